This is an optimization exercise on Yosys and OpenROAD, whose aim is small area, a short achievable clock period and few clock cycles per item, not a production implementation. At most, simulation tests tie the RTL to the original design; equivalence was not proved. The runs stand in the order in which they began. Some may have run side by side, so a run need not build on the results above it, and the first need not be the original design. Some runs may be left out. An edit can pass the tests and still lose a function that they never use. The RTL of runs 3 to 13, 15, 17, 20 to 24, 27 and 30 to 37 was laid out without a check of its function. Power is estimated from default activity; no workload was simulated.

$ cat config.mk
export PLATFORM = sky130hd
export DESIGN_NAME = TopModule
export DESIGN_NICKNAME = TopModule
export VERILOG_FILES = /design/flow/design.v
export SDC_FILE = /design/flow/constraint.sdc
export NUM_CORES = 4
export LEC_CHECK = 0
export CAP_MARGIN = 20
export CORE_MARGIN = 2
export CORE_UTILIZATION = 40
export SLEW_MARGIN = 20
$ cat constraint.sdc
create_clock -name core_clock -period 4.5 [get_ports {clk}]
set_input_delay 0.9000 -clock core_clock [delete_from_list [all_inputs] [get_ports {clk}]]
set_output_delay 0.9000 -clock core_clock [all_outputs]
set_load 0.01 [all_outputs]
$ cat design.v
module S00_AXI 
#(		
	  parameter integer AXI_DATA_WIDTH	= 32
	, parameter integer AXI_ADDR_WIDTH	= 10
	, parameter integer AXI_REGS_COUNT	= 20
)
(
	  AXI_ACLK
	, AXI_ARESETN
	, AXI_AWADDR
	, AXI_AWVALID
	, AXI_AWREADY
	, AXI_WDATA
	, AXI_WSTRB
	, AXI_WVALID
	, AXI_WREADY
	, AXI_BRESP
	, AXI_BVALID
	, AXI_BREADY
	, AXI_ARADDR
	, AXI_ARVALID
	, AXI_ARREADY
	, AXI_RDATA
	, AXI_RRESP
	, AXI_RVALID
	, AXI_RREADY
	, write_only_registers
	, read_only_registers
);
	localparam integer ADDR_LSB 				= (AXI_DATA_WIDTH/32) + 1;
	localparam integer OPT_MEM_ADDR_BITS 		= 4;
	typedef logic   [AXI_DATA_WIDTH - 1 : 0]    axi_data_t;
	typedef logic   [AXI_ADDR_WIDTH - 1 : 0]    axi_addr_t;
	typedef logic   [(AXI_DATA_WIDTH/8)-1 : 0]  axi_strb_t;
	typedef logic   [1 : 0]                     axi_resp_t;
	input		logic  			AXI_ACLK;
	input		logic  			AXI_ARESETN;
	input		axi_addr_t 		AXI_AWADDR;
	input		logic  			AXI_AWVALID;
	output		logic  			AXI_AWREADY;
	input		axi_data_t 		AXI_WDATA;
	input		axi_strb_t 		AXI_WSTRB;
	input		logic  			AXI_WVALID;
	output		logic  			AXI_WREADY;
	output		axi_resp_t 		AXI_BRESP;
	output		logic  			AXI_BVALID;
	input		logic  			AXI_BREADY;
	input		axi_addr_t 		AXI_ARADDR;
	input		logic  			AXI_ARVALID;
	output		logic  			AXI_ARREADY;
	output		axi_data_t 		AXI_RDATA;
	output		axi_resp_t 		AXI_RRESP;
	output		logic  			AXI_RVALID;
	input		logic  			AXI_RREADY;
	input 		axi_data_t [AXI_REGS_COUNT - 1 : 0]		write_only_registers;
	output		axi_data_t [AXI_REGS_COUNT - 1 : 0]		read_only_registers;
	axi_addr_t		axi_awaddr;
	logic  			axi_awready;
	logic  			axi_wready;
	axi_resp_t 		axi_bresp;
	logic  			axi_bvalid;
	axi_addr_t		axi_araddr;
	logic  			axi_arready;
	axi_data_t		axi_rdata;
	axi_resp_t 		axi_rresp;
	logic  			axi_rvalid;
	assign AXI_AWREADY		= axi_awready;
	assign AXI_WREADY		= axi_wready;
	assign AXI_BRESP		= axi_bresp;
	assign AXI_BVALID		= axi_bvalid;
	assign AXI_ARREADY		= axi_arready;
	assign AXI_RDATA		= axi_rdata;
	assign AXI_RRESP		= axi_rresp;
	assign AXI_RVALID		= axi_rvalid;
	axi_data_t [AXI_REGS_COUNT*2 - 1 : 0] allRegs;
	assign allRegs = {write_only_registers, read_only_registers};
	logic	aw_en;
	always_ff @(posedge AXI_ACLK)
	begin
		if(AXI_ARESETN == 1'b0)
		begin
			axi_awready	 	<= 1'b0;
			aw_en 			<= 1'b1;
		end 
		else
		begin    
			if(~axi_awready && AXI_AWVALID && AXI_WVALID && aw_en)
			begin
				axi_awready 	<= 1'b1;
				aw_en 			<= 1'b0;
			end
			else if(AXI_BREADY && axi_bvalid)
			begin
				aw_en 			<= 1'b1;
				axi_awready	 	<= 1'b0;
			end
			else           
			begin
				axi_awready <= 1'b0;
			end
		end 
	end       
	always_ff @(posedge AXI_ACLK)
	begin
		if(AXI_ARESETN == 1'b0)
		begin
			axi_awaddr <= 0;
		end 
		else
		begin    
			if(~axi_awready && AXI_AWVALID && AXI_WVALID && aw_en)
			begin
				axi_awaddr <= AXI_AWADDR;
			end
		end 
	end       
	always_ff @(posedge AXI_ACLK)
	begin
		if(AXI_ARESETN == 1'b0)
		begin
			axi_wready <= 1'b0;
		end 
		else
		begin    
			if(~axi_wready && AXI_WVALID && AXI_AWVALID && aw_en)
			begin
				axi_wready <= 1'b1;
			end
			else
			begin
				axi_wready <= 1'b0;
			end
		end 
	end       
	logic	 		writeEnable;
	axi_addr_t		writeAddr;
	assign writeEnable 				= axi_wready && AXI_WVALID && axi_awready && AXI_AWVALID;
	assign writeAddr 				= axi_awaddr[ADDR_LSB+OPT_MEM_ADDR_BITS : ADDR_LSB];
	assign writeAddr_valid 			= axi_awaddr[ADDR_LSB+OPT_MEM_ADDR_BITS : ADDR_LSB] < AXI_REGS_COUNT;
	always_ff @(posedge AXI_ACLK)
	begin
		if(AXI_ARESETN == 1'b0)
		begin
			for (integer i = 0; i < AXI_REGS_COUNT; i = i + 1) read_only_registers[i] <= 0;
		end 
		else 
		begin
			if(writeEnable & writeAddr_valid)
			begin
				for (integer byte_index = 0; byte_index <= (AXI_DATA_WIDTH/8)-1; byte_index = byte_index+1)
				begin
					if(AXI_WSTRB[byte_index] == 1) 
					begin
						read_only_registers[writeAddr][(byte_index*8) +: 8] <= AXI_WDATA[(byte_index*8) +: 8];
					end 
				end
			end
		end
	end    
	always_ff @(posedge AXI_ACLK)
	begin
		if(AXI_ARESETN == 1'b0)
		begin
			axi_bvalid  <= 0;
			axi_bresp   <= 2'b0;
		end 
		else
		begin    
			if(axi_awready && AXI_AWVALID && ~axi_bvalid && axi_wready && AXI_WVALID)
			begin
				axi_bvalid <= 1'b1;
				axi_bresp  <= 2'b0; 	       
			end
			else
			begin
				if(AXI_BREADY && axi_bvalid) 
				begin
					axi_bvalid <= 1'b0; 
				end  
			end
		end
	end   
	always_ff @(posedge AXI_ACLK)
	begin
		if(AXI_ARESETN == 1'b0)
		begin
			axi_arready <= 1'b0;
			axi_araddr  <= 32'b0;
		end 
		else
		begin    
			if(~axi_arready && AXI_ARVALID)
			begin
				axi_arready <= 1'b1;
				axi_araddr  <= AXI_ARADDR;
			end
			else
			begin
				axi_arready <= 1'b0;
			end
		end 
	end       
	always_ff @(posedge AXI_ACLK)
	begin
		if(AXI_ARESETN == 1'b0)
		begin
			axi_rvalid <= 0;
			axi_rresp  <= 0;
		end 
		else
		begin    
			if(axi_arready && AXI_ARVALID && ~axi_rvalid)
			begin
				axi_rvalid <= 1'b1;
				axi_rresp  <= 2'b0; 
			end   
			else if(axi_rvalid && AXI_RREADY)
			begin
				axi_rvalid <= 1'b0;
			end                
		end
	end    
	logic							readEnable;
	logic [AXI_DATA_WIDTH - 1 : 0]	dataOut;
	logic [AXI_ADDR_WIDTH - 1 : 0] 	readAddr;
	assign readEnable 		= axi_arready & AXI_ARVALID & ~axi_rvalid;
	assign readAddr 		= axi_araddr[ADDR_LSB+OPT_MEM_ADDR_BITS:ADDR_LSB];
	assign readAddr_valid 	= axi_araddr[ADDR_LSB+OPT_MEM_ADDR_BITS:ADDR_LSB] < AXI_REGS_COUNT*2;
	always_comb 
	begin
		dataOut <= readAddr_valid ? allRegs[readAddr] : 0;
	end
	always_ff @(posedge AXI_ACLK)
	begin
		if(AXI_ARESETN == 1'b0)
		begin
			axi_rdata  <= 0;
		end 
		else
		begin    
			if(readEnable)
			begin
				axi_rdata <= dataOut;     	        
			end   
		end
	end    
endmodule
module TopModule 
#(
      parameter integer   AXI_DATA_WIDTH	  = 32
    , parameter integer   AXI_ADDR_WIDTH	  = 8
)
(
    clk
  , areset_n
  , S00_AXI_AWADDR
  , S00_AXI_AWVALID
  , S00_AXI_AWREADY
  , S00_AXI_WDATA
  , S00_AXI_WSTRB
  , S00_AXI_WVALID
  , S00_AXI_WREADY
  , S00_AXI_BRESP
  , S00_AXI_BVALID
  , S00_AXI_BREADY
  , S00_AXI_ARADDR
  , S00_AXI_ARVALID
  , S00_AXI_ARREADY
  , S00_AXI_RDATA
  , S00_AXI_RRESP
  , S00_AXI_RVALID
  , S00_AXI_RREADY
);
  localparam integer   AXI_REGS_COUNT   = 20;
  typedef logic   [AXI_DATA_WIDTH - 1 : 0]    axi_data_t;
  typedef logic   [AXI_ADDR_WIDTH - 1 : 0]    axi_addr_t;
  typedef logic   [(AXI_DATA_WIDTH/8)-1 : 0]  axi_strb_t;
  typedef logic   [1 : 0]                     axi_resp_t;
  input     logic         clk;
  input     logic         areset_n;
  input     axi_addr_t    S00_AXI_AWADDR;
  input     logic         S00_AXI_AWVALID;
  output    logic         S00_AXI_AWREADY;
  input     axi_data_t    S00_AXI_WDATA;
  input     axi_strb_t    S00_AXI_WSTRB;
  input     logic         S00_AXI_WVALID;
  output    logic         S00_AXI_WREADY;
  output    axi_resp_t    S00_AXI_BRESP;
  output    logic         S00_AXI_BVALID;
  input     logic         S00_AXI_BREADY;
  input     axi_addr_t    S00_AXI_ARADDR;
  input     logic         S00_AXI_ARVALID;
  output    logic         S00_AXI_ARREADY;
  output    axi_data_t    S00_AXI_RDATA;
  output    axi_resp_t    S00_AXI_RRESP;
  output    logic         S00_AXI_RVALID;
  input     logic         S00_AXI_RREADY;
  axi_data_t [AXI_REGS_COUNT - 1 : 0] write_only_registers;
  axi_data_t [AXI_REGS_COUNT - 1 : 0] read_only_registers;
  always_ff @(posedge clk or negedge areset_n) 
  begin
    if(!areset_n) for (integer i = 0; i < AXI_REGS_COUNT; i = i + 1) write_only_registers[i] <= 0;
  end
  S00_AXI 
  #( 
      .AXI_DATA_WIDTH(AXI_DATA_WIDTH)
    , .AXI_ADDR_WIDTH(AXI_ADDR_WIDTH)
    , .AXI_REGS_COUNT(AXI_REGS_COUNT)
  ) 
  axi_slave 
  (
      .AXI_ACLK(        clk)
    , .AXI_ARESETN(     areset_n)
    , .AXI_AWADDR(      S00_AXI_AWADDR)
    , .AXI_AWVALID(     S00_AXI_AWVALID)
    , .AXI_AWREADY(     S00_AXI_AWREADY)
    , .AXI_WDATA(       S00_AXI_WDATA)
    , .AXI_WSTRB(       S00_AXI_WSTRB)
    , .AXI_WVALID(      S00_AXI_WVALID)
    , .AXI_WREADY(      S00_AXI_WREADY)
    , .AXI_BRESP(       S00_AXI_BRESP)
    , .AXI_BVALID(      S00_AXI_BVALID)
    , .AXI_BREADY(      S00_AXI_BREADY)
    , .AXI_ARADDR(      S00_AXI_ARADDR)
    , .AXI_ARVALID(     S00_AXI_ARVALID)
    , .AXI_ARREADY(     S00_AXI_ARREADY)
    , .AXI_RDATA(       S00_AXI_RDATA)
    , .AXI_RRESP(       S00_AXI_RRESP)
    , .AXI_RVALID(      S00_AXI_RVALID)
    , .AXI_RREADY(      S00_AXI_RREADY)
    , .write_only_registers(    write_only_registers)
    , .read_only_registers(     read_only_registers)
  );
endmodule
$ cat run.sh
#!/bin/bash
# synth_recipe.tcl (not shown) runs the flow's synth.tcl, then flattens the netlist and writes it again
# the make line also repeats each setting of config.mk as NAME=value (left out here)
make -C /OpenROAD-flow-scripts/flow DESIGN_CONFIG=/design/flow/config.mk WORK_HOME=/design/flow/orfs CLKGATE_MAP_FILE= SYNTH_SCRIPT=/design/flow/synth_recipe.tcl finish
==> results of run 1 <==
power by group:
group	internal, uW	total [uW]	leakage, uW	switching (uW)
logic	286	968	0.00464	683
registers	6110	6150	0.00554	34.1
clock network	3640	6200	0.00121	2570
how the worst min path moves through the flow:
stage | endpoint | depth (start not counted) | slack, ps
final | axi_slave.read_only_registers[258] | 2 | 450
after global placement | axi_slave.read_only_registers[260] | 2 | 440
after detailed placement | axi_slave.read_only_registers[258] | 2 | 440
after global routing | axi_slave.read_only_registers[256] | 2 | 460
after floorplan | axi_slave.read_only_registers[256] | 2 | 430
after CTS | axi_slave.read_only_registers[258] | 2 | 450
layout make-up:
| cell class | instances | area (sq um) |
|---|---|---|
| fillers | 6886 | 40100 |
| repair buffers | 167 | 1550 |
| well taps | 969 | 1210 |
| multi-input cells | 2170 | 15100 |
| inverters | 41 | 161 |
| clock inverters | 20 | 245 |
| flip-flops and latches | 688 | 13800 |
| clock buffers | 113 | 2210 |
per-layer routing:
metal,track usage (%),up-vias,part of all wire (%)
met5,0,-,0.013
met4,11.9,2,4.2
met3,4.82,236,7.5
met2,41.3,1068,46
met1,33.1,12800,42
li1,-,11600,-
cells by family (layout without fill, tap and decap cells):
family          after synthesis  after routing  share of synthesized area, %
other cells                   1              4                        0.0124
buf+inv                     331            341                          4.44
flops                       688            688                          45.7
fa+ha+maj                     6              6                         0.249
simple gates                894            894                          15.6
compound gates              826            826                          19.3
mux                         439            439                          14.6
xor+xnor                      1              1                        0.0291
flip-flops by register name (all words and copies together) (netlist names):
register	flops
axi_slave.read_only_registers	640
axi_slave.axi_rdata	32
axi_slave.axi_araddr	5
axi_slave.axi_awaddr	5
axi_slave.aw_en	1
axi_slave.axi_arready	1
axi_slave.axi_awready	1
axi_slave.axi_bvalid	1
axi_slave.axi_rvalid	1
axi_slave.axi_wready	1
through the flow:
step                      setup WS [ps]  hold WS, ps
after floorplan                    1220          428
after global placement              781          435
after detailed placement            676          441
after CTS                           659          450
after global routing                376          463
final                               667          449
worst register-to-register path, cell delays in order, from the launching register on:
cell      delay (ps)
dfxtp_1          330
clkinv_1         430
ha_1             560
nor2b_1          150
buf_4            250
nand3_1          680
or4_1           1060
mux2i_1          230
cell usage in the layout (no fill, tap or decap), types with 36 or more instances in the layout:
cell	instances
nand2_1	129
mux2i_1	437
dfxtp_1	686
a22oi_1	424
buf_4	72
clkbuf_16	77
clkdlybuf4s50_1	88
nor2_1	427
a21oi_1	79
a22o_1	96
o22ai_1	72
nand3_1	100
inv_1	36
o21ai_0	95
==> qor.csv, run 1 <==
metric,value,unit
wl_per_cell,24.5,um
worst_path_max_delay_cell,or4_1,
routed_wl,102000,um
via_per_inst,6.17,
clock_path_buffers,3,
ys_seq_area_share,45.7,%
cts_resized,0,
synth.area.top_cells,"dfxtp_1 46%, mux2i_1 15%, a22oi_1 11%, nor2_1 5.3%, a22o_1 2.8%",
rr_startpoint,axi_slave.axi_awaddr[6],
drtIter0Drc,2742,
crit_start,axi_slave.axi_awaddr[6],
ys_ff_latch,688,
first_pass_iters,6,
syn_inst,3186,
drt_drc_violations_left,0,
worstPathRequired,4960,ps
totalPowerFinal,13300,uW
hold_path.class,register to register,
tns,0,ps
syn_area,30100,sq um
clock-sinks,688,
place_hpwl,66400,um
clkTransAtPathRegs,60,ps
critPathArrivalTime,4300,ps
synthArstFlopShare,0,%
grt_util_all_layers,25.6,%
yosysTopAreaCell,dfxtp_1,
cts_tree,yes,
yosysMostFrequentCell,dfxtp_1,
synth-main-ff-cell,dfxtp_1,
max_freq,0.261,GHz
rows,100,
irDropWorstVdd,0.000253,V
min_from,axi_slave.read_only_registers[258],
post_cts_buffers,0,
setup-violations-final,0,
cts_hold_buffers,0,
htreeDepth,3,
grt_overflow,0,
die_area,77500,sq um
final_util,46.1,%
worst_pin_slew,1200,ps
p_leak,0.0114,uW
hold_viol_final,0,
clock_latency,630,ps
fin_cells,4168,
worstSetupPathDepth,7,
place_area,31800,sq um
final_area,34300,sq um
cp-start-kind,register,
ys_top_cells_by_count,"688 x dfxtp_1, 437 x mux2i_1, 429 x nor2_1",
start_util,40.5,%
synth_top_area_share,45.7,%
status,timing/DRC/antenna clean,
slew_headroom,19.7,%
fin_crit_sh,85.2,%
place_congestion,0.883,
die_h,278,um
cts_buffers,75,
crit_buf_inv,2,
p_per_area,388,nW/um^2
reg2reg_depth,7,
critPathMaxStageDelay,1060,ps
synth-warning-count,4,
io_buffers,89,
crit_path_max_fanout,20,
areaGrowthSynthToFinish,13.9,%
timing.rr.end,axi_slave.read_only_registers[128],
antenna_found_initial,4,
endpoint_kind,register,
crit_end,axi_slave.read_only_registers[128],
ant_nets,0,
core,74400,sq um
nets,3208,
first_global_vias,25300,
vias,25700,
crit_chain,"clkinv_1, ha_1, nor2b_1, buf_4, nand3_1, or4_1, mux2i_1",
cpLargestDelayFamily,simple AND/OR/NAND/NOR gates,
avgSynthCellArea,9.46,sq um
grt_max_degree,134,
max_cap_violations,0,
diodes,0,
fin_crit,3830,ps
synth_cell_types,64,
rsz0062_at_grt,no,
synth-edff-count,0,
ioPinCount,100,
grt_pass1_wl,154000,um
critical_path_class,register to register,
r2r_setup_slack,670,ps
clockRootBuffer,clkbuf_16,
slew_viol_final,0,
die_w,278,um
skew,29.4,ps
dp_cells,4033,
drive_gt1_share,8.91,%
Testbench counts, summed over its fixed seeds: cycles 9,600, items 3,200.
==> run 2, diff against run 1 <==
==> design.v (replaced) <==
module S00_AXI
#(
	  parameter integer AXI_DATA_WIDTH	= 32
	, parameter integer AXI_ADDR_WIDTH	= 8
	, parameter integer AXI_REGS_COUNT	= 20
)
(
	  input  logic                              AXI_ACLK
	, input  logic                              AXI_ARESETN
	, input  logic [AXI_ADDR_WIDTH - 1 : 0]     AXI_AWADDR
	, input  logic                              AXI_AWVALID
	, output logic                              AXI_AWREADY
	, input  logic [AXI_DATA_WIDTH - 1 : 0]     AXI_WDATA
	, input  logic [(AXI_DATA_WIDTH/8)-1 : 0]   AXI_WSTRB
	, input  logic                              AXI_WVALID
	, output logic                              AXI_WREADY
	, output logic [1 : 0]                      AXI_BRESP
	, output logic                              AXI_BVALID
	, input  logic                              AXI_BREADY
	, input  logic [AXI_ADDR_WIDTH - 1 : 0]     AXI_ARADDR
	, input  logic                              AXI_ARVALID
	, output logic                              AXI_ARREADY
	, output logic [AXI_DATA_WIDTH - 1 : 0]     AXI_RDATA
	, output logic [1 : 0]                      AXI_RRESP
	, output logic                              AXI_RVALID
	, input  logic                              AXI_RREADY
);
	localparam integer NBYTES = AXI_DATA_WIDTH/8;
	assign AXI_AWREADY = 1'b1;
	assign AXI_WREADY  = 1'b1;
	assign AXI_ARREADY = 1'b1;
	assign AXI_BRESP   = 2'b00;
	assign AXI_RRESP   = 2'b00;
	logic rst_q;
	always_ff @(posedge AXI_ACLK) rst_q <= ~AXI_ARESETN;
	logic                          aw_got, w_got, commit, bvalid;
	logic [4:0]                    waddr;
	logic [AXI_DATA_WIDTH - 1 : 0] wdata;
	logic [NBYTES - 1 : 0]         wstrb;
	logic aw_ok, w_ok;
	assign aw_ok = aw_got | AXI_AWVALID;
	assign w_ok  = w_got  | AXI_WVALID;
	always_ff @(posedge AXI_ACLK)
	begin
		if (!AXI_ARESETN)
		begin
			aw_got <= 1'b0;
			w_got  <= 1'b0;
			commit <= 1'b0;
			bvalid <= 1'b0;
		end
		else
		begin
			aw_got <= aw_ok & ~w_ok;
			w_got  <= w_ok & ~aw_ok;
			commit <= aw_ok & w_ok;
			bvalid <= bvalid ? ~AXI_BREADY : (aw_ok & w_ok);
		end
	end
	always_ff @(posedge AXI_ACLK)
	begin
		if (!aw_got) waddr <= AXI_AWADDR[6:2];
		if (!w_got)
		begin
			wdata <= AXI_WDATA;
			wstrb <= AXI_WSTRB;
		end
	end
	assign AXI_BVALID = bvalid;
	logic [AXI_DATA_WIDTH - 1 : 0] regs [AXI_REGS_COUNT];
	logic [AXI_DATA_WIDTH - 1 : 0] wdata_z;
	assign wdata_z = wdata & {AXI_DATA_WIDTH{~rst_q}};
	genvar r, b;
	generate
		for (r = 0; r < AXI_REGS_COUNT; r = r + 1)
		begin : g_row
			for (b = 0; b < NBYTES; b = b + 1)
			begin : g_byte
				logic ld;
				assign ld = rst_q | (commit & (waddr == r) & wstrb[b]);
				always_ff @(posedge AXI_ACLK)
					if (ld) regs[r][b*8 +: 8] <= wdata_z[b*8 +: 8];
			end
		end
	endgenerate
	logic                          rvalid;
	logic [AXI_REGS_COUNT - 1 : 0] rsel;
	always_ff @(posedge AXI_ACLK)
	begin
		if (!AXI_ARESETN) rvalid <= 1'b0;
		else              rvalid <= rvalid ? ~AXI_RREADY : AXI_ARVALID;
	end
	always_ff @(posedge AXI_ACLK)
	begin
		for (integer i = 0; i < AXI_REGS_COUNT; i = i + 1)
			if (!rvalid) rsel[i] <= (AXI_ARADDR[6:2] == i);
	end
	always_comb
	begin
		AXI_RDATA = '0;
		for (integer i = 0; i < AXI_REGS_COUNT; i = i + 1)
			AXI_RDATA = AXI_RDATA | ({AXI_DATA_WIDTH{rsel[i]}} & regs[i]);
	end
	assign AXI_RVALID = rvalid;
endmodule
module TopModule
#(
      parameter integer   AXI_DATA_WIDTH	  = 32
    , parameter integer   AXI_ADDR_WIDTH	  = 8
)
(
    input  logic                              clk
  , input  logic                              areset_n
  , input  logic [AXI_ADDR_WIDTH - 1 : 0]     S00_AXI_AWADDR
  , input  logic                              S00_AXI_AWVALID
  , output logic                              S00_AXI_AWREADY
  , input  logic [AXI_DATA_WIDTH - 1 : 0]     S00_AXI_WDATA
  , input  logic [(AXI_DATA_WIDTH/8)-1 : 0]   S00_AXI_WSTRB
  , input  logic                              S00_AXI_WVALID
  , output logic                              S00_AXI_WREADY
  , output logic [1 : 0]                      S00_AXI_BRESP
  , output logic                              S00_AXI_BVALID
  , input  logic                              S00_AXI_BREADY
  , input  logic [AXI_ADDR_WIDTH - 1 : 0]     S00_AXI_ARADDR
  , input  logic                              S00_AXI_ARVALID
  , output logic                              S00_AXI_ARREADY
  , output logic [AXI_DATA_WIDTH - 1 : 0]     S00_AXI_RDATA
  , output logic [1 : 0]                      S00_AXI_RRESP
  , output logic                              S00_AXI_RVALID
  , input  logic                              S00_AXI_RREADY
);
  S00_AXI
  #(
      .AXI_DATA_WIDTH(AXI_DATA_WIDTH)
    , .AXI_ADDR_WIDTH(AXI_ADDR_WIDTH)
    , .AXI_REGS_COUNT(20)
  )
  axi_slave
  (
      .AXI_ACLK(        clk)
    , .AXI_ARESETN(     areset_n)
    , .AXI_AWADDR(      S00_AXI_AWADDR)
    , .AXI_AWVALID(     S00_AXI_AWVALID)
    , .AXI_AWREADY(     S00_AXI_AWREADY)
    , .AXI_WDATA(       S00_AXI_WDATA)
    , .AXI_WSTRB(       S00_AXI_WSTRB)
    , .AXI_WVALID(      S00_AXI_WVALID)
    , .AXI_WREADY(      S00_AXI_WREADY)
    , .AXI_BRESP(       S00_AXI_BRESP)
    , .AXI_BVALID(      S00_AXI_BVALID)
    , .AXI_BREADY(      S00_AXI_BREADY)
    , .AXI_ARADDR(      S00_AXI_ARADDR)
    , .AXI_ARVALID(     S00_AXI_ARVALID)
    , .AXI_ARREADY(     S00_AXI_ARREADY)
    , .AXI_RDATA(       S00_AXI_RDATA)
    , .AXI_RRESP(       S00_AXI_RRESP)
    , .AXI_RVALID(      S00_AXI_RVALID)
    , .AXI_RREADY(      S00_AXI_RREADY)
  );
endmodule
==> run 2 against run 1 <==
Effect of this change: largest cell class is now sequential cells; clock power shrank 11%; still clean; sequential share of layout area is 30 points higher; count of clock-buffer cells in the layout fell by 19; first-iteration DRC count is 34% lower.
==> qor.csv, run 2 <==
metric,value,unit
status,timing/DRC/antenna clean,
yosysMostFrequentCell,edfxtp_1,
place_congestion,0.767,
clkTransAtPathRegs,60,ps
final_area,30000,sq um
syn_inst,1375,
critPathArrivalTime,3010,ps
hold_depth,1,
clock_latency,620,ps
drt_drc_violations_left,0,
seq_power_share,54.4,%
cts_tree,yes,
cts_buffers,70,
p_int,11200,uW
drive_gt1_share,10.6,%
synth.area.top_cells,"edfxtp_1 81%, a22o_1 4.2%, a221oi_1 4.1%, a21o_1 2.3%, a22oi_1 1.8%",
avgSynthCellArea,19.0,sq um
synthArstFlopShare,0,%
grt_util_all_layers,20.2,%
rsz0062_at_grt,no,
endpoint_kind,output port,
yosysTopAreaCell,edfxtp_1,
reg2reg_depth,4,
areaGrowthSynthToFinish,15.1,%
synth-edff-count,701,
ys_ff_latch,707,
vias,14100,
ant_nets,0,
first_pass_iters,5,
crit_path_max_fanout,32,
p_per_area,485,nW/um^2
fin_crit,3910,ps
irDropWorstVdd,0.000252,V
mostFrequentLayoutCells,"701 x edfxtp_1, 126 x a22o_1, 121 x a221oi_1",
synth_cell_types,33,
place_hpwl,37800,um
synth-warning-count,2,
final_common_cell,edfxtp_1,
via_per_inst,5.90,
grt_overflow,0,
start_util,40.4,%
clock-sinks,707,
grt_pass1_wl,96400,um
hold_path.class,register to register,
clock_path_buffers,3,
die_area,67200,sq um
synth_top_area_share,80.8,%
p_leak,0.0105,uW
fin_crit_sh,86.8,%
core,64500,sq um
nets,1542,
ys_seq_area_share,81.2,%
switching_share,22.7,%
ys_top_cells_by_count,"701 x edfxtp_1, 126 x a22o_1, 121 x a221oi_1",
htreeDepth,3,
pwr-share-comb,7.7,%
grt_max_degree,69,
ioPinCount,100,
syn_area,26100,sq um
hold_viol_final,0,
final_util,46.5,%
diodes,0,
n_fill_cell,5381,
antenna_found_initial,0,
place_area,27800,sq um
post_cts_buffers,0,
switchingPower,3310,uW
drtIter0Drc,1805,
die_w,259,um
cp-start-kind,register,
first_global_vias,13900,
io_buffers,86,
clkPwrFrac,37.9,%
rows,93,
setup-violations-final,0,
cts_resized,0,
cts_hold_buffers,0,
synth-main-ff-cell,edfxtp_1,
clockRootBuffer,clkbuf_16,
slew_headroom,33.8,%
worst_pin_slew,992,ps
totalPowerFinal,14500,uW
max_freq,0.256,GHz
tns,0,ps
top_register,axi_slave.regs,
die_h,259,um
largest_register_ffs,640,
critical_path_class,register to output port,
wl_per_cell,28.7,um
worstPathRequired,3600,ps
routed_wl,68600,um
top_regs,"axi_slave.regs: 640 flops, axi_slave.wdata: 32 flops, axi_slave.rsel: 20 flops",
max_cap_violations,0,
skew,25.0,ps
slew_viol_final,0,
==> run 2: logic make-up (layout without fill, tap and decap cells) <==
family,after synthesis,in the layout,synth area share (%)
other,2,7,0.0288
flip-flops,707,707,81.2
buffers and inverters,93,247,2.07
AND/OR/NAND/NOR,169,169,3.65
AO/OA/AOI/OAI,403,403,13.0
multiplexers,1,1,0.0432
==> run 2: layer usage <==
| metal | up-vias | GRT usage [%] | wire length [um] |
|---|---|---|---|
| met5 | - | 0 | 0 |
| met4 | 0 | 7.60 | 2100 |
| met1 | 7270 | 27.9 | 28800 |
| met3 | 114 | 4.51 | 5840 |
| met2 | 701 | 31.5 | 31900 |
| li1 | 6009 | - | - |
==> run 2: area by class of cell <==
cell class | instances | area (sq um) | area share (%)
clock buffers | 94 | 1950 | 6.49
clock inverters | 29 | 179 | 0.597
inverters | 4 | 16.3 | 0.0542
multi-input cells | 580 | 4430 | 14.8
flip-flops and latches | 707 | 21200 | 70.6
well taps | 855 | 1070 | 3.57
repair buffers | 120 | 1170 | 3.91
==> run 2: worst paths after layout <==
| path | from | to | slack [ps] |
|---|---|---|---|
| max | axi_slave.rsel[3] | S00_AXI_RDATA[27] | 590 |
| min | axi_slave.aw_got | axi_slave.w_got | 480 |
| max reg2reg | axi_slave.waddr[3] | axi_slave.regs[16][12] | 1750 |
| min reg2reg | axi_slave.aw_got | axi_slave.w_got | 480 |
==> run 2: power by group through the flow <==
stage,Clock (uW),Combinational (uW),Sequential (uW)
after floorplan,0,623,7980
after global placement,0,1100,8030
after detailed placement,0,1120,8060
after CTS,5550,1120,7920
after global routing,5800,1190,7950
final,5510,1120,7910
==> run 2: worst max-delay path: stages, from the launching register on <==
cell and delay (ps):
edfxtp_1 350, buf_4 330, a22o_1 280, a221oi_1 520
and3_1 260, nand4_1 140, clkdlybuf4s50_1 510
==> run 2: metrics by stage <==
stage,hold slack (ps),setup WS (ps),std cells
floorplan,438,2300,1380
global placement,463,1050,2265
detailed placement,469,1030,2265
CTS,488,351,2388
global route,513,472,2389
finish,480,593,2389
Testbench counts for the RTL of run 2, summed over its fixed seeds: cycles 6,400, items 3,200.
==> run 3, diff against run 2 <==
--- a/design.v
+++ b/design.v
@@ -84,23 +84,17 @@
 		end
 	endgenerate
 	logic                          rvalid;
-	logic [AXI_REGS_COUNT - 1 : 0] rsel;
+	logic [AXI_DATA_WIDTH - 1 : 0] rdata;
+	logic [4:0]                    ridx;
 	always_ff @(posedge AXI_ACLK)
 	begin
 		if (!AXI_ARESETN) rvalid <= 1'b0;
 		else              rvalid <= rvalid ? ~AXI_RREADY : AXI_ARVALID;
 	end
+	assign ridx = AXI_ARADDR[6:2];
 	always_ff @(posedge AXI_ACLK)
-	begin
-		for (integer i = 0; i < AXI_REGS_COUNT; i = i + 1)
-			if (!rvalid) rsel[i] <= (AXI_ARADDR[6:2] == i);
-	end
-	always_comb
-	begin
-		AXI_RDATA = '0;
-		for (integer i = 0; i < AXI_REGS_COUNT; i = i + 1)
-			AXI_RDATA = AXI_RDATA | ({AXI_DATA_WIDTH{rsel[i]}} & regs[i]);
-	end
+		if (!rvalid) rdata <= (ridx < AXI_REGS_COUNT) ? regs[ridx] : '0;
+	assign AXI_RDATA  = rdata;
 	assign AXI_RVALID = rvalid;
 endmodule
 module TopModule
--- a/config.mk
+++ b/config.mk
@@ -7,5 +7,6 @@
 export LEC_CHECK = 0
 export CAP_MARGIN = 20
 export CORE_MARGIN = 2
-export CORE_UTILIZATION = 40
+export CORE_UTILIZATION = 60
+export SETUP_SLACK_MARGIN = 2.5
 export SLEW_MARGIN = 20
==> run 3 against run 2 <==
Effect of this change: still clean; wire length increased by 56%; worst setup slack improved by 1600 ps; worst hold slack improved by 16 ps; critical path depth grew 2; cell area is 23% higher; sequential power grew 2%; count of clock-buffer cells in the layout shrank 2; core utilization grew 33 points; sequential share of layout area fell by 12 points; critical endpoint is now axi_slave.rdata[12]; highest routed layer is now met5.
==> qor.csv, run 3 <==
metric,value,unit
status,timing/DRC/antenna clean,
largest_register_ffs,640,
slew_headroom,26.5,%
grt_overflow,0,
totalPowerFinal,15400,uW
top_regs,"axi_slave.regs: 640 flops, axi_slave.rdata: 32 flops, axi_slave.wdata: 32 flops",
antenna_found_initial,3,
worst_path_max_delay_cell,nor3_4,
max_cap_violations,0,
first_global_vias,18500,
routed_wl,107000,um
final_common_cell,edfxtp_1,
fin_crit_sh,50.6,%
max_freq,0.439,GHz
core,46600,sq um
skew,32.3,ps
cp-start-kind,input port,
final_util,79.3,%
synth-edff-count,713,
mostFrequentLayoutCells,"713 x edfxtp_1, 178 x buf_4, 86 x a22oi_1",
drtIter0Drc,3379,
n_fill_cell,2411,
synth_cell_types,73,
seq_power_share,52.5,%
synthArstFlopShare,0,%
critPathMaxStageDelay,470,ps
yosysMostFrequentCell,edfxtp_1,
clkTransAtPathRegs,60,ps
tns,0,ps
clock_path_buffers,3,
hold_path.class,register to register,
syn_area,28300,sq um
synth_top_area_share,75.6,%
synth-main-ff-cell,edfxtp_1,
cts_hold_buffers,0,
fin_crit,2280,ps
areaGrowthSynthToFinish,30.3,%
critical_path_class,input port to register,
clock-sinks,719,
die_area,49000,sq um
htreeDepth,3,
cpLargestDelayFamily,buffers and inverters,
grt_max_degree,42,
io_buffers,86,
avgSynthCellArea,16.7,sq um
irDropWorstVdd,0.000350,V
ys_ff_latch,719,
synth.area.top_cells,"edfxtp_1 76%, a22oi_1 3.4%, a21o_1 2.4%, mux2i_1 2.0%, a21oi_1 1.1%",
ioPinCount,100,
fin_cells,2715,
clockRootBuffer,clkbuf_16,
crit_path_max_fanout,23,
syn_inst,1695,
switchingPower,3650,uW
place_hpwl,52900,um
critPathArrivalTime,2620,ps
grt_pass1_wl,141000,um
hold_depth,1,
slew_viol_final,0,
p_leak,0.0135,uW
place_congestion,0.903,
dp_cells,2330,
pwr-share-comb,9.9,%
drt_drc_violations_left,0,
p_per_area,417,nW/um^2
worstPathRequired,4840,ps
reg2reg_depth,2,
via_per_inst,7.33,
ys_seq_area_share,76.0,%
cts_tree,yes,
ys_top_cells_by_count,"713 x edfxtp_1, 127 x a22oi_1, 91 x a21o_1",
die_h,221,um
hold_viol_final,0,
synth-warning-count,2,
nets,2120,
clkPwrFrac,37.6,%
die_w,221,um
crit_buf_inv,4,
endpoint_kind,register,
ant_nets,0,
clock_latency,620,ps
wl_per_cell,39.5,um
cts_buffers,71,
setup-violations-final,0,
drive_gt1_share,37.3,%
vias,19900,
top_register,axi_slave.regs,
worst_pin_slew,1100,ps
p_int,11700,uW
grt_util_all_layers,42.1,%
hold_ws,496,ps
rsz0062_at_grt,yes,
yosysTopAreaCell,edfxtp_1,
switching_share,23.7,%
first_pass_iters,6,
start_util,60.9,%
worstSetupPathDepth,8,
rows,79,
crit_chain,"buf_16, buf_8, buf_12, nor3_4, nand2_2, buf_6, o21a_1, o31a_1",
## run 3: worst paths after layout
| kind | to | slack (ps) | start |
|---|---|---|---|
| worst max-delay path | axi_slave.rdata[12] | 2220 | S00_AXI_ARADDR[6] |
| worst min-delay path | axi_slave.w_got | 500 | axi_slave.aw_got |
| worst max register to register | axi_slave.regs[19][24] | 2380 | axi_slave.rst_q |
| worst min register to register | axi_slave.w_got | 500 | axi_slave.aw_got |
## run 3: layout make-up
type | count | area, sq um | area share (%)
Antenna cell | 2 | 5.00 | 0.0136
Clock buffer | 92 | 1940 | 5.25
Clock inverter | 26 | 220 | 0.596
Inverter | 9 | 41.3 | 0.112
Multi-Input combinational cell | 856 | 7780 | 21.1
Sequential cell | 719 | 21500 | 58.3
Tap cell | 607 | 759 | 2.06
Timing Repair Buffer | 404 | 4640 | 12.6
## run 3: worst register-to-register path: stages (launching register included)
cell	delay, ps
dfxtp_4	710
buf_6	490
a21o_2	550
## run 3: cells by family (layout without fill, tap and decap cells)
logic type	Yosys count	count (layout)	share of synthesized area, %
simple gates	303	308	6.42
compound gates	467	467	12.1
other cells	2	9	0.0265
flops	719	719	76.0
buf+inv	130	531	2.68
mux	74	74	2.74
## run 3: power groups by stage
stage	Sequential [uW]	Combinational, uW	Clock (uW)
2_1_floorplan	8150	574	0
3_3_place_gp	8180	1040	0
3_5_place_dp	8200	1050	0
4_1_cts	8060	1350	5660
5_1_grt	8120	1530	5990
6_report	8090	1520	5780
## run 3: metrics by stage
stage | worst slack, ps | area, sq um
final | 2220 | 36900
after global routing | 2330 | 36900
after CTS | 2350 | 35600
after detailed placement | 756 | 29800
after global placement | 734 | 29800
after floorplan | 2120 | 28600
## run 3: timing repair
action                     4_1_cts  5_1_grt
cloned                          22        2
buffers inserted               178       63
pin swaps                      103      101
hold endpoints to repair         0        0
resized for setup              533      138
setup endpoints to repair     1077      627
## run 3: metal layers
| layer | up-vias | part of all wire, % | GRT usage, % |
|---|---|---|---|
| li1 | 7608 | - | - |
| met1 | 9695 | 33 | 55.4 |
| met2 | 2052 | 42 | 60.6 |
| met3 | 548 | 17 | 16.1 |
| met4 | 4 | 7.8 | 23.7 |
| met5 | - | 0.023 | 0 |
==> run 4, diff against run 3 <==
--- a/config.mk
+++ b/config.mk
@@ -7,6 +7,6 @@
 export LEC_CHECK = 0
 export CAP_MARGIN = 20
 export CORE_MARGIN = 2
-export CORE_UTILIZATION = 60
+export CORE_UTILIZATION = 40
 export SETUP_SLACK_MARGIN = 2.5
 export SLEW_MARGIN = 20
==> run 4 against run 3 <==
Effect of this change: worst hold slack improved by 1.1 ps; combinational power hardly changed; clock power increased by 5.4%; global-route usage decreased by 14 points; largest power group unchanged.
==> qor.csv, run 4 <==
metric,value,unit
synth_top_area_share,75.6,%
die_w,270,um
rr_startpoint,axi_slave.waddr[4],
synth_cell_types,73,
min_from,axi_slave.aw_got,
r2r_setup_slack,2410,ps
first_global_vias,18500,
grt_util_all_layers,28.0,%
yosysTopAreaCell,edfxtp_1,
synth-warning-count,2,
areaGrowthSynthToFinish,33.2,%
core,70000,sq um
synth-edff-count,713,
skew,37.2,ps
dp_cells,2678,
critical_path_class,input port to register,
vias,19600,
ant_nets,0,
yosysMostFrequentCell,edfxtp_1,
wl_per_cell,34.7,um
crit_path_max_fanout,8,
hold_viol_final,0,
timing.rr.end,axi_slave.regs[2][22],
p_leak,0.0137,uW
clock_latency,640,ps
ys_seq_area_share,76.0,%
switchingPower,3680,uW
cts_buffers,74,
max_cap_violations,0,
routed_wl,107000,um
cts_tree,yes,
die_h,270,um
via_per_inst,6.38,
critPathArrivalTime,2690,ps
switching_share,23.5,%
fin_crit_sh,49.2,%
endpoint_kind,register,
setup-violations-final,0,
drt_drc_violations_left,0,
largest_register_ffs,640,
irDropWorstVdd,0.000258,V
cp-start-kind,input port,
ys_top_cells_by_count,"713 x edfxtp_1, 127 x a22oi_1, 91 x a21o_1",
status,timing/DRC/antenna clean,
place_hpwl,56500,um
rsz0062_at_grt,yes,
clkPwrFrac,38.8,%
rows,97,
fin_crit,2220,ps
p_per_area,416,nW/um^2
fin_cells,3080,
ys_ff_latch,719,
grt_pass1_wl,142000,um
totalPowerFinal,15700,uW
ioPinCount,100,
n_fill_cell,5315,
grt_max_degree,41,
nets,2141,
synth-main-ff-cell,edfxtp_1,
synth.area.top_cells,"edfxtp_1 76%, a22oi_1 3.4%, a21o_1 2.4%, mux2i_1 2.0%, a21oi_1 1.1%",
place_area,30400,sq um
mostFrequentLayoutCells,"713 x edfxtp_1, 193 x buf_4, 81 x a22oi_1, 81 x clkbuf_16, 58 x buf_12",
grt_overflow,0,
hold_end,axi_slave.w_got,
final_util,53.9,%
syn_area,28300,sq um
tns,0,ps
cts_hold_buffers,0,
hold_path.class,register to register,
reg2reg_depth,6,
final_common_cell,edfxtp_1,
slew_headroom,24.9,%
clock-sinks,719,
antenna_found_initial,3,
hold_depth,1,
start_util,40.5,%
place_congestion,0.893,
top_regs,"axi_slave.regs: 640 flops, axi_slave.rdata: 32 flops, axi_slave.wdata: 32 flops",
htreeDepth,3,
clock_path_buffers,3,
drive_gt1_share,37.9,%
drtIter0Drc,3339,
p_int,12000,uW
clkTransAtPathRegs,60,ps
worst_pin_slew,1130,ps
avgSynthCellArea,16.7,sq um
max_freq,0.451,GHz
final_area,37700,sq um
seq_power_share,51.5,%
die_area,73000,sq um
clockRootBuffer,clkbuf_16,
slew_viol_final,0,
synthArstFlopShare,0,%
syn_inst,1695,
io_buffers,86,
top_register,axi_slave.regs,
pwr-share-comb,9.7,%
worstPathRequired,4970,ps
first_pass_iters,6,
==> run 4: worst max-delay path: stages <==
cell and delay (ps):
buf_16 140, buf_4 150, nor2b_4 380, buf_6 240, nand2_1 220, o2bb2ai_1 340, nor4_2 100, a21oi_2 190
==> run 4: worst max-delay path by stage <==
stage	start	endpoint	slack, ps	cells after the start
after CTS	axi_slave.waddr[4]	axi_slave.regs[15][0]	2300	4
after global routing	S00_AXI_ARADDR[2]	axi_slave.rdata[17]	2280	8
after detailed placement	S00_AXI_ARADDR[4]	axi_slave.rdata[2]	610	6
final	S00_AXI_ARADDR[2]	axi_slave.rdata[17]	2280	8
after floorplan	S00_AXI_ARADDR[4]	axi_slave.rdata[12]	2120	7
after global placement	S00_AXI_ARADDR[4]	axi_slave.rdata[2]	610	8
==> run 4: cell families after synthesis <==
family | Yosys count | share of synthesized area [%]
other | 2 | 0.0265
muxes | 74 | 2.74
and+or+nand+nor | 303 | 6.42
buffers and inverters | 130 | 2.68
DFF | 719 | 76.0
AOI/OAI and AO/OA | 467 | 12.1
==> run 4: final cells by class <==
class	instances	area (sq um)	area share, %
Sequential cell	719	21500	57.1
Tap cell	940	1180	3.12
Antenna cell	1	2.50	0.00663
Inverter	9	38.8	0.103
Multi-Input combinational cell	851	7670	20.3
Timing Repair Buffer	427	4960	13.1
Clock inverter	28	228	0.604
Clock buffer	105	2120	5.61
==> run 4: power groups by stage <==
stage / combinational (uW) / clock, uW / sequential [uW]
after detailed placement: 1070 / 0 / 8200
final: 1520 / 6090 / 8080
after floorplan: 574 / 0 / 8150
after CTS: 1350 / 6050 / 8070
after global placement: 1060 / 0 / 8180
after global routing: 1540 / 6320 / 8120
==> run 4: repair_timing <==
| item | in CTS | in global routing |
|---|---|---|
| pin swaps | 104 | 104 |
| resized for setup | 517 | 149 |
| setup buffers | 182 | 67 |
| endpoints found under the setup margin | 1126 | 696 |
| gates cloned | 19 | 0 |
==> run 4: stage by stage <==
step,setup WS (ps),hold WS [ps]
after floorplan,2120,438
after global placement,609,460
after detailed placement,612,475
after CTS,2300,482
after global routing,2280,509
final,2280,497
==> run 4: routing by layer <==
| metal | vias to the layer above | wire (um) | GRT usage, % |
|---|---|---|---|
| met5 | - | 13 | 0 |
| li1 | 7650 | - | - |
| met3 | 416 | 15300 | 9.66 |
| met1 | 9837 | 38300 | 35.9 |
| met2 | 1741 | 46200 | 41.0 |
| met4 | 2 | 7090 | 16.5 |
==> run 5, diff against run 4 <==
--- a/design.v
+++ b/design.v
@@ -33,43 +33,45 @@
 	assign AXI_RRESP   = 2'b00;
 	logic rst_q;
 	always_ff @(posedge AXI_ACLK) rst_q <= ~AXI_ARESETN;
-	logic                          aw_got, w_got, commit, bvalid;
+	logic                          aw_got, w_got, bvalid, rvalid;
 	logic [4:0]                    waddr;
-	logic [AXI_DATA_WIDTH - 1 : 0] wdata;
 	logic [NBYTES - 1 : 0]         wstrb;
-	logic aw_ok, w_ok;
+	logic [AXI_DATA_WIDTH - 1 : 0] rdata;
+	logic [AXI_DATA_WIDTH - 1 : 0] regs [AXI_REGS_COUNT];
+	logic aw_ok, w_ok, wr;
 	assign aw_ok = aw_got | AXI_AWVALID;
 	assign w_ok  = w_got  | AXI_WVALID;
+	assign wr    = aw_ok & w_ok;
 	always_ff @(posedge AXI_ACLK)
 	begin
 		if (!AXI_ARESETN)
 		begin
 			aw_got <= 1'b0;
 			w_got  <= 1'b0;
-			commit <= 1'b0;
 			bvalid <= 1'b0;
+			rvalid <= 1'b0;
 		end
 		else
 		begin
 			aw_got <= aw_ok & ~w_ok;
 			w_got  <= w_ok & ~aw_ok;
-			commit <= aw_ok & w_ok;
-			bvalid <= bvalid ? ~AXI_BREADY : (aw_ok & w_ok);
+			bvalid <= bvalid ? ~AXI_BREADY : wr;
+			rvalid <= rvalid ? ~AXI_RREADY : AXI_ARVALID;
 		end
 	end
+	assign AXI_BVALID = bvalid;
+	assign AXI_RVALID = rvalid;
 	always_ff @(posedge AXI_ACLK)
 	begin
 		if (!aw_got) waddr <= AXI_AWADDR[6:2];
-		if (!w_got)
-		begin
-			wdata <= AXI_WDATA;
-			wstrb <= AXI_WSTRB;
-		end
+		if (!w_got)  wstrb <= AXI_WSTRB;
 	end
-	assign AXI_BVALID = bvalid;
-	logic [AXI_DATA_WIDTH - 1 : 0] regs [AXI_REGS_COUNT];
-	logic [AXI_DATA_WIDTH - 1 : 0] wdata_z;
-	assign wdata_z = wdata & {AXI_DATA_WIDTH{~rst_q}};
+	logic [4:0]                    wa;
+	logic [NBYTES - 1 : 0]         ws;
+	logic [AXI_DATA_WIDTH - 1 : 0] wd;
+	assign wa = aw_got ? waddr : AXI_AWADDR[6:2];
+	assign ws = w_got  ? wstrb : AXI_WSTRB;
+	assign wd = (w_got ? rdata : AXI_WDATA) & {AXI_DATA_WIDTH{~rst_q}};
 	genvar r, b;
 	generate
 		for (r = 0; r < AXI_REGS_COUNT; r = r + 1)
@@ -77,25 +79,22 @@
 			for (b = 0; b < NBYTES; b = b + 1)
 			begin : g_byte
 				logic ld;
-				assign ld = rst_q | (commit & (waddr == r) & wstrb[b]);
+				assign ld = rst_q | (wr & (wa == r) & ws[b]);
 				always_ff @(posedge AXI_ACLK)
-					if (ld) regs[r][b*8 +: 8] <= wdata_z[b*8 +: 8];
+					if (ld) regs[r][b*8 +: 8] <= wd[b*8 +: 8];
 			end
 		end
 	endgenerate
-	logic                          rvalid;
-	logic [AXI_DATA_WIDTH - 1 : 0] rdata;
-	logic [4:0]                    ridx;
+	logic [AXI_DATA_WIDTH - 1 : 0] rnext;
+	always_comb
+	begin
+		rnext = {AXI_DATA_WIDTH{AXI_WVALID}} & AXI_WDATA;
+		for (integer i = 0; i < AXI_REGS_COUNT; i = i + 1)
+			rnext = rnext | ({AXI_DATA_WIDTH{AXI_ARVALID & (AXI_ARADDR[6:2] == i)}} & regs[i]);
+	end
 	always_ff @(posedge AXI_ACLK)
-	begin
-		if (!AXI_ARESETN) rvalid <= 1'b0;
-		else              rvalid <= rvalid ? ~AXI_RREADY : AXI_ARVALID;
-	end
-	assign ridx = AXI_ARADDR[6:2];
-	always_ff @(posedge AXI_ACLK)
-		if (!rvalid) rdata <= (ridx < AXI_REGS_COUNT) ? regs[ridx] : '0;
-	assign AXI_RDATA  = rdata;
-	assign AXI_RVALID = rvalid;
+		if (!rvalid & !w_got) rdata <= rnext;
+	assign AXI_RDATA = rdata;
 endmodule
 module TopModule
 #(
--- a/config.mk
+++ b/config.mk
@@ -7,6 +7,6 @@
 export LEC_CHECK = 0
 export CAP_MARGIN = 20
 export CORE_MARGIN = 2
-export CORE_UTILIZATION = 40
+export CORE_UTILIZATION = 50
 export SETUP_SLACK_MARGIN = 2.5
 export SLEW_MARGIN = 20
==> run 5 against run 4 <==
Effect of this change: sequential cell count is 33 lower; non-clock buffer count is 38 higher; wire length is 6.6% lower; area after synthesis is 5.2% lower; critical path depth is 2 higher; global-route usage is 7.0 points higher; worst setup slack worse by 160 ps; combinational power is 3% higher; clock skew is 14 ps lower; sequential power is 4.3% lower; count of clock-buffer cells in the layout is 16 lower; first-iteration DRC count is 17% lower; critical endpoint is now axi_slave.regs[15][26]; largest cell class unchanged; largest power group unchanged; highest routed layer unchanged.
==> qor.csv, run 5 <==
metric,value,unit
status,timing/DRC/antenna clean,
grt_pass1_wl,135000,um
cpLargestDelayFamily,buffers and inverters,
totalPowerFinal,14900,uW
io_buffers,86,
clkPwrFrac,37.7,%
cts_hold_buffers,0,
cts_tree,yes,
clock-sinks,686,
mostFrequentLayoutCells,"672 x edfxtp_1, 177 x buf_4, 119 x mux2i_1",
clockRootBuffer,clkbuf_16,
critPathMaxStageDelay,360,ps
avgSynthCellArea,17.0,sq um
p_per_area,400,nW/um^2
vias,18500,
diodes,0,
rr_startpoint,axi_slave.aw_got,
pwr-share-comb,10.5,%
synthArstFlopShare,0,%
max_freq,0.422,GHz
fin_crit,2370,ps
irDropWorstVdd,0.000262,V
syn_inst,1577,
place_area,29700,sq um
endpoint_kind,register,
final_common_cell,edfxtp_1,
core,52900,sq um
critPathArrivalTime,2700,ps
skew,23.1,ps
synth-warning-count,2,
clkTransAtPathRegs,60,ps
fin_crit_sh,52.7,%
yosysTopAreaCell,edfxtp_1,
htreeDepth,3,
first_global_vias,17900,
hold_depth,2,
nets,2082,
ys_top_cells_by_count,"672 x edfxtp_1, 126 x mux2i_1, 100 x a22oi_1",
clock_latency,630,ps
yosysMostFrequentCell,edfxtp_1,
hold_viol_final,0,
drtIter0Drc,2760,
setup-violations-final,0,
critical_path_class,register to register,
clock_path_buffers,3,
ant_nets,0,
cts_buffers,70,
synth-main-ff-cell,edfxtp_1,
place_hpwl,53200,um
synth-edff-count,672,
tns,0,ps
ys_seq_area_share,76.2,%
worstPathRequired,4830,ps
hold_ws,489,ps
slew_headroom,46.0,%
top_register,axi_slave.regs,
cp-start-kind,register,
die_area,55600,sq um
seq_power_share,51.8,%
largest_register_ffs,640,
min_from,axi_slave.bvalid,
top_regs,"axi_slave.regs: 640 flops, axi_slave.rdata: 32 flops, axi_slave.waddr: 5 flops",
crit_path_max_fanout,7,
grt_overflow,0,
max_cap_violations,0,
antenna_found_initial,2,
final_area,37300,sq um
grt_max_degree,46,
worst_path_max_delay_cell,dfxtp_4,
switchingPower,3540,uW
switching_share,23.8,%
timing.rr.end,axi_slave.regs[15][26],
p_int,11400,uW
p_leak,0.0135,uW
synth_cell_types,67,
syn_area,26900,sq um
via_per_inst,6.68,
die_h,236,um
first_pass_iters,6,
crit_buf_inv,5,
rsz0062_at_grt,yes,
grt_util_all_layers,35.0,%
r2r_setup_slack,2130,ps
place_congestion,0.891,
synth_top_area_share,75.1,%
hold_end,axi_slave.bvalid,
start_util,50.8,%
ioPinCount,100,
worst_pin_slew,809,ps
reg2reg_depth,10,
ys_ff_latch,686,
rows,84,
areaGrowthSynthToFinish,38.9,%
routed_wl,99800,um
drive_gt1_share,40.8,%
slew_viol_final,0,
hold_path.class,register to register,
wl_per_cell,36.1,um
die_w,236,um
synth.area.top_cells,"edfxtp_1 75%, mux2i_1 4.7%, a22oi_1 2.8%, o21bai_1 1.5%, a22o_1 1.2%",
drt_drc_violations_left,0,
crit_chain,"buf_8, buf_12, nor3b_4, o22ai_4, buf_6, nor3_4, buf_6, nand2_8, o21bai_4, buf_12",
==> run 5: repair_timing <==
action | in CTS | in global routing
pin swaps | 147 | 124
setup endpoints to repair | 1285 | 1035
buffers inserted | 232 | 58
cloned | 12 | 1
endpoints found under the hold margin | 0 | 0
resized for setup | 498 | 127
==> run 5: per-stage QoR <==
stage / cells / setup WS (ps) / util [%]
finish: 2764 / 2130 / 70.6
global route: 2764 / 2120 / 70.6
CTS: 2705 / 2290 / 68.6
detailed placement: 2336 / 501 / 56.2
global placement: 2334 / 460 / 56.2
floorplan: 1582 / 2060 / -
==> run 5: power groups by stage <==
stage               clock network, uW  logic, uW  registers, uW
floorplan                           0        608           7810
global placement                    0       1050           7830
CTS                              5580       1430           7710
finish                           5620       1570           7730
global route                     5850       1610           7770
detailed placement                  0       1070           7860
==> run 5: kinds of logic (layout without fill, tap and decap cells) <==
family / after synthesis / after routing / synth area share [%]
AOI/OAI and AO/OA: 367 / 367 / 10.4
buffers and inverters: 108 / 600 / 1.94
and+or+nand+nor: 259 / 261 / 5.33
DFF: 686 / 686 / 76.2
muxes: 155 / 155 / 6.14
other: 2 / 7 / 0.0280
==> run 5: worst max path at each step <==
stage                            startpoint                endpoint  cells past startpoint
final                      axi_slave.aw_got  axi_slave.regs[15][26]                     10
after global routing       axi_slave.aw_got  axi_slave.regs[15][28]                     10
after CTS                  axi_slave.aw_got   axi_slave.regs[4][14]                      8
after detailed placement    S00_AXI_ARVALID     axi_slave.rdata[12]                      8
after global placement      S00_AXI_ARVALID     axi_slave.rdata[15]                      8
after floorplan           S00_AXI_ARADDR[5]      axi_slave.rdata[9]                      8
==> run 5: final cells by class <==
class | instances | area (sq um)
timing repair buffer | 465 | 5530
multi-input combinational | 790 | 8250
clock buffer | 89 | 1890
clock inverter | 36 | 260
fill | 3140 | 15600
sequential | 686 | 20500
tap | 688 | 861
inverter | 10 | 50.0
==> run 5: worst min-delay path, cell delays in order (launching register included) <==
cell and delay [ps]:
dfxtp_2 330, nand2b_1 60, a21oi_1 50
==> run 5: metal layers <==
metal / vias up / track usage, % / share of wire (%)
met3: 404 / 9.14 / 11
met1: 9315 / 45.0 / 36
li1: 7357 / - / -
met4: 4 / 21.8 / 7.3
met5: - / 0 / 0.027
met2: 1376 / 53.6 / 46
==> run 6, diff against run 5 <==
--- a/config.mk
+++ b/config.mk
@@ -8,5 +8,7 @@
 export CAP_MARGIN = 20
 export CORE_MARGIN = 2
 export CORE_UTILIZATION = 50
+export CTS_BUF_LIST = sky130_fd_sc_hd__clkbuf_4 sky130_fd_sc_hd__clkbuf_8
+export CTS_CLUSTER_SIZE = 25
 export SETUP_SLACK_MARGIN = 2.5
 export SLEW_MARGIN = 20
==> run 6 against run 5 <==
Effect of this change: clock power decreased by 8.0%; critical path type unchanged; still clean on timing, DRC and antenna; highest routed layer unchanged; largest power group unchanged; synthesized cell count is the same; total power shrank 3.3%; fmax rose by 1.7%.
==> qor.csv, run 6 <==
metric,value,unit
pwr-share-comb,10.6,%
rr_startpoint,axi_slave.aw_got,
status,timing/DRC/antenna clean,
slew_viol_final,0,
worst_path_max_delay_cell,dfxtp_4,
cp-start-kind,register,
hold_end,axi_slave.w_got,
synthArstFlopShare,0,%
crit_start,axi_slave.aw_got,
endpoint_kind,register,
synth-main-ff-cell,edfxtp_1,
slew_headroom,35.4,%
rsz0062_at_grt,yes,
antenna_found_initial,3,
critPathArrivalTime,2780,ps
n_fill_cell,3311,
p_int,10900,uW
crit_chain,"buf_12, nor3b_4, o22ai_4, buf_6, nor3_4, buf_6, buf_6, nand2_8, o21bai_4, buf_12",
switchingPower,3550,uW
hold_path.class,input port to register,
ys_seq_area_share,76.2,%
grt_overflow,0,
die_h,236,um
synth.area.top_cells,"edfxtp_1 75%, mux2i_1 4.7%, a22oi_1 2.8%, o21bai_1 1.5%, a22o_1 1.2%",
final_common_cell,edfxtp_1,
core,52900,sq um
hold_depth,2,
synth_cell_types,67,
first_global_vias,17500,
drive_gt1_share,40.3,%
clock-sinks,686,
worst_pin_slew,968,ps
areaGrowthSynthToFinish,35.5,%
ioPinCount,100,
tns,0,ps
vias,18400,
r2r_setup_slack,2170,ps
place_congestion,0.891,
fin_crit_sh,51.8,%
grt_max_degree,46,
min_from,S00_AXI_AWVALID,
irDropWorstVdd,0.000266,V
synth-warning-count,2,
start_util,50.8,%
syn_inst,1577,
io_buffers,86,
die_area,55600,sq um
synth_top_area_share,75.1,%
htreeDepth,3,
clockRootBuffer,clkbuf_8,
avgSynthCellArea,17.0,sq um
seq_power_share,53.6,%
grt_pass1_wl,131000,um
rows,84,
p_leak,0.0133,uW
routed_wl,96600,um
via_per_inst,6.53,
cts_buffers,107,
cts_tree,yes,
hold_ws,498,ps
first_pass_iters,6,
drtIter0Drc,2475,
p_per_area,396,nW/um^2
top_regs,"axi_slave.regs: 640 flops, axi_slave.rdata: 32 flops, axi_slave.waddr: 5 flops",
max_freq,0.429,GHz
synth-edff-count,672,
ys_top_cells_by_count,"672 x edfxtp_1, 126 x mux2i_1, 100 x a22oi_1",
top_register,axi_slave.regs,
yosysMostFrequentCell,edfxtp_1,
wl_per_cell,34.4,um
die_w,236,um
largest_register_ffs,640,
reg2reg_depth,10,
critical_path_class,register to register,
mostFrequentLayoutCells,"672 x edfxtp_1, 175 x buf_4, 120 x mux2i_1",
max_cap_violations,0,
worstPathRequired,4950,ps
setup-violations-final,0,
clkPwrFrac,35.9,%
ys_ff_latch,686,
clkTransAtPathRegs,70,ps
hold_viol_final,0,
place_hpwl,53200,um
clock_latency,770,ps
critPathMaxStageDelay,390,ps
crit_path_max_fanout,8,
switching_share,24.6,%
nets,2091,
drt_drc_violations_left,0,
clock_path_buffers,3,
syn_area,26900,sq um
ant_nets,0,
skew,42.2,ps
cp_common_cell,buf_6,
grt_util_all_layers,33.9,%
timing.rr.end,axi_slave.regs[7][28],
fin_crit,2330,ps
yosysTopAreaCell,edfxtp_1,
cts_hold_buffers,0,
[run 6: cell types whose count changed in the layout (fill, tap and decap cells not counted), moves of 5 or more]
cell,change
nor2_4,-5
buf_12,-20
a22oi_1,+8
o22ai_1,+5
clkinv_1,+13
clkinv_2,+10
clkbuf_1,-16
clkbuf_16,-74
clkbuf_4,+31
a221oi_1,+8
a221oi_2,-8
clkbuf_8,+111
a22oi_2,-8
[run 6: repair_timing]
item,4_1_cts,5_1_grt
cloned,8,1
gates resized for setup,450,89
setup endpoints to repair,1285,979
pin swaps,128,129
setup buffers,211,54
[run 6: stage by stage]
step | std cells | util [%] | total power, uW | cell area [sq um] | setup WS, ps
after floorplan | 1582 | - | 8420 | 28100 | 2060
after global placement | 2334 | 56.2 | 8880 | 29700 | 460
after detailed placement | 2336 | 56.2 | 8920 | 29700 | 501
after CTS | 2753 | 67.2 | 14200 | 35500 | 2180
after global routing | 2810 | 68.9 | 14800 | 36400 | 2160
final | 2811 | 68.9 | 14400 | 36400 | 2170
[run 6: worst max-delay path by stage]
stage | to | depth (start not counted)
floorplan | axi_slave.rdata[9] | 8
global placement | axi_slave.rdata[15] | 8
detailed placement | axi_slave.rdata[12] | 8
CTS | S00_AXI_RDATA[29] | 1
global route | axi_slave.regs[7][28] | 10
finish | axi_slave.regs[7][28] | 10
[run 6: metal layers]
metal	up-vias	part of all wire, %	wire, um	GRT usage [%]
met5	-	0.013	13	0
met4	2	6.1	5870	16.3
met3	367	11	11000	8.00
met2	1316	46	44800	53.3
met1	9286	36	34900	44.8
li1	7388	-	-	-
[run 6: critical path: cells and delay by family (launching register included)]
kind	cells	cell delay, ps
AND/OR/NAND/NOR	3	450
flip-flops	1	390
buffers and inverters	5	790
AO/OA/AOI/OAI	2	370
[run 6: cell type report]
| type | instances | area (sq um) | share of cell area, % |
|---|---|---|---|
| flip-flops and latches | 686 | 20500 | 56.2 |
| multi-input cells | 789 | 7940 | 21.8 |
| repair buffers | 438 | 5010 | 13.8 |
| clock buffers | 142 | 1760 | 4.83 |
| well taps | 688 | 861 | 2.36 |
| clock inverters | 56 | 313 | 0.859 |
| inverters | 10 | 47.5 | 0.131 |
| diodes | 2 | 5.00 | 0.0137 |
[run 6: kinds of logic after synthesis]
group | after synthesis | share of synthesized area [%]
flip-flops | 686 | 76.2
AO/OA/AOI/OAI | 367 | 10.4
AND/OR/NAND/NOR | 259 | 5.33
multiplexers | 155 | 6.14
buffers and inverters | 108 | 1.94
other | 2 | 0.0280
[run 6: power by group through the flow]
stage                     registers [uW]  clock network, uW  logic [uW]
after global routing                7760               5450        1570
after global placement              7830                  0        1050
after detailed placement            7860                  0        1070
final                               7720               5170        1530
after floorplan                     7810                  0         608
after CTS                           7710               5140        1400
==> run 7, diff against run 6 <==
--- a/design.v
+++ b/design.v
@@ -33,45 +33,45 @@
 	assign AXI_RRESP   = 2'b00;
 	logic rst_q;
 	always_ff @(posedge AXI_ACLK) rst_q <= ~AXI_ARESETN;
-	logic                          aw_got, w_got, bvalid, rvalid;
-	logic [4:0]                    waddr;
+	logic                          aw_got, w_got, commit, bvalid;
+	logic [AXI_REGS_COUNT - 1 : 0] wrow;
+	logic [AXI_DATA_WIDTH - 1 : 0] wdata;
 	logic [NBYTES - 1 : 0]         wstrb;
-	logic [AXI_DATA_WIDTH - 1 : 0] rdata;
-	logic [AXI_DATA_WIDTH - 1 : 0] regs [AXI_REGS_COUNT];
-	logic aw_ok, w_ok, wr;
+	logic aw_ok, w_ok;
 	assign aw_ok = aw_got | AXI_AWVALID;
 	assign w_ok  = w_got  | AXI_WVALID;
-	assign wr    = aw_ok & w_ok;
 	always_ff @(posedge AXI_ACLK)
 	begin
 		if (!AXI_ARESETN)
 		begin
 			aw_got <= 1'b0;
 			w_got  <= 1'b0;
+			commit <= 1'b0;
 			bvalid <= 1'b0;
-			rvalid <= 1'b0;
 		end
 		else
 		begin
 			aw_got <= aw_ok & ~w_ok;
 			w_got  <= w_ok & ~aw_ok;
-			bvalid <= bvalid ? ~AXI_BREADY : wr;
-			rvalid <= rvalid ? ~AXI_RREADY : AXI_ARVALID;
+			commit <= aw_ok & w_ok;
+			bvalid <= bvalid ? ~AXI_BREADY : (aw_ok & w_ok);
+		end
+	end
+	always_ff @(posedge AXI_ACLK)
+	begin
+		if (!aw_got)
+			for (integer i = 0; i < AXI_REGS_COUNT; i = i + 1)
+				wrow[i] <= (AXI_AWADDR[6:2] == i);
+		if (!w_got)
+		begin
+			wdata <= AXI_WDATA;
+			wstrb <= AXI_WSTRB;
 		end
 	end
 	assign AXI_BVALID = bvalid;
-	assign AXI_RVALID = rvalid;
-	always_ff @(posedge AXI_ACLK)
-	begin
-		if (!aw_got) waddr <= AXI_AWADDR[6:2];
-		if (!w_got)  wstrb <= AXI_WSTRB;
-	end
-	logic [4:0]                    wa;
-	logic [NBYTES - 1 : 0]         ws;
-	logic [AXI_DATA_WIDTH - 1 : 0] wd;
-	assign wa = aw_got ? waddr : AXI_AWADDR[6:2];
-	assign ws = w_got  ? wstrb : AXI_WSTRB;
-	assign wd = (w_got ? rdata : AXI_WDATA) & {AXI_DATA_WIDTH{~rst_q}};
+	logic [AXI_DATA_WIDTH - 1 : 0] regs [AXI_REGS_COUNT];
+	logic [AXI_DATA_WIDTH - 1 : 0] wdata_z;
+	assign wdata_z = wdata & {AXI_DATA_WIDTH{~rst_q}};
 	genvar r, b;
 	generate
 		for (r = 0; r < AXI_REGS_COUNT; r = r + 1)
@@ -79,22 +79,30 @@
 			for (b = 0; b < NBYTES; b = b + 1)
 			begin : g_byte
 				logic ld;
-				assign ld = rst_q | (wr & (wa == r) & ws[b]);
+				assign ld = rst_q | (wrow[r] & commit & wstrb[b]);
 				always_ff @(posedge AXI_ACLK)
-					if (ld) regs[r][b*8 +: 8] <= wd[b*8 +: 8];
+					if (ld) regs[r][b*8 +: 8] <= wdata_z[b*8 +: 8];
 			end
 		end
 	endgenerate
+	logic                          rvalid;
+	logic [AXI_DATA_WIDTH - 1 : 0] rdata;
+	always_ff @(posedge AXI_ACLK)
+	begin
+		if (!AXI_ARESETN) rvalid <= 1'b0;
+		else              rvalid <= rvalid ? ~AXI_RREADY : AXI_ARVALID;
+	end
 	logic [AXI_DATA_WIDTH - 1 : 0] rnext;
 	always_comb
 	begin
-		rnext = {AXI_DATA_WIDTH{AXI_WVALID}} & AXI_WDATA;
+		rnext = '0;
 		for (integer i = 0; i < AXI_REGS_COUNT; i = i + 1)
-			rnext = rnext | ({AXI_DATA_WIDTH{AXI_ARVALID & (AXI_ARADDR[6:2] == i)}} & regs[i]);
+			rnext = rnext | ({AXI_DATA_WIDTH{AXI_ARADDR[6:2] == i}} & regs[i]);
 	end
 	always_ff @(posedge AXI_ACLK)
-		if (!rvalid & !w_got) rdata <= rnext;
-	assign AXI_RDATA = rdata;
+		if (!rvalid) rdata <= rnext;
+	assign AXI_RDATA  = rdata;
+	assign AXI_RVALID = rvalid;
 endmodule
 module TopModule
 #(
--- a/config.mk
+++ b/config.mk
@@ -8,7 +8,5 @@
 export CAP_MARGIN = 20
 export CORE_MARGIN = 2
 export CORE_UTILIZATION = 50
-export CTS_BUF_LIST = sky130_fd_sc_hd__clkbuf_4 sky130_fd_sc_hd__clkbuf_8
-export CTS_CLUSTER_SIZE = 25
-export SETUP_SLACK_MARGIN = 2.5
+export SETUP_SLACK_MARGIN = 1.8
 export SLEW_MARGIN = 20
==> run 7 against run 6 <==
Effect of this change: cell area decreased by 11%; count of clock-buffer cells in the layout decreased by 44; sequential cell count increased by 48; area after synthesis increased by 4.9%; sequential share of layout area increased by 11 points; critical endpoint is now axi_slave.rdata[27]; highest routed layer unchanged.
==> qor.csv, run 7 <==
metric,value,unit
yosysMostFrequentCell,edfxtp_1,
ys_ff_latch,734,
synth_cell_types,67,
first_pass_iters,6,
cts_hold_buffers,0,
place_congestion,0.852,
cp-start-kind,input port,
worst_pin_slew,1020,ps
via_per_inst,6.46,
synth_top_area_share,77.6,%
fin_crit,2670,ps
clock_path_buffers,3,
min_from,axi_slave.w_got,
seq_area,22000,sq um
hold_viol_final,0,
ioPinCount,100,
syn_inst,1559,
routed_wl,83500,um
io_buffers,86,
top_register,axi_slave.regs,
grt_overflow,0,
areaGrowthSynthToFinish,15.3,%
crit_path_max_fanout,10,
avgSynthCellArea,18.1,sq um
drt_drc_violations_left,0,
multi_input_area,5590,sq um
final_common_cell,edfxtp_1,
clock_latency,620,ps
grt_pass1_wl,115000,um
nets,1769,
start_util,50.3,%
synth_xor_area_share,0,%
synth_compound_area_share,10.8,%
fin_ws,1830,ps
post-place-ws,498,ps
crit_start,S00_AXI_ARADDR[6],
grt_util_all_layers,29.1,%
hold_path.class,register to register,
die_h,241,um
skew,20.8,ps
tns,0,ps
slew_headroom,32.0,%
ant_nets,0,
grt_max_degree,81,
diodes,0,
synth-simple-area-share,5.37,%
critical_path_class,input port to register,
dp_cells,2375,
irDropWorstVdd,0.000237,V
rsz0062_at_grt,no,
synthArstFlopShare,0,%
synth-main-ff-cell,edfxtp_1,
synth_top_family_by_area,compound AO/OA/AOI/OAI gates,
yosysTopAreaCell,edfxtp_1,
wl_per_cell,33.1,um
rows,87,
ys_top_cells_by_count,"728 x edfxtp_1, 137 x a22oi_1, 80 x a31o_2",
syn_area,28200,sq um
htreeDepth,3,
rr_startpoint,axi_slave.rst_q,
fin_cells,2519,
die_area,58300,sq um
cts_buffers,75,
setup-violations-final,0,
largest_register_ffs,640,
hold_ws,498,ps
synth.area.top_cells,"edfxtp_1 78%, a22oi_1 3.7%, a31o_2 2.5%, mux2i_1 2.3%, buf_6 1.1%",
max_freq,0.374,GHz
clock-sinks,734,
totalPowerFinal,15300,uW
synth-edff-count,728,
worstPathRequired,4960,ps
max_cap_violations,0,
clkTransAtPathRegs,60,ps
vias,16300,
synthAdderAreaFrac,0,%
fin_crit_sh,59.3,%
endpoint_kind,register,
p_per_area,470,nW/um^2
cts_tree,yes,
ys_seq_area_share,78.0,%
clockRootBuffer,clkbuf_16,
drtIter0Drc,2501,
drive_gt1_share,20.8,%
status,timing/DRC/antenna clean,
mostFrequentLayoutCells,"728 x edfxtp_1, 137 x a22oi_1, 81 x clkdlybuf4s50_1",
n_fill_cell,4177,
top_regs,"axi_slave.regs: 640 flops, axi_slave.rdata: 32 flops, axi_slave.wdata: 32 flops",
first_global_vias,15200,
p_leak,0.0113,uW
synthMuxAreaShare,3.15,%
synth-warning-count,2,
antenna_found_initial,3,
place_hpwl,49800,um
critPathArrivalTime,3130,ps
core,56100,sq um
die_w,241,um
slew_viol_final,0,
==> run 7: changes by cell type after synthesis, sizes merged, moves of 29 or more <==
cell	before	now
nor2b	8	37
o21bai	52	0
a31o	0	80
edfxtp	672	728
mux2i	128	65
a22oi	100	139
==> run 7: what timing repair did <==
action / CTS / global route
cloned: 0 / 0
setup buffers: 13 / 0
pin swaps: 4 / 0
setup endpoints to repair: 32 / 9
resized for setup: 19 / 4
==> run 7: critical path, stage by stage <==
cell and delay, ps:
clkdlybuf4s15_2 320, nand3b_4 370, nor2_2 770, buf_4 350
a22oi_1 120, nand4_1 120, nand4b_1 170
==> run 7: where the power goes <==
| group | internal, uW | leakage, uW | switching (uW) |
|---|---|---|---|
| sequential | 8090 | 0.00751 | 168 |
| combinational | 329 | 0.00269 | 656 |
| clock | 3460 | 0.00113 | 2550 |
==> run 7: final cells by class <==
| type | instances | share of cell area, % |
|---|---|---|
| repair buffers | 174 | 5.00 |
| multi-input cells | 721 | 17.2 |
| clock buffers | 98 | 6.27 |
| flip-flops and latches | 734 | 67.7 |
| clock inverters | 32 | 0.863 |
| well taps | 756 | 2.91 |
| inverters | 4 | 0.0501 |
==> run 7: worst paths after layout <==
| kind | endpoint | slack (ps) | cells past startpoint |
|---|---|---|---|
| setup reg to reg | axi_slave.regs[19][20] | 1930 | 2 |
| hold / removal | axi_slave.aw_got | 500 | 1 |
| setup / recovery | axi_slave.rdata[27] | 1830 | 7 |
| hold reg to reg | axi_slave.aw_got | 500 | 1 |
==> run 7: per-layer routing <==
| layer | wire, um | track usage [%] | share of wire, % | up-vias |
|---|---|---|---|---|
| li1 | - | - | - | 6735 |
| met1 | 34100 | 42.0 | 41 | 8423 |
| met2 | 38200 | 44.3 | 46 | 952 |
| met3 | 8080 | 5.41 | 9.7 | 163 |
| met4 | 3060 | 11.5 | 3.7 | 8 |
| met5 | 50 | 0 | 0.060 | - |
==> run 7: cell families (layout without fill, tap and decap cells) <==
kind of cell           Yosys count  count (layout)
and+or+nand+nor                250             250
DFF                            734             734
AOI/OAI and AO/OA              381             381
muxes                           83              83
other                            2               7
buffers and inverters          109             308
==> run 7: metrics by stage <==
stage	util, %	cell area, sq um
after floorplan	-	28200
after global placement	53.3	29900
after detailed placement	53.3	29900
after CTS	57.8	32400
after global routing	57.9	32500
final	57.9	32500
==> run 8, diff against run 7 <==
--- a/config.mk
+++ b/config.mk
@@ -8,5 +8,5 @@
 export CAP_MARGIN = 20
 export CORE_MARGIN = 2
 export CORE_UTILIZATION = 50
-export SETUP_SLACK_MARGIN = 1.8
+export SETUP_SLACK_MARGIN = 2.3
 export SLEW_MARGIN = 20
==> run 8 against run 7 <==
Effect of this change: area after synthesis unchanged; worst setup slack better by 440 ps; die area unchanged; total power up 1.4%; sequential power about the same; largest cell class unchanged; largest power group unchanged.
==> qor.csv, run 8 <==
metric,value,unit
status,timing/DRC/antenna clean,
grt_max_degree,81,
synth-warning-count,2,
wl_per_cell,33.8,um
rows,87,
grt_util_all_layers,30.2,%
ys_top_cells_by_count,"728 x edfxtp_1, 137 x a22oi_1, 80 x a31o_2",
top_register,axi_slave.regs,
nets,1812,
p_leak,0.0119,uW
fin_crit,2230,ps
hold_path.class,register to register,
clock-sinks,734,
ys_ff_latch,734,
vias,16600,
ys_seq_area_share,78.0,%
via_per_inst,6.45,
fin_crit_sh,49.6,%
grt_pass1_wl,119000,um
synth.area.top_cells,"edfxtp_1 78%, a22oi_1 3.7%, a31o_2 2.5%, mux2i_1 2.3%, buf_6 1.1%",
slew_headroom,37.6,%
final_common_cell,edfxtp_1,
synthArstFlopShare,0,%
slew_viol_final,0,
ant_nets,0,
totalPowerFinal,15500,uW
irDropWorstVdd,0.000271,V
seq_power_share,53.4,%
core,56100,sq um
critPathArrivalTime,2560,ps
n_fill_cell,4147,
clockRootBuffer,clkbuf_16,
crit_path_max_fanout,11,
worst_path_max_delay_cell,a221oi_1,
synth-edff-count,728,
switchingPower,3400,uW
critPathMaxStageDelay,390,ps
first_global_vias,15700,
pwr-share-comb,6.8,%
hold_viol_final,0,
synth_top_area_share,77.6,%
critical_path_class,input port to register,
die_w,241,um
yosysMostFrequentCell,edfxtp_1,
place_hpwl,49900,um
drive_gt1_share,24.6,%
start_util,50.3,%
clock_path_buffers,3,
avgSynthCellArea,18.1,sq um
die_h,241,um
largest_register_ffs,640,
yosysTopAreaCell,edfxtp_1,
clkPwrFrac,39.8,%
io_buffers,86,
die_area,58300,sq um
ioPinCount,100,
routed_wl,86800,um
r2r_setup_slack,2430,ps
crit_chain,"clkbuf_4, buf_12, and3b_1, nand2_4, o22ai_1, a221oi_1, nand4_1",
clock_latency,620,ps
tns,0,ps
worst_pin_slew,933,ps
cts_hold_buffers,0,
synth-main-ff-cell,edfxtp_1,
clkTransAtPathRegs,60,ps
max_cap_violations,0,
areaGrowthSynthToFinish,19.2,%
setup-violations-final,0,
drt_drc_violations_left,0,
switching_share,22.0,%
syn_area,28200,sq um
mostFrequentLayoutCells,"728 x edfxtp_1, 120 x a22oi_1, 84 x buf_4",
first_pass_iters,5,
htreeDepth,3,
cts_tree,yes,
top_regs,"axi_slave.regs: 640 flops, axi_slave.rdata: 32 flops, axi_slave.wdata: 32 flops",
drtIter0Drc,2507,
rsz0062_at_grt,yes,
p_per_area,461,nW/um^2
worstPathRequired,4820,ps
skew,21.2,ps
synth_cell_types,67,
endpoint_kind,register,
cp-start-kind,input port,
antenna_found_initial,4,
cts_buffers,74,
grt_overflow,0,
place_congestion,0.858,
max_freq,0.448,GHz
p_int,12100,uW
syn_inst,1559,
[run 8: worst max-delay path, delay by kind of cell]
| family | cells | cell delay [ps] |
|---|---|---|
| buf+inv | 2 | 320 |
| compound gates | 2 | 510 |
| simple gates | 3 | 820 |
[run 8: layer usage]
layer	track usage [%]	routed length, um	up-vias
met5	0	29	-
met4	13.7	3820	4
met3	5.87	8680	195
met2	45.5	39200	1024
met1	43.1	35000	8521
li1	-	-	6832
[run 8: final timing paths]
check	start	endpoint	cells past startpoint
max reg2reg	axi_slave.rst_q	axi_slave.regs[12][29]	2
max	S00_AXI_ARADDR[5]	axi_slave.rdata[17]	7
min	axi_slave.w_got	axi_slave.aw_got	1
min reg2reg	axi_slave.w_got	axi_slave.aw_got	1
[run 8: logic make-up after synthesis]
family          after synthesis  share of synthesized area (%)
buf+inv                     109                           2.62
mux                          83                           3.15
flops                       734                           78.0
simple gates                250                           5.37
compound gates              381                           10.8
other cells                   2                         0.0267
[run 8: final cells by class]
class,count,area [sq um],area share [%]
sequential,734,22000,65.5
multi-input combinational,723,5830,17.4
timing repair buffer,216,2360,7.04
clock buffer,103,2160,6.43
tap,756,946,2.82
clock inverter,32,265,0.790
inverter,4,16.3,0.0485
antenna,1,2.50,0.00745
[run 8: stage by stage]
stage                     hold WS [ps]  util [%]  std cells  area, sq um  setup WS [ps]
after detailed placement           492      53.4       2366        29900            729
after CTS                          501      59.0       2548        33100           2220
after global routing               549      59.9       2568        33600           2270
final                              512      59.9       2569        33600           2270
after global placement             474      53.4       2366        29900            715
after floorplan                    438         -       1564        28400           2110
[run 8: repair_timing]
action	4_1_cts	5_1_grt
pin swaps	16	17
gates cloned	5	0
buffers inserted	42	19
resized for setup	109	36
setup endpoints to repair	474	30
[run 8: power groups by stage]
| stage | logic, uW | registers, uW | clock network [uW] |
|---|---|---|---|
| floorplan | 517 | 8350 | 0 |
| global placement | 950 | 8380 | 0 |
| detailed placement | 964 | 8410 | 0 |
| CTS | 1010 | 8260 | 6180 |
| global route | 1100 | 8300 | 6450 |
| finish | 1050 | 8260 | 6170 |
==> run 9, diff against run 8 <==
--- a/design.v
+++ b/design.v
@@ -31,12 +31,10 @@
 	assign AXI_ARREADY = 1'b1;
 	assign AXI_BRESP   = 2'b00;
 	assign AXI_RRESP   = 2'b00;
-	logic rst_q;
-	always_ff @(posedge AXI_ACLK) rst_q <= ~AXI_ARESETN;
 	logic                          aw_got, w_got, commit, bvalid;
 	logic [AXI_REGS_COUNT - 1 : 0] wrow;
+	logic [NBYTES - 1 : 0]         wstrb;
 	logic [AXI_DATA_WIDTH - 1 : 0] wdata;
-	logic [NBYTES - 1 : 0]         wstrb;
 	logic aw_ok, w_ok;
 	assign aw_ok = aw_got | AXI_AWVALID;
 	assign w_ok  = w_got  | AXI_WVALID;
@@ -46,42 +44,47 @@
 		begin
 			aw_got <= 1'b0;
 			w_got  <= 1'b0;
-			commit <= 1'b0;
 			bvalid <= 1'b0;
 		end
 		else
 		begin
 			aw_got <= aw_ok & ~w_ok;
 			w_got  <= w_ok & ~aw_ok;
-			commit <= aw_ok & w_ok;
 			bvalid <= bvalid ? ~AXI_BREADY : (aw_ok & w_ok);
 		end
 	end
+	assign AXI_BVALID = bvalid;
 	always_ff @(posedge AXI_ACLK)
 	begin
-		if (!aw_got)
-			for (integer i = 0; i < AXI_REGS_COUNT; i = i + 1)
-				wrow[i] <= (AXI_AWADDR[6:2] == i);
-		if (!w_got)
+		if (!AXI_ARESETN)
 		begin
-			wdata <= AXI_WDATA;
-			wstrb <= AXI_WSTRB;
+			commit <= 1'b1;
+			wrow   <= '1;
+			wstrb  <= '1;
+			wdata  <= '0;
+		end
+		else
+		begin
+			commit <= aw_ok & w_ok;
+			if (!aw_got)
+				for (integer i = 0; i < AXI_REGS_COUNT; i = i + 1)
+					wrow[i] <= (AXI_AWADDR[6:2] == i);
+			if (!w_got)
+			begin
+				wstrb <= AXI_WSTRB;
+				wdata <= AXI_WDATA;
+			end
 		end
 	end
-	assign AXI_BVALID = bvalid;
 	logic [AXI_DATA_WIDTH - 1 : 0] regs [AXI_REGS_COUNT];
-	logic [AXI_DATA_WIDTH - 1 : 0] wdata_z;
-	assign wdata_z = wdata & {AXI_DATA_WIDTH{~rst_q}};
 	genvar r, b;
 	generate
 		for (r = 0; r < AXI_REGS_COUNT; r = r + 1)
 		begin : g_row
 			for (b = 0; b < NBYTES; b = b + 1)
 			begin : g_byte
-				logic ld;
-				assign ld = rst_q | (wrow[r] & commit & wstrb[b]);
 				always_ff @(posedge AXI_ACLK)
-					if (ld) regs[r][b*8 +: 8] <= wdata_z[b*8 +: 8];
+					if (commit & wrow[r] & wstrb[b]) regs[r][b*8 +: 8] <= wdata[b*8 +: 8];
 			end
 		end
 	endgenerate
@@ -95,12 +98,11 @@
 	logic [AXI_DATA_WIDTH - 1 : 0] rnext;
 	always_comb
 	begin
-		rnext = '0;
+		rnext = {AXI_DATA_WIDTH{rvalid}} & rdata;
 		for (integer i = 0; i < AXI_REGS_COUNT; i = i + 1)
-			rnext = rnext | ({AXI_DATA_WIDTH{AXI_ARADDR[6:2] == i}} & regs[i]);
+			rnext = rnext | ({AXI_DATA_WIDTH{~rvalid & (AXI_ARADDR[6:2] == i)}} & regs[i]);
 	end
-	always_ff @(posedge AXI_ACLK)
-		if (!rvalid) rdata <= rnext;
+	always_ff @(posedge AXI_ACLK) rdata <= rnext;
 	assign AXI_RDATA  = rdata;
 	assign AXI_RVALID = rvalid;
 endmodule
--- a/config.mk
+++ b/config.mk
@@ -8,5 +8,5 @@
 export CAP_MARGIN = 20
 export CORE_MARGIN = 2
 export CORE_UTILIZATION = 50
-export SETUP_SLACK_MARGIN = 2.3
+export SETUP_SLACK_MARGIN = 2.6
 export SLEW_MARGIN = 20
==> run 9 against run 8 <==
Effect of this change: still clean on timing, DRC and antenna; clock skew grew 5.8 ps; worst setup slack better by 50 ps; area after synthesis shrank 1.6%; highest routed layer unchanged.
==> qor.csv, run 9 <==
metric,value,unit
die_h,239,um
areaGrowthSynthToFinish,22.8,%
io_buffers,86,
clockRootBuffer,clkbuf_16,
largest_register_ffs,640,
final_util,61.9,%
totalPowerFinal,15900,uW
place_congestion,0.837,
nets,1906,
die_w,239,um
routed_wl,83800,um
critPathArrivalTime,2750,ps
synthArstFlopShare,0,%
syn_inst,1620,
core,55000,sq um
first_pass_iters,5,
rows,86,
yosysMostFrequentCell,edfxtp_1,
grt_util_all_layers,29.9,%
place_area,29600,sq um
ys_seq_area_share,76.0,%
cp-start-kind,register,
slew_viol_final,0,
endpoint_kind,register,
place_hpwl,50000,um
grt_overflow,0,
synth_cell_types,58,
fin_crit_sh,48.5,%
worst_pin_slew,925,ps
p_per_area,467,nW/um^2
cts_tree,yes,
top_register,axi_slave.regs,
cts_hold_buffers,0,
avgSynthCellArea,17.1,sq um
grt_max_degree,81,
hold_path.class,register to register,
htreeDepth,3,
drive_gt1_share,26.7,%
clock_latency,630,ps
ys_ff_latch,733,
diodes,0,
clkTransAtPathRegs,70,ps
worstPathRequired,5070,ps
n_fill_cell,3990,
multi_input_area,6580,sq um
grt_pass1_wl,119000,um
setup-violations-final,0,
max_freq,0.458,GHz
final_area,34000,sq um
synth_top_area_share,69.3,%
hold_viol_final,0,
status,timing/DRC/antenna clean,
first_global_vias,16500,
critical_path_class,register to register,
seq_area,21200,sq um
synth-main-ff-cell,edfxtp_1,
drt_drc_violations_left,0,
antenna_found_initial,2,
fin_crit,2180,ps
clock_path_buffers,3,
synth-warning-count,2,
final_common_cell,edfxtp_1,
max_cap_violations,0,
start_util,50.4,%
clock-sinks,733,
slew_headroom,38.3,%
syn_area,27700,sq um
ant_nets,0,
drtIter0Drc,2106,
yosysTopAreaCell,edfxtp_1,
die_area,57300,sq um
via_per_inst,6.31,
ys_top_cells_by_count,"640 x edfxtp_1, 99 x a22oi_1, 94 x mux2i_1",
ioPinCount,100,
skew,27.0,ps
top_regs,"axi_slave.regs: 640 flops, axi_slave.rdata: 32 flops, axi_slave.wdata: 32 flops",
p_leak,0.0119,uW
vias,16800,
mostFrequentLayoutCells,"640 x edfxtp_1, 94 x mux2i_1, 90 x buf_4",
tns,0,ps
rsz0062_at_grt,yes,
fin_ws,2320,ps
cts_buffers,75,
wl_per_cell,31.5,um
irDropWorstVdd,0.000313,V
synth.area.top_cells,"edfxtp_1 69%, dfxtp_1 6.7%, mux2i_1 3.4%, a22oi_1 2.7%, mux4_2 2.4%",
post-place-ws,709,ps
synth-edff-count,640,
crit_path_max_fanout,11,
[run 9: where the power goes]
part / switching, uW / internal, uW / leakage, uW
clock network: 2590 / 3630 / 0.00117
registers: 345 / 8050 / 0.00693
logic: 745 / 529 / 0.00384
[run 9: path summary, 6_finish.rpt]
check	start	end	cells after the start	slack, ps
worst min-delay path	axi_slave.regs[5][0]	axi_slave.rdata[0]	2	470
worst max register to register	axi_slave.rvalid	axi_slave.rdata[10]	10	2320
worst max-delay path	axi_slave.rvalid	axi_slave.rdata[10]	10	2320
worst min register to register	axi_slave.regs[5][0]	axi_slave.rdata[0]	2	470
[run 9: cells by family (layout without fill, tap and decap cells)]
| group | Yosys count | after routing | synth area share (%) |
|---|---|---|---|
| flops | 733 | 733 | 76.0 |
| buf+inv | 113 | 395 | 1.98 |
| mux | 168 | 168 | 7.62 |
| simple gates | 315 | 318 | 6.36 |
| other cells | 2 | 7 | 0.0271 |
| compound gates | 289 | 289 | 7.96 |
[run 9: area by class of cell]
class | instances | area share, %
well taps | 748 | 2.75
clock inverters | 28 | 0.912
multi-input cells | 782 | 19.3
clock buffers | 112 | 6.25
repair buffers | 252 | 8.53
flip-flops and latches | 733 | 62.2
inverters | 3 | 0.0441
[run 9: critical path: stages, from the launching register on]
cell and delay [ps]:
dfxtp_4 360, buf_6 130, buf_12 120, or4_4 500, buf_8 160, buf_12 120
nor2_4 160, buf_12 190, a221oi_1 90, and3_1 180, nand4_1 80
[run 9: what timing repair did]
item	in CTS	in global routing
resized for setup	377	40
setup endpoints to repair	674	180
pin swaps	63	31
setup buffers	87	15
cloned	10	0
[run 9: stage by stage]
stage	cells	hold slack, ps
final	2658	471
after global routing	2658	497
after CTS	2643	472
after detailed placement	2406	456
after global placement	2406	448
after floorplan	1625	432
[run 9: metal layers]
layer / wire (um) / up-vias / track usage (%)
met3: 8550 / 190 / 7.23
met2: 38000 / 926 / 45.4
met1: 33900 / 8636 / 41.8
met5: 8 / - / 0
li1: - / 7027 / -
met4: 3320 / 2 / 12.1
==> run 10, diff against run 9 <==
--- a/config.mk
+++ b/config.mk
@@ -8,5 +8,5 @@
 export CAP_MARGIN = 20
 export CORE_MARGIN = 2
 export CORE_UTILIZATION = 50
-export SETUP_SLACK_MARGIN = 2.6
+export SETUP_SLACK_MARGIN = 2.3
 export SLEW_MARGIN = 20
==> run 10 against run 9 <==
Effect of this change: still clean; fmax is 5.0% lower; register-to-register slack worse by 98 ps; worst hold slack worse by 11 ps; worst setup slack worse by 120 ps; largest cell class unchanged.
==> qor.csv, run 10 <==
metric,value,unit
mostFrequentLayoutCells,"640 x edfxtp_1, 97 x a22oi_1, 94 x mux2i_1",
avgSynthCellArea,17.1,sq um
synth-warning-count,2,
core,55000,sq um
routed_wl,83200,um
status,timing/DRC/antenna clean,
worst_path_max_delay_cell,dfxtp_4,
first_global_vias,15900,
hold_depth,2,
synth-edff-count,640,
slew_headroom,40.9,%
drt_drc_violations_left,0,
max_freq,0.435,GHz
final_common_cell,edfxtp_1,
dp_cells,2406,
synth-main-ff-cell,edfxtp_1,
critPathMaxStageDelay,410,ps
ys_top_cells_by_count,"640 x edfxtp_1, 99 x a22oi_1, 94 x mux2i_1",
grt_max_degree,81,
io_buffers,86,
clkPwrFrac,38.5,%
switching_share,23.0,%
n_fill_cell,4141,
ys_seq_area_share,76.0,%
yosysMostFrequentCell,edfxtp_1,
synthArstFlopShare,0,%
clock_path_buffers,3,
fin_ws,2200,ps
rsz0062_at_grt,yes,
crit_path_max_fanout,6,
p_int,11900,uW
top_regs,"axi_slave.regs: 640 flops, axi_slave.rdata: 32 flops, axi_slave.wdata: 32 flops",
place_congestion,0.839,
fin_cells,2596,
timing.rr.end,axi_slave.rdata[19],
final_util,59.6,%
skew,24.7,ps
grt_pass1_wl,115000,um
p_per_area,473,nW/um^2
first_pass_iters,5,
reg2reg_depth,8,
tns,0,ps
synth_cell_types,58,
irDropWorstVdd,0.000272,V
top_register,axi_slave.regs,
multi_input_area,6320,sq um
critPathArrivalTime,1400,ps
start_util,50.4,%
hold_path.class,register to register,
grt_overflow,0,
wl_per_cell,32.1,um
pwr-share-comb,7.6,%
hold_end,axi_slave.rdata[14],
die_area,57300,sq um
via_per_inst,6.34,
rr_startpoint,axi_slave.rvalid,
seq_area,21100,sq um
switchingPower,3570,uW
clkTransAtPathRegs,60,ps
ant_nets,0,
syn_area,27700,sq um
fin_crit,2300,ps
r2r_setup_slack,2220,ps
largest_register_ffs,640,
nets,1847,
hold_viol_final,0,
p_leak,0.0115,uW
clock-sinks,733,
ioPinCount,100,
worstPathRequired,3600,ps
critical_path_class,register to output port,
cts_hold_buffers,0,
fin_crit_sh,51.1,%
grt_util_all_layers,29.0,%
place_hpwl,49300,um
crit_chain,"buf_12, clkdlybuf4s15_1",
die_h,239,um
endpoint_kind,output port,
synth.area.top_cells,"edfxtp_1 69%, dfxtp_1 6.7%, mux2i_1 3.4%, a22oi_1 2.7%, mux4_2 2.4%",
drtIter0Drc,2063,
ys_ff_latch,733,
diodes,0,
cts_tree,yes,
yosysTopAreaCell,edfxtp_1,
antenna_found_initial,1,
slew_viol_final,0,
worst_pin_slew,885,ps
clockRootBuffer,clkbuf_16,
synth_top_area_share,69.3,%
totalPowerFinal,15500,uW
seq_power_share,53.9,%
post-place-ws,697,ps
clock_latency,620,ps
vias,16500,
cts_buffers,74,
setup-violations-final,0,
max_cap_violations,0,
cp-start-kind,register,
rows,86,
drive_gt1_share,18.6,%
min_from,axi_slave.regs[16][14],
htreeDepth,3,
die_w,239,um
areaGrowthSynthToFinish,18.2,%
syn_inst,1620,
[run 10: final cells by class]
class,count,share of cell area [%]
tap,748,2.86
clock buffer,125,6.86
multi-input combinational,781,19.3
inverter,3,0.0344
timing repair buffer,195,6.34
sequential,733,64.4
clock inverter,11,0.252
[run 10: what timing repair did]
item | CTS | global route
gates cloned | 4 | 5
setup buffers | 27 | 18
pin swaps | 9 | 7
gates resized for setup | 105 | 30
setup endpoints to repair | 74 | 28
[run 10: worst max-delay path, delay by kind of cell (launching register included)]
family	cells	cell delay, ps
buffers and inverters	2	380
DFF	1	410
[run 10: metrics by stage]
step           instance area (sq um)  hold slack (ps)
2_1_floorplan                  27900              432
3_3_place_gp                   29600              449
3_5_place_dp                   29600              454
4_1_cts                        32400              471
5_1_grt                        32800              503
6_report                       32800              461
[run 10: worst max path at each step]
stage                 startpoint                  end
2_1_floorplan  S00_AXI_ARADDR[2]  axi_slave.rdata[25]
3_3_place_gp   S00_AXI_ARADDR[6]  axi_slave.rdata[10]
3_5_place_dp   S00_AXI_ARADDR[6]  axi_slave.rdata[19]
4_1_cts         axi_slave.rvalid       S00_AXI_RVALID
5_1_grt         axi_slave.rvalid       S00_AXI_RVALID
6_report        axi_slave.rvalid       S00_AXI_RVALID
[run 10: power groups by stage]
stage / Combinational [uW] / Clock (uW) / Sequential (uW)
2_1_floorplan: 624 / 0 / 8350
3_3_place_gp: 1090 / 0 / 8470
3_5_place_dp: 1110 / 0 / 8500
4_1_cts: 1140 / 6000 / 8360
5_1_grt: 1230 / 6270 / 8420
6_report: 1170 / 5970 / 8360
[run 10: layer usage]
layer  GRT usage (%)  routed length (um)  up-vias
li1                -                   -     6880
met2            45.8               38900      936
met4            10.1                2580        0
met3            6.17                8490      171
met5               0                   0        -
met1            40.2               33200     8463
[run 10: logic make-up after synthesis]
| kind of cell | share of synthesized area (%) |
|---|---|
| compound gates | 7.96 |
| buf+inv | 1.98 |
| flops | 76.0 |
| mux | 7.62 |
| other cells | 0.0271 |
| simple gates | 6.36 |
==> run 11, diff against run 10 <==
--- a/config.mk
+++ b/config.mk
@@ -5,8 +5,9 @@
 export SDC_FILE = /design/flow/constraint.sdc
 export NUM_CORES = 4
 export LEC_CHECK = 0
+export ABC_CLOCK_PERIOD_IN_PS = 1500
 export CAP_MARGIN = 20
 export CORE_MARGIN = 2
 export CORE_UTILIZATION = 50
-export SETUP_SLACK_MARGIN = 2.3
+export SETUP_SLACK_MARGIN = 2.6
 export SLEW_MARGIN = 20
==> run 11 against run 10 <==
Effect of this change: clock power increased by 4.0%; clock skew is 2.3 ps higher; die area unchanged; final cell count rose by 2.4%; core utilization rose by 2.3 points; sequential cell count did not move; global-route usage up 0.90 points; area after synthesis did not move; via count increased by 2.0%; count of clock-buffer cells in the layout is 13 lower.
==> qor.csv, run 11 <==
metric,value,unit
status,timing/DRC/antenna clean,
syn_area,27700,sq um
irDropWorstVdd,0.000313,V
drive_gt1_share,26.7,%
yosysMostFrequentCell,edfxtp_1,
p_per_area,467,nW/um^2
mostFrequentLayoutCells,"640 x edfxtp_1, 94 x mux2i_1, 90 x buf_4",
fin_crit,2180,ps
reg2reg_depth,10,
htreeDepth,3,
tns,0,ps
seq_power_share,52.8,%
max_cap_violations,0,
ys_top_cells_by_count,"640 x edfxtp_1, 99 x a22oi_1, 94 x mux2i_1",
n_fill_cell,3990,
clock-sinks,733,
critical_path_class,register to register,
place_hpwl,50000,um
clkPwrFrac,39.1,%
synthArstFlopShare,0,%
ys_ff_latch,733,
crit_path_max_fanout,11,
first_pass_iters,5,
die_h,239,um
clockRootBuffer,clkbuf_16,
critPathArrivalTime,2750,ps
hold_viol_final,0,
p_int,12200,uW
routed_wl,83800,um
multi_input_area,6580,sq um
die_area,57300,sq um
synth-main-ff-cell,edfxtp_1,
antenna_found_initial,2,
top_register,axi_slave.regs,
clock_latency,630,ps
top_regs,"axi_slave.regs: 640 flops, axi_slave.rdata: 32 flops, axi_slave.wdata: 32 flops",
worst_pin_slew,925,ps
hold_path.class,register to register,
setup-violations-final,0,
dr_wl_met3,8550,um
final_common_cell,edfxtp_1,
cts_buffers,75,
vias,16800,
switchingPower,3670,uW
wl_per_cell,31.5,um
first_global_vias,16500,
rows,86,
synth-edff-count,640,
rsz0062_at_grt,yes,
worstPathRequired,5070,ps
diodes,0,
p_leak,0.0119,uW
largest_register_ffs,640,
drtIter0Drc,2106,
cts_tree,yes,
totalPowerFinal,15900,uW
ys_seq_area_share,76.0,%
synth-warning-count,2,
grt_util_all_layers,29.9,%
synth_cell_types,58,
ioPinCount,100,
skew,27.0,ps
top_layer,met5,
die_w,239,um
cts_hold_buffers,0,
avgSynthCellArea,17.1,sq um
areaGrowthSynthToFinish,22.8,%
pwr-share-comb,8.0,%
nets,1906,
switching_share,23.1,%
start_util,50.4,%
cp-start-kind,register,
grt_pass1_wl,119000,um
seq_area,21200,sq um
syn_inst,1620,
grt_overflow,0,
hold_depth,2,
slew_headroom,38.3,%
max_freq,0.458,GHz
clkTransAtPathRegs,70,ps
drt_drc_violations_left,0,
via_per_inst,6.31,
place_congestion,0.837,
met1Wirelength,33900,um
io_buffers,86,
core,55000,sq um
yosysTopAreaCell,edfxtp_1,
fin_crit_sh,48.5,%
synth_top_area_share,69.3,%
ant_nets,0,
slew_viol_final,0,
clock_path_buffers,3,
endpoint_kind,register,
synth.area.top_cells,"edfxtp_1 69%, dfxtp_1 6.7%, mux2i_1 3.4%, a22oi_1 2.7%, mux4_2 2.4%",
dr_wl_met2,38000,um
grt_max_degree,81,
[run 11: cell counts after synthesis]
No cell type changed its count.
[run 11: through the flow]
stage / util (%) / cells / hold WS, ps / worst slack [ps] / area (sq um)
after floorplan: - / 1625 / 432 / 2080 / 27900
after global placement: 53.8 / 2406 / 448 / 721 / 29600
after detailed placement: 53.8 / 2406 / 456 / 709 / 29600
after CTS: 61.4 / 2643 / 472 / 2350 / 33800
after global routing: 61.9 / 2658 / 497 / 2280 / 34000
final: 61.9 / 2658 / 471 / 2320 / 34000
[run 11: worst max-delay path, cell delays in order, from the launching register on]
cell	delay, ps
dfxtp_4	360
buf_6	130
buf_12	120
or4_4	500
buf_8	160
buf_12	120
nor2_4	160
buf_12	190
a221oi_1	90
and3_1	180
nand4_1	80
[run 11: final cells by class]
class	count	area share (%)
Tap cell	748	2.75
Multi-Input combinational cell	782	19.3
Clock buffer	112	6.25
Sequential cell	733	62.2
Timing Repair Buffer	252	8.53
Inverter	3	0.0441
Clock inverter	28	0.912
[run 11: cell families (layout without fill, tap and decap cells)]
| group | after synthesis | count (layout) | share of synthesized area (%) |
|---|---|---|---|
| DFF | 733 | 733 | 76.0 |
| and+or+nand+nor | 315 | 318 | 6.36 |
| AOI/OAI and AO/OA | 289 | 289 | 7.96 |
| muxes | 168 | 168 | 7.62 |
| buffers and inverters | 113 | 395 | 1.98 |
| other | 2 | 7 | 0.0271 |
[run 11: timing repair]
item	4_1_cts	5_1_grt
endpoints found under the setup margin	674	180
cloned	10	0
hold endpoints to repair	0	0
gates resized for setup	377	40
pin swaps	63	31
setup buffers	87	15
[run 11: per-layer routing]
metal / vias up / track usage (%)
met5: - / 0
met4: 2 / 12.1
met3: 190 / 7.23
met2: 926 / 45.4
met1: 8636 / 41.8
li1: 7027 / -
[run 11: worst paths after layout]
kind | startpoint | end | slack, ps
setup / recovery | axi_slave.rvalid | axi_slave.rdata[10] | 2320
hold / removal | axi_slave.regs[5][0] | axi_slave.rdata[0] | 470
setup reg to reg | axi_slave.rvalid | axi_slave.rdata[10] | 2320
hold reg to reg | axi_slave.regs[5][0] | axi_slave.rdata[0] | 470
[run 11: power by group through the flow]
stage / clock (uW) / sequential [uW] / combinational, uW
finish: 6210 / 8390 / 1270
global route: 6520 / 8450 / 1340
CTS: 6250 / 8390 / 1250
detailed placement: 0 / 8500 / 1110
global placement: 0 / 8470 / 1100
floorplan: 0 / 8350 / 624
==> run 12, diff against run 11 <==
--- a/config.mk
+++ b/config.mk
@@ -5,9 +5,10 @@
 export SDC_FILE = /design/flow/constraint.sdc
 export NUM_CORES = 4
 export LEC_CHECK = 0
-export ABC_CLOCK_PERIOD_IN_PS = 1500
 export CAP_MARGIN = 20
 export CORE_MARGIN = 2
 export CORE_UTILIZATION = 50
+export CTS_CLUSTER_DIAMETER = 80
+export CTS_CLUSTER_SIZE = 25
 export SETUP_SLACK_MARGIN = 2.6
 export SLEW_MARGIN = 20
==> run 12 against run 11 <==
Effect of this change: critical path depth down 1; highest routed layer is now met4; global-route usage decreased by 0.055 points; synthesized cell count is the same; still clean; non-clock buffer count rose by 23; largest cell class unchanged; die area stayed put; count of clock-buffer cells in the layout down 54; worst hold slack gained 4.1 ps; register-to-register slack got worse by 60 ps; clock skew up 0.82 ps; area after synthesis unchanged; critical path type unchanged; cell area down 2.3%; fmax decreased by 2.5%.
==> qor.csv, run 12 <==
metric,value,unit
antenna_found_initial,1,
reg2reg_depth,9,
start_util,50.4,%
cpLargestDelayFamily,simple AND/OR/NAND/NOR gates,
ant_nets,0,
drt_drc_violations_left,0,
ys_seq_area_share,76.0,%
endpoint_kind,register,
die_area,57300,sq um
hold_depth,2,
critical_path_class,register to register,
worstPathRequired,4970,ps
grt_overflow,0,
mostFrequentLayoutCells,"640 x edfxtp_1, 98 x buf_4, 94 x mux2i_1",
clock_latency,610,ps
critPathMaxStageDelay,520,ps
skew,27.8,ps
synth-warning-count,2,
avgSynthCellArea,17.1,sq um
yosysTopAreaCell,edfxtp_1,
synth.area.top_cells,"edfxtp_1 69%, dfxtp_1 6.7%, mux2i_1 3.4%, a22oi_1 2.7%, mux4_2 2.4%",
worst_path_max_delay_cell,or4_1,
syn_area,27700,sq um
place_congestion,0.837,
critPathArrivalTime,2710,ps
core,55000,sq um
p_leak,0.0115,uW
nets,1889,
setup-violations-final,0,
ys_ff_latch,733,
r2r_setup_slack,2260,ps
status,timing/DRC/antenna clean,
crit_start,axi_slave.rvalid,
slew_headroom,38.8,%
final_common_cell,edfxtp_1,
hold_viol_final,0,
crit_buf_inv,4,
rsz0062_at_grt,yes,
synth-edff-count,640,
hold_path.class,register to register,
grt_pass1_wl,119000,um
clkTransAtPathRegs,100,ps
rr_startpoint,axi_slave.rvalid,
max_freq,0.447,GHz
rows,86,
worst_pin_slew,917,ps
wl_per_cell,32.3,um
slew_viol_final,0,
top_register,axi_slave.regs,
syn_inst,1620,
clock_path_buffers,3,
worstSetupPathDepth,9,
htreeDepth,2,
synthArstFlopShare,0,%
top_regs,"axi_slave.regs: 640 flops, axi_slave.rdata: 32 flops, axi_slave.wdata: 32 flops",
crit_chain,"buf_6, buf_12, or4_4, buf_8, nor2_4, buf_12, a222oi_1, o21ai_1, or4_1",
n_fill_cell,4072,
crit_path_max_fanout,7,
first_pass_iters,6,
final_area,33200,sq um
routed_wl,84400,um
cts_buffers,36,
place_area,29600,sq um
first_global_vias,16200,
drtIter0Drc,2346,
fin_crit_sh,49.7,%
grt_max_degree,81,
tns,0,ps
synth-main-ff-cell,edfxtp_1,
cp-start-kind,register,
ys_top_cells_by_count,"640 x edfxtp_1, 99 x a22oi_1, 94 x mux2i_1",
irDropWorstVdd,0.000249,V
fin_crit,2240,ps
ioPinCount,100,
synth_top_area_share,69.3,%
yosysMostFrequentCell,edfxtp_1,
die_h,239,um
min_from,axi_slave.regs[2][6],
clock-sinks,733,
cp_common_cell,buf_12,
io_buffers,86,
p_per_area,409,nW/um^2
synth_cell_types,58,
drive_gt1_share,27.0,%
max_cap_violations,0,
cts_tree,yes,
clockRootBuffer,clkbuf_16,
via_per_inst,6.38,
vias,16600,
grt_util_all_layers,29.8,%
areaGrowthSynthToFinish,19.9,%
largest_register_ffs,640,
die_w,239,um
cts_hold_buffers,0,
place_hpwl,50000,um
-- run 12: cell counts after synthesis --
No cell type changed its count.
-- run 12: layer usage --
layer / vias up / part of all wire [%] / GRT usage, %
met3: 182 / 10 / 5.68
met1: 8520 / 40 / 42.7
li1: 6944 / - / -
met5: - / 0 / 0
met4: 0 / 3.9 / 11.2
met2: 999 / 46 / 45.7
-- run 12: final cells by class --
class                   count  area, sq um  area share [%]
flip-flops and latches    733        21200            63.7
well taps                 748          936            2.82
clock buffers              58         1040            3.12
clock inverters             8          111           0.335
inverters                   3         15.0          0.0452
repair buffers            275         3210            9.65
diodes                      3         7.51          0.0226
multi-input cells         781         6760            20.3
-- run 12: what timing repair did --
item,in CTS,in global routing
setup endpoints to repair,675,185
cloned,11,0
pin swaps,68,42
setup buffers,107,16
resized for setup,403,59
-- run 12: worst register-to-register path: cells and delay by family (launching register included) --
kind / cells / cell delay, ps
simple gates: 3 / 710
buf+inv: 4 / 540
compound gates: 2 / 480
flops: 1 / 380
-- run 12: final timing paths --
kind	endpoint
setup / recovery	axi_slave.rdata[19]
setup reg to reg	axi_slave.rdata[19]
hold reg to reg	axi_slave.rdata[6]
hold / removal	axi_slave.rdata[6]
-- run 12: through the flow --
step,power (uW),worst slack [ps],utilization [%],instances,hold slack [ps]
4_1_cts,13600,2390,59.8,2590,480
5_1_grt,13900,2160,60.4,2606,506
6_report,13600,2260,60.5,2609,475
3_5_place_dp,9610,709,53.8,2406,456
3_3_place_gp,9570,721,53.8,2406,448
2_1_floorplan,8970,2080,-,1625,432
-- run 12: power breakdown --
part / leakage [uW] / internal [uW] / switching [uW]
sequential: 0.00693 / 8030 / 349
combinational: 0.00406 / 556 / 764
clock: 0.000552 / 1740 / 2150
total: 0.0115 / 10300 / 3260
-- run 12: cells by family (layout without fill, tap and decap cells) --
logic type,count (synthesis),in the layout,share of synthesized area [%]
flops,733,733,76.0
simple gates,315,317,6.36
compound gates,289,289,7.96
mux,168,168,7.62
buf+inv,113,344,1.98
other cells,2,10,0.0271
==> run 13, diff against run 12 <==
--- a/design.v
+++ b/design.v
@@ -83,8 +83,14 @@
 		begin : g_row
 			for (b = 0; b < NBYTES; b = b + 1)
 			begin : g_byte
-				always_ff @(posedge AXI_ACLK)
-					if (commit & wrow[r] & wstrb[b]) regs[r][b*8 +: 8] <= wdata[b*8 +: 8];
+				logic ld;
+				logic [7:0] nxt;
+				assign ld = commit & wrow[r] & wstrb[b];
+				for (genvar i = 0; i < 8; i = i + 1)
+				begin : g_bit
+					AO22 u_ao (.a(ld), .b(wdata[b*8+i]), .c(~ld), .d(regs[r][b*8+i]), .y(nxt[i]));
+				end
+				always_ff @(posedge AXI_ACLK) regs[r][b*8 +: 8] <= nxt;
 			end
 		end
 	endgenerate
@@ -96,15 +102,88 @@
 		else              rvalid <= rvalid ? ~AXI_RREADY : AXI_ARVALID;
 	end
 	logic [AXI_DATA_WIDTH - 1 : 0] rnext;
-	always_comb
-	begin
-		rnext = {AXI_DATA_WIDTH{rvalid}} & rdata;
-		for (integer i = 0; i < AXI_REGS_COUNT; i = i + 1)
-			rnext = rnext | ({AXI_DATA_WIDTH{~rvalid & (AXI_ARADDR[6:2] == i)}} & regs[i]);
+	logic [AXI_REGS_COUNT - 1 : 0] rsel;
+	RDEC #(.N(AXI_REGS_COUNT)) u_rdec (.a(AXI_ARADDR[6:2]), .hold(rvalid), .sel(rsel));
+	for (genvar i = 0; i < AXI_DATA_WIDTH; i = i + 1)
+	begin : g_rbit
+		logic [AXI_REGS_COUNT - 1 : 0] col;
+		for (genvar j = 0; j < AXI_REGS_COUNT; j = j + 1)
+		begin : g_col
+			assign col[j] = regs[j][i];
+		end
+		RMUX #(.N(AXI_REGS_COUNT)) u_rmux (.sel(rsel), .d(col), .hold(rvalid), .q(rdata[i]), .y(rnext[i]));
 	end
 	always_ff @(posedge AXI_ACLK) rdata <= rnext;
 	assign AXI_RDATA  = rdata;
 	assign AXI_RVALID = rvalid;
+endmodule
+module AO22
+(
+	  input  logic a
+	, input  logic b
+	, input  logic c
+	, input  logic d
+	, output logic y
+);
+	assign y = (a & b) | (c & d);
+endmodule
+module RDEC
+#(
+	  parameter integer N = 20
+)
+(
+	  input  logic [4:0]     a
+	, input  logic           hold
+	, output logic [N - 1:0] sel
+);
+	logic [3:0] lo;
+	logic [7:0] hi;
+	DEC2  u_lo (.a(a[1:0]), .y(lo));
+	DEC3H u_hi (.a(a[4:2]), .hold(hold), .y(hi));
+	for (genvar i = 0; i < N; i = i + 1)
+	begin : g_sel
+		AND2 u_and (.a(hi[i / 4]), .b(lo[i % 4]), .y(sel[i]));
+	end
+endmodule
+module DEC2
+(
+	  input  logic [1:0] a
+	, output logic [3:0] y
+);
+	always_comb
+		for (integer i = 0; i < 4; i = i + 1)
+			y[i] = (a == i);
+endmodule
+module DEC3H
+(
+	  input  logic [2:0] a
+	, input  logic       hold
+	, output logic [7:0] y
+);
+	always_comb
+		for (integer i = 0; i < 8; i = i + 1)
+			y[i] = ~hold & (a == i);
+endmodule
+module AND2
+(
+	  input  logic a
+	, input  logic b
+	, output logic y
+);
+	assign y = a & b;
+endmodule
+module RMUX
+#(
+	  parameter integer N = 20
+)
+(
+	  input  logic [N - 1:0] sel
+	, input  logic [N - 1:0] d
+	, input  logic           hold
+	, input  logic           q
+	, output logic           y
+);
+	assign y = (|(sel & d)) | (hold & q);
 endmodule
 module TopModule
 #(
--- a/config.mk
+++ b/config.mk
@@ -8,7 +8,7 @@
 export CAP_MARGIN = 20
 export CORE_MARGIN = 2
 export CORE_UTILIZATION = 50
-export CTS_CLUSTER_DIAMETER = 80
-export CTS_CLUSTER_SIZE = 25
 export SETUP_SLACK_MARGIN = 2.6
 export SLEW_MARGIN = 20
+export SYNTH_HIERARCHICAL = 1
+export SYNTH_MINIMUM_KEEP_SIZE = 0
==> run 13 against run 12 <==
Effect of this change: still clean; sequential share of layout area decreased by 17 points; total power grew 22%; worst hold slack got worse by 6.4 ps; die area fell by 7.4%; combinational power up 34%; fmax is 0.40% lower; largest power group unchanged.
==> qor.csv, run 13 <==
metric,value,unit
place_congestion,0.804,
largest_register_ffs,640,
post-place-ws,879,ps
avgSynthCellArea,11.8,sq um
fin_crit_sh,49.9,%
ant_nets,0,
die_h,230,um
drive_gt1_share,18.2,%
final_common_cell,dfxtp_1,
clock-sinks,733,
synth-warning-count,11,
mostFrequentLayoutCells,"690 x dfxtp_1, 640 x a22o_1, 234 x a22oi_1",
io_buffers,86,
n_fill_cell,4116,
drtIter0Drc,2576,
top_regs,"axi_slave.regs: 640 flops, axi_slave.rdata: 32 flops, axi_slave.wdata: 32 flops",
nets,2463,
place_hpwl,49900,um
clockRootBuffer,clkbuf_16,
drt_drc_violations_left,0,
max_freq,0.445,GHz
max_cap_violations,0,
final_area,31400,sq um
endpoint_kind,output port,
worst_pin_slew,1090,ps
htreeDepth,3,
slew_headroom,27.2,%
syn_area,25600,sq um
ioPinCount,100,
critPathArrivalTime,1350,ps
top_layer,met5,
vias,21900,
core,50400,sq um
dp_cells,2912,
via_per_inst,6.97,
fin_crit,2250,ps
grt_max_degree,63,
first_pass_iters,8,
setup-violations-final,0,
cts_buffers,75,
clock_latency,620,ps
routed_wl,97500,um
clock_path_buffers,3,
cts_tree,yes,
start_util,50.9,%
met1Wirelength,40200,um
clkTransAtPathRegs,60,ps
fin_ws,2250,ps
crit_path_max_fanout,2,
place_area,27300,sq um
slew_viol_final,0,
grt_pass1_wl,141000,um
worstPathRequired,3600,ps
p_leak,0.0128,uW
die_area,53100,sq um
skew,24.2,ps
grt_overflow,0,
first_global_vias,21000,
areaGrowthSynthToFinish,22.6,%
tns,0,ps
critical_path_class,register to output port,
hold_path.class,register to register,
dr_wl_met3,10200,um
fin_cells,3140,
irDropWorstVdd,0.000325,V
top_register,axi_slave.regs,
antenna_found_initial,9,
syn_inst,2182,
dr_wl_met2,42900,um
p_per_area,528,nW/um^2
hold_viol_final,0,
cp-start-kind,register,
wl_per_cell,31.1,um
grt_util_all_layers,35.6,%
die_w,230,um
rsz0062_at_grt,yes,
status,timing/DRC/antenna clean,
rows,82,
[run 13: repair_timing]
action                     4_1_cts  5_1_grt
setup endpoints to repair      706      580
cloned                          34        3
setup buffers                   50        0
pin swaps                      137       25
resized for setup              358       93
hold buffers                     0        0
[run 13: area by class of cell]
type                            count  area (sq um)  share of cell area [%]
Multi-Input combinational cell   1372         11300                    35.9
Sequential cell                   733         14700                    46.9
Tap cell                          672           841                    2.67
Clock inverter                     18           275                   0.875
Inverter                           80           300                   0.955
Clock buffer                      112          2300                    7.32
Timing Repair Buffer              142          1660                    5.28
Antenna cell                       11          27.5                  0.0875
[run 13: power by group]
part           switching (uW)  internal (uW)
clock                    2620           3930
sequential                794           7480
combinational             841            924
total                    4260          12300
[run 13: routing by layer]
layer / GRT usage [%] / vias up
li1: - / 9408
met1: 49.5 / 11000
met2: 53.5 / 1201
met3: 7.51 / 231
met4: 15.2 / 2
met5: 0 / -
[run 13: path summary, 6_finish.rpt]
check	start	to	slack, ps	cells past startpoint
worst max-delay path	axi_slave.rvalid	S00_AXI_RVALID	2250	3
worst min-delay path	axi_slave.regs[11][24]	axi_slave.regs[11][24]	470	1
worst max register to register	axi_slave.rvalid	axi_slave.rdata[0]	2260	7
worst min register to register	axi_slave.regs[11][24]	axi_slave.regs[11][24]	470	1
[run 13: metrics by stage]
step                      power (uW)  hold slack [ps]  util [%]
final                          16600              469      62.4
after floorplan                 9190              438         -
after global placement          9800              451      54.1
after detailed placement        9890              453      54.1
after CTS                      16500              472      61.9
after global routing           17100              481      62.4
[run 13: worst max-delay path: stages (launching register included)]
cell and delay, ps:
dfxtp_4 360, buf_12 140, buf_12 120, buf_6 110
==> run 14, diff against run 13 <==
--- a/design.v
+++ b/design.v
@@ -102,16 +102,11 @@
 		else              rvalid <= rvalid ? ~AXI_RREADY : AXI_ARVALID;
 	end
 	logic [AXI_DATA_WIDTH - 1 : 0] rnext;
-	logic [AXI_REGS_COUNT - 1 : 0] rsel;
-	RDEC #(.N(AXI_REGS_COUNT)) u_rdec (.a(AXI_ARADDR[6:2]), .hold(rvalid), .sel(rsel));
-	for (genvar i = 0; i < AXI_DATA_WIDTH; i = i + 1)
-	begin : g_rbit
-		logic [AXI_REGS_COUNT - 1 : 0] col;
-		for (genvar j = 0; j < AXI_REGS_COUNT; j = j + 1)
-		begin : g_col
-			assign col[j] = regs[j][i];
-		end
-		RMUX #(.N(AXI_REGS_COUNT)) u_rmux (.sel(rsel), .d(col), .hold(rvalid), .q(rdata[i]), .y(rnext[i]));
+	always_comb
+	begin
+		rnext = {AXI_DATA_WIDTH{rvalid}} & rdata;
+		for (integer i = 0; i < AXI_REGS_COUNT; i = i + 1)
+			rnext = rnext | ({AXI_DATA_WIDTH{~rvalid & (AXI_ARADDR[6:2] == i)}} & regs[i]);
 	end
 	always_ff @(posedge AXI_ACLK) rdata <= rnext;
 	assign AXI_RDATA  = rdata;
@@ -126,64 +121,6 @@
 	, output logic y
 );
 	assign y = (a & b) | (c & d);
-endmodule
-module RDEC
-#(
-	  parameter integer N = 20
-)
-(
-	  input  logic [4:0]     a
-	, input  logic           hold
-	, output logic [N - 1:0] sel
-);
-	logic [3:0] lo;
-	logic [7:0] hi;
-	DEC2  u_lo (.a(a[1:0]), .y(lo));
-	DEC3H u_hi (.a(a[4:2]), .hold(hold), .y(hi));
-	for (genvar i = 0; i < N; i = i + 1)
-	begin : g_sel
-		AND2 u_and (.a(hi[i / 4]), .b(lo[i % 4]), .y(sel[i]));
-	end
-endmodule
-module DEC2
-(
-	  input  logic [1:0] a
-	, output logic [3:0] y
-);
-	always_comb
-		for (integer i = 0; i < 4; i = i + 1)
-			y[i] = (a == i);
-endmodule
-module DEC3H
-(
-	  input  logic [2:0] a
-	, input  logic       hold
-	, output logic [7:0] y
-);
-	always_comb
-		for (integer i = 0; i < 8; i = i + 1)
-			y[i] = ~hold & (a == i);
-endmodule
-module AND2
-(
-	  input  logic a
-	, input  logic b
-	, output logic y
-);
-	assign y = a & b;
-endmodule
-module RMUX
-#(
-	  parameter integer N = 20
-)
-(
-	  input  logic [N - 1:0] sel
-	, input  logic [N - 1:0] d
-	, input  logic           hold
-	, input  logic           q
-	, output logic           y
-);
-	assign y = (|(sel & d)) | (hold & q);
 endmodule
 module TopModule
 #(
==> run 14 against run 13 <==
Effect of this change: final cell count increased by 7.9%; worst setup slack improved by 83 ps; core utilization increased by 0.34 points; largest cell class unchanged.
==> qor.csv, run 14 <==
metric,value,unit
synth_top_area_share,54.1,%
critPathArrivalTime,2720,ps
tns,0,ps
drt_drc_violations_left,0,
worst_path_max_delay_cell,or4b_4,
syn_area,27100,sq um
core,53700,sq um
top_regs,"axi_slave.regs: 640 flops, axi_slave.rdata: 32 flops, axi_slave.wdata: 32 flops",
max_freq,0.462,GHz
drtIter0Drc,2649,
synth-warning-count,9,
hold_viol_final,0,
areaGrowthSynthToFinish,24.3,%
mostFrequentLayoutCells,"696 x dfxtp_1, 663 x a22o_1, 148 x nand2_1",
critPathMaxStageDelay,550,ps
grt_overflow,0,
crit_path_max_fanout,6,
cts_tree,yes,
critical_path_class,input port to register,
slew_headroom,24.1,%
clock-sinks,733,
synth.area.top_cells,"dfxtp_1 54%, a22o_1 21%, mux2i_1 4.2%, a22oi_1 3.0%, nand2_1 2.1%",
rr_startpoint,axi_slave.rvalid,
die_w,237,um
syn_inst,2412,
hold_path.class,register to register,
first_pass_iters,6,
grt_pass1_wl,149000,um
cts_buffers,76,
synth-main-ff-cell,dfxtp_1,
drive_gt1_share,20.3,%
synth-edff-count,0,
ioPinCount,100,
die_h,237,um
status,timing/DRC/antenna clean,
clockRootBuffer,clkbuf_16,
fin_crit,2160,ps
vias,23000,
start_util,50.5,%
crit_chain,"buf_16, buf_12, or4b_4, buf_12, nor3_4, buf_6, clkbuf_16, a22oi_2, nand4_1, or4_1",
min_from,axi_slave.regs[14][3],
top_register,axi_slave.regs,
rsz0062_at_grt,yes,
endpoint_kind,register,
largest_register_ffs,640,
clkTransAtPathRegs,60,ps
ant_nets,0,
worst_pin_slew,1140,ps
skew,21.4,ps
ys_ff_latch,733,
via_per_inst,6.79,
routed_wl,103000,um
place_congestion,0.897,
slew_viol_final,0,
final_util,62.8,%
first_global_vias,21900,
setup-violations-final,0,
synth_cell_types,64,
cp_common_cell,buf_12,
ys_seq_area_share,54.1,%
place_hpwl,64900,um
worstPathRequired,5060,ps
yosysMostFrequentCell,dfxtp_1,
crit_buf_inv,5,
cp-start-kind,input port,
p_leak,0.0141,uW
antenna_found_initial,1,
max_cap_violations,0,
synthArstFlopShare,0,%
fin_crit_sh,48.1,%
ys_top_cells_by_count,"733 x dfxtp_1, 664 x a22o_1, 154 x nand2_1",
htreeDepth,3,
wl_per_cell,30.5,um
clock_latency,630,ps
cpLargestDelayFamily,simple AND/OR/NAND/NOR gates,
diodes,0,
avgSynthCellArea,11.2,sq um
io_buffers,86,
cts_hold_buffers,0,
crit_start,S00_AXI_ARADDR[3],
rows,85,
p_per_area,497,nW/um^2
grt_util_all_layers,35.6,%
yosysTopAreaCell,dfxtp_1,
totalPowerFinal,16800,uW
die_area,56100,sq um
irDropWorstVdd,0.000302,V
nets,2699,
clock_path_buffers,3,
grt_max_degree,37,
final_common_cell,dfxtp_1,
==> run 14: changes by cell type in the layout (fill, tap and decap cells not counted), moves of 47 or more <==
cell / change
and2_4: -47
a22oi_1: -159
nand2_1: +122
mux2i_1: +76
and3_2: -69
buf_4: +53
==> run 14: stage by stage <==
step,area [sq um],hold slack (ps),setup slack (ps),std cells
finish,33700,463,2340,3389
global route,33700,478,2300,3389
CTS,33100,465,2340,3368
detailed placement,28900,447,713,3147
global placement,28900,445,759,3147
floorplan,27600,431,2120,2417
==> run 14: power breakdown <==
group	internal [uW]	leakage (uW)	total (uW)	switching, uW
clock	3620	0.00118	6230	2610
sequential	7480	0.00610	8320	840
combinational	1120	0.00684	2200	1090
==> run 14: what timing repair did <==
item                       CTS  global route
setup endpoints to repair  706           252
setup buffers               79            18
pin swaps                   38            47
cloned                      11             3
resized for setup          397           105
==> run 14: logic make-up after synthesis <==
family                 count (synthesis)  synth area share (%)
AO/OA/AOI/OAI                        947                  29.0
buffers and inverters                188                  3.30
flip-flops                           733                  54.1
multiplexers                         154                  6.16
other                                  2                0.0277
AND/OR/NAND/NOR                      388                  7.38
==> run 14: area by class of cell <==
class | instances | area (sq um)
Fill cell | 4277 | 20000
Sequential cell | 733 | 14800
Multi-Input combinational cell | 1498 | 12400
Timing Repair Buffer | 249 | 2980
Clock buffer | 119 | 2270
Tap cell | 696 | 871
Inverter | 82 | 317
Clock inverter | 12 | 139
==> run 14: path summary, 6_finish.rpt <==
kind | end | slack, ps | cells past startpoint
setup / recovery | axi_slave.rdata[18] | 2340 | 10
hold / removal | axi_slave.regs[14][3] | 460 | 1
setup reg to reg | axi_slave.rdata[25] | 2360 | 7
hold reg to reg | axi_slave.regs[14][3] | 460 | 1
==> run 14: routing by layer <==
| layer | GRT usage [%] | vias to the layer above | share of wire, % |
|---|---|---|---|
| met5 | 0 | - | 0.013 |
| met4 | 15.2 | 2 | 4.9 |
| met3 | 8.03 | 300 | 9.3 |
| met2 | 55.4 | 1239 | 45 |
| met1 | 47.7 | 11500 | 41 |
| li1 | - | 9923 | - |
Testbench counts for the RTL of run 14, summed over its fixed seeds: cycles 6,400, items 3,200.
==> run 15, diff against run 14 <==
--- a/design.v
+++ b/design.v
@@ -34,7 +34,7 @@
 	logic                          aw_got, w_got, commit, bvalid;
 	logic [AXI_REGS_COUNT - 1 : 0] wrow;
 	logic [NBYTES - 1 : 0]         wstrb;
-	logic [AXI_DATA_WIDTH - 1 : 0] wdata;
+	logic [AXI_DATA_WIDTH - 1 : 0] wdata_n;
 	logic aw_ok, w_ok;
 	assign aw_ok = aw_got | AXI_AWVALID;
 	assign w_ok  = w_got  | AXI_WVALID;
@@ -61,7 +61,7 @@
 			commit <= 1'b1;
 			wrow   <= '1;
 			wstrb  <= '1;
-			wdata  <= '0;
+			wdata_n <= '1;
 		end
 		else
 		begin
@@ -72,11 +72,11 @@
 			if (!w_got)
 			begin
 				wstrb <= AXI_WSTRB;
-				wdata <= AXI_WDATA;
+				wdata_n <= ~AXI_WDATA;
 			end
 		end
 	end
-	logic [AXI_DATA_WIDTH - 1 : 0] regs [AXI_REGS_COUNT];
+	logic [AXI_DATA_WIDTH - 1 : 0] regs_n [AXI_REGS_COUNT];
 	genvar r, b;
 	generate
 		for (r = 0; r < AXI_REGS_COUNT; r = r + 1)
@@ -88,39 +88,143 @@
 				assign ld = commit & wrow[r] & wstrb[b];
 				for (genvar i = 0; i < 8; i = i + 1)
 				begin : g_bit
-					AO22 u_ao (.a(ld), .b(wdata[b*8+i]), .c(~ld), .d(regs[r][b*8+i]), .y(nxt[i]));
+					AO22 u_ao (.a(ld), .b(wdata_n[b*8+i]), .c(~ld), .d(regs_n[r][b*8+i]), .y(nxt[i]));
 				end
-				always_ff @(posedge AXI_ACLK) regs[r][b*8 +: 8] <= nxt;
+				always_ff @(posedge AXI_ACLK) regs_n[r][b*8 +: 8] <= nxt;
 			end
 		end
 	endgenerate
-	logic                          rvalid;
+	logic                          rvalid, rvalid_o;
 	logic [AXI_DATA_WIDTH - 1 : 0] rdata;
-	always_ff @(posedge AXI_ACLK)
-	begin
-		if (!AXI_ARESETN) rvalid <= 1'b0;
-		else              rvalid <= rvalid ? ~AXI_RREADY : AXI_ARVALID;
-	end
-	logic [AXI_DATA_WIDTH - 1 : 0] rnext;
+	logic                          rvalid_n;
+	assign rvalid_n = AXI_ARESETN & (rvalid ? ~AXI_RREADY : AXI_ARVALID);
+	always_ff @(posedge AXI_ACLK) rvalid <= rvalid_n;
+	OUTREG u_rvalid_o (.clk(AXI_ACLK), .d(rvalid_n), .q(rvalid_o));
+	logic [3:0]                    lo;
+	logic [7:0]                    hi;
+	logic [AXI_REGS_COUNT - 1 : 0] rsel_n;
+	DEC2  u_lo (.a(AXI_ARADDR[3:2]), .y(lo));
+	DEC3H u_hi (.a(AXI_ARADDR[6:4]), .hold(rvalid), .y(hi));
+	for (genvar i = 0; i < AXI_REGS_COUNT; i = i + 1)
+	begin : g_rsel
+		NAND2 u_nand (.a(hi[i / 4]), .b(lo[i % 4]), .y(rsel_n[i]));
+	end
+	for (genvar i = 0; i < AXI_DATA_WIDTH; i = i + 1)
+	begin : g_rbit
+		logic [10:0] t;
+		for (genvar j = 0; j < 10; j = j + 1)
+		begin : g_pair
+			OAI22 u_oai (.a(rsel_n[2*j]), .b(regs_n[2*j][i]), .c(rsel_n[2*j+1]), .d(regs_n[2*j+1][i]), .y(t[j]));
+		end
+		AND2 u_hold (.a(rvalid), .b(rdata[i]), .y(t[10]));
+		logic rnext;
+		OR11 u_or (.a(t), .y(rnext));
+		always_ff @(posedge AXI_ACLK) rdata[i] <= rnext;
+	end
+	assign AXI_RDATA  = rdata;
+	assign AXI_RVALID = rvalid_o;
+endmodule
+module OUTREG
+(
+	  input  logic clk
+	, input  logic d
+	, output logic q
+);
+	always_ff @(posedge clk) q <= d;
+endmodule
+module AO22
+(
+	  input  logic a
+	, input  logic b
+	, input  logic c
+	, input  logic d
+	, output logic y
+);
+	assign y = (a & b) | (c & d);
+endmodule
+module OAI22
+(
+	  input  logic a
+	, input  logic b
+	, input  logic c
+	, input  logic d
+	, output logic y
+);
+	assign y = ~((a | b) & (c | d));
+endmodule
+module NAND2
+(
+	  input  logic a
+	, input  logic b
+	, output logic y
+);
+	assign y = ~(a & b);
+endmodule
+module AND2
+(
+	  input  logic a
+	, input  logic b
+	, output logic y
+);
+	assign y = a & b;
+endmodule
+module OR11
+(
+	  input  logic [10:0] a
+	, output logic        y
+);
+	logic [3:0] g_n;
+	NOR3  u_n0 (.a(a[0]), .b(a[1]), .c(a[2]),  .y(g_n[0]));
+	NOR3  u_n1 (.a(a[3]), .b(a[4]), .c(a[5]),  .y(g_n[1]));
+	NOR3  u_n2 (.a(a[6]), .b(a[7]), .c(a[8]),  .y(g_n[2]));
+	NOR2  u_n3 (.a(a[9]), .b(a[10]),           .y(g_n[3]));
+	NAND4 u_y  (.a(g_n[0]), .b(g_n[1]), .c(g_n[2]), .d(g_n[3]), .y(y));
+endmodule
+module NOR3
+(
+	  input  logic a
+	, input  logic b
+	, input  logic c
+	, output logic y
+);
+	assign y = ~(a | b | c);
+endmodule
+module NOR2
+(
+	  input  logic a
+	, input  logic b
+	, output logic y
+);
+	assign y = ~(a | b);
+endmodule
+module NAND4
+(
+	  input  logic a
+	, input  logic b
+	, input  logic c
+	, input  logic d
+	, output logic y
+);
+	assign y = ~(a & b & c & d);
+endmodule
+module DEC2
+(
+	  input  logic [1:0] a
+	, output logic [3:0] y
+);
 	always_comb
-	begin
-		rnext = {AXI_DATA_WIDTH{rvalid}} & rdata;
-		for (integer i = 0; i < AXI_REGS_COUNT; i = i + 1)
-			rnext = rnext | ({AXI_DATA_WIDTH{~rvalid & (AXI_ARADDR[6:2] == i)}} & regs[i]);
-	end
-	always_ff @(posedge AXI_ACLK) rdata <= rnext;
-	assign AXI_RDATA  = rdata;
-	assign AXI_RVALID = rvalid;
-endmodule
-module AO22
-(
-	  input  logic a
-	, input  logic b
-	, input  logic c
-	, input  logic d
-	, output logic y
-);
-	assign y = (a & b) | (c & d);
+		for (integer i = 0; i < 4; i = i + 1)
+			y[i] = (a == i);
+endmodule
+module DEC3H
+(
+	  input  logic [2:0] a
+	, input  logic       hold
+	, output logic [7:0] y
+);
+	always_comb
+		for (integer i = 0; i < 8; i = i + 1)
+			y[i] = ~hold & (a == i);
 endmodule
 module TopModule
 #(
--- a/config.mk
+++ b/config.mk
@@ -8,7 +8,9 @@
 export CAP_MARGIN = 20
 export CORE_MARGIN = 2
 export CORE_UTILIZATION = 50
-export SETUP_SLACK_MARGIN = 2.6
+export CTS_CLUSTER_DIAMETER = 80
+export CTS_CLUSTER_SIZE = 25
+export SETUP_SLACK_MARGIN = 2.7
 export SLEW_MARGIN = 20
 export SYNTH_HIERARCHICAL = 1
 export SYNTH_MINIMUM_KEEP_SIZE = 0
==> run 15 against run 14 <==
Effect of this change: still clean on timing, DRC and antenna; combinational power rose by 8%; sequential share of layout area increased by 2.1 points; worst setup slack gained 180 ps; sequential power grew 7.5%; wire length fell by 6.3%; area after synthesis down 4.4%; count of clock-buffer cells in the layout down 76; worst hold slack better by 16 ps; cell area decreased by 4.6%; final cell count shrank 6.5%; register-to-register slack better by 170 ps; clock skew increased by 1.2 ps; critical path type is now register to output port; largest power group unchanged.
==> qor.csv, run 15 <==
metric,value,unit
status,timing/DRC/antenna clean,
drive_gt1_share,23.4,%
avgSynthCellArea,11.4,sq um
die_area,53700,sq um
max_freq,0.503,GHz
start_util,50.5,%
fin_crit_sh,44.2,%
slew_viol_final,0,
via_per_inst,6.90,
syn_area,25900,sq um
hold_path.class,register to register,
syn_inst,2281,
grt_max_degree,63,
wl_per_cell,30.6,um
critical_path_class,register to output port,
rr_startpoint,axi_slave.rvalid,
nets,2533,
crit_buf_inv,1,
clkTransAtPathRegs,100,ps
grt_util_all_layers,34.6,%
p_leak,0.0129,uW
antenna_found_initial,2,
first_global_vias,20700,
crit_chain,buf_6,
p_int,10900,uW
slew_headroom,23.7,%
die_h,232,um
worstPathRequired,3600,ps
setup-violations-final,0,
switching_share,28.3,%
drtIter0Drc,2372,
pwr-share-comb,15.6,%
totalPowerFinal,15200,uW
mostFrequentLayoutCells,"691 x dfxtp_1, 640 x a22o_1, 178 x o22ai_1",
top_regs,"axi_slave.regs_n: 640 flops, axi_slave.rdata: 32 flops, axi_slave.wdata_n: 32 flops",
clock-sinks,734,
vias,21900,
irDropWorstVdd,0.000348,V
io_buffers,86,
hold_depth,1,
seq_power_share,58.8,%
die_w,232,um
synth-warning-count,12,
critPathMaxStageDelay,370,ps
final_util,62.7,%
hold_viol_final,0,
timing.rr.end,axi_slave.rdata[28],
cts_tree,yes,
drt_drc_violations_left,0,
areaGrowthSynthToFinish,24.0,%
ant_nets,0,
switchingPower,4310,uW
first_pass_iters,6,
cpLargestDelayFamily,flip-flops,
fin_crit,1990,ps
clockRootBuffer,clkbuf_16,
routed_wl,96800,um
htreeDepth,2,
clock_path_buffers,3,
multi_input_area,13300,sq um
rows,83,
rsz0062_at_grt,yes,
r2r_setup_slack,2530,ps
seq_area,14800,sq um
worst_path_max_delay_cell,dfxtp_4,
largest_register_ffs,640,
reg2reg_depth,9,
clkPwrFrac,25.6,%
p_per_area,473,nW/um^2
top_register,axi_slave.regs_n,
place_hpwl,49600,um
crit_end,S00_AXI_RDATA[31],
tns,0,ps
worst_pin_slew,1140,ps
place_congestion,0.835,
endpoint_kind,output port,
cts_buffers,36,
critPathArrivalTime,1090,ps
max_cap_violations,0,
grt_pass1_wl,138000,um
crit_start,axi_slave.rdata[31],
core,51300,sq um
clock_latency,600,ps
n_fill_cell,4009,
final_common_cell,dfxtp_1,
grt_overflow,0,
worstSetupPathDepth,1,
crit_path_max_fanout,2,
skew,22.6,ps
ioPinCount,100,
cp-start-kind,register,
## run 15: metrics by stage
stage,cells,area (sq um),hold WS (ps),setup WS (ps)
after global routing,3167,32200,488,2490
after global placement,3017,27700,452,995
after CTS,3144,31100,480,2490
after detailed placement,3017,27700,453,939
final,3169,32200,479,2510
after floorplan,2286,26100,440,2390
## run 15: worst min-delay path by stage
| stage | from | end | slack [ps] |
|---|---|---|---|
| 3_5_place_dp | axi_slave.regs_n[18][21] | axi_slave.regs_n[18][21] | 450 |
| 3_3_place_gp | axi_slave.regs_n[14][5] | axi_slave.regs_n[14][5] | 450 |
| 5_1_grt | axi_slave.regs_n[1][17] | axi_slave.regs_n[1][17] | 490 |
| 4_1_cts | axi_slave.regs_n[3][25] | axi_slave.regs_n[3][25] | 480 |
| 2_1_floorplan | axi_slave.regs_n[0][0] | axi_slave.regs_n[0][0] | 440 |
| 6_report | axi_slave.regs_n[0][0] | axi_slave.regs_n[0][0] | 480 |
## run 15: power by group through the flow
stage | Sequential (uW) | Combinational (uW) | Clock, uW
final | 8940 | 2380 | 3900
after global routing | 9080 | 2540 | 4120
after CTS | 8830 | 2260 | 3890
after detailed placement | 8870 | 2030 | 0
after global placement | 8840 | 1970 | 0
after floorplan | 8570 | 1510 | 0
## run 15: repair_timing
action                                  in CTS  in global routing
gates resized for setup                    425                178
hold buffers                                 0                  0
endpoints found under the setup margin     706                590
cloned                                      39                  6
buffers inserted                            37                 17
pin swaps                                   66                 38
## run 15: layer usage
| metal | share of wire (%) | global-route usage, % |
|---|---|---|
| met5 | 0 | 0 |
| met4 | 4.5 | 13.8 |
| met3 | 9.0 | 6.19 |
| met2 | 44 | 52.7 |
| met1 | 42 | 48.5 |
## run 15: area by class of cell
cell class	count	area share [%]
clock inverter	8	0.377
sequential	734	45.9
antenna	2	0.0156
clock buffer	43	3.01
tap	680	2.65
timing repair buffer	152	5.91
multi-input combinational	1470	41.2
inverter	80	0.934
==> run 16, diff against run 15 <==
--- a/design.v
+++ b/design.v
@@ -34,7 +34,6 @@
 	logic                          aw_got, w_got, commit, bvalid;
 	logic [AXI_REGS_COUNT - 1 : 0] wrow;
 	logic [NBYTES - 1 : 0]         wstrb;
-	logic [AXI_DATA_WIDTH - 1 : 0] wdata_n;
 	logic aw_ok, w_ok;
 	assign aw_ok = aw_got | AXI_AWVALID;
 	assign w_ok  = w_got  | AXI_WVALID;
@@ -61,7 +60,6 @@
 			commit <= 1'b1;
 			wrow   <= '1;
 			wstrb  <= '1;
-			wdata_n <= '1;
 		end
 		else
 		begin
@@ -69,14 +67,13 @@
 			if (!aw_got)
 				for (integer i = 0; i < AXI_REGS_COUNT; i = i + 1)
 					wrow[i] <= (AXI_AWADDR[6:2] == i);
-			if (!w_got)
-			begin
-				wstrb <= AXI_WSTRB;
-				wdata_n <= ~AXI_WDATA;
-			end
+			if (!w_got) wstrb <= AXI_WSTRB;
 		end
 	end
 	logic [AXI_DATA_WIDTH - 1 : 0] regs_n [AXI_REGS_COUNT];
+	logic [AXI_DATA_WIDTH - 1 : 0] rdata;
+	logic [AXI_DATA_WIDTH - 1 : 0] wdata_n;
+	assign wdata_n = ~rdata;
 	genvar r, b;
 	generate
 		for (r = 0; r < AXI_REGS_COUNT; r = r + 1)
@@ -95,7 +92,6 @@
 		end
 	endgenerate
 	logic                          rvalid, rvalid_o;
-	logic [AXI_DATA_WIDTH - 1 : 0] rdata;
 	logic                          rvalid_n;
 	assign rvalid_n = AXI_ARESETN & (rvalid ? ~AXI_RREADY : AXI_ARVALID);
 	always_ff @(posedge AXI_ACLK) rvalid <= rvalid_n;
@@ -104,21 +100,24 @@
 	logic [7:0]                    hi;
 	logic [AXI_REGS_COUNT - 1 : 0] rsel_n;
 	DEC2  u_lo (.a(AXI_ARADDR[3:2]), .y(lo));
-	DEC3H u_hi (.a(AXI_ARADDR[6:4]), .hold(rvalid), .y(hi));
+	DEC3H u_hi (.a(AXI_ARADDR[6:4]), .en(AXI_ARVALID), .y(hi));
 	for (genvar i = 0; i < AXI_REGS_COUNT; i = i + 1)
 	begin : g_rsel
 		NAND2 u_nand (.a(hi[i / 4]), .b(lo[i % 4]), .y(rsel_n[i]));
 	end
+	logic hold;
+	assign hold = rvalid | w_got;
 	for (genvar i = 0; i < AXI_DATA_WIDTH; i = i + 1)
 	begin : g_rbit
-		logic [10:0] t;
+		logic [11:0] t;
 		for (genvar j = 0; j < 10; j = j + 1)
 		begin : g_pair
 			OAI22 u_oai (.a(rsel_n[2*j]), .b(regs_n[2*j][i]), .c(rsel_n[2*j+1]), .d(regs_n[2*j+1][i]), .y(t[j]));
 		end
-		AND2 u_hold (.a(rvalid), .b(rdata[i]), .y(t[10]));
+		AND2 u_hold (.a(hold), .b(rdata[i]), .y(t[10]));
+		AND2 u_wr (.a(AXI_WVALID), .b(AXI_WDATA[i]), .y(t[11]));
 		logic rnext;
-		OR11 u_or (.a(t), .y(rnext));
+		OR12 u_or (.a(t), .y(rnext));
 		always_ff @(posedge AXI_ACLK) rdata[i] <= rnext;
 	end
 	assign AXI_RDATA  = rdata;
@@ -168,16 +167,16 @@
 );
 	assign y = a & b;
 endmodule
-module OR11
-(
-	  input  logic [10:0] a
+module OR12
+(
+	  input  logic [11:0] a
 	, output logic        y
 );
 	logic [3:0] g_n;
-	NOR3  u_n0 (.a(a[0]), .b(a[1]), .c(a[2]),  .y(g_n[0]));
-	NOR3  u_n1 (.a(a[3]), .b(a[4]), .c(a[5]),  .y(g_n[1]));
-	NOR3  u_n2 (.a(a[6]), .b(a[7]), .c(a[8]),  .y(g_n[2]));
-	NOR2  u_n3 (.a(a[9]), .b(a[10]),           .y(g_n[3]));
+	NOR3  u_n0 (.a(a[0]), .b(a[1]),  .c(a[2]),  .y(g_n[0]));
+	NOR3  u_n1 (.a(a[3]), .b(a[4]),  .c(a[5]),  .y(g_n[1]));
+	NOR3  u_n2 (.a(a[6]), .b(a[7]),  .c(a[8]),  .y(g_n[2]));
+	NOR3  u_n3 (.a(a[9]), .b(a[10]), .c(a[11]), .y(g_n[3]));
 	NAND4 u_y  (.a(g_n[0]), .b(g_n[1]), .c(g_n[2]), .d(g_n[3]), .y(y));
 endmodule
 module NOR3
@@ -188,14 +187,6 @@
 	, output logic y
 );
 	assign y = ~(a | b | c);
-endmodule
-module NOR2
-(
-	  input  logic a
-	, input  logic b
-	, output logic y
-);
-	assign y = ~(a | b);
 endmodule
 module NAND4
 (
@@ -219,12 +210,12 @@
 module DEC3H
 (
 	  input  logic [2:0] a
-	, input  logic       hold
+	, input  logic       en
 	, output logic [7:0] y
 );
 	always_comb
 		for (integer i = 0; i < 8; i = i + 1)
-			y[i] = ~hold & (a == i);
+			y[i] = en & (a == i);
 endmodule
 module TopModule
 #(
==> run 16 against run 15 <==
Effect of this change: area after synthesis is 2.7% lower; register-to-register slack better by 180 ps; worst setup slack worse by 8.0 ps; sequential share of layout area is 0.35 points lower; cell area fell by 3.6%; worst hold slack got worse by 2.9 ps; critical path type unchanged; still clean; synthesized cell count shrank 3.2%; critical endpoint is now S00_AXI_RDATA[5]; largest cell class unchanged; sequential power rose by 1%; highest routed layer is now met5; critical path depth is the same.
==> qor.csv, run 16 <==
metric,value,unit
crit_chain,buf_6,
endpoint_kind,output port,
switchingPower,4870,uW
max_cap_violations,0,
slew_viol_final,0,
p_per_area,521,nW/um^2
avgSynthCellArea,11.4,sq um
fin_crit_sh,44.3,%
totalPowerFinal,16200,uW
first_pass_iters,7,
tns,0,ps
clkPwrFrac,24.1,%
drtIter0Drc,2246,
min_from,axi_slave.regs_n[2][30],
drive_gt1_share,22.8,%
skew,28.2,ps
place_congestion,0.834,
rsz0062_at_grt,yes,
syn_inst,2207,
drt_drc_violations_left,0,
worst_path_max_delay_cell,dfxtp_4,
syn_area,25200,sq um
largest_register_ffs,640,
max_freq,0.501,GHz
vias,21500,
antenna_found_initial,10,
critical_path_class,register to output port,
start_util,50.5,%
final_common_cell,dfxtp_1,
fin_ws,2500,ps
cp-start-kind,register,
io_buffers,86,
seq_power_share,56.1,%
rr_startpoint,axi_slave.commit,
ioPinCount,100,
cts_tree,yes,
fin_crit,2000,ps
clock_path_buffers,3,
synth-warning-count,12,
cts_hold_buffers,0,
mostFrequentLayoutCells,"661 x dfxtp_1, 640 x a22o_1, 217 x o22ai_1",
clock-sinks,702,
rows,82,
core,50000,sq um
areaGrowthSynthToFinish,22.8,%
slew_headroom,37.8,%
grt_max_degree,36,
hold_path.class,register to register,
status,timing/DRC/antenna clean,
cpLargestDelayFamily,flip-flops,
worstPathRequired,3600,ps
die_area,52300,sq um
grt_overflow,0,
place_hpwl,51000,um
top_register,axi_slave.regs_n,
ant_nets,0,
hold_viol_final,0,
crit_path_max_fanout,3,
via_per_inst,6.88,
switching_share,30.2,%
irDropWorstVdd,0.000313,V
nets,2494,
first_global_vias,20500,
critPathArrivalTime,1100,ps
crit_start,axi_slave.rdata[5],
p_int,11300,uW
die_h,229,um
worst_pin_slew,932,ps
clockRootBuffer,clkbuf_16,
routed_wl,94700,um
critPathMaxStageDelay,370,ps
post-place-ws,1020,ps
place_area,27000,sq um
cts_buffers,36,
clock_latency,610,ps
htreeDepth,2,
clkTransAtPathRegs,100,ps
p_leak,0.0128,uW
grt_util_all_layers,33.9,%
crit_buf_inv,1,
final_area,31000,sq um
top_regs,"axi_slave.regs_n: 640 flops, axi_slave.rdata: 32 flops, axi_slave.wrow: 20 flops",
setup-violations-final,0,
die_w,229,um
grt_pass1_wl,135000,um
wl_per_cell,30.3,um
pwr-share-comb,19.9,%
run 16: path summary, 6_finish.rpt:
kind,slack (ps),cells after the start,to
max reg2reg,2710,4,axi_slave.regs_n[11][31]
max,2500,1,S00_AXI_RDATA[5]
min reg2reg,480,1,axi_slave.regs_n[2][30]
min,480,1,axi_slave.regs_n[2][30]
run 16: cell type report:
cell class | instances | area [sq um]
fillers | 4091 | 19000
flip-flops and latches | 702 | 14100
multi-input cells | 1404 | 12400
repair buffers | 179 | 2040
clock buffers | 42 | 965
well taps | 672 | 841
inverters | 112 | 420
clock inverters | 10 | 166
diodes | 3 | 7.51
run 16: power by group through the flow:
stage	registers, uW	clock network [uW]	logic, uW
after floorplan	8750	0	2080
after global placement	8970	0	2800
after detailed placement	9010	0	2890
after CTS	8950	3880	3080
after global routing	9250	4100	3420
final	9060	3890	3210
run 16: metal layers:
layer / global-route usage, % / part of all wire, %
met1: 47.1 / 42
met2: 51.7 / 44
met3: 6.74 / 9.2
met4: 14.1 / 4.6
met5: 0 / 0.065
run 16: what timing repair did:
action	in CTS	in global routing
endpoints found under the setup margin	721	205
cloned	30	9
pin swaps	50	52
gates resized for setup	368	134
setup buffers	57	23
hold endpoints to repair	0	0
run 16: through the flow:
stage | hold slack (ps) | std cells | utilization [%]
finish | 476 | 3124 | 62.0
global route | 487 | 3121 | 62.0
CTS | 479 | 3089 | 60.0
detailed placement | 453 | 2950 | 54.0
global placement | 452 | 2950 | 54.0
floorplan | 440 | 2212 | -
Testbench counts for the RTL of run 16, summed over its fixed seeds: cycles 6,400, items 3,200.
==> run 17, diff against run 16 <==
--- a/design.v
+++ b/design.v
@@ -98,12 +98,16 @@
 	OUTREG u_rvalid_o (.clk(AXI_ACLK), .d(rvalid_n), .q(rvalid_o));
 	logic [3:0]                    lo;
 	logic [7:0]                    hi;
-	logic [AXI_REGS_COUNT - 1 : 0] rsel_n;
 	DEC2  u_lo (.a(AXI_ARADDR[3:2]), .y(lo));
 	DEC3H u_hi (.a(AXI_ARADDR[6:4]), .en(AXI_ARVALID), .y(hi));
-	for (genvar i = 0; i < AXI_REGS_COUNT; i = i + 1)
-	begin : g_rsel
-		NAND2 u_nand (.a(hi[i / 4]), .b(lo[i % 4]), .y(rsel_n[i]));
+	localparam integer RSEL_BITS = 8;
+	logic [AXI_REGS_COUNT - 1 : 0] rsel_n [AXI_DATA_WIDTH / RSEL_BITS];
+	for (genvar c = 0; c < AXI_DATA_WIDTH / RSEL_BITS; c = c + 1)
+	begin : g_rcopy
+		for (genvar i = 0; i < AXI_REGS_COUNT; i = i + 1)
+		begin : g_rsel
+			NAND2 u_nand (.a(hi[i / 4]), .b(lo[i % 4]), .y(rsel_n[c][i]));
+		end
 	end
 	logic hold;
 	assign hold = rvalid | w_got;
@@ -112,7 +116,7 @@
 		logic [11:0] t;
 		for (genvar j = 0; j < 10; j = j + 1)
 		begin : g_pair
-			OAI22 u_oai (.a(rsel_n[2*j]), .b(regs_n[2*j][i]), .c(rsel_n[2*j+1]), .d(regs_n[2*j+1][i]), .y(t[j]));
+			OAI22 u_oai (.a(rsel_n[i / RSEL_BITS][2*j]), .b(regs_n[2*j][i]), .c(rsel_n[i / RSEL_BITS][2*j+1]), .d(regs_n[2*j+1][i]), .y(t[j]));
 		end
 		AND2 u_hold (.a(hold), .b(rdata[i]), .y(t[10]));
 		AND2 u_wr (.a(AXI_WVALID), .b(AXI_WDATA[i]), .y(t[11]));
--- a/config.mk
+++ b/config.mk
@@ -10,7 +10,7 @@
 export CORE_UTILIZATION = 50
 export CTS_CLUSTER_DIAMETER = 80
 export CTS_CLUSTER_SIZE = 25
-export SETUP_SLACK_MARGIN = 2.7
+export SETUP_SLACK_MARGIN = 2.5
 export SLEW_MARGIN = 20
 export SYNTH_HIERARCHICAL = 1
 export SYNTH_MINIMUM_KEEP_SIZE = 0
==> run 17 against run 16 <==
Effect of this change: still clean on timing, DRC and antenna; sequential power decreased by 0.8%; first-iteration DRC count down 17%; synthesized cell count up 2.7%; final cell count fell by 0.86%; core utilization shrank 4.7 points; sequential cell count did not move; worst hold slack improved by 2.6 ps; area after synthesis rose by 0.89%; critical path type is now input port to register; critical endpoint is now axi_slave.rdata[9]; largest cell class unchanged.
==> qor.csv, run 17 <==
metric,value,unit
grt_overflow,0,
drt_drc_violations_left,0,
p_per_area,552,nW/um^2
avgSynthCellArea,11.2,sq um
fin_ws,2440,ps
post-place-ws,1120,ps
endpoint_kind,register,
tns,0,ps
grt_pass1_wl,123000,um
max_freq,0.486,GHz
htreeDepth,2,
mostFrequentLayoutCells,"662 x dfxtp_1, 640 x a22o_1, 307 x o22ai_1",
vias,20400,
grt_util_all_layers,30.4,%
rows,82,
fin_crit,2060,ps
antenna_found_initial,8,
hold_viol_final,0,
final_common_cell,dfxtp_1,
seq_area,14100,sq um
cts_buffers,37,
top_regs,"axi_slave.regs_n: 640 flops, axi_slave.rdata: 32 flops, axi_slave.wrow: 20 flops",
via_per_inst,6.59,
start_util,50.7,%
slew_viol_final,0,
wl_per_cell,26.7,um
die_w,230,um
worst_pin_slew,1090,ps
hold_path.class,register to register,
cts_tree,yes,
place_congestion,0.837,
clock_latency,600,ps
die_area,52700,sq um
grt_max_degree,41,
status,timing/DRC/antenna clean,
multi_input_area,11200,sq um
clock-sinks,702,
critical_path_class,input port to register,
setup-violations-final,0,
worstPathRequired,5030,ps
areaGrowthSynthToFinish,12.9,%
core,50200,sq um
max_cap_violations,0,
rsz0062_at_grt,yes,
final_util,57.3,%
io_buffers,86,
place_hpwl,50100,um
crit_path_max_fanout,16,
first_global_vias,19200,
fin_crit_sh,45.7,%
slew_headroom,27.4,%
irDropWorstVdd,0.000299,V
ioPinCount,100,
clkTransAtPathRegs,90,ps
syn_inst,2267,
p_leak,0.0120,uW
cts_hold_buffers,0,
syn_area,25500,sq um
cp-start-kind,input port,
skew,23.3,ps
ant_nets,0,
drive_gt1_share,15.2,%
critPathArrivalTime,2590,ps
first_pass_iters,5,
nets,2463,
largest_register_ffs,640,
routed_wl,82700,um
die_h,230,um
n_fill_cell,4203,
top_register,axi_slave.regs_n,
drtIter0Drc,1854,
clockRootBuffer,clkbuf_16,
clock_path_buffers,3,
synth-warning-count,13,
==> run 17: worst max-delay path, cell delays in order <==
cell and delay [ps]:
buf_2 290, nor4b_4 310, buf_8 250, nand2_1 210
o22ai_1 370, nor3_2 130, nand4_1 100
==> run 17: timing repair <==
action                     in CTS  in global routing
pin swaps                      12                  5
gates resized for setup       249                 41
setup buffers                  21                  3
setup endpoints to repair     540                544
cloned                          8                  0
==> run 17: stage by stage <==
| step | area (sq um) | total power, uW | hold slack, ps | instances |
|---|---|---|---|---|
| finish | 28700 | 15900 | 479 | 3097 |
| detailed placement | 27100 | 12000 | 453 | 3005 |
| global route | 28700 | 16500 | 491 | 3095 |
| global placement | 27100 | 11800 | 452 | 3005 |
| CTS | 28600 | 15800 | 480 | 3092 |
| floorplan | 25500 | 10800 | 440 | 2272 |
==> run 17: metal layers <==
| layer | global-route usage [%] | part of all wire (%) | vias to the layer above |
|---|---|---|---|
| met4 | 8.81 | 2.9 | 2 |
| met1 | 44.0 | 45 | 10200 |
| met2 | 47.4 | 44 | 762 |
| li1 | - | - | 9321 |
| met3 | 4.08 | 7.3 | 126 |
| met5 | 0 | 0.016 | - |
==> run 17: final timing paths <==
kind	from	end	slack, ps	cells past startpoint
setup / recovery	S00_AXI_ARVALID	axi_slave.rdata[9]	2440	7
hold / removal	axi_slave.regs_n[18][26]	axi_slave.regs_n[18][26]	480	1
setup reg to reg	axi_slave.w_got	axi_slave.rdata[27]	2580	5
hold reg to reg	axi_slave.regs_n[18][26]	axi_slave.regs_n[18][26]	480	1
==> run 17: layout make-up <==
type | count | area share (%)
inverters | 112 | 1.46
repair buffers | 115 | 3.60
clock buffers | 41 | 3.31
multi-input cells | 1436 | 38.9
clock inverters | 17 | 0.714
flip-flops and latches | 702 | 49.1
well taps | 672 | 2.92
diodes | 2 | 0.0174
==> run 17: report_power, final <==
part / leakage (uW) / switching [uW] / internal, uW
sequential: 0.00590 / 1050 / 7940
clock: 0.000548 / 2130 / 1740
combinational: 0.00555 / 1530 / 1470
total: 0.0120 / 4720 / 11100
==> run 18, diff against run 17 <==
--- a/design.v
+++ b/design.v
@@ -98,16 +98,12 @@
 	OUTREG u_rvalid_o (.clk(AXI_ACLK), .d(rvalid_n), .q(rvalid_o));
 	logic [3:0]                    lo;
 	logic [7:0]                    hi;
+	logic [AXI_REGS_COUNT - 1 : 0] rsel_n;
 	DEC2  u_lo (.a(AXI_ARADDR[3:2]), .y(lo));
 	DEC3H u_hi (.a(AXI_ARADDR[6:4]), .en(AXI_ARVALID), .y(hi));
-	localparam integer RSEL_BITS = 8;
-	logic [AXI_REGS_COUNT - 1 : 0] rsel_n [AXI_DATA_WIDTH / RSEL_BITS];
-	for (genvar c = 0; c < AXI_DATA_WIDTH / RSEL_BITS; c = c + 1)
-	begin : g_rcopy
-		for (genvar i = 0; i < AXI_REGS_COUNT; i = i + 1)
-		begin : g_rsel
-			NAND2 u_nand (.a(hi[i / 4]), .b(lo[i % 4]), .y(rsel_n[c][i]));
-		end
+	for (genvar i = 0; i < AXI_REGS_COUNT; i = i + 1)
+	begin : g_rsel
+		NAND2 u_nand (.a(hi[i / 4]), .b(lo[i % 4]), .y(rsel_n[i]));
 	end
 	logic hold;
 	assign hold = rvalid | w_got;
@@ -116,7 +112,7 @@
 		logic [11:0] t;
 		for (genvar j = 0; j < 10; j = j + 1)
 		begin : g_pair
-			OAI22 u_oai (.a(rsel_n[i / RSEL_BITS][2*j]), .b(regs_n[2*j][i]), .c(rsel_n[i / RSEL_BITS][2*j+1]), .d(regs_n[2*j+1][i]), .y(t[j]));
+			OAI22 u_oai (.a(rsel_n[2*j]), .b(regs_n[2*j][i]), .c(rsel_n[2*j+1]), .d(regs_n[2*j+1][i]), .y(t[j]));
 		end
 		AND2 u_hold (.a(hold), .b(rdata[i]), .y(t[10]));
 		AND2 u_wr (.a(AXI_WVALID), .b(AXI_WDATA[i]), .y(t[11]));
==> run 18 against run 17 <==
Effect of this change: largest cell class unchanged; synthesized cell count down 2.6%; register-to-register slack lost 30 ps; clock skew is 2.5 ps higher; critical path depth is 6 lower; clock power about the same; sequential power fell by 0.7%; largest power group unchanged; final cell count shrank 1.4%.
==> qor.csv, run 18 <==
metric,value,unit
slew_headroom,37.5,%
die_w,229,um
p_leak,0.0121,uW
htreeDepth,2,
wl_per_cell,27.7,um
critical_path_class,register to output port,
setup-violations-final,0,
cpLargestDelayFamily,flip-flops,
rows,82,
crit_path_max_fanout,3,
dr_wl_met2,36800,um
max_freq,0.503,GHz
drtIter0Drc,1943,
grt_overflow,0,
dp_cells,2950,
crit_buf_inv,1,
syn_area,25200,sq um
endpoint_kind,output port,
worstPathRequired,3600,ps
io_buffers,86,
cts_buffers,36,
avgSynthCellArea,11.4,sq um
rsz0062_at_grt,yes,
dr_wl_met3,7440,um
met1Wirelength,37000,um
irDropWorstVdd,0.000312,V
mostFrequentLayoutCells,"662 x dfxtp_1, 640 x a22o_1, 317 x o22ai_1",
clockRootBuffer,clkbuf_16,
final_common_cell,dfxtp_1,
hold_path.class,register to register,
clock-sinks,702,
worst_path_max_delay_cell,dfxtp_4,
tns,0,ps
synth-warning-count,12,
critPathMaxStageDelay,370,ps
post-place-ws,1020,ps
skew,25.8,ps
place_hpwl,51000,um
n_fill_cell,4288,
die_area,52300,sq um
critPathArrivalTime,1090,ps
via_per_inst,6.70,
fin_crit_sh,44.2,%
grt_max_degree,36,
ioPinCount,100,
status,timing/DRC/antenna clean,
cts_tree,yes,
grt_pass1_wl,125000,um
die_h,229,um
clock_latency,600,ps
ant_nets,0,
syn_inst,2207,
drive_gt1_share,15.5,%
cts_hold_buffers,0,
first_global_vias,19700,
p_per_area,546,nW/um^2
start_util,50.5,%
nets,2421,
drt_drc_violations_left,0,
routed_wl,84600,um
slew_viol_final,0,
first_pass_iters,6,
clkTransAtPathRegs,100,ps
fin_ws,2510,ps
largest_register_ffs,640,
core,50000,sq um
crit_chain,buf_6,
place_congestion,0.834,
top_register,axi_slave.regs_n,
hold_viol_final,0,
fin_crit,1990,ps
areaGrowthSynthToFinish,14.6,%
clock_path_buffers,3,
top_regs,"axi_slave.regs_n: 640 flops, axi_slave.rdata: 32 flops, axi_slave.wrow: 20 flops",
vias,20400,
top_layer,met5,
hold_ws,478,ps
fin_cells,3053,
antenna_found_initial,12,
grt_util_all_layers,31.3,%
cp-start-kind,register,
max_cap_violations,0,
worst_pin_slew,937,ps
[run 18: power by group]
group | internal (uW) | switching, uW
clock network | 1740 | 2110
registers | 7940 | 997
logic | 1470 | 1520
total | 11200 | 4630
[run 18: final timing paths]
kind                                          startpoint                       end  slack (ps)  cells past startpoint
worst min-delay path            axi_slave.regs_n[10][21]  axi_slave.regs_n[10][21]         480                      1
worst min register to register  axi_slave.regs_n[10][21]  axi_slave.regs_n[10][21]         480                      1
worst max register to register          axi_slave.commit  axi_slave.regs_n[13][17]        2550                      4
worst max-delay path                  axi_slave.rdata[5]          S00_AXI_RDATA[5]        2510                      1
[run 18: final cells by class]
type / instances / area (sq um) / share of cell area, %
multi-input combinational: 1377 / 11200 / 38.6
sequential: 702 / 14100 / 48.8
inverter: 112 / 420 / 1.45
tap: 672 / 841 / 2.91
clock inverter: 10 / 166 / 0.575
antenna: 5 / 12.5 / 0.0432
clock buffer: 42 / 965 / 3.33
timing repair buffer: 133 / 1250 / 4.33
[run 18: layer usage]
metal  up-vias  GRT usage [%]
li1       9194              -
met5         -              0
met1     10300           43.1
met2       812           46.5
met4        12           12.8
met3       153           8.33
[run 18: through the flow]
| step | total power (uW) | util [%] | instance area, sq um |
|---|---|---|---|
| final | 15800 | 57.9 | 28900 |
| after global routing | 16500 | 57.9 | 28900 |
| after CTS | 15700 | 57.7 | 28800 |
| after detailed placement | 11900 | 54.0 | 27000 |
| after global placement | 11800 | 54.0 | 27000 |
| after floorplan | 10800 | - | 25300 |
[run 18: what timing repair did]
item | 4_1_cts | 5_1_grt
pin swaps | 19 | 5
gates cloned | 9 | 0
gates resized for setup | 258 | 19
buffers inserted | 30 | 7
setup endpoints to repair | 523 | 312
Testbench counts for the RTL of run 18, summed over its fixed seeds: cycles 6,400, items 3,200.
==> run 19, diff against run 18 <==
==> flow/run.sh (new file) <==
#!/bin/bash
# The standard layout, with the port buffers inserted as the smallest buffer
# (the resizer sizes them up where timing needs it).
set -euo pipefail
bash standard.sh BUFFER_PORTS_ARGS="-buffer_cell sky130_fd_sc_hd__buf_1" finish > standard.log 2>&1
==> standard.sh (new file) <==
#!/bin/bash
# synth_recipe.tcl (not shown) runs the flow's synth.tcl, then flattens the netlist and writes it again
# the make line also repeats each setting of config.mk as NAME=value (left out here)
make -C /OpenROAD-flow-scripts/flow DESIGN_CONFIG=/design/flow/config.mk WORK_HOME=/design/flow/orfs CLKGATE_MAP_FILE= SYNTH_SCRIPT=/design/flow/synth_recipe.tcl "${@:-finish}"
removed: run.sh
==> run 19 against run 18 <==
Effect of this change: clock power is 1% lower; worst hold slack hardly changed; final cell count fell by 0.56%.
==> qor.csv, run 19 <==
metric,value,unit
status,timing/DRC/antenna clean,
worstPathRequired,4970,ps
die_w,229,um
place_congestion,0.818,
critPathArrivalTime,2520,ps
max_freq,0.487,GHz
critical_path_class,register to register,
mostFrequentLayoutCells,"670 x dfxtp_1, 640 x a22o_1, 317 x o22ai_1",
slew_viol_final,0,
grt_util_all_layers,30.4,%
dr_wl_met3,6380,um
reg2reg_depth,3,
hold_viol_final,0,
grt_max_degree,39,
core,50000,sq um
htreeDepth,2,
max_cap_violations,0,
worst_pin_slew,1050,ps
first_pass_iters,6,
cts_buffers,36,
wl_per_cell,27.7,um
start_util,50.5,%
drive_gt1_share,15.0,%
largest_register_ffs,640,
routed_wl,84100,um
synth-warning-count,12,
grt_pass1_wl,123000,um
clockRootBuffer,clkbuf_16,
crit_path_max_fanout,9,
vias,20300,
die_area,52300,sq um
p_leak,0.0118,uW
areaGrowthSynthToFinish,12.6,%
clock_latency,590,ps
final_common_cell,dfxtp_1,
ioPinCount,100,
top_register,axi_slave.regs_n,
clock-sinks,702,
clkTransAtPathRegs,100,ps
irDropWorstVdd,0.000361,V
syn_area,25200,sq um
slew_headroom,29.9,%
clock_path_buffers,3,
io_buffers,86,
place_hpwl,50000,um
dr_wl_met2,37500,um
first_global_vias,19200,
endpoint_kind,register,
cts_tree,yes,
top_regs,"axi_slave.regs_n: 640 flops, axi_slave.rdata: 32 flops, axi_slave.wrow: 20 flops",
hold_depth,1,
die_h,229,um
top_layer,met5,
ant_nets,0,
skew,19.6,ps
nets,2407,
n_fill_cell,4271,
seq_area,14100,sq um
syn_inst,2207,
tns,0,ps
avgSynthCellArea,11.4,sq um
fin_crit_sh,45.7,%
setup-violations-final,0,
antenna_found_initial,5,
totalPowerFinal,15700,uW
p_per_area,552,nW/um^2
rsz0062_at_grt,no,
grt_overflow,0,
fin_crit,2060,ps
cp-start-kind,register,
hold_path.class,register to register,
multi_input_area,11200,sq um
drt_drc_violations_left,0,
rows,82,
drtIter0Drc,2135,
met1Wirelength,37600,um
via_per_inst,6.70,
run 19: cell count changes in the layout (fill, tap and decap cells not counted), sizes merged:
cell	change
diode	-4
clkbuf	+1
inv	+3
nand2	+2
clkinv	+2
buf	+27
clkdlybuf4s15	-1
dlymetal6s2s	-1
clkinvlp	-2
clkdlybuf4s50	-44
run 19: final cells by class:
class,count,share of cell area [%]
antenna,1,0.00881
timing repair buffer,117,2.51
clock inverter,13,0.586
clock buffer,40,3.33
sequential,702,49.6
multi-input combinational,1379,39.5
tap,672,2.96
inverter,112,1.48
run 19: final timing paths:
kind,startpoint,to,slack (ps)
hold reg to reg,axi_slave.regs_n[3][23],axi_slave.regs_n[3][23],480
setup reg to reg,axi_slave.wrow[19],axi_slave.regs_n[19][7],2440
hold / removal,axi_slave.regs_n[3][23],axi_slave.regs_n[3][23],480
setup / recovery,axi_slave.wrow[19],axi_slave.regs_n[19][7],2440
run 19: metrics by stage:
| step | hold WS (ps) | std cells | setup WS, ps | area, sq um | utilization (%) |
|---|---|---|---|---|---|
| 2_1_floorplan | 440 | 2212 | 2370 | 25300 | - |
| 3_3_place_gp | 452 | 2942 | 1370 | 26400 | 52.8 |
| 3_5_place_dp | 453 | 2942 | 1320 | 26400 | 52.8 |
| 4_1_cts | 480 | 3007 | 2500 | 28000 | 56.0 |
| 5_1_grt | 490 | 3035 | 2490 | 28400 | 56.9 |
| 6_report | 478 | 3036 | 2440 | 28400 | 56.9 |
run 19: metal layers:
metal	vias up	GRT usage, %
met3	145	4.57
met2	907	46.7
met1	10200	44.1
met4	2	9.19
met5	-	0
li1	9130	-
run 19: worst max-delay path: stages (launching register included):
cell and delay (ps):
dfxtp_1 880, and3_1 540, inv_1 260, a22o_1 260
run 19: power breakdown:
part	internal (uW)	switching [uW]
logic	1430	1510
clock network	1720	2080
registers	7930	1000
run 19: what timing repair did:
action | CTS | global route
hold buffers | 0 | 0
setup endpoints to repair | 492 | 469
hold endpoints to repair | 0 | 0
cloned | 4 | 7
pin swaps | 10 | 12
resized for setup | 100 | 51
setup buffers | 8 | 21
==> run 20, diff against run 19 <==
--- a/design.v
+++ b/design.v
@@ -91,11 +91,8 @@
 			end
 		end
 	endgenerate
-	logic                          rvalid, rvalid_o;
-	logic                          rvalid_n;
-	assign rvalid_n = AXI_ARESETN & (rvalid ? ~AXI_RREADY : AXI_ARVALID);
-	always_ff @(posedge AXI_ACLK) rvalid <= rvalid_n;
-	OUTREG u_rvalid_o (.clk(AXI_ACLK), .d(rvalid_n), .q(rvalid_o));
+	logic rvalid;
+	always_ff @(posedge AXI_ACLK) rvalid <= AXI_ARESETN & (rvalid ? ~AXI_RREADY : AXI_ARVALID);
 	logic [3:0]                    lo;
 	logic [7:0]                    hi;
 	logic [AXI_REGS_COUNT - 1 : 0] rsel_n;
@@ -105,33 +102,35 @@
 	begin : g_rsel
 		NAND2 u_nand (.a(hi[i / 4]), .b(lo[i % 4]), .y(rsel_n[i]));
 	end
-	logic hold;
-	assign hold = rvalid | w_got;
+	logic hold_n, wvalid_n;
+	assign hold_n   = ~(rvalid | w_got);
+	assign wvalid_n = ~AXI_WVALID;
 	for (genvar i = 0; i < AXI_DATA_WIDTH; i = i + 1)
 	begin : g_rbit
-		logic [11:0] t;
+		logic [10:0] t;
 		for (genvar j = 0; j < 10; j = j + 1)
 		begin : g_pair
 			OAI22 u_oai (.a(rsel_n[2*j]), .b(regs_n[2*j][i]), .c(rsel_n[2*j+1]), .d(regs_n[2*j+1][i]), .y(t[j]));
 		end
-		AND2 u_hold (.a(hold), .b(rdata[i]), .y(t[10]));
-		AND2 u_wr (.a(AXI_WVALID), .b(AXI_WDATA[i]), .y(t[11]));
+		OAI22 u_hw (.a(hold_n), .b(wdata_n[i]), .c(wvalid_n), .d(~AXI_WDATA[i]), .y(t[10]));
 		logic rnext;
-		OR12 u_or (.a(t), .y(rnext));
+		OR11 u_or (.a(t), .y(rnext));
 		always_ff @(posedge AXI_ACLK) rdata[i] <= rnext;
 	end
 	assign AXI_RDATA  = rdata;
-	assign AXI_RVALID = rvalid_o;
-endmodule
-module OUTREG
-(
-	  input  logic clk
+	assign AXI_RVALID = rvalid;
+endmodule
+module AO22
+(
+	  input  logic a
+	, input  logic b
+	, input  logic c
 	, input  logic d
-	, output logic q
-);
-	always_ff @(posedge clk) q <= d;
-endmodule
-module AO22
+	, output logic y
+);
+	assign y = (a & b) | (c & d);
+endmodule
+module OAI22
 (
 	  input  logic a
 	, input  logic b
@@ -139,16 +138,6 @@
 	, input  logic d
 	, output logic y
 );
-	assign y = (a & b) | (c & d);
-endmodule
-module OAI22
-(
-	  input  logic a
-	, input  logic b
-	, input  logic c
-	, input  logic d
-	, output logic y
-);
 	assign y = ~((a | b) & (c | d));
 endmodule
 module NAND2
@@ -159,24 +148,16 @@
 );
 	assign y = ~(a & b);
 endmodule
-module AND2
-(
-	  input  logic a
-	, input  logic b
-	, output logic y
-);
-	assign y = a & b;
-endmodule
-module OR12
-(
-	  input  logic [11:0] a
+module OR11
+(
+	  input  logic [10:0] a
 	, output logic        y
 );
 	logic [3:0] g_n;
 	NOR3  u_n0 (.a(a[0]), .b(a[1]),  .c(a[2]),  .y(g_n[0]));
 	NOR3  u_n1 (.a(a[3]), .b(a[4]),  .c(a[5]),  .y(g_n[1]));
 	NOR3  u_n2 (.a(a[6]), .b(a[7]),  .c(a[8]),  .y(g_n[2]));
-	NOR3  u_n3 (.a(a[9]), .b(a[10]), .c(a[11]), .y(g_n[3]));
+	NOR2  u_n3 (.a(a[9]), .b(a[10]),            .y(g_n[3]));
 	NAND4 u_y  (.a(g_n[0]), .b(g_n[1]), .c(g_n[2]), .d(g_n[3]), .y(y));
 endmodule
 module NOR3
@@ -187,6 +168,14 @@
 	, output logic y
 );
 	assign y = ~(a | b | c);
+endmodule
+module NOR2
+(
+	  input  logic a
+	, input  logic b
+	, output logic y
+);
+	assign y = ~(a | b);
 endmodule
 module NAND4
 (
==> run.sh (new file) <==
#!/bin/bash
# synth_recipe.tcl (not shown) runs the flow's synth.tcl, then flattens the netlist and writes it again
# the make line also repeats each setting of config.mk as NAME=value (left out here)
make -C /OpenROAD-flow-scripts/flow DESIGN_CONFIG=/design/flow/config.mk WORK_HOME=/design/flow/orfs CLKGATE_MAP_FILE= SYNTH_SCRIPT=/design/flow/synth_recipe.tcl finish
removed: flow/run.sh
removed: standard.sh
==> run 20 against run 19 <==
Effect of this change: area after synthesis is 1.2% lower; sequential cell count is 1 lower; combinational power is 2% higher; worst setup slack improved by 64 ps; total power grew 0.69%; worst hold slack lost 0.73 ps; clock skew up 7.8 ps; global-route usage rose by 1.6 points; final cell count is 0.53% higher; non-clock buffer count increased by 10; largest cell class unchanged.
==> qor.csv, run 20 <==
metric,value,unit
worstPathRequired,3600,ps
place_congestion,0.839,
fin_cells,3052,
n_fill_cell,4122,
hold_path.class,register to register,
clock_latency,600,ps
grt_max_degree,41,
ioPinCount,100,
crit_chain,buf_6,
avgSynthCellArea,11.3,sq um
grt_util_all_layers,32.0,%
worst_pin_slew,1040,ps
status,timing/DRC/antenna clean,
drive_gt1_share,14.5,%
rows,81,
cp-start-kind,register,
top_register,axi_slave.regs_n,
p_int,11100,uW
cts_buffers,36,
antenna_found_initial,6,
first_pass_iters,6,
io_buffers,86,
core,49100,sq um
drtIter0Drc,2401,
routed_wl,88100,um
final_common_cell,dfxtp_1,
top_regs,"axi_slave.regs_n: 640 flops, axi_slave.rdata: 32 flops, axi_slave.wrow: 20 flops",
die_h,227,um
p_leak,0.0122,uW
clockRootBuffer,clkbuf_16,
clkTransAtPathRegs,90,ps
final_util,58.9,%
grt_overflow,0,
switchingPower,4660,uW
first_global_vias,19400,
slew_headroom,30.7,%
largest_register_ffs,640,
pwr-share-comb,18.9,%
worst_path_max_delay_cell,dfxtp_2,
totalPowerFinal,15800,uW
cts_tree,yes,
clock_path_buffers,3,
grt_pass1_wl,124000,um
skew,27.4,ps
die_area,51700,sq um
place_hpwl,49400,um
seq_power_share,56.4,%
hold_viol_final,0,
die_w,227,um
htreeDepth,2,
dp_cells,2940,
synth-warning-count,11,
tns,0,ps
max_cap_violations,0,
ant_nets,0,
switching_share,29.5,%
setup-violations-final,0,
drt_drc_violations_left,0,
via_per_inst,6.71,
nets,2425,
syn_inst,2207,
crit_buf_inv,1,
irDropWorstVdd,0.000347,V
start_util,50.8,%
cpLargestDelayFamily,flip-flops,
mostFrequentLayoutCells,"662 x dfxtp_1, 640 x a22o_1, 338 x o22ai_1",
crit_path_max_fanout,2,
fin_crit_sh,44.2,%
wl_per_cell,28.9,um
endpoint_kind,output port,
p_per_area,546,nW/um^2
critPathMaxStageDelay,380,ps
vias,20500,
clock-sinks,701,
areaGrowthSynthToFinish,15.9,%
critPathArrivalTime,1090,ps
critical_path_class,register to output port,
slew_viol_final,0,
fin_crit,1990,ps
max_freq,0.502,GHz
syn_area,24900,sq um
rsz0062_at_grt,yes,
clkPwrFrac,24.6,%
run 20: routing by layer:
metal / global-route usage (%) / wire length, um / share of wire [%]
met2: 49.9 / 39700 / 45
met4: 13.1 / 3880 / 4.4
met3: 5.07 / 6860 / 7.8
met5: 0 / 39 / 0.044
met1: 44.5 / 37600 / 43
run 20: final timing paths:
check,from,endpoint,slack [ps],cells after the start
min reg2reg,axi_slave.regs_n[13][28],axi_slave.regs_n[13][28],480,1
min,axi_slave.regs_n[13][28],axi_slave.regs_n[13][28],480,1
max,axi_slave.rdata[10],S00_AXI_RDATA[10],2510,1
max reg2reg,axi_slave.commit,axi_slave.regs_n[15][13],2530,4
run 20: area by class of cell:
cell class / count / area (sq um) / share of cell area, %
sequential: 701 / 14100 / 48.7
multi-input combinational: 1355 / 11000 / 38.1
timing repair buffer: 127 / 1270 / 4.41
clock buffer: 42 / 985 / 3.41
tap: 664 / 831 / 2.87
inverter: 145 / 544 / 1.88
clock inverter: 12 / 169 / 0.584
antenna: 6 / 15.0 / 0.0519
run 20: through the flow:
stage | cell area, sq um | hold WS, ps | worst slack [ps]
after floorplan | 25000 | 440 | 2370
after global placement | 26700 | 452 | 1150
after detailed placement | 26700 | 453 | 1140
after CTS | 28500 | 478 | 2370
after global routing | 28900 | 489 | 2490
final | 28900 | 477 | 2510
run 20: timing repair:
action / in CTS / in global routing
gates cloned: 10 / 9
hold buffers: 0 / 0
resized for setup: 238 / 45
setup endpoints to repair: 421 / 529
buffers inserted: 21 / 11
pin swaps: 14 / 19
run 20: power groups by stage:
stage	clock network (uW)	registers, uW	logic, uW
CTS	3900	8870	2900
global route	4100	9080	3210
detailed placement	0	8960	2870
global placement	0	8940	2780
finish	3890	8910	2990
floorplan	0	8700	2050
==> run 21, diff against run 20 <==
--- a/config.mk
+++ b/config.mk
@@ -7,7 +7,7 @@
 export LEC_CHECK = 0
 export CAP_MARGIN = 20
 export CORE_MARGIN = 2
-export CORE_UTILIZATION = 50
+export CORE_UTILIZATION = 70
 export CTS_CLUSTER_DIAMETER = 80
 export CTS_CLUSTER_SIZE = 25
 export SETUP_SLACK_MARGIN = 2.5
==> run 21 against run 20 <==
Effect of this change: clock skew down 2.5 ps; sequential share of layout area up 0.78 points; worst setup slack better by 3.2 ps.
==> qor.csv, run 21 <==
metric,value,unit
status,timing/DRC/antenna clean,
setup-violations-final,0,
hold_depth,1,
synth-warning-count,11,
switching_share,29.7,%
drtIter0Drc,2520,
mostFrequentLayoutCells,"666 x dfxtp_1, 640 x a22o_1, 335 x o22ai_1",
htreeDepth,2,
worst_pin_slew,1020,ps
top_register,axi_slave.regs_n,
hold_viol_final,0,
start_util,70.6,%
top_regs,"axi_slave.regs_n: 640 flops, axi_slave.rdata: 32 flops, axi_slave.wrow: 20 flops",
use_met1,57.3,%
fin_cells,2835,
critPathArrivalTime,2410,ps
ant_nets,0,
grt_pass1_wl,124000,um
use_met3,10.1,%
irDropWorstVdd,0.000540,V
die_h,193,um
critical_path_class,input port to register,
clkPwrFrac,22.5,%
grt_max_degree,33,
totalPowerFinal,15500,uW
p_per_area,544,nW/um^2
cp-start-kind,input port,
n_fill_cell,2168,
slew_viol_final,0,
final_common_cell,dfxtp_1,
drive_gt1_share,14.1,%
fin_crit_sh,44.2,%
dp_cells,2733,
die_w,193,um
switchingPower,4600,uW
crit_path_max_fanout,16,
p_leak,0.0120,uW
clock_path_buffers,3,
ioPinCount,100,
reg2reg_depth,3,
cts_hold_buffers,0,
rsz0062_at_grt,no,
seq_power_share,57.9,%
cts_buffers,34,
max_cap_violations,0,
p_int,10900,uW
pwr-share-comb,19.5,%
drt_drc_violations_left,0,
worstPathRequired,4920,ps
clock-sinks,701,
antenna_found_initial,8,
syn_area,24900,sq um
clkTransAtPathRegs,90,ps
first_global_vias,20500,
routed_wl,84600,um
syn_inst,2207,
clock_latency,570,ps
core,35300,sq um
rows,69,
avgSynthCellArea,11.3,sq um
place_hpwl,46400,um
grt_util_all_layers,44.2,%
first_pass_iters,8,
grt_overflow,0,
place_congestion,0.872,
endpoint_kind,register,
clockRootBuffer,clkbuf_16,
max_freq,0.503,GHz
nets,2422,
io_buffers,86,
largest_register_ffs,640,
cts_tree,yes,
die_area,37100,sq um
hold_path.class,register to register,
tns,0,ps
skew,24.9,ps
areaGrowthSynthToFinish,14.0,%
met2_usage,65.9,%
via_per_inst,7.67,
multi_input_area,11100,sq um
slew_headroom,32.2,%
grt.busiest_layer,met2,
fin_crit,1990,ps
wl_per_cell,29.9,um
hold_ws,479,ps
seq_area,14100,sq um
vias,21700,
run 21: worst paths after layout:
kind	end	slack, ps	start
worst min-delay path	axi_slave.regs_n[10][5]	480	axi_slave.regs_n[10][5]
worst max register to register	axi_slave.regs_n[17][10]	2530	axi_slave.wstrb[1]
worst max-delay path	axi_slave.rdata[9]	2510	S00_AXI_WVALID
worst min register to register	axi_slave.regs_n[10][5]	480	axi_slave.regs_n[10][5]
run 21: repair_timing:
action / 4_1_cts / 5_1_grt
setup endpoints to repair: 685 / 168
gates resized for setup: 254 / 23
buffers inserted: 29 / 3
cloned: 21 / 2
pin swaps: 24 / 5
run 21: cell type report:
type                       instances  share of cell area, %
timing repair buffer             122                   4.18
clock inverter                     2                 0.0880
inverter                         145                   1.93
tap                              461                   2.03
sequential                       701                   49.5
antenna                            6                 0.0528
multi-input combinational       1359                   38.9
clock buffer                      39                   3.32
run 21: worst max-delay path: stages:
cell and delay [ps]:
clkdlybuf4s50_1 510, clkinvlp_4 130, buf_4 280, o22ai_1 110, nor2_1 290, nand4_1 160
run 21: power by group through the flow:
stage	Sequential, uW	Clock (uW)	Combinational, uW
finish	8950	3490	3020
global route	9100	3660	3180
CTS	8890	3430	2900
detailed placement	8970	0	2820
global placement	8900	0	2680
floorplan	8700	0	2050
run 21: layer usage:
metal / vias up / share of wire [%]
li1: 9173 / -
met1: 10500 / 37
met2: 1641 / 43
met3: 411 / 12
met4: 4 / 7.6
met5: - / 0.032
run 21: per-stage QoR:
stage | setup WS, ps | utilization (%) | cell area, sq um
detailed placement | 1240 | 74.7 | 26400
global placement | 1270 | 74.7 | 26400
CTS | 2490 | 80.3 | 28300
global route | 2500 | 80.5 | 28400
finish | 2510 | 80.5 | 28400
floorplan | 2370 | - | 25000
==> run 22, diff against run 21 <==
--- a/config.mk
+++ b/config.mk
@@ -7,10 +7,11 @@
 export LEC_CHECK = 0
 export CAP_MARGIN = 20
 export CORE_MARGIN = 2
-export CORE_UTILIZATION = 70
+export CORE_UTILIZATION = 50
 export CTS_CLUSTER_DIAMETER = 80
 export CTS_CLUSTER_SIZE = 25
 export SETUP_SLACK_MARGIN = 2.5
 export SLEW_MARGIN = 20
 export SYNTH_HIERARCHICAL = 1
 export SYNTH_MINIMUM_KEEP_SIZE = 0
+export TNS_END_PERCENT = 10
==> run 22 against run 21 <==
Effect of this change: combinational power about the same; final cell count up 7.2%; sequential share of layout area down 0.64 points; synthesized cell count unchanged; core utilization down 22 points; clock power up 8.9%; global-route usage down 11 points; non-clock buffer count up 1; worst setup slack worse by 97 ps; wire length up 3.3%; clock skew down 2.9 ps; critical path depth down 5; highest routed layer is now met4.
==> qor.csv, run 22 <==
metric,value,unit
clockRootBuffer,clkbuf_16,
die_w,227,um
min_from,axi_slave.regs_n[5][10],
rr_startpoint,axi_slave.rvalid,
first_pass_iters,5,
core,49100,sq um
avgSynthCellArea,11.3,sq um
critPathArrivalTime,1180,ps
syn_area,24900,sq um
cts_tree,yes,
irDropWorstVdd,0.000322,V
tns,0,ps
totalPowerFinal,15700,uW
nets,2417,
seq_area,14100,sq um
ioPinCount,100,
ant_nets,0,
seq_power_share,56.6,%
p_leak,0.0120,uW
final_common_cell,dfxtp_1,
via_per_inst,6.81,
grt_util_all_layers,33.0,%
htreeDepth,2,
p_int,11100,uW
place_congestion,0.853,
wl_per_cell,28.8,um
worst_pin_slew,1110,ps
start_util,50.8,%
clkPwrFrac,24.2,%
grt_pass1_wl,128000,um
cts_buffers,35,
crit_path_max_fanout,2,
die_h,227,um
drive_gt1_share,11.9,%
cpLargestDelayFamily,flip-flops,
clock_path_buffers,3,
top_regs,"axi_slave.regs_n: 640 flops, axi_slave.rdata: 32 flops, axi_slave.wrow: 20 flops",
mostFrequentLayoutCells,"682 x dfxtp_1, 640 x a22o_1, 350 x o22ai_1",
slew_viol_final,0,
worstPathRequired,3600,ps
vias,20700,
place_hpwl,49800,um
syn_inst,2207,
routed_wl,87400,um
clock_latency,600,ps
endpoint_kind,output port,
antenna_found_initial,2,
areaGrowthSynthToFinish,15.4,%
drt_drc_violations_left,0,
max_cap_violations,0,
skew,22.0,ps
clock-sinks,701,
clkTransAtPathRegs,100,ps
crit_chain,clkdlybuf4s15_2,
grt_max_degree,42,
p_per_area,546,nW/um^2
setup-violations-final,0,
hold_path.class,register to register,
top_register,axi_slave.regs_n,
synth-warning-count,11,
io_buffers,86,
drtIter0Drc,2407,
slew_headroom,25.7,%
die_area,51700,sq um
first_global_vias,19700,
switchingPower,4610,uW
largest_register_ffs,640,
n_fill_cell,4211,
grt_overflow,0,
crit_buf_inv,1,
fin_crit_sh,46.3,%
rows,81,
worst_path_max_delay_cell,dfxtp_1,
cp-start-kind,register,
critPathMaxStageDelay,350,ps
fin_crit,2080,ps
max_freq,0.480,GHz
pwr-share-comb,19.1,%
rsz0062_at_grt,yes,
multi_input_area,10900,sq um
switching_share,29.4,%
status,timing/DRC/antenna clean,
crit_start,axi_slave.rdata[29],
critical_path_class,register to output port,
hold_viol_final,0,
-- run 22: stage by stage --
stage          setup WS, ps  area, sq um  util, %  cells  hold WS (ps)
6_report               2420        28800     58.6   3040           478
3_5_place_dp           1130        26700     54.3   2939           453
5_1_grt                2370        28800     58.6   3039           489
3_3_place_gp           1160        26700     54.3   2939           452
4_1_cts                2410        28700     58.6   3037           481
2_1_floorplan          2370        25000        -   2212           440
-- run 22: layout make-up --
cell class / instances / area share, %
Clock inverter: 8 / 0.352
Multi-Input combinational cell: 1352 / 37.8
Clock buffer: 46 / 3.54
Inverter: 145 / 1.89
Antenna cell: 1 / 0.00870
Timing Repair Buffer: 123 / 4.63
Tap cell: 664 / 2.89
Sequential cell: 701 / 48.9
-- run 22: power groups by stage --
stage	combinational [uW]	sequential [uW]	clock [uW]
floorplan	2050	8700	0
global placement	2770	8930	0
detailed placement	2870	8970	0
CTS	2950	8860	3820
global route	3210	9070	4040
finish	3000	8890	3800
-- run 22: path summary, 6_finish.rpt --
| path | end | slack (ps) | cells after the start |
|---|---|---|---|
| worst min register to register | axi_slave.regs_n[5][10] | 480 | 1 |
| worst max register to register | axi_slave.rdata[28] | 2530 | 5 |
| worst min-delay path | axi_slave.regs_n[5][10] | 480 | 1 |
| worst max-delay path | S00_AXI_RDATA[29] | 2420 | 1 |
-- run 22: worst reg2reg max path: cells and delay by family, from the launching register on --
family,cells,cell delay (ps)
flip-flops,1,360
AO/OA/AOI/OAI,1,180
AND/OR/NAND/NOR,3,1130
buffers and inverters,1,180
-- run 22: metal layers --
| layer | wire (um) | up-vias | share of wire, % | global-route usage [%] |
|---|---|---|---|---|
| met5 | 0 | - | 0 | 0 |
| met4 | 3650 | 0 | 4.2 | 13.1 |
| met3 | 5980 | 151 | 6.8 | 3.78 |
| met2 | 39700 | 888 | 45 | 52.1 |
| met1 | 38100 | 10500 | 44 | 46.4 |
| li1 | - | 9186 | - | - |
-- run 22: what timing repair did --
| item | in CTS | in global routing |
|---|---|---|
| gates resized for setup | 181 | 5 |
| cloned | 16 | 0 |
| buffers inserted | 28 | 2 |
| hold endpoints to repair | 0 | 0 |
| pin swaps | 34 | 0 |
| hold buffers | 0 | 0 |
| endpoints found under the setup margin | 355 | 693 |
==> run 23, diff against run 22 <==
--- a/design.v
+++ b/design.v
@@ -74,18 +74,21 @@
 	logic [AXI_DATA_WIDTH - 1 : 0] rdata;
 	logic [AXI_DATA_WIDTH - 1 : 0] wdata_n;
 	assign wdata_n = ~rdata;
+	logic [NBYTES - 1 : 0] cs;
+	assign cs = {NBYTES{commit}} & wstrb;
 	genvar r, b;
 	generate
 		for (r = 0; r < AXI_REGS_COUNT; r = r + 1)
 		begin : g_row
 			for (b = 0; b < NBYTES; b = b + 1)
 			begin : g_byte
-				logic ld;
+				logic ld, keep;
 				logic [7:0] nxt;
-				assign ld = commit & wrow[r] & wstrb[b];
+				AND2  u_ld   (.a(wrow[r]), .b(cs[b]), .y(ld));
+				NAND2 u_keep (.a(wrow[r]), .b(cs[b]), .y(keep));
 				for (genvar i = 0; i < 8; i = i + 1)
 				begin : g_bit
-					AO22 u_ao (.a(ld), .b(wdata_n[b*8+i]), .c(~ld), .d(regs_n[r][b*8+i]), .y(nxt[i]));
+					AO22 u_ao (.a(ld), .b(wdata_n[b*8+i]), .c(keep), .d(regs_n[r][b*8+i]), .y(nxt[i]));
 				end
 				always_ff @(posedge AXI_ACLK) regs_n[r][b*8 +: 8] <= nxt;
 			end
@@ -139,6 +142,14 @@
 	, output logic y
 );
 	assign y = ~((a | b) & (c | d));
+endmodule
+module AND2
+(
+	  input  logic a
+	, input  logic b
+	, output logic y
+);
+	assign y = a & b;
 endmodule
 module NAND2
 (
--- a/config.mk
+++ b/config.mk
@@ -14,4 +14,3 @@
 export SLEW_MARGIN = 20
 export SYNTH_HIERARCHICAL = 1
 export SYNTH_MINIMUM_KEEP_SIZE = 0
-export TNS_END_PERCENT = 10
==> run 23 against run 22 <==
Effect of this change: via count down 0.45%; global-route usage is 0.79 points lower; first-iteration DRC count shrank 2.9%; area after synthesis down 0.14%; synthesized cell count decreased by 0.54%; worst hold slack got worse by 2.6 ps; count of clock-buffer cells in the layout decreased by 5; worst setup slack improved by 35 ps; sequential power barely moved.
==> qor.csv, run 23 <==
metric,value,unit
drtIter0Drc,2337,
final_common_cell,dfxtp_1,
worst_path_max_delay_cell,dfxtp_4,
routed_wl,86400,um
largest_register_ffs,640,
grt_overflow,0,
cp-start-kind,register,
rsz0062_at_grt,yes,
max_freq,0.488,GHz
wl_per_cell,28.0,um
ant_nets,0,
setup-violations-final,0,
clock_path_buffers,3,
p_per_area,545,nW/um^2
areaGrowthSynthToFinish,16.7,%
clkTransAtPathRegs,100,ps
crit_chain,buf_6,
place_area,26700,sq um
critical_path_class,register to output port,
vias,20600,
met2_usage,48.9,%
ioPinCount,100,
use_met3,4.92,%
first_pass_iters,5,
clockRootBuffer,clkbuf_16,
hold_viol_final,0,
crit_buf_inv,1,
cts_hold_buffers,0,
tns,0,ps
first_global_vias,19100,
fin_crit_sh,45.5,%
avgSynthCellArea,11.3,sq um
worst_pin_slew,1040,ps
fin_crit,2050,ps
htreeDepth,2,
start_util,50.8,%
p_leak,0.0120,uW
n_fill_cell,4158,
place_hpwl,49800,um
die_area,51600,sq um
mostFrequentLayoutCells,"669 x dfxtp_1, 640 x a22o_1, 340 x o22ai_1",
cpLargestDelayFamily,flip-flops,
critPathMaxStageDelay,430,ps
die_w,227,um
nets,2452,
antenna_found_initial,2,
final_area,29100,sq um
rows,81,
grt_max_degree,41,
slew_headroom,30.7,%
slew_viol_final,0,
core,49100,sq um
syn_area,24900,sq um
crit_path_max_fanout,2,
cts_tree,yes,
grt_pass1_wl,125000,um
hold_path.class,register to register,
critPathArrivalTime,1150,ps
synth-warning-count,11,
place_congestion,0.804,
grt_util_all_layers,32.2,%
use_met1,46.6,%
clock-sinks,701,
worstPathRequired,3600,ps
via_per_inst,6.69,
clock_latency,590,ps
die_h,227,um
irDropWorstVdd,0.000329,V
drive_gt1_share,15.0,%
status,timing/DRC/antenna clean,
top_register,axi_slave.regs_n,
endpoint_kind,output port,
syn_inst,2195,
max_cap_violations,0,
cts_buffers,37,
skew,24.9,ps
top_regs,"axi_slave.regs_n: 640 flops, axi_slave.rdata: 32 flops, axi_slave.wrow: 20 flops",
grt.busiest_layer,met2,
drt_drc_violations_left,0,
io_buffers,86,
[run 23: per-stage QoR]
step	utilization, %	hold slack, ps	instances	worst slack, ps	total power (uW)
finish	59.2	475	3083	2450	15800
global route	59.2	487	3076	2430	16500
CTS	58.6	479	3060	2450	15700
detailed placement	54.5	453	2948	1080	11800
global placement	54.5	447	2948	1090	11700
floorplan	-	436	2200	2370	10800
[run 23: cell type report]
class,count,area [sq um],area share (%)
flip-flops and latches,701,14100,48.5
inverters,65,248,0.853
clock buffers,41,981,3.38
repair buffers,150,1450,4.97
diodes,7,17.5,0.0603
clock inverters,17,200,0.689
multi-input cells,1438,11300,38.7
well taps,664,831,2.86
[run 23: path summary, 6_finish.rpt]
| path | start | to | slack, ps | cells after the start |
|---|---|---|---|---|
| min reg2reg | axi_slave.regs_n[19][0] | axi_slave.regs_n[19][0] | 480 | 1 |
| min | axi_slave.regs_n[19][0] | axi_slave.regs_n[19][0] | 480 | 1 |
| max | axi_slave.bvalid | S00_AXI_BVALID | 2450 | 1 |
| max reg2reg | axi_slave.commit | axi_slave.regs_n[18][23] | 2660 | 4 |
[run 23: routing by layer]
metal | routed length, um | vias up
met2 | 38300 | 923
met3 | 6590 | 129
met5 | 0 | -
met4 | 2800 | 0
li1 | - | 9288
met1 | 38700 | 10300
[run 23: power breakdown]
group / switching (uW) / internal (uW) / total (uW)
logic: 1540 / 1440 / 2980
registers: 994 / 7910 / 8900
clock network: 2160 / 1780 / 3940
total: 4690 / 11100 / 15800
[run 23: timing repair]
item	CTS	global route
resized for setup	239	23
setup endpoints to repair	304	52
setup buffers	42	10
pin swaps	20	12
gates cloned	12	6
==> run 24, diff against run 23 <==
--- a/config.mk
+++ b/config.mk
@@ -10,7 +10,7 @@
 export CORE_UTILIZATION = 50
 export CTS_CLUSTER_DIAMETER = 80
 export CTS_CLUSTER_SIZE = 25
-export SETUP_SLACK_MARGIN = 2.5
+export SETUP_SLACK_MARGIN = 2.6
 export SLEW_MARGIN = 20
 export SYNTH_HIERARCHICAL = 1
 export SYNTH_MINIMUM_KEEP_SIZE = 0
==> run 24 against run 23 <==
Effect of this change: non-clock buffer count increased by 9; global-route usage increased by 1.4 points; critical endpoint unchanged; critical path type unchanged; die area stayed put; fmax is 0.31% higher; core utilization grew 0.84 points; final cell count is 0.58% higher; total power up 0.67%; clock skew rose by 0.87 ps; register-to-register slack better by 20 ps; sequential cell count unchanged; worst setup slack improved by 6.4 ps.
==> qor.csv, run 24 <==
metric,value,unit
grt_util_all_layers,33.7,%
clock_path_buffers,3,
top_regs,"axi_slave.regs_n: 640 flops, axi_slave.rdata: 32 flops, axi_slave.wrow: 20 flops",
rsz0062_at_grt,yes,
slew_headroom,31.3,%
mostFrequentLayoutCells,"665 x dfxtp_1, 640 x a22o_1, 340 x o22ai_1",
cp-start-kind,register,
p_leak,0.0123,uW
die_area,51600,sq um
htreeDepth,2,
slew_viol_final,0,
crit_path_max_fanout,2,
critPathMaxStageDelay,430,ps
worst_path_max_delay_cell,dfxtp_4,
setup-violations-final,0,
crit_buf_inv,1,
grt_overflow,0,
largest_register_ffs,640,
ioPinCount,100,
hold_path.class,register to register,
hold_ws,476,ps
nets,2468,
endpoint_kind,output port,
core,49100,sq um
worstPathRequired,3600,ps
cts_hold_buffers,0,
critical_path_class,register to output port,
cts_tree,yes,
drt_drc_violations_left,0,
routed_wl,88900,um
cts_buffers,37,
start_util,50.8,%
p_per_area,540,nW/um^2
max_cap_violations,0,
die_h,227,um
clockRootBuffer,clkbuf_16,
tns,0,ps
first_global_vias,19600,
final_common_cell,dfxtp_1,
irDropWorstVdd,0.000328,V
drive_gt1_share,15.8,%
ant_nets,0,
cpLargestDelayFamily,flip-flops,
via_per_inst,6.75,
io_buffers,86,
crit_chain,buf_6,
vias,20900,
die_w,227,um
grt_max_degree,41,
clock-sinks,701,
syn_inst,2195,
place_hpwl,49800,um
top_register,axi_slave.regs_n,
antenna_found_initial,4,
fin_crit_sh,45.4,%
syn_area,24900,sq um
hold_viol_final,0,
avgSynthCellArea,11.3,sq um
grt_pass1_wl,129000,um
skew,25.8,ps
clkTransAtPathRegs,100,ps
first_pass_iters,5,
status,timing/DRC/antenna clean,
place_congestion,0.804,
synth-warning-count,11,
areaGrowthSynthToFinish,18.3,%
max_freq,0.489,GHz
clock_latency,590,ps
rows,81,
totalPowerFinal,15900,uW
worst_pin_slew,1030,ps
critPathArrivalTime,1140,ps
drtIter0Drc,2394,
wl_per_cell,28.7,um
fin_crit,2040,ps
==> run 24: changes by cell type in the layout (fill, tap and decap cells not counted), sizes merged <==
cell and change:
clkdlybuf4s18 -1, nand2 +8, clkdlybuf4s15 -3, buf +12, and2b -1, clkbuf +1, diode +2
==> run 24: stage by stage <==
step,worst slack [ps],area [sq um],cells,utilization [%]
2_1_floorplan,2370,25000,2200,-
3_3_place_gp,1090,26700,2948,54.5
3_5_place_dp,1080,26700,2948,54.5
4_1_cts,2450,29300,3085,59.8
5_1_grt,2430,29400,3092,60.0
6_report,2460,29500,3101,60.1
==> run 24: where the power goes <==
part           switching, uW  leakage, uW  internal [uW]
clock                   2160     0.000572           1780
sequential              1010      0.00589           7910
combinational           1550      0.00579           1510
total                   4720       0.0123          11200
==> run 24: final timing paths <==
path	from	slack [ps]	endpoint	cells past startpoint
setup / recovery	axi_slave.bvalid	2460	S00_AXI_BVALID	1
hold / removal	axi_slave.regs_n[19][0]	480	axi_slave.regs_n[19][0]	1
setup reg to reg	axi_slave.w_got	2680	axi_slave.rdata[8]	5
hold reg to reg	axi_slave.regs_n[19][0]	480	axi_slave.regs_n[19][0]	1
==> run 24: per-layer routing <==
metal	share of wire [%]	global-route usage, %	vias up
li1	-	-	9334
met2	44	51.4	1000
met3	8.2	6.09	160
met4	3.5	12.8	2
met5	0.015	0	-
met1	44	47.6	10400
==> run 24: cell type report <==
| type | instances | area [sq um] |
|---|---|---|
| fill | 4101 | 19600 |
| sequential | 701 | 14100 |
| multi-input combinational | 1445 | 11400 |
| timing repair buffer | 159 | 1740 |
| clock buffer | 41 | 981 |
| tap | 664 | 831 |
| inverter | 65 | 248 |
| clock inverter | 17 | 200 |
| antenna | 9 | 22.5 |
==> run 24: timing repair <==
item | 4_1_cts | 5_1_grt
buffers inserted | 57 | 4
resized for setup | 300 | 19
cloned | 22 | 3
setup endpoints to repair | 329 | 250
pin swaps | 26 | 16
==> run 24: worst register-to-register path: stages (launching register included) <==
cell,delay (ps)
dfxtp_1,500
nor2_4,160
buf_4,490
o22ai_1,160
nor2_1,250
nand4_1,130
==> run 25, diff against run 24 <==
==> design.v: back to that of run 16 <==
--- a/config.mk
+++ b/config.mk
@@ -10,7 +10,7 @@
 export CORE_UTILIZATION = 50
 export CTS_CLUSTER_DIAMETER = 80
 export CTS_CLUSTER_SIZE = 25
-export SETUP_SLACK_MARGIN = 2.6
+export SETUP_SLACK_MARGIN = 2.45
 export SLEW_MARGIN = 20
 export SYNTH_HIERARCHICAL = 1
 export SYNTH_MINIMUM_KEEP_SIZE = 0
==> run 25 against run 24 <==
Effect of this change: still clean; via count fell by 2.4%; wire length fell by 5.1%; cell area fell by 2.2%; first-iteration DRC count fell by 19%; fmax barely moved; register-to-register slack got worse by 170 ps; sequential power barely moved; area after synthesis rose by 1.3%; global-route usage fell by 2.9 points; die area rose by 1.3%; critical path type is now input port to register; largest cell class unchanged.
==> qor.csv, run 25 <==
metric,value,unit
skew,23.4,ps
die_h,229,um
n_fill_cell,4306,
routed_wl,84400,um
place_hpwl,51000,um
clock-sinks,702,
status,timing/DRC/antenna clean,
hold_path.class,register to register,
synth-warning-count,12,
crit_path_max_fanout,15,
setup-violations-final,0,
cts_tree,yes,
place_congestion,0.834,
first_pass_iters,5,
rsz0062_at_grt,yes,
fin_crit,2040,ps
hold_viol_final,0,
syn_inst,2207,
worstPathRequired,5030,ps
first_global_vias,19600,
grt_pass1_wl,124000,um
vias,20400,
drive_gt1_share,15.4,%
switchingPower,4630,uW
grt_overflow,0,
p_leak,0.0120,uW
mostFrequentLayoutCells,"663 x dfxtp_1, 640 x a22o_1, 316 x o22ai_1",
slew_headroom,37.9,%
fin_crit_sh,45.4,%
rows,82,
clock_path_buffers,3,
post-place-ws,1020,ps
htreeDepth,2,
final_area,28800,sq um
irDropWorstVdd,0.000310,V
tns,0,ps
grt_util_all_layers,30.8,%
cts_buffers,36,
clkPwrFrac,24.5,%
largest_register_ffs,640,
cp-start-kind,input port,
syn_area,25200,sq um
slew_viol_final,0,
worst_pin_slew,932,ps
p_int,11100,uW
die_area,52300,sq um
critical_path_class,input port to register,
core,50000,sq um
top_regs,"axi_slave.regs_n: 640 flops, axi_slave.rdata: 32 flops, axi_slave.wrow: 20 flops",
seq_power_share,56.6,%
via_per_inst,6.70,
grt_max_degree,36,
endpoint_kind,register,
drt_drc_violations_left,0,
final_common_cell,dfxtp_1,
avgSynthCellArea,11.4,sq um
top_register,axi_slave.regs_n,
ant_nets,0,
drtIter0Drc,1949,
ioPinCount,100,
p_per_area,547,nW/um^2
max_freq,0.490,GHz
max_cap_violations,0,
dp_cells,2950,
fin_cells,3049,
die_w,229,um
clockRootBuffer,clkbuf_16,
switching_share,29.4,%
critPathArrivalTime,2580,ps
io_buffers,86,
areaGrowthSynthToFinish,14.2,%
fin_ws,2460,ps
wl_per_cell,27.7,um
place_area,27000,sq um
nets,2418,
clkTransAtPathRegs,90,ps
antenna_found_initial,11,
clock_latency,590,ps
pwr-share-comb,18.9,%
start_util,50.5,%
==> run 25: what timing repair did <==
action / 4_1_cts / 5_1_grt
buffers inserted: 28 / 6
endpoints found under the setup margin: 372 / 334
cloned: 5 / 4
hold buffers: 0 / 0
pin swaps: 14 / 12
gates resized for setup: 238 / 29
==> run 25: path summary, 6_finish.rpt <==
check | slack [ps] | cells after the start | startpoint | endpoint
worst min-delay path | 480 | 1 | axi_slave.regs_n[15][31] | axi_slave.regs_n[15][31]
worst max-delay path | 2460 | 8 | S00_AXI_ARADDR[5] | axi_slave.rdata[30]
worst max register to register | 2510 | 4 | axi_slave.commit | axi_slave.regs_n[13][17]
worst min register to register | 480 | 1 | axi_slave.regs_n[15][31] | axi_slave.regs_n[15][31]
==> run 25: cell type report <==
| class | count | area [sq um] | area share (%) |
|---|---|---|---|
| Antenna cell | 4 | 10.0 | 0.0347 |
| Sequential cell | 702 | 14100 | 48.9 |
| Tap cell | 672 | 841 | 2.92 |
| Inverter | 112 | 420 | 1.46 |
| Clock buffer | 42 | 965 | 3.35 |
| Multi-Input combinational cell | 1377 | 11200 | 38.8 |
| Clock inverter | 10 | 166 | 0.577 |
| Timing Repair Buffer | 130 | 1140 | 3.95 |
==> run 25: through the flow <==
stage | total power (uW) | util (%) | hold WS (ps)
final | 15800 | 57.7 | 477
after global placement | 11800 | 54.0 | 452
after CTS | 15700 | 57.5 | 479
after detailed placement | 11900 | 54.0 | 453
after floorplan | 10800 | - | 440
after global routing | 16500 | 57.7 | 487
==> run 25: power groups by stage <==
stage	sequential, uW	clock (uW)	combinational (uW)
floorplan	8750	0	2080
global placement	8970	0	2800
detailed placement	9010	0	2890
CTS	8900	3880	2940
global route	9130	4120	3210
finish	8930	3860	2980
==> run 25: critical path, stage by stage <==
cell and delay [ps]:
clkdlybuf4s15_2 240, and4bb_4 460, buf_4 210, nand2_8 130, buf_4 170, o22ai_1 240, nor3_2 110, nand4_1 100
==> run 25: routing by layer <==
layer / track usage, % / part of all wire (%) / vias to the layer above
met5: 0 / 0.052 / -
li1: - / - / 9183
met4: 11.8 / 3.7 / 6
met2: 46.1 / 44 / 844
met3: 7.67 / 8.8 / 149
met1: 42.7 / 44 / 10200
Testbench counts for the RTL of run 25, summed over its fixed seeds: cycles 6,400, items 3,200.
==> run 26, diff against run 25 <==
--- a/config.mk
+++ b/config.mk
@@ -10,7 +10,7 @@
 export CORE_UTILIZATION = 50
 export CTS_CLUSTER_DIAMETER = 80
 export CTS_CLUSTER_SIZE = 25
-export SETUP_SLACK_MARGIN = 2.45
+export SETUP_SLACK_MARGIN = 2.55
 export SLEW_MARGIN = 20
 export SYNTH_HIERARCHICAL = 1
 export SYNTH_MINIMUM_KEEP_SIZE = 0
==> run 26 against run 25 <==
Effect of this change: still clean; wire length grew 2.8%; core utilization is 1.6 points higher; clock skew up 7.3 ps; sequential share of layout area down 1.3 points; cell area up 2.8%; fmax rose by 2.7%; combinational power is 4% higher; final cell count grew 0.46%; first-iteration DRC count decreased by 8.1%; sequential power grew 0.7%; largest cell class unchanged; largest power group unchanged.
==> qor.csv, run 26 <==
metric,value,unit
start_util,50.5,%
ant_nets,0,
worstPathRequired,3600,ps
p_int,11200,uW
rows,82,
die_area,52300,sq um
cts_hold_buffers,0,
first_global_vias,19900,
grt_pass1_wl,128000,um
fin_ws,2510,ps
final_util,59.3,%
worst_pin_slew,932,ps
wl_per_cell,28.3,um
grt_max_degree,36,
clock-sinks,702,
crit_path_max_fanout,3,
switching_share,29.6,%
seq_power_share,56.3,%
max_freq,0.503,GHz
p_per_area,538,nW/um^2
drtIter0Drc,1791,
areaGrowthSynthToFinish,17.5,%
first_pass_iters,6,
setup-violations-final,0,
drt_drc_violations_left,0,
cts_tree,yes,
htreeDepth,2,
final_common_cell,dfxtp_1,
crit_chain,buf_6,
clockRootBuffer,clkbuf_16,
clkTransAtPathRegs,100,ps
routed_wl,86800,um
die_h,229,um
mostFrequentLayoutCells,"662 x dfxtp_1, 640 x a22o_1, 279 x o22ai_1",
clkPwrFrac,24.3,%
critPathArrivalTime,1090,ps
rsz0062_at_grt,yes,
cp-start-kind,register,
slew_headroom,37.8,%
slew_viol_final,0,
top_register,axi_slave.regs_n,
nets,2434,
hold_ws,476,ps
tns,0,ps
irDropWorstVdd,0.000321,V
ioPinCount,100,
crit_buf_inv,1,
n_fill_cell,4221,
dp_cells,2950,
via_per_inst,6.72,
pwr-share-comb,19.4,%
critPathMaxStageDelay,370,ps
cpLargestDelayFamily,flip-flops,
cts_buffers,36,
p_leak,0.0123,uW
synth-warning-count,12,
grt_util_all_layers,31.8,%
post-place-ws,1020,ps
critical_path_class,register to output port,
avgSynthCellArea,11.4,sq um
drive_gt1_share,18.0,%
worst_path_max_delay_cell,dfxtp_4,
max_cap_violations,0,
fin_crit_sh,44.2,%
crit_start,axi_slave.rdata[5],
top_regs,"axi_slave.regs_n: 640 flops, axi_slave.rdata: 32 flops, axi_slave.wrow: 20 flops",
io_buffers,86,
status,timing/DRC/antenna clean,
place_hpwl,51000,um
hold_path.class,register to register,
fin_crit,1990,ps
clock_latency,600,ps
place_congestion,0.834,
hold_viol_final,0,
fin_cells,3063,
rr_startpoint,axi_slave.commit,
min_from,axi_slave.regs_n[19][31],
skew,30.7,ps
syn_inst,2207,
syn_area,25200,sq um
largest_register_ffs,640,
clock_path_buffers,3,
switchingPower,4720,uW
antenna_found_initial,9,
core,50000,sq um
grt_overflow,0,
die_w,229,um
vias,20600,
endpoint_kind,output port,
## run 26: cell types whose count changed in the layout (fill, tap and decap cells not counted), sizes merged
cell	previous run	this run
clkbuf	46	42
dlymetal6s2s	1	0
dlygate4sd2	0	1
buf	79	93
nand2	56	62
diode	4	2
## run 26: power groups by stage
stage               clock network, uW  registers (uW)  logic [uW]
floorplan                           0            8750        2080
global placement                    0            8970        2800
finish                           3870            8990        3100
global route                     4120            9180        3320
CTS                              3880            8920        3020
detailed placement                  0            9010        2890
## run 26: metal layers
layer | vias to the layer above | GRT usage (%) | wire length (um)
met3 | 137 | 5.51 | 5980
met5 | - | 0 | 58
met2 | 768 | 49.0 | 38800
met4 | 8 | 10.3 | 2460
li1 | 9223 | - | -
met1 | 10500 | 45.5 | 39500
## run 26: path summary, 6_finish.rpt
kind                               to  slack [ps]  cells past startpoint
max reg2reg  axi_slave.regs_n[11][10]        2600                      4
min reg2reg  axi_slave.regs_n[19][31]         480                      1
min          axi_slave.regs_n[19][31]         480                      1
max                  S00_AXI_RDATA[5]        2510                      1
## run 26: layout make-up
| cell class | count | area [sq um] | share of cell area, % |
|---|---|---|---|
| Sequential cell | 702 | 14100 | 47.6 |
| Multi-Input combinational cell | 1383 | 11600 | 39.1 |
| Timing Repair Buffer | 140 | 1550 | 5.24 |
| Clock buffer | 42 | 965 | 3.25 |
| Tap cell | 672 | 841 | 2.84 |
| Inverter | 112 | 420 | 1.42 |
| Clock inverter | 10 | 166 | 0.561 |
| Antenna cell | 2 | 5.00 | 0.0169 |
## run 26: timing repair
action | in CTS | in global routing
endpoints found under the setup margin | 679 | 342
pin swaps | 21 | 12
cloned | 14 | 1
gates resized for setup | 300 | 73
setup buffers | 33 | 11
## run 26: stage by stage
| step | instance area (sq um) | total power (uW) |
|---|---|---|
| CTS | 29200 | 15800 |
| global route | 29600 | 16600 |
| global placement | 27000 | 11800 |
| finish | 29600 | 16000 |
| floorplan | 25300 | 10800 |
| detailed placement | 27000 | 11900 |
==> run 27, diff against run 26 <==
==> design.v: back to that of run 20 <==
==> flow/run.sh (new file) <==
#!/bin/bash
# The standard layout, with the port buffers inserted as buf_4 rather than the
# weakest buffer (the resizer still sizes them where timing needs it).
set -euo pipefail
bash standard.sh BUFFER_PORTS_ARGS="-buffer_cell sky130_fd_sc_hd__buf_4" finish > standard.log 2>&1
==> standard.sh (new file) <==
#!/bin/bash
# synth_recipe.tcl (not shown) runs the flow's synth.tcl, then flattens the netlist and writes it again
# the make line also repeats each setting of config.mk as NAME=value (left out here)
make -C /OpenROAD-flow-scripts/flow DESIGN_CONFIG=/design/flow/config.mk WORK_HOME=/design/flow/orfs CLKGATE_MAP_FILE= SYNTH_SCRIPT=/design/flow/synth_recipe.tcl "${@:-finish}"
--- a/config.mk
+++ b/config.mk
@@ -10,7 +10,7 @@
 export CORE_UTILIZATION = 50
 export CTS_CLUSTER_DIAMETER = 80
 export CTS_CLUSTER_SIZE = 25
-export SETUP_SLACK_MARGIN = 2.55
+export SETUP_SLACK_MARGIN = 2.5
 export SLEW_MARGIN = 20
 export SYNTH_HIERARCHICAL = 1
 export SYNTH_MINIMUM_KEEP_SIZE = 0
removed: run.sh
==> run 27 against run 26 <==
Effect of this change: still clean; clock skew down 9.7 ps; register-to-register slack worse by 60 ps; clock power down 5.4%; area after synthesis down 1.2%; core utilization down 2.3 points; sequential power down 1%; wire length down 6.0%; fmax down 2.9%; critical path type is now input port to register; critical endpoint is now axi_slave.rdata[9].
==> qor.csv, run 27 <==
metric,value,unit
status,timing/DRC/antenna clean,
clock-sinks,701,
dp_cells,2938,
skew,21.0,ps
clockRootBuffer,clkbuf_16,
met2_usage,48.8,%
areaGrowthSynthToFinish,12.2,%
top_register,axi_slave.regs_n,
grt_util_all_layers,30.9,%
cts_hold_buffers,0,
hold_path.class,input port to register,
critPathArrivalTime,2570,ps
worst_path_max_delay_cell,and4bb_2,
syn_area,24900,sq um
grt_max_degree,41,
routed_wl,81600,um
die_area,51700,sq um
first_global_vias,19100,
grt_pass1_wl,120000,um
rr_startpoint,axi_slave.wrow[18],
endpoint_kind,register,
cpLargestDelayFamily,simple AND/OR/NAND/NOR gates,
die_w,227,um
drtIter0Drc,2156,
fin_crit_sh,45.5,%
first_pass_iters,5,
largest_register_ffs,640,
fin_cells,3009,
fin_crit,2050,ps
rows,81,
slew_viol_final,0,
io_buffers,86,
seq_power_share,57.4,%
switching_share,29.3,%
crit_buf_inv,1,
ioPinCount,100,
clkTransAtPathRegs,100,ps
tns,0,ps
place_hpwl,49500,um
use_met3,4.81,%
min_from,S00_AXI_AWVALID,
rsz0062_at_grt,yes,
drive_gt1_share,13.7,%
mostFrequentLayoutCells,"673 x dfxtp_1, 640 x a22o_1, 352 x o22ai_1",
n_fill_cell,4301,
p_leak,0.0118,uW
clock_latency,590,ps
max_cap_violations,0,
cts_buffers,35,
hold_viol_final,0,
start_util,50.8,%
p_per_area,554,nW/um^2
post-place-ws,1530,ps
grt_overflow,0,
cp-start-kind,input port,
die_h,227,um
multi_input_area,10600,sq um
pwr-share-comb,19.0,%
clkPwrFrac,23.6,%
hold_depth,2,
antenna_found_initial,8,
avgSynthCellArea,11.3,sq um
final_common_cell,dfxtp_1,
worstPathRequired,5020,ps
synth-warning-count,11,
reg2reg_depth,3,
vias,20000,
ant_nets,0,
via_per_inst,6.66,
irDropWorstVdd,0.000287,V
p_int,11000,uW
crit_path_max_fanout,32,
use_met1,43.3,%
max_freq,0.488,GHz
htreeDepth,2,
slew_headroom,33.0,%
timing.rr.end,axi_slave.regs_n[18][19],
critical_path_class,input port to register,
crit_chain,"buf_4, and4bb_2, nand2_4, o22ai_1, nor3_2, nand4_1",
hold_end,axi_slave.w_got,
drt_drc_violations_left,0,
core,49100,sq um
worst_pin_slew,1000,ps
cts_tree,yes,
critPathMaxStageDelay,540,ps
switchingPower,4550,uW
top_regs,"axi_slave.regs_n: 640 flops, axi_slave.rdata: 32 flops, axi_slave.wrow: 20 flops",
setup-violations-final,0,
nets,2382,
syn_inst,2207,
grt.busiest_layer,met2,
place_congestion,0.824,
fin_ws,2450,ps
r2r_setup_slack,2540,ps
clock_path_buffers,3,
wl_per_cell,27.1,um
seq_area,14100,sq um
-- run 27: worst max-delay path by stage --
stage,startpoint,end,slack [ps],cells past startpoint
global placement,S00_AXI_ARADDR[2],axi_slave.rdata[9],1550,6
global route,S00_AXI_ARADDR[2],axi_slave.rdata[9],2460,6
detailed placement,S00_AXI_ARADDR[2],axi_slave.rdata[9],1530,6
CTS,S00_AXI_ARADDR[4],axi_slave.rdata[23],2490,6
finish,S00_AXI_ARADDR[4],axi_slave.rdata[9],2450,6
floorplan,S00_AXI_ARADDR[5],axi_slave.rdata[0],2370,5
-- run 27: repair_timing --
action,4_1_cts,5_1_grt
resized for setup,36,42
pin swaps,2,1
cloned,1,0
endpoints found under the hold margin,0,0
buffers inserted,5,6
setup endpoints to repair,488,520
-- run 27: final cells by class --
cell class / instances / share of cell area [%]
Sequential cell: 701 / 50.3
Tap cell: 664 / 2.97
Timing Repair Buffer: 103 / 3.07
Multi-Input combinational cell: 1337 / 37.9
Antenna cell: 5 / 0.0447
Clock buffer: 45 / 3.49
Inverter: 145 / 1.96
Clock inverter: 9 / 0.300
-- run 27: power by group through the flow --
stage	combinational (uW)	sequential, uW	clock [uW]
2_1_floorplan	2050	8700	0
3_3_place_gp	2740	8930	0
3_5_place_dp	2830	8970	0
4_1_cts	2880	8860	3700
5_1_grt	3170	9070	3940
6_report	2950	8890	3660
-- run 27: metrics by stage --
step / cell area [sq um] / util, % / total power [uW] / hold slack [ps]
floorplan: 25000 / - / 10700 / 440
global placement: 26400 / 53.9 / 11700 / 452
detailed placement: 26400 / 53.9 / 11800 / 453
CTS: 27700 / 56.5 / 15400 / 450
global route: 28000 / 57.0 / 16200 / 458
finish: 28000 / 57.0 / 15500 / 476
-- run 27: metal layers --
layer | wire (um) | part of all wire [%]
met5 | 58 | 0.071
met2 | 37700 | 46
met3 | 5510 | 6.7
met4 | 2370 | 2.9
met1 | 36000 | 44
==> run 28, diff against run 27 <==
==> design.v: back to that of run 16 <==
==> run 28 against run 27 <==
Effect of this change: still clean on timing, DRC and antenna; wire length down 2.3%; worst setup slack better by 75 ps; clock skew up 3.6 ps; combinational power about the same; cell area up 0.93%; via count down 0.73%; final cell count down 0.13%; core utilization down 0.52 points; critical path depth down 5; clock power up 4%.
==> qor.csv, run 28 <==
metric,value,unit
first_global_vias,19100,
min_from,axi_slave.regs_n[18][0],
clkPwrFrac,24.3,%
drt_drc_violations_left,0,
cts_buffers,37,
syn_area,25200,sq um
worst_path_max_delay_cell,dfxtp_2,
switching_share,29.4,%
cpLargestDelayFamily,flip-flops,
top_regs,"axi_slave.regs_n: 640 flops, axi_slave.rdata: 32 flops, axi_slave.wrow: 20 flops",
vias,19900,
cp-start-kind,register,
crit_path_max_fanout,3,
cts_tree,yes,
ioPinCount,100,
drtIter0Drc,1945,
final_common_cell,dfxtp_1,
mostFrequentLayoutCells,"672 x dfxtp_1, 640 x a22o_1, 320 x o22ai_1",
synth-warning-count,12,
fin_crit,1970,ps
p_leak,0.0118,uW
reg2reg_depth,4,
syn_inst,2207,
place_hpwl,49500,um
seq_power_share,57.0,%
place_congestion,0.801,
grt_util_all_layers,29.7,%
nets,2371,
multi_input_area,11000,sq um
via_per_inst,6.62,
hold_ws,478,ps
tns,0,ps
die_area,52300,sq um
setup-violations-final,0,
top_register,axi_slave.regs_n,
worstPathRequired,3600,ps
rr_startpoint,axi_slave.commit,
clockRootBuffer,clkbuf_16,
max_freq,0.507,GHz
critical_path_class,register to output port,
antenna_found_initial,6,
areaGrowthSynthToFinish,11.9,%
p_int,11000,uW
io_buffers,86,
die_h,229,um
clkTransAtPathRegs,90,ps
rsz0062_at_grt,yes,
first_pass_iters,5,
critPathMaxStageDelay,380,ps
hold_viol_final,0,
endpoint_kind,output port,
p_per_area,554,nW/um^2
hold_path.class,register to register,
irDropWorstVdd,0.000318,V
cts_hold_buffers,0,
die_w,229,um
r2r_setup_slack,2550,ps
grt_max_degree,36,
start_util,50.5,%
htreeDepth,2,
max_cap_violations,0,
status,timing/DRC/antenna clean,
routed_wl,79700,um
slew_headroom,32.7,%
switchingPower,4610,uW
fin_crit_sh,43.9,%
avgSynthCellArea,11.4,sq um
skew,24.6,ps
pwr-share-comb,18.7,%
wl_per_cell,26.5,um
crit_buf_inv,1,
crit_chain,buf_6,
ant_nets,0,
worst_pin_slew,1010,ps
largest_register_ffs,640,
clock_path_buffers,3,
core,50000,sq um
clock_latency,580,ps
hold_end,axi_slave.regs_n[18][0],
hold_depth,1,
clock-sinks,702,
slew_viol_final,0,
rows,82,
grt_overflow,0,
timing.rr.end,axi_slave.regs_n[16][28],
seq_area,14100,sq um
n_fill_cell,4342,
critPathArrivalTime,1070,ps
grt_pass1_wl,120000,um
drive_gt1_share,15.1,%
run 28: worst register-to-register path: cells and delay by family, from the launching register on:
family                 cells  cell delay (ps)
AO/OA/AOI/OAI              1              250
flip-flops                 1              590
AND/OR/NAND/NOR            1              440
buffers and inverters      2              560
run 28: routing by layer:
layer  vias up  GRT usage, %  share of wire (%)
li1       9065             -                  -
met1      9954          43.6                 46
met2       754          44.2                 44
met3       115          5.18                7.3
met4         0          9.80                2.9
met5         -             0                  0
run 28: worst max path at each step:
stage / startpoint / end / slack [ps] / cells after the start
global route: S00_AXI_ARADDR[2] / axi_slave.rdata[8] / 2480 / 6
detailed placement: S00_AXI_ARADDR[2] / axi_slave.rdata[8] / 1490 / 6
global placement: S00_AXI_ARADDR[2] / axi_slave.rdata[8] / 1510 / 6
floorplan: S00_AXI_ARADDR[5] / axi_slave.rdata[0] / 2370 / 5
CTS: S00_AXI_ARADDR[3] / axi_slave.rdata[8] / 2480 / 6
finish: axi_slave.rdata[5] / S00_AXI_RDATA[5] / 2530 / 1
run 28: per-stage QoR:
stage          instance area [sq um]  power [uW]  util, %  worst slack [ps]  cells
6_report                       28200       15700     56.5              2530   3005
5_1_grt                        28200       16400     56.5              2480   3003
4_1_cts                        28100       15600     56.1              2480   3003
3_5_place_dp                   26700       11800     53.4              1490   2942
3_3_place_gp                   26700       11700     53.4              1510   2942
2_1_floorplan                  25300       10800        -              2370   2212
run 28: cell type report:
class | instances | area share [%]
inverters | 112 | 1.49
diodes | 2 | 0.0177
clock inverters | 14 | 0.532
well taps | 672 | 2.98
multi-input cells | 1368 | 39.0
repair buffers | 91 | 2.57
clock buffers | 44 | 3.48
flip-flops and latches | 702 | 49.9
run 28: repair_timing:
| item | CTS | global route |
|---|---|---|
| gates resized for setup | 46 | 43 |
| pin swaps | 1 | 0 |
| endpoints found under the setup margin | 660 | 268 |
| buffers inserted | 3 | 0 |
run 28: power groups by stage:
stage | Combinational (uW) | Sequential (uW) | Clock, uW
detailed placement | 2840 | 9010 | 0
global placement | 2750 | 8970 | 0
floorplan | 2080 | 8750 | 0
CTS | 2880 | 8900 | 3830
global route | 3160 | 9130 | 4070
finish | 2930 | 8930 | 3800
Testbench counts for the RTL of run 28, summed over its fixed seeds: cycles 6,400, items 3,200.
==> run 29, diff against run 28 <==
--- a/config.mk
+++ b/config.mk
@@ -10,6 +10,7 @@
 export CORE_UTILIZATION = 50
 export CTS_CLUSTER_DIAMETER = 80
 export CTS_CLUSTER_SIZE = 25
+export PLACE_DENSITY = 0.8
 export SETUP_SLACK_MARGIN = 2.5
 export SLEW_MARGIN = 20
 export SYNTH_HIERARCHICAL = 1
==> run 29 against run 28 <==
Effect of this change: clock power shrank 9.2%; sequential power increased by 0.6%; synthesized cell count stayed put; first-iteration DRC count grew 10%; critical path type is now input port to register; sequential share of layout area grew 0.40 points; combinational power is essentially flat; still clean on timing, DRC and antenna.
==> qor.csv, run 29 <==
metric,value,unit
status,timing/DRC/antenna clean,
worst_path_max_delay_cell,nand2_4,
first_global_vias,19800,
worst_pin_slew,981,ps
synth-warning-count,12,
p_int,10900,uW
max_cap_violations,0,
slew_headroom,34.5,%
drtIter0Drc,2141,
min_from,axi_slave.regs_n[9][10],
switching_share,29.2,%
critPathMaxStageDelay,420,ps
crit_path_max_fanout,32,
setup-violations-final,0,
cp-start-kind,input port,
die_h,229,um
totalPowerFinal,15300,uW
clkTransAtPathRegs,100,ps
critPathArrivalTime,2460,ps
wl_per_cell,25.2,um
clock_latency,580,ps
final_area,28000,sq um
clkPwrFrac,22.5,%
syn_area,25200,sq um
slew_viol_final,0,
grt_max_degree,36,
r2r_setup_slack,2550,ps
grt_overflow,0,
place_area,26700,sq um
skew,20.1,ps
place_hpwl,47300,um
ioPinCount,100,
critical_path_class,input port to register,
irDropWorstVdd,0.000254,V
fin_crit,2030,ps
rr_startpoint,axi_slave.wrow[19],
fin_crit_sh,45.1,%
place_congestion,0.848,
grt_util_all_layers,27.5,%
cts_buffers,34,
drt_drc_violations_left,0,
reg2reg_depth,3,
avgSynthCellArea,11.4,sq um
die_w,229,um
n_fill_cell,4165,
clockRootBuffer,clkbuf_16,
hold_path.class,register to register,
fin_cells,2990,
core,50000,sq um
switchingPower,4470,uW
timing.rr.end,axi_slave.regs_n[19][0],
tns,0,ps
dp_cells,2941,
endpoint_kind,register,
top_regs,"axi_slave.regs_n: 640 flops, axi_slave.rdata: 32 flops, axi_slave.wrow: 20 flops",
nets,2367,
die_area,52300,sq um
crit_chain,"buf_4, and2_2, nand2_4, o22ai_1, nor3_2, nand4_1",
mostFrequentLayoutCells,"675 x dfxtp_1, 640 x a22o_1, 321 x o22ai_1",
final_common_cell,dfxtp_1,
top_register,axi_slave.regs_n,
hold_viol_final,0,
pwr-share-comb,19.0,%
worstPathRequired,4930,ps
final_util,56.1,%
areaGrowthSynthToFinish,11.0,%
seq_power_share,58.5,%
antenna_found_initial,7,
routed_wl,75200,um
p_per_area,548,nW/um^2
htreeDepth,2,
hold_depth,1,
start_util,50.5,%
io_buffers,86,
hold_end,axi_slave.regs_n[9][10],
cts_tree,yes,
syn_inst,2207,
max_freq,0.493,GHz
first_pass_iters,6,
grt_pass1_wl,114000,um
clock-sinks,702,
p_leak,0.0117,uW
ant_nets,0,
vias,20300,
rows,82,
largest_register_ffs,640,
drive_gt1_share,14.4,%
clock_path_buffers,3,
rsz0062_at_grt,yes,
via_per_inst,6.78,
==> run 29: metrics by stage <==
stage	hold WS [ps]	setup slack, ps
finish	478	2470
global placement	452	1620
floorplan	440	2370
global route	487	2470
detailed placement	453	1570
CTS	480	2500
==> run 29: final cells by class <==
class                   count  area (sq um)  area share, %
flip-flops and latches    702         14100           50.3
multi-input cells        1368         11000           39.2
clock buffers              38           930           3.32
well taps                 672           841           3.00
repair buffers             90           707           2.52
inverters                 112           420           1.50
clock inverters             2          27.5         0.0983
diodes                      6          15.0         0.0536
==> run 29: worst max-delay path by stage <==
stage                       start             endpoint  cells past startpoint
6_report        S00_AXI_ARADDR[3]  axi_slave.rdata[27]                      6
5_1_grt         S00_AXI_ARADDR[3]  axi_slave.rdata[27]                      6
4_1_cts        axi_slave.rdata[7]     S00_AXI_RDATA[7]                      1
3_5_place_dp    S00_AXI_ARADDR[2]  axi_slave.rdata[23]                      6
3_3_place_gp    S00_AXI_ARADDR[2]  axi_slave.rdata[23]                      6
2_1_floorplan   S00_AXI_ARADDR[5]   axi_slave.rdata[0]                      5
==> run 29: power by group through the flow <==
stage,combinational (uW),clock (uW),sequential (uW)
global placement,2670,0,8960
detailed placement,2800,0,9040
finish,2920,3450,8980
floorplan,2080,0,8750
CTS,2840,3440,8930
global route,3120,3660,9150
==> run 29: worst max-delay path, delay by kind of cell <==
kind | cells | cell delay (ps)
AOI/OAI and AO/OA | 1 | 190
and+or+nand+nor | 4 | 1210
buffers and inverters | 1 | 140
==> run 29: what timing repair did <==
action,CTS,global route
pin swaps,1,0
hold buffers,0,0
setup buffers,3,0
resized for setup,27,51
setup endpoints to repair,417,336
==> run 29: layer usage <==
| metal | routed length (um) | GRT usage [%] | vias up |
|---|---|---|---|
| li1 | - | - | 9037 |
| met1 | 31600 | 36.7 | 10100 |
| met2 | 33700 | 42.7 | 980 |
| met3 | 7140 | 6.87 | 171 |
| met4 | 2740 | 11.1 | 10 |
| met5 | 56 | 0 | - |
==> run 30, diff against run 29 <==
--- a/design.v
+++ b/design.v
@@ -32,7 +32,8 @@
 	assign AXI_BRESP   = 2'b00;
 	assign AXI_RRESP   = 2'b00;
 	logic                          aw_got, w_got, commit, bvalid;
-	logic [AXI_REGS_COUNT - 1 : 0] wrow;
+	logic [4:0]                    waddr;
+	logic                          rst_q;
 	logic [NBYTES - 1 : 0]         wstrb;
 	logic aw_ok, w_ok;
 	assign aw_ok = aw_got | AXI_AWVALID;
@@ -55,18 +56,16 @@
 	assign AXI_BVALID = bvalid;
 	always_ff @(posedge AXI_ACLK)
 	begin
+		rst_q <= ~AXI_ARESETN;
+		if (!aw_got) waddr <= AXI_AWADDR[6:2];
 		if (!AXI_ARESETN)
 		begin
 			commit <= 1'b1;
-			wrow   <= '1;
 			wstrb  <= '1;
 		end
 		else
 		begin
 			commit <= aw_ok & w_ok;
-			if (!aw_got)
-				for (integer i = 0; i < AXI_REGS_COUNT; i = i + 1)
-					wrow[i] <= (AXI_AWADDR[6:2] == i);
 			if (!w_got) wstrb <= AXI_WSTRB;
 		end
 	end
@@ -74,28 +73,32 @@
 	logic [AXI_DATA_WIDTH - 1 : 0] rdata;
 	logic [AXI_DATA_WIDTH - 1 : 0] wdata_n;
 	assign wdata_n = ~rdata;
+	logic [AXI_REGS_COUNT - 1 : 0] wrow;
+	always_comb
+		for (integer i = 0; i < AXI_REGS_COUNT; i = i + 1)
+			wrow[i] = rst_q | (waddr == i);
+	logic [NBYTES - 1 : 0] cs;
+	assign cs = {NBYTES{commit}} & wstrb;
 	genvar r, b;
 	generate
 		for (r = 0; r < AXI_REGS_COUNT; r = r + 1)
 		begin : g_row
 			for (b = 0; b < NBYTES; b = b + 1)
 			begin : g_byte
-				logic ld;
+				logic ld, keep;
 				logic [7:0] nxt;
-				assign ld = commit & wrow[r] & wstrb[b];
+				AND2  u_ld   (.a(wrow[r]), .b(cs[b]), .y(ld));
+				NAND2 u_keep (.a(wrow[r]), .b(cs[b]), .y(keep));
 				for (genvar i = 0; i < 8; i = i + 1)
 				begin : g_bit
-					AO22 u_ao (.a(ld), .b(wdata_n[b*8+i]), .c(~ld), .d(regs_n[r][b*8+i]), .y(nxt[i]));
+					AO22 u_ao (.a(ld), .b(wdata_n[b*8+i]), .c(keep), .d(regs_n[r][b*8+i]), .y(nxt[i]));
 				end
 				always_ff @(posedge AXI_ACLK) regs_n[r][b*8 +: 8] <= nxt;
 			end
 		end
 	endgenerate
-	logic                          rvalid, rvalid_o;
-	logic                          rvalid_n;
-	assign rvalid_n = AXI_ARESETN & (rvalid ? ~AXI_RREADY : AXI_ARVALID);
-	always_ff @(posedge AXI_ACLK) rvalid <= rvalid_n;
-	OUTREG u_rvalid_o (.clk(AXI_ACLK), .d(rvalid_n), .q(rvalid_o));
+	logic rvalid;
+	always_ff @(posedge AXI_ACLK) rvalid <= AXI_ARESETN & (rvalid ? ~AXI_RREADY : AXI_ARVALID);
 	logic [3:0]                    lo;
 	logic [7:0]                    hi;
 	logic [AXI_REGS_COUNT - 1 : 0] rsel_n;
@@ -105,33 +108,35 @@
 	begin : g_rsel
 		NAND2 u_nand (.a(hi[i / 4]), .b(lo[i % 4]), .y(rsel_n[i]));
 	end
-	logic hold;
-	assign hold = rvalid | w_got;
+	logic hold_n, wvalid_n;
+	assign hold_n   = ~(rvalid | w_got);
+	assign wvalid_n = ~AXI_WVALID;
 	for (genvar i = 0; i < AXI_DATA_WIDTH; i = i + 1)
 	begin : g_rbit
-		logic [11:0] t;
+		logic [10:0] t;
 		for (genvar j = 0; j < 10; j = j + 1)
 		begin : g_pair
 			OAI22 u_oai (.a(rsel_n[2*j]), .b(regs_n[2*j][i]), .c(rsel_n[2*j+1]), .d(regs_n[2*j+1][i]), .y(t[j]));
 		end
-		AND2 u_hold (.a(hold), .b(rdata[i]), .y(t[10]));
-		AND2 u_wr (.a(AXI_WVALID), .b(AXI_WDATA[i]), .y(t[11]));
+		OAI22 u_hw (.a(hold_n), .b(wdata_n[i]), .c(wvalid_n), .d(~AXI_WDATA[i]), .y(t[10]));
 		logic rnext;
-		OR12 u_or (.a(t), .y(rnext));
+		OR11 u_or (.a(t), .y(rnext));
 		always_ff @(posedge AXI_ACLK) rdata[i] <= rnext;
 	end
 	assign AXI_RDATA  = rdata;
-	assign AXI_RVALID = rvalid_o;
-endmodule
-module OUTREG
-(
-	  input  logic clk
+	assign AXI_RVALID = rvalid;
+endmodule
+module AO22
+(
+	  input  logic a
+	, input  logic b
+	, input  logic c
 	, input  logic d
-	, output logic q
-);
-	always_ff @(posedge clk) q <= d;
-endmodule
-module AO22
+	, output logic y
+);
+	assign y = (a & b) | (c & d);
+endmodule
+module OAI22
 (
 	  input  logic a
 	, input  logic b
@@ -139,18 +144,16 @@
 	, input  logic d
 	, output logic y
 );
-	assign y = (a & b) | (c & d);
-endmodule
-module OAI22
-(
-	  input  logic a
-	, input  logic b
-	, input  logic c
-	, input  logic d
-	, output logic y
-);
 	assign y = ~((a | b) & (c | d));
 endmodule
+module AND2
+(
+	  input  logic a
+	, input  logic b
+	, output logic y
+);
+	assign y = a & b;
+endmodule
 module NAND2
 (
 	  input  logic a
@@ -159,24 +162,16 @@
 );
 	assign y = ~(a & b);
 endmodule
-module AND2
-(
-	  input  logic a
-	, input  logic b
-	, output logic y
-);
-	assign y = a & b;
-endmodule
-module OR12
-(
-	  input  logic [11:0] a
+module OR11
+(
+	  input  logic [10:0] a
 	, output logic        y
 );
 	logic [3:0] g_n;
 	NOR3  u_n0 (.a(a[0]), .b(a[1]),  .c(a[2]),  .y(g_n[0]));
 	NOR3  u_n1 (.a(a[3]), .b(a[4]),  .c(a[5]),  .y(g_n[1]));
 	NOR3  u_n2 (.a(a[6]), .b(a[7]),  .c(a[8]),  .y(g_n[2]));
-	NOR3  u_n3 (.a(a[9]), .b(a[10]), .c(a[11]), .y(g_n[3]));
+	NOR2  u_n3 (.a(a[9]), .b(a[10]),            .y(g_n[3]));
 	NAND4 u_y  (.a(g_n[0]), .b(g_n[1]), .c(g_n[2]), .d(g_n[3]), .y(y));
 endmodule
 module NOR3
@@ -187,6 +182,14 @@
 	, output logic y
 );
 	assign y = ~(a | b | c);
+endmodule
+module NOR2
+(
+	  input  logic a
+	, input  logic b
+	, output logic y
+);
+	assign y = ~(a | b);
 endmodule
 module NAND4
 (
--- a/config.mk
+++ b/config.mk
@@ -10,7 +10,6 @@
 export CORE_UTILIZATION = 50
 export CTS_CLUSTER_DIAMETER = 80
 export CTS_CLUSTER_SIZE = 25
-export PLACE_DENSITY = 0.8
 export SETUP_SLACK_MARGIN = 2.5
 export SLEW_MARGIN = 20
 export SYNTH_HIERARCHICAL = 1
==> run 30 against run 29 <==
Effect of this change: sequential share of layout area decreased by 0.86 points; worst hold slack got worse by 26 ps; total power decreased by 0.11%; final cell count decreased by 0.10%; count of clock-buffer cells in the layout increased by 4; highest routed layer is now met4.
==> qor.csv, run 30 <==
metric,value,unit
place_congestion,0.815,
max_freq,0.482,GHz
critPathMaxStageDelay,490,ps
hold_end,axi_slave.bvalid,
syn_inst,2164,
io_buffers,86,
rr_startpoint,axi_slave.waddr[2],
die_h,226,um
r2r_setup_slack,2430,ps
core,48700,sq um
worst_path_max_delay_cell,edfxtp_1,
fin_crit_sh,46.1,%
via_per_inst,6.67,
ant_nets,0,
clock-sinks,687,
worstPathRequired,4980,ps
hold_ws,452,ps
avgSynthCellArea,11.4,sq um
grt.busiest_layer,met2,
clockRootBuffer,clkbuf_16,
mostFrequentLayoutCells,"665 x dfxtp_1, 640 x a22o_1, 348 x o22ai_1",
use_met1,42.2,%
setup-violations-final,0,
drt_drc_violations_left,0,
die_area,51000,sq um
areaGrowthSynthToFinish,13.7,%
status,timing/DRC/antenna clean,
clock_path_buffers,3,
timing.rr.end,axi_slave.regs_n[19][2],
worst_pin_slew,977,ps
grt_util_all_layers,30.1,%
clock_latency,590,ps
p_per_area,548,nW/um^2
htreeDepth,2,
drive_gt1_share,15.1,%
hold_path.class,register to register,
grt_overflow,0,
tns,0,ps
grt_max_degree,41,
drtIter0Drc,1915,
cts_hold_buffers,0,
skew,22.1,ps
critical_path_class,register to register,
endpoint_kind,register,
hold_depth,1,
min_from,axi_slave.bvalid,
crit_path_max_fanout,8,
crit_chain,"buf_4, nor3b_4, a31o_4, nand2_1, a22o_1",
synth-warning-count,11,
grt_pass1_wl,117000,um
ioPinCount,100,
final_common_cell,dfxtp_1,
rsz0062_at_grt,yes,
first_global_vias,18800,
top_register,axi_slave.regs_n,
slew_headroom,34.8,%
critPathArrivalTime,2550,ps
fin_crit,2070,ps
wl_per_cell,27.0,um
cts_buffers,35,
met2_usage,47.5,%
routed_wl,80600,um
start_util,50.5,%
p_leak,0.0117,uW
cp-start-kind,register,
place_hpwl,49000,um
irDropWorstVdd,0.000371,V
antenna_found_initial,0,
vias,19900,
hold_viol_final,0,
max_cap_violations,0,
syn_area,24600,sq um
rows,81,
first_pass_iters,5,
nets,2364,
n_fill_cell,4196,
cts_tree,yes,
use_met3,4.81,%
slew_viol_final,0,
die_w,226,um
clkTransAtPathRegs,100,ps
largest_register_ffs,640,
reg2reg_depth,5,
top_regs,"axi_slave.regs_n: 640 flops, axi_slave.rdata: 32 flops, axi_slave.waddr: 5 flops",
[run 30: worst max path at each step]
stage | slack, ps | from | to
2_1_floorplan | 2370 | S00_AXI_ARADDR[5] | axi_slave.rdata[0]
3_3_place_gp | 1530 | S00_AXI_ARADDR[2] | axi_slave.rdata[13]
3_5_place_dp | 1520 | S00_AXI_ARADDR[2] | axi_slave.rdata[13]
4_1_cts | 2320 | axi_slave.waddr[3] | axi_slave.regs_n[19][7]
5_1_grt | 2380 | axi_slave.waddr[2] | axi_slave.regs_n[19][0]
6_report | 2430 | axi_slave.waddr[2] | axi_slave.regs_n[19][2]
[run 30: area by class of cell]
class | count | area (sq um) | share of cell area, %
inverters | 68 | 259 | 0.926
clock inverters | 12 | 183 | 0.653
flip-flops and latches | 687 | 13800 | 49.4
repair buffers | 109 | 848 | 3.03
diodes | 1 | 2.50 | 0.00895
clock buffers | 42 | 965 | 3.45
well taps | 664 | 831 | 2.97
multi-input cells | 1404 | 11000 | 39.5
[run 30: where the power goes]
part / switching [uW] / internal [uW] / total [uW] / leakage (uW)
Clock: 2040 / 1780 / 3830 / 0.000554
Sequential: 886 / 7720 / 8600 / 0.00578
Combinational: 1510 / 1390 / 2900 / 0.00533
[run 30: what timing repair did]
action / CTS / global route
buffers inserted: 2 / 15
gates resized for setup: 68 / 45
hold endpoints to repair: 0 / 0
pin swaps: 1 / 8
gates cloned: 0 / 4
endpoints found under the setup margin: 610 / 481
[run 30: stage by stage]
stage	utilization [%]	power, uW	setup slack, ps	cell area [sq um]	cells
after floorplan	-	10500	2370	24700	2169
after global placement	53.6	11400	1530	26100	2911
after detailed placement	53.6	11500	1520	26100	2911
after CTS	56.6	15200	2320	27600	2967
after global routing	57.4	16000	2380	28000	2986
final	57.4	15300	2430	28000	2987
[run 30: per-layer routing]
layer / vias up / wire (um)
li1: 9020 / -
met1: 10000 / 36000
met2: 768 / 36600
met3: 137 / 5260
met4: 0 / 2770
met5: - / 0
[run 30: critical path: cells and delay by family, from the launching register on]
family	cells	cell delay [ps]
compound gates	2	670
buf+inv	1	210
simple gates	2	590
flops	1	490
==> run 31, diff against run 30 <==
--- a/config.mk
+++ b/config.mk
@@ -10,7 +10,7 @@
 export CORE_UTILIZATION = 50
 export CTS_CLUSTER_DIAMETER = 80
 export CTS_CLUSTER_SIZE = 25
-export SETUP_SLACK_MARGIN = 2.5
+export SETUP_SLACK_MARGIN = 2.55
 export SLEW_MARGIN = 20
 export SYNTH_HIERARCHICAL = 1
 export SYNTH_MINIMUM_KEEP_SIZE = 0
==> run 31 against run 30 <==
Effect of this change: count of clock-buffer cells in the layout did not move; clock power is essentially flat; area after synthesis unchanged; largest power group unchanged.
==> qor.csv, run 31 <==
metric,value,unit
status,timing/DRC/antenna clean,
clock-sinks,687,
die_area,51000,sq um
cts_buffers,35,
endpoint_kind,register,
switching_share,28.9,%
antenna_found_initial,1,
syn_area,24600,sq um
worstPathRequired,5030,ps
first_global_vias,18900,
routed_wl,80400,um
first_pass_iters,5,
nets,2370,
dp_cells,2911,
worst_path_max_delay_cell,edfxtp_1,
grt_pass1_wl,118000,um
n_fill_cell,4169,
place_congestion,0.815,
ioPinCount,100,
worst_pin_slew,1020,ps
die_w,226,um
drt_drc_violations_left,0,
clkTransAtPathRegs,100,ps
tns,0,ps
die_h,226,um
critPathMaxStageDelay,540,ps
clock_latency,600,ps
skew,22.8,ps
syn_inst,2164,
clock_path_buffers,3,
io_buffers,86,
hold_ws,468,ps
crit_buf_inv,1,
drive_gt1_share,15.7,%
grt_overflow,0,
slew_headroom,32.1,%
max_freq,0.499,GHz
cts_tree,yes,
largest_register_ffs,640,
fin_crit_sh,44.5,%
ant_nets,0,
place_hpwl,49000,um
cts_hold_buffers,0,
p_per_area,545,nW/um^2
p_int,10900,uW
pwr-share-comb,19.1,%
max_cap_violations,0,
final_common_cell,dfxtp_1,
seq_power_share,56.0,%
slew_viol_final,0,
drtIter0Drc,2031,
fin_crit,2000,ps
top_regs,"axi_slave.regs_n: 640 flops, axi_slave.rdata: 32 flops, axi_slave.waddr: 5 flops",
dr_wl_met3,5560,um
crit_path_max_fanout,8,
rows,81,
start_util,50.5,%
clockRootBuffer,clkbuf_16,
critical_path_class,register to register,
switchingPower,4450,uW
clkPwrFrac,24.8,%
hold_viol_final,0,
fin_cells,2993,
irDropWorstVdd,0.000374,V
grt_util_all_layers,30.5,%
r2r_setup_slack,2500,ps
dr_wl_met2,36500,um
grt_max_degree,41,
hold_path.class,input port to register,
core,48700,sq um
areaGrowthSynthToFinish,14.7,%
met1Wirelength,35400,um
cp-start-kind,register,
avgSynthCellArea,11.4,sq um
critPathArrivalTime,2530,ps
synth-warning-count,11,
top_layer,met5,
setup-violations-final,0,
via_per_inst,6.65,
htreeDepth,2,
wl_per_cell,26.9,um
vias,19900,
cpLargestDelayFamily,simple AND/OR/NAND/NOR gates,
p_leak,0.0117,uW
top_register,axi_slave.regs_n,
mostFrequentLayoutCells,"647 x dfxtp_1, 640 x a22o_1, 350 x o22ai_1",
crit_chain,"nor2b_1, a21o_2, buf_4, and2_1, a22o_1",
rsz0062_at_grt,yes,
==> run 31: cell types whose count changed in the layout (fill, tap and decap cells not counted), sizes merged <==
cell    before  now
buf        109  113
clkbuf      42   43
nand2      109  110
==> run 31: path summary, 6_finish.rpt <==
path                                 start                       end  depth (start not counted)
hold reg to reg   axi_slave.regs_n[18][23]  axi_slave.regs_n[18][23]                          1
setup / recovery        axi_slave.waddr[1]    axi_slave.regs_n[4][0]                          5
setup reg to reg        axi_slave.waddr[1]    axi_slave.regs_n[4][0]                          5
hold / removal              S00_AXI_RREADY          axi_slave.rvalid                          2
==> run 31: layer usage <==
metal / vias up / track usage (%)
li1: 9043 / -
met3: 140 / 5.41
met1: 9989 / 42.2
met2: 742 / 47.7
met5: - / 0
met4: 2 / 11.4
==> run 31: final cells by class <==
| class | instances | area, sq um | share of cell area (%) |
|---|---|---|---|
| clock buffers | 42 | 965 | 3.42 |
| multi-input cells | 1405 | 11100 | 39.3 |
| well taps | 664 | 831 | 2.94 |
| clock inverters | 12 | 183 | 0.648 |
| diodes | 1 | 2.50 | 0.00887 |
| repair buffers | 114 | 1040 | 3.70 |
| inverters | 68 | 259 | 0.918 |
| flip-flops and latches | 687 | 13800 | 49.1 |
==> run 31: power groups by stage <==
stage / logic (uW) / clock network, uW / registers (uW)
2_1_floorplan: 1980 / 0 / 8490
3_3_place_gp: 2710 / 0 / 8650
3_5_place_dp: 2790 / 0 / 8680
4_1_cts: 2870 / 3850 / 8600
5_1_grt: 3150 / 4090 / 8800
6_report: 2940 / 3820 / 8620
==> run 31: repair_timing <==
item,4_1_cts,5_1_grt
hold endpoints to repair,0,0
setup endpoints to repair,680,577
pin swaps,6,2
gates cloned,3,2
setup buffers,9,13
resized for setup,138,23
==> run 31: metrics by stage <==
stage | cell area, sq um | util [%] | setup WS (ps) | power, uW
after floorplan | 24700 | - | 2370 | 10500
after global placement | 26100 | 53.6 | 1530 | 11400
after detailed placement | 26100 | 53.6 | 1520 | 11500
after CTS | 27900 | 57.3 | 2360 | 15300
after global routing | 28200 | 57.9 | 2460 | 16000
final | 28200 | 57.9 | 2500 | 15400
==> run 32, diff against run 31 <==
==> flow/run.sh (replaced) <==
#!/bin/bash
# The standard layout, with the port buffers inserted as buf_2 rather than the
# weakest buffer (the resizer still sizes them where timing needs it).
set -euo pipefail
bash standard.sh BUFFER_PORTS_ARGS="-buffer_cell sky130_fd_sc_hd__buf_2" finish > standard.log 2>&1
--- a/config.mk
+++ b/config.mk
@@ -10,7 +10,7 @@
 export CORE_UTILIZATION = 50
 export CTS_CLUSTER_DIAMETER = 80
 export CTS_CLUSTER_SIZE = 25
-export SETUP_SLACK_MARGIN = 2.55
+export SETUP_SLACK_MARGIN = 2.5
 export SLEW_MARGIN = 20
 export SYNTH_HIERARCHICAL = 1
 export SYNTH_MINIMUM_KEEP_SIZE = 0
==> run 32 against run 31 <==
Effect of this change: still clean; sequential cell count unchanged; critical path depth unchanged; combinational power decreased by 3%; critical path type unchanged; largest power group unchanged.
==> qor.csv, run 32 <==
metric,value,unit
mostFrequentLayoutCells,"662 x dfxtp_1, 640 x a22o_1, 348 x o22ai_1",
timing.rr.end,axi_slave.regs_n[19][3],
critical_path_class,register to register,
max_freq,0.493,GHz
die_w,226,um
grt_pass1_wl,116000,um
crit_path_max_fanout,8,
nets,2365,
setup-violations-final,0,
vias,19700,
slew_headroom,34.3,%
avgSynthCellArea,11.4,sq um
clock_path_buffers,3,
via_per_inst,6.59,
p_per_area,550,nW/um^2
min_from,axi_slave.bvalid,
routed_wl,78900,um
fin_crit,2030,ps
clock-sinks,687,
place_congestion,0.814,
worst_pin_slew,985,ps
areaGrowthSynthToFinish,13.2,%
grt_util_all_layers,29.8,%
start_util,50.5,%
cp-start-kind,register,
grt_overflow,0,
synth-warning-count,11,
totalPowerFinal,15300,uW
p_leak,0.0117,uW
rr_startpoint,axi_slave.waddr[2],
clkTransAtPathRegs,100,ps
htreeDepth,2,
irDropWorstVdd,0.000374,V
largest_register_ffs,640,
rows,81,
die_h,226,um
hold_depth,1,
drtIter0Drc,2039,
core,48700,sq um
status,timing/DRC/antenna clean,
tns,0,ps
drive_gt1_share,14.9,%
worstPathRequired,5020,ps
cts_buffers,36,
drt_drc_violations_left,0,
skew,26.5,ps
place_hpwl,48700,um
top_register,axi_slave.regs_n,
max_cap_violations,0,
ioPinCount,100,
first_pass_iters,5,
grt_max_degree,41,
hold_path.class,register to register,
rsz0062_at_grt,yes,
clock_latency,600,ps
r2r_setup_slack,2470,ps
io_buffers,86,
hold_viol_final,0,
fin_crit_sh,45.1,%
antenna_found_initial,1,
hold_end,axi_slave.bvalid,
clockRootBuffer,clkbuf_16,
reg2reg_depth,5,
first_global_vias,18800,
die_area,51000,sq um
wl_per_cell,26.4,um
critPathArrivalTime,2550,ps
ant_nets,0,
cts_tree,yes,
syn_inst,2164,
n_fill_cell,4167,
endpoint_kind,register,
final_common_cell,dfxtp_1,
slew_viol_final,0,
top_regs,"axi_slave.regs_n: 640 flops, axi_slave.rdata: 32 flops, axi_slave.waddr: 5 flops",
syn_area,24600,sq um
run 32: where the power goes:
group          switching [uW]  leakage (uW)  internal, uW
Combinational            1480       0.00531          1350
Clock                    2060      0.000575          1800
Sequential                890       0.00578          7720
run 32: repair_timing:
action,in CTS,in global routing
hold buffers,0,0
buffers inserted,2,14
gates resized for setup,73,35
pin swaps,1,7
endpoints found under the setup margin,540,344
gates cloned,0,5
run 32: worst max path at each step:
| stage | startpoint | end | depth (start not counted) |
|---|---|---|---|
| global route | axi_slave.waddr[2] | axi_slave.regs_n[19][18] | 5 |
| CTS | axi_slave.waddr[3] | axi_slave.regs_n[19][8] | 4 |
| finish | axi_slave.waddr[2] | axi_slave.regs_n[19][3] | 5 |
| floorplan | S00_AXI_ARADDR[5] | axi_slave.rdata[0] | 5 |
| global placement | S00_AXI_ARADDR[5] | axi_slave.rdata[27] | 6 |
| detailed placement | S00_AXI_ARADDR[2] | axi_slave.rdata[25] | 6 |
run 32: through the flow:
step,cells,setup WS [ps],instance area (sq um),util (%),hold slack [ps]
floorplan,2169,2370,24700,-,435
finish,2993,2470,27900,57.1,466
CTS,2973,2400,27500,56.3,452
global placement,2911,1570,25900,53.2,452
global route,2992,2440,27900,57.1,455
detailed placement,2911,1530,25900,53.2,453
run 32: routing by layer:
| metal | routed length [um] | up-vias | global-route usage [%] |
|---|---|---|---|
| met5 | 0 | - | 0 |
| met2 | 36400 | 756 | 47.4 |
| met3 | 5370 | 111 | 6.01 |
| li1 | - | 9037 | - |
| met1 | 35000 | 9826 | 40.6 |
| met4 | 2080 | 0 | 9.72 |
run 32: worst max-delay path: stages, from the launching register on:
cell	delay [ps]
edfxtp_1	520
buf_4	200
nor3b_4	290
a31o_4	360
and2_1	390
a22o_1	210
run 32: area by class of cell:
type	count	area (sq um)	share of cell area (%)
well taps	664	831	2.98
inverters	68	259	0.930
diodes	1	2.50	0.00898
flip-flops and latches	687	13800	49.7
clock buffers	47	1010	3.64
repair buffers	108	727	2.61
clock inverters	13	176	0.633
multi-input cells	1405	11000	39.5
==> run 33, diff against run 32 <==
--- a/design.v
+++ b/design.v
@@ -32,8 +32,7 @@
 	assign AXI_BRESP   = 2'b00;
 	assign AXI_RRESP   = 2'b00;
 	logic                          aw_got, w_got, commit, bvalid;
-	logic [4:0]                    waddr;
-	logic                          rst_q;
+	logic [AXI_REGS_COUNT - 1 : 0] wrow;
 	logic [NBYTES - 1 : 0]         wstrb;
 	logic aw_ok, w_ok;
 	assign aw_ok = aw_got | AXI_AWVALID;
@@ -56,16 +55,18 @@
 	assign AXI_BVALID = bvalid;
 	always_ff @(posedge AXI_ACLK)
 	begin
-		rst_q <= ~AXI_ARESETN;
-		if (!aw_got) waddr <= AXI_AWADDR[6:2];
 		if (!AXI_ARESETN)
 		begin
 			commit <= 1'b1;
+			wrow   <= '1;
 			wstrb  <= '1;
 		end
 		else
 		begin
 			commit <= aw_ok & w_ok;
+			if (!aw_got)
+				for (integer i = 0; i < AXI_REGS_COUNT; i = i + 1)
+					wrow[i] <= (AXI_AWADDR[6:2] == i);
 			if (!w_got) wstrb <= AXI_WSTRB;
 		end
 	end
@@ -73,10 +74,6 @@
 	logic [AXI_DATA_WIDTH - 1 : 0] rdata;
 	logic [AXI_DATA_WIDTH - 1 : 0] wdata_n;
 	assign wdata_n = ~rdata;
-	logic [AXI_REGS_COUNT - 1 : 0] wrow;
-	always_comb
-		for (integer i = 0; i < AXI_REGS_COUNT; i = i + 1)
-			wrow[i] = rst_q | (waddr == i);
 	logic [NBYTES - 1 : 0] cs;
 	assign cs = {NBYTES{commit}} & wstrb;
 	genvar r, b;
==> flow/run.sh (replaced) <==
#!/bin/bash
# The standard layout, with the port buffers inserted as buf_4 rather than the
# weakest buffer (the resizer still sizes them where timing needs it).
set -euo pipefail
bash standard.sh BUFFER_PORTS_ARGS="-buffer_cell sky130_fd_sc_hd__buf_4" finish > standard.log 2>&1
==> run 33 against run 32 <==
Effect of this change: still clean on timing, DRC and antenna; core utilization about the same; die area up 1.2%; wire length up 0.13%; clock power up 6.2%; combinational power up 3%; fmax about the same; register-to-register slack better by 150 ps; via count up 0.75%; synthesized cell count up 1.4%; largest cell class unchanged.
==> qor.csv, run 33 <==
metric,value,unit
rows,81,
wl_per_cell,26.2,um
place_congestion,0.831,
skew,22.3,ps
cts_tree,yes,
grt_util_all_layers,30.0,%
setup-violations-final,0,
fin_crit_sh,45.1,%
grt_max_degree,41,
slew_headroom,32.5,%
vias,19900,
top_regs,"axi_slave.regs_n: 640 flops, axi_slave.rdata: 32 flops, axi_slave.wrow: 20 flops",
worst_pin_slew,1010,ps
ant_nets,0,
io_buffers,86,
status,timing/DRC/antenna clean,
worst_path_max_delay_cell,nand2_4,
via_per_inst,6.60,
final_common_cell,dfxtp_1,
p_per_area,567,nW/um^2
synth-warning-count,11,
final_util,57.2,%
drtIter0Drc,2241,
hold_end,axi_slave.wstrb[1],
hold_path.class,register to register,
htreeDepth,2,
grt_pass1_wl,117000,um
tns,0,ps
clock-sinks,701,
irDropWorstVdd,0.000372,V
critPathArrivalTime,2490,ps
top_register,axi_slave.regs_n,
mostFrequentLayoutCells,"679 x dfxtp_1, 640 x a22o_1, 353 x o22ai_1",
ioPinCount,100,
min_from,axi_slave.wstrb[1],
clock_path_buffers,3,
fin_crit,2030,ps
clkTransAtPathRegs,100,ps
antenna_found_initial,1,
place_hpwl,50000,um
p_leak,0.0117,uW
diodes,0,
reg2reg_depth,4,
crit_path_max_fanout,32,
cp-start-kind,input port,
clockRootBuffer,clkbuf_16,
largest_register_ffs,640,
first_pass_iters,6,
hold_viol_final,0,
fin_cells,3011,
avgSynthCellArea,11.3,sq um
drt_drc_violations_left,0,
rr_startpoint,axi_slave.commit,
syn_inst,2195,
start_util,50.8,%
slew_viol_final,0,
hold_ws,476,ps
areaGrowthSynthToFinish,12.6,%
die_area,51600,sq um
cts_hold_buffers,0,
cpLargestDelayFamily,simple AND/OR/NAND/NOR gates,
critical_path_class,input port to register,
crit_chain,"buf_4, and2_2, nand2_4, o22ai_1, nor3_2, nand4_1",
r2r_setup_slack,2620,ps
syn_area,24900,sq um
rsz0062_at_grt,yes,
hold_depth,2,
critPathMaxStageDelay,460,ps
die_h,227,um
endpoint_kind,register,
clock_latency,590,ps
crit_buf_inv,1,
nets,2384,
core,49100,sq um
die_w,227,um
max_freq,0.493,GHz
timing.rr.end,axi_slave.regs_n[18][18],
grt_overflow,0,
first_global_vias,18400,
dp_cells,2946,
worstPathRequired,4960,ps
max_cap_violations,0,
cts_buffers,37,
drive_gt1_share,13.4,%
routed_wl,79000,um
-- run 33: worst max path at each step --
| stage | start | endpoint | slack (ps) | cells past startpoint |
|---|---|---|---|---|
| final | S00_AXI_ARADDR[3] | axi_slave.rdata[3] | 2470 | 6 |
| after global routing | S00_AXI_ARADDR[4] | axi_slave.rdata[22] | 2440 | 6 |
| after CTS | S00_AXI_ARVALID | axi_slave.rdata[4] | 2490 | 6 |
| after detailed placement | S00_AXI_ARADDR[2] | axi_slave.rdata[4] | 1560 | 6 |
| after global placement | S00_AXI_ARADDR[2] | axi_slave.rdata[4] | 1570 | 6 |
| after floorplan | S00_AXI_ARADDR[5] | axi_slave.rdata[0] | 2370 | 5 |
-- run 33: metrics by stage --
stage | cell area [sq um] | worst slack (ps) | total power, uW
final | 28000 | 2470 | 15900
after global routing | 28000 | 2440 | 16600
after CTS | 27900 | 2490 | 15900
after detailed placement | 26500 | 1560 | 11800
after global placement | 26500 | 1570 | 11700
after floorplan | 25000 | 2370 | 10800
-- run 33: cell type report --
class	instances	area, sq um
Fill cell	4238	21000
Sequential cell	701	14100
Multi-Input combinational cell	1420	10900
Clock buffer	44	1000
Tap cell	664	831
Timing Repair Buffer	100	766
Clock inverter	17	265
Inverter	65	248
-- run 33: per-layer routing --
| layer | vias to the layer above | wire (um) | track usage [%] |
|---|---|---|---|
| met3 | 78 | 5390 | 5.20 |
| met4 | 0 | 1510 | 6.92 |
| met5 | - | 0 | 0 |
| li1 | 9110 | - | - |
| met2 | 729 | 35500 | 46.2 |
| met1 | 9961 | 36600 | 43.8 |
-- run 33: report_power, final --
group          total, uW  internal, uW  switching, uW
Sequential          8870          7900            973
Combinational       2920          1420           1500
Clock               4100          1970           2130
-- run 33: timing repair --
action,in CTS,in global routing
resized for setup,27,36
setup buffers,4,0
endpoints found under the setup margin,40,141
pin swaps,1,3
-- run 33: worst min-delay path: stages (launching register included) --
cell and delay (ps):
dfxtp_1 330, mux2i_1 70, nand2_1 60
==> run 34, diff against run 33 <==
--- a/design.v
+++ b/design.v
@@ -97,7 +97,7 @@
 	logic rvalid;
 	always_ff @(posedge AXI_ACLK) rvalid <= AXI_ARESETN & (rvalid ? ~AXI_RREADY : AXI_ARVALID);
 	logic [3:0]                    lo;
-	logic [7:0]                    hi;
+	logic [4:0]                    hi;
 	logic [AXI_REGS_COUNT - 1 : 0] rsel_n;
 	DEC2  u_lo (.a(AXI_ARADDR[3:2]), .y(lo));
 	DEC3H u_hi (.a(AXI_ARADDR[6:4]), .en(AXI_ARVALID), .y(hi));
@@ -211,11 +211,32 @@
 (
 	  input  logic [2:0] a
 	, input  logic       en
-	, output logic [7:0] y
-);
-	always_comb
-		for (integer i = 0; i < 8; i = i + 1)
-			y[i] = en & (a == i);
+	, output logic [4:0] y
+);
+	logic [2:0] a_n;
+	logic [3:0] lo_n;
+	logic [1:0] hi_n;
+	for (genvar i = 0; i < 3; i = i + 1)
+	begin : g_inv
+		INV u_inv (.a(a[i]), .y(a_n[i]));
+	end
+	for (genvar j = 0; j < 4; j = j + 1)
+	begin : g_lo
+		NAND2 u_nand (.a((j & 2) ? a[1] : a_n[1]), .b((j & 1) ? a[0] : a_n[0]), .y(lo_n[j]));
+	end
+	NAND2 u_hi0 (.a(en), .b(a_n[2]), .y(hi_n[0]));
+	NAND2 u_hi1 (.a(en), .b(a[2]),   .y(hi_n[1]));
+	for (genvar k = 0; k < 5; k = k + 1)
+	begin : g_y
+		NOR2 u_nor (.a(hi_n[k / 4]), .b(lo_n[k % 4]), .y(y[k]));
+	end
+endmodule
+module INV
+(
+	  input  logic a
+	, output logic y
+);
+	assign y = ~a;
 endmodule
 module TopModule
 #(
==> run 34 against run 33 <==
Effect of this change: combinational power is essentially flat; largest power group unchanged; area after synthesis is essentially flat; final cell count grew 0.76%; critical path type unchanged; die area is essentially flat; still clean on timing, DRC and antenna; highest routed layer unchanged; register-to-register slack is essentially flat.
==> qor.csv, run 34 <==
metric,value,unit
status,timing/DRC/antenna clean,
critPathArrivalTime,2540,ps
die_h,227,um
antenna_found_initial,1,
place_hpwl,50400,um
endpoint_kind,register,
dr_wl_met2,36300,um
place_congestion,0.825,
clock_latency,580,ps
slew_headroom,36.2,%
worst_pin_slew,957,ps
synthArstFlopShare,0,%
synth.area.top_cells,"dfxtp_1 56%, a22o_1 23%, o22ai_1 8.9%, nor3_2 3.9%, and2_1 2.1%",
crit_start,S00_AXI_ARADDR[2],
htreeDepth,2,
first_pass_iters,5,
hold_ws,478,ps
synth-warning-count,10,
areaGrowthSynthToFinish,13.7,%
nets,2405,
clkTransAtPathRegs,90,ps
critical_path_class,input port to register,
synth_top_area_share,56.4,%
largest_register_ffs,640,
fin_crit_sh,44.7,%
totalPowerFinal,15900,uW
synth-main-ff-cell,dfxtp_1,
worstPathRequired,5030,ps
drtIter0Drc,1800,
skew,17.6,ps
mostFrequentLayoutCells,"688 x dfxtp_1, 640 x a22o_1, 351 x o22ai_1",
syn_area,24900,sq um
yosysTopAreaCell,dfxtp_1,
wl_per_cell,26.5,um
ys_top_cells_by_count,"701 x dfxtp_1, 640 x a22o_1, 353 x o22ai_1",
drive_gt1_share,13.5,%
max_freq,0.497,GHz
fin_cells,3034,
top_register,axi_slave.regs_n,
clockRootBuffer,clkbuf_16,
clock-sinks,701,
synth-edff-count,0,
start_util,50.7,%
die_w,227,um
top_regs,"axi_slave.regs_n: 640 flops, axi_slave.rdata: 32 flops, axi_slave.wrow: 20 flops",
syn_inst,2204,
clock_path_buffers,3,
slew_viol_final,0,
irDropWorstVdd,0.000325,V
tns,0,ps
avgSynthCellArea,11.3,sq um
routed_wl,80500,um
io_buffers,86,
cts_buffers,37,
ant_nets,0,
grt_max_degree,41,
grt_pass1_wl,118000,um
grt_overflow,0,
drt_drc_violations_left,0,
ys_seq_area_share,56.4,%
rows,81,
dr_wl_met3,5120,um
hold_viol_final,0,
vias,20000,
min_from,axi_slave.regs_n[10][11],
cts_hold_buffers,0,
crit_path_max_fanout,32,
met1Wirelength,36300,um
setup-violations-final,0,
final_common_cell,dfxtp_1,
cp-start-kind,input port,
fin_crit,2010,ps
cts_tree,yes,
ioPinCount,100,
p_per_area,563,nW/um^2
rsz0062_at_grt,yes,
rr_startpoint,axi_slave.w_got,
grt_util_all_layers,30.4,%
core,49100,sq um
diodes,0,
yosysMostFrequentCell,dfxtp_1,
p_leak,0.0118,uW
top_layer,met4,
dp_cells,2954,
via_per_inst,6.59,
first_global_vias,19100,
die_area,51600,sq um
hold_path.class,register to register,
synth_cell_types,30,
max_cap_violations,0,
ys_ff_latch,701,
run 34: changes by cell type in the layout (fill, tap and decap cells not counted), moves of 5 or more:
cell	before	now
buf_4	96	103
nor2_4	2	7
buf_12	0	7
nand2_1	107	112
dfxtp_1	679	688
dfxtp_2	21	12
run 34: report_power, final:
group	switching (uW)	internal, uW
Combinational	1520	1430
Sequential	981	7900
Clock	2110	1990
Total	4610	11300
run 34: what timing repair did:
| item | CTS | global route |
|---|---|---|
| setup endpoints to repair | 342 | 39 |
| cloned | 0 | 1 |
| pin swaps | 0 | 4 |
| gates resized for setup | 18 | 23 |
| setup buffers | 1 | 15 |
run 34: final timing paths:
path                                    to  slack [ps]  cells after the start
setup / recovery       axi_slave.rdata[24]        2490                      6
setup reg to reg       axi_slave.rdata[29]        2630                      5
hold reg to reg   axi_slave.regs_n[10][11]         480                      1
hold / removal    axi_slave.regs_n[10][11]         480                      1
run 34: worst max-delay path, cell delays in order:
cell and delay, ps:
buf_4 140, and2b_2 520, nand2_8 320, o22ai_1 450
nor2_1 80, nand4_1 100
run 34: kinds of logic after synthesis:
group / after synthesis / share of synthesized area, %
DFF: 701 / 56.4
buffers and inverters: 82 / 1.37
and+or+nand+nor: 399 / 9.89
other: 2 / 0.0302
AOI/OAI and AO/OA: 1016 / 32.2
muxes: 4 / 0.161
run 34: per-stage QoR:
stage | util, % | setup WS [ps] | cell area, sq um
6_report | 57.7 | 2490 | 28300
2_1_floorplan | - | 2530 | 25100
5_1_grt | 57.7 | 2440 | 28300
3_3_place_gp | 54.2 | 1870 | 26600
4_1_cts | 56.9 | 2500 | 27900
3_5_place_dp | 54.2 | 1850 | 26600
run 34: Yosys stat by module, one instance, submodules excluded, a selection:
module | flops+latches | cells inside | times used
DEC2 | 0 | 4 | 1
NOR3 | 0 | 1 | 96
AO22 | 0 | 1 | 640
AND2 | 0 | 1 | 80
NAND4 | 0 | 1 | 32
OAI22 | 0 | 1 | 352
INV | 0 | 1 | 3
NAND2 | 0 | 1 | 106
NOR2 | 0 | 1 | 37
run 34: layout make-up:
class                   count  area (sq um)
fillers                  4180         20800
flip-flops and latches    701         14100
multi-input cells        1427         10900
clock buffers              45           976
repair buffers            111           941
well taps                 664           831
clock inverters            18           298
inverters                  68           255
run 34: layer usage:
metal | up-vias | global-route usage, %
met2 | 752 | 47.2
met3 | 114 | 4.89
li1 | 9156 | -
met5 | - | 0
met1 | 9962 | 42.5
met4 | 0 | 11.6
==> run 35, diff against run 34 <==
--- a/design.v
+++ b/design.v
@@ -74,28 +74,28 @@
 	logic [AXI_DATA_WIDTH - 1 : 0] rdata;
 	logic [AXI_DATA_WIDTH - 1 : 0] wdata_n;
 	assign wdata_n = ~rdata;
-	logic [NBYTES - 1 : 0] cs;
-	assign cs = {NBYTES{commit}} & wstrb;
 	genvar r, b;
 	generate
 		for (r = 0; r < AXI_REGS_COUNT; r = r + 1)
 		begin : g_row
 			for (b = 0; b < NBYTES; b = b + 1)
 			begin : g_byte
-				logic ld, keep;
+				logic ld;
 				logic [7:0] nxt;
-				AND2  u_ld   (.a(wrow[r]), .b(cs[b]), .y(ld));
-				NAND2 u_keep (.a(wrow[r]), .b(cs[b]), .y(keep));
+				assign ld = commit & wrow[r] & wstrb[b];
 				for (genvar i = 0; i < 8; i = i + 1)
 				begin : g_bit
-					AO22 u_ao (.a(ld), .b(wdata_n[b*8+i]), .c(keep), .d(regs_n[r][b*8+i]), .y(nxt[i]));
+					AO22 u_ao (.a(ld), .b(wdata_n[b*8+i]), .c(~ld), .d(regs_n[r][b*8+i]), .y(nxt[i]));
 				end
 				always_ff @(posedge AXI_ACLK) regs_n[r][b*8 +: 8] <= nxt;
 			end
 		end
 	endgenerate
-	logic rvalid;
-	always_ff @(posedge AXI_ACLK) rvalid <= AXI_ARESETN & (rvalid ? ~AXI_RREADY : AXI_ARVALID);
+	logic                          rvalid, rvalid_o;
+	logic                          rvalid_n;
+	assign rvalid_n = AXI_ARESETN & (rvalid ? ~AXI_RREADY : AXI_ARVALID);
+	always_ff @(posedge AXI_ACLK) rvalid <= rvalid_n;
+	OUTREG u_rvalid_o (.clk(AXI_ACLK), .d(rvalid_n), .q(rvalid_o));
 	logic [3:0]                    lo;
 	logic [4:0]                    hi;
 	logic [AXI_REGS_COUNT - 1 : 0] rsel_n;
@@ -105,23 +105,31 @@
 	begin : g_rsel
 		NAND2 u_nand (.a(hi[i / 4]), .b(lo[i % 4]), .y(rsel_n[i]));
 	end
-	logic hold_n, wvalid_n;
-	assign hold_n   = ~(rvalid | w_got);
-	assign wvalid_n = ~AXI_WVALID;
+	logic hold;
+	assign hold = rvalid | w_got;
 	for (genvar i = 0; i < AXI_DATA_WIDTH; i = i + 1)
 	begin : g_rbit
-		logic [10:0] t;
+		logic [11:0] t;
 		for (genvar j = 0; j < 10; j = j + 1)
 		begin : g_pair
 			OAI22 u_oai (.a(rsel_n[2*j]), .b(regs_n[2*j][i]), .c(rsel_n[2*j+1]), .d(regs_n[2*j+1][i]), .y(t[j]));
 		end
-		OAI22 u_hw (.a(hold_n), .b(wdata_n[i]), .c(wvalid_n), .d(~AXI_WDATA[i]), .y(t[10]));
+		AND2 u_hold (.a(hold), .b(rdata[i]), .y(t[10]));
+		AND2 u_wr (.a(AXI_WVALID), .b(AXI_WDATA[i]), .y(t[11]));
 		logic rnext;
-		OR11 u_or (.a(t), .y(rnext));
+		OR12 u_or (.a(t), .y(rnext));
 		always_ff @(posedge AXI_ACLK) rdata[i] <= rnext;
 	end
 	assign AXI_RDATA  = rdata;
-	assign AXI_RVALID = rvalid;
+	assign AXI_RVALID = rvalid_o;
+endmodule
+module OUTREG
+(
+	  input  logic clk
+	, input  logic d
+	, output logic q
+);
+	always_ff @(posedge clk) q <= d;
 endmodule
 module AO22
 (
@@ -143,6 +151,22 @@
 );
 	assign y = ~((a | b) & (c | d));
 endmodule
+module NOR2
+(
+	  input  logic a
+	, input  logic b
+	, output logic y
+);
+	assign y = ~(a | b);
+endmodule
+module NAND2
+(
+	  input  logic a
+	, input  logic b
+	, output logic y
+);
+	assign y = ~(a & b);
+endmodule
 module AND2
 (
 	  input  logic a
@@ -151,24 +175,16 @@
 );
 	assign y = a & b;
 endmodule
-module NAND2
-(
-	  input  logic a
-	, input  logic b
-	, output logic y
-);
-	assign y = ~(a & b);
-endmodule
-module OR11
-(
-	  input  logic [10:0] a
+module OR12
+(
+	  input  logic [11:0] a
 	, output logic        y
 );
 	logic [3:0] g_n;
 	NOR3  u_n0 (.a(a[0]), .b(a[1]),  .c(a[2]),  .y(g_n[0]));
 	NOR3  u_n1 (.a(a[3]), .b(a[4]),  .c(a[5]),  .y(g_n[1]));
 	NOR3  u_n2 (.a(a[6]), .b(a[7]),  .c(a[8]),  .y(g_n[2]));
-	NOR2  u_n3 (.a(a[9]), .b(a[10]),            .y(g_n[3]));
+	NOR3  u_n3 (.a(a[9]), .b(a[10]), .c(a[11]), .y(g_n[3]));
 	NAND4 u_y  (.a(g_n[0]), .b(g_n[1]), .c(g_n[2]), .d(g_n[3]), .y(y));
 endmodule
 module NOR3
@@ -179,14 +195,6 @@
 	, output logic y
 );
 	assign y = ~(a | b | c);
-endmodule
-module NOR2
-(
-	  input  logic a
-	, input  logic b
-	, output logic y
-);
-	assign y = ~(a | b);
 endmodule
 module NAND4
 (
==> run 35 against run 34 <==
Effect of this change: still clean on timing, DRC and antenna; worst hold slack worse by 2.0 ps; sequential cell count increased by 1; first-iteration DRC count decreased by 6.8%; cell area up 0.29%; clock skew is 1.0 ps higher; combinational power about the same; critical path type unchanged; largest power group unchanged; highest routed layer unchanged.
==> qor.csv, run 35 <==
metric,value,unit
synth-simple-area-share,10.9,%
max_freq,0.494,GHz
critical_path_class,input port to register,
clock-sinks,702,
rows,82,
die_h,229,um
skew,18.7,ps
htreeDepth,2,
cts_tree,yes,
first_global_vias,19200,
cp-start-kind,input port,
p_leak,0.0119,uW
grt_pass1_wl,120000,um
hold_viol_final,0,
synth.area.top_cells,"dfxtp_1 56%, a22o_1 22%, o22ai_1 8.0%, nor3_2 5.1%, and3_1 2.0%",
grt_util_all_layers,29.4,%
drt_drc_violations_left,0,
top_register,axi_slave.regs_n,
areaGrowthSynthToFinish,12.5,%
antenna_found_initial,2,
grt_overflow,0,
die_area,52300,sq um
hold_path.class,register to register,
synth_xor_area_share,0,%
die_w,229,um
crit_path_max_fanout,32,
setup-violations-final,0,
irDropWorstVdd,0.000309,V
avgSynthCellArea,11.4,sq um
yosysTopAreaCell,dfxtp_1,
synthArstFlopShare,0,%
fin_crit,2030,ps
start_util,50.5,%
cts_buffers,37,
crit_start,S00_AXI_ARADDR[2],
ys_ff_latch,702,
clockRootBuffer,clkbuf_16,
synth_top_area_share,55.7,%
place_congestion,0.812,
top_regs,"axi_slave.regs_n: 640 flops, axi_slave.rdata: 32 flops, axi_slave.wrow: 20 flops",
tns,0,ps
clock_latency,590,ps
rr_startpoint,axi_slave.w_got,
yosysMostFrequentCell,dfxtp_1,
ant_nets,0,
r2r_setup_slack,2610,ps
synthMuxAreaShare,0.159,%
worstPathRequired,5030,ps
critPathArrivalTime,2550,ps
synth_cell_types,32,
synth-edff-count,0,
nets,2387,
first_pass_iters,5,
status,timing/DRC/antenna clean,
fin_crit_sh,45.0,%
p_per_area,558,nW/um^2
synth-warning-count,11,
synthAdderAreaFrac,0,%
rsz0062_at_grt,yes,
vias,19700,
n_fill_cell,4398,
io_buffers,86,
hold_end,axi_slave.regs_n[19][29],
final_common_cell,dfxtp_1,
worst_pin_slew,917,ps
syn_area,25200,sq um
drive_gt1_share,15.1,%
slew_headroom,38.8,%
largest_register_ffs,640,
ys_seq_area_share,55.7,%
syn_inst,2216,
final_util,56.8,%
core,50000,sq um
mostFrequentLayoutCells,"668 x dfxtp_1, 640 x a22o_1, 319 x o22ai_1",
place_hpwl,49000,um
endpoint_kind,register,
drtIter0Drc,1677,
grt_max_degree,42,
wl_per_cell,26.3,um
ys_top_cells_by_count,"702 x dfxtp_1, 640 x a22o_1, 321 x o22ai_1",
min_from,axi_slave.regs_n[19][29],
synth_top_family_by_area,compound AO/OA/AOI/OAI gates,
clkTransAtPathRegs,90,ps
cts_hold_buffers,0,
via_per_inst,6.53,
reg2reg_depth,4,
clock_path_buffers,3,
routed_wl,79400,um
synth_compound_area_share,30.9,%
timing.rr.end,axi_slave.rdata[19],
slew_viol_final,0,
synth-main-ff-cell,dfxtp_1,
ioPinCount,100,
max_cap_violations,0,
hold_depth,1,
==> run 35: changes by cell type after synthesis, sizes merged <==
cell    delta
inv       +47
nor2      -33
and2      -20
dfxtp      +1
and3      +80
or2        +1
nand2     -80
clkbuf    +16
nor3      +32
o22ai     -32
==> run 35: through the flow <==
step                hold slack [ps]  instance area [sq um]  setup WS [ps]  cells  total power [uW]
floorplan                       440                  25400           2530   2221             10800
global placement                452                  26800           1810   2949             11700
detailed placement              453                  26800           1820   2949             11800
CTS                             460                  28000           2440   3010             15800
global route                    471                  28400           2470   3020             16500
finish                          476                  28400           2470   3023             15800
==> run 35: critical path, cell delays in order <==
cell and delay (ps):
buf_4 130, and2b_2 520, nand2_8 340, o22ai_1 460, nor3_2 80, nand4_1 100
==> run 35: kinds of logic after synthesis <==
kind of cell,after synthesis
AOI/OAI and AO/OA,984
other,2
buffers and inverters,145
DFF,702
muxes,4
and+or+nand+nor,379
==> run 35: timing repair <==
action | CTS | global route
setup buffers | 2 | 10
resized for setup | 17 | 42
setup endpoints to repair | 226 | 644
==> run 35: worst max-delay path by stage <==
stage               slack [ps]                  end  depth (start not counted)
floorplan                 2530   axi_slave.rdata[0]                          5
global placement          1810  axi_slave.rdata[11]                          8
detailed placement        1820  axi_slave.rdata[11]                          8
CTS                       2440  axi_slave.rdata[15]                          8
global route              2470  axi_slave.rdata[30]                          6
finish                    2470  axi_slave.rdata[30]                          6
==> run 35: metal layers <==
metal	share of wire [%]	vias up	GRT usage [%]
li1	-	9096	-
met2	45	733	46.5
met3	6.0	118	3.93
met1	45	9802	41.2
met4	3.2	0	10.4
met5	0	-	0
==> run 35: power by group <==
| part | switching [uW] | leakage [uW] | internal (uW) |
|---|---|---|---|
| sequential | 1000 | 0.00590 | 7930 |
| clock | 2140 | 0.000574 | 1830 |
| combinational | 1480 | 0.00541 | 1450 |
==> run 35: layout make-up <==
| type | count | area (sq um) | area share (%) |
|---|---|---|---|
| flip-flops and latches | 702 | 14100 | 49.7 |
| multi-input cells | 1374 | 11000 | 38.8 |
| clock buffers | 43 | 978 | 3.45 |
| well taps | 672 | 841 | 2.96 |
| repair buffers | 98 | 801 | 2.82 |
| inverters | 115 | 432 | 1.52 |
| clock inverters | 16 | 221 | 0.780 |
| diodes | 3 | 7.51 | 0.0265 |
==> run 35: Yosys stat by module, one instance, submodules excluded, a selection <==
| module | copies in the design | area, sq um | cells | flops+latches |
|---|---|---|---|---|
| INV | 3 | 3.75 | 1 | 0 |
| NOR3 | 128 | 10.0 | 1 | 0 |
| NOR2 | 5 | 3.75 | 1 | 0 |
| NAND2 | 26 | 3.75 | 1 | 0 |
| OAI22 | 320 | 6.26 | 1 | 0 |
| AND2 | 64 | 6.26 | 1 | 0 |
| OUTREG | 1 | 20.0 | 1 | 1 |
| AO22 | 640 | 8.76 | 1 | 0 |
| NAND4 | 32 | 6.26 | 1 | 0 |
| DEC2 | 1 | 26.3 | 4 | 0 |
==> run 36, diff against run 35 <==
--- a/design.v
+++ b/design.v
@@ -32,7 +32,8 @@
 	assign AXI_BRESP   = 2'b00;
 	assign AXI_RRESP   = 2'b00;
 	logic                          aw_got, w_got, commit, bvalid;
-	logic [AXI_REGS_COUNT - 1 : 0] wrow;
+	logic [4:0]                    waddr;
+	logic                          rst_q;
 	logic [NBYTES - 1 : 0]         wstrb;
 	logic aw_ok, w_ok;
 	assign aw_ok = aw_got | AXI_AWVALID;
@@ -55,18 +56,16 @@
 	assign AXI_BVALID = bvalid;
 	always_ff @(posedge AXI_ACLK)
 	begin
+		rst_q <= ~AXI_ARESETN;
+		if (!aw_got) waddr <= AXI_AWADDR[6:2];
 		if (!AXI_ARESETN)
 		begin
 			commit <= 1'b1;
-			wrow   <= '1;
 			wstrb  <= '1;
 		end
 		else
 		begin
 			commit <= aw_ok & w_ok;
-			if (!aw_got)
-				for (integer i = 0; i < AXI_REGS_COUNT; i = i + 1)
-					wrow[i] <= (AXI_AWADDR[6:2] == i);
 			if (!w_got) wstrb <= AXI_WSTRB;
 		end
 	end
@@ -74,28 +73,32 @@
 	logic [AXI_DATA_WIDTH - 1 : 0] rdata;
 	logic [AXI_DATA_WIDTH - 1 : 0] wdata_n;
 	assign wdata_n = ~rdata;
+	logic [AXI_REGS_COUNT - 1 : 0] wrow;
+	always_comb
+		for (integer i = 0; i < AXI_REGS_COUNT; i = i + 1)
+			wrow[i] = rst_q | (waddr == i);
+	logic [NBYTES - 1 : 0] cs;
+	assign cs = {NBYTES{commit}} & wstrb;
 	genvar r, b;
 	generate
 		for (r = 0; r < AXI_REGS_COUNT; r = r + 1)
 		begin : g_row
 			for (b = 0; b < NBYTES; b = b + 1)
 			begin : g_byte
-				logic ld;
+				logic ld, keep;
 				logic [7:0] nxt;
-				assign ld = commit & wrow[r] & wstrb[b];
+				AND2  u_ld   (.a(wrow[r]), .b(cs[b]), .y(ld));
+				NAND2 u_keep (.a(wrow[r]), .b(cs[b]), .y(keep));
 				for (genvar i = 0; i < 8; i = i + 1)
 				begin : g_bit
-					AO22 u_ao (.a(ld), .b(wdata_n[b*8+i]), .c(~ld), .d(regs_n[r][b*8+i]), .y(nxt[i]));
+					AO22 u_ao (.a(ld), .b(wdata_n[b*8+i]), .c(keep), .d(regs_n[r][b*8+i]), .y(nxt[i]));
 				end
 				always_ff @(posedge AXI_ACLK) regs_n[r][b*8 +: 8] <= nxt;
 			end
 		end
 	endgenerate
-	logic                          rvalid, rvalid_o;
-	logic                          rvalid_n;
-	assign rvalid_n = AXI_ARESETN & (rvalid ? ~AXI_RREADY : AXI_ARVALID);
-	always_ff @(posedge AXI_ACLK) rvalid <= rvalid_n;
-	OUTREG u_rvalid_o (.clk(AXI_ACLK), .d(rvalid_n), .q(rvalid_o));
+	logic rvalid;
+	always_ff @(posedge AXI_ACLK) rvalid <= AXI_ARESETN & (rvalid ? ~AXI_RREADY : AXI_ARVALID);
 	logic [3:0]                    lo;
 	logic [4:0]                    hi;
 	logic [AXI_REGS_COUNT - 1 : 0] rsel_n;
@@ -105,31 +108,23 @@
 	begin : g_rsel
 		NAND2 u_nand (.a(hi[i / 4]), .b(lo[i % 4]), .y(rsel_n[i]));
 	end
-	logic hold;
-	assign hold = rvalid | w_got;
+	logic hold_n, wvalid_n;
+	assign hold_n   = ~(rvalid | w_got);
+	assign wvalid_n = ~AXI_WVALID;
 	for (genvar i = 0; i < AXI_DATA_WIDTH; i = i + 1)
 	begin : g_rbit
-		logic [11:0] t;
+		logic [10:0] t;
 		for (genvar j = 0; j < 10; j = j + 1)
 		begin : g_pair
 			OAI22 u_oai (.a(rsel_n[2*j]), .b(regs_n[2*j][i]), .c(rsel_n[2*j+1]), .d(regs_n[2*j+1][i]), .y(t[j]));
 		end
-		AND2 u_hold (.a(hold), .b(rdata[i]), .y(t[10]));
-		AND2 u_wr (.a(AXI_WVALID), .b(AXI_WDATA[i]), .y(t[11]));
+		OAI22 u_hw (.a(hold_n), .b(wdata_n[i]), .c(wvalid_n), .d(~AXI_WDATA[i]), .y(t[10]));
 		logic rnext;
-		OR12 u_or (.a(t), .y(rnext));
+		OR11 u_or (.a(t), .y(rnext));
 		always_ff @(posedge AXI_ACLK) rdata[i] <= rnext;
 	end
 	assign AXI_RDATA  = rdata;
-	assign AXI_RVALID = rvalid_o;
-endmodule
-module OUTREG
-(
-	  input  logic clk
-	, input  logic d
-	, output logic q
-);
-	always_ff @(posedge clk) q <= d;
+	assign AXI_RVALID = rvalid;
 endmodule
 module AO22
 (
@@ -151,13 +146,13 @@
 );
 	assign y = ~((a | b) & (c | d));
 endmodule
-module NOR2
+module AND2
 (
 	  input  logic a
 	, input  logic b
 	, output logic y
 );
-	assign y = ~(a | b);
+	assign y = a & b;
 endmodule
 module NAND2
 (
@@ -167,24 +162,16 @@
 );
 	assign y = ~(a & b);
 endmodule
-module AND2
-(
-	  input  logic a
-	, input  logic b
-	, output logic y
-);
-	assign y = a & b;
-endmodule
-module OR12
+module OR11
 (
-	  input  logic [11:0] a
+	  input  logic [10:0] a
 	, output logic        y
 );
 	logic [3:0] g_n;
 	NOR3  u_n0 (.a(a[0]), .b(a[1]),  .c(a[2]),  .y(g_n[0]));
 	NOR3  u_n1 (.a(a[3]), .b(a[4]),  .c(a[5]),  .y(g_n[1]));
 	NOR3  u_n2 (.a(a[6]), .b(a[7]),  .c(a[8]),  .y(g_n[2]));
-	NOR3  u_n3 (.a(a[9]), .b(a[10]), .c(a[11]), .y(g_n[3]));
+	NOR2  u_n3 (.a(a[9]), .b(a[10]),            .y(g_n[3]));
 	NAND4 u_y  (.a(g_n[0]), .b(g_n[1]), .c(g_n[2]), .d(g_n[3]), .y(y));
 endmodule
 module NOR3
@@ -196,6 +183,14 @@
 );
 	assign y = ~(a | b | c);
 endmodule
+module NOR2
+(
+	  input  logic a
+	, input  logic b
+	, output logic y
+);
+	assign y = ~(a | b);
+endmodule
 module NAND4
 (
 	  input  logic a
==> run 36 against run 35 <==
Effect of this change: first-iteration DRC count grew 13%; die area shrank 2.5%; critical path depth shrank 2; critical path type is now register to register; critical endpoint is now axi_slave.regs_n[3][29]; largest power group unchanged.
==> qor.csv, run 36 <==
metric,value,unit
status,timing/DRC/antenna clean,
critical_path_class,register to register,
ys_seq_area_share,56.1,%
hold_viol_final,0,
clock_latency,590,ps
mostFrequentLayoutCells,"665 x dfxtp_1, 640 x a22o_1, 352 x o22ai_1",
core,48700,sq um
critPathArrivalTime,2520,ps
routed_wl,78400,um
grt_max_degree,41,
drt_drc_violations_left,0,
p_leak,0.0118,uW
antenna_found_initial,1,
drtIter0Drc,1898,
slew_headroom,34.5,%
grt_pass1_wl,117000,um
final_common_cell,dfxtp_1,
tns,0,ps
first_global_vias,18800,
synth-edff-count,5,
max_cap_violations,0,
top_register,axi_slave.regs_n,
slew_viol_final,0,
fin_crit_sh,45.3,%
place_congestion,0.822,
yosysTopAreaCell,dfxtp_1,
synth-warning-count,10,
via_per_inst,6.58,
cts_buffers,37,
largest_register_ffs,640,
ant_nets,0,
drive_gt1_share,14.8,%
clock_path_buffers,3,
synthArstFlopShare,0,%
clockRootBuffer,clkbuf_16,
vias,19800,
endpoint_kind,register,
die_w,226,um
fin_crit,2040,ps
grt_overflow,0,
setup-violations-final,0,
synth-main-ff-cell,dfxtp_1,
io_buffers,86,
p_per_area,555,nW/um^2
htreeDepth,2,
place_area,26200,sq um
max_freq,0.490,GHz
worst_pin_slew,981,ps
synth_cell_types,31,
synth.area.top_cells,"dfxtp_1 56%, a22o_1 23%, o22ai_1 9.0%, nor3_2 3.9%, and2_1 2.1%",
first_pass_iters,6,
start_util,50.4,%
syn_inst,2173,
hold_ws,458,ps
place_hpwl,49100,um
ioPinCount,100,
ys_top_cells_by_count,"682 x dfxtp_1, 640 x a22o_1, 353 x o22ai_1",
yosysMostFrequentCell,dfxtp_1,
skew,30.8,ps
final_area,28100,sq um
rsz0062_at_grt,yes,
cp-start-kind,register,
irDropWorstVdd,0.000342,V
worstPathRequired,4980,ps
clkTransAtPathRegs,100,ps
syn_area,24600,sq um
grt_util_all_layers,30.1,%
die_area,51000,sq um
top_regs,"axi_slave.regs_n: 640 flops, axi_slave.rdata: 32 flops, axi_slave.waddr: 5 flops",
wl_per_cell,26.1,um
nets,2377,
totalPowerFinal,15600,uW
die_h,226,um
final_util,57.6,%
hold_path.class,register to register,
synth_top_area_share,55.5,%
cts_tree,yes,
rows,81,
avgSynthCellArea,11.3,sq um
areaGrowthSynthToFinish,14.2,%
clock-sinks,687,
ys_ff_latch,687,
crit_path_max_fanout,8,
## run 36: repair_timing
action | in CTS | in global routing
hold buffers | 0 | 0
setup endpoints to repair | 535 | 423
buffers inserted | 3 | 18
resized for setup | 33 | 38
pin swaps | 2 | 5
## run 36: where the power goes
part	internal (uW)	switching, uW	total [uW]
Clock	1960	2100	4060
Combinational	1390	1510	2900
Sequential	7720	894	8610
## run 36: metrics by stage
| stage | instances | setup slack (ps) |
|---|---|---|
| 2_1_floorplan | 2178 | 2530 |
| 3_3_place_gp | 2921 | 1890 |
| 3_5_place_dp | 2921 | 1850 |
| 4_1_cts | 2985 | 2470 |
| 5_1_grt | 3004 | 2440 |
| 6_report | 3005 | 2460 |
## run 36: critical path, stage by stage (launching register included)
cell and delay, ps:
edfxtp_1 630, nor3b_4 350, a21o_2 380, nand2_1 280, a22o_1 290
## run 36: cell type report
type	count	area, sq um
clock buffers	43	988
inverters	71	270
fillers	4132	20700
clock inverters	18	292
diodes	1	2.50
flip-flops and latches	687	13800
multi-input cells	1406	10900
well taps	664	831
repair buffers	115	953
## run 36: logic make-up (layout without fill, tap and decap cells)
logic type | count (synthesis) | after routing | synth area share (%)
AOI/OAI and AO/OA | 1016 | 1016 | 32.6
buffers and inverters | 85 | 247 | 1.45
DFF | 687 | 687 | 56.1
muxes | 4 | 4 | 0.163
other | 2 | 8 | 0.0305
and+or+nand+nor | 379 | 379 | 9.66
## run 36: per-module statistics from Yosys, one instance, submodules excluded, a selection
| module | cells | copies in the design | flip-flops and latches | area (sq um) |
|---|---|---|---|---|
| DEC2 | 4 | 1 | 0 | 26.3 |
| OAI22 | 1 | 352 | 0 | 6.26 |
| NAND2 | 1 | 106 | 0 | 3.75 |
| NAND4 | 1 | 32 | 0 | 6.26 |
| NOR2 | 1 | 37 | 0 | 3.75 |
| INV | 1 | 3 | 0 | 3.75 |
| AND2 | 1 | 80 | 0 | 6.26 |
| AO22 | 1 | 640 | 0 | 8.76 |
| NOR3 | 1 | 96 | 0 | 10.0 |
## run 36: routing by layer
layer / track usage [%] / up-vias / routed length, um
met5: 0 / - / 0
met4: 7.86 / 0 / 1780
met3: 4.29 / 100 / 5190
met2: 45.5 / 760 / 34700
met1: 44.8 / 9855 / 36800
li1: - / 9049 / -
## run 36: final timing paths
check	end	slack (ps)	depth (start not counted)	from
hold / removal	axi_slave.bvalid	460	1	axi_slave.bvalid
setup reg to reg	axi_slave.regs_n[3][29]	2460	4	axi_slave.waddr[1]
hold reg to reg	axi_slave.bvalid	460	1	axi_slave.bvalid
setup / recovery	axi_slave.regs_n[3][29]	2460	4	axi_slave.waddr[1]
==> run 37, diff against run 36 <==
==> design.v: back to that of run 35 <==
--- a/config.mk
+++ b/config.mk
@@ -8,8 +8,8 @@
 export CAP_MARGIN = 20
 export CORE_MARGIN = 2
 export CORE_UTILIZATION = 50
-export CTS_CLUSTER_DIAMETER = 80
-export CTS_CLUSTER_SIZE = 25
+export CTS_CLUSTER_DIAMETER = 90
+export CTS_CLUSTER_SIZE = 30
 export SETUP_SLACK_MARGIN = 2.5
 export SLEW_MARGIN = 20
 export SYNTH_HIERARCHICAL = 1
==> run 37 against run 36 <==
Effect of this change: still clean on timing, DRC and antenna; fmax rose by 0.21%; count of clock-buffer cells in the layout is 8 lower; register-to-register slack gained 40 ps; sequential share of layout area grew 0.77 points; clock skew down 5.2 ps; critical path depth is 3 lower; first-iteration DRC count decreased by 10%; total power fell by 0.68%; worst hold slack worse by 30 ps; die area up 2.5%; wire length up 0.98%; clock power decreased by 13%; critical path type is now register to output port; largest power group unchanged.
==> qor.csv, run 37 <==
metric,value,unit
core,50000,sq um
synth.area.top_cells,"dfxtp_1 56%, a22o_1 22%, o22ai_1 8.0%, nor3_2 5.1%, and3_1 2.0%",
yosysMostFrequentCell,dfxtp_1,
dp_cells,2949,
skew,25.6,ps
ant_nets,0,
max_freq,0.491,GHz
io_buffers,86,
syn_area,25200,sq um
rr_startpoint,axi_slave.wrow[18],
grt_util_all_layers,29.4,%
rsz0062_at_grt,yes,
slew_headroom,38.1,%
p_per_area,548,nW/um^2
fin_crit,2040,ps
htreeDepth,1,
fin_crit_sh,45.2,%
clock_latency,640,ps
worst_pin_slew,927,ps
fin_cells,3016,
hold_depth,2,
cts_tree,yes,
crit_chain,buf_6,
setup-violations-final,0,
clkTransAtPathRegs,110,ps
tns,0,ps
clock-sinks,702,
worstPathRequired,3600,ps
timing.rr.end,axi_slave.regs_n[18][31],
ioPinCount,100,
max_cap_violations,0,
synth-edff-count,0,
crit_path_max_fanout,3,
worst_path_max_delay_cell,dfxtp_4,
place_area,26800,sq um
critPathMaxStageDelay,380,ps
irDropWorstVdd,0.000356,V
r2r_setup_slack,2500,ps
cp-start-kind,register,
place_congestion,0.812,
ys_seq_area_share,55.7,%
hold_end,axi_slave.w_got,
die_area,52300,sq um
crit_buf_inv,1,
top_register,axi_slave.regs_n,
clock_path_buffers,3,
grt_max_degree,41,
min_from,S00_AXI_AWVALID,
final_area,28200,sq um
start_util,50.5,%
avgSynthCellArea,11.4,sq um
top_regs,"axi_slave.regs_n: 640 flops, axi_slave.rdata: 32 flops, axi_slave.wrow: 20 flops",
cpLargestDelayFamily,flip-flops,
status,timing/DRC/antenna clean,
synth_top_area_share,55.7,%
final_common_cell,dfxtp_1,
synthArstFlopShare,0,%
clockRootBuffer,clkbuf_16,
via_per_inst,6.57,
hold_viol_final,0,
drive_gt1_share,15.3,%
endpoint_kind,output port,
nets,2386,
syn_inst,2216,
synth-main-ff-cell,dfxtp_1,
antenna_found_initial,2,
routed_wl,79200,um
largest_register_ffs,640,
slew_viol_final,0,
critPathArrivalTime,1140,ps
cts_buffers,30,
vias,19800,
first_pass_iters,5,
drtIter0Drc,1709,
grt_overflow,0,
ys_top_cells_by_count,"702 x dfxtp_1, 640 x a22o_1, 321 x o22ai_1",
hold_path.class,input port to register,
reg2reg_depth,3,
p_leak,0.0120,uW
grt_pass1_wl,121000,um
first_global_vias,19300,
yosysTopAreaCell,dfxtp_1,
rows,82,
critical_path_class,register to output port,
place_hpwl,49000,um
die_w,229,um
synth_cell_types,32,
die_h,229,um
areaGrowthSynthToFinish,11.8,%
totalPowerFinal,15500,uW
mostFrequentLayoutCells,"662 x dfxtp_1, 640 x a22o_1, 319 x o22ai_1",
drt_drc_violations_left,0,
ys_ff_latch,702,
wl_per_cell,26.3,um
synth-warning-count,11,
==> run 37: cell types whose count changed after synthesis, sizes merged, moves of 8 or more <==
| cell | change |
|---|---|
| nor3 | +30 |
| nand2 | -58 |
| and2 | -20 |
| clkbuf | +20 |
| o22ai | -32 |
| a31o | -8 |
| o211ai | +15 |
| inv | +44 |
| dfxtp | +20 |
| and3 | +80 |
| nor2 | -36 |
| a21o | -8 |
==> run 37: logic make-up after synthesis <==
| family | share of synthesized area [%] |
|---|---|
| compound gates | 30.9 |
| flops | 55.7 |
| simple gates | 10.9 |
| buf+inv | 2.29 |
| mux | 0.159 |
| other cells | 0.0298 |
==> run 37: layout make-up <==
type,instances,area [sq um]
Fill cell,4417,21800
Sequential cell,702,14100
Multi-Input combinational cell,1374,10900
Timing Repair Buffer,104,941
Tap cell,672,841
Clock buffer,35,811
Inverter,115,432
Clock inverter,13,181
Antenna cell,1,2.50
==> run 37: metal layers <==
layer  vias up  global-route usage [%]  wire length, um
met4         0                    8.58             2480
met2       733                    47.5            36400
li1       9083                       -                -
met5         -                       0                0
met3       122                    4.08             5300
met1      9867                    41.1            35000
==> run 37: modules after synthesis (local to each module, per instance), a selection <==
module / flip-flops and latches / cell area (sq um)
NAND4: 0 / 6.26
DEC2: 0 / 26.3
INV: 0 / 3.75
NOR3: 0 / 10.0
AND2: 0 / 6.26
NOR2: 0 / 3.75
OUTREG: 1 / 20.0
OAI22: 0 / 6.26
AO22: 0 / 8.76
==> run 37: worst max-delay path by stage <==
stage	startpoint	end	slack [ps]	cells after the start
floorplan	S00_AXI_ARADDR[2]	axi_slave.rdata[0]	2530	5
global placement	S00_AXI_ARADDR[5]	axi_slave.rdata[11]	1810	8
detailed placement	S00_AXI_ARADDR[5]	axi_slave.rdata[11]	1820	8
CTS	axi_slave.rdata[1]	S00_AXI_RDATA[1]	2440	1
global route	axi_slave.rdata[1]	S00_AXI_RDATA[1]	2430	1
finish	axi_slave.rdata[1]	S00_AXI_RDATA[1]	2460	1
==> run 37: what timing repair did <==
action                     4_1_cts  5_1_grt
hold buffers                     0        0
buffers inserted                15        3
pin swaps                        0        1
gates resized for setup         71       17
setup endpoints to repair      355      323
==> run 37: report_power, final <==
| group | switching (uW) | total (uW) | internal [uW] |
|---|---|---|---|
| logic | 1480 | 2990 | 1510 |
| clock network | 2080 | 3540 | 1460 |
| registers | 1000 | 8940 | 7940 |
==> run 37: through the flow <==
step / hold WS [ps] / setup WS [ps] / util [%]
global placement: 452 / 1810 / 53.6
detailed placement: 453 / 1820 / 53.6
CTS: 404 / 2440 / 56.2
floorplan: 440 / 2530 / -
finish: 428 / 2460 / 56.5
global route: 411 / 2430 / 56.4
==> run 38, diff against run 37 <==
--- a/design.v
+++ b/design.v
@@ -97,7 +97,7 @@
 	always_ff @(posedge AXI_ACLK) rvalid <= rvalid_n;
 	OUTREG u_rvalid_o (.clk(AXI_ACLK), .d(rvalid_n), .q(rvalid_o));
 	logic [3:0]                    lo;
-	logic [4:0]                    hi;
+	logic [7:0]                    hi;
 	logic [AXI_REGS_COUNT - 1 : 0] rsel_n;
 	DEC2  u_lo (.a(AXI_ARADDR[3:2]), .y(lo));
 	DEC3H u_hi (.a(AXI_ARADDR[6:4]), .en(AXI_ARVALID), .y(hi));
@@ -151,14 +151,6 @@
 );
 	assign y = ~((a | b) & (c | d));
 endmodule
-module NOR2
-(
-	  input  logic a
-	, input  logic b
-	, output logic y
-);
-	assign y = ~(a | b);
-endmodule
 module NAND2
 (
 	  input  logic a
@@ -219,32 +211,11 @@
 (
 	  input  logic [2:0] a
 	, input  logic       en
-	, output logic [4:0] y
-);
-	logic [2:0] a_n;
-	logic [3:0] lo_n;
-	logic [1:0] hi_n;
-	for (genvar i = 0; i < 3; i = i + 1)
-	begin : g_inv
-		INV u_inv (.a(a[i]), .y(a_n[i]));
-	end
-	for (genvar j = 0; j < 4; j = j + 1)
-	begin : g_lo
-		NAND2 u_nand (.a((j & 2) ? a[1] : a_n[1]), .b((j & 1) ? a[0] : a_n[0]), .y(lo_n[j]));
-	end
-	NAND2 u_hi0 (.a(en), .b(a_n[2]), .y(hi_n[0]));
-	NAND2 u_hi1 (.a(en), .b(a[2]),   .y(hi_n[1]));
-	for (genvar k = 0; k < 5; k = k + 1)
-	begin : g_y
-		NOR2 u_nor (.a(hi_n[k / 4]), .b(lo_n[k % 4]), .y(y[k]));
-	end
-endmodule
-module INV
-(
-	  input  logic a
-	, output logic y
-);
-	assign y = ~a;
+	, output logic [7:0] y
+);
+	always_comb
+		for (integer i = 0; i < 8; i = i + 1)
+			y[i] = en & (a == i);
 endmodule
 module TopModule
 #(
==> run 38 against run 37 <==
Effect of this change: wire length increased by 0.62%; clock power increased by 3%; critical path depth increased by 5; total power increased by 0.62%; worst setup slack improved by 8.5 ps; area after synthesis about the same; global-route usage increased by 0.11 points; critical path type is now input port to register.
==> qor.csv, run 38 <==
metric,value,unit
syn_inst,2207,
first_pass_iters,5,
rows,82,
critPathArrivalTime,2600,ps
clkTransAtPathRegs,110,ps
final_area,28300,sq um
top_register,axi_slave.regs_n,
mostFrequentLayoutCells,"662 x dfxtp_1, 640 x a22o_1, 321 x o22ai_1",
rsz0062_at_grt,yes,
grt_util_all_layers,29.5,%
via_per_inst,6.62,
ant_nets,0,
worst_pin_slew,1010,ps
clkPwrFrac,23.3,%
clockRootBuffer,clkbuf_16,
routed_wl,79700,um
multi_input_area,11000,sq um
ioPinCount,100,
p_int,11000,uW
grt_max_degree,36,
max_freq,0.493,GHz
drtIter0Drc,1925,
switchingPower,4600,uW
pwr-share-comb,19.3,%
fin_crit_sh,45.0,%
worstPathRequired,5070,ps
hold_path.class,input port to register,
slew_viol_final,0,
p_per_area,549,nW/um^2
fin_crit,2030,ps
rr_startpoint,axi_slave.commit,
p_leak,0.0119,uW
drt_drc_violations_left,0,
final_common_cell,dfxtp_1,
largest_register_ffs,640,
cts_buffers,31,
nets,2377,
start_util,50.5,%
seq_power_share,57.4,%
cp-start-kind,input port,
vias,19900,
grt_overflow,0,
place_congestion,0.801,
tns,0,ps
switching_share,29.6,%
grt_pass1_wl,120000,um
first_global_vias,19300,
min_from,S00_AXI_AWVALID,
crit_path_max_fanout,32,
endpoint_kind,register,
syn_area,25200,sq um
clock_latency,630,ps
synth-warning-count,12,
hold_viol_final,0,
hold_depth,2,
die_area,52300,sq um
setup-violations-final,0,
htreeDepth,1,
cts_tree,yes,
antenna_found_initial,6,
areaGrowthSynthToFinish,12.3,%
core,50000,sq um
seq_area,14100,sq um
crit_start,S00_AXI_ARADDR[2],
top_regs,"axi_slave.regs_n: 640 flops, axi_slave.rdata: 32 flops, axi_slave.wrow: 20 flops",
clock-sinks,702,
skew,13.8,ps
status,timing/DRC/antenna clean,
slew_headroom,32.5,%
die_h,229,um
wl_per_cell,26.5,um
max_cap_violations,0,
clock_path_buffers,3,
place_area,26700,sq um
die_w,229,um
critical_path_class,input port to register,
drive_gt1_share,15.8,%
irDropWorstVdd,0.000376,V
reg2reg_depth,4,
n_fill_cell,4343,
avgSynthCellArea,11.4,sq um
io_buffers,86,
place_hpwl,49500,um
[run 38: area by class of cell]
class                   count  share of cell area (%)
multi-input cells        1368                    38.7
well taps                 672                    2.97
flip-flops and latches    702                    49.8
clock buffers              33                    2.80
repair buffers            103                    3.31
diodes                      2                  0.0177
inverters                 112                    1.48
clock inverters            18                   0.909
[run 38: final timing paths]
kind,to,slack [ps]
hold reg to reg,axi_slave.regs_n[18][26],480
setup / recovery,axi_slave.rdata[23],2470
setup reg to reg,axi_slave.regs_n[16][29],2560
hold / removal,axi_slave.w_got,450
[run 38: worst max-delay path: stages]
cell and delay [ps]:
buf_4 130, nor2_4 470, nand2_4 440, o22ai_1 420
nor3_2 120, nand4_1 100
[run 38: repair_timing]
action	4_1_cts	5_1_grt
setup buffers	13	2
pin swaps	1	0
hold buffers	0	0
gates resized for setup	92	33
endpoints found under the setup margin	679	335
gates cloned	0	0
[run 38: power groups by stage]
stage | logic [uW] | registers (uW) | clock network [uW]
after floorplan | 2080 | 8750 | 0
after global placement | 2750 | 8970 | 0
after detailed placement | 2840 | 9010 | 0
after CTS | 2940 | 8910 | 3670
after global routing | 3230 | 9140 | 3900
final | 3000 | 8940 | 3630
[run 38: through the flow]
step / worst slack (ps) / hold slack, ps / instances / power (uW) / utilization (%)
2_1_floorplan: 2370 / 440 / 2212 / 10800 / -
3_3_place_gp: 1510 / 452 / 2942 / 11700 / 53.4
3_5_place_dp: 1490 / 453 / 2942 / 11800 / 53.4
4_1_cts: 2450 / 419 / 3006 / 15500 / 56.3
5_1_grt: 2440 / 430 / 3008 / 16300 / 56.7
6_report: 2470 / 449 / 3010 / 15600 / 56.7
[run 38: layer usage]
layer / part of all wire, % / vias to the layer above / global-route usage [%]
met5: 0 / - / 0
met1: 45 / 9998 / 43.7
met2: 44 / 764 / 44.8
met4: 2.7 / 0 / 7.90
met3: 8.2 / 102 / 4.55
li1: - / 9075 / -
Testbench counts for the RTL of run 38, summed over its fixed seeds: cycles 6,400, items 3,200.

static timing again, ports no longer ideal:
No port has a modelled driver above. Below, the same layouts with a new extraction and two added sets of constraints. Step 1: set_driving_cell puts a clkbuf_16 on clk and a buf_2 on each other input, an assumption about the parent block. Step 2 moves the port delays by t, midway between the first and last clock arrival at a register: inputs arrive t later, outputs are due t later. That takes back most of the time a late clock gives input paths. a / b / c = ideal / step 1 / step 2; a / b = the first two.
run | shift t [ns] | setup slack, ns | worst hold slack (ns) | clock arrival spread, ns | slew at the worst register clock pin (ns)
run 1 | 0.685 | 0.667 / 0.667 / 0.667 | 0.449 / 0.449 / 0.449 | 0.031 / 0.031 | 0.06 / 0.06
run 2 | 0.667 | 0.593 / 0.530 / 1.197 | 0.480 / 0.480 / 0.480 | 0.025 / 0.025 | 0.07 / 0.07
run 3 | 0.672 | 2.222 / 2.026 / 1.354 | 0.496 / 0.496 / 0.496 | 0.042 / 0.042 | 0.07 / 0.07
run 4 | 0.691 | 2.284 / 2.068 / 1.377 | 0.497 / 0.497 / 0.497 | 0.037 / 0.038 | 0.07 / 0.07
run 5 | 0.681 | 2.129 / 2.129 / 1.501 | 0.489 / 0.489 / 0.489 | 0.026 / 0.026 | 0.07 / 0.07
run 6 | 0.812 | 2.169 / 2.125 / 1.461 | 0.498 / 0.462 / 0.557 | 0.047 / 0.048 | 0.07 / 0.07
run 7 | 0.665 | 1.830 / 1.868 / 1.202 | 0.498 / 0.498 / 0.498 | 0.025 / 0.025 | 0.06 / 0.06
run 8 | 0.672 | 2.268 / 2.127 / 1.455 | 0.512 / 0.512 / 0.512 | 0.025 / 0.024 | 0.06 / 0.06
run 9 | 0.681 | 2.318 / 2.259 / 1.578 | 0.471 / 0.471 / 0.471 | 0.028 / 0.028 | 0.07 / 0.07
run 10 | 0.669 | 2.203 / 2.130 / 1.461 | 0.461 / 0.461 / 0.461 | 0.030 / 0.030 | 0.06 / 0.06
run 11 | 0.681 | 2.318 / 2.259 / 1.578 | 0.471 / 0.471 / 0.471 | 0.028 / 0.028 | 0.07 / 0.07
run 12 | 0.653 | 2.262 / 2.200 / 1.547 | 0.475 / 0.475 / 0.475 | 0.033 / 0.033 | 0.10 / 0.10
run 13 | 0.675 | 2.253 / 2.190 / 1.623 | 0.469 / 0.469 / 0.469 | 0.025 / 0.025 | 0.07 / 0.07
run 14 | 0.683 | 2.337 / 2.256 / 1.573 | 0.463 / 0.463 / 0.463 | 0.025 / 0.025 | 0.07 / 0.07
run 15 | 0.653 | 2.513 / 2.451 / 1.978 | 0.479 / 0.479 / 0.479 | 0.023 / 0.023 | 0.11 / 0.11
run 16 | 0.649 | 2.505 / 2.444 / 1.978 | 0.476 / 0.476 / 0.476 | 0.040 / 0.039 | 0.11 / 0.11
run 17 | 0.648 | 2.443 / 2.467 / 1.832 | 0.479 / 0.479 / 0.479 | 0.029 / 0.028 | 0.11 / 0.11
run 18 | 0.645 | 2.512 / 2.449 / 1.938 | 0.478 / 0.478 / 0.478 | 0.033 / 0.033 | 0.11 / 0.11
run 19 | 0.639 | 2.445 / 2.445 / 1.911 | 0.478 / 0.477 / 0.478 | 0.022 / 0.023 | 0.10 / 0.10
run 20 | 0.653 | 2.509 / 2.445 / 1.927 | 0.477 / 0.477 / 0.477 | 0.036 / 0.035 | 0.10 / 0.10
run 21 | 0.615 | 2.512 / 2.473 / 1.929 | 0.479 / 0.479 / 0.479 | 0.032 / 0.031 | 0.10 / 0.10
run 22 | 0.647 | 2.415 / 2.356 / 1.817 | 0.478 / 0.478 / 0.478 | 0.026 / 0.026 | 0.10 / 0.10
run 23 | 0.645 | 2.451 / 2.387 / 1.879 | 0.475 / 0.475 / 0.475 | 0.029 / 0.029 | 0.10 / 0.10
run 24 | 0.645 | 2.457 / 2.393 / 1.981 | 0.476 / 0.476 / 0.476 | 0.026 / 0.026 | 0.10 / 0.10
run 25 | 0.647 | 2.457 / 2.422 / 1.851 | 0.477 / 0.477 / 0.477 | 0.028 / 0.028 | 0.10 / 0.10
run 26 | 0.647 | 2.511 / 2.450 / 1.930 | 0.476 / 0.476 / 0.476 | 0.038 / 0.039 | 0.11 / 0.11
run 27 | 0.641 | 2.451 / 2.471 / 1.843 | 0.476 / 0.443 / 0.478 | 0.025 / 0.025 | 0.10 / 0.10
run 28 | 0.639 | 2.526 / 2.465 / 1.931 | 0.478 / 0.454 / 0.478 | 0.039 / 0.039 | 0.11 / 0.11
run 29 | 0.623 | 2.471 / 2.470 / 1.847 | 0.478 / 0.468 / 0.478 | 0.027 / 0.027 | 0.10 / 0.10
run 30 | 0.637 | 2.426 / 2.426 / 1.869 | 0.452 / 0.448 / 0.452 | 0.023 / 0.023 | 0.10 / 0.10
run 31 | 0.649 | 2.497 / 2.465 / 1.926 | 0.468 / 0.438 / 0.477 | 0.023 / 0.023 | 0.10 / 0.10
run 32 | 0.643 | 2.470 / 2.462 / 1.924 | 0.466 / 0.445 / 0.466 | 0.028 / 0.029 | 0.10 / 0.10
run 33 | 0.643 | 2.470 / 2.464 / 1.864 | 0.476 / 0.449 / 0.476 | 0.029 / 0.029 | 0.10 / 0.10
run 34 | 0.635 | 2.488 / 2.457 / 1.890 | 0.478 / 0.463 / 0.478 | 0.022 / 0.021 | 0.10 / 0.10
run 35 | 0.643 | 2.474 / 2.469 / 1.870 | 0.476 / 0.456 / 0.476 | 0.022 / 0.022 | 0.10 / 0.10
run 36 | 0.631 | 2.460 / 2.460 / 1.859 | 0.458 / 0.446 / 0.458 | 0.031 / 0.032 | 0.10 / 0.10
run 37 | 0.689 | 2.465 / 2.404 / 1.862 | 0.428 / 0.398 / 0.477 | 0.027 / 0.027 | 0.12 / 0.12
run 38 | 0.685 | 2.473 / 2.417 / 1.820 | 0.449 / 0.418 / 0.479 | 0.016 / 0.016 | 0.11 / 0.11
After both steps setup and hold are still met in every run listed. For run 4, which loses most, drivers alone change the setup slack by -0.216 ns; drivers and shift together by -0.907 ns.
